What follows belongs to an exercise in optimizing a design on an open flow for small area, a short achievable clock period and few clock cycles; a production flow would make more cautious choices. At most, simulation tests tie the RTL to the original design; equivalence was not proved. The runs stand in the order in which they began. Some may have run side by side, so a run need not build on the results above it, and the first need not be the original design. The series may have gaps, and a smaller design here may also do less where the tests do not look. Function not checked in runs 1 to 3, 5 to 10, 21, 22, 38, 46, 47 and 53: the RTL went through the layout flow alone. No activity file was given, so power comes from the tool's default toggle rates.

## flow/run.sh

```bash
#!/bin/bash
# synth_recipe.tcl (not shown) runs the flow's synth.tcl, then flattens the netlist and writes it again
# the make line also repeats each setting of config.mk as NAME=value (left out here)
make -C /OpenROAD-flow-scripts/flow DESIGN_CONFIG=/design/flow/config.mk WORK_HOME=/design/flow/orfs CLKGATE_MAP_FILE= SYNTH_SCRIPT=/design/flow/synth_recipe.tcl finish
```

## flow/config.mk

```make
export PLATFORM = sky130hd
export DESIGN_NAME = cordic
export DESIGN_NICKNAME = cordic
export VERILOG_FILES = /design/flow/design.v
export SDC_FILE = /design/flow/constraint.sdc
export NUM_CORES = 4
export LEC_CHECK = 0
export CAP_MARGIN = 20
export CORE_MARGIN = 2
export CORE_UTILIZATION = 40
export SLEW_MARGIN = 20
```

## flow/constraint.sdc

```tcl
create_clock -name core_clock -period 10.0 [get_ports {clk}]
set_input_delay 2.0000 -clock core_clock [delete_from_list [all_inputs] [get_ports {clk}]]
set_output_delay 2.0000 -clock core_clock [all_outputs]
set_load 0.01 [all_outputs]
```

## flow/design.v

```verilog
/*verilator lint_off EOFNEWLINE*/
/*verilator lint_off WIDTHEXPAND*/
module cordic #(
    parameter WIDTH = 16,                
    parameter ITERATIONS = 12,           
    parameter MODE = 0                   
)(
    input wire clk,
    input wire rst_n,
    input wire start,                    
    input wire [WIDTH-1:0] x_in,         
    input wire [WIDTH-1:0] y_in,         
    input wire [WIDTH-1:0] z_in,         
    output reg done,                     
    output reg [WIDTH-1:0] x_out,        
    output reg [WIDTH-1:0] y_out,        
    output reg [WIDTH-1:0] z_out         
);
    localparam IDLE = 2'd0;
    localparam SETUP = 2'd1;
    localparam ITERATE = 2'd2;
    localparam DONE = 2'd3;
    reg [1:0] state, next_state;
    reg signed [WIDTH-1:0] x, y;
    reg [WIDTH-1:0] z;
    reg signed [WIDTH-1:0] x_next, y_next;
    reg [WIDTH-1:0] z_next;
    reg [$clog2(ITERATIONS)-1:0] iteration;
    function [WIDTH-1:0] atan_table;
        input [3:0] idx;
        begin
            case (idx)
                4'd0:  atan_table = 16'd8192;    
                4'd1:  atan_table = 16'd4836;    
                4'd2:  atan_table = 16'd2555;    
                4'd3:  atan_table = 16'd1297;    
                4'd4:  atan_table = 16'd651;     
                4'd5:  atan_table = 16'd326;     
                4'd6:  atan_table = 16'd163;     
                4'd7:  atan_table = 16'd81;      
                4'd8:  atan_table = 16'd41;      
                4'd9:  atan_table = 16'd20;      
                4'd10: atan_table = 16'd10;      
                4'd11: atan_table = 16'd5;       
                default: atan_table = 16'd0;
            endcase
        end
    endfunction
    always @(posedge clk or negedge rst_n) begin
        if (!rst_n) begin
            state <= IDLE;
            x <= 0;
            y <= 0;
            z <= 0;
            iteration <= 0;
            done <= 1'b0;
            x_out <= 0;
            y_out <= 0;
            z_out <= 0;
        end else begin
            state <= next_state;
            case (state)
                IDLE: begin
                    done <= 1'b0;
                end
                SETUP: begin
                    x <= x_in;
                    y <= y_in;
                    z <= z_in;
                    iteration <= 0;
                end
                ITERATE: begin
                    x <= x_next;
                    y <= y_next;
                    z <= z_next;
                    iteration <= iteration + 1;
                end
                DONE: begin
                    done <= 1'b1;
                    x_out <= x;
                    y_out <= y;
                    z_out <= z;
                end
            endcase
        end
    end
    always @(*) begin
        next_state = state;
        case (state)
            IDLE: begin
                if (start) begin
                    next_state = SETUP;
                end
            end
            SETUP: begin
                next_state = ITERATE;
            end
            ITERATE: begin
                if (iteration == ITERATIONS - 1) begin
                    next_state = DONE;
                end
            end
            DONE: begin
                next_state = IDLE;
            end
        endcase
    end
    wire [WIDTH-1:0] shift_x = x >>> iteration;
    wire [WIDTH-1:0] shift_y = y >>> iteration;
    always @(*) begin
        x_next = x;
        y_next = y;
        z_next = z;
        if (state == ITERATE) begin
            if (MODE == 0) begin
                if (z[WIDTH-1] == 1'b0) begin   
                    x_next = x - shift_y;
                    y_next = y + shift_x;
                    z_next = z - atan_table(iteration);
                end else begin   
                    x_next = x + shift_y;
                    y_next = y - shift_x;
                    z_next = z + atan_table(iteration);
                end
            end else begin
                if (y[WIDTH-1] == 1'b0) begin   
                    x_next = x + shift_y;
                    y_next = y - shift_x;
                    z_next = z + atan_table(iteration);
                end else begin   
                    x_next = x - shift_y;
                    y_next = y + shift_x;
                    z_next = z - atan_table(iteration);
                end
            end
        end
    end
endmodule
/*verilator lint_on EOFNEWLINE*/
/*verilator lint_on WIDTHEXPAND*/ 
```

==> run notes, run 1 <==
GRT:
- For this run, the total global-route usage over all layers was measured as 20.6%.
- The maximum number of pins on one net before global-route repair is 85.
- The number of global-route vias before repair is 7674.
- The first global-routing pass estimated roughly 40000 um of wire.
- The initial antenna violation count is 0.
- Global routing finished with a remaining overflow of 0.

Floorplan:
- The chip width is around 160 um.
- The area of the die is 24200 um^2.
- The initialized floorplan defines 55 standard-cell rows.
- The placeable core region is 22600 um^2.
- The vertical extent of the die is 155 um.
- The initial utilization of the core area, before any placement, comes to about two fifths.
- The number of top-level pins is 100.

Synth:
- The total standard cell area after synthesis is 9180 um^2.
- The share of the Yosys chip area taken by registers is 28.1%.
- The number of unique standard cell types used by synthesis is 70.
- In the synthesized netlist the async set-or-reset flop fraction comes to 100%.
- The mean instance size in the synthesized netlist is between 9 and 10 um^2.
- The count of flip-flops with a built-in enable after synthesis is 0.
- For this run, the leading register cell type out of synthesis is sky130_fd_sc_hd__dfrtp_1.
- Synthesis handed over a netlist of 993 instances.
- The number of warnings printed during yosys synthesis is 1.
- The post-synth net total is 1113.
- In this run, synthesis produced a sequential element count of about 100.

Timing:
- Setup repair after global routing left no endpoint under its margin.
- The highest attainable clock frequency is 193 MHz.
- The final critical-path share of the clock period is 51.9%.
- In the post-route analysis, the smallest setup slack over all paths is 4810 ps.
- For the finished layout, the period the worst path requires is 5190 ps.
- For the final database, setup skew stands at between 7 and 8 ps.
- At the pin with the least slew margin, the transition time is between 800 and 900 ps.
- The hold violation count in the final report came to 0.
- The number of failing setup endpoints in the final timing report is 0.
- The worst-case headroom to the max-slew limit is a little over two fifths.
- The number of max-slew violations in the final report is 0.
- The setup TNS after final layout is 0 ps.

CTS:
- In this run the post-CTS setup repair buffer count came out at 0.
- The clock insertion delay at the later pin of the skew report is between 300 and 400 ps.
- In this run, post-CTS repair resized a total of 0 instances.
- Clock tree synthesis selected as its root buffer the cell sky130_fd_sc_hd__clkbuf_16.
- The CTS tree is built.
- The CTS buffer count is 9.
- Clock-pin slew was measured on the worst setup and hold paths at 70 ps.
- Clock tree synthesis found a total of 103 sinks.
- The depth of the CTS H-tree is 3.
- For this design, the CTS-stage hold fixing added 0 buffers.
- The longest clock path from root to sink contains 2 buffers.

Detailed routing:
- The pre-antenna-repair detailed-routing pass consisted of 5 iterations.
- The remaining design rule violation count is 0.
- In this run the remaining antenna-violating nets after routing total 0.
- The DRC violation total after the first TritonRoute iteration is around 530.
- The routed design has 24300 um of wire.
- In the final routed layout, each cell accounts on average for 18.1 um.
- The via count is 7737.
- Using the TritonRoute via totals, the vias-per-cell ratio works out to 5.76.

Run:
- Across the run, the number of max-cap violations was 0.

Layout:
- Leaving out fill and tap cells, the most frequent cell in the layout is sky130_fd_sc_hd__a21oi_1.
- The fraction of final layout cells with drive strength greater than 1 is approximately an eighth.
- The area growth from synthesis to layout is 16.4%.
- The number of antenna diodes in the final layout is 0.
- The finished cells cover roughly 11000 um^2.
- Leaving out fill and tap cells, the most frequent cells in the layout are 104 x sky130_fd_sc_hd__a21oi_1, 101 x sky130_fd_sc_hd__dfrtp_1, 98 x sky130_fd_sc_hd__clkdlybuf4s50_1.
- The net count of the finished layout is approximately 1.2k.
- Cells fill 47.3% of the core in the end.

Worst setup path:
- The class of the most critical setup path is reg2reg.
- The arrival time reported for the critical path endpoint is between 5000 and 6000 ps.
- Data on the critical path is required at its endpoint by roughly 10000 ps.
- The startpoint type of the worst setup path is a register.
- The type of destination of the critical path is a register.
- The peak fanout along the critical path is 31.

Placed design:
- The worst setup slack after placement is slightly below 5000 ps.
- After detailed placement, the total cell area comes to 10400 um^2.
- The detailed placer's ending HPWL is roughly 18000 um.
- The weighted congestion at the end of routability-driven global placement is between 0.9 and 1.
- The number of port buffers is 99.

Status:
- The run finished with no timing, DRC or antenna violations.

Worst hold path:
- The min-delay analysis places its worst path in the category reg2reg.
-- per-layer routing --
metal	track usage, %	routed length [um]	up-vias
met5	0	0	-
met2	35.5	11800	240
met3	3.01	1350	28
met4	5.11	322	0
li1	-	-	3771
met1	27.1	10900	3698
-- final cells by class --
cell class / instances / area (um^2)
Tap cell: 285 / 357
Timing Repair Buffer: 111 / 1080
Clock buffer: 10 / 229
Inverter: 29 / 109
Multi-Input combinational cell: 801 / 6260
Clock inverter: 4 / 72.6
Fill cell: 2157 / 11900
Sequential cell: 103 / 2580
-- registers in the layout, indices dropped and copies added, names as in the netlist --
| register | flops |
|---|---|
| y | 16 |
| z | 16 |
| done | 1 |
| iteration | 4 |
| x | 16 |
| y_out | 16 |
| x_out | 16 |
| z_out | 16 |
| state | 2 |
-- worst paths after layout --
path                         startpoint      endpoint  slack, ps  depth (start not counted)
max                        iteration[0]         y[14]       4810                         15
min                            z_out[2]      z_out[2]        500                          1
max reg2reg                iteration[0]         y[14]       4810                         15
min reg2reg                    z_out[2]      z_out[2]        500                          1
max in group asynchronous         rst_n  iteration[1]       7110                          2
min in group asynchronous         rst_n     z_out[12]       1690                          1
-- synthesized netlist by cell type, types with 28 or more instances --
cell type / n / area (um^2)
sky130_fd_sc_hd__nand2_1: 50 / 188
sky130_fd_sc_hd__mux2i_1: 51 / 510
sky130_fd_sc_hd__xnor2_1: 40 / 350
sky130_fd_sc_hd__mux4_2: 28 / 631
sky130_fd_sc_hd__a21oi_1: 104 / 521
sky130_fd_sc_hd__nor2_1: 92 / 345
sky130_fd_sc_hd__ha_1: 66 / 826
sky130_fd_sc_hd__o21ai_0: 32 / 160
sky130_fd_sc_hd__xor2_1: 28 / 245
sky130_fd_sc_hd__clkbuf_1: 36 / 135
sky130_fd_sc_hd__dfrtp_1: 103 / 2580
sky130_fd_sc_hd__mux2_2: 57 / 642
-- critical path, stage by stage, from the launching register on --
cell                        delay (ps)
sky130_fd_sc_hd__dfrtp_2           530
sky130_fd_sc_hd__buf_4             500
sky130_fd_sc_hd__mux4_2            620
sky130_fd_sc_hd__mux4_2            520
sky130_fd_sc_hd__a311o_1           340
sky130_fd_sc_hd__nor2_2            140
sky130_fd_sc_hd__and2_1            220
sky130_fd_sc_hd__nor2_1             70
sky130_fd_sc_hd__xnor2_1           170
sky130_fd_sc_hd__ha_1              250
sky130_fd_sc_hd__a2111oi_0         580
sky130_fd_sc_hd__o31ai_1           220
sky130_fd_sc_hd__o41ai_1           460
sky130_fd_sc_hd__o21ai_0           200
sky130_fd_sc_hd__xnor2_1           160
sky130_fd_sc_hd__o21ai_0            80
-- metrics by stage --
step,instances,hold WS [ps]
after floorplan,993,473
after global placement,1329,489
after detailed placement,1329,494
after CTS,1343,511
after global routing,1343,519
final,1343,504
-- kinds of logic after synthesis --
group	count (synthesis)	synth area share (%)
simple gates	262	13.8
xor+xnor	68	6.49
fa+ha+maj	69	9.65
mux	139	19.8
flops	103	28.1
compound gates	263	18.3
buf+inv	89	3.94
Power of run 1 is not shown: default switching activity piles up to over one toggle a cycle in this logic, so the estimate is an artifact.
==> run 2, diff against run 1 <==
==> flow/design.v (replaced) <==
module cordic (
    input  wire        clk,
    input  wire        rst_n,
    input  wire        start,
    input  wire [15:0] x_in,
    input  wire [15:0] y_in,
    input  wire [15:0] z_in,
    output reg         done,
    output wire [15:0] x_out,
    output wire [15:0] y_out,
    output wire [15:0] z_out
);
    reg signed [15:0] x, y;
    reg        [15:0] z;
    reg        [3:0]  iter;
    reg               busy;
    function [15:0] z_step;
        input [3:0] idx;
        input       neg;
        reg   [15:0] a;
        begin
            case (idx)
                4'd0:  a = 16'd8192;
                4'd1:  a = 16'd4836;
                4'd2:  a = 16'd2555;
                4'd3:  a = 16'd1297;
                4'd4:  a = 16'd651;
                4'd5:  a = 16'd326;
                4'd6:  a = 16'd163;
                4'd7:  a = 16'd81;
                4'd8:  a = 16'd41;
                4'd9:  a = 16'd20;
                4'd10: a = 16'd10;
                4'd11: a = 16'd5;
                default: a = 16'd0;
            endcase
            z_step = neg ? a : (~a + 16'd1);
        end
    endfunction
    wire        neg = z[15];
    wire [15:0] xs  = x >>> iter;
    wire [15:0] ys  = y >>> iter;
    wire [16:0] xa  = {x, 1'b1} + {(neg ? ys : ~ys), ~neg};
    wire [16:0] ya  = {y, 1'b1} + {(neg ? ~xs : xs), neg};
    wire [15:0] zn  = z + z_step(iter, neg);
    always @(posedge clk) begin
        if (start) begin
            x <= x_in;
            y <= y_in;
            z <= z_in;
        end else begin
            x <= xa[16:1];
            y <= ya[16:1];
            z <= zn;
        end
    end
    always @(posedge clk or negedge rst_n) begin
        if (!rst_n) begin
            iter <= 4'd0;
            busy <= 1'b0;
            done <= 1'b0;
        end else begin
            done <= busy && iter == 4'd11;
            if (start) begin
                iter <= 4'd0;
                busy <= 1'b1;
            end else begin
                iter <= iter + 4'd1;
                if (iter == 4'd11) busy <= 1'b0;
            end
        end
    end
    assign x_out = x;
    assign y_out = y;
    assign z_out = z;
endmodule
==> run 2 against run 1 <==
  * Via count shrank 24%
  * Hold slack lost 22 ps
  * Final area shrank 31%
  * Clock-buffer cell count shrank 4
  * Register-to-register slack gained 97 ps
  * Critical path depth grew 4
  * Clock skew grew 0.55 ps
==> run notes, run 2 <==
Synth:
- The number of unique standard cell types used by synthesis is 68 (-2.9%).
- The number of warnings printed during yosys synthesis is 1 (unchanged).
- In the post-synthesis netlist, the cell with the most instances is sky130_fd_sc_hd__nand2_1.
- The biggest area contributor in the post-synthesis netlist is sky130_fd_sc_hd__dfxtp_1.
- The total standard cell area after synthesis was 6240 um^2 (-32%).
- The count of flip-flops with a built-in enable after synthesis is 0 (unchanged).
- The post-synthesis share of cell area spent on xor and xnor gates is 10.4% (+3.9 points).
- The mean instance size in the synthesized netlist is 7.96 um^2 (-14%).
- The post-synth net total came to 891 (-20%).
- The number of instances in the synthesized netlist came to 784 (-21%).
- The most used flip-flop cell after synthesis is sky130_fd_sc_hd__dfxtp_1.
- The compound-gate portion of the synthesized area is 23.3% (+5.0 points).
- The simple-gate share of the synthesized area is 17.6% (+3.8 points).
- By area the synthesized netlist is led by sky130_fd_sc_hd__dfxtp_1 15%, sky130_fd_sc_hd__ha_1 11%, sky130_fd_sc_hd__xnor2_1 7.4%.

Detailed routing:
- The DRC violation total after the first TritonRoute iteration came to 319 (-40%).
- The mean number of vias per cell is 5.68 (-1.4%).
- The remaining design rule violation count is 0 (unchanged).
- The via count is 5902 (-24%).
- The final wirelength is 17900 um (-26%).
- The detailed-routing wirelength on met1 is 8760 um (-19%).
- The routed wire length on met3 was 887 um (-34%).
- The routed length on met2 is 8010 um (-32%).
- The detailed-route wire length per cell is 17.2 um (-4.9%).
- The length of the first detailed-routing pass in iterations was 5 (unchanged).

CTS:
- The clock sink total is 54 (-48%).
- The clock insertion delay at the later pin of the skew report is 310 ps (-50 ps).
- The buffers inserted during post-CTS setup optimization is 0 (unchanged).
- The number of buffers added to fix hold violations after cts is 0 (unchanged).
- The CTS buffer count came to 5 (-4).
- The CTS tree is built.
- The register clock-pin slew on the reported worst setup and hold paths is 80 ps (about the same).
- The root buffer cell chosen for the clock tree is sky130_fd_sc_hd__clkbuf_16.
- The maximum clock path buffer count was 2 (unchanged).

Status:
- The flow ran to the end and the layout has no timing, DRC or antenna violations.

Floorplan:
- The standard-cell row count is 45 (-18%).
- The chip width was 129 um (-17%).
- The placeable core region is 15200 um^2 (-33%).
- The number of top-level pins is 100 (unchanged).
- The area of the die is 16600 um^2 (-31%).
- The initial core utilization is 41.0% (+0.39 points).

Timing:
- The final critical-path share of the clock period is 50.9% (-0.97 points).
- The worst-case headroom to the max-slew limit was 34.0% (-9.2 points).
- The setup TNS after final layout is 0 ps (unchanged).
- The final worst clock skew is 7.77 ps (+0.555 ps).
- The number of failing setup endpoints in the final timing report was 0 (unchanged).
- The transition time of the tightest slew-check pin was 989 ps (+138 ps).
- The worst hold margin is 482 ps (-21.8 ps).
- The number of max-slew violations in the final report is 0 (unchanged).
- Setup repair after global routing left no endpoint under its margin.

GRT:
- The overflow left after global routing came to 0 (unchanged).
- The first-pass GRT wire length is 28700 um (-28%).
- The maximum number of pins on one net before global-route repair is 57 (-33%).
- The initial antenna violation count came to 0 (unchanged).
- The combined global-route utilization of all metal layers is 21.6% (+1.1 points).

Worst setup path:
- The critical path buffer and inverter count came to 2 (+1).
- The depth of the worst register-to-register path is 19 (+4).
- The most frequent cell on the critical path is sky130_fd_sc_hd__nor2b_1.
- The slowest stage of the critical path is the sky130_fd_sc_hd__a211oi_1 cell.
- The arrival time reported for the critical path endpoint is 5280 ps (-130 ps).
- The total number of cells along the worst setup path was 19 (+4).
- Grouping stages by cell kind, the critical path spends the most delay in simple AND/OR/NAND/NOR gates.
- The register-to-register path setup slack is 4910 ps (+100 ps).

Layout:
- The fraction of final layout cells with drive strength greater than 1 is 6.93% (-5.3 points).
- The final-stage net count came to 957 (-19%).
- The largest registers in the layout are x x16, y x16, z x16.
- The area growth from synthesis to layout is 18.3%.

Placed design:
- The weighted congestion at the end of routability-driven global placement is 0.878 (-3.1%).
- The number of port buffers is 99 (unchanged).

Worst hold path:
- The min-delay analysis places its worst path in the category reg2reg.
- The number of instances on the worst hold path is 2 (+1).

Run:
- The number of maximum-capacitance constraint violations is 0 (unchanged).
==> run 2: kinds of logic (layout without fill, tap and decap cells) <==
family | Yosys count | in the layout
compound gates | 233 | 233
fa+ha+maj | 56 | 56
xor+xnor | 74 | 74
mux | 59 | 59
flops | 54 | 54
simple gates | 238 | 238
buf+inv | 70 | 137
==> run 2: per-stage QoR <==
stage	util (%)	setup WS, ps	instances
after global routing	48.6	4520	1039
after floorplan	-	5320	784
after CTS	48.6	4990	1039
after global placement	47.5	5160	1031
after detailed placement	47.5	5000	1031
final	48.6	4910	1039
==> run 2: cell type report <==
cell class | count | area [um^2] | area share, %
Multi-Input combinational cell | 660 | 4750 | 64.4
Sequential cell | 54 | 1110 | 15.1
Timing Repair Buffer | 105 | 1030 | 14.0
Tap cell | 188 | 235 | 3.19
Clock buffer | 6 | 139 | 1.88
Inverter | 24 | 90.1 | 1.22
Clock inverter | 2 | 17.5 | 0.237
==> run 2: metal layers <==
layer | vias to the layer above | global-route usage (%)
met5 | - | 0
met4 | 0 | 4.99
met3 | 20 | 3.45
met2 | 168 | 34.6
met1 | 2769 | 30.7
li1 | 2945 | -
==> run 2: path summary, 6_finish.rpt <==
check,start,endpoint
max,iter[1],z[15]
min,busy,busy
max reg2reg,iter[1],z[15]
min reg2reg,busy,busy
max in group asynchronous,rst_n,iter[2]
min in group asynchronous,rst_n,done
==> run 2: worst reg2reg max path, cell delays in order, from the launching register on <==
cell                       delay (ps)
sky130_fd_sc_hd__dfrtp_1          370
sky130_fd_sc_hd__buf_4            260
sky130_fd_sc_hd__inv_2            370
sky130_fd_sc_hd__ha_1             390
sky130_fd_sc_hd__nor2b_1           80
sky130_fd_sc_hd__o31a_1           310
sky130_fd_sc_hd__nor4bb_1         360
sky130_fd_sc_hd__nor2b_1          200
sky130_fd_sc_hd__nor2b_1          190
sky130_fd_sc_hd__nand2b_1         130
sky130_fd_sc_hd__and2_1           270
sky130_fd_sc_hd__mux2_2           310
sky130_fd_sc_hd__ha_1             350
sky130_fd_sc_hd__and3_1           200
sky130_fd_sc_hd__a31o_2           250
sky130_fd_sc_hd__a211oi_1         400
sky130_fd_sc_hd__o31ai_1          130
sky130_fd_sc_hd__a21oi_1          190
sky130_fd_sc_hd__xnor2_1          120
sky130_fd_sc_hd__o21ai_0           80
Power of run 2 is not shown: the default activity estimate is doubtful for this run.
==> run 3, diff against run 2 <==
--- a/flow/config.mk
+++ b/flow/config.mk
@@ -8,4 +8,5 @@
 export CAP_MARGIN = 20
 export CORE_MARGIN = 2
 export CORE_UTILIZATION = 40
+export SETUP_SLACK_MARGIN = 5
 export SLEW_MARGIN = 20
==> run 3 against run 2 <==
  * Maximum frequency is 9.4% higher
  * Utilization is 0.31 points higher
  * Hold slack worse by 2.1 ps
  * Via count is 0.24% higher
  * Die area stayed put
  * Critical path depth stayed put
  * Area after synthesis stayed put
  * Critical endpoint unchanged
  * Largest cell class unchanged
  * Highest routed layer unchanged
==> run notes, run 3 <==
Status:
- The flow ran to the end and the layout has no timing, DRC or antenna violations.

Layout:
- Compared with the post-synthesis result, the final layout area differs by 19.0%.
- The number of fill cells in the layout is 1518.
- The diode insertion count for antenna repair is 0.
- In the final layout, the registers with the most flip-flops are x x16, y x16, z x16.
- The fraction of final layout cells with drive strength greater than 1 was 7.51% (+0.58 points).
- With fillers left out, the area of the finished cells amounts to 7430 um^2.
- The final-stage net count is 958 (+0.10%).

Worst hold path:
- The type of the most critical hold path is reg2reg.

Floorplan:
- The area of the die came to 16600 um^2 (unchanged).
- The standard-cell row count is 45 (unchanged).
- The chip width is 129 um (unchanged).
- The initial core utilization is 41.0% (unchanged).
- The placeable core region came to 15200 um^2 (unchanged).
- The number of top-level pins is 100 (unchanged).

Placed design:
- The number of port buffers is 99 (unchanged).
- The worst setup slack after placement was 5000 ps (unchanged).
- The weighted congestion at the end of routability-driven global placement is 0.878 (unchanged).

Synth:
- The number of warnings printed during yosys synthesis came to 1 (unchanged).
- The most used standard cell by instance count after synthesis is sky130_fd_sc_hd__nand2_1.
- For this run, the leading register cell type out of synthesis is sky130_fd_sc_hd__dfxtp_1.
- The total standard cell area after synthesis is 6240 um^2 (unchanged).
- Yosys attributes the largest share of cell area to sky130_fd_sc_hd__dfxtp_1 15%, sky130_fd_sc_hd__ha_1 11%, sky130_fd_sc_hd__xnor2_1 7.4%.
- The number of unique standard cell types used by synthesis is 68 (unchanged).
- The post-synth net total is 891 (unchanged).
- Of all cell types, the one taking the most synthesized area is sky130_fd_sc_hd__dfxtp_1.
- The count of flip-flops with a built-in enable after synthesis is 0 (unchanged).
- The mean instance size in the synthesized netlist came to 7.96 um^2 (unchanged).
- The number of instances in the synthesized netlist is 784 (unchanged).

Detailed routing:
- The final wirelength came to 18000 um (+0.58%).
- The routed length on met2 is 8160 um (+1.9%).
- The length of the first detailed-routing pass in iterations is 5 (unchanged).
- The routed wire length on met3 is 912 um (+2.8%).
- The remaining design rule violation count is 0 (unchanged).
- The detailed-routing wirelength on met1 is 8690 um (-0.72%).
- The detailed-route wire length per cell was 17.3 um (+0.48%).
- The via count is 5916 (+0.24%).
- The mean number of vias per cell is 5.69 (+0.14%).
- The DRC violation total after the first TritonRoute iteration is 288 (-9.7%).

Timing:
- The final worst-path setup slack was 5350 ps (+436 ps).
- Setup repair after global routing left no endpoint under its margin.
- The number of max-slew violations in the final report came to 0 (unchanged).
- The worst-case headroom to the max-slew limit is 46.9% (+13 points).
- The final critical-path share of the clock period came to 46.5% (-4.4 points).
- The number of failing setup endpoints in the final timing report is 0 (unchanged).
- The final worst clock skew is 7.90 ps (+0.125 ps).
- The setup TNS after final layout is 0 ps (unchanged).
- Timing would allow up to 215 MHz.
- The transition time of the tightest slew-check pin is 796 ps (-193 ps).

GRT:
- The maximum number of pins on one net before global-route repair is 57 (unchanged).
- The overflow left after global routing came to 0 (unchanged).
- The initial antenna violation count is 0 (unchanged).
- The first-pass GRT wire length was 28700 um (unchanged).
- The combined global-route utilization of all metal layers is 21.6% (unchanged).

CTS:
- The register clock-pin slew on the reported worst setup and hold paths is 80 ps (about the same).
- The maximum clock path buffer count is 2 (unchanged).
- The clock sink total is 54 (unchanged).
- The root buffer cell is sky130_fd_sc_hd__clkbuf_16.
- TritonCTS built the clock tree.
- The CTS buffer count is 5 (unchanged).
- The clock insertion delay at the later pin of the skew report came to 310 ps (about the same).
- The buffers inserted during post-CTS setup optimization is 0 (unchanged).

Worst setup path:
- The arrival time reported for the critical path endpoint was 4840 ps (-440 ps).
- STA classifies the critical path startpoint as a register.
- The most numerous cell type found on the critical path is sky130_fd_sc_hd__nor2b_1.
- Among all stages on the critical path, the largest delay is contributed by sky130_fd_sc_hd__dfrtp_1.
- The critical path buffer and inverter count is 2 (unchanged).
- The kind of cell with the highest combined delay on the critical path is simple AND/OR/NAND/NOR gates.
- The signal on the critical path passes through clkbuf_8 -> inv_6 -> ha_2 -> nor2b_1 -> o31a_1 -> nor4bb_1 -> nor2b_1 -> nor2b_1 -> nand2b_1 -> and2_1 -> mux2_2 -> ha_1 -> and3_1 -> a31o_2 -> a211oi_2 -> o31ai_1 -> a21oi_1 -> xnor2_1 -> o21ai_0.
- The type of destination of the critical path is a register.

Run:
- The number of maximum-capacitance constraint violations is 0 (unchanged).
-- run 3: cell counts after synthesis --
No cell type changed its count.
-- run 3: per-stage QoR --
step,utilization (%),cells,hold slack (ps)
floorplan,-,784,438
detailed placement,47.5,1031,456
finish,48.9,1040,480
global route,48.9,1040,513
CTS,48.6,1039,479
global placement,47.5,1031,451
-- run 3: tightest hold or removal path, stage by stage (launching register included) --
cell	delay [ps]
sky130_fd_sc_hd__dfrtp_1	350
sky130_fd_sc_hd__nand2_1	50
sky130_fd_sc_hd__nand2_1	50
-- run 3: final timing paths --
path                       slack (ps)  cells after the start      end    start
min                               480                      2     busy     busy
min reg2reg                       480                      2     busy     busy
max reg2reg                      5350                     19    z[15]  iter[1]
min in group asynchronous        1930                      1     done    rst_n
max                              5350                     19    z[15]  iter[1]
max in group asynchronous        7820                      1  iter[2]    rst_n
-- run 3: metal layers --
layer  up-vias  track usage, %
met5         -               0
met4         0            4.99
met3        20            3.45
met2       174            34.6
met1      2765            30.7
li1       2957               -
-- run 3: kinds of logic (layout without fill, tap and decap cells) --
logic type	after synthesis	after routing	synth area share, %
AND/OR/NAND/NOR	238	238	17.6
flip-flops	54	54	17.8
AO/OA/AOI/OAI	233	233	23.3
adder cells (fa/ha/maj)	56	56	11.3
XOR/XNOR	74	74	10.4
multiplexers	59	59	13.6
buffers and inverters	70	138	6.02
-- run 3: final cells by class --
cell class	count	area (um^2)	share of cell area (%)
inverters	24	98.8	1.33
multi-input cells	660	4770	64.2
clock inverters	2	17.5	0.236
clock buffers	6	139	1.87
repair inverters	1	5.00	0.0674
well taps	188	235	3.17
flip-flops and latches	54	1120	15.0
repair buffers	105	1050	14.1
-- run 3: what timing repair did --
action	in CTS	in global routing
gates cloned	0	1
setup endpoints to repair	1	10
endpoints found under the hold margin	0	0
gates resized for setup	1	12
hold buffers	0	0
Power of run 3 is not shown: the default activity estimate is doubtful for this run.
==> run 4, diff against run 3 <==
--- a/flow/design.v
+++ b/flow/design.v
@@ -17,24 +17,34 @@
     function [15:0] z_step;
         input [3:0] idx;
         input       neg;
-        reg   [15:0] a;
         begin
-            case (idx)
-                4'd0:  a = 16'd8192;
-                4'd1:  a = 16'd4836;
-                4'd2:  a = 16'd2555;
-                4'd3:  a = 16'd1297;
-                4'd4:  a = 16'd651;
-                4'd5:  a = 16'd326;
-                4'd6:  a = 16'd163;
-                4'd7:  a = 16'd81;
-                4'd8:  a = 16'd41;
-                4'd9:  a = 16'd20;
-                4'd10: a = 16'd10;
-                4'd11: a = 16'd5;
-                default: a = 16'd0;
+            case ({neg, idx})
+                5'b0_0000: z_step = 16'he000;   
+                5'b0_0001: z_step = 16'hed1c;   
+                5'b0_0010: z_step = 16'hf605;   
+                5'b0_0011: z_step = 16'hfaef;   
+                5'b0_0100: z_step = 16'hfd75;   
+                5'b0_0101: z_step = 16'hfeba;   
+                5'b0_0110: z_step = 16'hff5d;   
+                5'b0_0111: z_step = 16'hffaf;   
+                5'b0_1000: z_step = 16'hffd7;   
+                5'b0_1001: z_step = 16'hffec;   
+                5'b0_1010: z_step = 16'hfff6;   
+                5'b0_1011: z_step = 16'hfffb;   
+                5'b1_0000: z_step = 16'h2000;   
+                5'b1_0001: z_step = 16'h12e4;   
+                5'b1_0010: z_step = 16'h09fb;   
+                5'b1_0011: z_step = 16'h0511;   
+                5'b1_0100: z_step = 16'h028b;   
+                5'b1_0101: z_step = 16'h0146;   
+                5'b1_0110: z_step = 16'h00a3;   
+                5'b1_0111: z_step = 16'h0051;   
+                5'b1_1000: z_step = 16'h0029;   
+                5'b1_1001: z_step = 16'h0014;   
+                5'b1_1010: z_step = 16'h000a;   
+                5'b1_1011: z_step = 16'h0005;   
+                default: z_step = 16'h0000;
             endcase
-            z_step = neg ? a : (~a + 16'd1);
         end
     endfunction
     wire        neg = z[15];
==> run 4 against run 3 <==
  * Clock-buffer cell count did not move
  * Maximum frequency increased by 0.77%
  * Register-to-register slack gained 40 ps
  * Still clean
  * Area after synthesis fell by 2.6%
  * Sequential cell count unchanged
  * Synthesized cell count grew 1.5%
  * Critical path type unchanged
  * Hold slack better by 4.7 ps
  * Worst setup slack better by 36 ps
  * Critical path depth down 4
  * Die area is 2.5% lower
==> run notes, run 4 <==
Status:
- The run finished with no timing, DRC or antenna violations.

Detailed routing:
- The mean number of vias per cell came to 5.67 (-0.24%).
- The DRC violation total after the first TritonRoute iteration was 418 (+45%).
- The final wirelength is 18600 um (+3.5%).
- The detailed-route wire length per cell was 17.8 um (+2.6%).
- The length of the first detailed-routing pass in iterations is 5 (unchanged).
- The remaining design rule violation count is 0 (unchanged).
- The via count was 5953 (+0.63%).

CTS:
- The maximum clock path buffer count is 2 (unchanged).
- The register clock-pin slew on the reported worst setup and hold paths came to 70 ps (about the same).
- The clock sink total is 54 (unchanged).
- The clock insertion delay at the later pin of the skew report was 310 ps (about the same).
- The buffers inserted during post-CTS setup optimization is 0 (unchanged).
- The root buffer cell is sky130_fd_sc_hd__clkbuf_16.
- The CTS buffer count was 5 (unchanged).
- TritonCTS built the clock tree.

Timing:
- The number of failing setup endpoints in the final timing report is 0 (unchanged).
- The transition time of the tightest slew-check pin is 914 ps (+118 ps).
- The final critical-path share of the clock period was 46.2% (-0.36 points).
- The highest attainable clock frequency is 217 MHz (+0.77%).
- The final worst clock skew was 7.29 ps (-0.612 ps).
- The setup TNS after final layout came to 0 ps (unchanged).
- The number of max-slew violations in the final report is 0 (unchanged).
- The worst-case headroom to the max-slew limit came to 39.0% (-7.9 points).
- The time the final worst path needs with I/O delays and setup is 4620 ps.
- Setup repair after global routing could not meet its margin everywhere.

Worst hold path:
- The type of the most critical hold path is reg2reg.
- In this run the most critical hold path is launched from busy.
- The hold-critical path endpoint is busy.
- The number of instances on the worst hold path was 2 (unchanged).

Worst setup path:
- The most numerous cell type found on the critical path is sky130_fd_sc_hd__a21oi_1.
- Among all stages on the critical path, the largest delay is contributed by sky130_fd_sc_hd__a2111oi_0.
- Traced cell by cell, the critical path runs through buf_6 -> mux2i_1 -> a21oi_1 -> a211oi_1 -> a21oi_1 -> xnor2_1 -> ha_1 -> a21o_1 -> a21o_1 -> a2111oi_0 -> o31ai_1 -> a221oi_1 -> a21oi_1 -> a31oi_1 -> o211ai_1.
- The launching point of the worst reg2reg path is iter[1].
- Among cell families on the critical path, the largest total delay comes from compound AO/OA/AOI/OAI gates.
- The type of destination of the critical path is a register.
- The critical path buffer and inverter count is 1 (-1).
- The critical path launch point is iter[1].
- The arrival time reported for the critical path endpoint came to 4800 ps (-40 ps).
- In this run the critical register-to-register path is captured at y[15].
- The depth of the worst register-to-register path is 15 (-4).
- The register-to-register path setup slack is 5380 ps (+40 ps).

Layout:
- The fraction of final layout cells with drive strength greater than 1 is 6.16% (-1.4 points).
- The final-stage net count was 970 (+1.3%).
- The final cell count without fillers was 1049 (+0.87%).
- In the final layout, the registers with the most flip-flops are x x16, y x16, z x16.
- The area growth from synthesis to layout is 20.3%.

GRT:
- The maximum number of pins on one net before global-route repair is 63 (+11%).
- The first-pass GRT wire length came to 30000 um (+4.4%).
- The initial antenna violation count is 0 (unchanged).
- The overflow left after global routing is 0 (unchanged).
- The combined global-route utilization of all metal layers is 23.0% (+1.4 points).

Placed design:
- The weighted congestion at the end of routability-driven global placement came to 0.932 (+6.1%).
- The post-placement cell count was 1041 (+0.97%).
- The number of port buffers was 99 (unchanged).

Floorplan:
- The placeable core region is 15000 um^2 (-1.1%).
- The area of the die is 16200 um^2 (-2.5%).
- The chip width is 127 um (-1.3%).
- The number of top-level pins is 100 (unchanged).
- The standard-cell row count came to 45 (unchanged).

Synth:
- The total standard cell area after synthesis came to 6080 um^2 (-2.6%).
- The number of warnings printed during yosys synthesis came to 1 (unchanged).
- Sorting the synthesized cells by area gives the leading types as sky130_fd_sc_hd__dfxtp_1 16%, sky130_fd_sc_hd__ha_1 12%, sky130_fd_sc_hd__mux2i_1 6.9%.
- Yosys instantiated no cell more often than sky130_fd_sc_hd__nand2_1.
- Among all flip-flop cells after synthesis, the most frequent one is sky130_fd_sc_hd__dfxtp_1.
- The number of unique standard cell types used by synthesis is 62 (-8.8%).
- The number of instances in the synthesized netlist is 796 (+1.5%).
- The mean instance size in the synthesized netlist is 7.63 um^2 (-4.1%).
- The post-synth net total is 906 (+1.7%).
- The count of flip-flops with a built-in enable after synthesis is 0 (unchanged).

Run:
- The number of maximum-capacitance constraint violations is 0 (unchanged).
==> run 4: cell types whose count changed in the layout (fill, tap and decap cells not counted), moves of 7 or more <==
cell	change
sky130_fd_sc_hd__mux2i_1	+13
sky130_fd_sc_hd__mux4_2	-10
sky130_fd_sc_hd__nor2_1	-8
sky130_fd_sc_hd__nor2b_1	-7
sky130_fd_sc_hd__o21ai_0	+12
sky130_fd_sc_hd__o22ai_1	+7
==> run 4: worst max-delay path by stage <==
stage / slack (ps) / cells past startpoint / to
5_1_grt: 4980 / 15 / z[11]
6_report: 5380 / 15 / y[15]
3_5_place_dp: 5400 / 15 / y[15]
2_1_floorplan: 5910 / 16 / y[15]
3_3_place_gp: 5500 / 15 / y[15]
4_1_cts: 5380 / 15 / y[15]
==> run 4: layout make-up <==
type / instances / area [um^2]
Fill cell: 1528 / 7720
Multi-Input combinational cell: 670 / 4660
Sequential cell: 54 / 1110
Timing Repair Buffer: 106 / 1040
Tap cell: 188 / 235
Clock buffer: 6 / 129
Inverter: 23 / 90.1
Clock inverter: 2 / 37.5
==> run 4: metal layers <==
layer	track usage (%)	up-vias	share of wire [%]
met3	3.02	25	4.1
met5	0	-	0
met4	7.05	0	2.3
li1	-	3008	-
met1	32.6	2757	49
met2	36.6	163	45
==> run 4: cells by family (layout without fill, tap and decap cells) <==
group | after synthesis | after routing | synth area share, %
AO/OA/AOI/OAI | 253 | 253 | 25.2
buffers and inverters | 72 | 137 | 4.98
multiplexers | 68 | 68 | 13.3
AND/OR/NAND/NOR | 223 | 223 | 16.3
flip-flops | 54 | 54 | 18.3
adder cells (fa/ha/maj) | 59 | 59 | 12.3
XOR/XNOR | 67 | 67 | 9.66
==> run 4: timing repair <==
item                       in CTS  in global routing
gates resized for setup         0                  2
hold buffers                    0                  0
setup endpoints to repair       0                  1
==> run 4: stage by stage <==
step                      setup WS, ps  cell area [um^2]
after CTS                         5380              7300
after global placement            5500              7140
final                             5380              7310
after global routing              4980              7310
after floorplan                   5910              6080
after detailed placement          5400              7140
Testbench counts for the RTL of run 4, summed over its fixed seeds: cycles 12,488.
Power of run 4 is not shown: the default activity estimate is doubtful for this run.
==> run 5, diff against run 4 <==
==> flow/design.v (replaced) <==
module cordic (
    input  wire        clk,
    input  wire        rst_n,
    input  wire        start,
    input  wire [15:0] x_in,
    input  wire [15:0] y_in,
    input  wire [15:0] z_in,
    output reg         done,
    output wire [15:0] x_out,
    output wire [15:0] y_out,
    output wire [15:0] z_out
);
    reg [15:0] x, y, z;
    reg [3:0] step;      
    reg        busy;
    function [15:0] add16;
        input [15:0] a, b;
        input ci;
        reg [15:0] p, g, pp, gg;
        begin
            p = a ^ b;
            g = a & b;
            gg = g; pp = p;
            gg[0] = g[0] | (p[0] & ci);
            gg[15] = gg[15] | (pp[15] & gg[14]); pp[15] = pp[15] & pp[14];
            gg[13] = gg[13] | (pp[13] & gg[12]); pp[13] = pp[13] & pp[12];
            gg[11] = gg[11] | (pp[11] & gg[10]); pp[11] = pp[11] & pp[10];
            gg[9] = gg[9] | (pp[9] & gg[8]); pp[9] = pp[9] & pp[8];
            gg[7] = gg[7] | (pp[7] & gg[6]); pp[7] = pp[7] & pp[6];
            gg[5] = gg[5] | (pp[5] & gg[4]); pp[5] = pp[5] & pp[4];
            gg[3] = gg[3] | (pp[3] & gg[2]); pp[3] = pp[3] & pp[2];
            gg[1] = gg[1] | (pp[1] & gg[0]); pp[1] = pp[1] & pp[0];
            gg[15] = gg[15] | (pp[15] & gg[13]); pp[15] = pp[15] & pp[13];
            gg[11] = gg[11] | (pp[11] & gg[9]); pp[11] = pp[11] & pp[9];
            gg[7] = gg[7] | (pp[7] & gg[5]); pp[7] = pp[7] & pp[5];
            gg[3] = gg[3] | (pp[3] & gg[1]); pp[3] = pp[3] & pp[1];
            gg[15] = gg[15] | (pp[15] & gg[11]); pp[15] = pp[15] & pp[11];
            gg[7] = gg[7] | (pp[7] & gg[3]); pp[7] = pp[7] & pp[3];
            gg[15] = gg[15] | (pp[15] & gg[7]); pp[15] = pp[15] & pp[7];
            gg[11] = gg[11] | (pp[11] & gg[7]); pp[11] = pp[11] & pp[7];
            gg[13] = gg[13] | (pp[13] & gg[11]); pp[13] = pp[13] & pp[11];
            gg[9] = gg[9] | (pp[9] & gg[7]); pp[9] = pp[9] & pp[7];
            gg[5] = gg[5] | (pp[5] & gg[3]); pp[5] = pp[5] & pp[3];
            gg[14] = gg[14] | (pp[14] & gg[13]); pp[14] = pp[14] & pp[13];
            gg[12] = gg[12] | (pp[12] & gg[11]); pp[12] = pp[12] & pp[11];
            gg[10] = gg[10] | (pp[10] & gg[9]); pp[10] = pp[10] & pp[9];
            gg[8] = gg[8] | (pp[8] & gg[7]); pp[8] = pp[8] & pp[7];
            gg[6] = gg[6] | (pp[6] & gg[5]); pp[6] = pp[6] & pp[5];
            gg[4] = gg[4] | (pp[4] & gg[3]); pp[4] = pp[4] & pp[3];
            gg[2] = gg[2] | (pp[2] & gg[1]); pp[2] = pp[2] & pp[1];
            add16 = p ^ {gg[14:0], ci};
        end
    endfunction
    function [15:0] zadd0;
        input [3:0] s;
        input neg;
        begin
            case ({neg, s})
                {1'b0, 4'd0}: zadd0 = 16'he000;   
                {1'b1, 4'd0}: zadd0 = 16'h2000;   
                {1'b0, 4'd1}: zadd0 = 16'hed1c;   
                {1'b1, 4'd1}: zadd0 = 16'h12e4;   
                {1'b0, 4'd2}: zadd0 = 16'hf605;   
                {1'b1, 4'd2}: zadd0 = 16'h09fb;   
                {1'b0, 4'd3}: zadd0 = 16'hfaef;   
                {1'b1, 4'd3}: zadd0 = 16'h0511;   
                {1'b0, 4'd4}: zadd0 = 16'hfd75;   
                {1'b1, 4'd4}: zadd0 = 16'h028b;   
                {1'b0, 4'd5}: zadd0 = 16'hfeba;   
                {1'b1, 4'd5}: zadd0 = 16'h0146;   
                {1'b0, 4'd6}: zadd0 = 16'hff5d;   
                {1'b1, 4'd6}: zadd0 = 16'h00a3;   
                {1'b0, 4'd7}: zadd0 = 16'hffaf;   
                {1'b1, 4'd7}: zadd0 = 16'h0051;   
                {1'b0, 4'd8}: zadd0 = 16'hffd7;   
                {1'b1, 4'd8}: zadd0 = 16'h0029;   
                {1'b0, 4'd9}: zadd0 = 16'hffec;   
                {1'b1, 4'd9}: zadd0 = 16'h0014;   
                {1'b0, 4'd10}: zadd0 = 16'hfff6;   
                {1'b1, 4'd10}: zadd0 = 16'h000a;   
                {1'b0, 4'd11}: zadd0 = 16'hfffb;   
                {1'b1, 4'd11}: zadd0 = 16'h0005;   
                default: zadd0 = 16'h0000;
            endcase
        end
    endfunction
    function [15:0] sh0;
        input [15:0] v;
        input [3:0] s;
        begin
            case (s)
                4'd0: sh0 = $signed(v) >>> 0;
                4'd1: sh0 = $signed(v) >>> 1;
                4'd2: sh0 = $signed(v) >>> 2;
                4'd3: sh0 = $signed(v) >>> 3;
                4'd4: sh0 = $signed(v) >>> 4;
                4'd5: sh0 = $signed(v) >>> 5;
                4'd6: sh0 = $signed(v) >>> 6;
                4'd7: sh0 = $signed(v) >>> 7;
                4'd8: sh0 = $signed(v) >>> 8;
                4'd9: sh0 = $signed(v) >>> 9;
                4'd10: sh0 = $signed(v) >>> 10;
                default: sh0 = $signed(v) >>> 11;
            endcase
        end
    endfunction
    wire [15:0] x0 = x, y0 = y, z0 = z;
    wire        n0 = z0[15];
    wire [15:0] xs0 = sh0(x0, step);
    wire [15:0] ys0 = sh0(y0, step);
    wire [15:0] x1 = add16(x0, n0 ? ys0 : ~ys0, ~n0);
    wire [15:0] y1 = add16(y0, n0 ? ~xs0 : xs0, n0);
    wire [15:0] z1 = add16(z0, zadd0(step, n0), 1'b0);
    always @(posedge clk) begin
        if (start) begin
            x <= x_in;
            y <= y_in;
            z <= z_in;
        end else begin
            x <= x1;
            y <= y1;
            z <= z1;
        end
    end
    always @(posedge clk or negedge rst_n) begin
        if (!rst_n) begin
            step <= 4'd0;
            busy <= 1'b0;
            done <= 1'b0;
        end else begin
            done <= busy && step == 4'd11;
            if (start) begin
                step <= 4'd0;
                busy <= 1'b1;
            end else begin
                step <= (step == 4'd11) ? 4'd0 : step + 4'd1;
                if (step == 4'd11) busy <= 1'b0;
            end
        end
    end
    assign x_out = x;
    assign y_out = y;
    assign z_out = z;
endmodule
==> run 5 against run 4 <==
  * Sequential cell count stayed put
  * Still clean on timing, DRC and antenna
  * Largest cell class unchanged
  * Maximum frequency is 1.9% lower
  * Die area is 2.4% lower
  * Clock skew hardly changed
  * Utilization is 0.76 points higher
  * Non-clock buffer count is 3 higher
  * Via count is 0.24% higher
  * Worst setup slack worse by 87 ps
  * Final area is 2.2% lower
  * Highest routed layer unchanged
  * Wire length is 6.2% higher
==> run notes, run 5 <==
Status:
- The run finished with no timing, DRC or antenna violations.

Placed design:
- The post-placement cell count is 977 (-6.1%).
- The area of placed instances is 6920 um^2 (-3.0%).
- The weighted congestion at the end of routability-driven global placement was 0.935 (+0.32%).
- The number of port buffers is 99 (unchanged).

Timing:
- The worst-case headroom to the max-slew limit is 42.9% (+3.9 points).
- The highest attainable clock frequency is 213 MHz (-1.9%).
- The number of failing setup endpoints in the final timing report is 0 (unchanged).
- The number of max-slew violations in the final report is 0 (unchanged).
- Setup repair after global routing could not meet its margin everywhere.
- The final worst-path setup slack was 5300 ps (-87.2 ps).
- The setup TNS after final layout was 0 ps (unchanged).
- The final critical-path share of the clock period is 47.0% (+0.87 points).
- The time the final worst path needs with I/O delays and setup is 4700 ps (+87.2 ps).
- The transition time of the tightest slew-check pin is 856 ps (-57.4 ps).

Floorplan:
- The standard-cell row count is 44 (-2.2%).
- The chip width was 126 um (-1.2%).
- The placeable core region is 14500 um^2 (-3.7%).
- The area of the die came to 15800 um^2 (-2.4%).
- The number of top-level pins is 100 (unchanged).

Detailed routing:
- The final wirelength is 19800 um (+6.2%).
- The length of the first detailed-routing pass in iterations came to 5 (unchanged).
- The remaining design rule violation count came to 0 (unchanged).
- The via count came to 5967 (+0.24%).
- The DRC violation total after the first TritonRoute iteration is 547 (+31%).
- The mean number of vias per cell is 6.05 (+6.5%).
- The detailed-route wire length per cell came to 20.1 um (+13%).

Synth:
- The total standard cell area after synthesis was 5930 um^2 (-2.5%).
- By area the synthesized netlist is led by sky130_fd_sc_hd__dfxtp_1 16%, sky130_fd_sc_hd__ha_1 9.5%, sky130_fd_sc_hd__fa_1 8.1%.
- The number of unique standard cell types used by synthesis is 62 (unchanged).
- The number of instances in the synthesized netlist is 748 (-6.0%).
- The number of warnings printed during yosys synthesis is 1 (unchanged).
- The count of flip-flops with a built-in enable after synthesis is 0 (unchanged).
- The post-synth net total is 868 (-4.2%).
- The most used standard cell by instance count after synthesis is sky130_fd_sc_hd__nand2_1.
- The most used flip-flop cell after synthesis is sky130_fd_sc_hd__dfxtp_1.

GRT:
- The met2 global-route usage was 41.0% (+4.4 points).
- The first-pass GRT wire length is 31700 um (+5.8%).
- The busiest layer in global routing is met2.
- The overflow left after global routing is 0 (unchanged).
- The maximum number of pins on one net before global-route repair is 78 (+24%).
- The met3 capacity usage during global routing was 5.18% (+2.2 points).
- The met1 track demand over resource in global routing was 31.7% (-0.90 points).
- The combined global-route utilization of all metal layers came to 24.9% (+1.8 points).

CTS:
- The register clock-pin slew on the reported worst setup and hold paths came to 80 ps (about the same).
- TritonCTS built the clock tree.
- The clock sink total is 54 (unchanged).
- Clock tree synthesis selected as its root buffer the cell sky130_fd_sc_hd__clkbuf_16.
- The number of buffers added to fix hold violations after cts came to 0 (unchanged).
- The CTS buffer count came to 5 (unchanged).

Worst setup path:
- The type of destination of the critical path is a register.
- The arrival time reported for the critical path endpoint is 4910 ps (+110 ps).
- The most frequent cell on the critical path is sky130_fd_sc_hd__ha_1.
- The kind of cell with the highest combined delay along the critical path is compound AO/OA/AOI/OAI gates.
- The register-to-register path setup slack is 5300 ps (-90 ps).
- On the critical path, the stage with the largest delay is an instance of sky130_fd_sc_hd__dfrtp_2.
- The critical path buffer and inverter count is 2 (+1).

Run:
- The number of maximum-capacitance constraint violations is 0 (unchanged).

Layout:
- In the final layout, the registers with the most flip-flops are x x16, y x16, z x16.
- The number of antenna diodes in the final layout is 0.
- The number of fill cells in the layout came to 1421 (-7.0%).
- Cells fill 49.4% of the core in the end.
- The final instance area is 7150 um^2 (-2.2%).
- Relative to the synthesized area, the layout overhead comes to 20.6%.
- The final-stage net count is 922 (-4.9%).
- The final cell count without fillers came to 987 (-5.9%).
- The fraction of final layout cells with drive strength greater than 1 is 6.85% (+0.69 points).
- The area of the multi-input gates is 4440 um^2 (-4.9%).
- The storage element area is 1110 um^2 (+0.11%).

Worst hold path:
- The type of the most critical hold path is reg2reg.

Power and ir drop:
- The proportion of power drawn by the clock network is 7.0%.
-- run 5: changes by cell type after synthesis, moves of 13 or more --
cell | previous run | this run
sky130_fd_sc_hd__a21oi_1 | 72 | 50
sky130_fd_sc_hd__a22oi_1 | 3 | 28
sky130_fd_sc_hd__buf_2 | 1 | 28
sky130_fd_sc_hd__fa_1 | 1 | 24
sky130_fd_sc_hd__ha_1 | 58 | 45
sky130_fd_sc_hd__inv_1 | 20 | 36
sky130_fd_sc_hd__mux2i_1 | 42 | 15
sky130_fd_sc_hd__nor2_1 | 53 | 34
sky130_fd_sc_hd__o21ai_0 | 83 | 60
sky130_fd_sc_hd__o22ai_1 | 8 | 21
-- run 5: path summary, 6_finish.rpt --
path | start | end | cells past startpoint
max | step[0] | y[10] | 16
min | busy | busy | 2
max reg2reg | step[0] | y[10] | 16
min reg2reg | busy | busy | 2
max in group asynchronous | rst_n | step[3] | 1
min in group asynchronous | rst_n | done | 1
-- run 5: worst min-delay path, stage by stage, from the launching register on --
cell,delay (ps)
sky130_fd_sc_hd__dfrtp_1,350
sky130_fd_sc_hd__nand2_1,50
sky130_fd_sc_hd__nand2_1,50
-- run 5: repair_timing --
action,CTS,global route
pin swaps,0,2
resized for setup,6,10
setup buffers,0,1
setup endpoints to repair,11,12
gates cloned,0,1
-- run 5: final cells by class --
type | instances | share of cell area, %
clock inverter | 3 | 0.298
clock buffer | 5 | 1.75
tap | 184 | 3.22
multi-input combinational | 593 | 62.0
timing repair inverter | 1 | 0.0700
inverter | 38 | 2.05
sequential | 54 | 15.6
timing repair buffer | 109 | 15.0
-- run 5: kinds of logic (layout without fill, tap and decap cells) --
group,Yosys count,in the layout,share of synthesized area (%)
muxes,32,32,5.76
adders and majority gates,69,69,17.6
AOI/OAI and AO/OA,257,257,28.7
and+or+nand+nor,180,180,13.7
DFF,54,54,18.7
xor gates and xnor gates,55,55,8.13
buffers and inverters,101,156,7.37
-- run 5: per-layer routing --
layer / part of all wire, % / vias to the layer above
met5: 0 / -
met4: 4.1 / 0
met3: 7.0 / 43
met2: 46 / 251
met1: 43 / 2870
li1: - / 2803
-- run 5: power by group through the flow --
| stage | sequential [uW] | clock [uW] | combinational, uW |
|---|---|---|---|
| 6_report | 558 | 183 | 1890 |
| 5_1_grt | 579 | 199 | 2120 |
| 4_1_cts | 554 | 192 | 1900 |
| 3_5_place_dp | 556 | 0 | 1880 |
| 3_3_place_gp | 559 | 0 | 1820 |
| 2_1_floorplan | 490 | 0 | 1320 |
==> run 6, diff against run 5 <==
==> flow/flow/run.sh (new file) <==
#!/bin/bash
# Standard layout, with the port buffers made from the smallest buffer cell.
set -euo pipefail
export BUFFER_PORTS_ARGS="-buffer_cell sky130_fd_sc_hd__buf_1"
bash standard.sh finish > standard.log 2>&1
==> flow/standard.sh (new file) <==
#!/bin/bash
# synth_recipe.tcl (not shown) runs the flow's synth.tcl, then flattens the netlist and writes it again
# the make line also repeats each setting of config.mk as NAME=value (left out here)
make -C /OpenROAD-flow-scripts/flow DESIGN_CONFIG=/design/flow/config.mk WORK_HOME=/design/flow/orfs CLKGATE_MAP_FILE= SYNTH_SCRIPT=/design/flow/synth_recipe.tcl "${@:-finish}"
removed: flow/run.sh
==> run 6 against run 5 <==
  * Critical endpoint is now y[15]
  * Critical path depth is 2 lower
  * Clock power grew 13%
  * Final area fell by 8.3%
  * Sequential share of layout area up 1.4 points
  * Largest cell class unchanged
  * Final cell count grew 0.20%
  * Sequential power barely moved
==> run notes, run 6 <==
Layout:
- The largest registers in the layout are x x16, y x16, z x16.
- The fraction of final layout cells with drive strength greater than 1 was 6.46% (-0.39 points).
- The commonest non-fill, non-tap cell in the layout is sky130_fd_sc_hd__buf_1.
- Relative to the synthesized area, the layout overhead comes to 10.6%.
- The utilization after layout is 45.3% (-4.1 points).
- The diode insertion count for antenna repair was 0 (unchanged).
- The final cell count without fillers is 989 (+0.20%).
- The final-stage net count is 924 (+0.22%).

Synth:
- The count of flip-flops with a built-in enable after synthesis is 0 (unchanged).
- Sorting the synthesized cells by area gives the leading types as sky130_fd_sc_hd__dfxtp_1 16%, sky130_fd_sc_hd__ha_1 9.5%, sky130_fd_sc_hd__fa_1 8.1%.
- The total standard cell area after synthesis is 5930 um^2 (unchanged).
- The most used flip-flop cell after synthesis is sky130_fd_sc_hd__dfxtp_1.
- The number of warnings printed during yosys synthesis is 1 (unchanged).
- The number of instances in the synthesized netlist is 748 (unchanged).
- sky130_fd_sc_hd__nand2_1 is the most common cell in the netlist.
- The post-synth net total is 868 (unchanged).

GRT:
- The overflow left after global routing is 0 (unchanged).
- The met3 capacity usage during global routing is 3.65% (-1.5 points).
- The first-pass GRT wire length is 29500 um (-7.0%).
- The maximum number of pins on one net before global-route repair is 78 (unchanged).
- The layer flagged by global routing as most heavily used is met2.
- The met1 track demand over resource in global routing is 31.5% (-0.18 points).
- The met2 global-route usage is 36.1% (-4.9 points).
- The combined global-route utilization of all metal layers is 23.0% (-1.9 points).

Worst setup path:
- The arrival time reported for the critical path endpoint was 4890 ps (-20 ps).
- The worst setup path is captured at a register.
- The critical path launch point is step[3].
- The startpoint identified for the worst register-to-register timing path is step[3].
- Following the worst setup path forward leads to its endpoint at y[15].
- The register-to-register path setup slack came to 5290 ps (about the same).
- The worst setup path is launched from a register.
- The depth of the worst register-to-register path is 14 (-2).
- The cell with the largest stage delay on the worst path is sky130_fd_sc_hd__dfrtp_2.
- In this design, the critical path's most frequently occurring cell is sky130_fd_sc_hd__fa_1.
- The endpoint of the worst register-to-register path is y[15].

Timing:
- Setup repair after global routing left no endpoint under its margin.
- The final critical-path share of the clock period was 47.1% (+0.11 points).
- The final worst-path setup slack is 5290 ps (-11.0 ps).
- The setup TNS after final layout is 0 ps (unchanged).
- The worst-case headroom to the max-slew limit came to 45.8% (+2.9 points).
- The highest attainable clock frequency is 212 MHz (-0.23%).
- The transition time of the tightest slew-check pin came to 812 ps (-43.7 ps).
- The number of max-slew violations in the final report is 0 (unchanged).
- The time the final worst path needs with I/O delays and setup is 4710 ps (+11.0 ps).
- The number of failing setup endpoints in the final timing report is 0 (unchanged).

Worst hold path:
- The number of instances on the worst hold path is 2 (unchanged).
- The type of the most critical hold path is reg2reg.

Detailed routing:
- The remaining design rule violation count came to 0 (unchanged).
- The length of the first detailed-routing pass in iterations is 6 (+1).
- The DRC violation total after the first TritonRoute iteration is 584 (+6.8%).
- The via count is 5840 (-2.1%).
- The detailed-route wire length per cell is 18.5 um (-8.0%).
- The final wirelength is 18300 um (-7.8%).
- Once detail routing completed, the nets flagged for antenna violations numbered 0.
- The mean number of vias per cell is 5.90 (-2.3%).

CTS:
- The clock sink total came to 54 (unchanged).
- The CTS buffer count came to 5 (unchanged).
- TritonCTS built the clock tree.
- The root buffer cell is sky130_fd_sc_hd__clkbuf_16.
- The clock insertion delay at the later pin of the skew report is 310 ps.

Floorplan:
- The standard-cell row count was 44 (unchanged).
- The number of top-level pins is 100 (unchanged).
- Once the floorplan was initialized, standard cells occupied 40.9% of the core.
- The placeable core region is 14500 um^2 (unchanged).
- The area of the die was 15800 um^2 (unchanged).

Placed design:
- The weighted congestion at the end of routability-driven global placement is 0.894 (-4.3%).
- The number of port buffers was 99 (unchanged).
- The post-placement cell count is 977 (unchanged).

Status:
- The flow ran to the end and the layout has no timing, DRC or antenna violations.

Power and ir drop:
- The worst supply voltage drop on vdd is 0.128 mV.

Run:
- The number of maximum-capacitance constraint violations was 0 (unchanged).
[run 6: where the power goes]
group	leakage [uW]	internal, uW	switching [uW]
clock	0.0000760	118	88.9
sequential	0.000476	329	232
combinational	0.00202	791	922
total	0.00257	1240	1240
[run 6: layout make-up]
cell class	instances	area [um^2]
clock buffer	5	125
timing repair buffer	112	487
fill	1513	7920
multi-input combinational	593	4410
inverter	38	143
sequential	54	1110
tap	184	230
clock inverter	3	45.0
[run 6: worst min-delay path by stage]
stage / start / end / slack [ps]
2_1_floorplan: busy / busy / 440
3_3_place_gp: busy / busy / 460
3_5_place_dp: busy / busy / 470
4_1_cts: busy / busy / 490
5_1_grt: busy / busy / 530
6_report: busy / busy / 490
[run 6: logic make-up (layout without fill, tap and decap cells)]
family                     count (synthesis)  count (layout)  share of synthesized area [%]
DFF                                       54              54                           18.7
adders and majority gates                 69              69                           17.6
muxes                                     32              32                           5.76
and+or+nand+nor                          180             180                           13.7
buffers and inverters                    101             158                           7.37
AOI/OAI and AO/OA                        257             257                           28.7
xor gates and xnor gates                  55              55                           8.13
[run 6: repair_timing]
action                     CTS  global route
hold buffers                 0             0
pin swaps                    0             2
resized for setup            3             5
buffers inserted             0             4
setup endpoints to repair    3            13
[run 6: worst max-delay path: cells and delay by family, from the launching register on]
| family | cells | cell delay, ps |
|---|---|---|
| adders and majority gates | 2 | 840 |
| muxes | 1 | 180 |
| AOI/OAI and AO/OA | 6 | 1370 |
| xor gates and xnor gates | 1 | 150 |
| buffers and inverters | 1 | 500 |
| and+or+nand+nor | 3 | 760 |
| DFF | 1 | 740 |
[run 6: per-layer routing]
layer | wire [um] | up-vias
li1 | - | 2820
met1 | 7940 | 2689
met2 | 8250 | 285
met3 | 1500 | 46
met4 | 575 | 0
met5 | 0 | -
[run 6: stage by stage]
step | total power, uW | hold WS, ps | area (um^2)
after detailed placement | 2260 | 471 | 6310
after CTS | 2490 | 489 | 6490
final | 2480 | 492 | 6560
after global placement | 2260 | 458 | 6310
after global routing | 2780 | 525 | 6560
after floorplan | 1810 | 439 | 5930
==> run 7, diff against run 6 <==
==> flow/flow/run.sh (replaced) <==
#!/bin/bash
# Standard layout, with the port buffers made from the smallest buffer cell
# and timing repair aimed at a setup slack of 7 ns.
set -euo pipefail
export BUFFER_PORTS_ARGS="-buffer_cell sky130_fd_sc_hd__buf_1"
bash standard.sh SETUP_SLACK_MARGIN=7 finish > standard.log 2>&1
--- a/flow/config.mk
+++ b/flow/config.mk
@@ -8,5 +8,4 @@
 export CAP_MARGIN = 20
 export CORE_MARGIN = 2
 export CORE_UTILIZATION = 40
-export SETUP_SLACK_MARGIN = 5
 export SLEW_MARGIN = 20
==> run 7 against run 6 <==
  * Die area did not move
  * Critical path depth increased by 4
  * Final cell count increased by 9.3%
  * Largest cell class unchanged
  * Still clean on timing, DRC and antenna
  * Sequential share of layout area fell by 2.8 points
  * Synthesized cell count did not move
  * Sequential cell count stayed put
  * Utilization increased by 12 points
  * Maximum frequency up 13%
  * Register-to-register slack gained 530 ps
  * Highest routed layer unchanged
  * Area after synthesis unchanged
  * Non-clock buffer count up 91
  * Global-route usage up 5.8 points
==> run notes, run 7 <==
Worst hold path:
- The worst hold path begins at busy.
- The number of instances on the worst hold path is 2 (unchanged).
- The path with the worst hold slack has its endpoint at busy.
- The min-delay analysis places its worst path in the category reg2reg.

Synth:
- sky130_fd_sc_hd__nand2_1 is the most common cell in the netlist.
- In this run the mean area of a mapped cell was 7.92 um^2.
- The total standard cell area after synthesis is 5930 um^2 (unchanged).
- The number of instances in the synthesized netlist is 748 (unchanged).
- The count of flip-flops with a built-in enable after synthesis came to 0 (unchanged).
- Ranked by total cell area, the synthesized netlist is headed by sky130_fd_sc_hd__dfxtp_1 16%, sky130_fd_sc_hd__ha_1 9.5%, sky130_fd_sc_hd__fa_1 8.1%.
- The post-synth net total is 868 (unchanged).
- The number of warnings printed during yosys synthesis is 1 (unchanged).
- The most used flip-flop cell after synthesis is sky130_fd_sc_hd__dfxtp_1.

Timing:
- The highest attainable clock frequency is 239 MHz (+13%).
- The hold violation count in the final report is 0.
- The number of max-slew violations in the final report is 0 (unchanged).
- The setup TNS after final layout came to 0 ps (unchanged).
- Setup repair after global routing could not meet its margin everywhere.
- The final critical-path share of the clock period is 41.9% (-5.3 points).
- The number of failing setup endpoints in the final timing report was 0 (unchanged).
- The worst-case headroom to the max-slew limit is 49.8% (+4.0 points).
- The time the final worst path needs with I/O delays and setup came to 4190 ps (-528 ps).
- The transition time of the tightest slew-check pin is 748 ps (-64.1 ps).

Detailed routing:
- The DRC violation total after the first TritonRoute iteration is 853 (+46%).
- The post-detailed-route count of antenna-violating nets was 0 (unchanged).
- The via count is 6617 (+13%).
- The detailed-route wire length per cell is 22.1 um (+19%).
- The final wirelength is 23800 um (+31%).
- The length of the first detailed-routing pass in iterations is 9 (+3).
- The mean number of vias per cell is 6.12 (+3.7%).
- The remaining design rule violation count is 0 (unchanged).

Layout:
- The area of the multi-input gates came to 4970 um^2 (+13%).
- The storage element area is 1160 um^2 (+4.5%).
- The number of fill cells in the layout is 1317 (-13%).
- The area growth from synthesis to layout is 38.7%.
- The final-stage net count is 1016 (+10%).
- The diode insertion count for antenna repair came to 0 (unchanged).
- The commonest non-fill, non-tap cell in the layout is sky130_fd_sc_hd__buf_1.
- The largest registers in the layout are x x16, y x16, z x16.
- The fraction of final layout cells with drive strength greater than 1 was 29.9% (+23 points).

Floorplan:
- The area of the die is 15800 um^2 (unchanged).
- The initial core utilization is 40.9% (unchanged).
- The number of top-level pins is 100 (unchanged).
- The standard-cell row count is 44 (unchanged).
- The placeable core region is 14500 um^2 (unchanged).

Worst setup path:
- The slowest stage of the critical path is the sky130_fd_sc_hd__dfrtp_2 cell.
- The register-to-register path setup slack is 5810 ps (+530 ps).
- Among the stages of the critical path, the cell type that occurs most often is sky130_fd_sc_hd__buf_4.
- The worst setup path is captured at a register.
- The depth of the worst register-to-register path was 18 (+4).
- In this run the critical register-to-register path is captured at y[15].
- STA classifies the critical path startpoint as a register.
- The arrival time reported for the critical path endpoint is 4410 ps (-480 ps).
- The startpoint identified for the worst register-to-register timing path is step[0].

CTS:
- Clock-pin slew was measured on the worst setup and hold paths at 80 ps.
- The number of buffers added to fix hold violations after cts is 0 (unchanged).
- The CTS buffer count is 5 (unchanged).
- The clock sink total is 54 (unchanged).
- The root buffer cell is sky130_fd_sc_hd__clkbuf_16.
- The CTS tree is built.
- The depth of the CTS H-tree is 2.
- The clock insertion delay at the later pin of the skew report came to 310 ps (about the same).

GRT:
- The combined global-route utilization of all metal layers is 28.8% (+5.8 points).
- The overflow left after global routing was 0 (unchanged).
- The maximum number of pins on one net before global-route repair came to 84 (+7.7%).
- The first-pass GRT wire length is 36300 um (+23%).

Placed design:
- The detailed placer's ending HPWL is roughly 14000 um.
- The number of port buffers came to 99 (unchanged).
- The weighted congestion at the end of routability-driven global placement is 0.924 (+3.4%).

Run:
- The number of maximum-capacitance constraint violations was 0 (unchanged).

Status:
- The run finished with no timing, DRC or antenna violations.
-- run 7: metal layers --
layer  routed length [um]  track usage (%)
met3                 2630             7.18
met4                  955             9.87
met1                 9770             40.2
met5                    0                0
met2                10500             43.5
-- run 7: critical path, delay by kind of cell, from the launching register on --
| kind | cells | cell delay, ps |
|---|---|---|
| adder cells (fa/ha/maj) | 3 | 1050 |
| flip-flops | 1 | 450 |
| AND/OR/NAND/NOR | 2 | 380 |
| XOR/XNOR | 2 | 290 |
| buffers and inverters | 5 | 820 |
| AO/OA/AOI/OAI | 6 | 1120 |
-- run 7: timing repair --
action / 4_1_cts / 5_1_grt
gates cloned: 8 / 2
resized for setup: 99 / 43
pin swaps: 34 / 17
setup endpoints to repair: 73 / 54
buffers inserted: 61 / 28
-- run 7: layout make-up --
cell class,instances,share of cell area (%)
well taps,184,2.80
repair buffers,203,18.5
repair inverters,1,0.0913
flip-flops and latches,54,14.2
inverters,38,1.89
clock buffers,5,1.52
multi-input cells,593,60.5
clock inverters,3,0.487
-- run 7: logic make-up after synthesis --
logic type | Yosys count | share of synthesized area [%]
mux | 32 | 5.76
fa+ha+maj | 69 | 17.6
compound gates | 257 | 28.7
flops | 54 | 18.7
xor+xnor | 55 | 8.13
simple gates | 180 | 13.7
buf+inv | 101 | 7.37
-- run 7: stage by stage --
stage                     utilization [%]  std cells  hold slack [ps]  cell area (um^2)  worst slack [ps]
final                                56.8       1081              485              8220              5810
after floorplan                         -        748              439              6270              6090
after global placement               45.2        974              455              6540              5470
after global routing                 56.8       1081              515              8220              5680
after detailed placement             45.2        974              460              6540              5380
after CTS                            53.7       1051              481              7780              6000
-- run 7: worst max path at each step --
| stage | start | to | slack [ps] | depth (start not counted) |
|---|---|---|---|---|
| after global routing | step[0] | y[15] | 5680 | 19 |
| after global placement | step[3] | x[10] | 5470 | 14 |
| final | step[0] | y[15] | 5810 | 18 |
| after detailed placement | step[3] | x[10] | 5380 | 14 |
| after floorplan | step[0] | y[10] | 6090 | 17 |
| after CTS | step[0] | x[15] | 6000 | 17 |
Power of run 7 is not shown: the default activity estimate is doubtful for this run.
==> run 8, diff against run 7 <==
==> flow/flow/run.sh (replaced) <==
#!/bin/bash
# Standard layout, with the port buffers made from the smallest buffer cell
# and timing repair aimed at a setup slack of 6 ns.
set -euo pipefail
export BUFFER_PORTS_ARGS="-buffer_cell sky130_fd_sc_hd__buf_1"
bash standard.sh SETUP_SLACK_MARGIN=6 finish > standard.log 2>&1
==> run 8 against run 7 <==
  * Die area stayed put
  * Wire length is 14% lower
  * Final cell count is 3.3% lower
  * Worst setup slack better by 21 ps
  * First-iteration DRC count is 21% lower
  * Register-to-register slack better by 20 ps
  * Hold slack worse by 9.8 ps
  * Via count is 4.9% lower
  * Still clean
  * Sequential share of layout area is 0.75 points higher
  * Non-clock buffer count is 36 lower
  * Clock skew is 0.68 ps higher
==> run notes, run 8 <==
Timing:
- The highest attainable clock frequency is 240 MHz (+0.51%).
- The number of max-slew violations in the final report came to 0 (unchanged).
- The hold violation count in the final report was 0 (unchanged).
- The number of failing setup endpoints in the final timing report is 0 (unchanged).
- Setup repair after global routing could not meet its margin everywhere.
- The final critical-path share of the clock period is 41.6% (-0.21 points).
- The setup TNS after final layout is 0 ps (unchanged).
- The time the final worst path needs with I/O delays and setup is 4160 ps (-21.4 ps).
- The final worst-path setup slack is 5840 ps (+21.4 ps).
- The transition time of the tightest slew-check pin is 751 ps (+3.01 ps).
- The worst-case headroom to the max-slew limit was 49.9% (+0.11 points).

Layout:
- The commonest non-fill, non-tap cell in the layout is sky130_fd_sc_hd__buf_1.
- The fraction of final layout cells with drive strength greater than 1 came to 18.4% (-12 points).
- The largest registers in the layout are x x16, y x16, z x16.
- Relative to the synthesized area, the layout overhead comes to 26.2%.
- The diode insertion count for antenna repair is 0 (unchanged).
- The final-stage net count is 980 (-3.5%).

GRT:
- The met2 global-route usage is 37.1% (-6.3 points).
- The met1 track demand over resource in global routing is 34.9% (-5.3 points).
- The combined global-route utilization of all metal layers is 25.0% (-3.8 points).
- met2 is the most crowded layer.
- The maximum number of pins on one net before global-route repair is 84 (unchanged).
- The first-pass GRT wire length is 31700 um (-13%).
- The met3 capacity usage during global routing came to 5.18% (-2.0 points).
- The overflow left after global routing is 0 (unchanged).

Floorplan:
- The initial core utilization was 40.9% (unchanged).
- The area of the die is 15800 um^2 (unchanged).
- The standard-cell row count is 44 (unchanged).
- The chip width is 126 um.
- The placeable core region is 14500 um^2 (unchanged).

Synth:
- By area the synthesized netlist is led by sky130_fd_sc_hd__dfxtp_1 16%, sky130_fd_sc_hd__ha_1 9.5%, sky130_fd_sc_hd__fa_1 8.1%.
- The number of warnings printed during yosys synthesis is 1 (unchanged).
- The number of instances in the synthesized netlist is 748 (unchanged).
- The post-synth net total is 868 (unchanged).
- sky130_fd_sc_hd__nand2_1 is the most common cell in the netlist.
- The most used flip-flop cell after synthesis is sky130_fd_sc_hd__dfxtp_1.
- The mean instance size in the synthesized netlist is 7.92 um^2 (unchanged).
- The count of flip-flops with a built-in enable after synthesis is 0 (unchanged).
- The total standard cell area after synthesis was 5930 um^2 (unchanged).

CTS:
- The number of buffers added to fix hold violations after cts is 0 (unchanged).
- The depth of the CTS H-tree is 2 (unchanged).
- Clock tree synthesis selected as its root buffer the cell sky130_fd_sc_hd__clkbuf_16.
- The CTS tree is built.
- The register clock-pin slew on the reported worst setup and hold paths was 80 ps (about the same).
- The buffers inserted during post-CTS setup optimization is 39 (-36%).
- The clock insertion delay at the later pin of the skew report is 310 ps (about the same).
- The clock sink total is 54 (unchanged).

Detailed routing:
- The length of the first detailed-routing pass in iterations is 7 (-2).
- The detailed-route wire length per cell came to 19.5 um (-11%).
- The final wirelength was 20400 um (-14%).
- Signal routing reaches up to met4.
- The detailed-routing wirelength on met1 came to 8950 um (-8.4%).
- The remaining design rule violation count is 0 (unchanged).
- The DRC violation total after the first TritonRoute iteration is 677 (-21%).
- The routed wire length on met3 came to 1990 um (-24%).
- The routed length on met2 is 8590 um (-18%).
- The post-detailed-route count of antenna-violating nets is 0 (unchanged).
- The via count is 6293 (-4.9%).

Worst setup path:
- The startpoint type of the worst setup path is a register.
- STA classifies the critical path endpoint as a register.
- The critical path launch point is step[0].
- The launching point of the worst reg2reg path is step[0].
- The arrival time reported for the critical path endpoint is 4330 ps (-80 ps).

Placed design:
- The worst setup slack after placement came to 4790 ps (-591 ps).
- The weighted congestion at the end of routability-driven global placement came to 0.924 (about the same).
- The detailed placer's ending HPWL was 12600 um (-8.0%).
- The number of port buffers is 99 (unchanged).

Worst hold path:
- The type of the most critical hold path is reg2reg.
- The startpoint identified for the worst hold timing path is busy.

Status:
- The flow ran to the end and the layout has no timing, DRC or antenna violations.

Run:
- The number of maximum-capacitance constraint violations is 0 (unchanged).
-- run 8: cell types whose count changed in the layout (fill, tap and decap cells not counted), sizes merged --
cell | before | now
clkbuf | 9 | 7
bufbuf | 5 | 3
clkinv | 5 | 2
inv | 33 | 35
buf | 194 | 162
clkinvlp | 3 | 4
-- run 8: through the flow --
step	area [um^2]	hold slack (ps)	utilization, %	std cells
after floorplan	5970	439	-	748
after global placement	6310	456	43.6	974
after detailed placement	6310	456	43.6	974
after CTS	7150	476	49.4	1025
after global routing	7480	495	51.7	1045
final	7480	475	51.7	1045
-- run 8: cell families (layout without fill, tap and decap cells) --
| family | Yosys count | count (layout) | synth area share (%) |
|---|---|---|---|
| compound gates | 257 | 257 | 28.7 |
| simple gates | 180 | 180 | 13.7 |
| buf+inv | 101 | 214 | 7.37 |
| fa+ha+maj | 69 | 69 | 17.6 |
| xor+xnor | 55 | 55 | 8.13 |
| flops | 54 | 54 | 18.7 |
| mux | 32 | 32 | 5.76 |
-- run 8: worst paths after layout --
kind                       endpoint  slack, ps  cells after the start
max in group asynchronous   step[3]       8120                      1
max                           y[15]       5840                     18
min in group asynchronous      done       1580                      1
min reg2reg                    busy        480                      2
min                            busy        480                      2
max reg2reg                   y[15]       5840                     18
-- run 8: final cells by class --
type | instances | area, um^2
sequential | 54 | 1120
clock buffer | 5 | 125
timing repair inverter | 1 | 5.00
tap | 184 | 230
inverter | 38 | 154
clock inverter | 3 | 43.8
fill | 1388 | 7000
multi-input combinational | 593 | 4710
timing repair buffer | 167 | 1090
-- run 8: critical path, stage by stage (launching register included) --
cell and delay [ps]:
sky130_fd_sc_hd__dfrtp_2 440, sky130_fd_sc_hd__buf_6 140, sky130_fd_sc_hd__ha_4 160, sky130_fd_sc_hd__buf_12 140
sky130_fd_sc_hd__a222oi_1 350, sky130_fd_sc_hd__buf_4 190, sky130_fd_sc_hd__o21ai_1 70, sky130_fd_sc_hd__a221o_1 370
sky130_fd_sc_hd__mux2i_4 190, sky130_fd_sc_hd__xnor2_2 100, sky130_fd_sc_hd__ha_1 300, sky130_fd_sc_hd__nor2b_4 170
sky130_fd_sc_hd__o2111ai_4 150, sky130_fd_sc_hd__a211oi_2 330, sky130_fd_sc_hd__nor3_4 100, sky130_fd_sc_hd__o21a_1 220
sky130_fd_sc_hd__fa_2 350, sky130_fd_sc_hd__xnor2_1 140, sky130_fd_sc_hd__o21ai_0 80
Power of run 8 is not shown: the default activity estimate is doubtful for this run.
==> run 9, diff against run 8 <==
==> flow/design.v (replaced) <==
module cordic (
    input  wire        clk,
    input  wire        rst_n,
    input  wire        start,
    input  wire [15:0] x_in,
    input  wire [15:0] y_in,
    input  wire [15:0] z_in,
    output reg         done,
    output wire [15:0] x_out,
    output wire [15:0] y_out,
    output wire [15:0] z_out
);
    reg [15:0] x, y, z;
    reg        busy;
    reg [3:0]  it;            
    wire [3:0] i_x = it, i_y = it, i_z = it;
    function [15:0] add16;
        input [15:0] a, b;
        input ci;
        reg [15:0] p, g, pp, gg;
        begin
            p = a ^ b;
            g = a & b;
            gg = g; pp = p;
            gg[0] = g[0] | (p[0] & ci);
            gg[15] = gg[15] | (pp[15] & gg[14]); pp[15] = pp[15] & pp[14];
            gg[13] = gg[13] | (pp[13] & gg[12]); pp[13] = pp[13] & pp[12];
            gg[11] = gg[11] | (pp[11] & gg[10]); pp[11] = pp[11] & pp[10];
            gg[9] = gg[9] | (pp[9] & gg[8]); pp[9] = pp[9] & pp[8];
            gg[7] = gg[7] | (pp[7] & gg[6]); pp[7] = pp[7] & pp[6];
            gg[5] = gg[5] | (pp[5] & gg[4]); pp[5] = pp[5] & pp[4];
            gg[3] = gg[3] | (pp[3] & gg[2]); pp[3] = pp[3] & pp[2];
            gg[1] = gg[1] | (pp[1] & gg[0]); pp[1] = pp[1] & pp[0];
            gg[15] = gg[15] | (pp[15] & gg[13]); pp[15] = pp[15] & pp[13];
            gg[11] = gg[11] | (pp[11] & gg[9]); pp[11] = pp[11] & pp[9];
            gg[7] = gg[7] | (pp[7] & gg[5]); pp[7] = pp[7] & pp[5];
            gg[3] = gg[3] | (pp[3] & gg[1]); pp[3] = pp[3] & pp[1];
            gg[15] = gg[15] | (pp[15] & gg[11]); pp[15] = pp[15] & pp[11];
            gg[7] = gg[7] | (pp[7] & gg[3]); pp[7] = pp[7] & pp[3];
            gg[15] = gg[15] | (pp[15] & gg[7]); pp[15] = pp[15] & pp[7];
            gg[11] = gg[11] | (pp[11] & gg[7]); pp[11] = pp[11] & pp[7];
            gg[13] = gg[13] | (pp[13] & gg[11]); pp[13] = pp[13] & pp[11];
            gg[9] = gg[9] | (pp[9] & gg[7]); pp[9] = pp[9] & pp[7];
            gg[5] = gg[5] | (pp[5] & gg[3]); pp[5] = pp[5] & pp[3];
            gg[14] = gg[14] | (pp[14] & gg[13]); pp[14] = pp[14] & pp[13];
            gg[12] = gg[12] | (pp[12] & gg[11]); pp[12] = pp[12] & pp[11];
            gg[10] = gg[10] | (pp[10] & gg[9]); pp[10] = pp[10] & pp[9];
            gg[8] = gg[8] | (pp[8] & gg[7]); pp[8] = pp[8] & pp[7];
            gg[6] = gg[6] | (pp[6] & gg[5]); pp[6] = pp[6] & pp[5];
            gg[4] = gg[4] | (pp[4] & gg[3]); pp[4] = pp[4] & pp[3];
            gg[2] = gg[2] | (pp[2] & gg[1]); pp[2] = pp[2] & pp[1];
            add16 = p ^ {gg[14:0], ci};
        end
    endfunction
    function [15:0] zadd;
        input [3:0] i;
        input neg;
        begin
            case ({neg, i})
                {1'b0, 4'd0}: zadd = 16'he000;   
                {1'b1, 4'd0}: zadd = 16'h2000;   
                {1'b0, 4'd1}: zadd = 16'hed1c;   
                {1'b1, 4'd1}: zadd = 16'h12e4;   
                {1'b0, 4'd2}: zadd = 16'hf605;   
                {1'b1, 4'd2}: zadd = 16'h09fb;   
                {1'b0, 4'd3}: zadd = 16'hfaef;   
                {1'b1, 4'd3}: zadd = 16'h0511;   
                {1'b0, 4'd4}: zadd = 16'hfd75;   
                {1'b1, 4'd4}: zadd = 16'h028b;   
                {1'b0, 4'd5}: zadd = 16'hfeba;   
                {1'b1, 4'd5}: zadd = 16'h0146;   
                {1'b0, 4'd6}: zadd = 16'hff5d;   
                {1'b1, 4'd6}: zadd = 16'h00a3;   
                {1'b0, 4'd7}: zadd = 16'hffaf;   
                {1'b1, 4'd7}: zadd = 16'h0051;   
                {1'b0, 4'd8}: zadd = 16'hffd7;   
                {1'b1, 4'd8}: zadd = 16'h0029;   
                {1'b0, 4'd9}: zadd = 16'hffec;   
                {1'b1, 4'd9}: zadd = 16'h0014;   
                {1'b0, 4'd10}: zadd = 16'hfff6;   
                {1'b1, 4'd10}: zadd = 16'h000a;   
                {1'b0, 4'd11}: zadd = 16'hfffb;   
                {1'b1, 4'd11}: zadd = 16'h0005;   
                default: zadd = 16'h0000;
            endcase
        end
    endfunction
    function [15:0] shr;
        input [15:0] v;
        input [3:0] s;
        begin
            shr = $signed(v) >>> s;
        end
    endfunction
    wire        neg = z[15];
    wire [15:0] xs  = shr(x, i_x);
    wire [15:0] ys  = shr(y, i_y);
    wire [15:0] xn  = add16(x, neg ? ys : ~ys, ~neg);
    wire [15:0] yn  = add16(y, neg ? ~xs : xs, neg);
    wire [15:0] zn  = add16(z, zadd(i_z, neg), 1'b0);
    always @(posedge clk) begin
        if (start) begin
            x <= x_in;
            y <= y_in;
            z <= z_in;
        end else begin
            x <= xn;
            y <= yn;
            z <= zn;
        end
    end
    always @(posedge clk) begin
        if (start) it <= 4'd0;
        else       it <= it + 4'd1;
    end
    wire last = it == 4'd11;
    always @(posedge clk or negedge rst_n) begin
        if (!rst_n) begin
            busy <= 1'b0;
            done <= 1'b0;
        end else begin
            done <= busy && last;
            if (start)     busy <= 1'b1;
            else if (last) busy <= 1'b0;
        end
    end
    assign x_out = x;
    assign y_out = y;
    assign z_out = z;
endmodule
==> flow/flow/run.sh (replaced) <==
#!/bin/bash
# Standard layout, with the port buffers made from the smallest buffer cell
# and timing repair aimed at a setup slack of 5 ns.
set -euo pipefail
export BUFFER_PORTS_ARGS="-buffer_cell sky130_fd_sc_hd__buf_1"
bash standard.sh SETUP_SLACK_MARGIN=5 finish > standard.log 2>&1
==> run 9 against run 8 <==
  * Clock-buffer cell count is 2 higher
  * Register-to-register slack worse by 480 ps
  * Area after synthesis is 5.9% lower
  * Clock skew hardly changed
  * Worst setup slack worse by 480 ps
  * Via count is 20% lower
  * Highest routed layer unchanged
  * Non-clock buffer count is 62 lower
==> run notes, run 9 <==
Synth:
- Among all cell types in the netlist, the one instantiated most often is sky130_fd_sc_hd__nand2_1.
- The number of warnings printed during yosys synthesis is 1 (unchanged).
- By area the synthesized netlist is led by sky130_fd_sc_hd__dfxtp_1 19%, sky130_fd_sc_hd__ha_1 10%, sky130_fd_sc_hd__fa_1 8.6%.
- The most used flip-flop cell after synthesis is sky130_fd_sc_hd__dfxtp_1.
- The number of instances in the synthesized netlist is 639 (-15%).
- The total standard cell area after synthesis is 5580 um^2 (-5.9%).
- The post-synth net total came to 759 (-13%).
- The count of flip-flops with a built-in enable after synthesis is 0 (unchanged).
- The mean instance size in the synthesized netlist was 8.73 um^2 (+10%).
- The async set-or-reset flop fraction in the synthesized netlist is between 3 and 4%.

Floorplan:
- The placeable core region was 13800 um^2 (-4.9%).
- The initial core utilization is 40.5% (-0.44 points).
- The standard-cell row count came to 43 (-2.3%).
- The chip width is 122 um (-2.9%).

GRT:
- The maximum number of pins on one net before global-route repair came to 84 (unchanged).
- The overflow left after global routing is 0 (unchanged).
- The combined global-route utilization of all metal layers came to 20.9% (-4.1 points).
- The first-pass GRT wire length is 24600 um (-22%).

CTS:
- CTS placed an instance of sky130_fd_sc_hd__clkbuf_16 at the clock tree root.
- The depth of the CTS H-tree was 2 (unchanged).
- The register clock-pin slew on the reported worst setup and hold paths is 70 ps (about the same).
- The clock insertion delay at the later pin of the skew report was 310 ps (about the same).
- The clock sink total is 54 (unchanged).
- TritonCTS built the clock tree.
- Buffers inserted during clock tree synthesis total 5.
- The buffers inserted during post-CTS setup optimization came to 0 (-100%).

Layout:
- The area growth from synthesis to layout is 10.6%.
- The diode insertion count for antenna repair came to 0 (unchanged).
- The number of fill cells in the layout is 1407 (+1.4%).
- The final-stage net count is 828 (-16%).
- The commonest non-fill, non-tap cell in the layout is sky130_fd_sc_hd__buf_1.
- The storage element area is 1100 um^2 (-1.8%).
- In the layout the commonest cells are 98 x sky130_fd_sc_hd__buf_1, 83 x sky130_fd_sc_hd__nand2_1, 78 x sky130_fd_sc_hd__o21ai_0.
- The area of the multi-input gates came to 4180 um^2 (-11%).
- The final instance area is 6170 um^2 (-18%).
- The largest registers in the layout are x x16, y x16, z x16.

Timing:
- The number of max-slew violations in the final report is 0 (unchanged).
- The worst-case headroom to the max-slew limit is 32.1% (-18 points).
- The time the final worst path needs with I/O delays and setup is 4650 ps (+481 ps).
- The highest attainable clock frequency came to 215 MHz (-10%).
- The setup TNS after final layout was 0 ps (unchanged).
- Setup repair after global routing left no endpoint under its margin.
- The hold violation count in the final report is 0 (unchanged).
- The number of failing setup endpoints in the final timing report came to 0 (unchanged).
- The final critical-path share of the clock period came to 46.5% (+4.8 points).
- The transition time of the tightest slew-check pin is 1020 ps (+266 ps).

Worst setup path:
- The critical path launch point is it[2].
- The signal on the critical path passes through buf_4 -> clkinvlp_2 -> mux2_2 -> mux2_2 -> xnor2_1 -> ha_1 -> a21o_1 -> a21oi_1 -> nand2_1 -> a31oi_1 -> o21ai_0 -> fa_1 -> mux2_2.
- The slowest stage of the critical path belongs to the cell sky130_fd_sc_hd__clkinvlp_2.
- The critical path buffer and inverter count is 2 (-1).
- The type of destination of the critical path is a register.
- Grouping stages by cell kind, the critical path spends the most delay in buffers and inverters.
- The arrival time reported for the critical path endpoint is 4850 ps (+520 ps).
- The launching point of the worst reg2reg path is it[2].
- The delay of the slowest cell on the worst path is 840 ps (+400 ps).
- The most frequent cell on the critical path is sky130_fd_sc_hd__mux2_2.

Detailed routing:
- The length of the first detailed-routing pass in iterations came to 4 (-3).
- The detailed-route wire length per cell was 17.2 um (-12%).
- The via count is 5004 (-20%).
- The final wirelength is 15300 um (-25%).
- The DRC violation total after the first TritonRoute iteration is 333 (-51%).
- The remaining design rule violation count is 0 (unchanged).
- The post-detailed-route count of antenna-violating nets is 0 (unchanged).

Placed design:
- The weighted congestion at the end of routability-driven global placement is 0.906 (-2.0%).
- The detailed placer's ending HPWL is 11300 um (-11%).
- The number of port buffers is 99 (unchanged).
- The area of placed instances is 6010 um^2 (-4.8%).

Run:
- The number of maximum-capacitance constraint violations is 0 (unchanged).

Worst hold path:
- The worst hold path belongs to the class reg2reg.
- The worst min-delay path startpoint is busy.

Status:
- The run finished with no timing, DRC or antenna violations.
run 9: changes by cell type after synthesis, moves of 10 or more:
| cell | change |
|---|---|
| sky130_fd_sc_hd__o21ai_0 | +18 |
| sky130_fd_sc_hd__o22ai_1 | -14 |
| sky130_fd_sc_hd__inv_1 | -13 |
| sky130_fd_sc_hd__a21oi_1 | -10 |
| sky130_fd_sc_hd__buf_2 | -18 |
| sky130_fd_sc_hd__a22oi_1 | -27 |
| sky130_fd_sc_hd__mux2_2 | +14 |
run 9: worst reg2reg max path, delay by kind of cell, from the launching register on:
family / cells / cell delay, ps
xor+xnor: 1 / 130
mux: 3 / 1070
buf+inv: 2 / 1350
fa+ha+maj: 2 / 680
compound gates: 4 / 860
simple gates: 1 / 130
flops: 1 / 320
run 9: metrics by stage:
| step | worst slack (ps) | cells | utilization [%] | hold WS (ps) |
|---|---|---|---|---|
| floorplan | 6180 | 639 | - | 438 |
| global placement | 5420 | 880 | 43.6 | 459 |
| detailed placement | 5290 | 880 | 43.6 | 467 |
| CTS | 5290 | 888 | 44.7 | 485 |
| global route | 5070 | 889 | 44.8 | 532 |
| finish | 5350 | 889 | 44.8 | 482 |
run 9: cell families after synthesis:
logic type	share of synthesized area, %
simple gates	11.8
buf+inv	5.54
flops	19.6
mux	17.5
fa+ha+maj	18.7
xor+xnor	8.48
compound gates	18.4
run 9: final cells by class:
cell class / instances / area share [%]
inverters: 25 / 1.64
well taps: 180 / 3.65
repair inverters: 1 / 0.0811
multi-input cells: 516 / 67.7
repair buffers: 105 / 6.77
clock buffers: 7 / 2.31
flip-flops and latches: 54 / 17.8
clock inverters: 1 / 0.0811
run 9: repair_timing:
item | CTS | global route
hold buffers | 0 | 0
endpoints found under the setup margin | 0 | 1
hold endpoints to repair | 0 | 0
gates resized for setup | 0 | 3
run 9: worst paths after layout:
kind                         end  slack [ps]  cells past startpoint
max                        x[10]        5350                     13
min                         busy         480                      2
max reg2reg                x[10]        5350                     13
min reg2reg                 busy         480                      2
max in group asynchronous   busy        8410                      1
min in group asynchronous   done        1460                      1
run 9: routing by layer:
layer	vias up	GRT usage, %	wire [um]
met2	140	36.0	7500
met5	-	0	0
met3	20	2.90	616
met1	2432	27.2	6970
li1	2412	-	-
met4	0	5.82	228
Power of run 9 is not shown: the default activity estimate is doubtful for this run.
==> run 10, diff against run 9 <==
==> flow/flow/run.sh (replaced) <==
#!/bin/bash
# Standard layout, with the port buffers made from the smallest buffer cell
# and timing repair aimed at a setup slack of 0 ns.
set -euo pipefail
export BUFFER_PORTS_ARGS="-buffer_cell sky130_fd_sc_hd__buf_1"
bash standard.sh SETUP_SLACK_MARGIN=0 finish > standard.log 2>&1
==> run 10 against run 9 <==
  * Sequential cell count did not move
  * Final cell count fell by 0.11%
  * Non-clock buffer count did not move
  * Via count fell by 0.88%
  * Utilization fell by 0.11 points
  * Still clean
  * Critical path type unchanged
  * Hold slack barely moved
==> run notes, run 10 <==
Layout:
- The area of the multi-input gates is 4180 um^2 (unchanged).
- The storage element area came to 1090 um^2 (-0.23%).
- Cells with a size suffix above 1 make up 8.76% of the layout.
- The largest registers in the layout are x x16, y x16, z x16.
- The area growth from synthesis to layout is 10.4%.
- In the layout the commonest cells are 98 x sky130_fd_sc_hd__buf_1, 83 x sky130_fd_sc_hd__nand2_1, 78 x sky130_fd_sc_hd__o21ai_0.
- The final-stage net count was 827 (-0.12%).
- The diode insertion count for antenna repair is 0 (unchanged).
- Leaving out fill and tap cells, the most frequent cell in the layout is sky130_fd_sc_hd__buf_1.
- The number of fill cells in the layout was 1408 (+0.071%).

CTS:
- The CTS buffer count is 5 (unchanged).
- The clock passes through at most 2 buffers.
- TritonCTS built the clock tree.
- The number of buffers added to fix hold violations after cts is 0 (unchanged).
- The clock insertion delay at the later pin of the skew report is 310 ps (about the same).
- The buffers inserted during post-CTS setup optimization is 0 (unchanged).
- The depth of the CTS H-tree is 2 (unchanged).
- The root buffer cell is sky130_fd_sc_hd__clkbuf_16.
- The clock sink total is 54 (unchanged).
- The number of cells upsized or downsized after cts was 0 (unchanged).
- The register clock-pin slew on the reported worst setup and hold paths is 70 ps (about the same).

Status:
- The flow ran to the end and the layout has no timing, DRC or antenna violations.

GRT:
- The overflow left after global routing came to 0 (unchanged).
- The number of global-route vias before repair was 4917.
- The initial antenna violation count came to 0.
- The first-pass GRT wire length is 24600 um (unchanged).
- The maximum number of pins on one net before global-route repair was 84 (unchanged).
- The combined global-route utilization of all metal layers was 20.9% (unchanged).

Worst setup path:
- The delay of the slowest cell on the worst path is 750 ps (-90 ps).
- The kind of cell with the highest combined delay on the critical path is multiplexers.
- The most frequent cell on the critical path is sky130_fd_sc_hd__mux2_2.
- The register-to-register path setup slack was 5330 ps (-30 ps).
- The worst setup path is captured at a register.
- The critical path buffer and inverter count came to 1 (-1).
- The signal on the critical path passes through buf_4 -> mux4_1 -> mux2_2 -> mux2_4 -> xnor2_1 -> ha_1 -> nor2b_1 -> o2111ai_1 -> nand2_1 -> a31oi_1 -> o21ai_0 -> fa_1 -> mux2_2.
- The peak fanout along the critical path is 29.
- At the worst endpoint, the required time is 10210 ps.
- The arrival time reported for the critical path endpoint is 4880 ps (+30 ps).
- By startpoint and endpoint, the worst setup path is classified as reg2reg.
- STA classifies the critical path startpoint as a register.
- On the critical path, the stage with the largest delay is an instance of sky130_fd_sc_hd__dfxtp_2.

Detailed routing:
- The post-detailed-route count of antenna-violating nets is 0 (unchanged).
- Using the TritonRoute via totals, the vias-per-cell ratio works out to 5.59.
- The detailed-route wire length per cell is 17.1 um (-0.73%).
- The final wirelength is 15200 um (-0.84%).
- The DRC violation total after the first TritonRoute iteration is 298 (-11%).
- The remaining design rule violation count is 0 (unchanged).
- The via count came to 4960 (-0.88%).
- The length of the first detailed-routing pass in iterations came to 5 (+1).

Floorplan:
- The vertical extent of the die is 122 um.
- The placeable core region is 13800 um^2 (unchanged).
- The chip width was 122 um (unchanged).
- The initial core utilization came to 40.5% (unchanged).
- The number of top-level pins is 100.
- The standard-cell row count was 43 (unchanged).
- The area of the die is 14900 um^2.

Synth:
- The synthesized design spends more area on one cell type than any other, namely sky130_fd_sc_hd__dfxtp_1.
- After synthesis, the largest family of logic cells by area is adder cells.
- The mean instance size in the synthesized netlist is 8.73 um^2 (unchanged).
- The compound-gate portion of the synthesized area is 18.4% (unchanged).
- The count of flip-flops with a built-in enable after synthesis was 0 (unchanged).
- The commonest cells after synthesis are 83 x sky130_fd_sc_hd__nand2_1, 78 x sky130_fd_sc_hd__o21ai_0, 52 x sky130_fd_sc_hd__dfxtp_1.
- Among all cell types in the netlist, the one instantiated most often is sky130_fd_sc_hd__nand2_1.
- Synthesis inferred 54 register bits.
- The async set-or-reset flop fraction in the synthesized netlist is 3.70% (unchanged).
- The post-synth net total is 759 (unchanged).
- The simple-gate share of the synthesized area is 11.8% (unchanged).
- The netlist uses between 50 and 60 different library cells.
- The portion of netlist area occupied by mux cells was 17.5% (unchanged).
- The post-synthesis share of cell area spent on xor and xnor gates is 8.48% (unchanged).
- By area the synthesized netlist is led by sky130_fd_sc_hd__dfxtp_1 19%, sky130_fd_sc_hd__ha_1 10%, sky130_fd_sc_hd__fa_1 8.6%.
- The synthesized design devotes to its leading area cell type a little under a fifth of total area.
- The most used flip-flop cell after synthesis is sky130_fd_sc_hd__dfxtp_1.
- The arithmetic-cell share of the synthesized area counting full adders, half adders and majority gates is 18.7% (unchanged).
- The total standard cell area after synthesis is 5580 um^2 (unchanged).
- Of the synthesized area, sequential elements account for 19.6%.
- The number of instances in the synthesized netlist is 639 (unchanged).
- The number of warnings printed during yosys synthesis is 1 (unchanged).

Timing:
- The number of failing setup endpoints in the final timing report is 0 (unchanged).
- The setup TNS after final layout is 0 ps (unchanged).
- The transition time of the tightest slew-check pin is 1020 ps (+3.21 ps).
- The number of max-slew violations in the final report is 0 (unchanged).
- The highest attainable clock frequency is 214 MHz (-0.61%).
- The worst-case headroom to the max-slew limit was 31.9% (-0.21 points).
- Across the routed clock network, the largest skew measured is ~7.5 ps.
- The time the final worst path needs with I/O delays and setup came to 4670 ps (+28.3 ps).
- The final critical-path share of the clock period came to 46.7% (+0.28 points).
- The hold violation count in the final report is 0 (unchanged).
- Setup repair after global routing left no endpoint under its margin.

Run:
- The number of maximum-capacitance constraint violations was 0 (unchanged).

Placed design:
- The detailed placer's ending HPWL came to 11300 um (unchanged).
- The weighted congestion at the end of routability-driven global placement is 0.906 (unchanged).
- The number of port buffers is 99 (unchanged).

Worst hold path:
- The tightest min-delay check is of the reg2reg type.
==> run 10: worst paths after layout <==
check,startpoint,endpoint,cells after the start
max,it[0],x[10],13
min,busy,busy,2
max reg2reg,it[0],x[10],13
min reg2reg,busy,busy,2
max in group asynchronous,rst_n,busy,1
min in group asynchronous,rst_n,done,1
==> run 10: area by class of cell <==
class,count,area share (%)
timing repair buffer,105,6.79
sequential,54,17.8
inverter,25,1.52
clock inverter,1,0.0813
tap,180,3.66
multi-input combinational,516,67.9
clock buffer,7,2.32
==> run 10: logic make-up after synthesis <==
group	after synthesis
AOI/OAI and AO/OA	175
xor gates and xnor gates	54
adders and majority gates	69
buffers and inverters	69
DFF	54
muxes	68
and+or+nand+nor	150
==> run 10: per-stage QoR <==
stage / hold slack, ps / util [%] / worst slack (ps) / cells / instance area [um^2]
finish: 482 / 44.7 / 5330 / 888 / 6160
global placement: 459 / 43.6 / 5420 / 880 / 6010
CTS: 485 / 44.7 / 5290 / 888 / 6160
floorplan: 438 / - / 6180 / 639 / 5580
detailed placement: 467 / 43.6 / 5290 / 880 / 6010
global route: 532 / 44.7 / 4910 / 888 / 6160
==> run 10: tightest hold or removal path: cells and delay by family, from the launching register on <==
| family | cells | cell delay, ps |
|---|---|---|
| flops | 1 | 340 |
| simple gates | 2 | 110 |
==> run 10: routing by layer <==
layer	GRT usage, %	share of wire, %	vias to the layer above
li1	-	-	2410
met1	27.2	45	2380
met2	36.0	50	154
met3	2.90	4.3	16
met4	5.82	1.5	0
met5	0	0	-
Power of run 10 is not shown: the default activity estimate is doubtful for this run.
==> run 11, diff against run 10 <==
--- a/flow/design.v
+++ b/flow/design.v
@@ -85,11 +85,11 @@
             endcase
         end
     endfunction
-    function [15:0] shr;
-        input [15:0] v;
+    function signed [15:0] shr;
+        input signed [15:0] v;
         input [3:0] s;
         begin
-            shr = $signed(v) >>> s;
+            shr = v >>> s;
         end
     endfunction
     wire        neg = z[15];
==> flow/flow/run.sh (replaced) <==
#!/bin/bash
# Standard layout, with the port buffers made from the smallest buffer cell
# and timing repair aimed at a setup slack of 5 ns.
set -euo pipefail
export BUFFER_PORTS_ARGS="-buffer_cell sky130_fd_sc_hd__buf_1"
bash standard.sh SETUP_SLACK_MARGIN=5 finish > standard.log 2>&1
==> run 11 against run 10 <==
  * First-iteration DRC count increased by 12%
  * Worst setup slack improved by 28 ps
  * Area after synthesis did not move
  * Synthesized cell count stayed put
  * Final cell count increased by 0.11%
  * Maximum frequency increased by 0.61%
  * Critical path depth unchanged
  * Utilization increased by 0.11 points
  * Global-route usage is the same
  * Die area is the same
==> run notes, run 11 <==
Status:
- The run finished with no timing, DRC or antenna violations.

CTS:
- The register clock-pin slew on the reported worst setup and hold paths is 70 ps (about the same).
- TritonCTS built the clock tree.
- The depth of the CTS H-tree is 2 (unchanged).
- The clock insertion delay at the later pin of the skew report is 310 ps (about the same).
- The maximum clock path buffer count was 2 (unchanged).
- The number of buffers added to fix hold violations after cts was 0 (unchanged).
- The CTS buffer count is 5 (unchanged).
- The clock sink total is 54 (unchanged).

Floorplan:
- The area of the die is 14900 um^2 (unchanged).
- The standard-cell row count is 43 (unchanged).
- The placeable core region is 13800 um^2 (unchanged).
- The chip width is 122 um (unchanged).
- The number of top-level pins is 100 (unchanged).

Synth:
- The portion of netlist area occupied by mux cells was 17.5% (unchanged).
- The mean instance size in the synthesized netlist came to 8.73 um^2 (unchanged).
- For this run, the leading register cell type out of synthesis is sky130_fd_sc_hd__dfxtp_1.
- By count the netlist is led by 83 x sky130_fd_sc_hd__nand2_1, 78 x sky130_fd_sc_hd__o21ai_0, 52 x sky130_fd_sc_hd__dfxtp_1.
- The total of flip-flops plus latches after synthesis is 54 (unchanged).
- The arithmetic-cell share of the synthesized area counting full adders, half adders and majority gates came to 18.7% (unchanged).
- The number of instances in the synthesized netlist is 639 (unchanged).
- The fraction of synthesized cell area taken by the top area cell type is 18.7% (unchanged).
- The post-synthesis share of cell area spent on xor and xnor gates is 8.48% (unchanged).
- Yosys attributes the largest share of cell area to sky130_fd_sc_hd__dfxtp_1 19%, sky130_fd_sc_hd__ha_1 10%, sky130_fd_sc_hd__fa_1 8.6%.
- The count of flip-flops with a built-in enable after synthesis came to 0 (unchanged).
- The number of unique standard cell types used by synthesis is 55 (unchanged).
- The number of warnings printed during yosys synthesis came to 1 (unchanged).
- sky130_fd_sc_hd__nand2_1 is the most common cell in the netlist.
- The synthesized design spends more area on one cell type than any other, namely sky130_fd_sc_hd__dfxtp_1.
- The portion of the post-synthesis area used by sequential elements is 19.6% (unchanged).
- By area, the combinational part of the netlist is dominated by adder cells.
- The post-synth net total was 759 (unchanged).

Detailed routing:
- The via count is 5004 (+0.89%).
- The remaining design rule violation count is 0 (unchanged).
- The length of the first detailed-routing pass in iterations is 4 (-1).
- The post-detailed-route count of antenna-violating nets is 0 (unchanged).
- The detailed-route wire length per cell is 17.2 um (+0.74%).
- The final wirelength is 15300 um (+0.85%).
- The mean number of vias per cell is 5.63 (+0.77%).

Timing:
- The time the final worst path needs with I/O delays and setup is 4650 ps (-28.3 ps).
- The hold violation count in the final report is 0 (unchanged).
- The transition time of the tightest slew-check pin came to 1020 ps (-3.21 ps).
- The setup TNS after final layout is 0 ps (unchanged).
- The highest attainable clock frequency is 215 MHz (+0.61%).
- Setup repair after global routing left no endpoint under its margin.
- The number of max-slew violations in the final report is 0 (unchanged).
- The number of failing setup endpoints in the final timing report is 0 (unchanged).

Layout:
- The area of the multi-input gates came to 4180 um^2 (unchanged).
- The top cell types in the final layout, fill and taps aside, are 98 x sky130_fd_sc_hd__buf_1, 83 x sky130_fd_sc_hd__nand2_1, 78 x sky130_fd_sc_hd__o21ai_0.
- The largest registers in the layout are x x16, y x16, z x16.
- The area growth from synthesis to layout is 10.6%.
- The fraction of final layout cells with drive strength greater than 1 is 9.17% (+0.41 points).
- The final-stage net count was 828 (+0.12%).
- The final cell count without fillers is 889 (+0.11%).
- The diode insertion count for antenna repair was 0 (unchanged).

Placed design:
- The weighted congestion at the end of routability-driven global placement is 0.906 (unchanged).
- The detailed placer's ending HPWL was 11300 um (unchanged).
- The area of placed instances is 6010 um^2 (unchanged).

Worst setup path:
- The cell with the largest stage delay on the worst path is sky130_fd_sc_hd__clkinvlp_2.
- The peak fanout along the critical path is 55 (+90%).
- The type of destination of the critical path is a register.
- The critical path goes through buf_4 -> clkinvlp_2 -> mux2_2 -> mux2_2 -> xnor2_1 -> ha_1 -> a21o_1 -> a21oi_1 -> nand2_1 -> a31oi_1 -> o21ai_0 -> fa_1 -> mux2_2.
- The class of the most critical setup path is reg2reg.
- The most frequent cell on the critical path is sky130_fd_sc_hd__mux2_2.
- The worst setup path is launched from a register.
- The delay of the slowest cell on the worst path was 840 ps (+90 ps).

GRT:
- The overflow left after global routing was 0 (unchanged).
- The number of global-route vias before repair is 4917 (unchanged).
- The initial antenna violation count is 0 (unchanged).
- The first-pass GRT wire length is 24600 um (unchanged).

Worst hold path:
- The min-delay analysis places its worst path in the category reg2reg.
-- run 11: cell counts after synthesis --
No cell type changed its count.
-- run 11: cells by family (layout without fill, tap and decap cells) --
kind of cell	count (synthesis)	in the layout
fa+ha+maj	69	69
xor+xnor	54	54
mux	68	68
buf+inv	69	139
simple gates	150	150
flops	54	54
compound gates	175	175
-- run 11: through the flow --
step | util, % | hold WS [ps] | setup WS [ps]
after global routing | 44.8 | 532 | 5070
after detailed placement | 43.6 | 467 | 5290
final | 44.8 | 482 | 5350
after CTS | 44.7 | 485 | 5290
after global placement | 43.6 | 459 | 5420
after floorplan | - | 438 | 6180
-- run 11: path summary, 6_finish.rpt --
| path | from | to | slack, ps | cells past startpoint |
|---|---|---|---|---|
| max | it[2] | x[10] | 5350 | 13 |
| min reg2reg | busy | busy | 480 | 2 |
| min | busy | busy | 480 | 2 |
| min in group asynchronous | rst_n | done | 1460 | 1 |
| max reg2reg | it[2] | x[10] | 5350 | 13 |
| max in group asynchronous | rst_n | busy | 8410 | 1 |
-- run 11: per-layer routing --
metal / track usage [%] / share of wire, % / vias to the layer above
met5: 0 / 0 / -
met4: 5.82 / 1.5 / 0
met3: 2.90 / 4.0 / 20
met2: 36.0 / 49 / 140
met1: 27.2 / 46 / 2432
li1: - / - / 2412
-- run 11: final cells by class --
cell class,count,share of cell area [%]
clock buffers,7,2.31
well taps,180,3.65
multi-input cells,516,67.7
repair inverters,1,0.0811
repair buffers,105,6.77
clock inverters,1,0.0811
inverters,25,1.64
flip-flops and latches,54,17.8
-- run 11: worst max-delay path, delay by kind of cell, from the launching register on --
family                     cells  cell delay [ps]
and+or+nand+nor                1              130
adders and majority gates      2              680
AOI/OAI and AO/OA              4              860
muxes                          3             1070
DFF                            1              320
buffers and inverters          2             1320
xor gates and xnor gates       1              130
-- run 11: what timing repair did --
| action | in CTS | in global routing |
|---|---|---|
| endpoints found under the hold margin | 0 | 0 |
| resized for setup | 0 | 3 |
| setup buffers | 0 | 0 |
| setup endpoints to repair | 0 | 1 |
Testbench counts for the RTL of run 11, summed over its fixed seeds: cycles 12,488.
Power of run 11 is not shown: the default activity estimate is doubtful for this run.
==> run 12, diff against run 11 <==
--- a/flow/design.v
+++ b/flow/design.v
@@ -12,8 +12,10 @@
 );
     reg [15:0] x, y, z;
     reg        busy;
-    reg [3:0]  it;            
-    wire [3:0] i_x = it, i_y = it, i_z = it;
+    reg [3:0]  ia, ib;
+    wire [3:0] i_x = ia;
+    wire [3:0] i_y = ~ib;
+    wire [3:0] i_z = ia;
     function [15:0] add16;
         input [15:0] a, b;
         input ci;
@@ -110,10 +112,15 @@
         end
     end
     always @(posedge clk) begin
-        if (start) it <= 4'd0;
-        else       it <= it + 4'd1;
+        if (start) begin
+            ia <= 4'd0;
+            ib <= 4'd15;
+        end else begin
+            ia <= ia + 4'd1;
+            ib <= ib - 4'd1;
+        end
     end
-    wire last = it == 4'd11;
+    wire last = ia == 4'd11;
     always @(posedge clk or negedge rst_n) begin
         if (!rst_n) begin
             busy <= 1'b0;
==> run 12 against run 11 <==
  * Final cell count fell by 0.45%
  * Still clean
  * Critical path depth did not move
  * Via count fell by 3.1%
  * Synthesized cell count fell by 1.6%
==> run notes, run 12 <==
Synth:
- The portion of the post-synthesis area used by sequential elements is 20.7% (+1.1 points).
- The total of flip-flops plus latches after synthesis is 58 (+7.4%).
- The count of flip-flops with a built-in enable after synthesis was 0 (unchanged).
- The post-synth net total was 750 (-1.2%).
- The number of unique standard cell types used by synthesis is 52 (-5.5%).
- The number of instances in the synthesized netlist is 629 (-1.6%).
- Ranked by instance count, the synthesized netlist is headed by 70 x sky130_fd_sc_hd__nand2_1, 68 x sky130_fd_sc_hd__o21ai_0, 56 x sky130_fd_sc_hd__dfxtp_1.
- The top cell type by total area after synthesis is sky130_fd_sc_hd__dfxtp_1.
- Yosys attributes the largest share of cell area to sky130_fd_sc_hd__dfxtp_1 20%, sky130_fd_sc_hd__ha_1 10%, sky130_fd_sc_hd__fa_1 8.5%.
- The most common cell in the synthesized netlist is sky130_fd_sc_hd__nand2_1.
- The mean instance size in the synthesized netlist is 9.00 um^2 (+3.1%).
- In the synthesized netlist the dominant register cell turns out to be sky130_fd_sc_hd__dfxtp_1.
- The fraction of synthesized cell area taken by the top area cell type is 19.8% (+1.1 points).
- The number of warnings printed during yosys synthesis was 1 (unchanged).

Detailed routing:
- The mean number of vias per cell is 5.48 (-2.7%).
- The length of the first detailed-routing pass in iterations is 6 (+2).
- The via count is 4847 (-3.1%).
- The post-detailed-route count of antenna-violating nets came to 0 (unchanged).
- After the first detailed-routing iteration, the DRC count stood at 280.
- The remaining design rule violation count is 0 (unchanged).
- The detailed-route wire length per cell is 16.3 um (-5.2%).
- The final wirelength was 14500 um (-5.6%).

GRT:
- The number of global-route vias before repair is 4777 (-2.8%).
- The first-pass GRT wire length came to 23600 um (-4.2%).
- The initial antenna violation count is 0 (unchanged).
- The overflow left after global routing is 0 (unchanged).

Worst setup path:
- Walking the worst path, the cells encountered are mux2_2 -> mux4_2 -> o221ai_2 -> o21ai_0 -> fa_1 -> nor2b_1 -> o2111ai_1 -> a211oi_1 -> nor3_1 -> o21a_1 -> fa_1 -> xor2_1 -> o21ai_0.
- STA puts the critical path data required time at 10260 ps.
- The critical path buffer and inverter count is 0 (-2).
- The type of destination of the critical path is a register.
- The delay of the slowest cell on the worst path is 960 ps (+120 ps).
- The total number of cells along the worst setup path is 13 (unchanged).
- The depth of the worst register-to-register path was 13 (unchanged).
- The startpoint type of the worst setup path is a register.
- The class of the most critical setup path is reg2reg.
- Among all stages on the critical path, the largest delay is contributed by sky130_fd_sc_hd__dfxtp_1.
- The kind of cell with the highest combined delay on the critical path is compound AO/OA/AOI/OAI gates.
- The peak fanout along the critical path came to 21 (-62%).

CTS:
- The clock sink total is 58 (+7.4%).
- The CTS tree is built.
- The depth of the CTS H-tree is 3 (+1).
- The CTS buffer count is 9 (+4).
- The maximum clock path buffer count is 2 (unchanged).
- The clock insertion delay at the later pin of the skew report is 340 ps (+30 ps).
- The buffers inserted during post-CTS setup optimization is 0 (unchanged).
- The register clock-pin slew on the reported worst setup and hold paths is 50 ps (-20 ps).

Floorplan:
- The area of the die is 15100 um^2 (+1.5%).
- The placeable core region was 13800 um^2 (+0.39%).
- The standard-cell row count was 43 (unchanged).
- The chip width is 123 um (+0.72%).
- The initial core utilization is 40.9%.

Timing:
- The highest attainable clock frequency is 217 MHz (+1.0%).
- The number of max-slew violations in the final report is 0 (unchanged).
- The setup TNS after final layout is 0 ps (unchanged).
- The time the final worst path needs with I/O delays and setup is 4600 ps (-46.3 ps).
- The transition time of the tightest slew-check pin came to 982 ps (-35.4 ps).
- The final worst-path setup slack is 5400 ps (+46.3 ps).
- The hold violation count in the final report is 0 (unchanged).
- The number of failing setup endpoints in the final timing report is 0 (unchanged).

Layout:
- The final-stage net count is 821 (-0.85%).
- The diode insertion count for antenna repair was 0 (unchanged).
- The fraction of final layout cells with drive strength greater than 1 is 8.51% (-0.66 points).
- The area growth from synthesis to layout is 12.8%.
- The library cells used most frequently in the layout, excluding fill and tap cells, are 98 x sky130_fd_sc_hd__buf_1, 70 x sky130_fd_sc_hd__nand2_1, 68 x sky130_fd_sc_hd__o21ai_0.
- In the final layout, the registers with the most flip-flops are x x16, y x16, z x16.

Worst hold path:
- The type of the most critical hold path is reg2reg.
- The number of instances on the worst hold path is 1 (-1).

Status:
- The flow ran to the end and the layout has no timing, DRC or antenna violations.

Placed design:
- The worst setup slack after placement was 4950 ps (-342 ps).
- The detailed placer's ending HPWL is 11000 um (-2.4%).
- The weighted congestion at the end of routability-driven global placement is 0.908 (+0.24%).
-- run 12: changes by cell type after synthesis, moves of 4 or more --
cell                       before  now
sky130_fd_sc_hd__buf_2         10    6
sky130_fd_sc_hd__o21ai_0       78   68
sky130_fd_sc_hd__a21oi_1       40   35
sky130_fd_sc_hd__nor2_1        28   23
sky130_fd_sc_hd__xnor2_1       46   50
sky130_fd_sc_hd__mux2_2        31   23
sky130_fd_sc_hd__mux2i_1       17   39
sky130_fd_sc_hd__nor3_1         8    4
sky130_fd_sc_hd__inv_1         23   28
sky130_fd_sc_hd__nand2_1       83   70
sky130_fd_sc_hd__dfxtp_1       52   56
sky130_fd_sc_hd__clkbuf_1      20   26
-- run 12: metal layers --
layer | vias to the layer above | global-route usage, % | routed length, um
li1 | 2383 | - | -
met5 | - | 0 | 0
met4 | 0 | 7.46 | 311
met2 | 124 | 35.2 | 7230
met3 | 20 | 3.46 | 646
met1 | 2320 | 24.9 | 6270
-- run 12: kinds of logic after synthesis --
logic type	count (synthesis)	synth area share (%)
xor+xnor	59	9.13
simple gates	125	9.66
buf+inv	73	5.44
flops	58	20.7
mux	81	19.2
fa+ha+maj	70	18.7
compound gates	163	17.2
-- run 12: worst paths after layout --
check,slack (ps),end,startpoint
setup / recovery,5400,x[15],ib[0]
hold / removal,470,busy,busy
setup reg to reg,5400,x[15],ib[0]
hold reg to reg,470,busy,busy
max in group asynchronous,8450,busy,rst_n
min in group asynchronous,1430,done,rst_n
-- run 12: through the flow --
step / hold WS [ps] / instance area [um^2] / std cells / util [%]
final: 471 / 6380 / 885 / 46.2
after detailed placement: 461 / 6100 / 869 / 44.1
after floorplan: 442 / 5660 / 629 / -
after global placement: 456 / 6100 / 869 / 44.1
after CTS: 473 / 6380 / 885 / 46.2
after global routing: 505 / 6380 / 885 / 46.2
-- run 12: area by class of cell --
| class | instances | area, um^2 |
|---|---|---|
| well taps | 180 | 225 |
| multi-input cells | 498 | 4180 |
| clock buffers | 14 | 274 |
| clock inverters | 2 | 10.0 |
| flip-flops and latches | 58 | 1170 |
| fillers | 1396 | 7440 |
| inverters | 29 | 109 |
| repair buffers | 104 | 410 |
-- run 12: what timing repair did --
action | in CTS | in global routing
gates resized for setup | 1 | 0
hold buffers | 0 | 0
setup endpoints to repair | 1 | 0
Testbench counts for the RTL of run 12, summed over its fixed seeds: cycles 12,488.
Power of run 12 is not shown: the default activity estimate is doubtful for this run.
==> run 13, diff against run 12 <==
==> flow/flow/run.sh (replaced) <==
#!/bin/bash
# Standard layout, with the port buffers made from the smallest buffer cell
# and timing repair aimed at a setup slack of 5.5 ns.
set -euo pipefail
export BUFFER_PORTS_ARGS="-buffer_cell sky130_fd_sc_hd__buf_1"
bash standard.sh SETUP_SLACK_MARGIN=5.5 finish > standard.log 2>&1
==> run 13 against run 12 <==
  * Clock-buffer cell count stayed put
  * Final area is 0.47% higher
  * Non-clock buffer count stayed put
  * Hold slack better by 1.1 ps
  * Clock skew hardly changed
==> run notes, run 13 <==
Synth:
- The number of instances in the synthesized netlist is 629 (unchanged).
- The fraction of synthesized cell area taken by the top area cell type is 19.8% (unchanged).
- The count of flip-flops with a built-in enable after synthesis is 0 (unchanged).
- Among all cell types in the netlist, the one instantiated most often is sky130_fd_sc_hd__nand2_1.
- The number of warnings printed during yosys synthesis is 1 (unchanged).
- The most used flip-flop cell after synthesis is sky130_fd_sc_hd__dfxtp_1.
- The async set-or-reset flop fraction in the synthesized netlist is 3.45%.
- The mean instance size in the synthesized netlist came to 9.00 um^2 (unchanged).
- In this run the cell area of the synthesized design comes to 5660 um^2.
- The portion of the post-synthesis area used by sequential elements is 20.7% (unchanged).
- By area the synthesized netlist is led by sky130_fd_sc_hd__dfxtp_1 20%, sky130_fd_sc_hd__ha_1 10%, sky130_fd_sc_hd__fa_1 8.5%.
- After synthesis, the most frequently instantiated cells are 70 x sky130_fd_sc_hd__nand2_1, 68 x sky130_fd_sc_hd__o21ai_0, 56 x sky130_fd_sc_hd__dfxtp_1.
- The number of unique standard cell types used by synthesis is 52 (unchanged).
- Of all cell types, the one taking the most synthesized area is sky130_fd_sc_hd__dfxtp_1.
- The total of flip-flops plus latches after synthesis is 58 (unchanged).
- The post-synth net total was 750 (unchanged).

GRT:
- The number of global-route vias before repair is 4777 (unchanged).
- Global routing consumed, over all layers together, 20.2% of the routing resources.
- The initial antenna violation count was 0 (unchanged).
- The first-pass GRT wire length is 23600 um (unchanged).
- The maximum number of pins on one net before global-route repair is between 90 and 100.
- The overflow left after global routing is 0 (unchanged).

Worst setup path:
- The peak fanout along the critical path is 44 (+110%).
- The worst setup path is launched from a register.
- The data required time at the worst endpoint is 10230 ps (-30 ps).
- The type of destination of the critical path is a register.
- The class of the most critical setup path is reg2reg.
- For the worst setup path, the data arrival time is approximately 4400 ps.

CTS:
- The depth of the CTS H-tree came to 3 (unchanged).
- The number of buffers added to fix hold violations after cts is 0 (unchanged).
- The maximum clock path buffer count is 2 (unchanged).
- The root buffer cell is sky130_fd_sc_hd__clkbuf_16.
- The register clock-pin slew on the reported worst setup and hold paths was 50 ps (about the same).
- The CTS buffer count is 9 (unchanged).
- The clock insertion delay at the later pin of the skew report is 340 ps (about the same).
- The buffers inserted during post-CTS setup optimization was 0 (unchanged).
- TritonCTS built the clock tree.
- The clock sink total came to 58 (unchanged).

Floorplan:
- The initial core utilization is 40.9% (unchanged).
- The number of top-level pins is 100.
- The vertical extent of the die is 123 um.
- The standard-cell row count was 43 (unchanged).
- The chip width is 123 um (unchanged).
- The placeable core region is 13800 um^2 (unchanged).
- The area of the die is 15100 um^2 (unchanged).

Layout:
- The fraction of final layout cells with drive strength greater than 1 is 9.21% (+0.70 points).
- The diode insertion count for antenna repair came to 0 (unchanged).
- The commonest non-fill, non-tap cell in the layout is sky130_fd_sc_hd__buf_1.
- The final-stage net count is 822 (+0.12%).
- Compared with the post-synthesis result, the final layout area differs by 13.3%.
- In the layout the commonest cells are 98 x sky130_fd_sc_hd__buf_1, 70 x sky130_fd_sc_hd__nand2_1, 67 x sky130_fd_sc_hd__o21ai_0.
- In the final layout, the registers with the most flip-flops are x x16, y x16, z x16.

Timing:
- The setup TNS after final layout is 0 ps (unchanged).
- The worst-case headroom to the max-slew limit is 44.3%.
- The final worst clock skew is around 7 ps.
- The hold violation count in the final report is 0 (unchanged).
- The transition time of the tightest slew-check pin was 835 ps (-147 ps).
- The highest attainable clock frequency is 240 MHz (+11%).
- Setup repair after global routing left no endpoint under its margin.
- The final worst-path setup slack is 5840 ps (+441 ps).
- The time the final worst path needs with I/O delays and setup is 4160 ps (-441 ps).
- After layout, the worst path uses 41.6% of the clock period.
- The number of failing setup endpoints in the final timing report is 0 (unchanged).
- The number of max-slew violations in the final report is 0 (unchanged).

Run:
- The tool flagged a number of max-cap violations equal to 0.

Detailed routing:
- The length of the first detailed-routing pass in iterations is 7 (+1).
- The detailed-route wire length per cell was 16.4 um (+0.68%).
- The final wirelength was 14600 um (+0.80%).
- The DRC violation total after the first TritonRoute iteration was 240 (-14%).
- The post-detailed-route count of antenna-violating nets was 0 (unchanged).
- The via count was 4852 (+0.10%).
- The remaining design rule violation count was 0 (unchanged).
- The mean number of vias per cell is 5.48 (about the same).

Worst hold path:
- The type of the most critical hold path is reg2reg.

Placed design:
- During placement, the flow inserted port buffers numbering 99.
- The weighted congestion at the end of routability-driven global placement is 0.908 (unchanged).
- The worst setup slack after placement is 4950 ps (unchanged).
- The detailed placer's ending HPWL was 11000 um (unchanged).

Status:
- The run finished with no timing, DRC or antenna violations.
==> run 13: final timing paths <==
kind,from,end,slack (ps),cells past startpoint
hold reg to reg,busy,busy,470,1
min in group asynchronous,rst_n,done,1430,1
setup / recovery,ia[2],y[10],5840,14
hold / removal,busy,busy,470,1
max in group asynchronous,rst_n,busy,8450,1
setup reg to reg,ia[2],y[10],5840,14
==> run 13: area by class of cell <==
type | instances | area (um^2)
flip-flops and latches | 58 | 1180
repair buffers | 104 | 418
multi-input cells | 498 | 4190
inverters | 29 | 113
clock buffers | 14 | 274
well taps | 180 | 225
repair inverters | 1 | 5.00
clock inverters | 2 | 10.0
fillers | 1395 | 7410
==> run 13: routing by layer <==
layer | GRT usage, % | vias to the layer above | wire length (um)
met4 | 7.46 | 0 | 308
met1 | 24.9 | 2324 | 6450
met3 | 3.46 | 20 | 578
met2 | 35.2 | 120 | 7230
li1 | - | 2388 | -
met5 | 0 | - | 0
==> run 13: worst max-delay path, cell delays in order, from the launching register on <==
cell and delay (ps):
sky130_fd_sc_hd__dfxtp_1 330, sky130_fd_sc_hd__buf_6 300, sky130_fd_sc_hd__mux4_2 560, sky130_fd_sc_hd__mux2i_1 290, sky130_fd_sc_hd__a221oi_2 160, sky130_fd_sc_hd__nor2_1 120, sky130_fd_sc_hd__a21oi_1 70, sky130_fd_sc_hd__fa_1 440
sky130_fd_sc_hd__nor2b_1 210, sky130_fd_sc_hd__o2111ai_1 180, sky130_fd_sc_hd__nand2_1 150, sky130_fd_sc_hd__a31oi_1 150, sky130_fd_sc_hd__o21ai_0 310, sky130_fd_sc_hd__fa_1 480, sky130_fd_sc_hd__mux2_2 270
==> run 13: through the flow <==
step / cells / cell area [um^2] / hold slack (ps) / util, %
floorplan: 629 / 5660 / 442 / -
detailed placement: 869 / 6100 / 461 / 44.1
global route: 886 / 6410 / 505 / 46.4
CTS: 885 / 6380 / 473 / 46.2
global placement: 869 / 6100 / 456 / 44.1
finish: 886 / 6410 / 472 / 46.4
==> run 13: timing repair <==
item	4_1_cts	5_1_grt
resized for setup	2	8
setup endpoints to repair	16	13
gates cloned	0	1
==> run 13: kinds of logic after synthesis <==
kind of cell	after synthesis	synth area share, %
XOR/XNOR	59	9.13
adder cells (fa/ha/maj)	70	18.7
multiplexers	81	19.2
flip-flops	58	20.7
AO/OA/AOI/OAI	163	17.2
AND/OR/NAND/NOR	125	9.66
buffers and inverters	73	5.44
Power of run 13 is not shown: the default activity estimate is doubtful for this run.
==> run 14, diff against run 13 <==
==> flow/flow/run.sh (replaced) <==
#!/bin/bash
# Standard layout, with the port buffers made from the smallest buffer cell
# and timing repair aimed at a setup slack of 6.5 ns.
set -euo pipefail
export BUFFER_PORTS_ARGS="-buffer_cell sky130_fd_sc_hd__buf_1"
bash standard.sh SETUP_SLACK_MARGIN=6.5 finish > standard.log 2>&1
==> run 14 against run 13 <==
  * Still clean on timing, DRC and antenna
  * Clock skew up 4.7 ps
  * Critical path depth down 1
  * Hold slack better by 2.2 ps
  * Synthesized cell count unchanged
  * Non-clock buffer count up 61
  * Global-route usage up 1.8 points
  * Worst setup slack better by 500 ps
  * Die area unchanged
  * Via count up 6.7%
==> run notes, run 14 <==
Synth:
- In the post-synthesis netlist, the biggest area contributors are sky130_fd_sc_hd__dfxtp_1 20%, sky130_fd_sc_hd__ha_1 10%, sky130_fd_sc_hd__fa_1 8.5%.
- The count of flip-flops with a built-in enable after synthesis is 0 (unchanged).
- The total of flip-flops plus latches after synthesis came to 58 (unchanged).
- The async set-or-reset flop fraction in the synthesized netlist is 3.45% (unchanged).
- The number of warnings printed during yosys synthesis is 1 (unchanged).
- The number of instances in the synthesized netlist was 629 (unchanged).
- The number of unique standard cell types used by synthesis is 52 (unchanged).
- The biggest area contributor in the post-synthesis netlist is sky130_fd_sc_hd__dfxtp_1.
- In the synthesized netlist, the cells that appear most often are 70 x sky130_fd_sc_hd__nand2_1, 68 x sky130_fd_sc_hd__o21ai_0, 56 x sky130_fd_sc_hd__dfxtp_1.
- The portion of the post-synthesis area used by sequential elements is 20.7% (unchanged).
- The post-synth net total is 750 (unchanged).
- The mean instance size in the synthesized netlist is 9.00 um^2 (unchanged).
- The most used flip-flop cell after synthesis is sky130_fd_sc_hd__dfxtp_1.
- In the post-synthesis netlist, the cell with the most instances is sky130_fd_sc_hd__nand2_1.

Worst setup path:
- The most frequent cell on the critical path is sky130_fd_sc_hd__fa_2.
- The peak fanout along the critical path was 7 (-84%).
- The data required time at the worst endpoint is 10200 ps (-30 ps).
- The delay of the slowest cell on the worst path is 540 ps (-20 ps).
- The arrival time reported for the critical path endpoint is 3850 ps (-540 ps).
- The class of the most critical setup path is reg2reg.
- The critical path goes through buf_6 -> mux4_2 -> or3b_4 -> o221ai_4 -> o21ai_2 -> fa_2 -> nor2b_4 -> o2111ai_4 -> a211oi_2 -> nor3_2 -> o21a_1 -> fa_2 -> o21ai_1.

Detailed routing:
- The remaining design rule violation count came to 0 (unchanged).
- The mean number of vias per cell is 5.46 (-0.28%).
- The DRC violation total after the first TritonRoute iteration is 311 (+30%).
- The final wirelength is 16300 um (+12%).
- The via count is 5177 (+6.7%).
- The length of the first detailed-routing pass in iterations is 7 (unchanged).
- The detailed-route wire length per cell is 17.2 um (+4.5%).
- The post-detailed-route count of antenna-violating nets is 0 (unchanged).

GRT:
- The maximum number of pins on one net before global-route repair is 92 (unchanged).
- The initial antenna violation count is 0 (unchanged).
- The overflow left after global routing is 0 (unchanged).
- The first-pass GRT wire length is 25700 um (+8.8%).
- The combined global-route utilization of all metal layers is 21.9% (+1.8 points).

Floorplan:
- The placeable core region was 13800 um^2 (unchanged).
- The chip width is 123 um (unchanged).
- The vertical extent of the die was 123 um (unchanged).
- The standard-cell row count is 43 (unchanged).
- The number of top-level pins is 100 (unchanged).
- The area of the die came to 15100 um^2 (unchanged).
- The initial core utilization is 40.9% (unchanged).

CTS:
- The clock insertion delay at the later pin of the skew report was 350 ps (about the same).
- The CTS buffer count is 9 (unchanged).
- The register clock-pin slew on the reported worst setup and hold paths is 50 ps (about the same).
- The clock sink total is 58 (unchanged).
- The depth of the CTS H-tree came to 3 (unchanged).

Placed design:
- The number of port buffers is 99 (unchanged).
- The detailed placer's ending HPWL is 11200 um (+2.0%).
- The post-placement cell count came to 868 (-0.12%).
- The weighted congestion at the end of routability-driven global placement is 0.936 (+3.1%).

Layout:
- The fraction of final layout cells with drive strength greater than 1 is 26.7% (+17 points).
- The library cells used most frequently in the layout, excluding fill and tap cells, are 98 x sky130_fd_sc_hd__buf_1, 68 x sky130_fd_sc_hd__nand2_1, 54 x sky130_fd_sc_hd__o21ai_0.
- The commonest non-fill, non-tap cell in the layout is sky130_fd_sc_hd__buf_1.
- In the final layout, the registers with the most flip-flops are x x16, y x16, z x16.
- The area growth from synthesis to layout is 31.3%.
- The final-stage net count is 884 (+7.5%).
- The diode insertion count for antenna repair was 0 (unchanged).

Timing:
- Setup repair after global routing could not meet its margin everywhere.
- The highest attainable clock frequency is 274 MHz (+14%).
- The time the final worst path needs with I/O delays and setup came to 3650 ps (-503 ps).
- The hold violation count in the final report is 0 (unchanged).
- The worst-case headroom to the max-slew limit came to 44.0% (-0.31 points).
- The number of failing setup endpoints in the final timing report is 0 (unchanged).
- The setup TNS after final layout came to 0 ps (unchanged).
- The final worst clock skew is 11.9 ps (+4.68 ps).
- The number of max-slew violations in the final report came to 0 (unchanged).
- The transition time of the tightest slew-check pin is 839 ps (+4.58 ps).
- The final critical-path share of the clock period was 36.5% (-5.0 points).

Run:
- The number of maximum-capacitance constraint violations was 0 (unchanged).

Worst hold path:
- The worst hold path belongs to the class reg2reg.

Status:
- The run finished with no timing, DRC or antenna violations.
[run 14: what timing repair did]
item,CTS,global route
buffers inserted,45,16
endpoints found under the hold margin,0,0
gates cloned,2,1
pin swaps,22,37
endpoints found under the setup margin,35,26
hold buffers,0,0
gates resized for setup,72,60
[run 14: cell type report]
| type | instances | area, um^2 |
|---|---|---|
| clock buffers | 13 | 250 |
| clock inverters | 3 | 15.0 |
| fillers | 1260 | 6390 |
| inverters | 29 | 131 |
| multi-input cells | 498 | 4590 |
| flip-flops and latches | 58 | 1190 |
| well taps | 180 | 225 |
| repair buffers | 165 | 1020 |
| repair inverters | 2 | 12.5 |
[run 14: kinds of logic (layout without fill, tap and decap cells)]
logic type	after synthesis	after routing	synth area share, %
mux	81	81	19.2
buf+inv	73	212	5.44
fa+ha+maj	70	70	18.7
xor+xnor	59	59	9.13
flops	58	58	20.7
compound gates	163	163	17.2
simple gates	125	125	9.66
[run 14: final timing paths]
path | start | end | slack (ps) | cells past startpoint
worst max register to register | ib[0] | x[14] | 6350 | 13
worst min-delay path | busy | busy | 470 | 1
worst max-delay path | ib[0] | x[14] | 6350 | 13
max in group asynchronous | rst_n | done | 8450 | 1
worst min register to register | busy | busy | 470 | 1
min in group asynchronous | rst_n | busy | 1430 | 1
[run 14: critical path: cells and delay by family, from the launching register on]
| kind | cells | cell delay, ps |
|---|---|---|
| buffers and inverters | 1 | 150 |
| flip-flops | 1 | 400 |
| multiplexers | 1 | 520 |
| AND/OR/NAND/NOR | 3 | 630 |
| AO/OA/AOI/OAI | 6 | 840 |
| adder cells (fa/ha/maj) | 2 | 960 |
[run 14: routing by layer]
layer,vias to the layer above,global-route usage (%),share of wire (%)
met5,-,0,0
met4,0,10.0,3.7
met3,44,3.74,4.6
met2,171,37.6,48
met1,2456,26.9,43
li1,2506,-,-
[run 14: stage by stage]
| step | utilization [%] | hold slack, ps | instance area (um^2) | setup slack (ps) |
|---|---|---|---|---|
| after floorplan | - | 442 | 5710 | 6480 |
| after global placement | 44.3 | 455 | 6130 | 5850 |
| after detailed placement | 44.3 | 461 | 6130 | 5720 |
| after CTS | 50.7 | 472 | 7010 | 6350 |
| after global routing | 53.8 | 504 | 7430 | 6210 |
| final | 53.8 | 474 | 7430 | 6350 |
Power of run 14 is not shown: the default activity estimate is doubtful for this run.
==> run 15, diff against run 14 <==
==> flow/flow/run.sh (replaced) <==
#!/bin/bash
# Standard layout, with the port buffers made from the smallest buffer cell
# and timing repair aimed at a setup slack of 7 ns.
set -euo pipefail
export BUFFER_PORTS_ARGS="-buffer_cell sky130_fd_sc_hd__buf_1"
bash standard.sh SETUP_SLACK_MARGIN=7 finish > standard.log 2>&1
==> run 15 against run 14 <==
  * Sequential cell count did not move
  * Via count rose by 3.6%
  * Critical path depth rose by 3
  * Critical path type unchanged
  * Largest cell class unchanged
==> run notes, run 15 <==
Synth:
- The number of unique standard cell types used by synthesis came to 52 (unchanged).
- The share of synthesized area in the top cell type comes to 19.8%.
- The most used standard cell by instance count after synthesis is sky130_fd_sc_hd__nand2_1.
- The most used flip-flop cell after synthesis is sky130_fd_sc_hd__dfxtp_1.
- The mean instance size in the synthesized netlist was 9.00 um^2 (unchanged).
- The count of flip-flops with a built-in enable after synthesis is 0 (unchanged).
- The number of warnings printed during yosys synthesis was 1 (unchanged).
- The portion of the post-synthesis area used by sequential elements is 20.7% (unchanged).
- The top cell type by total area after synthesis is sky130_fd_sc_hd__dfxtp_1.
- The total of flip-flops plus latches after synthesis is 58 (unchanged).
- The async set-or-reset flop fraction in the synthesized netlist is 3.45% (unchanged).
- Sorting the synthesized cells by area gives the leading types as sky130_fd_sc_hd__dfxtp_1 20%, sky130_fd_sc_hd__ha_1 10%, sky130_fd_sc_hd__fa_1 8.5%.
- Ranked by instance count, the synthesized netlist is headed by 70 x sky130_fd_sc_hd__nand2_1, 68 x sky130_fd_sc_hd__o21ai_0, 56 x sky130_fd_sc_hd__dfxtp_1.
- The cell area that synthesis handed to floorplanning was 5660 um^2.
- The post-synth net total came to 750 (unchanged).
- The number of instances in the synthesized netlist is 629 (unchanged).

Floorplan:
- The placeable core region is 13800 um^2 (unchanged).
- The chip width is 123 um (unchanged).
- The standard-cell row count is 43 (unchanged).
- The number of top-level pins was 100 (unchanged).
- The area of the die is 15100 um^2 (unchanged).
- The initial core utilization is 40.9% (unchanged).
- The vertical extent of the die was 123 um (unchanged).

Layout:
- The final-stage net count is 904 (+2.3%).
- The commonest non-fill, non-tap cell in the layout is sky130_fd_sc_hd__buf_1.
- The storage element area is 1220 um^2 (+2.9%).
- The final instance area is 7950 um^2 (+7.0%).
- The area growth from synthesis to layout is 40.4%.
- Leaving out fill and tap cells, the most frequent cells in the layout are 97 x sky130_fd_sc_hd__buf_1, 66 x sky130_fd_sc_hd__nand2_1, 59 x sky130_fd_sc_hd__buf_4.
- The area of the multi-input gates is 4820 um^2 (+4.8%).
- The number of fill cells in the layout is 1201 (-4.7%).
- The diode insertion count for antenna repair is 0 (unchanged).
- The largest registers in the layout are x x16, y x16, z x16.
- The fraction of final layout cells with drive strength greater than 1 came to 35.8% (+9.1 points).

CTS:
- The register clock-pin slew on the reported worst setup and hold paths is 50 ps (about the same).
- The maximum clock path buffer count is 2.
- The depth of the CTS H-tree is 3 (unchanged).
- The clock insertion delay at the later pin of the skew report is 340 ps (about the same).
- The root buffer cell is sky130_fd_sc_hd__clkbuf_16.
- The clock sink total was 58 (unchanged).
- The CTS buffer count is 9 (unchanged).
- TritonCTS built the clock tree.

Placed design:
- The number of port buffers is 99 (unchanged).
- The worst setup slack after placement was 5960 ps (+242 ps).
- The weighted congestion at the end of routability-driven global placement came to 0.875 (-6.5%).
- The detailed placer's ending HPWL is 11100 um (-1.3%).
- The area of placed instances came to 6240 um^2 (+1.7%).

GRT:
- The maximum number of pins on one net before global-route repair is 61 (-34%).
- The initial antenna violation count was 0 (unchanged).
- The number of global-route vias before repair came to between 5k and 6k.
- The first-pass GRT wire length is 27500 um (+7.3%).
- The combined global-route utilization of all metal layers is 23.5% (+1.6 points).
- The overflow left after global routing is 0 (unchanged).

Timing:
- The highest attainable clock frequency came to 279 MHz (+2.1%).
- The number of failing setup endpoints in the final timing report is 0 (unchanged).
- The hold violation count in the final report came to 0 (unchanged).
- The final worst-path setup slack was 6420 ps (+75.3 ps).
- The worst-case headroom to the max-slew limit was 44.4% (+0.45 points).
- The transition time of the tightest slew-check pin came to 832 ps (-6.70 ps).
- The worst hold margin is 488 ps (+13.5 ps).
- The setup TNS after final layout is 0 ps (unchanged).
- The final worst clock skew is 5.22 ps (-6.65 ps).
- The final critical-path share of the clock period was 35.8% (-0.75 points).
- Setup repair after global routing could not meet its margin everywhere.
- The time the final worst path needs with I/O delays and setup is 3580 ps (-75.3 ps).
- The number of max-slew violations in the final report is 0 (unchanged).

Run:
- The number of maximum-capacitance constraint violations is 0 (unchanged).

Detailed routing:
- The final wirelength was 17400 um (+7.1%).
- The mean number of vias per cell is 5.54 (+1.5%).
- The remaining design rule violation count is 0 (unchanged).
- The post-detailed-route count of antenna-violating nets came to 0 (unchanged).
- The length of the first detailed-routing pass in iterations came to 5 (-2).
- The via count is 5363 (+3.6%).
- The DRC violation total after the first TritonRoute iteration is 303 (-2.6%).
- The detailed-route wire length per cell is 18.0 um (+4.9%).

Worst setup path:
- The class of the most critical setup path is reg2reg.
- Walking the worst path, the cells encountered are buf_6 -> buf_4 -> mux2i_2 -> mux2i_1 -> mux2i_1 -> mux2i_1 -> xnor2_1 -> fa_2 -> nor2b_2 -> o2111ai_2 -> a211oi_2 -> nor3_2 -> o21a_1 -> fa_2 -> xor2_1 -> o21ai_1.
- The worst setup path is launched from a register.
- The delay of the slowest cell on the worst path is 400 ps (-140 ps).
- The critical path buffer and inverter count is 2 (+1).
- The peak fanout along the critical path was 10 (+3).
- Among cell families on the critical path, the largest total delay comes from compound AO/OA/AOI/OAI gates.
- The arrival time reported for the critical path endpoint was 3850 ps (about the same).
- The data required time at the worst endpoint came to 10270 ps (+70 ps).
- The largest individual stage delay along the critical path comes from the cell sky130_fd_sc_hd__dfxtp_4.
- The type of destination of the critical path is a register.
- The cell that appears most often on the critical path is sky130_fd_sc_hd__mux2i_1.

Worst hold path:
- The type of the most critical hold path is reg2reg.

Status:
- The run finished with no timing, DRC or antenna violations.
[run 15: cell counts after synthesis]
No cell type changed its count.
[run 15: cells by family after synthesis]
kind of cell	share of synthesized area, %
muxes	19.2
AOI/OAI and AO/OA	17.2
xor gates and xnor gates	9.13
buffers and inverters	5.44
adders and majority gates	18.7
DFF	20.7
and+or+nand+nor	9.66
[run 15: layout make-up]
| cell class | instances | share of cell area (%) |
|---|---|---|
| multi-input combinational | 498 | 60.6 |
| timing repair buffer | 186 | 16.1 |
| sequential | 58 | 15.4 |
| clock buffer | 13 | 3.15 |
| tap | 180 | 2.83 |
| inverter | 29 | 1.68 |
| clock inverter | 3 | 0.189 |
| timing repair inverter | 1 | 0.0944 |
[run 15: path summary, 6_finish.rpt]
| check | start | to | slack, ps | cells after the start |
|---|---|---|---|---|
| max in group asynchronous | rst_n | done | 8450 | 1 |
| worst max-delay path | ib[0] | x[15] | 6420 | 16 |
| worst min-delay path | busy | busy | 490 | 1 |
| worst max register to register | ib[0] | x[15] | 6420 | 16 |
| min in group asynchronous | rst_n | busy | 1430 | 1 |
| worst min register to register | busy | busy | 490 | 1 |
[run 15: layer usage]
| layer | track usage (%) | wire length (um) |
|---|---|---|
| met1 | 27.4 | 7080 |
| met5 | 0 | 0 |
| met4 | 8.45 | 450 |
| met2 | 41.8 | 8950 |
| met3 | 5.90 | 959 |
[run 15: repair_timing]
action	CTS	global route
endpoints found under the setup margin	59	51
hold buffers	0	0
gates cloned	6	0
setup buffers	66	13
pin swaps	60	49
resized for setup	131	56
[run 15: per-stage QoR]
step,utilization (%),cells
floorplan,-,629
global placement,45.1,867
detailed placement,45.1,867
CTS,55.3,955
global route,57.5,968
finish,57.5,968
Power of run 15 is not shown: the default activity estimate is doubtful for this run.
==> run 16, diff against run 15 <==
==> flow/flow/run.sh (replaced) <==
#!/bin/bash
# Standard layout, with the port buffers made from the smallest buffer cell
# and timing repair aimed at a setup slack of 6 ns.
set -euo pipefail
export BUFFER_PORTS_ARGS="-buffer_cell sky130_fd_sc_hd__buf_1"
bash standard.sh SETUP_SLACK_MARGIN=6 finish > standard.log 2>&1
==> run 16 against run 15 <==
  * Still clean on timing, DRC and antenna
  * Final cell count decreased by 6.5%
  * Die area is the same
  * Worst setup slack worse by 320 ps
  * Hold slack worse by 16 ps
  * Utilization down 8.8 points
==> run notes, run 16 <==
Layout:
- The top cell types in the final layout, fill and taps aside, are 98 x sky130_fd_sc_hd__buf_1, 69 x sky130_fd_sc_hd__nand2_1, 61 x sky130_fd_sc_hd__o21ai_0.
- The diode insertion count for antenna repair is 0 (unchanged).
- The final cell count without fillers is 905 (-6.5%).
- The final-stage net count is 841 (-7.0%).
- The largest registers in the layout are x x16, y x16, z x16.
- Relative to the synthesized area, the layout overhead comes to 18.9%.
- The commonest non-fill, non-tap cell in the layout is sky130_fd_sc_hd__buf_1.
- The fraction of final layout cells with drive strength greater than 1 is 14.8% (-21 points).

GRT:
- The overflow left after global routing came to 0 (unchanged).
- The first-pass GRT wire length is 24000 um (-13%).
- The maximum number of pins on one net before global-route repair is 92 (+51%).
- The initial antenna violation count is 0 (unchanged).
- The combined global-route utilization of all metal layers came to 20.6% (-3.0 points).
- The number of global-route vias before repair came to 4844 (-13%).

Synth:
- The most common cell in the synthesized netlist is sky130_fd_sc_hd__nand2_1.
- The number of unique standard cell types used by synthesis is 52 (unchanged).
- The fraction of synthesized cell area taken by the top area cell type is 19.8% (unchanged).
- The number of warnings printed during yosys synthesis is 1 (unchanged).
- By area the synthesized netlist is led by sky130_fd_sc_hd__dfxtp_1 20%, sky130_fd_sc_hd__ha_1 10%, sky130_fd_sc_hd__fa_1 8.5%.
- The post-synth net total is 750 (unchanged).
- The number of instances in the synthesized netlist is 629 (unchanged).
- The mean instance size in the synthesized netlist is 9.00 um^2 (unchanged).
- The async set-or-reset flop fraction in the synthesized netlist was 3.45% (unchanged).
- The portion of the post-synthesis area used by sequential elements is 20.7% (unchanged).
- The count of flip-flops with a built-in enable after synthesis is 0 (unchanged).
- The most used flip-flop cell after synthesis is sky130_fd_sc_hd__dfxtp_1.
- The commonest cells after synthesis are 70 x sky130_fd_sc_hd__nand2_1, 68 x sky130_fd_sc_hd__o21ai_0, 56 x sky130_fd_sc_hd__dfxtp_1.
- The total of flip-flops plus latches after synthesis came to 58 (unchanged).
- The total standard cell area after synthesis came to 5660 um^2 (unchanged).
- The top cell type by total area after synthesis is sky130_fd_sc_hd__dfxtp_1.

Placed design:
- The worst setup slack after placement is 4950 ps (-1010 ps).
- The post-placement cell count is 869 (+0.23%).
- The detailed placer's ending HPWL is 11000 um (-0.61%).
- The number of port buffers came to 99 (unchanged).
- The weighted congestion at the end of routability-driven global placement is 0.908 (+3.8%).

Floorplan:
- The standard-cell row count was 43 (unchanged).
- The chip width came to 123 um (unchanged).
- The placeable core region is 13800 um^2 (unchanged).
- The vertical extent of the die is 123 um (unchanged).
- The number of top-level pins is 100 (unchanged).
- The initial core utilization is 40.9% (unchanged).
- The area of the die came to 15100 um^2 (unchanged).

Worst setup path:
- The signal on the critical path passes through mux4_2 -> o21a_1 -> o21ai_0 -> xnor2_1 -> ha_1 -> nor2b_2 -> o2111ai_2 -> nand2_1 -> a31oi_2 -> o21ai_1 -> fa_1 -> mux2_2.
- The data required time at the worst endpoint is 10230 ps (-40 ps).
- The peak fanout along the critical path is 14 (+4).
- The kind of cell with the highest combined delay on the critical path is compound AO/OA/AOI/OAI gates.
- The cell with the largest stage delay on the worst path is sky130_fd_sc_hd__mux4_2.
- The arrival time reported for the critical path endpoint is 4130 ps (+280 ps).
- The critical path buffer and inverter count came to 0 (-2).
- The delay of the slowest cell on the worst path came to 580 ps (+180 ps).
- The startpoint type of the worst setup path is a register.
- The class of the most critical setup path is reg2reg.
- The type of destination of the critical path is a register.

CTS:
- The maximum clock path buffer count is 2 (unchanged).
- The register clock-pin slew on the reported worst setup and hold paths is 50 ps (about the same).
- The CTS buffer count was 9 (unchanged).
- The number of buffers added to fix hold violations after cts was 0 (unchanged).
- Clock tree synthesis selected as its root buffer the cell sky130_fd_sc_hd__clkbuf_16.
- The clock insertion delay at the later pin of the skew report is 340 ps (about the same).
- The CTS tree is built.
- The depth of the CTS H-tree came to 3 (unchanged).
- The clock sink total is 58 (unchanged).

Status:
- The flow ran to the end and the layout has no timing, DRC or antenna violations.

Detailed routing:
- The via count is 4979 (-7.2%).
- The final wirelength is 15100 um (-13%).
- The DRC violation total after the first TritonRoute iteration was 253 (-17%).
- The post-detailed-route count of antenna-violating nets came to 0 (unchanged).
- The detailed-route wire length per cell is 16.7 um (-7.1%).
- The length of the first detailed-routing pass in iterations was 5 (unchanged).
- The remaining design rule violation count came to 0 (unchanged).
- The mean number of vias per cell came to 5.50 (-0.70%).

Timing:
- The setup TNS after final layout is 0 ps (unchanged).
- The highest attainable clock frequency came to 256 MHz (-8.2%).
- The worst-case headroom to the max-slew limit is 44.3% (-0.14 points).
- The final worst-path setup slack was 6100 ps (-322 ps).
- The worst hold margin is 472 ps (-15.6 ps).
- The number of max-slew violations in the final report is 0 (unchanged).
- The transition time of the tightest slew-check pin was 835 ps (+2.15 ps).
- The time the final worst path needs with I/O delays and setup is 3900 ps (+322 ps).
- The number of failing setup endpoints in the final timing report is 0 (unchanged).
- The final worst clock skew is 7.59 ps (+2.37 ps).
- The hold violation count in the final report is 0 (unchanged).
- Setup repair after global routing could not meet its margin everywhere.
- The final critical-path share of the clock period came to 39.0% (+3.2 points).

Worst hold path:
- The type of the most critical hold path is reg2reg.

Run:
- The number of maximum-capacitance constraint violations is 0 (unchanged).
run 16: per-stage QoR:
| step | area, um^2 | utilization (%) |
|---|---|---|
| after floorplan | 5660 | - |
| final | 6730 | 48.7 |
| after global placement | 6100 | 44.1 |
| after detailed placement | 6100 | 44.1 |
| after global routing | 6730 | 48.7 |
| after CTS | 6540 | 47.3 |
run 16: per-layer routing:
layer,GRT usage [%],up-vias,wire length (um),part of all wire [%]
li1,-,2424,-,-
met5,0,-,0,0
met4,7.03,0,290,1.9
met2,36.0,140,7660,51
met3,3.46,21,679,4.5
met1,25.5,2394,6520,43
run 16: cell type report:
class,instances,area (um^2)
inverters,29,120
well taps,180,225
fillers,1381,7090
clock buffers,14,274
repair buffers,123,628
clock inverters,2,10.0
multi-input cells,498,4280
flip-flops and latches,58,1180
repair inverters,1,7.51
run 16: cell families (layout without fill, tap and decap cells):
family / count (synthesis) / after routing / share of synthesized area [%]
simple gates: 125 / 125 / 9.66
flops: 58 / 58 / 20.7
mux: 81 / 81 / 19.2
buf+inv: 73 / 169 / 5.44
fa+ha+maj: 70 / 70 / 18.7
xor+xnor: 59 / 59 / 9.13
compound gates: 163 / 163 / 17.2
run 16: path summary, 6_finish.rpt:
path                       slack (ps)  cells after the start  startpoint    end
setup / recovery                 6100                     12       ia[0]  y[10]
hold / removal                    470                      1        busy   busy
setup reg to reg                 6100                     12       ia[0]  y[10]
hold reg to reg                   470                      1        busy   busy
max in group asynchronous        8450                      1       rst_n   busy
min in group asynchronous        1430                      1       rst_n   done
run 16: timing repair:
item / CTS / global route
endpoints found under the setup margin: 33 / 13
pin swaps: 0 / 1
cloned: 2 / 1
buffers inserted: 9 / 8
resized for setup: 18 / 31
Power of run 16 is not shown: the default activity estimate is doubtful for this run.
==> run 17, diff against run 16 <==
--- a/flow/design.v
+++ b/flow/design.v
@@ -34,23 +34,29 @@
             gg[3] = gg[3] | (pp[3] & gg[2]); pp[3] = pp[3] & pp[2];
             gg[1] = gg[1] | (pp[1] & gg[0]); pp[1] = pp[1] & pp[0];
             gg[15] = gg[15] | (pp[15] & gg[13]); pp[15] = pp[15] & pp[13];
+            gg[14] = gg[14] | (pp[14] & gg[13]); pp[14] = pp[14] & pp[13];
             gg[11] = gg[11] | (pp[11] & gg[9]); pp[11] = pp[11] & pp[9];
+            gg[10] = gg[10] | (pp[10] & gg[9]); pp[10] = pp[10] & pp[9];
             gg[7] = gg[7] | (pp[7] & gg[5]); pp[7] = pp[7] & pp[5];
+            gg[6] = gg[6] | (pp[6] & gg[5]); pp[6] = pp[6] & pp[5];
             gg[3] = gg[3] | (pp[3] & gg[1]); pp[3] = pp[3] & pp[1];
+            gg[2] = gg[2] | (pp[2] & gg[1]); pp[2] = pp[2] & pp[1];
             gg[15] = gg[15] | (pp[15] & gg[11]); pp[15] = pp[15] & pp[11];
+            gg[14] = gg[14] | (pp[14] & gg[11]); pp[14] = pp[14] & pp[11];
+            gg[13] = gg[13] | (pp[13] & gg[11]); pp[13] = pp[13] & pp[11];
+            gg[12] = gg[12] | (pp[12] & gg[11]); pp[12] = pp[12] & pp[11];
             gg[7] = gg[7] | (pp[7] & gg[3]); pp[7] = pp[7] & pp[3];
+            gg[6] = gg[6] | (pp[6] & gg[3]); pp[6] = pp[6] & pp[3];
+            gg[5] = gg[5] | (pp[5] & gg[3]); pp[5] = pp[5] & pp[3];
+            gg[4] = gg[4] | (pp[4] & gg[3]); pp[4] = pp[4] & pp[3];
             gg[15] = gg[15] | (pp[15] & gg[7]); pp[15] = pp[15] & pp[7];
+            gg[14] = gg[14] | (pp[14] & gg[7]); pp[14] = pp[14] & pp[7];
+            gg[13] = gg[13] | (pp[13] & gg[7]); pp[13] = pp[13] & pp[7];
+            gg[12] = gg[12] | (pp[12] & gg[7]); pp[12] = pp[12] & pp[7];
             gg[11] = gg[11] | (pp[11] & gg[7]); pp[11] = pp[11] & pp[7];
-            gg[13] = gg[13] | (pp[13] & gg[11]); pp[13] = pp[13] & pp[11];
+            gg[10] = gg[10] | (pp[10] & gg[7]); pp[10] = pp[10] & pp[7];
             gg[9] = gg[9] | (pp[9] & gg[7]); pp[9] = pp[9] & pp[7];
-            gg[5] = gg[5] | (pp[5] & gg[3]); pp[5] = pp[5] & pp[3];
-            gg[14] = gg[14] | (pp[14] & gg[13]); pp[14] = pp[14] & pp[13];
-            gg[12] = gg[12] | (pp[12] & gg[11]); pp[12] = pp[12] & pp[11];
-            gg[10] = gg[10] | (pp[10] & gg[9]); pp[10] = pp[10] & pp[9];
             gg[8] = gg[8] | (pp[8] & gg[7]); pp[8] = pp[8] & pp[7];
-            gg[6] = gg[6] | (pp[6] & gg[5]); pp[6] = pp[6] & pp[5];
-            gg[4] = gg[4] | (pp[4] & gg[3]); pp[4] = pp[4] & pp[3];
-            gg[2] = gg[2] | (pp[2] & gg[1]); pp[2] = pp[2] & pp[1];
             add16 = p ^ {gg[14:0], ci};
         end
     endfunction
--- a/flow/config.mk
+++ b/flow/config.mk
@@ -7,5 +7,5 @@
 export LEC_CHECK = 0
 export CAP_MARGIN = 20
 export CORE_MARGIN = 2
-export CORE_UTILIZATION = 40
+export CORE_UTILIZATION = 60
 export SLEW_MARGIN = 20
==> run 17 against run 16 <==
  * Wire length grew 0.30%
  * Sequential share of layout area grew 0.80 points
  * Clock-buffer cell count is the same
  * Critical path depth grew 4
  * Non-clock buffer count shrank 19
  * First-iteration DRC count grew 5.1%
  * Hold slack gained 9.7 ps
  * Area after synthesis grew 4.0%
  * Largest cell class unchanged
  * Highest routed layer unchanged
==> run notes, run 17 <==
Timing:
- Setup repair after global routing could not meet its margin everywhere.
- The highest attainable clock frequency is 262 MHz (+2.2%).
- The hold violation count in the final report is 0 (unchanged).
- The worst-case headroom to the max-slew limit is 39.2% (-5.1 points).
- The transition time of the tightest slew-check pin was 912 ps (+77.6 ps).
- The final worst clock skew came to 7.27 ps (-0.323 ps).
- The setup TNS after final layout was 0 ps (unchanged).
- The time the final worst path needs with I/O delays and setup is 3820 ps (-85.4 ps).
- The worst hold margin was 482 ps (+9.74 ps).
- The final worst-path setup slack is 6180 ps (+85.4 ps).
- The final critical-path share of the clock period is 38.2% (-0.85 points).
- The number of failing setup endpoints in the final timing report is 0 (unchanged).
- The number of max-slew violations in the final report was 0 (unchanged).

Detailed routing:
- The routed wire length on met3 came to 730 um (+7.5%).
- The post-detailed-route count of antenna-violating nets is 0 (unchanged).
- The highest layer used for signal routing is met4.
- The length of the first detailed-routing pass in iterations is 5 (unchanged).
- The final wirelength is 15200 um (+0.30%).
- The remaining design rule violation count was 0 (unchanged).
- The routed length on met2 is 7780 um (+1.6%).
- The detailed-routing wirelength on met1 is 6420 um (-1.4%).
- The detailed-route wire length per cell came to 16.6 um (-1.0%).
- The mean number of vias per cell came to 5.91 (+7.4%).

Placed design:
- The detailed placer's ending HPWL is 11000 um (about the same).
- The weighted congestion at the end of routability-driven global placement is 0.871 (-4.1%).

Worst setup path:
- The data required time at the worst endpoint is 10220 ps (about the same).
- STA classifies the critical path endpoint as a register.
- The startpoint type of the worst setup path is a register.
- The peak fanout along the critical path is 39 (+25).
- The class of the most critical setup path is reg2reg.
- The arrival time reported for the critical path endpoint came to 4040 ps (-90 ps).

CTS:
- The maximum clock path buffer count was 2 (unchanged).
- TritonCTS built the clock tree.
- The buffers inserted during post-CTS setup optimization was 0 (-9).
- The CTS buffer count is 9 (unchanged).
- The clock insertion delay at the later pin of the skew report is 380 ps (+40 ps).
- CTS placed an instance of sky130_fd_sc_hd__clkbuf_8 at the clock tree root.
- The number of buffers added to fix hold violations after cts is 0 (unchanged).
- The depth of the CTS H-tree is 3 (unchanged).

Worst hold path:
- In this run the worst hold path is classified as reg2reg.

Layout:
- Compared with the post-synthesis result, the final layout area differs by 9.43%.
- The diode insertion count for antenna repair is 0 (unchanged).
- The commonest non-fill, non-tap cell in the layout is sky130_fd_sc_hd__buf_1.
- The final-stage net count is 893 (+6.2%).
- In the layout the commonest cells are 98 x sky130_fd_sc_hd__buf_1, 72 x sky130_fd_sc_hd__nand2_1, 60 x sky130_fd_sc_hd__o21ai_0.

Synth:
- The mean instance size in the synthesized netlist is 8.27 um^2 (-8.1%).
- Ranked by instance count, the synthesized netlist is headed by 72 x sky130_fd_sc_hd__nand2_1, 60 x sky130_fd_sc_hd__o21ai_0, 56 x sky130_fd_sc_hd__dfxtp_1.
- The post-synth net total was 824 (+9.9%).
- The most used flip-flop cell after synthesis is sky130_fd_sc_hd__dfxtp_1.
- The top cell type by total area after synthesis is sky130_fd_sc_hd__dfxtp_1.
- The number of warnings printed during yosys synthesis was 1 (unchanged).
- The number of unique standard cell types used by synthesis is 63 (+21%).
- The count of flip-flops with a built-in enable after synthesis is 0 (unchanged).
- Sorting the synthesized cells by area gives the leading types as sky130_fd_sc_hd__dfxtp_1 19%, sky130_fd_sc_hd__ha_1 10%, sky130_fd_sc_hd__mux2i_1 7.8%.
- The async set-or-reset flop fraction in the synthesized netlist is 3.45% (unchanged).
- The fraction of synthesized cell area taken by the top area cell type is 19.0% (-0.77 points).
- The number of instances in the synthesized netlist is 712 (+13%).
- The total of flip-flops plus latches after synthesis was 58 (unchanged).
- The portion of the post-synthesis area used by sequential elements is 19.9% (-0.80 points).
- The total standard cell area after synthesis was 5890 um^2 (+4.0%).

GRT:
- The overflow left after global routing is 0 (unchanged).
- The first-pass GRT wire length was 23800 um (-1.0%).

Floorplan:
- The number of top-level pins is 100 (unchanged).
- The initial core utilization was 61.1% (+20 points).
- The standard-cell row count is 36 (-16%).
- The chip width is 103 um (-16%).
- The vertical extent of the die is 103 um (-16%).
- The placeable core region is 9640 um^2 (-30%).
- The area of the die came to 10600 um^2 (-30%).

Run:
- The number of maximum-capacitance constraint violations is 0 (unchanged).

Status:
- The run finished with no timing, DRC or antenna violations.
[run 17: cell type report]
cell class | instances | area, um^2
fillers | 860 | 3190
inverters | 37 | 143
multi-input cells | 570 | 4360
well taps | 133 | 166
clock buffers | 14 | 153
flip-flops and latches | 58 | 1180
repair inverters | 1 | 5.00
repair buffers | 104 | 438
[run 17: cell families after synthesis]
| group | share of synthesized area [%] |
|---|---|
| AO/OA/AOI/OAI | 21.0 |
| XOR/XNOR | 8.77 |
| adder cells (fa/ha/maj) | 14.5 |
| buffers and inverters | 6.16 |
| flip-flops | 19.9 |
| multiplexers | 16.4 |
| AND/OR/NAND/NOR | 13.3 |
[run 17: metrics by stage]
stage / instance area, um^2 / instances / util, %
2_1_floorplan: 5890 / 712 / -
3_3_place_gp: 6250 / 902 / 64.8
3_5_place_dp: 6250 / 902 / 64.8
4_1_cts: 6410 / 916 / 66.5
5_1_grt: 6450 / 917 / 66.9
6_report: 6450 / 917 / 66.9
[run 17: worst paths after layout]
check | start | end | slack, ps | cells past startpoint
max | ia[2] | y[9] | 6180 | 16
min | busy | busy | 480 | 1
min in group asynchronous | rst_n | busy | 1400 | 1
min reg2reg | busy | busy | 480 | 1
max reg2reg | ia[2] | y[9] | 6180 | 16
max in group asynchronous | rst_n | done | 8480 | 1
[run 17: layer usage]
metal	up-vias	GRT usage, %
met2	152	52.0
li1	2674	-
met1	2561	33.5
met5	-	0
met4	0	10.2
met3	29	6.98
[run 17: critical path, cell delays in order (launching register included)]
cell                       delay (ps)
sky130_fd_sc_hd__dfxtp_1          360
sky130_fd_sc_hd__buf_12           220
sky130_fd_sc_hd__mux4_2           540
sky130_fd_sc_hd__mux2_2           310
sky130_fd_sc_hd__nand2_1           80
sky130_fd_sc_hd__o21ai_2           80
sky130_fd_sc_hd__nor2_1           100
sky130_fd_sc_hd__a21oi_1           70
sky130_fd_sc_hd__fa_1             410
sky130_fd_sc_hd__nand2b_1         170
sky130_fd_sc_hd__a21o_1           200
sky130_fd_sc_hd__nor2b_1          170
sky130_fd_sc_hd__o21bai_1         190
sky130_fd_sc_hd__a21oi_1          120
sky130_fd_sc_hd__fa_1             410
sky130_fd_sc_hd__xor2_1           160
sky130_fd_sc_hd__o21ai_0           80
[run 17: timing repair]
item / in CTS / in global routing
gates cloned: 0 / 1
endpoints found under the setup margin: 9 / 6
gates resized for setup: 4 / 12
Testbench counts for the RTL of run 17, summed over its fixed seeds: cycles 12,488.
Power of run 17 is not shown: the default activity estimate is doubtful for this run.
==> run 18, diff against run 17 <==
==> flow/flow/run.sh (replaced) <==
#!/bin/bash
# Standard layout, with the port buffers made from the smallest buffer cell
# and timing repair aimed at a setup slack of 6.5 ns.
set -euo pipefail
export BUFFER_PORTS_ARGS="-buffer_cell sky130_fd_sc_hd__buf_1"
bash standard.sh SETUP_SLACK_MARGIN=6.5 finish > standard.log 2>&1
--- a/flow/config.mk
+++ b/flow/config.mk
@@ -7,5 +7,5 @@
 export LEC_CHECK = 0
 export CAP_MARGIN = 20
 export CORE_MARGIN = 2
-export CORE_UTILIZATION = 60
+export CORE_UTILIZATION = 40
 export SLEW_MARGIN = 20
==> run 18 against run 17 <==
  * Still clean on timing, DRC and antenna
  * Final area up 13%
  * Wire length rose by 8.9%
  * Final cell count up 10%
  * Die area is 48% higher
  * Via count rose by 1.5%
  * Critical path depth grew 3
  * Synthesized cell count stayed put
  * Hold slack worse by 11 ps
  * Critical path type unchanged
==> run notes, run 18 <==
Synth:
- In the post-synthesis netlist, the biggest area contributors are sky130_fd_sc_hd__dfxtp_1 19%, sky130_fd_sc_hd__ha_1 10%, sky130_fd_sc_hd__mux2i_1 7.8%.
- The top cell type by total area after synthesis is sky130_fd_sc_hd__dfxtp_1.
- The number of instances in the synthesized netlist is 712 (unchanged).
- The number of unique standard cell types used by synthesis was 63 (unchanged).
- The portion of netlist area occupied by mux cells was 16.4% (unchanged).
- The total standard cell area after synthesis is 5890 um^2 (unchanged).
- The portion of the post-synthesis area used by sequential elements is 19.9% (unchanged).
- By count the netlist is led by 72 x sky130_fd_sc_hd__nand2_1, 60 x sky130_fd_sc_hd__o21ai_0, 56 x sky130_fd_sc_hd__dfxtp_1.
- The mean instance size in the synthesized netlist is 8.27 um^2 (unchanged).
- The fraction of synthesized cell area taken by the top area cell type is 19.0% (unchanged).
- The async set-or-reset flop fraction in the synthesized netlist was 3.45% (unchanged).
- The number of warnings printed during yosys synthesis is 1 (unchanged).
- The most used flip-flop cell after synthesis is sky130_fd_sc_hd__dfxtp_1.
- The post-synth net total is 824 (unchanged).
- The largest family of logic cells by synthesized area is compound AO/OA/AOI/OAI gates.
- The compound-gate portion of the synthesized area is 21.0% (unchanged).
- The post-synthesis share of cell area spent on xor and xnor gates is 8.77% (unchanged).
- The simple-gate share of the synthesized area is 13.3% (unchanged).
- The count of flip-flops with a built-in enable after synthesis came to 0 (unchanged).
- The arithmetic-cell share of the synthesized area counting full adders, half adders and majority gates is 14.5% (unchanged).

CTS:
- The number of cells upsized or downsized after cts was 38 (+34).
- The buffers inserted during post-CTS setup optimization is 26 (+26).
- The clock insertion delay at the later pin of the skew report is 350 ps (-30 ps).
- The cell sitting at the root of the clock tree is a sky130_fd_sc_hd__clkbuf_16.
- The depth of the CTS H-tree is 3 (unchanged).
- TritonCTS built the clock tree.
- The CTS buffer count is 9 (unchanged).

Floorplan:
- The standard-cell row count came to 44 (+22%).
- The placeable core region is 14500 um^2 (+50%).
- The initial core utilization came to 40.7% (-20 points).
- The number of top-level pins is 100 (unchanged).
- The area of the die is 15700 um^2 (+48%).
- The chip width is 125 um (+22%).
- The vertical extent of the die is 125 um (+22%).

Timing:
- The time the final worst path needs with I/O delays and setup came to 3530 ps (-287 ps).
- The highest attainable clock frequency is 283 MHz (+8.1%).
- The worst-case headroom to the max-slew limit is 36.6% (-2.6 points).
- The worst hold margin is 471 ps (-11.2 ps).
- The hold violation count in the final report is 0 (unchanged).
- The final critical-path share of the clock period is 35.3% (-2.9 points).
- The transition time of the tightest slew-check pin came to 951 ps (+38.5 ps).
- The number of failing setup endpoints in the final timing report is 0 (unchanged).
- The setup TNS after final layout is 0 ps (unchanged).
- The number of max-slew violations in the final report is 0 (unchanged).
- The final worst clock skew came to 4.78 ps (-2.49 ps).
- Setup repair after global routing could not meet its margin everywhere.

Layout:
- The final cell count without fillers is 1010 (+10%).
- The diode insertion count for antenna repair was 0 (unchanged).
- The library cell used most frequently in the layout, excluding fill and tap cells, is sky130_fd_sc_hd__buf_1.
- The area growth from synthesis to layout is 24.1%.
- The final-stage net count was 933 (+4.5%).
- In the layout the commonest cells are 98 x sky130_fd_sc_hd__buf_1, 70 x sky130_fd_sc_hd__nand2_1, 55 x sky130_fd_sc_hd__o21ai_0.

Detailed routing:
- The length of the first detailed-routing pass in iterations is 5 (unchanged).
- The post-detailed-route count of antenna-violating nets is 0 (unchanged).
- The mean number of vias per cell is 5.44 (-7.9%).
- The final wirelength is 16500 um (+8.9%).

GRT:
- The number of global-route vias before repair is 5280.
- The first-pass GRT wire length is 26400 um (+11%).
- The overflow left after global routing is 0 (unchanged).

Status:
- The run finished with no timing, DRC or antenna violations.

Worst setup path:
- The data required time at the worst endpoint is 10190 ps (-30 ps).
- The arrival time reported for the critical path endpoint is 3720 ps (-320 ps).
- The startpoint type of the worst setup path is a register.
- The critical path in this run is classified as reg2reg.
- The type of destination of the critical path is a register.
- The peak fanout along the critical path was 14 (-64%).

Placed design:
- The detailed placer's ending HPWL is 11300 um (+2.4%).
- The weighted congestion at the end of routability-driven global placement came to 0.861 (-1.1%).
- The post-placement cell count is 953 (+5.7%).

Run:
- The number of maximum-capacitance constraint violations is 0 (unchanged).

Worst hold path:
- In this run the worst hold path is classified as reg2reg.
-- run 18: cell counts after synthesis --
Identical to the previous run, type by type.
-- run 18: logic make-up (layout without fill, tap and decap cells) --
logic type               after synthesis  in the layout
flip-flops                            58             58
AO/OA/AOI/OAI                        200            200
AND/OR/NAND/NOR                      172            172
XOR/XNOR                              59             59
multiplexers                          78             78
adder cells (fa/ha/maj)               61             61
buffers and inverters                 84            198
-- run 18: routing by layer --
layer | wire length, um | GRT usage [%] | vias to the layer above
li1 | - | - | 2769
met1 | 7440 | 26.5 | 2552
met2 | 7970 | 34.9 | 150
met3 | 802 | 5.52 | 26
met4 | 330 | 6.21 | 0
met5 | 0 | 0 | -
-- run 18: layout make-up --
type | count | area [um^2]
fillers | 1410 | 7170
multi-input cells | 570 | 4510
flip-flops and latches | 58 | 1200
repair buffers | 144 | 877
well taps | 184 | 230
clock buffers | 10 | 229
inverters | 37 | 154
clock inverters | 6 | 105
repair inverters | 1 | 7.51
-- run 18: worst paths after layout --
check,from,endpoint,slack (ps),cells after the start
worst max-delay path,ia[1],y[7],6470,19
worst min-delay path,busy,busy,470,1
worst max register to register,ia[1],y[7],6470,19
worst min register to register,busy,busy,470,1
max in group asynchronous,rst_n,busy,8440,1
min in group asynchronous,rst_n,done,1430,1
-- run 18: metrics by stage --
stage               worst slack [ps]  util (%)  cell area (um^2)
global route                    6330      50.5              7310
finish                          6470      50.5              7310
detailed placement              5720      43.7              6330
global placement                5820      43.7              6330
floorplan                       6530         -              5920
CTS                             6490      49.0              7090
-- run 18: critical path: stages, from the launching register on --
cell and delay, ps:
sky130_fd_sc_hd__dfxtp_2 330, sky130_fd_sc_hd__buf_4 130, sky130_fd_sc_hd__bufbuf_16 280, sky130_fd_sc_hd__mux2i_2 170, sky130_fd_sc_hd__mux2_2 300, sky130_fd_sc_hd__nor2_1 90
sky130_fd_sc_hd__a21oi_1 60, sky130_fd_sc_hd__a21oi_1 240, sky130_fd_sc_hd__xnor2_1 190, sky130_fd_sc_hd__ha_1 310, sky130_fd_sc_hd__nand2b_4 90, sky130_fd_sc_hd__a21o_1 150
sky130_fd_sc_hd__nor2b_4 200, sky130_fd_sc_hd__o21bai_4 80, sky130_fd_sc_hd__buf_4 130, sky130_fd_sc_hd__buf_4 120, sky130_fd_sc_hd__buf_4 120, sky130_fd_sc_hd__buf_4 120
sky130_fd_sc_hd__xnor2_1 170, sky130_fd_sc_hd__o21ai_0 100
Power of run 18 is not shown: the default activity estimate is doubtful for this run.
==> run 19, diff against run 18 <==
==> flow/flow/run.sh (replaced) <==
#!/bin/bash
# Standard layout, with the port buffers made from the smallest buffer cell
# and timing repair aimed at a setup slack of 6 ns.
set -euo pipefail
export BUFFER_PORTS_ARGS="-buffer_cell sky130_fd_sc_hd__buf_1"
bash standard.sh SETUP_SLACK_MARGIN=6 finish > standard.log 2>&1
==> run 19 against run 18 <==
  * Global-route usage decreased by 1.0 points
  * First-iteration DRC count increased by 65%
  * Wire length decreased by 7.5%
  * Area after synthesis unchanged
  * Die area unchanged
  * Sequential share of layout area increased by 1.3 points
  * Final area decreased by 8.5%
==> run notes, run 19 <==
Status:
- The flow ran to the end and the layout has no timing, DRC or antenna violations.

Layout:
- The diode insertion count for antenna repair is 0 (unchanged).
- In the layout the commonest cells are 98 x sky130_fd_sc_hd__buf_1, 72 x sky130_fd_sc_hd__nand2_1, 60 x sky130_fd_sc_hd__o21ai_0.
- The utilization after layout is 46.2% (-4.3 points).
- The final instance area is 6690 um^2 (-8.5%).
- The number of fill cells in the layout is 1518 (+7.7%).
- The area of the multi-input gates was 4360 um^2 (-3.2%).
- The final-stage net count was 895 (-4.1%).
- Relative to the synthesized area, the layout overhead comes to 13.5%.

Detailed routing:
- The highest metal layer carrying signal wires in the routed design is met4.
- The routed length on met2 is 7410 um (-7.1%).
- The final wirelength was 15300 um (-7.5%).
- The mean number of vias per cell was 5.43 (-0.30%).
- The post-detailed-route count of antenna-violating nets came to 0 (unchanged).
- The length of the first detailed-routing pass in iterations came to 4 (-1).

GRT:
- The number of global-route vias before repair is 5076 (-3.9%).
- Entering global routing, the biggest net connects 63 pins.
- The first-pass GRT wire length is 25000 um (-5.1%).

Placed design:
- The area of placed instances is 6310 um^2 (-0.26%).
- The detailed placer's ending HPWL is 11300 um (+0.31%).
- The worst setup slack after placement was 5760 ps (+33.7 ps).

Worst setup path:
- STA classifies the critical path endpoint as a register.
- The delay of the slowest cell on the worst path is 490 ps (+160 ps).
- The worst register-to-register path begins at ia[1].
- The arrival time reported for the critical path endpoint came to 3990 ps (+270 ps).
- The peak fanout along the critical path came to 14 (unchanged).
- STA classifies the critical path startpoint as a register.
- The register-to-register path setup slack was 6290 ps (-180 ps).
- The class of the most critical setup path is reg2reg.
- The endpoint of the worst register-to-register path is y[9].
- The data required time at the worst endpoint came to 10270 ps (+80 ps).
- The signal on the critical path passes through buf_12 -> mux4_2 -> mux2_2 -> nand2_1 -> o21ai_2 -> nor2_1 -> a21oi_1 -> fa_1 -> nand2b_1 -> a21o_1 -> nor2b_1 -> o21bai_1 -> a21oi_1 -> fa_1 -> xor2_1 -> o21ai_0.

Synth:
- The number of unique standard cell types used by synthesis is 63 (unchanged).
- The top cell type by total area after synthesis is sky130_fd_sc_hd__dfxtp_1.
- The portion of netlist area occupied by mux cells is 16.4% (unchanged).
- The count of flip-flops with a built-in enable after synthesis came to 0 (unchanged).
- The portion of the post-synthesis area used by sequential elements is 19.9% (unchanged).
- The mean instance size in the synthesized netlist is 8.27 um^2 (unchanged).
- The total standard cell area after synthesis is 5890 um^2 (unchanged).
- The arithmetic-cell share of the synthesized area counting full adders, half adders and majority gates is 14.5% (unchanged).
- The post-synthesis share of cell area spent on xor and xnor gates is 8.77% (unchanged).
- The number of warnings printed during yosys synthesis is 1 (unchanged).
- The most used flip-flop cell after synthesis is sky130_fd_sc_hd__dfxtp_1.
- The number of instances in the synthesized netlist is 712 (unchanged).
- The async set-or-reset flop fraction in the synthesized netlist is 3.45% (unchanged).
- The post-synth net total is 824 (unchanged).
- The compound-gate portion of the synthesized area came to 21.0% (unchanged).
- The fraction of synthesized cell area taken by the top area cell type was 19.0% (unchanged).
- The simple-gate share of the synthesized area is 13.3% (unchanged).

Run:
- The number of maximum-capacitance constraint violations is 0 (unchanged).

Floorplan:
- The chip width is 125 um (unchanged).
- The area of the die was 15700 um^2 (unchanged).
- The vertical extent of the die is 125 um (unchanged).
- The standard-cell row count is 44 (unchanged).
- The initial core utilization came to 40.7% (unchanged).

CTS:
- The depth of the CTS H-tree was 3 (unchanged).
- TritonCTS built the clock tree.
- The CTS buffer count is 9 (unchanged).
- The clock insertion delay at the later pin of the skew report was 350 ps (about the same).

Timing:
- The hold violation count in the final report was 0 (unchanged).
- The final worst clock skew came to 4.05 ps (-0.732 ps).
- The final critical-path share of the clock period is 37.1% (+1.8 points).
- The final worst-path setup slack came to 6290 ps (-184 ps).
- The highest attainable clock frequency is 269 MHz (-4.9%).
- The setup TNS after final layout is 0 ps (unchanged).
- The number of failing setup endpoints in the final timing report was 0 (unchanged).
- The time the final worst path needs with I/O delays and setup is 3710 ps (+184 ps).
- Setup repair after global routing left no endpoint under its margin.

Worst hold path:
- The number of instances on the worst hold path is 1 (unchanged).
- For hold timing, the worst endpoint is busy.
- The worst min-delay path startpoint is busy.
run 19: cells by family (layout without fill, tap and decap cells):
logic type      Yosys count  count (layout)
flops                    58              58
compound gates          200             200
simple gates            172             172
buf+inv                  84             159
fa+ha+maj                61              61
xor+xnor                 59              59
mux                      78              78
run 19: worst max path at each step:
stage | cells after the start | startpoint | to
final | 16 | ia[1] | y[9]
after global routing | 16 | ia[2] | y[9]
after CTS | 14 | z[15] | z[9]
after detailed placement | 15 | ib[0] | x[9]
after global placement | 15 | ib[0] | x[9]
after floorplan | 18 | ia[1] | z[9]
run 19: worst max-delay path, delay by kind of cell (launching register included):
kind                       cells  cell delay (ps)
DFF                            1              370
AOI/OAI and AO/OA              6              790
and+or+nand+nor                4              520
adders and majority gates      2              820
muxes                          2              790
xor gates and xnor gates       1              170
buffers and inverters          1              170
run 19: repair_timing:
action | in CTS | in global routing
endpoints found under the hold margin | 0 | 0
setup endpoints to repair | 6 | 14
cloned | 1 | 1
setup buffers | 0 | 1
gates resized for setup | 3 | 14
run 19: area by class of cell:
class | count | area share [%]
Timing Repair Buffer | 106 | 6.96
Timing Repair inverter | 1 | 0.112
Tap cell | 184 | 3.44
Clock inverter | 2 | 0.150
Multi-Input combinational cell | 570 | 65.2
Sequential cell | 58 | 17.7
Clock buffer | 13 | 4.19
Inverter | 37 | 2.19
run 19: routing by layer:
metal / GRT usage, % / up-vias
met5: 0 / -
met4: 5.49 / 0
met2: 33.6 / 120
met1: 25.9 / 2442
met3: 3.89 / 15
li1: - / 2692
run 19: through the flow:
| stage | instances | hold slack (ps) |
|---|---|---|
| after global placement | 953 | 453 |
| after floorplan | 712 | 442 |
| final | 971 | 467 |
| after CTS | 969 | 471 |
| after detailed placement | 953 | 459 |
| after global routing | 971 | 487 |
Power of run 19 is not shown: the default activity estimate is doubtful for this run.
==> run 20, diff against run 19 <==
--- a/flow/config.mk
+++ b/flow/config.mk
@@ -5,6 +5,7 @@
 export SDC_FILE = /design/flow/constraint.sdc
 export NUM_CORES = 4
 export LEC_CHECK = 0
+export ABC_AREA = 1
 export CAP_MARGIN = 20
 export CORE_MARGIN = 2
 export CORE_UTILIZATION = 40
==> run 20 against run 19 <==
  * First-iteration DRC count is 69% higher
  * Register-to-register slack better by 40 ps
  * Synthesized cell count is 42% higher
  * Global-route usage is 1.3 points higher
==> run notes, run 20 <==
Status:
- The flow ran to the end and the layout has no timing, DRC or antenna violations.

CTS:
- The clock insertion delay at the later pin of the skew report is 340 ps (about the same).
- The CTS tree is built.
- The clock net in this run drives a total of 58 sinks.
- After clock tree synthesis, the clock-pin slew on the worst setup and hold paths is 50 ps.
- The depth of the CTS H-tree came to 3 (unchanged).
- The CTS buffer count is 9 (unchanged).

Synth:
- The commonest cells after synthesis are 396 x sky130_fd_sc_hd__nand2_1, 153 x sky130_fd_sc_hd__nand3_1, 97 x sky130_fd_sc_hd__inv_1.
- The mean instance size in the synthesized netlist came to 5.90 um^2 (-29%).
- The simple-gate share of the synthesized area came to 41.7% (+28 points).
- The total of flip-flops plus latches after synthesis is 58.
- The compound-gate portion of the synthesized area was 10.3% (-11 points).
- The fraction of synthesized cell area taken by the top area cell type is 25.0% (+5.9 points).
- The portion of netlist area occupied by mux cells was 0% (-16 points).
- The count of flip-flops with a built-in enable after synthesis is 0 (unchanged).
- By area, the combinational part of the netlist is dominated by simple AND/OR/NAND/NOR gates.
- The post-synth net total is 1122 (+36%).
- The total standard cell area after synthesis is 5960 um^2 (+1.1%).
- The number of unique standard cell types used by synthesis is 34 (-46%).
- The async set-or-reset flop fraction in the synthesized netlist is 3.45% (unchanged).
- The arithmetic-cell share of the synthesized area counting full adders, half adders and majority gates came to 14.3% (-0.16 points).
- The portion of the post-synthesis area used by sequential elements is 19.7% (-0.22 points).
- The number of instances in the synthesized netlist is 1010 (+42%).
- The most used flip-flop cell after synthesis is sky130_fd_sc_hd__dfxtp_1.
- The number of warnings printed during yosys synthesis is 1 (unchanged).
- The top cell type by total area after synthesis is sky130_fd_sc_hd__nand2_1.
- The post-synthesis share of cell area spent on xor and xnor gates is 3.38% (-5.4 points).

Layout:
- The number of fill cells in the layout is 1604 (+5.7%).
- The area of the multi-input gates is 4160 um^2 (-4.7%).
- The area growth from synthesis to layout is 11.3%.
- In the layout the commonest cells are 396 x sky130_fd_sc_hd__nand2_1, 153 x sky130_fd_sc_hd__nand3_1, 98 x sky130_fd_sc_hd__buf_1.
- The diode insertion count for antenna repair is 0 (unchanged).
- The final-stage net count is 1190 (+33%).
- The fraction of final layout cells with drive strength greater than 1 is 2.40%.
- The commonest non-fill, non-tap cell in the layout is sky130_fd_sc_hd__nand2_1.

Detailed routing:
- The mean number of vias per cell is 5.04 (-7.1%).
- The post-detailed-route count of antenna-violating nets is 0 (unchanged).
- The via count is 6384.
- Dividing the detail-routed wire length by the instance count gives between 10 and 15 um.
- The length of the first detailed-routing pass in iterations came to 5 (+1).
- The remaining design rule violation count is 0.
- The final wirelength is 16800 um (+9.9%).
- The DRC violation total after the first TritonRoute iteration is 570.

GRT:
- The number of global-route vias before repair is 5638 (+11%).
- The maximum number of pins on one net before global-route repair is 73 (+16%).
- The first-pass GRT wire length was 27600 um (+10%).
- The overflow left after global routing is 0.

Floorplan:
- The vertical extent of the die is 126 um (+0.54%).
- The total area inside the core boundary comes to roughly 15000 um^2.
- The chip width is 126 um (+0.54%).
- The standard-cell row count is 44 (unchanged).
- The initial core utilization is 41.0% (+0.30 points).
- The area of the die is 15900 um^2 (+1.1%).

Worst setup path:
- The type of destination of the critical path is a register.
- The data required time at the worst endpoint is 10190 ps (-80 ps).
- The arrival time reported for the critical path endpoint is 3860 ps (-130 ps).
- The peak fanout along the critical path is 27 (+13).
- The startpoint type of the worst setup path is a register.
- The class of the most critical setup path is reg2reg.

Placed design:
- The detailed placer's ending HPWL is 12700 um (+12%).

Timing:
- The hold violation count in the final report was 0 (unchanged).
- The time the final worst path needs with I/O delays and setup came to 3670 ps (-43.5 ps).
- The final worst clock skew came to 6.18 ps (+2.14 ps).
- The highest attainable clock frequency came to 273 MHz (+1.2%).
- For the pin with the worst max-slew slack, the measured transition is 726 ps.
- The number of failing setup endpoints in the final timing report is 0 (unchanged).
- The worst-case headroom to the max-slew limit is 51.6%.
- The final critical-path share of the clock period is 36.7% (-0.43 points).
- The setup TNS after final layout is 0 ps (unchanged).
- Setup repair after global routing left no endpoint under its margin.

Run:
- The number of maximum-capacitance constraint violations is 0 (unchanged).
run 20: path summary, 6_finish.rpt:
check	cells past startpoint	slack (ps)	endpoint	from
max in group asynchronous	1	8440	busy	rst_n
min in group asynchronous	1	1440	done	rst_n
setup reg to reg	17	6330	z[9]	ia[0]
hold / removal	2	470	busy	busy
setup / recovery	17	6330	z[9]	ia[0]
hold reg to reg	2	470	busy	busy
run 20: cell families after synthesis:
family	after synthesis
and+or+nand+nor	606
buffers and inverters	150
AOI/OAI and AO/OA	112
adders and majority gates	61
DFF	58
xor gates and xnor gates	23
run 20: routing by layer:
metal | global-route usage (%) | vias to the layer above | wire length (um)
li1 | - | 3381 | -
met1 | 32.1 | 2793 | 8600
met2 | 30.7 | 195 | 7040
met3 | 3.31 | 15 | 916
met4 | 6.27 | 0 | 257
met5 | 0 | - | 0
run 20: repair_timing:
item,4_1_cts,5_1_grt
setup buffers,0,0
endpoints found under the setup margin,1,7
gates cloned,0,0
gates resized for setup,1,1
hold buffers,0,0
run 20: cell type report:
type	instances	area share, %
multi-input combinational	802	62.7
tap	184	3.47
sequential	58	17.7
clock inverter	3	0.226
clock buffer	12	3.87
inverter	102	5.77
timing repair buffer	105	6.30
run 20: per-stage QoR:
stage / instance area (um^2) / utilization, % / hold WS, ps / std cells / worst slack [ps]
2_1_floorplan: 5960 / - / 442 / 1010 / 6900
3_3_place_gp: 6360 / 43.8 / 455 / 1251 / 6110
3_5_place_dp: 6360 / 43.8 / 459 / 1251 / 5970
4_1_cts: 6630 / 45.6 / 472 / 1266 / 6010
5_1_grt: 6630 / 45.6 / 512 / 1266 / 6030
6_report: 6630 / 45.6 / 472 / 1266 / 6330
run 20: critical path: stages, from the launching register on:
cell and delay, ps:
sky130_fd_sc_hd__dfxtp_2 630, sky130_fd_sc_hd__inv_2 270, sky130_fd_sc_hd__ha_1 390, sky130_fd_sc_hd__nor2_1 120, sky130_fd_sc_hd__inv_1 80, sky130_fd_sc_hd__o21ai_0 190
sky130_fd_sc_hd__ha_1 180, sky130_fd_sc_hd__inv_1 50, sky130_fd_sc_hd__fa_1 370, sky130_fd_sc_hd__inv_1 90, sky130_fd_sc_hd__nand3_1 80, sky130_fd_sc_hd__nand2_1 110
sky130_fd_sc_hd__nand2_1 60, sky130_fd_sc_hd__nand2_1 200, sky130_fd_sc_hd__inv_1 90, sky130_fd_sc_hd__fa_1 410, sky130_fd_sc_hd__xor2_1 130, sky130_fd_sc_hd__o21ai_0 80
Power of run 20 is not shown: the default activity estimate is doubtful for this run.
==> run 21, diff against run 20 <==
--- a/flow/design.v
+++ b/flow/design.v
@@ -101,10 +101,10 @@
         end
     endfunction
     wire        neg = z[15];
-    wire [15:0] xs  = shr(x, i_x);
-    wire [15:0] ys  = shr(y, i_y);
-    wire [15:0] xn  = add16(x, neg ? ys : ~ys, ~neg);
-    wire [15:0] yn  = add16(y, neg ? ~xs : xs, neg);
+    wire [15:0] xsi = shr(neg ? ~x : x, i_x);    
+    wire [15:0] ysi = shr(neg ? y : ~y, i_y);    
+    wire [15:0] xn  = add16(x, ysi, ~neg);
+    wire [15:0] yn  = add16(y, xsi, neg);
     wire [15:0] zn  = add16(z, zadd(i_z, neg), 1'b0);
     always @(posedge clk) begin
         if (start) begin
--- a/flow/config.mk
+++ b/flow/config.mk
@@ -5,7 +5,6 @@
 export SDC_FILE = /design/flow/constraint.sdc
 export NUM_CORES = 4
 export LEC_CHECK = 0
-export ABC_AREA = 1
 export CAP_MARGIN = 20
 export CORE_MARGIN = 2
 export CORE_UTILIZATION = 40
==> run 21 against run 20 <==
  * Wire length is 10% lower
  * Die area is 4.3% lower
  * Maximum frequency is 3.4% lower
  * Sequential cell count stayed put
  * Via count is 19% lower
  * Utilization is 1.8 points higher
  * Register-to-register slack worse by 130 ps
  * Worst setup slack worse by 130 ps
  * Hold slack worse by 5.3 ps
  * Critical path depth is 2 lower
  * Highest routed layer unchanged
==> run notes, run 21 <==
Status:
- The flow ran to the end and the layout has no timing, DRC or antenna violations.

Floorplan:
- 100 I/O pins were placed.
- The vertical extent of the die is 123 um (-2.2%).
- The initial core utilization is 41.0% (about the same).
- The placeable core region was 13900 um^2 (-4.5%).
- The standard-cell row count is 43 (-2.3%).
- The area of the die is 15200 um^2 (-4.3%).
- The chip width is 123 um (-2.2%).

Timing:
- The time the final worst path needs with I/O delays and setup is 3800 ps (+129 ps).
- The setup TNS after final layout came to 0 ps (unchanged).
- The final worst-path setup slack is 6200 ps (-129 ps).
- The worst-case headroom to the max-slew limit came to 41.5% (-10 points).
- The transition time of the tightest slew-check pin is 877 ps (+152 ps).
- The final worst clock skew was 8.52 ps (+2.34 ps).
- Setup repair after global routing left no endpoint under its margin.
- The hold violation count in the final report is 0 (unchanged).
- The final critical-path share of the clock period is 38.0% (+1.3 points).
- The highest attainable clock frequency is 263 MHz (-3.4%).
- The number of failing setup endpoints in the final timing report was 0 (unchanged).

Layout:
- The library cell used most frequently in the layout, excluding fill and tap cells, is sky130_fd_sc_hd__buf_1.
- The utilization after layout is 47.4% (+1.8 points).
- The area growth from synthesis to layout is 15.6%.
- The fraction of final layout cells with drive strength greater than 1 is 10.8% (+8.4 points).
- The number of fill cells in the layout came to 1399 (-13%).
- The diode insertion count for antenna repair is 0 (unchanged).
- The final-stage net count is 891 (-25%).
- Leaving out fill and tap cells, the most frequent cells in the layout are 98 x sky130_fd_sc_hd__buf_1, 92 x sky130_fd_sc_hd__nand2_1, 71 x sky130_fd_sc_hd__o21ai_0.

Synth:
- Sorting the synthesized cells by how often they occur yields 92 x sky130_fd_sc_hd__nand2_1, 72 x sky130_fd_sc_hd__o21ai_0, 56 x sky130_fd_sc_hd__dfxtp_1.
- The number of instances in the synthesized netlist is 696 (-31%).
- The compound-gate portion of the synthesized area was 20.9% (+11 points).
- For this run, the leading register cell type out of synthesis is sky130_fd_sc_hd__dfxtp_1.
- The async set-or-reset flop fraction in the synthesized netlist was 3.45% (unchanged).
- The number of unique standard cell types used by synthesis was 54 (+59%).
- The total standard cell area after synthesis is 5690 um^2 (-4.4%).
- The fraction of synthesized cell area taken by the top area cell type is 19.7% (-5.3 points).
- The top cell type by total area after synthesis is sky130_fd_sc_hd__dfxtp_1.
- The post-synth net total was 810 (-28%).
- The arithmetic-cell share of the synthesized area counting full adders, half adders and majority gates is 15.7% (+1.4 points).
- The total of flip-flops plus latches after synthesis is 58 (unchanged).
- The number of warnings printed during yosys synthesis is 1 (unchanged).
- The largest family of logic cells by synthesized area is compound AO/OA/AOI/OAI gates.
- The portion of netlist area occupied by mux cells is 13.2% (+13 points).

Detailed routing:
- The mean number of vias per cell came to 5.40 (+7.0%).
- The via count came to 5186 (-19%).
- The length of the first detailed-routing pass in iterations is 5 (unchanged).
- The post-detailed-route count of antenna-violating nets was 0 (unchanged).
- The DRC violation total after the first TritonRoute iteration is 368 (-35%).
- The remaining design rule violation count came to 0 (unchanged).
- The detailed-route wire length per cell is 15.7 um (+18%).
- The final wirelength came to 15100 um (-10%).

Worst setup path:
- The arrival time reported for the critical path endpoint was 4030 ps (+170 ps).
- The delay of the slowest cell on the worst path came to 380 ps (-250 ps).
- The peak fanout along the critical path came to 28 (+3.7%).
- The worst setup path is captured at a register.
- The most frequent cell on the critical path is sky130_fd_sc_hd__nor2_1.
- The worst setup path is launched from a register.
- The worst setup path is of the reg2reg kind.
- The cell with the largest stage delay on the worst path is sky130_fd_sc_hd__mux2_2.
- The data required time at the worst endpoint was 10230 ps (+40 ps).

CTS:
- The register clock-pin slew on the reported worst setup and hold paths is 50 ps (about the same).
- The depth of the CTS H-tree came to 3 (unchanged).
- The clock sink total is 58 (unchanged).
- The CTS tree is built.
- The CTS buffer count is 9 (unchanged).
- The clock insertion delay at the later pin of the skew report is 350 ps (about the same).

GRT:
- The maximum number of pins on one net before global-route repair is 97 (+33%).
- The first-pass GRT wire length came to 24000 um (-13%).
- The number of global-route vias before repair is 4777 (-15%).

Worst hold path:
- The tightest min-delay check is of the reg2reg type.

Placed design:
- The worst setup slack after placement came to 5420 ps (-542 ps).
- The detailed placer's ending HPWL was 11200 um (-12%).
-- run 21: changes by cell type after synthesis, moves of 15 or more --
cell,delta
sky130_fd_sc_hd__nand2_1,-304
sky130_fd_sc_hd__nand3_1,-146
sky130_fd_sc_hd__inv_1,-71
sky130_fd_sc_hd__xnor2_1,+34
sky130_fd_sc_hd__mux2i_1,+29
sky130_fd_sc_hd__o21ai_0,+23
sky130_fd_sc_hd__a21oi_1,+19
sky130_fd_sc_hd__mux2_2,+15
-- run 21: layer usage --
layer / vias to the layer above / track usage [%] / routed length (um)
li1: 2599 / - / -
met1: 2421 / 28.1 / 7240
met2: 145 / 31.4 / 6790
met3: 21 / 3.27 / 673
met4: 0 / 9.30 / 394
met5: - / 0 / 0
-- run 21: critical path, delay by kind of cell (launching register included) --
kind            cells  cell delay [ps]
simple gates        3              320
flops               1              320
compound gates      8             1930
xor+xnor            1              180
mux                 1              380
fa+ha+maj           1              290
buf+inv             1              260
-- run 21: cell type report --
class | instances | area [um^2] | share of cell area, %
Clock buffer | 13 | 260 | 3.95
Clock inverter | 2 | 12.5 | 0.190
Sequential cell | 58 | 1180 | 18.0
Inverter | 30 | 124 | 1.88
Multi-Input combinational cell | 563 | 4260 | 64.7
Timing Repair Buffer | 115 | 517 | 7.85
Tap cell | 180 | 225 | 3.42
-- run 21: final timing paths --
check / startpoint / endpoint / slack [ps] / cells past startpoint
min in group asynchronous: rst_n / done / 1430 / 1
setup / recovery: ia[1] / y[14] / 6200 / 15
setup reg to reg: ia[1] / y[14] / 6200 / 15
hold reg to reg: busy / busy / 470 / 1
hold / removal: busy / busy / 470 / 1
max in group asynchronous: rst_n / busy / 8440 / 1
-- run 21: through the flow --
stage          instance area, um^2  std cells  hold WS (ps)
6_report                      6580        961           467
5_1_grt                       6580        961           482
4_1_cts                       6440        954           470
3_5_place_dp                  6130        936           459
3_3_place_gp                  6130        936           459
2_1_floorplan                 5690        696           442
-- run 21: what timing repair did --
item / CTS / global route
setup buffers: 3 / 7
gates cloned: 0 / 0
pin swaps: 0 / 0
resized for setup: 5 / 23
setup endpoints to repair: 10 / 16
Power of run 21 is not shown: the default activity estimate is doubtful for this run.
==> run 22, diff against run 21 <==
--- a/flow/config.mk
+++ b/flow/config.mk
@@ -5,6 +5,7 @@
 export SDC_FILE = /design/flow/constraint.sdc
 export NUM_CORES = 4
 export LEC_CHECK = 0
+export ABC_AREA = 1
 export CAP_MARGIN = 20
 export CORE_MARGIN = 2
 export CORE_UTILIZATION = 40
==> run 22 against run 21 <==
  * Synthesized cell count grew 50%
  * Worst setup slack gained 160 ps
  * Global-route usage grew 1.6 points
  * Sequential share of layout area shrank 0.80 points
  * Critical endpoint is now x[8]
  * Non-clock buffer count shrank 10
  * Utilization shrank 1.9 points
==> run notes, run 22 <==
Timing:
- The final worst clock skew came to 5.26 ps (-3.26 ps).
- The final critical-path share of the clock period is 36.4% (-1.6 points).
- The number of failing setup endpoints in the final timing report is 0 (unchanged).
- The transition time of the tightest slew-check pin is 735 ps (-142 ps).
- The highest attainable clock frequency is 275 MHz (+4.5%).
- The setup TNS after final layout came to 0 ps (unchanged).
- Setup repair after global routing left no endpoint under its margin.
- The hold violation count in the final report is 0 (unchanged).
- The time the final worst path needs with I/O delays and setup is 3640 ps (-163 ps).

GRT:
- The first-pass GRT wire length came to 28800 um (+20%).
- The number of global-route vias before repair is 5949 (+25%).
- The maximum number of pins on one net before global-route repair was 77 (-21%).

Layout:
- The multi-input logic portion of the cell area is 62.5% (-2.2 points).
- The storage element area came to 1180 um^2 (-0.32%).
- The layout sequential cell count is 58 (unchanged).
- Ranked by total area, the top cell class in this layout is multi-input gates.
- The library cell used most frequently in the layout, excluding fill and tap cells, is sky130_fd_sc_hd__nand2_1.
- The number of multi-input combinational cells is 819 (+45%).
- The proportion of final cell area spent on non-clock buffers is 6.27% (-1.6 points).
- The sequential portion of the cell area came to 17.2% (-0.80 points).
- The number of non-clock buffers came to 105 (-8.7%).
- The diode insertion count for antenna repair is 0 (unchanged).
- The non-clock inverter total of the final layout was 122 (+310%).
- Compared with the post-synthesis result, the final layout area differs by 11.7%.
- The final-stage net count is 1229 (+38%).
- The clock distribution area overhead in the final layout is 3.84% (-0.30 points).
- The number of fill cells in the layout is 1686 (+21%).

Worst setup path:
- The type of destination of the critical path is a register.
- The arrival time reported for the critical path endpoint was 3860 ps (-170 ps).
- STA classifies the critical path startpoint as a register.
- By startpoint and endpoint, the worst setup path is classified as reg2reg.
- The data required time at the worst endpoint was 10230 ps (about the same).
- The peak fanout along the critical path came to 18 (-36%).

Floorplan:
- The chip width is 128 um (+3.8%).
- The vertical extent of the die was 128 um (+3.8%).
- The area of the die was 16400 um^2 (+7.7%).
- The standard-cell row count is 45 (+4.7%).
- The number of top-level pins came to 100 (unchanged).
- The initial core utilization is 40.7% (-0.28 points).
- The placeable core region is 15100 um^2 (+8.7%).
- The number of tap instances is 188 (+4.4%).

Synth:
- The number of unique standard cell types used by synthesis is 36 (-33%).
- The number of instances in the synthesized netlist is 1041 (+50%).
- Summing the areas of all and, or, nand and nor instances in the mapped netlist gives between 40% and 50% of the synthesized area.
- The top cell type by total area after synthesis is sky130_fd_sc_hd__nand2_1.
- The total standard cell area after synthesis came to 6150 um^2 (+8.0%).
- The number of warnings printed during yosys synthesis was 1 (unchanged).
- After synthesis, the largest family of logic cells by area is simple AND/OR/NAND/NOR gates.
- The post-synth net total was 1155 (+43%).
- After synthesis, the most frequently instantiated cells are 396 x sky130_fd_sc_hd__nand2_1, 162 x sky130_fd_sc_hd__nand3_1, 117 x sky130_fd_sc_hd__inv_1.
- The compound-gate portion of the synthesized area was 9.73% (-11 points).
- The total of flip-flops plus latches after synthesis is 58 (unchanged).
- The arithmetic-cell share of the synthesized area counting full adders, half adders and majority gates was 14.5% (-1.2 points).
- The fraction of synthesized cell area taken by the top area cell type is 24.2% (+4.5 points).
- The portion of netlist area occupied by mux cells came to 0% (-13 points).
- The most used flip-flop cell after synthesis is sky130_fd_sc_hd__dfxtp_1.

CTS:
- The CTS buffer count is 9 (unchanged).
- The clock sink total is 58 (unchanged).
- The depth of the CTS H-tree came to 3 (unchanged).
- The clock insertion delay at the later pin of the skew report came to 330 ps (-20 ps).
- The register clock-pin slew on the reported worst setup and hold paths is 50 ps (about the same).
- TritonCTS built the clock tree.

Placed design:
- The detailed placer's ending HPWL was 13300 um (+19%).

Status:
- The flow ran to the end and the layout has no timing, DRC or antenna violations.

Worst hold path:
- In this run the worst hold path is classified as reg2reg.

Detailed routing:
- The detailed-route wire length per cell was 13.3 um (-15%).
- The DRC violation total after the first TritonRoute iteration is 405 (+10%).
- The remaining design rule violation count came to 0 (unchanged).
- The post-detailed-route count of antenna-violating nets is 0 (unchanged).
- The via count is 6564 (+27%).
- The mean number of vias per cell was 5.03 (-6.9%).
[run 22: path summary, 6_finish.rpt]
check / start / end / slack, ps / cells after the start
setup / recovery: ib[2] / x[8] / 6360 / 15
hold / removal: busy / busy / 510 / 2
setup reg to reg: ib[2] / x[8] / 6360 / 15
hold reg to reg: busy / busy / 510 / 2
max in group asynchronous: rst_n / busy / 8430 / 1
min in group asynchronous: rst_n / done / 1440 / 1
[run 22: per-stage QoR]
stage | util [%] | hold slack [ps] | cells | instance area (um^2) | setup slack, ps
global placement | 43.4 | 483 | 1288 | 6550 | 5910
CTS | 45.3 | 506 | 1303 | 6830 | 6100
floorplan | - | 456 | 1041 | 6150 | 6870
finish | 45.5 | 508 | 1306 | 6870 | 6360
global route | 45.5 | 539 | 1306 | 6870 | 6010
detailed placement | 43.4 | 493 | 1288 | 6550 | 5840
[run 22: cells by family (layout without fill, tap and decap cells)]
| logic type | after synthesis | in the layout |
|---|---|---|
| AOI/OAI and AO/OA | 111 | 111 |
| buffers and inverters | 164 | 241 |
| adders and majority gates | 63 | 63 |
| xor gates and xnor gates | 26 | 26 |
| and+or+nand+nor | 619 | 619 |
| DFF | 58 | 58 |
[run 22: worst max-delay path: stages, from the launching register on]
cell and delay (ps):
sky130_fd_sc_hd__dfxtp_1 730, sky130_fd_sc_hd__inv_1 440, sky130_fd_sc_hd__nand3_1 200, sky130_fd_sc_hd__nand2_1 100, sky130_fd_sc_hd__nand2_1 80, sky130_fd_sc_hd__nand2_1 70
sky130_fd_sc_hd__fa_1 390, sky130_fd_sc_hd__fa_1 410, sky130_fd_sc_hd__inv_1 100, sky130_fd_sc_hd__nand3_1 70, sky130_fd_sc_hd__nand2_1 100, sky130_fd_sc_hd__nand2_1 60
sky130_fd_sc_hd__nand2_1 220, sky130_fd_sc_hd__fa_1 450, sky130_fd_sc_hd__nand2_1 70, sky130_fd_sc_hd__nand2_1 40
[run 22: repair_timing]
| item | in CTS | in global routing |
|---|---|---|
| setup buffers | 0 | 2 |
| pin swaps | 0 | 0 |
| resized for setup | 2 | 9 |
| gates cloned | 1 | 1 |
| endpoints found under the setup margin | 5 | 25 |
[run 22: metal layers]
| layer | vias up | wire length, um | global-route usage (%) |
|---|---|---|---|
| met5 | - | 0 | 0 |
| met4 | 0 | 289 | 7.24 |
| met3 | 15 | 761 | 2.80 |
| met2 | 183 | 7390 | 33.1 |
| met1 | 2879 | 8980 | 32.5 |
| li1 | 3487 | - | - |
Power of run 22 is not shown: the default activity estimate is doubtful for this run.
==> run 23, diff against run 22 <==
--- a/flow/design.v
+++ b/flow/design.v
@@ -101,10 +101,10 @@
         end
     endfunction
     wire        neg = z[15];
-    wire [15:0] xsi = shr(neg ? ~x : x, i_x);    
-    wire [15:0] ysi = shr(neg ? y : ~y, i_y);    
-    wire [15:0] xn  = add16(x, ysi, ~neg);
-    wire [15:0] yn  = add16(y, xsi, neg);
+    wire [15:0] xs  = shr(x, i_x);
+    wire [15:0] ys  = shr(y, i_y);
+    wire [15:0] xn  = add16(x, neg ? ys : ~ys, ~neg);
+    wire [15:0] yn  = add16(y, neg ? ~xs : xs, neg);
     wire [15:0] zn  = add16(z, zadd(i_z, neg), 1'b0);
     always @(posedge clk) begin
         if (start) begin
--- a/flow/config.mk
+++ b/flow/config.mk
@@ -5,8 +5,10 @@
 export SDC_FILE = /design/flow/constraint.sdc
 export NUM_CORES = 4
 export LEC_CHECK = 0
-export ABC_AREA = 1
 export CAP_MARGIN = 20
 export CORE_MARGIN = 2
 export CORE_UTILIZATION = 40
+export CTS_BUF_LIST = sky130_fd_sc_hd__clkbuf_4
+export CTS_CLUSTER_DIAMETER = 100
+export CTS_CLUSTER_SIZE = 30
 export SLEW_MARGIN = 20
==> run 23 against run 22 <==
  * Non-clock buffer count up 2
  * Utilization down 0.66 points
  * Clock skew up 7.0 ps
  * Global-route usage down 2.5 points
  * First-iteration DRC count down 20%
  * Largest cell class unchanged
  * Highest routed layer unchanged
==> run notes, run 23 <==
Status:
- The flow ran to the end and the layout has no timing, DRC or antenna violations.

Floorplan:
- The standard-cell row count came to 44 (-2.2%).
- The vertical extent of the die was 125 um (-2.0%).
- The chip width came to 125 um (-2.0%).
- The number of top-level pins is 100 (unchanged).
- The area of the die is 15700 um^2 (-4.0%).
- The initial core utilization is 40.7% (-0.045 points).
- The placeable core region is 14500 um^2 (-4.0%).

CTS:
- The clock sink total is 58 (unchanged).
- The clock insertion delay at the later pin of the skew report is 450 ps (+120 ps).
- The CTS tree is built.
- The CTS buffer count is 9 (unchanged).
- The register clock-pin slew on the reported worst setup and hold paths was 110 ps (+60 ps).
- The depth of the CTS H-tree was 3 (unchanged).

Detailed routing:
- The DRC violation total after the first TritonRoute iteration is 325 (-20%).
- The remaining design rule violation count is 0 (unchanged).
- The detailed-route wire length per cell is 15.7 um (+18%).
- The via count is 5289 (-19%).
- The post-detailed-route count of antenna-violating nets is 0 (unchanged).
- The mean number of vias per cell is 5.44 (+8.3%).

Synth:
- The number of warnings printed during yosys synthesis came to 1 (unchanged).
- The post-synth net total was 824 (-29%).
- By count the netlist is led by 72 x sky130_fd_sc_hd__nand2_1, 60 x sky130_fd_sc_hd__o21ai_0, 56 x sky130_fd_sc_hd__dfxtp_1.
- The number of unique standard cell types used by synthesis is 63 (+75%).
- The most used flip-flop cell after synthesis is sky130_fd_sc_hd__dfxtp_1.
- The fraction of synthesized cell area taken by the top area cell type is 19.0% (-5.2 points).
- The largest total area in the synthesized netlist belongs to sky130_fd_sc_hd__dfxtp_1.
- The number of instances in the synthesized netlist is 712 (-32%).
- The total of flip-flops plus latches after synthesis is 58 (unchanged).
- The total standard cell area after synthesis is 5890 um^2 (-4.2%).

GRT:
- The first-pass GRT wire length is 24700 um (-14%).
- The initial antenna violation count came to 0.
- The maximum number of pins on one net before global-route repair was 63 (-18%).
- After global routing the overflow that remains totals 0.
- The number of global-route vias before repair is 5065 (-15%).

Layout:
- The utilization after layout is 44.8% (-0.66 points).
- The storage element area was 1190 um^2 (+0.64%).
- The number of fill cells in the layout is 1545 (-8.4%).
- Relative to the synthesized area, the layout overhead comes to 10.2%.
- Leaving out fill and tap cells, the most frequent cells in the layout are 98 x sky130_fd_sc_hd__buf_1, 72 x sky130_fd_sc_hd__nand2_1, 60 x sky130_fd_sc_hd__o21ai_0.
- The commonest non-fill, non-tap cell in the layout is sky130_fd_sc_hd__buf_1.
- The final-stage net count was 896 (-27%).
- The diode insertion count for antenna repair is 0 (unchanged).

Worst setup path:
- The depth of the worst register-to-register path was 16 (+1).
- The peak fanout along the critical path was 14 (-4).
- The type of destination of the critical path is a register.
- Walking the worst path, the cells encountered are buf_12 -> mux4_2 -> mux2_2 -> nand2_1 -> o21ai_2 -> nor2_1 -> a21oi_1 -> fa_1 -> nand2b_1 -> a21o_1 -> nor2b_1 -> o21bai_1 -> a21oi_1 -> fa_1 -> xor2_1 -> o21ai_0.
- The arrival time reported for the critical path endpoint was 4110 ps (+250 ps).
- The most critical setup path has its endpoint at y[9].
- The worst register-to-register path ends at y[9].
- The class of the most critical setup path is reg2reg.
- The delay of the slowest cell on the worst path is 490 ps (-240 ps).
- The worst register-to-register path begins at ia[1].
- The critical path launch point is ia[1].
- The cell with the largest stage delay on the worst path is sky130_fd_sc_hd__mux4_2.
- The startpoint type of the worst setup path is a register.
- The register-to-register path setup slack came to 6270 ps (-100 ps).
- The data required time at the worst endpoint is 10370 ps (+140 ps).

Timing:
- The final worst clock skew was 12.3 ps (+7.03 ps).
- The transition time of the tightest slew-check pin was 757 ps (+21.8 ps).
- The setup TNS after final layout is 0 ps (unchanged).
- The highest attainable clock frequency is 268 MHz (-2.6%).
- The number of failing setup endpoints in the final timing report is 0 (unchanged).
- The time the final worst path needs with I/O delays and setup came to 3730 ps (+95.3 ps).
- The hold violation count in the final report came to 0 (unchanged).
- The worst hold margin is 481 ps (-26.9 ps).
- Setup repair after global routing left no endpoint under its margin.
- The final critical-path share of the clock period is 37.3% (+0.95 points).

Placed design:
- The detailed placer's ending HPWL is 11300 um (-15%).
- The number of port buffers is 99.

Worst hold path:
- In this run the worst hold path is classified as reg2reg.
## run 23: cell types whose count changed in the layout (fill, tap and decap cells not counted), sizes merged, moves of 7 or more
cell,before,now
nand3,163,8
a21o,0,15
or2,8,1
o21a,0,10
inv,118,35
xnor2,12,48
o21ai,44,65
nand2b,0,14
nand2,396,73
mux2,0,19
mux2i,0,46
mux4,0,13
a31oi,1,8
a211oi,1,8
## run 23: critical path, delay by kind of cell (launching register included)
family	cells	cell delay, ps
XOR/XNOR	1	170
buffers and inverters	1	170
AO/OA/AOI/OAI	6	790
flip-flops	1	390
AND/OR/NAND/NOR	4	530
multiplexers	2	790
adder cells (fa/ha/maj)	2	820
## run 23: metrics by stage
stage	cell area (um^2)	setup slack (ps)	instances
floorplan	5890	6430	712
global placement	6310	5840	953
detailed placement	6310	5760	953
CTS	6420	6020	969
global route	6490	6000	972
finish	6490	6270	972
## run 23: area by class of cell
cell class | instances | share of cell area [%]
Clock buffer | 9 | 1.04
Clock inverter | 6 | 0.385
Inverter | 37 | 2.25
Multi-Input combinational cell | 570 | 67.1
Sequential cell | 58 | 18.3
Tap cell | 184 | 3.55
Timing Repair Buffer | 107 | 7.28
Timing Repair inverter | 1 | 0.0771
## run 23: worst min path at each step
stage          start  endpoint  slack, ps  cells after the start
2_1_floorplan   busy      busy        440                      1
3_3_place_gp    busy      busy        450                      1
3_5_place_dp    busy      busy        460                      1
4_1_cts         busy      busy        480                      1
5_1_grt         busy      busy        500                      1
6_report        busy      busy        480                      1
## run 23: layer usage
metal | share of wire, % | track usage [%] | vias up
li1 | - | - | 2691
met5 | 0 | 0 | -
met2 | 49 | 33.1 | 127
met4 | 1.5 | 5.69 | 0
met1 | 45 | 25.4 | 2453
met3 | 4.5 | 3.85 | 18
## run 23: what timing repair did
action                                  in CTS  in global routing
endpoints found under the setup margin       6                  8
hold buffers                                 0                  0
resized for setup                            4                 12
cloned                                       1                  1
setup buffers                                0                  2
## run 23: cells by family (layout without fill, tap and decap cells)
group                    Yosys count  count (layout)  share of synthesized area, %
buffers and inverters             84             160                          6.16
AO/OA/AOI/OAI                    200             200                          21.0
adder cells (fa/ha/maj)           61              61                          14.5
XOR/XNOR                          59              59                          8.77
flip-flops                        58              58                          19.9
AND/OR/NAND/NOR                  172             172                          13.3
multiplexers                      78              78                          16.4
Testbench counts for the RTL of run 23, summed over its fixed seeds: cycles 12,488.
Power of run 23 is not shown: the default activity estimate is doubtful for this run.
==> run 24, diff against run 23 <==
--- a/flow/config.mk
+++ b/flow/config.mk
@@ -5,6 +5,7 @@
 export SDC_FILE = /design/flow/constraint.sdc
 export NUM_CORES = 4
 export LEC_CHECK = 0
+export ABC_AREA = 1
 export CAP_MARGIN = 20
 export CORE_MARGIN = 2
 export CORE_UTILIZATION = 40
==> run 24 against run 23 <==
  * Still clean on timing, DRC and antenna
  * Register-to-register slack better by 50 ps
  * Clock-buffer cell count is 1 higher
  * Critical path depth is 1 higher
  * Final cell count is 30% higher
  * Final area is 0.50% lower
  * Clock skew is 4.7 ps higher
  * Global-route usage is 1.6 points higher
  * Largest cell class unchanged
==> run notes, run 24 <==
Timing:
- The worst hold margin came to 479 ps (-1.72 ps).
- The final worst clock skew is 17.0 ps (+4.70 ps).
- The time the final worst path needs with I/O delays and setup was 3680 ps (-54.9 ps).
- The final critical-path share of the clock period came to 36.8% (-0.55 points).
- The number of failing setup endpoints in the final timing report is 0 (unchanged).
- The setup TNS after final layout is 0 ps (unchanged).
- The transition time of the tightest slew-check pin is 739 ps (-18.3 ps).
- The final worst-path setup slack is 6320 ps (+54.9 ps).
- The hold violation count in the final report is 0 (unchanged).

Layout:
- The final-stage net count was 1190 (+33%).
- In the layout the commonest cells are 396 x sky130_fd_sc_hd__nand2_1, 153 x sky130_fd_sc_hd__nand3_1, 98 x sky130_fd_sc_hd__buf_1.
- The final cell count without fillers was 1267 (+30%).
- The utilization after layout is 44.5% (-0.39 points).
- The final instance area is 6460 um^2 (-0.50%).
- Leaving out fill and tap cells, the most frequent cell in the layout is sky130_fd_sc_hd__nand2_1.
- The area growth from synthesis to layout is 8.46%.

Detailed routing:
- The remaining design rule violation count was 0 (unchanged).
- The DRC violation total after the first TritonRoute iteration is 586 (+80%).
- The via count is 6411 (+21%).
- The detailed-route wire length per cell is 13.3 um (-16%).
- The mean number of vias per cell came to 5.06 (-7.0%).
- The first detailed-routing pass took 5 iterations.
- The post-detailed-route count of antenna-violating nets came to 0 (unchanged).

Floorplan:
- The chip width was 126 um (+0.54%).
- The standard-cell row count is 44 (unchanged).
- The number of top-level pins is 100 (unchanged).
- The initial core utilization came to 41.0% (+0.30 points).
- The area of the die is 15900 um^2 (+1.1%).
- The placeable core region was 14500 um^2 (+0.38%).
- The vertical extent of the die is 126 um (+0.54%).

Synth:
- The most used flip-flop cell after synthesis is sky130_fd_sc_hd__dfxtp_1.
- The mean instance size in the synthesized netlist is 5.90 um^2.
- The number of unique standard cell types used by synthesis is 34 (-46%).
- The biggest area contributor in the post-synthesis netlist is sky130_fd_sc_hd__nand2_1.
- The total of flip-flops plus latches after synthesis was 58 (unchanged).
- The number of instances in the synthesized netlist is 1010 (+42%).
- The fraction of synthesized cell area taken by the top area cell type is 25.0% (+5.9 points).
- The total standard cell area after synthesis is 5960 um^2 (+1.1%).
- The post-synth net total is 1122 (+36%).
- The number of warnings printed during yosys synthesis was 1 (unchanged).
- Sorting the synthesized cells by how often they occur yields 396 x sky130_fd_sc_hd__nand2_1, 153 x sky130_fd_sc_hd__nand3_1, 97 x sky130_fd_sc_hd__inv_1.

CTS:
- The clock sink total is 58 (unchanged).
- The number of buffers added to fix hold violations after cts is 0 (unchanged).
- The clock insertion delay at the later pin of the skew report is 460 ps (about the same).
- The buffers inserted during post-CTS setup optimization is 0 (unchanged).
- The depth of the CTS H-tree is 3 (unchanged).
- The register clock-pin slew on the reported worst setup and hold paths is 100 ps (about the same).
- The CTS buffer count is 9 (unchanged).
- The CTS tree is built.

GRT:
- The number of global-route vias before repair came to 5612 (+11%).
- The combined global-route utilization of all metal layers is 21.1%.
- The maximum number of pins on one net before global-route repair is 73 (+16%).
- The first-pass GRT wire length is 27500 um (+11%).
- The overflow left after global routing was 0 (unchanged).
- The initial antenna violation count is 1 (+1).

Worst setup path:
- The arrival time reported for the critical path endpoint is 4000 ps (-110 ps).
- The startpoint type of the worst setup path is a register.
- STA classifies the critical path endpoint as a register.
- The delay of the slowest cell on the worst path is 650 ps (+160 ps).
- Walking the worst path, the cells encountered are inv_2 -> ha_1 -> nor2_1 -> inv_1 -> o21ai_0 -> ha_1 -> inv_1 -> fa_1 -> inv_1 -> nand3_1 -> nand2_1 -> nand2_1 -> nand2_1 -> inv_1 -> fa_1 -> xor2_1 -> o21ai_0.
- The critical path is of the reg2reg type.
- The data required time at the worst endpoint is 10320 ps (-50 ps).
- The peak fanout along the critical path is 27 (+13).
- The largest individual stage delay along the critical path comes from the cell sky130_fd_sc_hd__dfxtp_2.

Placed design:
- The number of port buffers is 99 (unchanged).
- The area of placed instances is 6360 um^2 (+0.75%).
- The post-placement cell count is 1251 (+31%).
- Routability-driven placement finished with a final weighted congestion of 0.889.
- The detailed placer's ending HPWL was 12700 um (+12%).

Status:
- The flow ran to the end and the layout has no timing, DRC or antenna violations.

Worst hold path:
- The type of the most critical hold path is reg2reg.
-- run 24: changes by cell type after synthesis, moves of 11 or more --
| cell | change |
|---|---|
| sky130_fd_sc_hd__nand3_1 | +145 |
| sky130_fd_sc_hd__nand2_1 | +324 |
| sky130_fd_sc_hd__o21ai_0 | -11 |
| sky130_fd_sc_hd__mux4_2 | -13 |
| sky130_fd_sc_hd__a21oi_1 | -14 |
| sky130_fd_sc_hd__nand2b_1 | -14 |
| sky130_fd_sc_hd__mux2i_1 | -46 |
| sky130_fd_sc_hd__mux2_2 | -19 |
| sky130_fd_sc_hd__a21o_1 | -12 |
| sky130_fd_sc_hd__xnor2_1 | -45 |
| sky130_fd_sc_hd__inv_1 | +64 |
-- run 24: timing repair --
| item | CTS | global route |
|---|---|---|
| pin swaps | 0 | 0 |
| gates cloned | 0 | 0 |
| endpoints found under the setup margin | 1 | 8 |
| gates resized for setup | 1 | 1 |
-- run 24: final timing paths --
check	depth (start not counted)	endpoint	startpoint	slack (ps)
max	17	z[9]	ia[0]	6320
min	2	busy	busy	480
max reg2reg	17	z[9]	ia[0]	6320
min reg2reg	2	busy	busy	480
max in group asynchronous	1	busy	rst_n	8570
min in group asynchronous	1	done	rst_n	1310
-- run 24: final cells by class --
cell class	count	area [um^2]
diodes	1	2.50
clock buffers	10	75.1
clock inverters	5	22.5
fillers	1636	8070
inverters	102	383
multi-input cells	802	4160
flip-flops and latches	58	1170
well taps	184	230
repair buffers	105	418
-- run 24: cells by family (layout without fill, tap and decap cells) --
kind of cell	Yosys count	in the layout	synth area share, %
buffers and inverters	150	222	10.6
DFF	58	58	19.7
adders and majority gates	61	61	14.3
and+or+nand+nor	606	606	41.7
other	0	1	0
AOI/OAI and AO/OA	112	112	10.3
xor gates and xnor gates	23	23	3.38
-- run 24: critical path, delay by kind of cell (launching register included) --
kind | cells | cell delay, ps
DFF | 1 | 650
buffers and inverters | 5 | 590
adders and majority gates | 4 | 1340
xor gates and xnor gates | 1 | 130
AOI/OAI and AO/OA | 2 | 270
and+or+nand+nor | 5 | 570
-- run 24: layer usage --
| layer | global-route usage [%] | part of all wire, % | vias up |
|---|---|---|---|
| li1 | - | - | 3379 |
| met3 | 3.14 | 5.7 | 19 |
| met5 | 0 | 0 | - |
| met4 | 7.30 | 1.8 | 0 |
| met2 | 30.7 | 42 | 194 |
| met1 | 31.7 | 51 | 2819 |
Power of run 24 is not shown: the default activity estimate is doubtful for this run.
==> run 25, diff against run 24 <==
--- a/flow/config.mk
+++ b/flow/config.mk
@@ -12,4 +12,5 @@
 export CTS_BUF_LIST = sky130_fd_sc_hd__clkbuf_4
 export CTS_CLUSTER_DIAMETER = 100
 export CTS_CLUSTER_SIZE = 30
+export PLACE_DENSITY = 0.8
 export SLEW_MARGIN = 20
==> run 25 against run 24 <==
  * Wire length is 5.0% lower
  * Highest routed layer unchanged
  * Utilization is 0.13 points higher
  * Global-route usage is 0.42 points lower
  * Maximum frequency is 1.9% higher
  * Sequential share of layout area hardly changed
  * First-iteration DRC count is 6.0% lower
  * Worst setup slack better by 70 ps
  * Still clean on timing, DRC and antenna
  * Final area is 0.29% higher
  * Largest cell class unchanged
  * Die area stayed put
==> run notes, run 25 <==
Layout:
- The area of the multi-input gates is 4160 um^2 (unchanged).
- The number of fill cells in the layout came to 1602 (-2.1%).
- Leaving out fill and tap cells, the most frequent cells in the layout are 396 x sky130_fd_sc_hd__nand2_1, 153 x sky130_fd_sc_hd__nand3_1, 98 x sky130_fd_sc_hd__buf_1.
- The storage element area is 1180 um^2 (+0.32%).
- The final instance area is 6480 um^2 (+0.29%).
- The final-stage net count is 1190 (unchanged).
- From synthesis to final layout, the design area changed by 8.78%.
- The commonest non-fill, non-tap cell in the layout is sky130_fd_sc_hd__nand2_1.

Timing:
- The time the final worst path needs with I/O delays and setup came to 3610 ps (-69.8 ps).
- The hold violation count in the final report is 0 (unchanged).
- The final critical-path share of the clock period is 36.1% (-0.70 points).
- The number of failing setup endpoints in the final timing report was 0 (unchanged).
- The setup TNS after final layout is 0 ps (unchanged).
- The final worst clock skew is 13.0 ps (-3.98 ps).
- The transition time of the tightest slew-check pin is 1010 ps (+267 ps).

Floorplan:
- The chip width is 126 um (unchanged).
- The area of the die was 15900 um^2 (unchanged).
- The number of top-level pins is 100 (unchanged).
- The standard-cell row count is 44 (unchanged).
- The placeable core region is 14500 um^2 (unchanged).
- The initial core utilization came to 41.0% (unchanged).
- The vertical extent of the die is 126 um (unchanged).

Detailed routing:
- The DRC violation total after the first TritonRoute iteration is 551 (-6.0%).
- The via count is 6477 (+1.0%).
- The length of the first detailed-routing pass in iterations was 8 (+3).
- The remaining design rule violation count is 0 (unchanged).
- The detailed-route wire length per cell came to 12.6 um (-5.1%).
- The post-detailed-route count of antenna-violating nets is 0 (unchanged).

Synth:
- Sorting the synthesized cells by how often they occur yields 396 x sky130_fd_sc_hd__nand2_1, 153 x sky130_fd_sc_hd__nand3_1, 97 x sky130_fd_sc_hd__inv_1.
- In the post-synthesis netlist, the biggest area contributors are sky130_fd_sc_hd__nand2_1 25%, sky130_fd_sc_hd__dfxtp_1 19%, sky130_fd_sc_hd__nand3_1 13%.
- The most used standard cell by instance count after synthesis is sky130_fd_sc_hd__nand2_1.
- The number of unique standard cell types used by synthesis came to 34 (unchanged).
- Counting flops with a built-in enable in the synthesized netlist gives 0.
- The most used flip-flop cell after synthesis is sky130_fd_sc_hd__dfxtp_1.
- The post-synth net total is 1122 (unchanged).
- The top cell type by total area after synthesis is sky130_fd_sc_hd__nand2_1.
- The mean instance size in the synthesized netlist was 5.90 um^2 (unchanged).
- The total standard cell area after synthesis is 5960 um^2 (unchanged).
- The number of warnings printed during yosys synthesis is 1 (unchanged).
- The fraction of synthesized cell area taken by the top area cell type is 25.0% (unchanged).
- The number of instances in the synthesized netlist is 1010 (unchanged).

CTS:
- The depth of the CTS H-tree was 3 (unchanged).
- The CTS tree is built.
- The CTS buffer count is 9 (unchanged).
- The clock insertion delay at the later pin of the skew report came to 460 ps (about the same).
- The register clock-pin slew on the reported worst setup and hold paths is 110 ps (about the same).
- The clock sink total is 58 (unchanged).
- The root buffer cell is sky130_fd_sc_hd__clkbuf_4.

GRT:
- The first-pass GRT wire length was 27200 um (-1.1%).
- The overflow left after global routing came to 0 (unchanged).
- The combined global-route utilization of all metal layers is 20.7% (-0.42 points).
- The initial antenna violation count was 1 (unchanged).
- The maximum number of pins on one net before global-route repair came to 73 (unchanged).
- The number of global-route vias before repair is 5765 (+2.7%).

Placed design:
- The detailed placer's ending HPWL is 12300 um (-3.5%).
- The number of port buffers was 99 (unchanged).
- The area of placed instances is 6340 um^2 (-0.35%).
- The weighted congestion at the end of routability-driven global placement is 0.945 (+6.2%).

Worst setup path:
- The critical path in this run is classified as reg2reg.
- The critical path buffer and inverter count is 5 (unchanged).
- The peak fanout along the critical path was 27 (unchanged).
- The delay of the slowest cell on the worst path came to 660 ps (about the same).
- The critical path goes through inv_2 -> ha_1 -> nor2_1 -> inv_1 -> o21ai_0 -> ha_1 -> inv_1 -> fa_1 -> inv_1 -> nand3_1 -> nand2_1 -> nand2_1 -> nand2_1 -> inv_1 -> fa_1 -> xor2_1 -> o21ai_0.
- The arrival time reported for the critical path endpoint is 4000 ps (about the same).
- The type of destination of the critical path is a register.
- The kind of cell with the highest combined delay along the critical path is adder cells.
- The data required time at the worst endpoint is 10400 ps (+80 ps).
- The cell with the largest stage delay on the worst path is sky130_fd_sc_hd__dfxtp_2.

Worst hold path:
- The type of the most critical hold path is reg2reg.

Run:
- Max-cap violations in this run came to 0.

Status:
- The run finished with no timing, DRC or antenna violations.
-- run 25: cell counts after synthesis --
Identical to the previous run, type by type.
-- run 25: cell type report --
cell class	instances	area share [%]
clock inverter	4	0.290
antenna	1	0.0386
timing repair buffer	105	6.45
tap	184	3.55
sequential	58	18.2
clock buffer	12	1.39
inverter	102	5.97
multi-input combinational	802	64.1
-- run 25: worst paths after layout --
path | startpoint | endpoint | slack, ps | cells past startpoint
setup / recovery | ia[0] | z[9] | 6390 | 17
hold / removal | busy | busy | 480 | 2
setup reg to reg | ia[0] | z[9] | 6390 | 17
hold reg to reg | busy | busy | 480 | 2
max in group asynchronous | rst_n | busy | 8570 | 1
min in group asynchronous | rst_n | done | 1300 | 1
-- run 25: what timing repair did --
item | in CTS | in global routing
hold buffers | 0 | 0
cloned | 0 | 0
resized for setup | 1 | 5
buffers inserted | 0 | 3
setup endpoints to repair | 1 | 14
-- run 25: through the flow --
stage               worst slack, ps  hold WS, ps  instances  utilization [%]
finish                         6390          481       1268             44.6
global route                   6050          545       1268             44.6
CTS                            6080          487       1264             44.4
detailed placement             5990          462       1248             43.6
global placement               6080          466       1248             43.6
floorplan                      6900          442       1010                -
-- run 25: cells by family (layout without fill, tap and decap cells) --
group           count (synthesis)  count (layout)  synth area share (%)
flops                          58              58                  19.7
simple gates                  606             606                  41.7
xor+xnor                       23              23                  3.38
fa+ha+maj                      61              61                  14.3
compound gates                112             112                  10.3
other cells                     0               1                     0
buf+inv                       150             223                  10.6
-- run 25: layer usage --
| layer | GRT usage (%) | wire length (um) |
|---|---|---|
| met5 | 0 | 0 |
| met4 | 7.82 | 327 |
| met3 | 3.95 | 1050 |
| met2 | 31.0 | 6820 |
| met1 | 29.5 | 7770 |
-- run 25: worst reg2reg max path: cells and delay by family (launching register included) --
family | cells | cell delay [ps]
buf+inv | 5 | 590
simple gates | 5 | 530
fa+ha+maj | 4 | 1340
compound gates | 2 | 280
xor+xnor | 1 | 140
flops | 1 | 660
Power of run 25 is not shown: the default activity estimate is doubtful for this run.
==> run 26, diff against run 25 <==
==> flow/flow/run.sh (replaced) <==
#!/bin/bash
# The standard layout with three changes:
# - synthesis is the standard script, with ABC's mapping script replaced by
#   flow/abc_map.script (the registers are mapped before ABC runs, so they
#   are the standard synthesis's);
# - the port buffers are made from the smallest buffer cell;
# - timing repair aims at a setup slack of 6 ns.
set -euo pipefail
here=$(pwd)
{
  head -n 1 synth_recipe.tcl
  echo "proc abc {args} { set i [lsearch \$args -script]; lset args [expr {\$i + 1}] $here/flow/abc_map.script; yosys abc {*}\$args }"
  tail -n +2 synth_recipe.tcl
} > flow_synth.tcl
export BUFFER_PORTS_ARGS="-buffer_cell sky130_fd_sc_hd__buf_1"
bash standard.sh SYNTH_SCRIPT="$here/flow_synth.tcl" SETUP_SLACK_MARGIN=6 finish > standard.log 2>&1
==> flow/flow/abc_map.script (new file) <==
strash
dch
map -D 2500
topo
buffer -c
upsize -c -D 2500
dnsize -c -D 2500
==> flow/config.mk (replaced) <==
export PLATFORM = sky130hd
export DESIGN_NAME = cordic
export DESIGN_NICKNAME = cordic
export VERILOG_FILES = /design/flow/design.v
export SDC_FILE = /design/flow/constraint.sdc
export NUM_CORES = 4
export LEC_CHECK = 0
export CAP_MARGIN = 20
export CORE_MARGIN = 2
export CORE_UTILIZATION = 40
export CTS_BUF_LIST = sky130_fd_sc_hd__clkbuf_4 sky130_fd_sc_hd__clkbuf_8
export CTS_CLUSTER_DIAMETER = 100
export CTS_CLUSTER_SIZE = 30
export SLEW_MARGIN = 20
==> run 26 against run 25 <==
  * First-iteration DRC count decreased by 38%
  * Worst setup slack got worse by 130 ps
  * Register-to-register slack got worse by 130 ps
  * Critical path depth increased by 2
  * Final area decreased by 5.9%
  * Maximum frequency decreased by 3.4%
==> run notes, run 26 <==
GRT:
- The maximum number of pins on one net before global-route repair is 71 (-2.7%).
- The met3 capacity usage during global routing is 5.80% (+1.8 points).
- The met2 global-route usage is 36.7% (+5.7 points).
- The combined global-route utilization of all metal layers is 21.8% (+1.1 points).
- The number of global-route vias before repair is 5029 (-13%).
- The first-pass GRT wire length came to 24600 um (-9.7%).
- The met1 track demand over resource in global routing came to 27.4% (-2.1 points).

CTS:
- The CTS buffer count came to 9 (unchanged).
- The root buffer cell is sky130_fd_sc_hd__clkbuf_8.
- The number of cells upsized or downsized after cts was 10 (+9).
- The register clock-pin slew on the reported worst setup and hold paths is 70 ps (-40 ps).
- The clock insertion delay at the later pin of the skew report is 380 ps (-80 ps).
- The number of buffers added to fix hold violations after cts is 0 (unchanged).
- TritonCTS built the clock tree.

Worst setup path:
- The data required time at the worst endpoint came to 10290 ps (-110 ps).
- The cell with the largest stage delay on the worst path is sky130_fd_sc_hd__dfxtp_4.
- The arrival time reported for the critical path endpoint came to 4030 ps (+30 ps).
- The worst setup path is captured at a register.
- Broken down by cell family, the worst path's largest delay share belongs to compound AO/OA/AOI/OAI gates.
- The delay of the slowest cell on the worst path is 480 ps (-180 ps).
- By startpoint and endpoint, the worst setup path is classified as reg2reg.
- The peak fanout along the critical path is 19 (-30%).
- The critical path buffer and inverter count is 4 (-1).
- Traced cell by cell, the critical path runs through clkinvlp_4 -> buf_4 -> buf_4 -> nand2_1 -> o21ai_0 -> a221o_1 -> o21ai_0 -> xor2_1 -> fa_1 -> o31ai_2 -> a31oi_1 -> nor2_1 -> a211oi_2 -> o21ai_2 -> inv_1 -> nor2_1 -> nor2_1 -> xor2_1 -> o21ai_0.

Detailed routing:
- The highest metal layer carrying signal wires in the routed design is met4.
- The length of the first detailed-routing pass in iterations is 5 (-3).
- The routed wire length on met3 is 957 um (-8.6%).
- The via count was 5384 (-17%).
- The routed length on met2 is 7360 um (+8.0%).
- The DRC violation total after the first TritonRoute iteration is 342 (-38%).
- The post-detailed-route count of antenna-violating nets is 0 (unchanged).
- The detailed-routing wirelength on met1 is 6580 um (-15%).
- The remaining design rule violation count is 0 (unchanged).
- The detailed-route wire length per cell came to 14.4 um (+15%).

Timing:
- The final worst clock skew is 8.39 ps (-4.62 ps).
- The time the final worst path needs with I/O delays and setup is 3730 ps (+125 ps).
- The hold violation count in the final report is 0 (unchanged).
- The number of failing setup endpoints in the final timing report came to 0 (unchanged).
- The final critical-path share of the clock period is 37.3% (+1.3 points).
- The setup TNS after final layout is 0 ps (unchanged).
- The transition time of the tightest slew-check pin came to 677 ps (-329 ps).

Synth:
- The number of unique standard cell types used by synthesis came to 33 (-2.9%).
- Sorting the synthesized cells by area gives the leading types as sky130_fd_sc_hd__dfxtp_1 21%, sky130_fd_sc_hd__ha_1 12%, sky130_fd_sc_hd__nand2_1 11%.
- The total standard cell area after synthesis is 5280 um^2 (-11%).
- The post-synth net total is 896 (-20%).
- The number of instances in the synthesized netlist came to 784 (-22%).
- The count of flip-flops with a built-in enable after synthesis is 0 (unchanged).
- The number of warnings printed during yosys synthesis is 1 (unchanged).
- The fraction of synthesized cell area taken by the top area cell type is 21.2% (-3.7 points).
- The most used flip-flop cell after synthesis is sky130_fd_sc_hd__dfxtp_1.
- The mean instance size in the synthesized netlist was 6.74 um^2 (+14%).
- The commonest cells after synthesis are 153 x sky130_fd_sc_hd__nand2_1, 114 x sky130_fd_sc_hd__o21ai_0, 91 x sky130_fd_sc_hd__inv_1.

Floorplan:
- The vertical extent of the die is 119 um (-5.7%).
- The placeable core region is 12800 um^2 (-12%).
- The area of the die was 14100 um^2 (-11%).
- The initial core utilization is 41.3% (+0.36 points).
- The chip width came to 119 um (-5.7%).
- The standard-cell row count is 41 (-6.8%).

Layout:
- The diode insertion count for antenna repair was 0 (-1).
- The number of fill cells in the layout is 1374 (-14%).
- The library cells used most frequently in the layout, excluding fill and tap cells, are 153 x sky130_fd_sc_hd__nand2_1, 109 x sky130_fd_sc_hd__o21ai_0, 98 x sky130_fd_sc_hd__buf_1.
- The storage element area came to 1190 um^2 (+0.85%).
- In the final layout, the share of cells above drive strength 1 is 6.17%.
- The final-stage net count is 983 (-17%).
- The area growth from synthesis to layout is 15.4%.

Placed design:
- The number of port buffers is 99 (unchanged).
- The detailed placer's ending HPWL is 11300 um (-7.7%).
- The weighted congestion at the end of routability-driven global placement is 0.925 (-2.1%).

Worst hold path:
- The min-delay analysis places its worst path in the category reg2reg.

Status:
- The run finished with no timing, DRC or antenna violations.

Run:
- The number of maximum-capacitance constraint violations came to 0 (unchanged).
-- run 26: cell count changes in the layout (fill, tap and decap cells not counted), moves of 6 or more --
| cell | change |
|---|---|
| sky130_fd_sc_hd__a31oi_1 | +8 |
| sky130_fd_sc_hd__nand3_1 | -145 |
| sky130_fd_sc_hd__xor2_1 | +25 |
| sky130_fd_sc_hd__o21a_1 | +6 |
| sky130_fd_sc_hd__buf_4 | +7 |
| sky130_fd_sc_hd__o211ai_1 | -6 |
| sky130_fd_sc_hd__clkbuf_8 | +9 |
| sky130_fd_sc_hd__nand2_1 | -243 |
| sky130_fd_sc_hd__clkbuf_4 | -10 |
| sky130_fd_sc_hd__o21ai_0 | +60 |
| sky130_fd_sc_hd__inv_1 | -8 |
| sky130_fd_sc_hd__mux2i_1 | +12 |
| sky130_fd_sc_hd__nor2_1 | +29 |
| sky130_fd_sc_hd__a21oi_1 | +24 |
-- run 26: final cells by class --
class | count | share of cell area [%]
inverter | 95 | 6.16
clock buffer | 11 | 2.28
sequential | 58 | 19.5
timing repair buffer | 113 | 8.05
clock inverter | 4 | 0.328
tap | 172 | 3.53
multi-input combinational | 593 | 60.1
timing repair inverter | 1 | 0.0821
-- run 26: cells by family after synthesis --
group                      after synthesis  synth area share, %
adders and majority gates               61                 16.2
muxes                                   12                 2.27
buffers and inverters                  133                 9.52
xor gates and xnor gates                49                 8.13
AOI/OAI and AO/OA                      223                 23.5
DFF                                     58                 22.2
and+or+nand+nor                        248                 18.2
-- run 26: per-stage QoR --
| stage | area, um^2 | setup WS [ps] | hold WS (ps) | std cells | util, % |
|---|---|---|---|---|---|
| floorplan | 5280 | 6330 | 455 | 784 | - |
| global placement | 5750 | 5190 | 487 | 1021 | 45.0 |
| detailed placement | 5750 | 5160 | 488 | 1021 | 45.0 |
| CTS | 5950 | 6010 | 504 | 1039 | 46.6 |
| global route | 6100 | 5970 | 537 | 1047 | 47.7 |
| finish | 6100 | 6270 | 500 | 1047 | 47.7 |
-- run 26: worst paths after layout --
| kind | start | endpoint | slack, ps | depth (start not counted) |
|---|---|---|---|---|
| hold / removal | busy | busy | 500 | 2 |
| max in group asynchronous | rst_n | busy | 8470 | 1 |
| setup / recovery | ia[1] | y[13] | 6270 | 19 |
| hold reg to reg | busy | busy | 500 | 2 |
| min in group asynchronous | rst_n | done | 1400 | 1 |
| setup reg to reg | ia[1] | y[13] | 6270 | 19 |
Power of run 26 is not shown: the default activity estimate is doubtful for this run.
==> run 27, diff against run 26 <==
--- a/flow/design.v
+++ b/flow/design.v
@@ -12,10 +12,8 @@
 );
     reg [15:0] x, y, z;
     reg        busy;
-    reg [3:0]  ia, ib;
-    wire [3:0] i_x = ia;
-    wire [3:0] i_y = ~ib;
-    wire [3:0] i_z = ia;
+    reg [3:0]  it;            
+    wire [3:0] i_x = it, i_y = it, i_z = it;
     function [15:0] add16;
         input [15:0] a, b;
         input ci;
@@ -118,15 +116,10 @@
         end
     end
     always @(posedge clk) begin
-        if (start) begin
-            ia <= 4'd0;
-            ib <= 4'd15;
-        end else begin
-            ia <= ia + 4'd1;
-            ib <= ib - 4'd1;
-        end
+        if (start) it <= 4'd0;
+        else       it <= it + 4'd1;
     end
-    wire last = ia == 4'd11;
+    wire last = it == 4'd11;
     always @(posedge clk or negedge rst_n) begin
         if (!rst_n) begin
             busy <= 1'b0;
==> run 27 against run 26 <==
  * Clock-buffer cell count shrank 6
  * Synthesized cell count decreased by 2.2%
  * Final cell count is 2.1% lower
  * Clock skew up 11 ps
  * Worst setup slack lost 110 ps
  * Final area decreased by 0.99%
  * Non-clock buffer count up 5
  * Utilization is 0.30 points higher
  * Maximum frequency shrank 2.8%
  * Hold slack improved by 9.4 ps
  * Area after synthesis fell by 2.9%
  * Global-route usage down 0.28 points
  * Highest routed layer unchanged
==> run notes, run 27 <==
Synth:
- By count the netlist is led by 153 x sky130_fd_sc_hd__nand2_1, 111 x sky130_fd_sc_hd__o21ai_0, 85 x sky130_fd_sc_hd__inv_1.
- The number of instances in the synthesized netlist is 767 (-2.2%).
- The fraction of synthesized cell area taken by the top area cell type is 20.3% (-0.93 points).
- In the post-synthesis netlist, the biggest area contributors are sky130_fd_sc_hd__dfxtp_1 20%, sky130_fd_sc_hd__ha_1 12%, sky130_fd_sc_hd__nand2_1 11%.
- The synthesized design contains 54 register bits.
- The total standard cell area after synthesis is 5130 um^2 (-2.9%).
- The number of warnings printed during yosys synthesis is 1 (unchanged).
- The mean instance size in the synthesized netlist was 6.69 um^2 (-0.71%).
- The number of unique standard cell types used by synthesis is 36 (+9.1%).
- In the synthesized netlist the dominant register cell turns out to be sky130_fd_sc_hd__dfxtp_1.
- The post-synth net total is 878 (-2.0%).
- The count of flip-flops with a built-in enable after synthesis is 0 (unchanged).

Detailed routing:
- The remaining design rule violation count came to 0 (unchanged).
- The post-detailed-route count of antenna-violating nets is 0 (unchanged).
- The final wirelength is around 15000 um.
- The via count is 5267 (-2.2%).
- The detailed-route wire length per cell is 14.7 um (+1.7%).
- The length of the first detailed-routing pass in iterations is 5 (unchanged).
- The DRC violation total after the first TritonRoute iteration is 370 (+8.2%).

Placed design:
- The weighted congestion at the end of routability-driven global placement is 0.931 (+0.67%).
- The number of port buffers is 99 (unchanged).
- The detailed placer's ending HPWL is 11000 um (-2.8%).
- The post-placement cell count came to 1006 (-1.5%).

Layout:
- From synthesis to final layout, the design area changed by 17.7%.
- The final cell count without fillers is 1025 (-2.1%).
- The number of fill cells in the layout is 1351 (-1.7%).
- The final-stage net count is 963 (-2.0%).
- The library cells used most frequently in the layout, excluding fill and tap cells, are 153 x sky130_fd_sc_hd__nand2_1, 98 x sky130_fd_sc_hd__o21ai_0, 98 x sky130_fd_sc_hd__buf_1.
- The diode insertion count for antenna repair is 0 (unchanged).
- The fraction of final layout cells with drive strength greater than 1 is 6.80% (+0.63 points).

Worst setup path:
- STA classifies the critical path endpoint as a register.
- The kind of cell with the highest combined delay on the critical path is compound AO/OA/AOI/OAI gates.
- The worst setup path is of the reg2reg kind.
- Walking the worst path, the cells encountered are buf_12 -> clkbuf_16 -> mux2i_1 -> o21ai_0 -> o21ai_0 -> a32oi_1 -> xor2_1 -> fa_2 -> o31ai_4 -> a31oi_2 -> nor2_1 -> a211oi_2 -> buf_4 -> o21ai_4 -> inv_1 -> nor2_2 -> nor2_1 -> xor2_1 -> o21ai_0.
- The arrival time reported for the critical path endpoint is 4100 ps (+70 ps).
- The most numerous cell type found on the critical path is sky130_fd_sc_hd__o21ai_0.
- The delay of the slowest cell on the worst path was 450 ps (-30 ps).
- The data required time at the worst endpoint came to 10260 ps (-30 ps).
- Among all stages on the critical path, the largest delay is contributed by sky130_fd_sc_hd__o21ai_0.
- The critical path buffer and inverter count came to 4 (unchanged).
- The peak fanout along the critical path came to 11 (-8).

Status:
- The run finished with no timing, DRC or antenna violations.

Timing:
- The time the final worst path needs with I/O delays and setup is 3840 ps (+107 ps).
- The hold violation count in the final report is 0 (unchanged).
- The worst pin sits at a relative slew slack of 56.5%.
- The final critical-path share of the clock period came to 38.4% (+1.1 points).
- The number of failing setup endpoints in the final timing report was 0 (unchanged).
- The final worst clock skew is 18.9 ps (+10.5 ps).
- The transition time of the tightest slew-check pin was 651 ps (-25.7 ps).
- The setup TNS after final layout is 0 ps (unchanged).

Worst hold path:
- In this run the worst hold path is classified as reg2reg.

Floorplan:
- The vertical extent of the die is 117 um (-1.4%).
- The standard-cell row count is 41 (unchanged).
- The initial core utilization is 40.8% (-0.53 points).
- The chip width was 117 um (-1.4%).
- The area of the die is 13700 um^2 (-2.8%).
- The placeable core region is 12600 um^2 (-1.6%).

CTS:
- The CTS buffer count is 5 (-4).
- The CTS tree is built.
- The clock insertion delay at the later pin of the skew report came to 340 ps (-40 ps).
- The tree is rooted in a sky130_fd_sc_hd__clkbuf_8.
- The register clock-pin slew on the reported worst setup and hold paths is 120 ps (+50 ps).

Run:
- The number of maximum-capacitance constraint violations is 0 (unchanged).

GRT:
- The first-pass GRT wire length is 23200 um (-5.4%).
- The busiest layer in global routing is met2.
- The maximum number of pins on one net before global-route repair is 47 (-34%).
- The combined global-route utilization of all metal layers is 21.6% (-0.28 points).
- The met3 capacity usage during global routing is 3.60% (-2.2 points).
- The met1 track demand over resource in global routing was 31.4% (+4.0 points).
- The met2 global-route usage was 32.8% (-4.0 points).
- The number of global-route vias before repair is 4649 (-7.6%).
## run 27: what timing repair did
| action | 4_1_cts | 5_1_grt |
|---|---|---|
| gates resized for setup | 20 | 37 |
| hold buffers | 0 | 0 |
| pin swaps | 1 | 10 |
| cloned | 0 | 2 |
| buffers inserted | 1 | 8 |
| setup endpoints to repair | 40 | 23 |
## run 27: cell type report
type / instances / area, um^2 / share of cell area (%)
Inverter: 87 / 332 / 5.49
Multi-Input combinational cell: 586 / 3690 / 61.2
Clock inverter: 3 / 21.3 / 0.352
Clock buffer: 5 / 68.8 / 1.14
Sequential cell: 54 / 1100 / 18.3
Timing Repair Buffer: 118 / 603 / 9.99
Tap cell: 172 / 215 / 3.57
## run 27: routing by layer
metal  part of all wire [%]  vias up
li1                       -     2714
met1                     49     2358
met2                     44      174
met3                    5.5       21
met4                    1.5        0
met5                      0        -
## run 27: path summary, 6_finish.rpt
| kind | start | endpoint | slack (ps) | cells after the start |
|---|---|---|---|---|
| worst max-delay path | it[0] | y[13] | 6160 | 19 |
| worst min-delay path | busy | busy | 510 | 2 |
| worst max register to register | it[0] | y[13] | 6160 | 19 |
| worst min register to register | busy | busy | 510 | 2 |
| max in group asynchronous | rst_n | busy | 8470 | 1 |
| min in group asynchronous | rst_n | busy | 1410 | 1 |
## run 27: cells by family after synthesis
| family | synth area share [%] |
|---|---|
| AO/OA/AOI/OAI | 23.5 |
| XOR/XNOR | 8.20 |
| adder cells (fa/ha/maj) | 16.4 |
| buffers and inverters | 9.37 |
| flip-flops | 21.3 |
| multiplexers | 1.95 |
| AND/OR/NAND/NOR | 19.3 |
## run 27: worst min-delay path, cell delays in order, from the launching register on
cell                      delay [ps]
sky130_fd_sc_hd__dfrtp_1         360
sky130_fd_sc_hd__o21ai_0          80
sky130_fd_sc_hd__nand2_1          50
## run 27: through the flow
stage | setup WS [ps] | hold slack [ps] | cell area [um^2] | utilization, %
after floorplan | 6210 | 455 | 5130 | -
after global placement | 4890 | 486 | 5620 | 44.7
after detailed placement | 4780 | 487 | 5620 | 44.7
after CTS | 5960 | 518 | 5780 | 46.0
after global routing | 5950 | 566 | 6040 | 48.0
final | 6160 | 509 | 6040 | 48.0
Testbench counts for the RTL of run 27, summed over its fixed seeds: cycles 12,488.
Power of run 27 is not shown: the default activity estimate is doubtful for this run.
==> run 28, diff against run 27 <==
--- a/flow/design.v
+++ b/flow/design.v
@@ -12,8 +12,10 @@
 );
     reg [15:0] x, y, z;
     reg        busy;
-    reg [3:0]  it;            
-    wire [3:0] i_x = it, i_y = it, i_z = it;
+    reg [3:0]  ia, ib;
+    wire [3:0] i_x = ia;
+    wire [3:0] i_y = ~ib;
+    wire [3:0] i_z = ia;
     function [15:0] add16;
         input [15:0] a, b;
         input ci;
@@ -116,10 +118,15 @@
         end
     end
     always @(posedge clk) begin
-        if (start) it <= 4'd0;
-        else       it <= it + 4'd1;
+        if (start) begin
+            ia <= 4'd0;
+            ib <= 4'd15;
+        end else begin
+            ia <= ia + 4'd1;
+            ib <= ib - 4'd1;
+        end
     end
-    wire last = it == 4'd11;
+    wire last = ia == 4'd11;
     always @(posedge clk or negedge rst_n) begin
         if (!rst_n) begin
             busy <= 1'b0;
--- a/flow/config.mk
+++ b/flow/config.mk
@@ -11,4 +11,5 @@
 export CTS_BUF_LIST = sky130_fd_sc_hd__clkbuf_4 sky130_fd_sc_hd__clkbuf_8
 export CTS_CLUSTER_DIAMETER = 100
 export CTS_CLUSTER_SIZE = 30
+export PLACE_DENSITY = 0.8
 export SLEW_MARGIN = 20
==> run 28 against run 27 <==
  * Still clean
  * Wire length down 2.5%
  * First-iteration DRC count up 10%
  * Utilization up 0.17 points
  * Via count up 3.6%
  * Worst setup slack better by 100 ps
  * Final cell count up 2.5%
  * Clock-buffer cell count up 5
  * Largest cell class unchanged
==> run notes, run 28 <==
Synth:
- Among all flip-flop cells after synthesis, the most frequent one is sky130_fd_sc_hd__dfxtp_1.
- The number of unique standard cell types used by synthesis is 33 (-8.3%).
- After synthesis, the cell types taking the most area are sky130_fd_sc_hd__dfxtp_1 21%, sky130_fd_sc_hd__ha_1 12%, sky130_fd_sc_hd__nand2_1 11%.
- In the synthesized netlist, the cells that appear most often are 153 x sky130_fd_sc_hd__nand2_1, 114 x sky130_fd_sc_hd__o21ai_0, 91 x sky130_fd_sc_hd__inv_1.
- The total standard cell area after synthesis is 5280 um^2 (+3.0%).
- The mean instance size in the synthesized netlist is 6.74 um^2 (+0.72%).
- The total of flip-flops plus latches after synthesis is 58 (+7.4%).
- The post-synth net total was 896 (+2.1%).
- The count of flip-flops with a built-in enable after synthesis was 0 (unchanged).
- The number of instances in the synthesized netlist came to 784 (+2.2%).
- The fraction of synthesized cell area taken by the top area cell type is 21.2% (+0.93 points).
- The number of warnings printed during yosys synthesis is 1 (unchanged).

Layout:
- The fraction of final layout cells with drive strength greater than 1 came to 6.26% (-0.54 points).
- The library cells used most frequently in the layout, excluding fill and tap cells, are 153 x sky130_fd_sc_hd__nand2_1, 109 x sky130_fd_sc_hd__o21ai_0, 98 x sky130_fd_sc_hd__buf_1.
- The diode insertion count for antenna repair is 0 (unchanged).
- The final instance area came to 6160 um^2 (+2.0%).
- Relative to the synthesized area, the layout overhead comes to 16.6%.
- The largest registers in the layout are x x16, y x16, z x16.
- The utilization after layout was 48.2% (+0.17 points).
- The final-stage net count is 986 (+2.4%).

GRT:
- The first-pass GRT wire length was 23600 um (+1.6%).
- The maximum number of pins on one net before global-route repair is 95 (+100%).
- The combined global-route utilization of all metal layers came to 20.7% (-0.88 points).
- After global routing the overflow that remains totals 0.
- The number of global-route vias before repair is 4976 (+7.0%).

Detailed routing:
- The length of the first detailed-routing pass in iterations is 5 (unchanged).
- The detailed-route wire length per cell is 14.0 um (-5.0%).
- The DRC violation total after the first TritonRoute iteration is 408 (+10%).
- The remaining design rule violation count is 0 (unchanged).
- The post-detailed-route count of antenna-violating nets is 0 (unchanged).
- The final wirelength came to 14700 um (-2.5%).
- The via count is 5454 (+3.6%).

Timing:
- The setup TNS after final layout is 0 ps (unchanged).
- The hold violation count in the final report is 0 (unchanged).
- The time the final worst path needs with I/O delays and setup is 3740 ps (-101 ps).
- The transition time of the tightest slew-check pin was 840 ps (+189 ps).
- Static timing analysis puts the maximum clock frequency at 268 MHz.
- The number of failing setup endpoints in the final timing report is 0 (unchanged).
- The worst-case headroom to the max-slew limit is 44.0% (-13 points).
- The final worst clock skew is 11.3 ps (-7.63 ps).
- The final critical-path share of the clock period was 37.4% (-1.0 points).

Placed design:
- The area of placed instances was 5750 um^2 (+2.2%).
- The detailed placer's ending HPWL was 11000 um (+0.36%).
- The weighted congestion at the end of routability-driven global placement is 0.936 (+0.50%).
- The number of port buffers was 99 (unchanged).

CTS:
- The register clock-pin slew on the reported worst setup and hold paths is 60 ps (-60 ps).
- The CTS buffer count is 9 (+4).
- The number of buffers added to fix hold violations after cts is 0 (unchanged).
- The clock insertion delay at the later pin of the skew report is 370 ps (+30 ps).
- The CTS tree is built.
- The root buffer cell is sky130_fd_sc_hd__clkbuf_8.

Worst setup path:
- The critical path buffer and inverter count is 4 (unchanged).
- The kind of cell with the highest combined delay on the critical path is compound AO/OA/AOI/OAI gates.
- The most frequent cell on the critical path is sky130_fd_sc_hd__nor2_1.
- The largest individual stage delay along the critical path comes from the cell sky130_fd_sc_hd__dfxtp_4.
- The data required time at the worst endpoint came to 10210 ps (-50 ps).
- The peak fanout along the critical path came to 19 (+8).
- The critical path in this run is classified as reg2reg.
- The arrival time reported for the critical path endpoint is 3950 ps (-150 ps).
- The delay of the slowest cell on the worst path is 470 ps (+20 ps).
- The critical path goes through clkinvlp_4 -> ha_1 -> nor2_1 -> inv_1 -> o22ai_1 -> ha_1 -> inv_1 -> fa_1 -> o31ai_1 -> a31oi_1 -> nor2_1 -> a211oi_2 -> o21ai_2 -> inv_1 -> nor2_1 -> nor2_1 -> xor2_1 -> o21ai_0.
- The type of destination of the critical path is a register.

Floorplan:
- The vertical extent of the die is 119 um (+1.4%).
- The chip width is 119 um (+1.4%).
- The placeable core region is 12800 um^2 (+1.6%).
- The initial core utilization came to 41.3% (+0.53 points).
- The standard-cell row count was 41 (unchanged).
- The area of the die is 14100 um^2 (+2.9%).

Worst hold path:
- The path class of the tightest hold or removal check is reg2reg.

Status:
- The flow ran to the end and the layout has no timing, DRC or antenna violations.

Run:
- The number of maximum-capacitance constraint violations is 0 (unchanged).
-- run 28: cell families (layout without fill, tap and decap cells) --
| family | count (synthesis) | after routing | share of synthesized area [%] |
|---|---|---|---|
| AND/OR/NAND/NOR | 248 | 248 | 18.2 |
| adder cells (fa/ha/maj) | 61 | 61 | 16.2 |
| flip-flops | 58 | 58 | 22.2 |
| multiplexers | 12 | 12 | 2.27 |
| XOR/XNOR | 49 | 49 | 8.13 |
| AO/OA/AOI/OAI | 223 | 223 | 23.5 |
| buffers and inverters | 133 | 228 | 9.52 |
-- run 28: layout make-up --
type / instances / area [um^2]
multi-input combinational: 593 / 3630
clock inverter: 6 / 105
inverter: 95 / 373
timing repair buffer: 116 / 500
sequential: 58 / 1190
fill: 1323 / 6620
timing repair inverter: 1 / 5.00
tap: 172 / 215
clock buffer: 10 / 131
-- run 28: worst paths after layout --
path / slack, ps / from / cells after the start / to
setup / recovery: 6260 / ia[1] / 18 / z[13]
hold / removal: 490 / busy / 2 / busy
setup reg to reg: 6260 / ia[1] / 18 / z[13]
hold reg to reg: 490 / busy / 2 / busy
max in group asynchronous: 8450 / rst_n / 1 / busy
min in group asynchronous: 1420 / rst_n / 1 / done
-- run 28: what timing repair did --
item                                    4_1_cts  5_1_grt
endpoints found under the hold margin         0        0
gates resized for setup                      12       17
endpoints found under the setup margin       29       23
pin swaps                                     0        1
buffers inserted                              2       12
cloned                                        0        1
-- run 28: stage by stage --
step	cells	setup WS (ps)	hold slack (ps)
CTS	1038	6060	500
detailed placement	1020	5260	484
global placement	1020	5360	484
floorplan	784	6330	455
finish	1051	6260	494
global route	1051	5980	554
-- run 28: worst min-delay path, delay by kind of cell, from the launching register on --
family | cells | cell delay [ps]
and+or+nand+nor | 1 | 50
AOI/OAI and AO/OA | 1 | 80
DFF | 1 | 340
-- run 28: routing by layer --
metal	vias up	track usage, %	share of wire [%]
met5	-	0	0
met4	0	5.73	1.4
met3	20	5.12	6.3
met2	171	34.6	48
met1	2473	26.5	45
li1	2790	-	-
Testbench counts for the RTL of run 28, summed over its fixed seeds: cycles 12,488.
Power of run 28 is not shown: the default activity estimate is doubtful for this run.
==> run 29, diff against run 28 <==
==> flow/flow/abc_map.script (replaced) <==
strash
dch
map -a
topo
buffer -c
upsize -c
dnsize -c
--- a/flow/config.mk
+++ b/flow/config.mk
@@ -11,5 +11,4 @@
 export CTS_BUF_LIST = sky130_fd_sc_hd__clkbuf_4 sky130_fd_sc_hd__clkbuf_8
 export CTS_CLUSTER_DIAMETER = 100
 export CTS_CLUSTER_SIZE = 30
-export PLACE_DENSITY = 0.8
 export SLEW_MARGIN = 20
==> run 29 against run 28 <==
  * Synthesized cell count unchanged
  * Utilization decreased by 2.4 points
  * Maximum frequency increased by 4.1%
  * Highest routed layer unchanged
  * Critical path depth decreased by 3
  * Global-route usage increased by 0.82 points
  * Clock-buffer cell count increased by 3
==> run notes, run 29 <==
Status:
- The flow ran to the end and the layout has no timing, DRC or antenna violations.

Run:
- The number of maximum-capacitance constraint violations was 0 (unchanged).

Layout:
- The final cell count without fillers is 1039 (-1.1%).
- The final-stage net count came to 970 (-1.6%).
- The final instance area is 6040 um^2 (-1.9%).
- The diode insertion count for antenna repair was 0 (unchanged).
- The area of the multi-input gates is 3710 um^2 (+2.0%).
- The area growth from synthesis to layout is 12.0%.
- The fraction of final layout cells with drive strength greater than 1 is 9.50% (+3.2 points).
- The largest registers in the layout are x x16, y x16, z x16.
- The top cell types in the final layout, fill and taps aside, are 153 x sky130_fd_sc_hd__nand2_1, 98 x sky130_fd_sc_hd__buf_1, 81 x sky130_fd_sc_hd__o21ai_1.

GRT:
- The combined global-route utilization of all metal layers came to 21.5% (+0.82 points).
- The overflow left after global routing is 0 (unchanged).
- The maximum number of pins on one net before global-route repair came to 95 (unchanged).
- The number of global-route vias before repair is 5007 (+0.62%).
- The first-pass GRT wire length is 24600 um (+4.2%).

Detailed routing:
- The post-detailed-route count of antenna-violating nets is 0 (unchanged).
- The length of the first detailed-routing pass in iterations is 5 (unchanged).
- The final wirelength was 14600 um (-0.37%).
- The remaining design rule violation count came to 0 (unchanged).
- The via count is 5216 (-4.4%).

Worst setup path:
- The total number of cells along the worst setup path is 15 (-3).
- The peak fanout along the critical path is 19 (unchanged).
- The most frequent cell on the critical path is sky130_fd_sc_hd__o21ai_1.
- The cell with the largest stage delay on the worst path is sky130_fd_sc_hd__dfxtp_2.
- The type of destination of the critical path is a register.
- Traced cell by cell, the critical path runs through inv_2 -> o21ai_1 -> nand2_1 -> a31oi_1 -> o21ai_1 -> nand2_1 -> o21ai_0 -> fa_1 -> o31ai_2 -> a31oi_2 -> nor2_2 -> a211oi_2 -> fa_1 -> xor2_1 -> o21ai_1.
- The arrival time reported for the critical path endpoint was 3810 ps (-140 ps).
- The delay of the slowest cell on the worst path was 550 ps (+80 ps).
- The cell family contributing the most delay on the critical path is compound AO/OA/AOI/OAI gates.
- The data required time at the worst endpoint came to 10210 ps (about the same).
- The critical path buffer and inverter count is 1 (-3).
- The depth of the worst register-to-register path is 15 (-3).

Synth:
- The simple-gate share of the synthesized area is 18.4% (+0.18 points).
- The count of flip-flops with a built-in enable after synthesis is 0 (unchanged).
- For this run, the leading register cell type out of synthesis is sky130_fd_sc_hd__dfxtp_1.
- The arithmetic-cell share of the synthesized area counting full adders, half adders and majority gates is 15.8% (-0.33 points).
- The compound-gate portion of the synthesized area is 24.4% (+0.84 points).
- The post-synthesis share of cell area spent on xor and xnor gates is 7.96% (-0.17 points).
- The fraction of synthesized cell area taken by the top area cell type is 20.8% (-0.43 points).
- After synthesis, the cell types taking the most area are sky130_fd_sc_hd__dfxtp_1 21%, sky130_fd_sc_hd__ha_1 11%, sky130_fd_sc_hd__nand2_1 11%.
- The mean instance size in the synthesized netlist is 6.88 um^2 (+2.1%).
- The number of instances in the synthesized netlist came to 784 (unchanged).
- The number of unique standard cell types used by synthesis is 43 (+30%).
- The total standard cell area after synthesis was 5390 um^2 (+2.1%).
- After synthesis, the largest family of logic cells by area is compound AO/OA/AOI/OAI gates.
- The total of flip-flops plus latches after synthesis is 58 (unchanged).
- The number of warnings printed during yosys synthesis is 1 (unchanged).

Placed design:
- The area of placed instances is 5850 um^2 (+1.8%).
- The weighted congestion at the end of routability-driven global placement is 0.919 (-1.8%).
- The post-placement cell count was 1023 (+0.29%).
- The detailed placer's ending HPWL is 11300 um (+2.7%).

Floorplan:
- The chip width is 120 um (+1.0%).
- The initial core utilization is 40.9% (-0.47 points).
- The vertical extent of the die was 120 um (+1.0%).
- The standard-cell row count is 42 (+2.4%).

CTS:
- TritonCTS built the clock tree.
- The CTS buffer count is 9 (unchanged).
- The clock drives 58 sinks.
- The clock insertion delay at the later pin of the skew report came to 380 ps (about the same).
- The buffers inserted during post-CTS setup optimization is 0 (-2).
- The root buffer cell is sky130_fd_sc_hd__clkbuf_8.

Timing:
- The worst-case headroom to the max-slew limit came to 41.2% (-2.8 points).
- The worst hold margin is 477 ps (-16.8 ps).
- The number of failing setup endpoints in the final timing report is 0 (unchanged).
- The transition time of the tightest slew-check pin is 882 ps (+41.3 ps).
- The time the final worst path needs with I/O delays and setup was 3590 ps (-146 ps).
- The setup TNS after final layout is 0 ps (unchanged).
- The final worst clock skew is 15.4 ps (+4.11 ps).

Worst hold path:
- The number of instances on the worst hold path is 2 (unchanged).
- The type of the most critical hold path is reg2reg.
-- run 29: what timing repair did --
item,CTS,global route
endpoints found under the setup margin,8,23
endpoints found under the hold margin,0,0
resized for setup,1,6
hold buffers,0,0
-- run 29: cell families (layout without fill, tap and decap cells) --
logic type      after synthesis  after routing
compound gates              223            223
buf+inv                     133            212
xor+xnor                     49             49
mux                          12             12
flops                        58             58
simple gates                248            248
fa+ha+maj                    61             61
-- run 29: layout make-up --
cell class / count / share of cell area [%]
multi-input cells: 593 / 61.4
clock inverters: 3 / 0.249
repair buffers: 101 / 6.46
clock buffers: 13 / 2.76
inverters: 95 / 5.91
flip-flops and latches: 58 / 19.6
well taps: 176 / 3.65
-- run 29: path summary, 6_finish.rpt --
| path | startpoint | endpoint | slack, ps |
|---|---|---|---|
| setup / recovery | ib[0] | x[9] | 6410 |
| hold / removal | busy | busy | 480 |
| setup reg to reg | ib[0] | x[9] | 6410 |
| hold reg to reg | busy | busy | 480 |
| max in group asynchronous | rst_n | busy | 8480 |
| min in group asynchronous | rst_n | done | 1400 |
-- run 29: per-stage QoR --
stage / util (%) / worst slack [ps]
after CTS: 45.7 / 6110
after global placement: 44.3 / 6040
after floorplan: - / 6640
final: 45.8 / 6410
after global routing: 45.8 / 5980
after detailed placement: 44.3 / 5930
-- run 29: layer usage --
metal  GRT usage (%)  part of all wire [%]  wire, um
met1            28.5                    49      7090
met2            35.3                    46      6720
met3            4.90                   4.3       622
met4            5.59                   1.2       177
met5               0                     0         0
-- run 29: worst min-delay path, cell delays in order, from the launching register on --
cell                      delay [ps]
sky130_fd_sc_hd__dfrtp_1         340
sky130_fd_sc_hd__o21ai_1          60
sky130_fd_sc_hd__nand2_1          50
Power of run 29 is not shown: the default activity estimate is doubtful for this run.
==> run 30, diff against run 29 <==
==> flow/flow/run.sh (replaced) <==
#!/bin/bash
# The standard layout with these changes:
# - synthesis is the standard script, with ABC's mapping script replaced by
#   flow/abc_map.script and without the step that maps adders to full- and
#   half-adder cells, so ABC maps the adders' logic itself (the registers are
#   mapped before ABC runs and are the standard synthesis's);
# - the port buffers are made from the smallest buffer cell;
# - timing repair aims at a setup slack of 6 ns.
set -euo pipefail
here=$(pwd)
{
  head -n 1 synth_recipe.tcl
  echo "proc abc {args} { set i [lsearch \$args -script]; lset args [expr {\$i + 1}] $here/flow/abc_map.script; yosys abc {*}\$args }"
  tail -n +2 synth_recipe.tcl
} > flow_synth.tcl
export BUFFER_PORTS_ARGS="-buffer_cell sky130_fd_sc_hd__buf_1"
bash standard.sh SYNTH_SCRIPT="$here/flow_synth.tcl" ADDER_MAP_FILE= SETUP_SLACK_MARGIN=6 finish > standard.log 2>&1
==> run 30 against run 29 <==
  * Clock-buffer cell count decreased by 2
  * First-iteration DRC count is 97% higher
  * Still clean on timing, DRC and antenna
  * Die area rose by 4.8%
  * Critical endpoint is now z[13]
==> run notes, run 30 <==
Status:
- The run finished with no timing, DRC or antenna violations.

Floorplan:
- The vertical extent of the die is 123 um (+2.4%).
- The chip width came to 123 um (+2.4%).
- The initial core utilization is 40.9% (+0.054 points).
- The standard-cell row count was 43 (+2.4%).
- For this design the top-level I/O count stands at 100.

Synth:
- The count of flip-flops with a built-in enable after synthesis is 0 (unchanged).
- The number of unique standard cell types used by synthesis is 52 (+21%).
- The arithmetic-cell share of the synthesized area counting full adders, half adders and majority gates came to 0% (-16 points).
- The fraction of synthesized cell area taken by the top area cell type is 19.8% (-0.98 points).
- By area the synthesized netlist is led by sky130_fd_sc_hd__dfxtp_1 20%, sky130_fd_sc_hd__nand2_1 15%, sky130_fd_sc_hd__nor2_1 9.6%.
- In the synthesized netlist the dominant register cell turns out to be sky130_fd_sc_hd__dfxtp_1.
- After synthesis, the most frequently instantiated cells are 227 x sky130_fd_sc_hd__nand2_1, 145 x sky130_fd_sc_hd__nor2_1, 106 x sky130_fd_sc_hd__inv_1.
- The total of flip-flops plus latches after synthesis is 58 (unchanged).
- The simple-gate share of the synthesized area is 31.5% (+13 points).
- The post-synthesis share of cell area spent on xor and xnor gates is 9.75% (+1.8 points).
- The mean instance size in the synthesized netlist is 5.91 um^2 (-14%).
- The total standard cell area after synthesis came to 5660 um^2 (+5.0%).
- By area, the combinational part of the netlist is dominated by simple AND/OR/NAND/NOR gates.
- The number of instances in the synthesized netlist is 958 (+22%).
- The number of warnings printed during yosys synthesis is 1 (unchanged).
- The compound-gate portion of the synthesized area is 24.9% (+0.57 points).

Timing:
- The worst-case headroom to the max-slew limit is 38.9% (-2.3 points).
- The transition time of the tightest slew-check pin is 915 ps (+33.4 ps).
- The final worst clock skew was 17.6 ps (+2.16 ps).
- The number of failing setup endpoints in the final timing report is 0 (unchanged).
- Static timing analysis puts the maximum clock frequency at 277 MHz.
- The setup TNS after final layout is 0 ps (unchanged).
- The time the final worst path needs with I/O delays and setup is 3620 ps (+23.2 ps).

Layout:
- The area growth from synthesis to layout is 10.8%.
- The final-stage net count came to 1083 (+12%).
- The top cell types in the final layout, fill and taps aside, are 227 x sky130_fd_sc_hd__nand2_1, 145 x sky130_fd_sc_hd__nor2_1, 106 x sky130_fd_sc_hd__inv_1.
- The fraction of final layout cells with drive strength greater than 1 came to 10.0% (+0.53 points).
- The final cell count without fillers was 1217 (+17%).
- In the final layout, the registers with the most flip-flops are x x16, y x16, z x16.
- The diode insertion count for antenna repair is 0 (unchanged).

Worst setup path:
- The critical path buffer and inverter count was 5 (+4).
- The total number of cells along the worst setup path was 21 (+6).
- Traced cell by cell, the critical path runs through inv_2 -> nor2_2 -> nor2_4 -> inv_2 -> o31ai_4 -> xor2_1 -> inv_1 -> nor2_1 -> a21oi_1 -> nor2_1 -> nor2_2 -> nand2_1 -> nand2_1 -> inv_2 -> a211oi_2 -> nor2_2 -> a21oi_2 -> inv_2 -> a31oi_1 -> xor2_1 -> o21ai_1.
- The type of destination of the critical path is a register.
- The delay of the slowest cell on the worst path is 820 ps (+270 ps).
- The arrival time reported for the critical path endpoint is 3860 ps (+50 ps).
- The cell with the largest stage delay on the worst path is sky130_fd_sc_hd__dfxtp_1.
- The data required time at the worst endpoint came to 10240 ps (+30 ps).
- In this design, the critical path's most frequently occurring cell is sky130_fd_sc_hd__inv_2.
- The critical path is of the reg2reg type.
- The peak fanout along the critical path is 21 (+2).
- In this design, the largest share of critical-path delay is due to compound AO/OA/AOI/OAI gates.
- The depth of the worst register-to-register path was 21 (+6).

Worst hold path:
- The number of instances on the worst hold path is 2 (unchanged).
- The type of the most critical hold path is reg2reg.

GRT:
- The first-pass GRT wire length is 24700 um (+0.53%).
- The number of global-route vias before repair is 5205 (+4.0%).
- The maximum number of pins on one net before global-route repair came to 71 (-25%).
- The overflow left after global routing is 0 (unchanged).
- The combined global-route utilization of all metal layers is 20.7% (-0.83 points).

Detailed routing:
- The final wirelength came to 15000 um (+2.5%).
- The post-detailed-route count of antenna-violating nets is 0 (unchanged).
- The remaining design rule violation count is 0 (unchanged).
- The via count is 5893 (+13%).
- The length of the first detailed-routing pass in iterations is 5 (unchanged).

CTS:
- The CTS tree is built.
- The clock insertion delay at the later pin of the skew report is 380 ps (about the same).
- The root buffer cell chosen for the clock tree is sky130_fd_sc_hd__clkbuf_8.
- The clock sink total is 58 (unchanged).
- The CTS buffer count is 9 (unchanged).

Placed design:
- The detailed placer's ending HPWL is 11600 um (+2.4%).
- The worst setup slack after placement is 6390 ps (+464 ps).
- The post-placement cell count came to 1201 (+17%).
- The weighted congestion at the end of routability-driven global placement is 0.897 (-2.3%).

Run:
- The number of maximum-capacitance constraint violations is 0 (unchanged).
[run 30: changes by cell type in the layout (fill, tap and decap cells not counted), moves of 8 or more]
cell	change
sky130_fd_sc_hd__nand2_1	+74
sky130_fd_sc_hd__o21ai_1	-8
sky130_fd_sc_hd__fa_1	-12
sky130_fd_sc_hd__o21ai_0	+12
sky130_fd_sc_hd__nor2_1	+81
sky130_fd_sc_hd__xor2_1	+11
sky130_fd_sc_hd__ha_1	-49
sky130_fd_sc_hd__mux2i_1	-12
sky130_fd_sc_hd__inv_1	+42
[run 30: final timing paths]
path	startpoint	endpoint	slack, ps
max	ia[2]	z[13]	6380
min	busy	busy	510
max reg2reg	ia[2]	z[13]	6380
min reg2reg	busy	busy	510
max in group asynchronous	rst_n	busy	8460
min in group asynchronous	rst_n	done	1400
[run 30: what timing repair did]
action / in CTS / in global routing
endpoints found under the setup margin: 0 / 6
hold buffers: 0 / 0
resized for setup: 0 / 1
setup buffers: 0 / 0
hold endpoints to repair: 0 / 0
[run 30: cell type report]
| cell class | instances | area, um^2 |
|---|---|---|
| fill | 1567 | 7560 |
| multi-input combinational | 722 | 3740 |
| clock buffer | 11 | 151 |
| tap | 180 | 225 |
| inverter | 139 | 524 |
| sequential | 58 | 1170 |
| clock inverter | 5 | 52.6 |
| timing repair buffer | 102 | 398 |
[run 30: cell families after synthesis]
logic type / count (synthesis)
XOR/XNOR: 63
AO/OA/AOI/OAI: 232
AND/OR/NAND/NOR: 427
flip-flops: 58
buffers and inverters: 178
[run 30: layer usage]
metal,share of wire (%),track usage (%),up-vias
li1,-,-,3209
met1,52,30.1,2524
met2,42,30.7,148
met3,4.8,4.06,12
met4,1.2,6.18,0
met5,0,0,-
[run 30: tightest hold or removal path, cell delays in order, from the launching register on]
cell and delay, ps:
sky130_fd_sc_hd__dfrtp_1 350, sky130_fd_sc_hd__o21ai_0 80, sky130_fd_sc_hd__nand2_1 60
[run 30: per-stage QoR]
| stage | area [um^2] | hold WS [ps] | utilization, % |
|---|---|---|---|
| detailed placement | 6060 | 487 | 43.9 |
| floorplan | 5660 | 455 | - |
| CTS | 6270 | 512 | 45.3 |
| global route | 6270 | 538 | 45.3 |
| global placement | 6060 | 482 | 43.9 |
| finish | 6270 | 511 | 45.3 |
Power of run 30 is not shown: the default activity estimate is doubtful for this run.
==> run 31, diff against run 30 <==
==> flow/flow/run.sh (replaced) <==
#!/bin/bash
# The standard layout with three changes:
# - synthesis is the standard script, with ABC's mapping script replaced by
#   flow/abc_map.script (the registers are mapped before ABC runs, so they
#   are the standard synthesis's);
# - the port buffers are made from the smallest buffer cell;
# - timing repair aims at a setup slack of 6.5 ns.
set -euo pipefail
here=$(pwd)
{
  head -n 1 synth_recipe.tcl
  echo "proc abc {args} { set i [lsearch \$args -script]; lset args [expr {\$i + 1}] $here/flow/abc_map.script; yosys abc {*}\$args }"
  tail -n +2 synth_recipe.tcl
} > flow_synth.tcl
export BUFFER_PORTS_ARGS="-buffer_cell sky130_fd_sc_hd__buf_1"
bash standard.sh SYNTH_SCRIPT="$here/flow_synth.tcl" SETUP_SLACK_MARGIN=6.5 finish > standard.log 2>&1
==> run 31 against run 30 <==
  * Synthesized cell count decreased by 18%
  * Sequential share of layout area decreased by 0.29 points
  * Clock-buffer cell count increased by 2
  * Critical endpoint is now x[9]
  * Global-route usage increased by 0.86 points
  * Worst setup slack improved by 200 ps
  * Critical path depth decreased by 5
  * Maximum frequency increased by 5.7%
  * Sequential cell count unchanged
  * Via count decreased by 8.0%
==> run notes, run 31 <==
Floorplan:
- The chip width is 120 um (-2.3%).
- The vertical extent of the die came to 120 um (-2.3%).
- The standard-cell row count is 42 (-2.3%).
- The number of top-level pins was 100 (unchanged).
- The initial core utilization is 40.9% (-0.054 points).

Timing:
- The final critical-path share of the clock period is 34.2%.
- The transition time of the tightest slew-check pin came to 869 ps (-45.5 ps).
- The highest attainable clock frequency is 292 MHz (+5.7%).
- The time the final worst path needs with I/O delays and setup is 3420 ps (-196 ps).
- The number of failing setup endpoints in the final timing report is 0 (unchanged).
- The setup TNS after final layout is 0 ps (unchanged).
- The worst-case headroom to the max-slew limit came to 42.0% (+3.1 points).
- The final worst clock skew is 16.4 ps (-1.13 ps).

Layout:
- Leaving out fill and tap cells, the most frequent cells in the layout are 151 x sky130_fd_sc_hd__nand2_1, 98 x sky130_fd_sc_hd__buf_1, 74 x sky130_fd_sc_hd__o21ai_1.
- The storage element area is 1190 um^2 (+1.9%).
- The area of the multi-input gates is 3900 um^2 (+4.1%).
- The commonest non-fill, non-tap cell in the layout is sky130_fd_sc_hd__nand2_1.
- The area growth from synthesis to layout is 20.4%.
- The fraction of final layout cells with drive strength greater than 1 is 15.6% (+5.6 points).
- The diode insertion count for antenna repair is 0 (unchanged).
- The final-stage net count is 997 (-7.9%).
- The number of fill cells in the layout is 1408 (-10%).

Placed design:
- The weighted congestion at the end of routability-driven global placement came to 0.919 (+2.4%).
- The detailed placer's ending HPWL is 11300 um (-2.3%).

GRT:
- The number of global-route vias before repair was 5018 (-3.6%).
- The overflow left after global routing is 0 (unchanged).
- The first-pass GRT wire length came to 24600 um (-0.39%).
- The combined global-route utilization of all metal layers is 21.5% (+0.86 points).
- The maximum number of pins on one net before global-route repair is 95 (+34%).

Synth:
- After synthesis, the largest family of logic cells by area is compound AO/OA/AOI/OAI gates.
- The count of flip-flops with a built-in enable after synthesis is 0 (unchanged).
- Yosys attributes the largest share of cell area to sky130_fd_sc_hd__dfxtp_1 21%, sky130_fd_sc_hd__ha_1 11%, sky130_fd_sc_hd__nand2_1 11%.
- The compound-gate portion of the synthesized area was 24.4% (-0.57 points).
- By count the netlist is led by 153 x sky130_fd_sc_hd__nand2_1, 81 x sky130_fd_sc_hd__o21ai_1, 64 x sky130_fd_sc_hd__inv_1, 64 x sky130_fd_sc_hd__nor2_1.
- The total standard cell area after synthesis is 5390 um^2 (-4.7%).
- The fraction of synthesized cell area taken by the top area cell type is 20.8% (+0.98 points).
- The arithmetic-cell share of the synthesized area counting full adders, half adders and majority gates is 15.8% (+16 points).
- In the synthesized netlist the dominant register cell turns out to be sky130_fd_sc_hd__dfxtp_1.
- The post-synthesis share of cell area spent on xor and xnor gates is 7.96% (-1.8 points).
- The mean instance size in the synthesized netlist was 6.88 um^2 (+16%).
- The number of instances in the synthesized netlist is 784 (-18%).
- The total of flip-flops plus latches after synthesis came to 58 (unchanged).
- The number of warnings printed during yosys synthesis is 1 (unchanged).
- The number of unique standard cell types used by synthesis is 43 (-17%).
- The simple-gate share of the synthesized area came to 18.4% (-13 points).

Detailed routing:
- The via count was 5419 (-8.0%).
- The final wirelength is 15300 um (+2.5%).
- The length of the first detailed-routing pass in iterations came to 4 (-1).
- The remaining design rule violation count is 0 (unchanged).
- The post-detailed-route count of antenna-violating nets is 0 (unchanged).

CTS:
- The CTS buffer count is 9 (unchanged).
- The CTS tree is built.
- In this run the clock root is driven by a sky130_fd_sc_hd__clkbuf_8.
- The clock insertion delay at the later pin of the skew report is 380 ps (about the same).
- The clock sink total is 58 (unchanged).
- The depth of the CTS H-tree is 3.
- The maximum clock path buffer count is 2.
- The number of buffers added to fix hold violations after cts came to 0 (unchanged).

Worst setup path:
- The worst setup path is of the reg2reg kind.
- The type of destination of the critical path is a register.
- The data required time at the worst endpoint was 10220 ps (-20 ps).
- On the critical path the largest part of the delay comes from compound AO/OA/AOI/OAI gates.
- The largest individual stage delay along the critical path comes from the cell sky130_fd_sc_hd__fa_1.
- The arrival time reported for the critical path endpoint is 3630 ps (-230 ps).
- The peak fanout along the critical path was 8 (-62%).
- The critical path buffer and inverter count was 3 (-2).
- Traced cell by cell, the critical path runs through buf_8 -> o21ai_1 -> mux2i_1 -> a221oi_1 -> a21oi_1 -> xor2_1 -> ha_1 -> inv_1 -> o31ai_4 -> a31oi_4 -> nor2_4 -> a211oi_4 -> buf_4 -> fa_1 -> xor2_1 -> o21ai_1.
- The delay of the slowest cell on the worst path is 400 ps (-420 ps).

Run:
- The number of maximum-capacitance constraint violations is 0 (unchanged).

Status:
- The flow ran to the end and the layout has no timing, DRC or antenna violations.

Worst hold path:
- The worst hold path belongs to the class reg2reg.
run 31: cell count changes after synthesis, sizes merged, moves of 4 or more:
| cell | previous run | this run |
|---|---|---|
| nand2 | 231 | 153 |
| fa | 0 | 12 |
| a21oi | 55 | 59 |
| xor2 | 56 | 45 |
| clkbuf | 15 | 28 |
| o21a | 0 | 6 |
| buf | 24 | 10 |
| nor2 | 166 | 76 |
| o21ai | 124 | 114 |
| inv | 135 | 94 |
| mux2i | 0 | 12 |
| ha | 0 | 49 |
run 31: layout make-up:
type	instances	area share, %
repair buffers	128	9.66
multi-input cells	593	60.1
clock inverters	3	0.231
flip-flops and latches	58	18.4
inverters	95	5.69
well taps	176	3.39
clock buffers	13	2.56
run 31: stage by stage:
stage	utilization, %	area, um^2	hold slack [ps]	instances	setup WS, ps
after floorplan	-	5390	440	784	6640
after global placement	44.3	5850	465	1023	6040
after detailed placement	44.3	5850	468	1023	5930
after CTS	45.9	6050	485	1040	6490
after global routing	49.2	6490	511	1066	6370
final	49.2	6490	478	1066	6580
run 31: worst min-delay path, delay by kind of cell, from the launching register on:
kind	cells	cell delay, ps
AOI/OAI and AO/OA	1	60
DFF	1	340
and+or+nand+nor	1	50
run 31: metal layers:
metal,wire length [um],share of wire (%),track usage [%]
met5,0,0,0
met4,280,1.8,5.59
met3,710,4.6,4.90
met2,7170,47,35.5
met1,7190,47,28.4
run 31: worst paths after layout:
check | start | end | slack, ps | cells past startpoint
worst max register to register | ib[0] | x[9] | 6580 | 16
worst max-delay path | ib[0] | x[9] | 6580 | 16
max in group asynchronous | rst_n | busy | 8480 | 1
min in group asynchronous | rst_n | done | 1390 | 1
worst min register to register | busy | busy | 480 | 2
worst min-delay path | busy | busy | 480 | 2
run 31: kinds of logic after synthesis:
logic type	Yosys count
compound gates	223
flops	58
xor+xnor	49
buf+inv	133
simple gates	248
fa+ha+maj	61
mux	12
run 31: timing repair:
| item | in CTS | in global routing |
|---|---|---|
| setup buffers | 1 | 26 |
| pin swaps | 0 | 28 |
| endpoints found under the setup margin | 33 | 27 |
| gates resized for setup | 9 | 63 |
Power of run 31 is not shown: the default activity estimate is doubtful for this run.
==> run 32, diff against run 31 <==
==> flow/flow/run.sh (replaced) <==
#!/bin/bash
# The standard layout with these changes:
# - synthesis is the standard script, with ABC's mapping script replaced by
#   flow/abc_map.script and without the step that maps adders to full- and
#   half-adder cells, so ABC maps the adders' logic itself (the registers are
#   mapped before ABC runs and are the standard synthesis's);
# - the port buffers are made from the smallest buffer cell;
# - timing repair aims at a setup slack of 6.5 ns.
set -euo pipefail
here=$(pwd)
{
  head -n 1 synth_recipe.tcl
  echo "proc abc {args} { set i [lsearch \$args -script]; lset args [expr {\$i + 1}] $here/flow/abc_map.script; yosys abc {*}\$args }"
  tail -n +2 synth_recipe.tcl
} > flow_synth.tcl
export BUFFER_PORTS_ARGS="-buffer_cell sky130_fd_sc_hd__buf_1"
bash standard.sh SYNTH_SCRIPT="$here/flow_synth.tcl" ADDER_MAP_FILE= SETUP_SLACK_MARGIN=6.5 finish > standard.log 2>&1
==> run 32 against run 31 <==
  * Register-to-register slack gained 270 ps
  * Sequential share of layout area grew 0.47 points
  * Non-clock buffer count shrank 26
==> run notes, run 32 <==
Detailed routing:
- The routed length on met2 is 6250 um (-13%).
- The routed wire length on met3 is 799 um (+13%).
- The remaining design rule violation count is 0 (unchanged).
- The length of the first detailed-routing pass in iterations is 5 (+1).
- The via count is 5888 (+8.7%).
- In this run the top signal layer used is met4.
- The final wirelength is 15000 um (-2.3%).
- For this block, the initial DRC count from the detailed router was 476.
- The detailed-routing wirelength on met1 is 7750 um (+7.8%).
- The post-detailed-route count of antenna-violating nets is 0 (unchanged).

Worst setup path:
- The arrival time reported for the critical path endpoint is 1290 ps (-2340 ps).
- The class of the most critical setup path is reg2out.
- The peak fanout along the critical path is 28 (+20).
- The data required time at the worst endpoint is 8000 ps (-2220 ps).
- The worst setup path is captured at an output pin.

Synth:
- The count of flip-flops with a built-in enable after synthesis was 0 (unchanged).
- The total standard cell area after synthesis is 5660 um^2 (+5.0%).
- The number of instances in the synthesized netlist is 958 (+22%).
- The number of warnings printed during yosys synthesis is 1 (unchanged).
- The fraction of synthesized cell area taken by the top area cell type is 19.8% (-0.98 points).
- The total of flip-flops plus latches after synthesis is 58 (unchanged).
- Ranked by instance count, the synthesized netlist is headed by 227 x sky130_fd_sc_hd__nand2_1, 145 x sky130_fd_sc_hd__nor2_1, 106 x sky130_fd_sc_hd__inv_1.
- The number of unique standard cell types used by synthesis was 52 (+21%).
- After synthesis, the cell types taking the most area are sky130_fd_sc_hd__dfxtp_1 20%, sky130_fd_sc_hd__nand2_1 15%, sky130_fd_sc_hd__nor2_1 9.6%.
- The most used flip-flop cell after synthesis is sky130_fd_sc_hd__dfxtp_1.

CTS:
- The cell sitting at the root of the clock tree is a sky130_fd_sc_hd__clkbuf_8.
- The CTS tree is built.
- The depth of the CTS H-tree is 3 (unchanged).
- The clock insertion delay at the later pin of the skew report is 390 ps (about the same).
- The maximum clock path buffer count is 2 (unchanged).
- The clock sink total is 58 (unchanged).
- The buffers inserted during post-CTS setup optimization is 0 (-1).

Timing:
- The setup TNS after final layout is 0 ps (unchanged).
- The time the final worst path needs with I/O delays and setup is 3290 ps (-127 ps).
- The number of failing setup endpoints in the final timing report is 0 (unchanged).
- The final worst-path setup slack is 6710 ps (+127 ps).
- The final worst clock skew was 18.4 ps (+1.95 ps).
- The transition time of the tightest slew-check pin is 680 ps (-190 ps).
- The worst-case headroom to the max-slew limit is 54.7% (+13 points).
- Setup repair after global routing could not meet its margin everywhere.
- The worst hold margin was 511 ps (+33.6 ps).
- The final critical-path share of the clock period is 32.9% (-1.3 points).
- The highest attainable clock frequency is 304 MHz (+3.9%).

Layout:
- The final-stage net count was 1083 (+8.6%).
- The storage element area came to 1190 um^2 (-0.42%).
- The commonest non-fill, non-tap cell in the layout is sky130_fd_sc_hd__nand2_1.
- The number of fill cells in the layout was 1560 (+11%).
- The diode insertion count for antenna repair is 0 (unchanged).
- The library cells used most frequently in the layout, excluding fill and tap cells, are 227 x sky130_fd_sc_hd__nand2_1, 145 x sky130_fd_sc_hd__nor2_1, 106 x sky130_fd_sc_hd__inv_1.
- The largest registers in the layout are x x16, y x16, z x16.
- Compared with the post-synthesis result, the final layout area differs by 11.4%.
- The area of the multi-input gates is 3740 um^2 (-3.9%).
- The final cell count without fillers is 1217 (+14%).
- The fraction of final layout cells with drive strength greater than 1 is 10.7% (-4.9 points).

GRT:
- The overflow left after global routing is 0 (unchanged).
- The initial antenna violation count is 0.
- The number of global-route vias before repair was 5211 (+3.8%).
- The maximum number of pins on one net before global-route repair is 71 (-25%).
- The combined global-route utilization of all metal layers is 20.7% (-0.85 points).

Run:
- The number of maximum-capacitance constraint violations is 0 (unchanged).

Floorplan:
- The number of top-level pins is 100 (unchanged).
- The chip width is 123 um (+2.4%).
- The standard-cell row count was 43 (+2.4%).
- The initial core utilization is 40.9% (+0.054 points).
- The vertical extent of the die was 123 um (+2.4%).

Placed design:
- The worst setup slack after placement is 6390 ps (+464 ps).
- The weighted congestion at the end of routability-driven global placement is 0.897 (-2.3%).
- The post-placement cell count is 1201 (+17%).
- The detailed placer's ending HPWL was 11600 um (+2.4%).

Worst hold path:
- The type of the most critical hold path is reg2reg.

Status:
- The run finished with no timing, DRC or antenna violations.
run 32: cell types whose count changed in the layout (fill, tap and decap cells not counted), moves of 7 or more:
cell / change
sky130_fd_sc_hd__a31oi_1: +7
sky130_fd_sc_hd__buf_4: -22
sky130_fd_sc_hd__fa_1: -10
sky130_fd_sc_hd__ha_1: -49
sky130_fd_sc_hd__inv_1: +42
sky130_fd_sc_hd__nand2_1: +76
sky130_fd_sc_hd__nor2_1: +84
sky130_fd_sc_hd__o21ai_0: +15
sky130_fd_sc_hd__xor2_1: +11
run 32: area by class of cell:
class | instances | area share (%)
multi-input combinational | 722 | 59.4
clock buffer | 11 | 2.40
inverter | 139 | 8.46
clock inverter | 5 | 0.834
timing repair buffer | 102 | 6.43
sequential | 58 | 18.9
tap | 180 | 3.57
run 32: per-layer routing:
| layer | vias up | track usage [%] |
|---|---|---|
| li1 | 3215 | - |
| met1 | 2505 | 30.1 |
| met2 | 153 | 30.7 |
| met3 | 15 | 4.06 |
| met4 | 0 | 6.18 |
| met5 | - | 0 |
run 32: worst max-delay path: stages (launching register included):
cell                      delay [ps]
sky130_fd_sc_hd__dfxtp_1         310
sky130_fd_sc_hd__buf_4           370
sky130_fd_sc_hd__buf_1           230
run 32: final timing paths:
kind                        from         to  slack [ps]  cells after the start
hold / removal              busy       busy         510                      2
setup / recovery           z[15]  z_out[15]        6710                      2
hold reg to reg             busy       busy         510                      2
min in group asynchronous  rst_n       done        1400                      1
max in group asynchronous  rst_n       busy        8470                      1
setup reg to reg           ib[3]      x[13]        6850                     18
run 32: what timing repair did:
action                                  CTS  global route
gates resized for setup                   4            14
hold buffers                              0             0
endpoints found under the hold margin     0             0
endpoints found under the setup margin   11            24
run 32: cells by family after synthesis:
| kind of cell | after synthesis | share of synthesized area (%) |
|---|---|---|
| AO/OA/AOI/OAI | 232 | 24.9 |
| buffers and inverters | 178 | 13.1 |
| XOR/XNOR | 63 | 9.75 |
| flip-flops | 58 | 20.7 |
| AND/OR/NAND/NOR | 427 | 31.5 |
run 32: per-stage QoR:
step / util (%) / area (um^2)
6_report: 45.6 / 6300
5_1_grt: 45.6 / 6300
4_1_cts: 45.4 / 6270
3_5_place_dp: 43.9 / 6060
3_3_place_gp: 43.9 / 6060
2_1_floorplan: - / 5660
Power of run 32 is not shown: the default activity estimate is doubtful for this run.
==> run 33, diff against run 32 <==
--- a/flow/design.v
+++ b/flow/design.v
@@ -12,10 +12,8 @@
 );
     reg [15:0] x, y, z;
     reg        busy;
-    reg [3:0]  ia, ib;
-    wire [3:0] i_x = ia;
-    wire [3:0] i_y = ~ib;
-    wire [3:0] i_z = ia;
+    reg [3:0]  it;            
+    wire [3:0] i_x = it, i_y = it, i_z = it;
     function [15:0] add16;
         input [15:0] a, b;
         input ci;
@@ -118,15 +116,10 @@
         end
     end
     always @(posedge clk) begin
-        if (start) begin
-            ia <= 4'd0;
-            ib <= 4'd15;
-        end else begin
-            ia <= ia + 4'd1;
-            ib <= ib - 4'd1;
-        end
+        if (start) it <= 4'd0;
+        else       it <= it + 4'd1;
     end
-    wire last = ia == 4'd11;
+    wire last = it == 4'd11;
     always @(posedge clk or negedge rst_n) begin
         if (!rst_n) begin
             busy <= 1'b0;
==> run 33 against run 32 <==
  * Still clean
  * Wire length grew 0.10%
  * Critical path depth up 20
  * Non-clock buffer count is 3 higher
  * Critical endpoint is now z[11]
  * Largest cell class unchanged
==> run notes, run 33 <==
Layout:
- Leaving out fill and tap cells, the most frequent cell in the layout is sky130_fd_sc_hd__nand2_1.
- The utilization after layout came to 44.7% (-0.86 points).
- The area of the multi-input gates is 3790 um^2 (+1.2%).
- The final-stage net count came to 1056 (-2.5%).
- The fraction of final layout cells with drive strength greater than 1 is 11.1% (+0.43 points).
- The storage element area came to 1090 um^2 (-8.2%).
- The number of fill cells in the layout is 1540 (-1.3%).
- The area growth from synthesis to layout is 9.75%.
- The diode insertion count for antenna repair was 0 (unchanged).
- In the layout the commonest cells are 220 x sky130_fd_sc_hd__nand2_1, 130 x sky130_fd_sc_hd__nor2_1, 105 x sky130_fd_sc_hd__inv_1.
- The largest registers in the layout are x x16, y x16, z x16.

Detailed routing:
- The highest layer used for signal routing is met4.
- The detailed-routing wirelength on met1 is 7230 um (-6.6%).
- The final wirelength is 15000 um (+0.10%).
- The length of the first detailed-routing pass in iterations was 5 (unchanged).
- The remaining design rule violation count is 0 (unchanged).
- The DRC violation total after the first TritonRoute iteration is 328 (-31%).
- The routed wire length on met3 is 748 um (-6.4%).
- The post-detailed-route count of antenna-violating nets is 0 (unchanged).
- The via count is 5828 (-1.0%).
- The routed length on met2 is 6790 um (+8.5%).

Floorplan:
- The number of top-level pins is 100 (unchanged).
- The initial core utilization is 40.7% (-0.18 points).
- The standard-cell row count is 43 (unchanged).
- The chip width was 123 um (-0.22%).
- The vertical extent of the die is 123 um (-0.22%).

Timing:
- The setup TNS after final layout was 0 ps (unchanged).
- Setup repair after global routing could not meet its margin everywhere.
- The transition time of the tightest slew-check pin is 692 ps (+12.1 ps).
- The final worst clock skew came to 14.4 ps (-3.98 ps).
- The worst-case headroom to the max-slew limit is 53.8% (-0.85 points).
- The final worst-path setup slack is 6750 ps (+41.2 ps).
- The time the final worst path needs with I/O delays and setup was 3250 ps (-41.2 ps).
- The number of failing setup endpoints in the final timing report was 0 (unchanged).
- The final critical-path share of the clock period is 32.5% (-0.41 points).
- The highest attainable clock frequency is 308 MHz (+1.3%).

CTS:
- The clock insertion delay at the later pin of the skew report came to 340 ps (-50 ps).
- The root buffer cell is sky130_fd_sc_hd__clkbuf_8.
- The number of buffers added to fix hold violations after cts is 0 (unchanged).
- The clock sink total is 54 (-6.9%).
- The maximum clock path buffer count is 2 (unchanged).
- TritonCTS built the clock tree.
- The depth of the CTS H-tree is 2 (-1).

Worst setup path:
- The arrival time reported for the critical path endpoint is 3480 ps (+2190 ps).
- The peak fanout along the critical path was 36 (+29%).
- The worst setup path is captured at a register.
- The data required time at the worst endpoint was 10230 ps (+2230 ps).
- The critical path goes through buf_6 -> clkinv_8 -> nor2_4 -> nor2_4 -> o21ai_1 -> o21ai_2 -> xor2_1 -> inv_1 -> nor2_1 -> a21oi_2 -> nor2_1 -> nor2_2 -> nand2_1 -> nand2_1 -> inv_2 -> a211oi_2 -> nor2_2 -> a21oi_4 -> inv_2 -> a21oi_1 -> xor2_1 -> o21ai_1.
- The delay of the slowest cell on the worst path came to 340 ps (-30 ps).
- The cell with the largest stage delay on the worst path is sky130_fd_sc_hd__dfxtp_1.
- The worst setup path is of the reg2reg kind.

Run:
- The number of maximum-capacitance constraint violations is 0 (unchanged).

Synth:
- The portion of the post-synthesis area used by sequential elements is 19.4%.
- The number of unique standard cell types used by synthesis came to 58 (+12%).
- The fraction of synthesized cell area taken by the top area cell type is 18.5% (-1.3 points).
- The most used flip-flop cell after synthesis is sky130_fd_sc_hd__dfxtp_1.
- The total of flip-flops plus latches after synthesis is 54 (-6.9%).
- The number of warnings printed during yosys synthesis is 1 (unchanged).
- The number of instances in the synthesized netlist is 933 (-2.6%).
- By area the synthesized netlist is led by sky130_fd_sc_hd__dfxtp_1 18%, sky130_fd_sc_hd__nand2_1 15%, sky130_fd_sc_hd__nor2_1 8.7%.
- The total standard cell area after synthesis is 5630 um^2 (-0.44%).

GRT:
- The combined global-route utilization of all metal layers is 20.4% (-0.30 points).
- The initial antenna violation count came to 0 (unchanged).
- The maximum number of pins on one net before global-route repair is 87 (+23%).
- The overflow left after global routing is 0 (unchanged).
- The number of global-route vias before repair is 5124 (-1.7%).

Worst hold path:
- The min-delay analysis places its worst path in the category reg2reg.

Placed design:
- The worst setup slack after placement is 6200 ps (-188 ps).
- The weighted congestion at the end of routability-driven global placement was 0.861 (-4.0%).
- The detailed placer's ending HPWL is 11500 um (-0.84%).

Status:
- The flow ran to the end and the layout has no timing, DRC or antenna violations.
==> run 33: changes by cell type after synthesis, moves of 4 or more <==
cell                      previous run  this run
sky130_fd_sc_hd__nand3_1             9        15
sky130_fd_sc_hd__a21oi_1            50        40
sky130_fd_sc_hd__inv_2              28        23
sky130_fd_sc_hd__o22ai_1             6        11
sky130_fd_sc_hd__o21ai_1            73        77
sky130_fd_sc_hd__nand2_1           227       220
sky130_fd_sc_hd__o21ai_2             9        14
sky130_fd_sc_hd__dfxtp_1            56        52
sky130_fd_sc_hd__o21ai_0            42        35
sky130_fd_sc_hd__nor2_1            145       130
sky130_fd_sc_hd__nor2_2             15        10
==> run 33: cells by family after synthesis <==
group / synth area share [%]
AO/OA/AOI/OAI: 25.3
flip-flops: 19.4
multiplexers: 0.244
XOR/XNOR: 10.3
buffers and inverters: 13.4
AND/OR/NAND/NOR: 31.3
==> run 33: cell type report <==
type | count | share of cell area, %
Clock inverter | 3 | 0.648
Tap cell | 180 | 3.64
Timing Repair Buffer | 105 | 7.14
Inverter | 135 | 8.52
Sequential cell | 54 | 17.7
Multi-Input combinational cell | 704 | 61.3
Clock buffer | 5 | 1.11
==> run 33: worst max-delay path: cells and delay by family (launching register included) <==
kind / cells / cell delay, ps
flip-flops: 1 / 340
buffers and inverters: 5 / 700
XOR/XNOR: 2 / 350
AND/OR/NAND/NOR: 8 / 700
AO/OA/AOI/OAI: 7 / 1050
==> run 33: path summary, 6_finish.rpt <==
path	cells past startpoint	slack, ps	to	startpoint
max in group asynchronous	1	8440	busy	rst_n
hold / removal	2	500	busy	busy
setup reg to reg	22	6750	z[11]	it[2]
min in group asynchronous	1	1430	done	rst_n
hold reg to reg	2	500	busy	busy
setup / recovery	22	6750	z[11]	it[2]
==> run 33: routing by layer <==
layer	vias to the layer above	track usage (%)
met5	-	0
met4	0	6.61
met3	20	2.74
met2	150	32.9
met1	2532	28.0
li1	3126	-
==> run 33: repair_timing <==
action	4_1_cts	5_1_grt
endpoints found under the hold margin	0	0
gates resized for setup	0	14
setup endpoints to repair	0	28
buffers inserted	0	0
==> run 33: stage by stage <==
stage | hold WS (ps) | instance area (um^2) | std cells
floorplan | 456 | 5630 | 933
global placement | 481 | 6040 | 1178
detailed placement | 479 | 6040 | 1178
CTS | 504 | 6140 | 1186
global route | 574 | 6180 | 1186
finish | 498 | 6180 | 1186
Testbench counts for the RTL of run 33, summed over its fixed seeds: cycles 12,488.
Power of run 33 is not shown: the default activity estimate is doubtful for this run.
==> run 34, diff against run 33 <==
==> flow/design.v: back to that of run 12 <==
==> run 34 against run 33 <==
  * Sequential cell count grew 4
  * Via count grew 6.2%
  * Register-to-register slack lost 190 ps
  * Maximum frequency shrank 5.5%
  * Clock skew shrank 2.2 ps
==> run notes, run 34 <==
CTS:
- The maximum clock path buffer count was 2 (unchanged).
- The CTS tree is built.
- The number of buffers added to fix hold violations after cts is 0 (unchanged).
- The clock sink total was 58 (+7.4%).
- The clock insertion delay at the later pin of the skew report is 370 ps (+30 ps).
- The depth of the CTS H-tree was 3 (+1).
- The root buffer cell is sky130_fd_sc_hd__clkbuf_8.

Worst setup path:
- In this run the worst setup path begins at ia[0].
- The startpoint identified for the worst register-to-register timing path is ia[0].
- The register-to-register path setup slack came to 6560 ps (-190 ps).
- The data required time at the worst endpoint was 10240 ps (about the same).
- Among cell families on the critical path, the largest total delay comes from simple AND/OR/NAND/NOR gates.
- The endpoint identified for the worst register-to-register timing path is z[14].
- The critical path buffer and inverter count came to 6 (+1).
- The depth of the worst register-to-register path is 25 (+14%).
- The type of destination of the critical path is a register.
- The end point of the critical path is z[14].
- The class of the most critical setup path is reg2reg.
- The delay of the slowest cell on the worst path is 450 ps (+110 ps).
- The arrival time reported for the critical path endpoint came to 3680 ps (+200 ps).
- The peak fanout along the critical path came to 8 (-78%).
- Among all stages on the critical path, the largest delay is contributed by sky130_fd_sc_hd__dfxtp_4.

Synth:
- The number of warnings printed during yosys synthesis is 1 (unchanged).
- The portion of the post-synthesis area used by sequential elements is 22.1% (+2.7 points).
- The portion of netlist area occupied by mux cells is 0.189% (-0.055 points).
- The compound-gate portion of the synthesized area is 25.0% (-0.30 points).
- The arithmetic-cell share of the synthesized area counting full adders, half adders and majority gates is 0% (unchanged).
- The total standard cell area after synthesis is 5300 um^2 (-5.9%).
- The number of unique standard cell types used by synthesis is 49 (-16%).
- The fraction of synthesized cell area taken by the top area cell type was 21.1% (+2.7 points).
- The simple-gate share of the synthesized area is 30.9% (-0.39 points).
- By area, the combinational part of the netlist is dominated by simple AND/OR/NAND/NOR gates.
- By area the synthesized netlist is led by sky130_fd_sc_hd__dfxtp_1 21%, sky130_fd_sc_hd__nand2_1 16%, sky130_fd_sc_hd__nor2_1 10%.
- The most used flip-flop cell after synthesis is sky130_fd_sc_hd__dfxtp_1.

Floorplan:
- The vertical extent of the die is 119 um (-2.9%).
- The standard-cell row count is 42 (-2.3%).
- The initial core utilization came to 40.5% (-0.23 points).
- The number of top-level pins is 100 (unchanged).

Timing:
- The worst-case headroom to the max-slew limit is 57.9% (+4.1 points).
- The time the final worst path needs with I/O delays and setup is 3440 ps (+188 ps).
- The final worst clock skew was 12.2 ps (-2.20 ps).
- The highest attainable clock frequency is 291 MHz (-5.5%).
- The worst hold margin is 511 ps (+12.7 ps).
- The setup TNS after final layout is 0 ps (unchanged).
- The transition time of the tightest slew-check pin was 631 ps (-60.6 ps).
- The final critical-path share of the clock period is 34.4% (+1.9 points).
- Setup repair after global routing could not meet its margin everywhere.

Run:
- The number of maximum-capacitance constraint violations is 0 (unchanged).

Layout:
- The final cell count without fillers was 1223 (+3.1%).
- The number of fill cells in the layout is 1379 (-10%).
- The final-stage net count is 1094 (+3.6%).
- The utilization after layout is 52.1% (+7.4 points).
- The fraction of final layout cells with drive strength greater than 1 is 17.7% (+6.5 points).
- In the layout the commonest cells are 217 x sky130_fd_sc_hd__nand2_1, 123 x sky130_fd_sc_hd__nor2_1, 98 x sky130_fd_sc_hd__buf_1.
- The area growth from synthesis to layout is 28.7%.
- The library cell used most frequently in the layout, excluding fill and tap cells, is sky130_fd_sc_hd__nand2_1.
- The largest registers in the layout are x x16, y x16, z x16.

Placed design:
- The weighted congestion at the end of routability-driven global placement came to 0.890 (+3.3%).
- The detailed placer's ending HPWL was 11600 um (+0.47%).
- The post-placement cell count is 1142 (-3.1%).

GRT:
- The overflow left after global routing is 0 (unchanged).
- The combined global-route utilization of all metal layers is 22.5% (+2.2 points).
- The initial antenna violation count was 0 (unchanged).

Status:
- The run finished with no timing, DRC or antenna violations.

Detailed routing:
- The length of the first detailed-routing pass in iterations is 5 (unchanged).
- The via count is 6192 (+6.2%).
- The remaining design rule violation count is 0 (unchanged).
- The DRC violation total after the first TritonRoute iteration was 371 (+13%).
- The post-detailed-route count of antenna-violating nets is 0 (unchanged).
- The final wirelength came to 17300 um (+15%).
- The routed wire length on met3 is 981 um (+31%).
run 34: what timing repair did:
action,CTS,global route
pin swaps,7,37
setup buffers,22,40
cloned,2,2
resized for setup,44,107
setup endpoints to repair,38,17
run 34: how the worst min path moves through the flow:
| stage | from | endpoint | cells past startpoint |
|---|---|---|---|
| final | busy | busy | 2 |
| after global routing | busy | done | 1 |
| after CTS | busy | busy | 2 |
| after detailed placement | busy | busy | 2 |
| after global placement | busy | busy | 2 |
| after floorplan | busy | busy | 2 |
run 34: final cells by class:
class                   instances  area (um^2)  share of cell area [%]
repair inverters                2         12.5                   0.183
inverters                     111          453                    6.64
clock inverters                 2         35.0                   0.513
clock buffers                  13          173                    2.53
flip-flops and latches         58         1200                    17.6
well taps                     176          220                    3.23
multi-input cells             696         3780                    55.4
repair buffers                165          951                    13.9
run 34: where the power goes:
part	switching, uW	leakage (uW)	internal, uW	total [uW]
sequential	99.6	0.000497	333	433
clock	104	0.000109	137	241
combinational	1080	0.00255	720	1800
run 34: per-stage QoR:
step | setup WS [ps] | cell area [um^2]
6_report | 6560 | 6820
2_1_floorplan | 6940 | 5300
3_5_place_dp | 5630 | 5710
5_1_grt | 6320 | 6820
3_3_place_gp | 5600 | 5710
4_1_cts | 6480 | 6240
run 34: logic make-up after synthesis:
family,after synthesis
compound gates,226
flops,58
buf+inv,151
simple gates,408
mux,1
xor+xnor,61
run 34: worst min-delay path, stage by stage (launching register included):
cell,delay (ps)
sky130_fd_sc_hd__dfrtp_1,340
sky130_fd_sc_hd__o21ai_0,80
sky130_fd_sc_hd__nand2_1,60
run 34: layer usage:
layer | vias up | GRT usage [%]
li1 | 3192 | -
met1 | 2798 | 29.2
met2 | 180 | 37.4
met3 | 22 | 4.89
met4 | 0 | 6.85
met5 | - | 0
Testbench counts for the RTL of run 34, summed over its fixed seeds: cycles 12,488.
==> run 35, diff against run 34 <==
==> flow/design.v: back to that of run 27 <==
--- a/flow/flow/run.sh
+++ b/flow/flow/run.sh
@@ -5,7 +5,7 @@
 #   half-adder cells, so ABC maps the adders' logic itself (the registers are
 #   mapped before ABC runs and are the standard synthesis's);
 # - the port buffers are made from the smallest buffer cell;
-# - timing repair aims at a setup slack of 6.5 ns.
+# - timing repair aims at a setup slack of 7 ns.
 set -euo pipefail
 here=$(pwd)
 {
@@ -14,4 +14,4 @@
   tail -n +2 synth_recipe.tcl
 } > flow_synth.tcl
 export BUFFER_PORTS_ARGS="-buffer_cell sky130_fd_sc_hd__buf_1"
-bash standard.sh SYNTH_SCRIPT="$here/flow_synth.tcl" ADDER_MAP_FILE= SETUP_SLACK_MARGIN=6.5 finish > standard.log 2>&1
+bash standard.sh SYNTH_SCRIPT="$here/flow_synth.tcl" ADDER_MAP_FILE= SETUP_SLACK_MARGIN=7 finish > standard.log 2>&1
==> flow/flow/abc_map.script (replaced) <==
strash
balance
rewrite
refactor
balance
rewrite
rewrite -z
balance
refactor -z
rewrite -z
balance
dch
map -a
topo
buffer -c
upsize -c
dnsize -c
==> run 35 against run 34 <==
  * Maximum frequency up 4.2%
  * Hold slack better by 7.4 ps
  * First-iteration DRC count up 10%
  * Clock-buffer cell count down 8
  * Worst setup slack better by 140 ps
  * Clock skew about the same
  * Sequential share of layout area down 3.1 points
  * Via count up 6.5%
  * Critical endpoint is now x[1]
==> run notes, run 35 <==
Timing:
- The highest attainable clock frequency came to 303 MHz (+4.2%).
- The setup TNS after final layout was 0 ps (unchanged).
- The time the final worst path needs with I/O delays and setup came to 3300 ps (-139 ps).
- The worst-case headroom to the max-slew limit is 67.3% (+9.4 points).
- The transition time of the tightest slew-check pin is 490 ps (-142 ps).
- The final worst clock skew was 12.4 ps (+0.199 ps).
- Setup repair after global routing could not meet its margin everywhere.
- The final critical-path share of the clock period is 33.0% (-1.4 points).

Worst setup path:
- The data required time at the worst endpoint was 10270 ps (+30 ps).
- The peak fanout along the critical path is 7 (-1).
- The delay of the slowest cell on the worst path is 410 ps (-40 ps).
- In this run the critical register-to-register path is launched from it[0].
- The register-to-register path setup slack is 6700 ps (+140 ps).
- The arrival time reported for the critical path endpoint was 3570 ps (-110 ps).
- The depth of the worst register-to-register path is 24 (-4.0%).
- On the critical path, the stage with the largest delay is an instance of sky130_fd_sc_hd__dfxtp_4.
- The worst setup path is of the reg2reg kind.
- The endpoint of the worst register-to-register path is x[1].
- STA classifies the critical path endpoint as a register.

Synth:
- The number of unique standard cell types used by synthesis was 51 (+4.1%).
- The fraction of synthesized cell area taken by the top area cell type was 19.5% (-1.7 points).
- The simple-gate share of the synthesized area is 32.0% (+1.1 points).
- The synthesized design contains 54 register bits.
- The portion of the post-synthesis area used by sequential elements came to 20.4% (-1.7 points).
- The compound-gate portion of the synthesized area is 24.6% (-0.49 points).
- After synthesis, the largest family of logic cells by area is simple AND/OR/NAND/NOR gates.
- The arithmetic-cell share of the synthesized area counting full adders, half adders and majority gates is 0.187% (+0.19 points).
- The portion of netlist area occupied by mux cells is 0% (-0.19 points).
- The number of warnings printed during yosys synthesis came to 1 (unchanged).
- By area the synthesized netlist is led by sky130_fd_sc_hd__dfxtp_1 19%, sky130_fd_sc_hd__nand2_1 15%, sky130_fd_sc_hd__nor2_1 12%.
- The most used flip-flop cell after synthesis is sky130_fd_sc_hd__dfxtp_1.

Floorplan:
- The vertical extent of the die was 120 um (+0.35%).
- The initial core utilization is 40.6% (+0.13 points).
- The standard-cell row count came to 42 (unchanged).
- The number of top-level pins is 100 (unchanged).

CTS:
- The number of buffers added to fix hold violations after cts is 0 (unchanged).
- The depth of the CTS H-tree came to 2 (-1).
- The clock insertion delay at the later pin of the skew report was 360 ps (about the same).
- The maximum clock path buffer count is 2 (unchanged).
- The clock sink total is 54 (-6.9%).
- The root buffer cell is sky130_fd_sc_hd__clkbuf_8.
- TritonCTS built the clock tree.

Placed design:
- The weighted congestion at the end of routability-driven global placement is 0.897 (+0.81%).
- The area of placed instances was 5750 um^2 (+0.72%).
- The detailed placer's ending HPWL is 11100 um (-4.0%).

Layout:
- The library cell used most frequently in the layout, excluding fill and tap cells, is sky130_fd_sc_hd__nand2_1.
- The area growth from synthesis to layout is 43.5%.
- The largest registers in the layout are x x16, y x16, z x16.
- The top cell types in the final layout, fill and taps aside, are 183 x sky130_fd_sc_hd__nand2_1, 150 x sky130_fd_sc_hd__nor2_1, 97 x sky130_fd_sc_hd__buf_1.
- The fraction of final layout cells with drive strength greater than 1 is 27.9% (+10 points).
- The utilization after layout is 58.3% (+6.2 points).
- The final instance area was 7660 um^2 (+12%).
- The final-stage net count is 1151 (+5.2%).
- The number of fill cells in the layout is 1286 (-6.7%).

Detailed routing:
- The post-detailed-route count of antenna-violating nets came to 0 (unchanged).
- The final wirelength is 18500 um (+7.3%).
- The routed wire length on met3 came to 1140 um (+16%).
- The highest layer used for signal routing is met5.
- The DRC violation total after the first TritonRoute iteration is 408 (+10%).
- The remaining design rule violation count came to 0 (unchanged).
- The via count is 6592 (+6.5%).
- The length of the first detailed-routing pass in iterations was 7 (+2).

Worst hold path:
- For hold timing, the worst endpoint is busy.
- The startpoint identified for the worst hold timing path is busy.
- The type of the most critical hold path is reg2reg.
- The number of instances on the worst hold path is 2 (unchanged).

GRT:
- The overflow left after global routing is 0 (unchanged).
- The combined global-route utilization of all metal layers came to 24.3% (+1.8 points).
- The initial antenna violation count came to 1 (+1).

Status:
- The flow ran to the end and the layout has no timing, DRC or antenna violations.

Run:
- The number of maximum-capacitance constraint violations is 0 (unchanged).
## run 35: routing by layer
metal | vias up | track usage (%)
met5 | - | 0
li1 | 3318 | -
met2 | 250 | 42.5
met4 | 2 | 9.85
met3 | 56 | 3.66
met1 | 2966 | 29.8
## run 35: logic make-up after synthesis
logic type,Yosys count
and+or+nand+nor,427
AOI/OAI and AO/OA,218
buffers and inverters,156
xor gates and xnor gates,65
DFF,54
adders and majority gates,1
## run 35: repair_timing
action / CTS / global route
setup endpoints to repair: 50 / 44
gates resized for setup: 109 / 119
pin swaps: 44 / 81
setup buffers: 60 / 43
endpoints found under the hold margin: 0 / 0
cloned: 7 / 1
## run 35: critical path: cells and delay by family, from the launching register on
kind | cells | cell delay [ps]
buffers and inverters | 12 | 1450
and+or+nand+nor | 6 | 550
DFF | 1 | 410
xor gates and xnor gates | 2 | 430
AOI/OAI and AO/OA | 4 | 350
## run 35: how the worst max path moves through the flow
stage | from | end | depth (start not counted)
floorplan | start | x[2] | 5
global placement | it[2] | z[13] | 22
detailed placement | it[2] | z[13] | 22
CTS | it[2] | z[12] | 22
global route | it[0] | y[13] | 21
finish | it[0] | x[1] | 24
## run 35: final cells by class
type | count | area (um^2) | area share [%]
multi-input combinational | 711 | 4240 | 55.4
timing repair buffer | 212 | 1480 | 19.4
sequential | 54 | 1110 | 14.5
inverter | 115 | 480 | 6.27
tap | 176 | 220 | 2.87
clock buffer | 5 | 68.8 | 0.898
clock inverter | 3 | 47.5 | 0.621
timing repair inverter | 1 | 7.51 | 0.0980
## run 35: per-stage QoR
step                      setup WS (ps)  hold slack (ps)  std cells
after floorplan                    7020              455        921
after global placement             6000              485       1158
after detailed placement           5850              492       1158
after CTS                          6890              521       1233
after global routing               6550              583       1277
final                              6700              518       1277
Testbench counts for the RTL of run 35, summed over its fixed seeds: cycles 12,488.
Power of run 35 is not shown: the default activity estimate is doubtful for this run.
==> run 36, diff against run 35 <==
--- a/flow/flow/run.sh
+++ b/flow/flow/run.sh
@@ -5,7 +5,7 @@
 #   half-adder cells, so ABC maps the adders' logic itself (the registers are
 #   mapped before ABC runs and are the standard synthesis's);
 # - the port buffers are made from the smallest buffer cell;
-# - timing repair aims at a setup slack of 7 ns.
+# - timing repair aims at a setup slack of 6.5 ns.
 set -euo pipefail
 here=$(pwd)
 {
@@ -14,4 +14,4 @@
   tail -n +2 synth_recipe.tcl
 } > flow_synth.tcl
 export BUFFER_PORTS_ARGS="-buffer_cell sky130_fd_sc_hd__buf_1"
-bash standard.sh SYNTH_SCRIPT="$here/flow_synth.tcl" ADDER_MAP_FILE= SETUP_SLACK_MARGIN=7 finish > standard.log 2>&1
+bash standard.sh SYNTH_SCRIPT="$here/flow_synth.tcl" ADDER_MAP_FILE= SETUP_SLACK_MARGIN=6.5 finish > standard.log 2>&1
==> run 36 against run 35 <==
  * Highest routed layer is now met4
  * Non-clock buffer count is 103 lower
  * Area after synthesis stayed put
  * Wire length is 18% lower
==> run notes, run 36 <==
Floorplan:
- The placeable core region is about 13000 um^2.
- The standard-cell row count is 42 (unchanged).
- The initial core utilization is 40.6% (unchanged).
- The die covers 14300 um^2.
- The number of top-level pins is 100 (unchanged).
- The chip width is roughly 120 um.
- The vertical extent of the die is 120 um (unchanged).

CTS:
- The clock insertion delay at the later pin of the skew report is 350 ps (about the same).
- The depth of the CTS H-tree is 2 (unchanged).
- TritonCTS created 5 clock buffers.
- TritonCTS built the clock tree.
- The maximum clock path buffer count is 2 (unchanged).
- The clock sink total came to 54 (unchanged).
- The register clock-pin slew on the reported worst setup and hold paths is 120 ps.
- In this run the clock root is driven by a sky130_fd_sc_hd__clkbuf_8.

GRT:
- The met2 global-route usage came to 36.7% (-5.8 points).
- The first-pass GRT wire length is 24500 um.
- The combined global-route utilization of all metal layers is 20.8% (-3.5 points).
- The number of global-route vias before repair is about 5.3k.
- The met1 track demand over resource in global routing was 26.2% (-3.6 points).
- Entering global routing, the biggest net connects 81 pins.
- The busiest layer in global routing is met2.
- The met3 capacity usage during global routing is 2.85% (-0.81 points).
- The overflow left after global routing is 0 (unchanged).
- The initial antenna violation count came to 0 (-1).

Synth:
- The most used standard cell by instance count after synthesis is sky130_fd_sc_hd__nand2_1.
- The mean instance size in the synthesized netlist is 5.80 um^2.
- In the synthesized netlist the dominant register cell turns out to be sky130_fd_sc_hd__dfxtp_1.
- The number of instances in the synthesized netlist is 921.
- The number of warnings printed during yosys synthesis was 1 (unchanged).
- The post-synth net total is 972.
- In the synthesized netlist, the cells that appear most often are 210 x sky130_fd_sc_hd__nand2_1, 170 x sky130_fd_sc_hd__nor2_1, 92 x sky130_fd_sc_hd__inv_1.
- The synthesized design contains 0 enable-type register cells.
- The top cell type by total area after synthesis is sky130_fd_sc_hd__dfxtp_1.
- Yosys attributes the largest share of cell area to sky130_fd_sc_hd__dfxtp_1 19%, sky130_fd_sc_hd__nand2_1 15%, sky130_fd_sc_hd__nor2_1 12%.
- The portion of the post-synthesis area used by sequential elements came to 20.4% (unchanged).
- The synthesized netlist occupies a cell area of around 5300 um^2.
- After synthesis, the share of flip-flops with an asynchronous set or reset is between 3 and 4%.
- The total of flip-flops plus latches after synthesis was 54 (unchanged).
- The number of unique standard cell types used by synthesis is 51 (unchanged).
- The fraction of synthesized cell area taken by the top area cell type is 19.5% (unchanged).

Timing:
- The final worst-path setup slack was 6740 ps (+44.1 ps).
- The hold violation count in the final report was 0.
- The highest attainable clock frequency is 307 MHz (+1.4%).
- Setup repair after global routing left no endpoint under its margin.
- The transition time of the tightest slew-check pin is 618 ps (+128 ps).
- The final worst clock skew is 15.1 ps (+2.74 ps).
- The number of max-slew violations in the final report is 0.
- The worst-case headroom to the max-slew limit is 58.8% (-8.5 points).
- The setup TNS after final layout is 0 ps (unchanged).
- The time the final worst path needs with I/O delays and setup is 3260 ps (-44.1 ps).
- Setup violations remaining at the end of the flow were counted as 0.
- The final critical-path share of the clock period is 32.6% (-0.44 points).

Layout:
- The final-stage net count is 1048 (-8.9%).
- The number of antenna diodes in the final layout is 0.
- The number of fill cells in the layout was 1497 (+16%).
- The library cell used most frequently in the layout, excluding fill and tap cells, is sky130_fd_sc_hd__nand2_1.
- The final instance area is 6060 um^2 (-21%).
- The area growth from synthesis to layout is 13.5%.
- The area of the multi-input gates came to 3650 um^2 (-14%).
- The storage element area came to 1110 um^2 (-0.67%).
- The largest registers in the layout are x x16, y x16, z x16.
- The fraction of final layout cells with drive strength greater than 1 came to 8.62% (-19 points).
- In the layout the commonest cells are 210 x sky130_fd_sc_hd__nand2_1, 167 x sky130_fd_sc_hd__nor2_1, 98 x sky130_fd_sc_hd__buf_1.

Worst setup path:
- Walking the worst path, the cells encountered are buf_4 -> buf_1.
- The critical path buffer and inverter count was 2 (-10).
- The startpoint type of the worst setup path is a register.
- The arrival time reported for the critical path endpoint is 1260 ps (-2310 ps).
- The kind of cell with the highest combined delay on the critical path is buffers and inverters.
- The peak fanout along the critical path is 26 (+19).
- The slowest stage of the critical path is the sky130_fd_sc_hd__dfxtp_1 cell.
- The type of destination of the critical path is an output pin.
- The delay of the slowest cell on the worst path is 360 ps (-50 ps).
- The data required time at the worst endpoint is 8000 ps (-2270 ps).
- The class of the most critical setup path is reg2out.

Placed design:
- The count of buffers added on input and output ports is 99.
- The area of placed instances was 5750 um^2 (unchanged).
- The worst setup slack after placement is 5850 ps (unchanged).
- The detailed placer's ending HPWL is 11100 um (unchanged).
- The weighted congestion at the end of routability-driven global placement is 0.897 (unchanged).

Status:
- The run finished with no timing, DRC or antenna violations.

Detailed routing:
- In the routed layout, each cell is associated on average with a via count of between 5 and 6.
- The final wirelength is 15300 um (-18%).
- The remaining design rule violation count is 0 (unchanged).
- The length of the first detailed-routing pass in iterations is 5 (-2).
- The via count is 5884 (-11%).
- The detailed-route wire length per cell is about 13 um.
- The post-detailed-route count of antenna-violating nets is 0 (unchanged).
- The DRC violation total after the first TritonRoute iteration is 323 (-21%).

Worst hold path:
- In this run the worst hold path is classified as reg2reg.

Run:
- The number of maximum-capacitance constraint violations is 0 (unchanged).
-- run 36: stage by stage --
stage | instances | hold slack (ps) | util (%)
3_3_place_gp | 1158 | 485 | 43.8
3_5_place_dp | 1158 | 492 | 43.8
5_1_grt | 1174 | 583 | 46.1
4_1_cts | 1166 | 521 | 44.8
6_report | 1174 | 515 | 46.1
2_1_floorplan | 921 | 455 | -
-- run 36: what timing repair did --
item | 4_1_cts | 5_1_grt
resized for setup | 9 | 28
cloned | 0 | 3
buffers inserted | 0 | 5
hold endpoints to repair | 0 | 0
hold buffers | 0 | 0
endpoints found under the setup margin | 33 | 35
pin swaps | 0 | 3
-- run 36: worst min-delay path, delay by kind of cell, from the launching register on --
| kind | cells | cell delay, ps |
|---|---|---|
| simple gates | 1 | 60 |
| compound gates | 1 | 80 |
| flops | 1 | 350 |
-- run 36: logic make-up (layout without fill, tap and decap cells) --
group | Yosys count | in the layout | synth area share [%]
buffers and inverters | 156 | 233 | 12.0
AND/OR/NAND/NOR | 427 | 427 | 32.0
adder cells (fa/ha/maj) | 1 | 1 | 0.187
XOR/XNOR | 65 | 65 | 10.8
flip-flops | 54 | 54 | 20.4
AO/OA/AOI/OAI | 218 | 218 | 24.6
-- run 36: final cells by class --
cell class / count / area share, %
Multi-Input combinational cell: 711 / 60.3
Sequential cell: 54 / 18.2
Timing Repair Buffer: 109 / 8.30
Inverter: 115 / 7.51
Tap cell: 176 / 3.63
Clock buffer: 5 / 1.14
Clock inverter: 3 / 0.784
Timing Repair inverter: 1 / 0.124
-- run 36: final timing paths --
| path | to | from | slack, ps | cells past startpoint |
|---|---|---|---|---|
| worst min-delay path | busy | busy | 510 | 2 |
| min in group asynchronous | done | rst_n | 1420 | 1 |
| worst max-delay path | z_out[15] | z[15] | 6740 | 2 |
| worst min register to register | busy | busy | 510 | 2 |
| worst max register to register | z[13] | it[0] | 6770 | 20 |
| max in group asynchronous | busy | rst_n | 8440 | 1 |
-- run 36: per-layer routing --
metal / up-vias / part of all wire [%]
met4: 0 / 2.1
met5: - / 0
met3: 28 / 5.4
met2: 175 / 48
met1: 2573 / 44
li1: 3108 / -
Power of run 36 is not shown: the default activity estimate is doubtful for this run.
==> run 37, diff against run 36 <==
--- a/flow/flow/run.sh
+++ b/flow/flow/run.sh
@@ -5,7 +5,8 @@
 #   half-adder cells, so ABC maps the adders' logic itself (the registers are
 #   mapped before ABC runs and are the standard synthesis's);
 # - the port buffers are made from the smallest buffer cell;
-# - timing repair aims at a setup slack of 6.5 ns.
+# - timing repair aims at a setup slack of 6.5 ns;
+# - clock tree synthesis adds no dummy loads.
 set -euo pipefail
 here=$(pwd)
 {
@@ -14,4 +15,5 @@
   tail -n +2 synth_recipe.tcl
 } > flow_synth.tcl
 export BUFFER_PORTS_ARGS="-buffer_cell sky130_fd_sc_hd__buf_1"
-bash standard.sh SYNTH_SCRIPT="$here/flow_synth.tcl" ADDER_MAP_FILE= SETUP_SLACK_MARGIN=6.5 finish > standard.log 2>&1
+cts_args="-sink_clustering_enable -repair_clock_nets -sink_clustering_size 30 -sink_clustering_max_diameter 100 -buf_list {sky130_fd_sc_hd__clkbuf_4 sky130_fd_sc_hd__clkbuf_8} -dont_use_dummy_load"
+bash standard.sh CTS_ARGS="$cts_args" SYNTH_SCRIPT="$here/flow_synth.tcl" ADDER_MAP_FILE= SETUP_SLACK_MARGIN=6.5 finish > standard.log 2>&1
==> flow/flow/abc_map.script (replaced) <==
strash
balance
rewrite
refactor
balance
rewrite
rewrite -z
balance
refactor -z
rewrite -z
balance
&get -n
&st
&dch
&nf -R 100 -p
&put
buffer -c
topo
upsize -c
dnsize -c
==> run 37 against run 36 <==
  * Critical path type is now reg2reg
  * Largest cell class unchanged
  * Synthesized cell count fell by 20%
  * Register-to-register slack worse by 50 ps
  * Final cell count fell by 15%
  * Via count is 7.6% lower
  * Still clean on timing, DRC and antenna
==> run notes, run 37 <==
Status:
- The flow ran to the end and the layout has no timing, DRC or antenna violations.

Synth:
- The post-synth net total was 788 (-19%).
- The number of warnings printed during yosys synthesis was 1 (unchanged).
- The total of flip-flops plus latches after synthesis came to 54 (unchanged).
- The total standard cell area after synthesis is 5220 um^2 (-2.2%).
- The async set-or-reset flop fraction in the synthesized netlist is 3.70% (unchanged).
- The number of instances in the synthesized netlist was 737 (-20%).
- The fraction of synthesized cell area taken by the top area cell type came to 19.9% (+0.44 points).
- In the post-synthesis netlist, the biggest area contributors are sky130_fd_sc_hd__dfxtp_1 20%, sky130_fd_sc_hd__xnor2_1 10%, sky130_fd_sc_hd__nand2_1 10%.
- The portion of the post-synthesis area used by sequential elements is 20.9% (+0.47 points).
- Counting instances in the post-synthesis netlist gives the leading cell types as 142 x sky130_fd_sc_hd__nand2_1, 86 x sky130_fd_sc_hd__o21ai_0, 61 x sky130_fd_sc_hd__xnor2_1.
- The number of unique standard cell types used by synthesis came to 63 (+24%).
- The mean instance size in the synthesized netlist is 7.08 um^2 (+22%).

Detailed routing:
- The detailed-route wire length per cell came to 15.1 um (+16%).
- The via count is 5434 (-7.6%).
- Signal routing reaches up to met4.
- The detailed-routing wirelength on met1 was 6480 um (-4.4%).
- The mean number of vias per cell is 5.44 (+8.5%).
- The DRC violation total after the first TritonRoute iteration came to 384 (+19%).
- The remaining design rule violation count is 0 (unchanged).
- The routed length on met2 is 7560 um (+2.8%).
- The length of the first detailed-routing pass in iterations came to 5 (unchanged).
- The post-detailed-route count of antenna-violating nets is 0 (unchanged).

Floorplan:
- The area of the die came to 14000 um^2 (-2.2%).
- The placeable core region is 12700 um^2 (-3.6%).
- The vertical extent of the die is 118 um (-1.1%).
- The initial core utilization came to 41.2% (+0.56 points).
- The standard-cell row count was 41 (-2.4%).
- The number of top-level pins is 100 (unchanged).

Layout:
- The fraction of final layout cells with drive strength greater than 1 came to 11.4% (+2.7 points).
- The largest registers in the layout are x x16, y x16, z x16.
- The area growth from synthesis to layout is 17.1%.
- The final cell count without fillers is 999 (-15%).
- The final instance area is 6110 um^2 (+0.83%).
- In the layout the commonest cells are 139 x sky130_fd_sc_hd__nand2_1, 98 x sky130_fd_sc_hd__buf_1, 73 x sky130_fd_sc_hd__o21ai_0.
- The number of fill cells in the layout is 1373 (-8.3%).
- The final-stage net count is 880 (-16%).

Worst setup path:
- The depth of the worst register-to-register path is 14 (-30%).
- For this design, the slowest cell found on the critical path is sky130_fd_sc_hd__a2111o_1.
- Traced cell by cell, the critical path runs through buf_12 -> nor2_2 -> nor2_1 -> a2111o_1 -> and3_1 -> nor2_1 -> a21o_1 -> and2_1 -> a21o_1 -> a31oi_4 -> o221ai_4 -> a21oi_1 -> xnor2_1 -> mux2_2.
- The peak fanout along the critical path is 24 (-7.7%).
- The class of the most critical setup path is reg2reg.
- The data required time at the worst endpoint is 10240 ps (+2240 ps).
- The worst setup path is captured at a register.
- The arrival time reported for the critical path endpoint is 3520 ps (+2260 ps).

GRT:
- The met1 track demand over resource in global routing was 25.9% (-0.25 points).
- The initial antenna violation count is 0 (unchanged).
- The met2 global-route usage is 37.4% (+0.71 points).
- The combined global-route utilization of all metal layers is 20.9% (+0.073 points).
- The met3 capacity usage during global routing is 3.28% (+0.43 points).
- The first-pass GRT wire length was 24300 um (-0.84%).

Placed design:
- The detailed placer's ending HPWL is 11000 um (-1.1%).
- The post-placement cell count is 972 (-16%).
- The weighted congestion at the end of routability-driven global placement is 0.920 (+2.6%).
- The number of port buffers is 99 (unchanged).
- The area of placed instances is 5630 um^2 (-2.0%).

CTS:
- The clock insertion delay at the later pin of the skew report came to 340 ps (about the same).
- The register clock-pin slew on the reported worst setup and hold paths came to 100 ps (-20 ps).
- The CTS buffer count is 5 (unchanged).
- The CTS tree is built.

Run:
- The number of maximum-capacitance constraint violations was 0 (unchanged).

Worst hold path:
- The number of instances on the worst hold path is 1 (-1).
- The tightest min-delay check is of the reg2reg type.

Timing:
- The number of failing setup endpoints in the final timing report is 0 (unchanged).
- The highest attainable clock frequency is 305 MHz (-0.73%).
- The time the final worst path needs with I/O delays and setup is 3280 ps (+24.1 ps).
- Setup repair after global routing left no endpoint under its margin.
- The number of max-slew violations in the final report is 0 (unchanged).
- The setup TNS after final layout is 0 ps (unchanged).
- The final worst clock skew is 15.5 ps (+0.321 ps).
- The transition time of the tightest slew-check pin came to 849 ps (+231 ps).
## run 37: cell types whose count changed after synthesis, moves of 10 or more
cell,previous run,this run
sky130_fd_sc_hd__a21boi_0,0,10
sky130_fd_sc_hd__nor2b_1,0,19
sky130_fd_sc_hd__inv_1,92,24
sky130_fd_sc_hd__xor2_1,51,33
sky130_fd_sc_hd__mux2_2,0,15
sky130_fd_sc_hd__nor2_1,170,58
sky130_fd_sc_hd__o21ai_1,56,17
sky130_fd_sc_hd__nand2_1,210,142
sky130_fd_sc_hd__mux2i_1,0,20
sky130_fd_sc_hd__xnor2_1,13,61
sky130_fd_sc_hd__nand2b_1,0,16
sky130_fd_sc_hd__o21ai_0,47,86
sky130_fd_sc_hd__inv_2,21,1
## run 37: cell type report
type | instances | area, um^2 | area share [%]
Clock buffer | 5 | 68.8 | 1.13
Inverter | 25 | 110 | 1.80
Multi-Input combinational cell | 617 | 3920 | 64.1
Sequential cell | 54 | 1110 | 18.1
Tap cell | 172 | 215 | 3.52
Timing Repair Buffer | 126 | 691 | 11.3
## run 37: final timing paths
| path | from | end |
|---|---|---|
| setup / recovery | it[0] | z[14] |
| hold / removal | busy | busy |
| setup reg to reg | it[0] | z[14] |
| hold reg to reg | busy | busy |
| max in group asynchronous | rst_n | busy |
| min in group asynchronous | rst_n | done |
## run 37: per-stage QoR
| step | hold slack [ps] | setup WS, ps |
|---|---|---|
| global placement | 452 | 5710 |
| CTS | 481 | 6500 |
| finish | 474 | 6720 |
| detailed placement | 459 | 5540 |
| global route | 498 | 6500 |
| floorplan | 442 | 6950 |
## run 37: cells by family (layout without fill, tap and decap cells)
family / after synthesis / after routing / share of synthesized area (%)
simple gates: 260 / 260 / 21.5
compound gates: 217 / 217 / 26.5
xor+xnor: 94 / 94 / 15.8
buf+inv: 66 / 156 / 5.89
flops: 54 / 54 / 20.9
mux: 37 / 37 / 7.64
fa+ha+maj: 9 / 9 / 1.80
## run 37: repair_timing
item / CTS / global route
setup buffers: 6 / 13
hold buffers: 0 / 0
endpoints found under the setup margin: 42 / 27
gates cloned: 0 / 3
hold endpoints to repair: 0 / 0
resized for setup: 20 / 46
pin swaps: 0 / 6
## run 37: worst max-delay path: cells and delay by family (launching register included)
kind                   cells  cell delay, ps
AO/OA/AOI/OAI              6            1330
AND/OR/NAND/NOR            5             870
flip-flops                 1             380
multiplexers               1             260
buffers and inverters      1             170
XOR/XNOR                   1             150
Power of run 37 is not shown: the default activity estimate is doubtful for this run.
==> run 38, diff against run 37 <==
--- a/flow/design.v
+++ b/flow/design.v
@@ -99,10 +99,10 @@
         end
     endfunction
     wire        neg = z[15];
-    wire [15:0] xs  = shr(x, i_x);
-    wire [15:0] ys  = shr(y, i_y);
-    wire [15:0] xn  = add16(x, neg ? ys : ~ys, ~neg);
-    wire [15:0] yn  = add16(y, neg ? ~xs : xs, neg);
+    wire [15:0] xsi = shr(neg ? ~x : x, i_x);    
+    wire [15:0] ysi = shr(neg ? y : ~y, i_y);    
+    wire [15:0] xn  = add16(x, ysi, ~neg);
+    wire [15:0] yn  = add16(y, xsi, neg);
     wire [15:0] zn  = add16(z, zadd(i_z, neg), 1'b0);
     always @(posedge clk) begin
         if (start) begin
==> flow/flow/abc_map.script (replaced) <==
strash
balance
rewrite
refactor
balance
rewrite
rewrite -z
balance
refactor -z
rewrite -z
balance
dch
map -a
topo
buffer -c
upsize -c
dnsize -c
==> run 38 against run 37 <==
  * Still clean
  * Clock-buffer cell count unchanged
  * Die area up 0.69%
  * Global-route usage grew 0.39 points
  * Non-clock buffer count is 4 lower
  * Critical path type unchanged
==> run notes, run 38 <==
Layout:
- Leaving out fill and tap cells, the most frequent cells in the layout are 235 x sky130_fd_sc_hd__nand2_1, 145 x sky130_fd_sc_hd__nor2_1, 98 x sky130_fd_sc_hd__buf_1.
- The fraction of final layout cells with drive strength greater than 1 is 7.76% (-3.6 points).
- The number of fill cells in the layout came to 1409 (+2.6%).
- Relative to the synthesized area, the layout overhead comes to 16.6%.
- The final instance area is 6130 um^2 (+0.35%).
- The largest registers in the layout are x x16, y x16, z x16.
- The final-stage net count is 1045 (+19%).

CTS:
- The register clock-pin slew on the reported worst setup and hold paths is 100 ps (about the same).
- The clock insertion delay at the later pin of the skew report is 330 ps (about the same).
- The number of buffers added to fix hold violations after cts came to 0 (unchanged).
- TritonCTS built the clock tree.
- The CTS buffer count is 5 (unchanged).

Detailed routing:
- The detailed-route wire length per cell is 13.5 um (-11%).
- The post-detailed-route count of antenna-violating nets was 0 (unchanged).
- The length of the first detailed-routing pass in iterations is 5 (unchanged).
- The via count is 5855 (+7.7%).
- The DRC violation total after the first TritonRoute iteration is 515 (+34%).
- The remaining design rule violation count is 0 (unchanged).

GRT:
- Entering global routing, the biggest net connects 75 pins.
- The first-pass GRT wire length is 24800 um (+2.2%).
- The met2 global-route usage is 30.8% (-6.6 points).
- The initial antenna violation count is 0 (unchanged).
- The met3 capacity usage during global routing is 4.05% (+0.77 points).
- The combined global-route utilization of all metal layers is 21.3% (+0.39 points).

Timing:
- Setup repair after global routing could not meet its margin everywhere.
- The setup TNS after final layout is 0 ps (unchanged).
- The highest attainable clock frequency is 301 MHz (-1.4%).
- The transition time of the tightest slew-check pin is 724 ps (-125 ps).
- The final worst clock skew was 18.7 ps (+3.26 ps).
- The number of failing setup endpoints in the final timing report is 0 (unchanged).
- The time the final worst path needs with I/O delays and setup is 3330 ps (+45.2 ps).
- The number of max-slew violations in the final report is 0 (unchanged).

Synth:
- The total standard cell area after synthesis is 5260 um^2 (+0.72%).
- The most used flip-flop cell after synthesis is sky130_fd_sc_hd__dfxtp_1.
- Yosys attributes the largest share of cell area to sky130_fd_sc_hd__dfxtp_1 20%, sky130_fd_sc_hd__nand2_1 17%, sky130_fd_sc_hd__nor2_1 11%.
- The async set-or-reset flop fraction in the synthesized netlist is 3.70% (unchanged).
- The number of unique standard cell types used by synthesis is 53 (-16%).
- The total of flip-flops plus latches after synthesis is 54 (unchanged).
- The number of warnings printed during yosys synthesis came to 1 (unchanged).
- The number of instances in the synthesized netlist is 904 (+23%).
- The portion of the post-synthesis area used by sequential elements is 20.7% (-0.15 points).
- The post-synth net total is 955 (+21%).
- Sorting the synthesized cells by how often they occur yields 237 x sky130_fd_sc_hd__nand2_1, 149 x sky130_fd_sc_hd__nor2_1, 85 x sky130_fd_sc_hd__inv_1, 85 x sky130_fd_sc_hd__o21ai_0, 52 x sky130_fd_sc_hd__dfxtp_1.
- The fraction of synthesized cell area taken by the top area cell type came to 19.8% (-0.14 points).

Worst hold path:
- The worst hold path terminates at busy.
- The path class of the tightest hold or removal check is reg2reg.
- The worst min-delay path startpoint is busy.
- The number of instances on the worst hold path is 2 (+1).

Worst setup path:
- The arrival time reported for the critical path endpoint is 3510 ps (about the same).
- By startpoint and endpoint, the worst setup path is classified as reg2reg.
- Traced cell by cell, the critical path runs through buf_12 -> xor2_1 -> inv_1 -> o21ai_1 -> nand2_1 -> a31oi_2 -> o21ai_2 -> xor2_2 -> nand2_1 -> o21a_1 -> or2_4 -> nand2_4 -> a21oi_4 -> or3_4 -> nand2_8 -> inv_4 -> nor3_4 -> nor3_2 -> xor2_1 -> o21ai_1.
- The data required time at the worst endpoint is 10190 ps (-50 ps).
- The critical path buffer and inverter count is 3 (+2).
- The depth of the worst register-to-register path is 20 (+6).
- The peak fanout along the critical path was 7 (-71%).
- The type of destination of the critical path is a register.
- The endpoint of the worst register-to-register path is y[13].
- In this run the critical register-to-register path is launched from z[15].
- The kind of cell with the highest combined delay on the critical path is simple AND/OR/NAND/NOR gates.

Placed design:
- The weighted congestion at the end of routability-driven global placement came to 0.929 (+0.97%).
- The area of placed instances was 5660 um^2 (+0.56%).
- The detailed placer's ending HPWL was 11200 um (+2.1%).
- The number of port buffers is 99 (unchanged).

Floorplan:
- The vertical extent of the die is 119 um (+0.35%).
- The area of the die is 14100 um^2 (+0.69%).
- The standard-cell row count was 41 (unchanged).
- The initial core utilization was 41.3% (+0.13 points).
- The number of top-level pins is 100 (unchanged).
- The placeable core region came to 12700 um^2 (+0.40%).

Status:
- The run finished with no timing, DRC or antenna violations.

Run:
- The number of maximum-capacitance constraint violations is 0 (unchanged).
-- run 38: cell types whose count changed in the layout (fill, tap and decap cells not counted), moves of 17 or more --
cell,delta
sky130_fd_sc_hd__inv_1,+61
sky130_fd_sc_hd__mux2i_1,-17
sky130_fd_sc_hd__nand2_1,+96
sky130_fd_sc_hd__nand3_1,+20
sky130_fd_sc_hd__nor2b_1,-18
sky130_fd_sc_hd__xnor2_1,-37
sky130_fd_sc_hd__nor2_1,+91
-- run 38: final cells by class --
type	instances	area (um^2)	share of cell area (%)
timing repair buffer	122	626	10.2
clock buffer	5	68.8	1.12
multi-input combinational	720	3750	61.2
sequential	54	1100	18.0
timing repair inverter	2	12.5	0.204
inverter	89	355	5.79
tap	172	215	3.51
-- run 38: worst max-delay path by stage --
stage,from,endpoint,slack (ps),cells past startpoint
global placement,it[1],z[13],5760,24
global route,it[2],z[13],6430,21
finish,z[15],y[13],6670,20
floorplan,start,x[11],7030,5
CTS,it[2],z[13],6430,20
detailed placement,it[1],z[13],5620,24
-- run 38: cell families (layout without fill, tap and decap cells) --
logic type | after synthesis | after routing | synth area share (%)
xor+xnor | 68 | 68 | 11.5
buf+inv | 130 | 218 | 10.6
flops | 54 | 54 | 20.7
compound gates | 202 | 202 | 22.2
mux | 4 | 4 | 0.785
simple gates | 446 | 446 | 34.2
-- run 38: routing by layer --
| layer | up-vias | wire length [um] |
|---|---|---|
| li1 | 3087 | - |
| met1 | 2526 | 7920 |
| met2 | 217 | 6460 |
| met3 | 25 | 1120 |
| met4 | 0 | 226 |
| met5 | - | 0 |
-- run 38: timing repair --
action                                  CTS  global route
setup buffers                             2            13
endpoints found under the setup margin   44            31
endpoints found under the hold margin     0             0
pin swaps                                 0             2
gates cloned                              2             3
gates resized for setup                  12            37
-- run 38: per-stage QoR --
step	std cells	setup slack (ps)	hold WS, ps	util [%]
after floorplan	904	7030	457	-
after global placement	1139	5760	495	44.5
after detailed placement	1139	5620	489	44.5
after CTS	1148	6430	513	45.8
after global routing	1164	6430	546	48.2
final	1164	6670	524	48.2
Power of run 38 is not shown: the default activity estimate is doubtful for this run.
==> run 39, diff against run 38 <==
--- a/flow/design.v
+++ b/flow/design.v
@@ -99,10 +99,10 @@
         end
     endfunction
     wire        neg = z[15];
-    wire [15:0] xsi = shr(neg ? ~x : x, i_x);    
-    wire [15:0] ysi = shr(neg ? y : ~y, i_y);    
-    wire [15:0] xn  = add16(x, ysi, ~neg);
-    wire [15:0] yn  = add16(y, xsi, neg);
+    wire [15:0] xs  = shr(x, i_x);
+    wire [15:0] ys  = shr(y, i_y);
+    wire [15:0] xn  = add16(x, neg ? ys : ~ys, ~neg);
+    wire [15:0] yn  = add16(y, neg ? ~xs : xs, neg);
     wire [15:0] zn  = add16(z, zadd(i_z, neg), 1'b0);
     always @(posedge clk) begin
         if (start) begin
==> run 39 against run 38 <==
  * Still clean
  * Critical path depth decreased by 18
  * Sequential share of layout area grew 0.49 points
  * Die area is 1.5% higher
  * Highest routed layer unchanged
  * Hold slack got worse by 9.8 ps
  * Global-route usage shrank 0.50 points
  * Clock skew up 13 ps
  * First-iteration DRC count decreased by 37%
  * Critical endpoint is now z_out[15]
  * Wire length is 2.9% lower
  * Sequential cell count unchanged
  * Non-clock buffer count fell by 15
  * Final cell count up 0.43%
==> run notes, run 39 <==
Floorplan:
- The area of the die is 14300 um^2 (+1.5%).
- The initial core utilization is 40.6% (-0.69 points).
- The standard-cell row count is 42 (+2.4%).
- The placeable core region is 13100 um^2 (+3.3%).
- The number of top-level pins is 100 (unchanged).
- The vertical extent of the die is 120 um (+0.75%).

Timing:
- The highest attainable clock frequency is 307 MHz (+2.1%).
- The final worst clock skew is 31.3 ps (+12.6 ps).
- The worst hold margin was 514 ps (-9.75 ps).
- Setup repair after global routing could not meet its margin everywhere.
- The number of max-slew violations in the final report was 0 (unchanged).
- The number of failing setup endpoints in the final timing report is 0 (unchanged).
- The setup TNS after final layout is 0 ps (unchanged).
- The transition time of the tightest slew-check pin is 605 ps (-120 ps).
- The time the final worst path needs with I/O delays and setup is 3260 ps (-68.0 ps).

Layout:
- The final cell count without fillers was 1169 (+0.43%).
- From synthesis to final layout, the design area changed by 12.1%.
- The number of fill cells in the layout is 1511 (+7.2%).
- The final-stage net count is 1046 (+0.096%).
- The fraction of final layout cells with drive strength greater than 1 is 7.75% (-0.0078 points).
- The largest registers in the layout are x x16, y x16, z x16.
- Leaving out fill and tap cells, the most frequent cells in the layout are 210 x sky130_fd_sc_hd__nand2_1, 168 x sky130_fd_sc_hd__nor2_1, 98 x sky130_fd_sc_hd__buf_1.
- The diode insertion count for antenna repair is 0.

Worst setup path:
- The peak fanout along the critical path is 26 (+19).
- The signal on the critical path passes through buf_4 -> buf_1.
- The worst setup path is captured at an output pin.
- The setup path with the least slack is of type reg2out.
- The data required time at the worst endpoint is 8000 ps (-2190 ps).
- The arrival time reported for the critical path endpoint is 1260 ps (-2250 ps).

Run:
- The number of maximum-capacitance constraint violations is 0 (unchanged).

Synth:
- The simple-gate share of the synthesized area came to 32.0% (-2.1 points).
- The fraction of synthesized cell area taken by the top area cell type is 19.5% (-0.30 points).
- The async set-or-reset flop fraction in the synthesized netlist is 3.70% (unchanged).
- By area, the combinational part of the netlist is dominated by simple AND/OR/NAND/NOR gates.
- The portion of the post-synthesis area used by sequential elements is 20.4% (-0.32 points).
- The post-synth net total was 972 (+1.8%).
- The total standard cell area after synthesis is 5340 um^2 (+1.5%).
- After synthesis, the cell types taking the most area are sky130_fd_sc_hd__dfxtp_1 19%, sky130_fd_sc_hd__nand2_1 15%, sky130_fd_sc_hd__nor2_1 12%.
- The number of unique standard cell types used by synthesis was 51 (-3.8%).
- The number of warnings printed during yosys synthesis is 1 (unchanged).
- The portion of netlist area occupied by mux cells came to 0% (-0.79 points).
- The compound-gate portion of the synthesized area is 24.6% (+2.3 points).
- Averaged over all synthesized cells, the footprint is 5.80 um^2.
- The number of instances in the synthesized netlist is 921 (+1.9%).
- The post-synthesis share of cell area spent on xor and xnor gates is 10.8% (-0.67 points).
- The most used flip-flop cell after synthesis is sky130_fd_sc_hd__dfxtp_1.
- The arithmetic-cell share of the synthesized area counting full adders, half adders and majority gates is 0.187% (+0.19 points).
- By count the netlist is led by 210 x sky130_fd_sc_hd__nand2_1, 170 x sky130_fd_sc_hd__nor2_1, 92 x sky130_fd_sc_hd__inv_1.
- The total of flip-flops plus latches after synthesis was 54 (unchanged).

GRT:
- The first-pass GRT wire length is 24500 um (-1.5%).
- The initial antenna violation count is 0 (unchanged).
- The combined global-route utilization of all metal layers was 20.8% (-0.50 points).
- The maximum number of pins on one net before global-route repair is 81 (+8.0%).

Detailed routing:
- The length of the first detailed-routing pass in iterations came to 5 (unchanged).
- The DRC violation total after the first TritonRoute iteration is 322 (-37%).
- The post-detailed-route count of antenna-violating nets is 0 (unchanged).
- The remaining design rule violation count is 0 (unchanged).
- The detailed-route wire length per cell came to 13.1 um (-3.3%).
- The via count is 5873 (+0.31%).

CTS:
- TritonCTS built the clock tree.
- The register clock-pin slew on the reported worst setup and hold paths is 120 ps (+20 ps).
- The clock insertion delay at the later pin of the skew report came to 350 ps (+20 ps).
- The maximum clock path buffer count is 2.
- The CTS buffer count is 5 (unchanged).
- The clock sink total is 54.

Status:
- The run finished with no timing, DRC or antenna violations.

Placed design:
- The weighted congestion at the end of routability-driven global placement was 0.897 (-3.5%).
- The number of port buffers came to 99 (unchanged).
- The post-placement cell count came to 1158 (+1.7%).
- The detailed placer's ending HPWL is 11100 um (-0.96%).

Worst hold path:
- The type of the most critical hold path is reg2reg.
## run 39: changes by cell type in the layout (fill, tap and decap cells not counted), moves of 14 or more
| cell | change |
|---|---|
| sky130_fd_sc_hd__buf_4 | -14 |
| sky130_fd_sc_hd__o21ai_0 | -36 |
| sky130_fd_sc_hd__nor2_1 | +23 |
| sky130_fd_sc_hd__o21ai_1 | +39 |
| sky130_fd_sc_hd__inv_2 | +17 |
| sky130_fd_sc_hd__nand2_1 | -25 |
## run 39: logic make-up after synthesis
kind of cell,Yosys count
buffers and inverters,156
and+or+nand+nor,427
AOI/OAI and AO/OA,218
adders and majority gates,1
xor gates and xnor gates,65
DFF,54
## run 39: area by class of cell
type	count	area [um^2]	area share, %
inverters	115	455	7.61
well taps	176	220	3.68
flip-flops and latches	54	1110	18.5
multi-input cells	711	3640	60.8
clock buffers	5	68.8	1.15
repair buffers	107	488	8.15
repair inverters	1	7.51	0.125
## run 39: layer usage
metal | GRT usage, % | up-vias | share of wire [%]
li1 | - | 3102 | -
met1 | 26.2 | 2576 | 45
met2 | 36.6 | 171 | 48
met3 | 2.85 | 24 | 5.0
met4 | 6.54 | 0 | 1.9
met5 | 0 | - | 0
## run 39: worst paths after layout
path | start | to | slack, ps | depth (start not counted)
setup / recovery | z[15] | z_out[15] | 6740 | 2
hold / removal | busy | busy | 510 | 2
setup reg to reg | it[3] | z[13] | 6780 | 18
hold reg to reg | busy | busy | 510 | 2
max in group asynchronous | rst_n | busy | 8440 | 1
min in group asynchronous | rst_n | done | 1420 | 1
## run 39: repair_timing
| action | 4_1_cts | 5_1_grt |
|---|---|---|
| gates cloned | 0 | 3 |
| buffers inserted | 0 | 3 |
| endpoints found under the hold margin | 0 | 0 |
| setup endpoints to repair | 33 | 35 |
| hold buffers | 0 | 0 |
| resized for setup | 9 | 24 |
## run 39: worst max-delay path, delay by kind of cell, from the launching register on
| family | cells | cell delay [ps] |
|---|---|---|
| flops | 1 | 360 |
| buf+inv | 2 | 550 |
## run 39: stage by stage
stage                     setup slack, ps  utilization, %  cell area, um^2
after global placement               6000            43.8             5750
after CTS                            6480            44.4             5840
after floorplan                      7020               -             5340
after detailed placement             5850            43.8             5750
after global routing                 6470            45.6             5980
final                                6740            45.6             5980
Testbench counts for the RTL of run 39, summed over its fixed seeds: cycles 12,488.
Power of run 39 is not shown: the default activity estimate is doubtful for this run.
==> run 40, diff against run 39 <==
--- a/flow/flow/run.sh
+++ b/flow/flow/run.sh
@@ -5,7 +5,7 @@
 #   half-adder cells, so ABC maps the adders' logic itself (the registers are
 #   mapped before ABC runs and are the standard synthesis's);
 # - the port buffers are made from the smallest buffer cell;
-# - timing repair aims at a setup slack of 6.5 ns;
+# - timing repair aims at a setup slack of 6.2 ns;
 # - clock tree synthesis adds no dummy loads.
 set -euo pipefail
 here=$(pwd)
@@ -16,4 +16,4 @@
 } > flow_synth.tcl
 export BUFFER_PORTS_ARGS="-buffer_cell sky130_fd_sc_hd__buf_1"
 cts_args="-sink_clustering_enable -repair_clock_nets -sink_clustering_size 30 -sink_clustering_max_diameter 100 -buf_list {sky130_fd_sc_hd__clkbuf_4 sky130_fd_sc_hd__clkbuf_8} -dont_use_dummy_load"
-bash standard.sh CTS_ARGS="$cts_args" SYNTH_SCRIPT="$here/flow_synth.tcl" ADDER_MAP_FILE= SETUP_SLACK_MARGIN=6.5 finish > standard.log 2>&1
+bash standard.sh CTS_ARGS="$cts_args" SYNTH_SCRIPT="$here/flow_synth.tcl" ADDER_MAP_FILE= SETUP_SLACK_MARGIN=6.2 finish > standard.log 2>&1
==> run 40 against run 39 <==
  * Still clean on timing, DRC and antenna
  * Via count is 1.4% lower
  * Global-route usage about the same
  * Clock-buffer cell count stayed put
  * Utilization is 1.1 points lower
  * Maximum frequency shrank 5.6%
  * Final area shrank 2.4%
  * Final cell count fell by 0.51%
  * Highest routed layer unchanged
==> run notes, run 40 <==
Status:
- The flow ran to the end and the layout has no timing, DRC or antenna violations.

Synth:
- After synthesis, the cell types taking the most area are sky130_fd_sc_hd__dfxtp_1 19%, sky130_fd_sc_hd__nand2_1 15%, sky130_fd_sc_hd__nor2_1 12%.
- The async set-or-reset flop fraction in the synthesized netlist is 3.70% (unchanged).
- The number of unique standard cell types used by synthesis is 51 (unchanged).
- The post-synthesis share of cell area spent on xor and xnor gates is 10.8% (unchanged).
- The simple-gate share of the synthesized area is 32.0% (unchanged).
- The compound-gate portion of the synthesized area is 24.6% (unchanged).
- The number of warnings printed during yosys synthesis is 1 (unchanged).
- The mean instance size in the synthesized netlist is 5.80 um^2 (unchanged).
- The most used flip-flop cell after synthesis is sky130_fd_sc_hd__dfxtp_1.
- The total of flip-flops plus latches after synthesis is 54 (unchanged).
- The fraction of synthesized cell area taken by the top area cell type is 19.5% (unchanged).
- The arithmetic-cell share of the synthesized area counting full adders, half adders and majority gates came to 0.187% (unchanged).
- The post-synth net total was 972 (unchanged).
- The largest total area in the synthesized netlist belongs to sky130_fd_sc_hd__dfxtp_1.
- The largest family of logic cells by synthesized area is simple AND/OR/NAND/NOR gates.
- The number of instances in the synthesized netlist is 921 (unchanged).
- The count of flip-flops with a built-in enable after synthesis is 0.
- In the synthesized netlist, the cells that appear most often are 210 x sky130_fd_sc_hd__nand2_1, 170 x sky130_fd_sc_hd__nor2_1, 92 x sky130_fd_sc_hd__inv_1.
- The total standard cell area after synthesis is 5340 um^2 (unchanged).
- The portion of netlist area occupied by mux cells is 0% (unchanged).
- The portion of the post-synthesis area used by sequential elements is 20.4% (unchanged).

GRT:
- The initial antenna violation count is 0 (unchanged).
- The first-pass GRT wire length came to 24400 um (-0.22%).
- The combined global-route utilization of all metal layers is 20.7% (-0.048 points).
- The maximum number of pins on one net before global-route repair is 81 (unchanged).

Run:
- The number of maximum-capacitance constraint violations was 0 (unchanged).

Detailed routing:
- The post-detailed-route count of antenna-violating nets is 0 (unchanged).
- The via count is 5793 (-1.4%).
- The remaining design rule violation count is 0 (unchanged).
- The detailed-route wire length per cell is 12.4 um (-5.3%).
- The DRC violation total after the first TritonRoute iteration is 291 (-9.6%).
- The length of the first detailed-routing pass in iterations is 5 (unchanged).

Floorplan:
- The initial core utilization is 40.6% (unchanged).
- The area of the die came to 14300 um^2 (unchanged).
- The standard-cell row count was 42 (unchanged).
- The number of top-level pins is 100 (unchanged).
- The placeable core region is 13100 um^2 (unchanged).
- The vertical extent of the die is 120 um (unchanged).

Layout:
- The library cells used most frequently in the layout, excluding fill and tap cells, are 210 x sky130_fd_sc_hd__nand2_1, 169 x sky130_fd_sc_hd__nor2_1, 98 x sky130_fd_sc_hd__buf_1.
- The fraction of final layout cells with drive strength greater than 1 is 6.69% (-1.1 points).
- The largest registers in the layout are x x16, y x16, z x16.
- The diode insertion count for antenna repair is 0 (unchanged).
- The utilization after layout is 44.5% (-1.1 points).
- The final-stage net count is 1040 (-0.57%).
- From synthesis to final layout, the design area changed by 9.42%.

Worst setup path:
- Traced cell by cell, the critical path runs through inv_4 -> nand2_2 -> a21oi_2 -> o22ai_1 -> nor2_1 -> inv_1 -> nor3_2 -> nor2_1 -> nor2_1 -> nor2_1 -> inv_2 -> nand2_1 -> nand2_2 -> a311o_1 -> nand4_1 -> nand2_2 -> inv_2 -> o31ai_2 -> xor2_1 -> o21ai_1.
- The data required time at the worst endpoint is 10230 ps (+2230 ps).
- The class of the most critical setup path is reg2reg.
- The peak fanout along the critical path is 33 (+27%).
- The worst setup path is captured at a register.
- The arrival time reported for the critical path endpoint is 3680 ps (+2420 ps).

Timing:
- The number of failing setup endpoints in the final timing report is 0 (unchanged).
- The time the final worst path needs with I/O delays and setup was 3450 ps (+192 ps).
- The transition time of the tightest slew-check pin was 870 ps (+265 ps).
- The worst hold margin is 524 ps (+9.70 ps).
- The setup TNS after final layout is 0 ps (unchanged).
- The final worst clock skew is 33.8 ps (+2.54 ps).
- Setup repair after global routing left no endpoint under its margin.
- The number of max-slew violations in the final report is 0 (unchanged).
- The highest attainable clock frequency is 290 MHz (-5.6%).

Placed design:
- The detailed placer's ending HPWL is 11100 um (unchanged).
- The number of port buffers came to 99 (unchanged).
- The weighted congestion at the end of routability-driven global placement was 0.897 (unchanged).

CTS:
- The CTS tree is built.
- The maximum clock path buffer count was 2 (unchanged).
- The CTS buffer count was 5 (unchanged).
- The clock sink total is 54 (unchanged).
- The buffers inserted during post-CTS setup optimization came to 0 (unchanged).
- The register clock-pin slew on the reported worst setup and hold paths was 120 ps (about the same).
- The clock insertion delay at the later pin of the skew report was 350 ps (about the same).
-- run 40: cell counts after synthesis --
Identical to the previous run, type by type.
-- run 40: per-stage QoR --
stage / setup WS, ps / instances / area (um^2)
floorplan: 7020 / 921 / 5340
global placement: 6000 / 1158 / 5750
detailed placement: 5850 / 1158 / 5750
CTS: 6300 / 1163 / 5820
global route: 6240 / 1163 / 5840
finish: 6550 / 1163 / 5840
-- run 40: path summary, 6_finish.rpt --
path                             from  slack (ps)  endpoint  cells after the start
worst max-delay path            it[2]        6550     z[13]                     20
worst min register to register   busy         520      busy                      2
worst max register to register  it[2]        6550     z[13]                     20
min in group asynchronous       rst_n        1410      done                      1
worst min-delay path             busy         520      busy                      2
max in group asynchronous       rst_n        8450      busy                      1
-- run 40: timing repair --
| action | CTS | global route |
|---|---|---|
| gates cloned | 0 | 0 |
| hold buffers | 0 | 0 |
| setup endpoints to repair | 24 | 25 |
| resized for setup | 3 | 12 |
-- run 40: cell type report --
class / instances / area [um^2]
Clock buffer: 5 / 68.8
Fill cell: 1521 / 7290
Inverter: 115 / 437
Multi-Input combinational cell: 711 / 3610
Sequential cell: 54 / 1100
Tap cell: 176 / 220
Timing Repair Buffer: 102 / 403
-- run 40: critical path: cells and delay by family (launching register included) --
kind / cells / cell delay [ps]
and+or+nand+nor: 10 / 1290
AOI/OAI and AO/OA: 5 / 910
buffers and inverters: 4 / 480
DFF: 1 / 470
xor gates and xnor gates: 1 / 170
-- run 40: cells by family after synthesis --
logic type               Yosys count
XOR/XNOR                          65
adder cells (fa/ha/maj)            1
buffers and inverters            156
AO/OA/AOI/OAI                    218
AND/OR/NAND/NOR                  427
flip-flops                        54
-- run 40: layer usage --
layer,up-vias,routed length [um],track usage [%]
li1,3087,-,-
met1,2539,6600,26.2
met2,142,6940,36.4
met3,25,584,2.85
met4,0,269,6.54
met5,-,0,0
Power of run 40 is not shown: the default activity estimate is doubtful for this run.
==> run 41, diff against run 40 <==
--- a/flow/flow/run.sh
+++ b/flow/flow/run.sh
@@ -5,7 +5,7 @@
 #   half-adder cells, so ABC maps the adders' logic itself (the registers are
 #   mapped before ABC runs and are the standard synthesis's);
 # - the port buffers are made from the smallest buffer cell;
-# - timing repair aims at a setup slack of 6.2 ns;
+# - timing repair aims at a setup slack of 6.8 ns;
 # - clock tree synthesis adds no dummy loads.
 set -euo pipefail
 here=$(pwd)
@@ -16,4 +16,4 @@
 } > flow_synth.tcl
 export BUFFER_PORTS_ARGS="-buffer_cell sky130_fd_sc_hd__buf_1"
 cts_args="-sink_clustering_enable -repair_clock_nets -sink_clustering_size 30 -sink_clustering_max_diameter 100 -buf_list {sky130_fd_sc_hd__clkbuf_4 sky130_fd_sc_hd__clkbuf_8} -dont_use_dummy_load"
-bash standard.sh CTS_ARGS="$cts_args" SYNTH_SCRIPT="$here/flow_synth.tcl" ADDER_MAP_FILE= SETUP_SLACK_MARGIN=6.2 finish > standard.log 2>&1
+bash standard.sh CTS_ARGS="$cts_args" SYNTH_SCRIPT="$here/flow_synth.tcl" ADDER_MAP_FILE= SETUP_SLACK_MARGIN=6.8 finish > standard.log 2>&1
==> run 41 against run 40 <==
  * Final area grew 11%
  * Clock-buffer cell count is the same
  * Critical path depth shrank 7
  * Sequential cell count is the same
  * Non-clock buffer count grew 34
  * Sequential share of layout area shrank 1.9 points
  * Area after synthesis is the same
  * Final cell count grew 3.0%
  * Wire length grew 12%
  * Critical path type unchanged
==> run notes, run 41 <==
Placed design:
- The weighted congestion at the end of routability-driven global placement is 0.897 (unchanged).
- The detailed placer's ending HPWL is 11100 um (unchanged).
- The number of port buffers is 99 (unchanged).

GRT:
- The maximum number of pins on one net before global-route repair came to 82 (+1.2%).
- The initial antenna violation count is 0 (unchanged).
- The first-pass GRT wire length is 25500 um (+4.5%).
- The number of global-route vias before repair came to 5484.
- Summed over all layers, the global routing overflow is 0.
- The combined global-route utilization of all metal layers was 21.8% (+1.1 points).

Detailed routing:
- The via count came to 6127 (+5.8%).
- Summed over all layers, the routed wires come to 16100 um.
- The detailed-route wire length per cell was 13.5 um (+8.9%).
- After detailed routing, the number of vias per cell comes to 5.11.
- The post-detailed-route count of antenna-violating nets is 0 (unchanged).
- The length of the first detailed-routing pass in iterations is 5 (unchanged).
- The DRC violation total after the first TritonRoute iteration came to 368 (+26%).
- The remaining design rule violation count is 0 (unchanged).

Floorplan:
- The initial core utilization came to 40.6% (unchanged).
- The number of top-level pins came to 100 (unchanged).
- The chip width is around 120 um.
- The standard-cell row count is 42 (unchanged).
- The area of the die is 14300 um^2 (unchanged).
- The placeable core region is 13100 um^2 (unchanged).
- The vertical extent of the die is 120 um (unchanged).

Synth:
- The number of unique standard cell types used by synthesis came to 51 (unchanged).
- The post-synth net total came to 972 (unchanged).
- The total of flip-flops plus latches after synthesis came to 54 (unchanged).
- Among all flip-flop cells after synthesis, the most frequent one is sky130_fd_sc_hd__dfxtp_1.
- The portion of the post-synthesis area used by sequential elements was 20.4% (unchanged).
- By count the netlist is led by 210 x sky130_fd_sc_hd__nand2_1, 170 x sky130_fd_sc_hd__nor2_1, 92 x sky130_fd_sc_hd__inv_1.
- sky130_fd_sc_hd__dfxtp_1 takes more of the synthesized area than any other cell.
- The count of flip-flops with a built-in enable after synthesis came to 0 (unchanged).
- By area the synthesized netlist is led by sky130_fd_sc_hd__dfxtp_1 19%, sky130_fd_sc_hd__nand2_1 15%, sky130_fd_sc_hd__nor2_1 12%.
- The number of instances in the synthesized netlist is 921 (unchanged).
- The most used standard cell by instance count after synthesis is sky130_fd_sc_hd__nand2_1.
- The total standard cell area after synthesis came to 5340 um^2 (unchanged).
- The async set-or-reset flop fraction in the synthesized netlist is 3.70% (unchanged).
- The fraction of synthesized cell area taken by the top area cell type is 19.5% (unchanged).
- The number of warnings printed during yosys synthesis was 1 (unchanged).
- The mean instance size in the synthesized netlist is 5.80 um^2 (unchanged).

Worst setup path:
- The most frequent cell on the critical path is sky130_fd_sc_hd__xor2_1.
- The critical path goes through buf_16 -> o21ai_1 -> a21oi_1 -> o21ai_0 -> o21ai_0 -> xor2_1 -> xor2_1 -> a311oi_1 -> nand2_2 -> buf_4 -> a311oi_2 -> xor2_1 -> o21ai_1.
- The cell with the largest stage delay on the worst path is sky130_fd_sc_hd__dfxtp_4.
- STA classifies the critical path endpoint as a register.
- The delay of the slowest cell on the worst path is between 400 and 500 ps.
- The arrival time reported for the critical path endpoint is 3340 ps (-340 ps).
- STA classifies the critical path startpoint as a register.
- The data required time at the worst endpoint is 10200 ps (-30 ps).
- The peak fanout along the critical path is 28 (-15%).
- The class of the most critical setup path is reg2reg.

Timing:
- The number of failing setup endpoints in the final timing report is 0 (unchanged).
- The transition time of the tightest slew-check pin is 660 ps (-210 ps).
- Setup repair after global routing could not meet its margin everywhere.
- The time the final worst path needs with I/O delays and setup is 3140 ps (-307 ps).
- The worst-case headroom to the max-slew limit is 56.0%.
- The setup TNS after final layout came to 0 ps (unchanged).
- The hold violation count in the final report came to 0.
- The final critical-path share of the clock period is 31.4%.
- The final worst clock skew is 31.1 ps (-2.79 ps).
- The highest attainable clock frequency came to 318 MHz (+9.8%).
- The number of max-slew violations in the final report is 0 (unchanged).

Layout:
- Leaving out fill and tap cells, the most frequent cells in the layout are 198 x sky130_fd_sc_hd__nand2_1, 162 x sky130_fd_sc_hd__nor2_1, 98 x sky130_fd_sc_hd__buf_1.
- The diode insertion count for antenna repair is 0 (unchanged).
- The final-stage net count is 1075 (+3.4%).
- The fraction of final layout cells with drive strength greater than 1 is 15.6% (+8.9 points).
- From synthesis to final layout, the design area changed by 22.0%.
- The largest registers in the layout are x x16, y x16, z x16.
- The commonest non-fill, non-tap cell in the layout is sky130_fd_sc_hd__nand2_1.

CTS:
- The clock insertion delay at the later pin of the skew report is 350 ps (about the same).
- TritonCTS built the clock tree.
- The clock sink total was 54 (unchanged).
- In this run the number of H-tree levels came out at 2.
- The maximum clock path buffer count is 2 (unchanged).
- The register clock-pin slew on the reported worst setup and hold paths is 120 ps (about the same).
- The cell sitting at the root of the clock tree is a sky130_fd_sc_hd__clkbuf_8.
- The CTS buffer count was 5 (unchanged).

Worst hold path:
- The tightest min-delay check is of the reg2reg type.

Status:
- The flow ran to the end and the layout has no timing, DRC or antenna violations.

Run:
- The number of maximum-capacitance constraint violations is 0 (unchanged).
run 41: critical path, delay by kind of cell (launching register included):
kind / cells / cell delay [ps]
compound gates: 7 / 1380
xor+xnor: 3 / 640
flops: 1 / 450
buf+inv: 2 / 360
simple gates: 1 / 170
run 41: area by class of cell:
class                   count  area (um^2)
repair buffers            136          742
fillers                  1463         6620
multi-input cells         711         3900
flip-flops and latches     54         1110
inverters                 115          465
repair inverters            1         7.51
well taps                 176          220
clock buffers               5         68.8
run 41: cells by family (layout without fill, tap and decap cells):
logic type               after synthesis  after routing  share of synthesized area (%)
flip-flops                            54             54                           20.4
AND/OR/NAND/NOR                      427            427                           32.0
adder cells (fa/ha/maj)                1              1                          0.187
buffers and inverters                156            257                           12.0
XOR/XNOR                              65             65                           10.8
AO/OA/AOI/OAI                        218            218                           24.6
run 41: stage by stage:
stage | instance area, um^2 | hold slack [ps] | cells | utilization [%] | worst slack, ps
after floorplan | 5340 | 455 | 921 | - | 7020
after global placement | 5750 | 485 | 1158 | 43.8 | 6000
after detailed placement | 5750 | 492 | 1158 | 43.8 | 5850
after CTS | 5940 | 521 | 1168 | 45.2 | 6770
after global routing | 6520 | 583 | 1198 | 49.6 | 6590
final | 6520 | 514 | 1198 | 49.6 | 6860
run 41: routing by layer:
| metal | GRT usage, % | part of all wire (%) | up-vias | wire (um) |
|---|---|---|---|---|
| met4 | 7.79 | 1.8 | 0 | 293 |
| met3 | 3.04 | 5.4 | 25 | 870 |
| met2 | 38.2 | 50 | 180 | 8040 |
| met5 | 0 | 0 | - | 0 |
| li1 | - | - | 3164 | - |
| met1 | 27.3 | 43 | 2758 | 6940 |
run 41: timing repair:
action	in CTS	in global routing
pin swaps	0	39
setup buffers	3	27
gates cloned	2	3
setup endpoints to repair	46	33
hold buffers	0	0
resized for setup	22	84
run 41: final timing paths:
check | cells past startpoint | endpoint | startpoint | slack (ps)
max | 13 | y[13] | it[0] | 6860
min | 2 | busy | busy | 510
max reg2reg | 13 | y[13] | it[0] | 6860
min reg2reg | 2 | busy | busy | 510
max in group asynchronous | 1 | busy | rst_n | 8450
min in group asynchronous | 1 | done | rst_n | 1410
Power of run 41 is not shown: the default activity estimate is doubtful for this run.
==> run 42, diff against run 41 <==
==> flow/flow/run.sh (replaced) <==
#!/bin/bash
# The standard layout with these changes:
# - synthesis is the standard script, with ABC's mapping script replaced by
#   flow/abc_map.script and without the step that maps adders to full- and
#   half-adder cells, so ABC maps the adders' logic itself (the registers are
#   mapped before ABC runs and are the standard synthesis's);
# - the port buffers are made from the smallest buffer cell;
# - timing repair aims at a setup slack of 6.5 ns;
# - clock tree synthesis adds no dummy loads.
set -euo pipefail
here=$(pwd)
{
  head -n 1 synth_recipe.tcl
  echo "proc abc {args} { set i [lsearch \$args -script]; lset args [expr {\$i + 1}] $here/flow/abc_map.script; yosys abc {*}\$args }"
  tail -n +2 synth_recipe.tcl
} > flow_synth.tcl
export BUFFER_PORTS_ARGS="-buffer_cell sky130_fd_sc_hd__buf_1"
cts_args="-sink_clustering_enable -repair_clock_nets -sink_clustering_size 20 -sink_clustering_max_diameter 60 -buf_list {sky130_fd_sc_hd__clkbuf_4 sky130_fd_sc_hd__clkbuf_8} -dont_use_dummy_load"
bash standard.sh CTS_ARGS="$cts_args" SYNTH_SCRIPT="$here/flow_synth.tcl" ADDER_MAP_FILE= SETUP_SLACK_MARGIN=6.5 finish > standard.log 2>&1
--- a/flow/config.mk
+++ b/flow/config.mk
@@ -9,6 +9,6 @@
 export CORE_MARGIN = 2
 export CORE_UTILIZATION = 40
 export CTS_BUF_LIST = sky130_fd_sc_hd__clkbuf_4 sky130_fd_sc_hd__clkbuf_8
-export CTS_CLUSTER_DIAMETER = 100
-export CTS_CLUSTER_SIZE = 30
+export CTS_CLUSTER_DIAMETER = 60
+export CTS_CLUSTER_SIZE = 20
 export SLEW_MARGIN = 20
==> run 42 against run 41 <==
  * Critical path type is now reg2out
  * Clock-buffer cell count is the same
  * Synthesized cell count is the same
  * Still clean on timing, DRC and antenna
  * Area after synthesis is the same
  * Critical path depth shrank 11
  * Maximum frequency shrank 3.5%
  * Non-clock buffer count decreased by 29
  * Register-to-register slack worse by 80 ps
  * Sequential share of layout area up 1.5 points
  * Highest routed layer unchanged
==> run notes, run 42 <==
Timing:
- Setup repair after global routing could not meet its margin everywhere.
- The highest attainable clock frequency is 307 MHz (-3.5%).
- The worst-case headroom to the max-slew limit is 59.6% (+3.7 points).
- The final worst clock skew came to 31.3 ps (+0.253 ps).
- The setup TNS after final layout is 0 ps (unchanged).
- The hold violation count in the final report is 0 (unchanged).
- The final critical-path share of the clock period is 32.6% (+1.2 points).
- The number of failing setup endpoints in the final timing report is 0 (unchanged).
- The final worst-path setup slack is 6740 ps (-115 ps).
- The number of max-slew violations in the final report is 0 (unchanged).
- The time the final worst path needs with I/O delays and setup is 3260 ps (+115 ps).
- The transition time of the tightest slew-check pin is 605 ps (-55.2 ps).

CTS:
- The register clock-pin slew on the reported worst setup and hold paths came to 120 ps (about the same).
- The depth of the CTS H-tree is 2 (unchanged).
- The clock sink total is 54 (unchanged).
- The number of buffers added to fix hold violations after cts was 0 (unchanged).
- The tree is rooted in a sky130_fd_sc_hd__clkbuf_8.
- The maximum clock path buffer count is 2 (unchanged).
- The clock insertion delay at the later pin of the skew report came to 350 ps (about the same).
- The CTS tree is built.
- The CTS buffer count came to 5 (unchanged).

Layout:
- The final cell count without fillers is 1169 (-2.4%).
- The final-stage net count is 1046 (-2.7%).
- In the final layout, the registers with the most flip-flops are x x16, y x16, z x16.
- The fraction of final layout cells with drive strength greater than 1 is 7.75% (-7.8 points).
- The library cell used most frequently in the layout, excluding fill and tap cells, is sky130_fd_sc_hd__nand2_1.
- The diode insertion count for antenna repair is 0 (unchanged).
- The final instance area came to 5980 um^2 (-8.1%).
- The library cells used most frequently in the layout, excluding fill and tap cells, are 210 x sky130_fd_sc_hd__nand2_1, 168 x sky130_fd_sc_hd__nor2_1, 98 x sky130_fd_sc_hd__buf_1.
- Relative to the synthesized area, the layout overhead comes to 12.1%.

Floorplan:
- The standard-cell row count is 42 (unchanged).
- The number of top-level pins came to 100 (unchanged).
- The initial core utilization is 40.6% (unchanged).
- The chip width is 120 um (unchanged).
- The vertical extent of the die is 120 um (unchanged).
- The area of the die was 14300 um^2 (unchanged).
- The placeable core region was 13100 um^2 (unchanged).

Placed design:
- The detailed placer's ending HPWL is 11100 um (unchanged).
- The number of port buffers is 99 (unchanged).
- The post-placement cell count is 1158 (unchanged).
- The weighted congestion at the end of routability-driven global placement is 0.897 (unchanged).
- The worst setup slack after placement is 5850 ps (unchanged).
- The area of placed instances came to 5750 um^2 (unchanged).

GRT:
- The maximum number of pins on one net before global-route repair is 81 (-1.2%).
- The initial antenna violation count is 0 (unchanged).
- The number of global-route vias before repair is 5313 (-3.1%).
- The first-pass GRT wire length is 24500 um (-4.1%).
- The overflow left after global routing is 0 (unchanged).
- The combined global-route utilization of all metal layers is 20.8% (-1.0 points).

Synth:
- The mean instance size in the synthesized netlist is 5.80 um^2 (unchanged).
- The total of flip-flops plus latches after synthesis was 54 (unchanged).
- After synthesis, the cell types taking the most area are sky130_fd_sc_hd__dfxtp_1 19%, sky130_fd_sc_hd__nand2_1 15%, sky130_fd_sc_hd__nor2_1 12%.
- The portion of the post-synthesis area used by sequential elements is 20.4% (unchanged).
- The largest total area in the synthesized netlist belongs to sky130_fd_sc_hd__dfxtp_1.
- In the synthesized netlist, the cells that appear most often are 210 x sky130_fd_sc_hd__nand2_1, 170 x sky130_fd_sc_hd__nor2_1, 92 x sky130_fd_sc_hd__inv_1.
- The count of flip-flops with a built-in enable after synthesis is 0 (unchanged).
- The number of unique standard cell types used by synthesis was 51 (unchanged).
- The async set-or-reset flop fraction in the synthesized netlist is 3.70% (unchanged).
- The number of instances in the synthesized netlist is 921 (unchanged).
- The total standard cell area after synthesis is 5340 um^2 (unchanged).
- The number of warnings printed during yosys synthesis came to 1 (unchanged).
- The fraction of synthesized cell area taken by the top area cell type is 19.5% (unchanged).
- For this run, the leading register cell type out of synthesis is sky130_fd_sc_hd__dfxtp_1.
- The most used standard cell by instance count after synthesis is sky130_fd_sc_hd__nand2_1.
- The post-synth net total came to 972 (unchanged).

Detailed routing:
- The DRC violation total after the first TritonRoute iteration was 322 (-13%).
- The detailed-route wire length per cell came to 13.1 um (-3.1%).
- The length of the first detailed-routing pass in iterations is 5 (unchanged).
- The final wirelength is 15300 um (-5.4%).
- The remaining design rule violation count is 0 (unchanged).
- The mean number of vias per cell is 5.02 (-1.8%).
- The via count is 5873 (-4.1%).
- The post-detailed-route count of antenna-violating nets is 0 (unchanged).

Worst setup path:
- STA classifies the critical path startpoint as a register.
- The type of destination of the critical path is an output pin.
- The register-to-register path setup slack is 6780 ps (-80 ps).
- The data required time at the worst endpoint is 8000 ps (-2200 ps).
- The setup path with the least slack is of type reg2out.
- The arrival time reported for the critical path endpoint is 1260 ps (-2080 ps).
- The peak fanout along the critical path was 26 (-7.1%).

Status:
- The run finished with no timing, DRC or antenna violations.

Run:
- The number of maximum-capacitance constraint violations was 0 (unchanged).

Worst hold path:
- The path class of the tightest hold or removal check is reg2reg.
==> run 42: metal layers <==
metal | wire, um | global-route usage (%)
met1 | 6950 | 26.2
met2 | 7270 | 36.6
met3 | 764 | 2.85
met4 | 289 | 6.54
met5 | 0 | 0
==> run 42: timing repair <==
action,CTS,global route
endpoints found under the setup margin,33,35
cloned,0,3
gates resized for setup,9,24
buffers inserted,0,3
==> run 42: critical path, cell delays in order, from the launching register on <==
cell and delay [ps]:
sky130_fd_sc_hd__dfxtp_1 360, sky130_fd_sc_hd__buf_4 350, sky130_fd_sc_hd__buf_1 200
==> run 42: worst paths after layout <==
path / start / endpoint / cells past startpoint
min in group asynchronous: rst_n / done / 1
max in group asynchronous: rst_n / busy / 1
worst max-delay path: z[15] / z_out[15] / 2
worst max register to register: it[3] / z[13] / 18
worst min register to register: busy / busy / 2
worst min-delay path: busy / busy / 2
==> run 42: through the flow <==
stage               utilization [%]  hold WS, ps
detailed placement             43.8          492
finish                         45.6          514
global route                   45.6          583
CTS                            44.4          521
global placement               43.8          485
floorplan                         -          455
==> run 42: cells by family after synthesis <==
group | count (synthesis) | share of synthesized area (%)
xor gates and xnor gates | 65 | 10.8
AOI/OAI and AO/OA | 218 | 24.6
adders and majority gates | 1 | 0.187
DFF | 54 | 20.4
and+or+nand+nor | 427 | 32.0
buffers and inverters | 156 | 12.0
==> run 42: layout make-up <==
class                      instances  area, um^2
tap                              176         220
timing repair buffer             107         488
inverter                         115         455
fill                            1511        7150
multi-input combinational        711        3640
clock buffer                       5        68.8
timing repair inverter             1        7.51
sequential                        54        1110
Power of run 42 is not shown: the default activity estimate is doubtful for this run.
==> run 43, diff against run 42 <==
--- a/flow/config.mk
+++ b/flow/config.mk
@@ -7,7 +7,7 @@
 export LEC_CHECK = 0
 export CAP_MARGIN = 20
 export CORE_MARGIN = 2
-export CORE_UTILIZATION = 40
+export CORE_UTILIZATION = 55
 export CTS_BUF_LIST = sky130_fd_sc_hd__clkbuf_4 sky130_fd_sc_hd__clkbuf_8
 export CTS_CLUSTER_DIAMETER = 60
 export CTS_CLUSTER_SIZE = 20
==> run 43 against run 42 <==
  * Wire length rose by 3.1%
  * Hold slack improved by 25 ps
  * Sequential cell count did not move
  * Sequential share of layout area fell by 0.46 points
  * Non-clock buffer count rose by 13
  * Global-route usage rose by 7.6 points
  * Area after synthesis did not move
  * Final area rose by 2.5%
  * Final cell count fell by 2.8%
  * Highest routed layer unchanged
==> run notes, run 43 <==
Synth:
- The total standard cell area after synthesis is 5340 um^2 (unchanged).
- Sorting the synthesized cells by how often they occur yields 210 x sky130_fd_sc_hd__nand2_1, 170 x sky130_fd_sc_hd__nor2_1, 92 x sky130_fd_sc_hd__inv_1.
- The largest total area in the synthesized netlist belongs to sky130_fd_sc_hd__dfxtp_1.
- The fraction of synthesized cell area taken by the top area cell type is 19.5% (unchanged).
- By instance count, the leading cell after synthesis is sky130_fd_sc_hd__nand2_1.
- The post-synth net total was 972 (unchanged).
- The total of flip-flops plus latches after synthesis is 54 (unchanged).
- The number of warnings printed during yosys synthesis was 1 (unchanged).
- The portion of the post-synthesis area used by sequential elements came to 20.4% (unchanged).
- The number of unique standard cell types used by synthesis is 51 (unchanged).
- The mean instance size in the synthesized netlist came to 5.80 um^2 (unchanged).
- The number of instances in the synthesized netlist came to 921 (unchanged).
- The count of flip-flops with a built-in enable after synthesis is 0 (unchanged).

Placed design:
- The number of port buffers is 99 (unchanged).
- The post-placement cell count is 1111 (-4.1%).
- The detailed placer's ending HPWL is 11100 um (-0.35%).
- The area of placed instances is 5690 um^2 (-1.0%).

Timing:
- The final critical-path share of the clock period is 32.6% (about the same).
- The final worst clock skew is 30.1 ps (-1.20 ps).
- The number of failing setup endpoints in the final timing report is 0 (unchanged).
- The worst-case headroom to the max-slew limit came to 54.4% (-5.2 points).
- The time the final worst path needs with I/O delays and setup is 3260 ps (-0.920 ps).
- The setup TNS after final layout is 0 ps (unchanged).
- The transition time of the tightest slew-check pin is 682 ps (+77.7 ps).
- Setup repair after global routing could not meet its margin everywhere.
- The number of max-slew violations in the final report was 0 (unchanged).
- The highest attainable clock frequency is 307 MHz (about the same).

Floorplan:
- The standard-cell row count is 35 (-17%).
- The initial core utilization is 57.3% (+17 points).
- The area of the die is 10500 um^2 (-26%).
- The vertical extent of the die is 103 um (-14%).
- The number of top-level pins came to 100 (unchanged).
- The placeable core region is 9330 um^2 (-29%).

GRT:
- The first-pass GRT wire length was 24100 um (-1.4%).
- The maximum number of pins on one net before global-route repair is 82 (+1.2%).
- The number of global-route vias before repair is 5350 (+0.70%).
- The overflow left after global routing is 0 (unchanged).

CTS:
- The number of buffers added to fix hold violations after cts is 0 (unchanged).
- The CTS buffer count is 5 (unchanged).
- The maximum clock path buffer count came to 2 (unchanged).
- The clock insertion delay at the later pin of the skew report came to 330 ps (-20 ps).
- The cell sitting at the root of the clock tree is a sky130_fd_sc_hd__clkbuf_8.
- The clock sink total is 54 (unchanged).
- TritonCTS built the clock tree.
- The depth of the CTS H-tree was 2 (unchanged).

Detailed routing:
- The via count is 6122 (+4.2%).
- The mean number of vias per cell is 5.39 (+7.3%).
- The detailed-route wire length per cell is 13.9 um (+6.1%).
- The length of the first detailed-routing pass in iterations is 5 (unchanged).
- The post-detailed-route count of antenna-violating nets is 0 (unchanged).
- The DRC violation total after the first TritonRoute iteration is 319 (-0.93%).
- The remaining design rule violation count is 0 (unchanged).
- The final wirelength is 15800 um (+3.1%).

Layout:
- The largest registers in the layout are x x16, y x16, z x16.
- The area of the multi-input gates is 3720 um^2 (+2.2%).
- The final-stage net count was 1060 (+1.3%).
- The fraction of final layout cells with drive strength greater than 1 came to 10.3% (+2.6 points).
- The commonest non-fill, non-tap cell in the layout is sky130_fd_sc_hd__nand2_1.
- The utilization after layout is 65.8% (+20 points).
- The storage element area is 1110 um^2 (unchanged).
- The number of fill cells in the layout is 953 (-37%).
- The diode insertion count for antenna repair is 0 (unchanged).
- The final cell count without fillers is 1136 (-2.8%).

Worst setup path:
- The setup path with the least slack is of type reg2reg.
- The worst setup path is captured at a register.
- The arrival time reported for the critical path endpoint is 3450 ps (+2190 ps).
- The peak fanout along the critical path is 7 (-73%).
- The startpoint type of the worst setup path is a register.

Run:
- The number of maximum-capacitance constraint violations is 0 (unchanged).

Worst hold path:
- In this run the worst hold path is classified as reg2reg.

Status:
- The run finished with no timing, DRC or antenna violations.
## run 43: per-layer routing
layer  track usage [%]  share of wire (%)  vias to the layer above
li1                  -                  -                     3125
met1              35.3                 43                     2792
met2              52.5                 50                      186
met3              3.12                5.6                       19
met4              6.56                1.4                        0
met5                 0                  0                        -
## run 43: cells by family after synthesis
logic type | share of synthesized area, %
AO/OA/AOI/OAI | 24.6
buffers and inverters | 12.0
XOR/XNOR | 10.8
adder cells (fa/ha/maj) | 0.187
AND/OR/NAND/NOR | 32.0
flip-flops | 20.4
## run 43: timing repair
action / CTS / global route
pin swaps: 0 / 9
setup endpoints to repair: 30 / 32
resized for setup: 8 / 42
cloned: 1 / 1
buffers inserted: 4 / 14
## run 43: worst paths after layout
kind / cells past startpoint / startpoint / endpoint
max in group asynchronous: 1 / rst_n / done
min in group asynchronous: 1 / rst_n / busy
min reg2reg: 2 / busy / busy
max reg2reg: 22 / it[0] / x[13]
min: 2 / busy / busy
max: 22 / it[0] / x[13]
## run 43: area by class of cell
class                   count  area share (%)
clock buffers               5            1.12
flip-flops and latches     54            18.0
multi-input cells         711            60.6
inverters                 115            7.73
repair buffers            120            9.62
well taps                 129            2.63
repair inverters            2           0.265
## run 43: critical path, stage by stage, from the launching register on
cell                      delay [ps]
sky130_fd_sc_hd__dfxtp_4         410
sky130_fd_sc_hd__buf_4           190
sky130_fd_sc_hd__nand2_1          60
sky130_fd_sc_hd__o21ai_1         100
sky130_fd_sc_hd__inv_2            80
sky130_fd_sc_hd__o21ai_2         170
sky130_fd_sc_hd__nor2_1           80
sky130_fd_sc_hd__a31oi_2         210
sky130_fd_sc_hd__or2_1           140
sky130_fd_sc_hd__nand2_1          90
sky130_fd_sc_hd__inv_2            70
sky130_fd_sc_hd__nand2_1          50
sky130_fd_sc_hd__o21ai_0         100
sky130_fd_sc_hd__nand2_1         100
sky130_fd_sc_hd__nand2_1         100
sky130_fd_sc_hd__inv_2            60
sky130_fd_sc_hd__o32ai_4         330
sky130_fd_sc_hd__nand4_1         140
sky130_fd_sc_hd__nand2_2         160
sky130_fd_sc_hd__inv_2            70
sky130_fd_sc_hd__o21ai_1         150
sky130_fd_sc_hd__xor2_1          190
sky130_fd_sc_hd__o21ai_1          70
Power of run 43 is not shown: the default activity estimate is doubtful for this run.
==> run 44, diff against run 43 <==
--- a/flow/flow/run.sh
+++ b/flow/flow/run.sh
@@ -15,5 +15,5 @@
   tail -n +2 synth_recipe.tcl
 } > flow_synth.tcl
 export BUFFER_PORTS_ARGS="-buffer_cell sky130_fd_sc_hd__buf_1"
-cts_args="-sink_clustering_enable -repair_clock_nets -sink_clustering_size 20 -sink_clustering_max_diameter 60 -buf_list {sky130_fd_sc_hd__clkbuf_4 sky130_fd_sc_hd__clkbuf_8} -dont_use_dummy_load"
+cts_args="-sink_clustering_enable -repair_clock_nets -sink_clustering_size 30 -sink_clustering_max_diameter 100 -buf_list {sky130_fd_sc_hd__clkbuf_4 sky130_fd_sc_hd__clkbuf_8} -dont_use_dummy_load"
 bash standard.sh CTS_ARGS="$cts_args" SYNTH_SCRIPT="$here/flow_synth.tcl" ADDER_MAP_FILE= SETUP_SLACK_MARGIN=6.5 finish > standard.log 2>&1
==> flow/flow/abc_map.script (replaced) <==
strash
balance
rewrite
refactor
balance
rewrite
rewrite -z
balance
refactor -z
rewrite -z
balance
dch
amap
topo
buffer -c
upsize -c
dnsize -c
--- a/flow/config.mk
+++ b/flow/config.mk
@@ -7,8 +7,8 @@
 export LEC_CHECK = 0
 export CAP_MARGIN = 20
 export CORE_MARGIN = 2
-export CORE_UTILIZATION = 55
+export CORE_UTILIZATION = 40
 export CTS_BUF_LIST = sky130_fd_sc_hd__clkbuf_4 sky130_fd_sc_hd__clkbuf_8
-export CTS_CLUSTER_DIAMETER = 60
-export CTS_CLUSTER_SIZE = 20
+export CTS_CLUSTER_DIAMETER = 100
+export CTS_CLUSTER_SIZE = 30
 export SLEW_MARGIN = 20
==> run 44 against run 43 <==
  * Non-clock buffer count up 12
  * Global-route usage shrank 6.7 points
  * Hold slack worse by 13 ps
  * Worst setup slack got worse by 150 ps
  * Synthesized cell count is 13% lower
  * Sequential cell count unchanged
  * Final cell count down 8.5%
  * Clock skew decreased by 4.2 ps
  * Maximum frequency fell by 4.4%
  * Critical path depth decreased by 3
  * Via count decreased by 3.8%
  * Register-to-register slack lost 150 ps
==> run notes, run 44 <==
Timing:
- Setup repair after global routing could not meet its margin everywhere.
- The number of failing setup endpoints in the final timing report is 0 (unchanged).
- The highest attainable clock frequency is 293 MHz (-4.4%).
- The final worst clock skew came to 25.9 ps (-4.20 ps).
- The time the final worst path needs with I/O delays and setup is 3410 ps (+151 ps).
- The final critical-path share of the clock period came to 34.1% (+1.5 points).
- The number of max-slew violations in the final report is 0 (unchanged).
- The setup TNS after final layout came to 0 ps (unchanged).

CTS:
- The tree is rooted in a sky130_fd_sc_hd__clkbuf_8.
- The clock sink total is 54 (unchanged).
- The clock insertion delay at the later pin of the skew report is 350 ps (+20 ps).
- The CTS tree is built.
- The maximum clock path buffer count came to 2 (unchanged).
- The depth of the CTS H-tree is 2 (unchanged).
- The CTS buffer count came to 5 (unchanged).
- The number of buffers added to fix hold violations after cts came to 0 (unchanged).

Worst setup path:
- Tracing the worst setup path back leads to its startpoint at it[0].
- The delay of the slowest cell on the worst path is 460 ps (+50 ps).
- The cell with the largest stage delay on the worst path is sky130_fd_sc_hd__dfxtp_4.
- The arrival time reported for the critical path endpoint is 3600 ps (+150 ps).
- The endpoint identified for the worst register-to-register timing path is x[14].
- Counting stages on the worst path, the most repeated cell is sky130_fd_sc_hd__nor2_1.
- The startpoint type of the worst setup path is a register.
- In this run the worst setup path terminates at x[14].
- STA classifies the critical path endpoint as a register.
- The peak fanout along the critical path is 8 (+1).
- The worst register-to-register path begins at it[0].
- The signal on the critical path passes through clkinv_8 -> o22ai_4 -> nor2_1 -> a221oi_2 -> o221ai_2 -> o21a_1 -> nand2_1 -> o21ai_2 -> nor2_2 -> a21o_1 -> nor2_1 -> nor2_2 -> o32ai_4 -> a311oi_4 -> inv_2 -> a21oi_2 -> nor2_1 -> a21oi_1 -> o21ai_1.
- The depth of the worst register-to-register path was 19 (-14%).
- The class of the most critical setup path is reg2reg.

Worst hold path:
- The number of instances on the worst hold path is 2 (unchanged).
- The worst min-delay path startpoint is busy.
- The tightest min-delay check is of the reg2reg type.

Synth:
- The count of flip-flops with a built-in enable after synthesis came to 0 (unchanged).
- The fraction of synthesized cell area taken by the top area cell type was 21.1% (+1.6 points).
- The post-synth net total came to 849 (-13%).
- By count the netlist is led by 168 x sky130_fd_sc_hd__nor2_1, 97 x sky130_fd_sc_hd__a21oi_1, 90 x sky130_fd_sc_hd__nand2_1.
- The portion of the post-synthesis area used by sequential elements is 22.1% (+1.7 points).
- The total standard cell area after synthesis is 4930 um^2 (-7.7%).
- The mean instance size in the synthesized netlist was 6.17 um^2 (+6.5%).
- The number of warnings printed during yosys synthesis came to 1 (unchanged).
- The number of instances in the synthesized netlist is 798 (-13%).
- The most used standard cell by instance count after synthesis is sky130_fd_sc_hd__nor2_1.
- The number of unique standard cell types used by synthesis is 49 (-3.9%).

Status:
- The run finished with no timing, DRC or antenna violations.

Layout:
- The diode insertion count for antenna repair is 0 (unchanged).
- The number of fill cells in the layout is 1289 (+35%).
- The final-stage net count came to 945 (-11%).
- The fraction of final layout cells with drive strength greater than 1 came to 13.0% (+2.7 points).
- In the final layout, the registers with the most flip-flops are x x16, y x16, z x16.
- The commonest non-fill, non-tap cell in the layout is sky130_fd_sc_hd__nor2_1.

Detailed routing:
- The remaining design rule violation count came to 0 (unchanged).
- The length of the first detailed-routing pass in iterations came to 6 (+1).
- The post-detailed-route count of antenna-violating nets was 0 (unchanged).
- The mean number of vias per cell was 5.67 (+5.2%).
- The detailed-route wire length per cell is 15.0 um (+8.1%).
- The via count is 5889 (-3.8%).
- The DRC violation total after the first TritonRoute iteration came to 541 (+70%).

Placed design:
- The detailed placer's ending HPWL is 10500 um (-5.1%).
- The area of placed instances is 5310 um^2 (-6.6%).

Floorplan:
- The placeable core region is 12000 um^2 (+29%).
- The standard-cell row count is 40 (+14%).
- The number of top-level pins is 100 (unchanged).
- The vertical extent of the die came to 115 um (+12%).
- The area of the die came to 13200 um^2 (+26%).

GRT:
- The number of global-route vias before repair came to 4854 (-9.3%).
- The overflow left after global routing is 0 (unchanged).
- The maximum number of pins on one net before global-route repair is 77 (-6.1%).

Run:
- The number of maximum-capacitance constraint violations is 0 (unchanged).

Power and ir drop:
- In this run switching power makes up 55.2% of total power.
- The combinational group share of total power is between 70% and 80%.
==> run 44: changes by cell type in the layout (fill, tap and decap cells not counted), sizes merged, moves of 8 or more <==
| cell | delta |
|---|---|
| a21oi | +40 |
| a31oi | +8 |
| buf | +11 |
| inv | -59 |
| nand2 | -125 |
| nand3 | -8 |
| nor2b | +17 |
| o22a | +40 |
| o22ai | +34 |
| o32ai | +8 |
| xnor2 | -11 |
| xor2 | -52 |
==> run 44: power by group through the flow <==
stage               logic [uW]  clock network [uW]  registers [uW]
floorplan                 1140                   0             432
global placement          1450                   0             426
detailed placement        1450                   0             427
CTS                       1480                 126             420
global route              1850                 133             442
finish                    1650                 123             429
==> run 44: per-layer routing <==
metal | share of wire (%) | global-route usage, % | vias up
li1 | - | - | 3048
met1 | 48 | 32.3 | 2557
met2 | 42 | 32.0 | 253
met3 | 8.3 | 4.32 | 31
met4 | 1.5 | 5.14 | 0
met5 | 0 | 0 | -
==> run 44: cell type report <==
class	count	area, um^2	share of cell area, %
well taps	147	184	3.05
clock buffers	5	68.8	1.14
repair inverters	3	25.0	0.415
flip-flops and latches	54	1110	18.3
multi-input cells	644	3710	61.6
repair buffers	132	699	11.6
inverters	54	233	3.86
==> run 44: logic make-up after synthesis <==
group	synth area share (%)
AO/OA/AOI/OAI	44.8
flip-flops	22.1
AND/OR/NAND/NOR	24.2
buffers and inverters	8.48
XOR/XNOR	0.356
==> run 44: repair_timing <==
| action | in CTS | in global routing |
|---|---|---|
| gates cloned | 3 | 3 |
| resized for setup | 18 | 80 |
| endpoints found under the setup margin | 48 | 44 |
| pin swaps | 4 | 27 |
| setup buffers | 8 | 17 |
==> run 44: critical path: cells and delay by family (launching register included) <==
family                 cells  cell delay, ps
AND/OR/NAND/NOR            6             630
flip-flops                 1             460
buffers and inverters      2             260
AO/OA/AOI/OAI             11            1900
==> run 44: stage by stage <==
step | cells | util [%] | worst slack (ps) | hold slack [ps]
floorplan | 798 | - | 6930 | 469
global placement | 1003 | 44.2 | 5590 | 511
detailed placement | 1003 | 44.2 | 5560 | 518
CTS | 1019 | 46.1 | 6510 | 533
global route | 1039 | 50.2 | 6380 | 556
finish | 1039 | 50.2 | 6590 | 526
==> run 45, diff against run 44 <==
--- a/flow/flow/run.sh
+++ b/flow/flow/run.sh
@@ -5,7 +5,7 @@
 #   half-adder cells, so ABC maps the adders' logic itself (the registers are
 #   mapped before ABC runs and are the standard synthesis's);
 # - the port buffers are made from the smallest buffer cell;
-# - timing repair aims at a setup slack of 6.5 ns;
+# - timing repair aims at a setup slack of 6.2 ns;
 # - clock tree synthesis adds no dummy loads.
 set -euo pipefail
 here=$(pwd)
@@ -16,4 +16,4 @@
 } > flow_synth.tcl
 export BUFFER_PORTS_ARGS="-buffer_cell sky130_fd_sc_hd__buf_1"
 cts_args="-sink_clustering_enable -repair_clock_nets -sink_clustering_size 30 -sink_clustering_max_diameter 100 -buf_list {sky130_fd_sc_hd__clkbuf_4 sky130_fd_sc_hd__clkbuf_8} -dont_use_dummy_load"
-bash standard.sh CTS_ARGS="$cts_args" SYNTH_SCRIPT="$here/flow_synth.tcl" ADDER_MAP_FILE= SETUP_SLACK_MARGIN=6.5 finish > standard.log 2>&1
+bash standard.sh CTS_ARGS="$cts_args" SYNTH_SCRIPT="$here/flow_synth.tcl" ADDER_MAP_FILE= SETUP_SLACK_MARGIN=6.2 finish > standard.log 2>&1
==> run 45 against run 44 <==
  * Non-clock buffer count is 11 lower
  * Total power shrank 7.0%
  * Still clean
  * Final area shrank 6.7%
  * First-iteration DRC count is 21% lower
  * Clock power is essentially flat
  * Global-route usage decreased by 0.79 points
  * Maximum frequency decreased by 2.8%
  * Area after synthesis did not move
  * Register-to-register slack lost 98 ps
  * Final cell count is 1.3% lower
==> run notes, run 45 <==
Worst setup path:
- The critical path launch point is it[1].
- The endpoint of the worst register-to-register path is x[15].
- The cell that appears most often on the critical path is sky130_fd_sc_hd__nor2_1.
- The critical path in this run is classified as reg2reg.
- Traced cell by cell, the critical path runs through buf_12 -> nor2_1 -> a222oi_1 -> nor2_1 -> a21oi_1 -> o22ai_1 -> nor2_1 -> a21oi_1 -> nor2_1 -> nor2_1 -> o32ai_2 -> a311oi_4 -> inv_2 -> a31oi_1 -> nand2_1 -> o21ai_0 -> o21ai_1.
- The kind of cell with the highest combined delay on the critical path is compound AO/OA/AOI/OAI gates.
- The critical path buffer and inverter count is 2 (unchanged).
- The arrival time reported for the critical path endpoint is 3720 ps (+120 ps).
- The launching point of the worst reg2reg path is it[1].
- The depth of the worst register-to-register path is 17 (-2).
- The cell with the largest stage delay on the worst path is sky130_fd_sc_hd__a311oi_4.
- The delay of the slowest cell on the worst path is 450 ps (about the same).
- The end point of the critical path is x[15].
- The startpoint type of the worst setup path is a register.
- The total number of cells along the worst setup path is 17 (-2).
- The peak fanout along the critical path is 19 (+11).
- The type of destination of the critical path is a register.

Detailed routing:
- The DRC violation total after the first TritonRoute iteration was 428 (-21%).
- The via count came to 5639 (-4.2%).
- The remaining design rule violation count is 0 (unchanged).
- The mean number of vias per cell is 5.50 (-2.9%).
- The detailed-route wire length per cell is 14.0 um (-6.3%).
- The length of the first detailed-routing pass in iterations is 5 (-1).
- The post-detailed-route count of antenna-violating nets is 0 (unchanged).

CTS:
- The clock insertion delay at the later pin of the skew report is 340 ps (about the same).
- The number of buffers added to fix hold violations after cts is 0 (unchanged).
- The CTS buffer count is 5 (unchanged).
- The maximum clock path buffer count was 2 (unchanged).
- The number of cells upsized or downsized after cts is 6 (-12).
- The depth of the CTS H-tree is 2 (unchanged).
- The clock sink total is 54 (unchanged).
- TritonCTS built the clock tree.

Synth:
- The portion of the post-synthesis area used by sequential elements is 22.1% (unchanged).
- The commonest cells after synthesis are 168 x sky130_fd_sc_hd__nor2_1, 97 x sky130_fd_sc_hd__a21oi_1, 90 x sky130_fd_sc_hd__nand2_1.
- The number of warnings printed during yosys synthesis is 1 (unchanged).
- By instance count, the leading cell after synthesis is sky130_fd_sc_hd__nor2_1.
- The number of instances in the synthesized netlist is 798 (unchanged).
- The number of unique standard cell types used by synthesis is 49 (unchanged).
- The post-synth net total is 849 (unchanged).
- The count of flip-flops with a built-in enable after synthesis is 0 (unchanged).
- The fraction of synthesized cell area taken by the top area cell type is 21.1% (unchanged).
- The mean instance size in the synthesized netlist is 6.17 um^2 (unchanged).
- The total standard cell area after synthesis came to 4930 um^2 (unchanged).

Placed design:
- The detailed placer's ending HPWL came to 10500 um (unchanged).
- The worst setup slack after placement is 5560 ps (unchanged).
- The post-placement cell count is 1003 (unchanged).
- The count of buffers added on input and output ports is 99.

Layout:
- The utilization after layout is 46.8% (-3.4 points).
- The fraction of final layout cells with drive strength greater than 1 was 6.95% (-6.1 points).
- In the final layout, the registers with the most flip-flops are x x16, y x16, z x16.
- The final-stage net count came to 931 (-1.5%).
- The commonest non-fill, non-tap cell in the layout is sky130_fd_sc_hd__nor2_1.
- The diode insertion count for antenna repair is 0 (unchanged).

GRT:
- The overflow left after global routing came to 0 (unchanged).
- The maximum number of pins on one net before global-route repair came to 77 (unchanged).
- The global routing stage identified its most utilized layer as met1.
- The met1 track demand over resource in global routing is 31.6% (-0.68 points).

Timing:
- Setup repair after global routing left no endpoint under its margin.
- The final worst clock skew was 26.9 ps (+0.962 ps).
- The number of failing setup endpoints in the final timing report was 0 (unchanged).
- The final worst-path setup slack is 6490 ps (-98.3 ps).
- The number of max-slew violations in the final report was 0 (unchanged).
- The time the final worst path needs with I/O delays and setup is 3510 ps (+98.3 ps).
- The setup TNS after final layout is 0 ps (unchanged).

Floorplan:
- The vertical extent of the die is 115 um (unchanged).
- The area of the die is 13200 um^2 (unchanged).
- The placeable core region is 12000 um^2 (unchanged).
- The number of top-level pins is 100 (unchanged).
- The standard-cell row count is 40 (unchanged).

Worst hold path:
- The type of the most critical hold path is reg2reg.

Status:
- The flow ran to the end and the layout has no timing, DRC or antenna violations.
-- run 45: area by class of cell --
type | count | area [um^2] | share of cell area (%)
Sequential cell | 54 | 1100 | 19.6
Tap cell | 147 | 184 | 3.27
Timing Repair inverter | 1 | 7.51 | 0.134
Clock buffer | 5 | 68.8 | 1.22
Inverter | 54 | 216 | 3.85
Timing Repair Buffer | 121 | 594 | 10.6
Multi-Input combinational cell | 643 | 3450 | 61.4
-- run 45: where the power goes --
group / internal [uW] / switching (uW) / total, uW / leakage, uW
combinational: 577 / 927 / 1500 / 0.00170
sequential: 311 / 112 / 423 / 0.000462
clock: 45.5 / 76.4 / 122 / 0.0000359
-- run 45: worst register-to-register path: stages, from the launching register on --
cell and delay (ps):
sky130_fd_sc_hd__dfxtp_2 370, sky130_fd_sc_hd__buf_12 160, sky130_fd_sc_hd__nor2_1 450, sky130_fd_sc_hd__a222oi_1 240, sky130_fd_sc_hd__nor2_1 130, sky130_fd_sc_hd__a21oi_1 50, sky130_fd_sc_hd__o22ai_1 270, sky130_fd_sc_hd__nor2_1 100
sky130_fd_sc_hd__a21oi_1 170, sky130_fd_sc_hd__nor2_1 80, sky130_fd_sc_hd__nor2_1 190, sky130_fd_sc_hd__o32ai_2 150, sky130_fd_sc_hd__a311oi_4 450, sky130_fd_sc_hd__inv_2 110, sky130_fd_sc_hd__a31oi_1 240, sky130_fd_sc_hd__nand2_1 70
sky130_fd_sc_hd__o21ai_0 80, sky130_fd_sc_hd__o21ai_1 70
-- run 45: stage by stage --
| step | instance area (um^2) | hold WS [ps] | total power (uW) |
|---|---|---|---|
| 3_3_place_gp | 5310 | 511 | 1870 |
| 2_1_floorplan | 4930 | 469 | 1570 |
| 4_1_cts | 5420 | 533 | 2010 |
| 6_report | 5620 | 534 | 2050 |
| 3_5_place_dp | 5310 | 518 | 1880 |
| 5_1_grt | 5620 | 556 | 2290 |
-- run 45: routing by layer --
layer | wire length, um | vias up | part of all wire (%)
met5 | 0 | - | 0
met3 | 1120 | 16 | 7.8
met4 | 167 | 0 | 1.2
met1 | 7250 | 2403 | 50
met2 | 5850 | 206 | 41
li1 | - | 3014 | -
-- run 45: cells by family (layout without fill, tap and decap cells) --
| kind of cell | Yosys count | count (layout) | synth area share (%) |
|---|---|---|---|
| compound gates | 345 | 345 | 44.8 |
| flops | 54 | 54 | 22.1 |
| xor+xnor | 2 | 2 | 0.356 |
| simple gates | 296 | 296 | 24.2 |
| buf+inv | 101 | 181 | 8.48 |
==> run 46, diff against run 45 <==
--- a/flow/design.v
+++ b/flow/design.v
@@ -94,8 +94,19 @@
     function signed [15:0] shr;
         input signed [15:0] v;
         input [3:0] s;
+        reg signed [15:0] t;
         begin
-            shr = v >>> s;
+            case (s[3:2])
+                2'd0: t = v;
+                2'd1: t = v >>> 4;
+                default: t = v >>> 8;
+            endcase
+            case (s[1:0])
+                2'd0: shr = t >>> 0;
+                2'd1: shr = t >>> 1;
+                2'd2: shr = t >>> 2;
+                2'd3: shr = t >>> 3;
+            endcase
         end
     endfunction
     wire        neg = z[15];
--- a/flow/flow/run.sh
+++ b/flow/flow/run.sh
@@ -5,7 +5,7 @@
 #   half-adder cells, so ABC maps the adders' logic itself (the registers are
 #   mapped before ABC runs and are the standard synthesis's);
 # - the port buffers are made from the smallest buffer cell;
-# - timing repair aims at a setup slack of 6.2 ns;
+# - timing repair aims at a setup slack of 6.5 ns;
 # - clock tree synthesis adds no dummy loads.
 set -euo pipefail
 here=$(pwd)
@@ -16,4 +16,4 @@
 } > flow_synth.tcl
 export BUFFER_PORTS_ARGS="-buffer_cell sky130_fd_sc_hd__buf_1"
 cts_args="-sink_clustering_enable -repair_clock_nets -sink_clustering_size 30 -sink_clustering_max_diameter 100 -buf_list {sky130_fd_sc_hd__clkbuf_4 sky130_fd_sc_hd__clkbuf_8} -dont_use_dummy_load"
-bash standard.sh CTS_ARGS="$cts_args" SYNTH_SCRIPT="$here/flow_synth.tcl" ADDER_MAP_FILE= SETUP_SLACK_MARGIN=6.2 finish > standard.log 2>&1
+bash standard.sh CTS_ARGS="$cts_args" SYNTH_SCRIPT="$here/flow_synth.tcl" ADDER_MAP_FILE= SETUP_SLACK_MARGIN=6.5 finish > standard.log 2>&1
==> flow/flow/abc_map.script (replaced) <==
strash
balance
rewrite
refactor
balance
rewrite
rewrite -z
balance
refactor -z
rewrite -z
balance
dch
map -a
topo
buffer -c
upsize -c
dnsize -c
==> run 46 against run 45 <==
  * Area after synthesis increased by 7.1%
  * Final cell count increased by 11%
  * Sequential share of layout area decreased by 2.0 points
  * Utilization increased by 2.6 points
  * Clock-buffer cell count unchanged
  * Maximum frequency increased by 6.5%
  * Via count increased by 4.5%
  * Critical endpoint is now z[10]
  * Largest cell class unchanged
==> run notes, run 46 <==
Status:
- The flow ran to the end and the layout has no timing, DRC or antenna violations.

CTS:
- TritonCTS built the clock tree.
- The number of buffers added to fix hold violations after cts is 0 (unchanged).
- The CTS buffer count came to 5 (unchanged).
- The maximum clock path buffer count is 2 (unchanged).
- The clock insertion delay at the later pin of the skew report came to 350 ps (about the same).
- The depth of the CTS H-tree was 2 (unchanged).
- The clock sink total came to 54 (unchanged).

Floorplan:
- The placeable core region came to 12800 um^2 (+6.3%).
- The vertical extent of the die came to 119 um (+3.4%).
- The number of top-level pins was 100 (unchanged).
- The standard-cell row count was 41 (+2.5%).
- The area of the die is 14100 um^2 (+6.8%).

Detailed routing:
- The DRC violation total after the first TritonRoute iteration was 454 (+6.1%).
- The routed wire length on met3 is 1230 um (+9.5%).
- The mean number of vias per cell came to 5.17 (-6.0%).
- The length of the first detailed-routing pass in iterations is 5 (unchanged).
- The highest layer used for signal routing is met4.
- The remaining design rule violation count is 0 (unchanged).
- The post-detailed-route count of antenna-violating nets is 0 (unchanged).
- The detailed-routing wirelength on met1 is 8150 um (+13%).
- The via count was 5893 (+4.5%).
- The detailed-route wire length per cell came to 14.4 um (+2.5%).
- The routed length on met2 is 6800 um (+16%).

Placed design:
- At the end of routability-driven placement, the weighted congestion stood at 0.918.
- The detailed placer's ending HPWL is 11600 um (+11%).
- The number of port buffers is 99 (unchanged).

Layout:
- Leaving out fill and tap cells, the most frequent cell in the layout is sky130_fd_sc_hd__nand2_1.
- The largest registers in the layout are x x16, y x16, z x16.
- The diode insertion count for antenna repair is 0 (unchanged).
- The final-stage net count is 1021 (+9.7%).
- The fraction of final layout cells with drive strength greater than 1 is 13.1% (+6.2 points).

GRT:
- The number of global-route vias before repair is approximately 5.3k.
- met1 is the most crowded layer.
- The met1 track demand over resource in global routing is 34.7% (+3.1 points).
- The maximum number of pins on one net before global-route repair is 83 (+7.8%).
- The met2 global-route usage is 34.1%.
- The overflow left after global routing is 0 (unchanged).

Synth:
- The portion of netlist area occupied by mux cells is 0% (unchanged).
- The total standard cell area after synthesis was 5280 um^2 (+7.1%).
- The post-synth net total is 913 (+7.5%).
- The fraction of synthesized cell area taken by the top area cell type is 19.7% (-1.4 points).
- By instance count, the leading cell after synthesis is sky130_fd_sc_hd__nand2_1.
- The count of flip-flops with a built-in enable after synthesis is 0 (unchanged).
- The number of instances in the synthesized netlist came to 862 (+8.0%).
- The portion of the post-synthesis area used by sequential elements came to 20.7% (-1.5 points).
- The arithmetic-cell share of the synthesized area counting full adders, half adders and majority gates came to 0.190% (+0.19 points).
- The mean instance size in the synthesized netlist is 6.12 um^2 (-0.87%).
- The number of warnings printed during yosys synthesis is 1 (unchanged).
- The compound-gate portion of the synthesized area is 26.5% (-18 points).
- The number of unique standard cell types used by synthesis is 61 (+24%).
- The post-synthesis share of cell area spent on xor and xnor gates came to 10.8% (+10 points).
- The simple-gate share of the synthesized area was 29.0% (+4.9 points).
- The commonest cells after synthesis are 164 x sky130_fd_sc_hd__nand2_1, 155 x sky130_fd_sc_hd__nor2_1, 119 x sky130_fd_sc_hd__inv_1.
- By area, the combinational part of the netlist is dominated by simple AND/OR/NAND/NOR gates.

Worst setup path:
- In this run the register-to-register setup slack is 6710 ps.
- The startpoint type of the worst setup path is a register.
- The arrival time reported for the critical path endpoint was 3510 ps (-210 ps).
- The launching point of the worst reg2reg path is it[0].
- STA classifies the critical path endpoint as a register.
- The peak fanout along the critical path came to 12 (-7).
- The critical path launch point is it[0].

Timing:
- The number of failing setup endpoints in the final timing report is 0 (unchanged).
- For the pin with the worst max-slew slack, the measured transition is approximately 700 ps.
- Setup repair after global routing could not meet its margin everywhere.
- The final worst clock skew is 26.8 ps (-0.0389 ps).
- The setup TNS after final layout is 0 ps (unchanged).
- The hold violation count in the final report is 0.
- The number of max-slew violations in the final report is 0 (unchanged).
- The time the final worst path needs with I/O delays and setup is 3290 ps (-215 ps).

Worst hold path:
- The worst hold path belongs to the class reg2reg.
[run 46: cell count changes after synthesis, sizes merged, moves of 8 or more]
cell / delta
o32ai: -8
nand2: +76
a22oi: +13
o21ai: -36
xor2: +58
o22ai: -23
nor2b: -17
a21oi: -66
inv: +74
o22a: -40
nand3: +11
buf: -9
[run 46: area by class of cell]
type                    count  area (um^2)
inverters                 127          498
clock buffers               5         68.8
well taps                 172          215
repair inverters            1         7.51
fillers                  1356         6460
repair buffers            136          703
flip-flops and latches     54         1110
multi-input cells         645         3710
[run 46: path summary, 6_finish.rpt]
path	to	cells past startpoint
max in group asynchronous	busy	1
worst min register to register	it[3]	1
worst max-delay path	z[10]	19
worst max register to register	z[10]	19
min in group asynchronous	done	1
worst min-delay path	it[3]	1
[run 46: stage by stage]
step / instances / setup slack, ps / hold slack, ps / cell area [um^2] / utilization [%]
6_report: 1140 / 6710 / 517 / 6310 / 49.4
3_5_place_dp: 1100 / 5810 / 506 / 5700 / 44.6
4_1_cts: 1116 / 6500 / 532 / 5890 / 46.1
3_3_place_gp: 1100 / 5830 / 483 / 5700 / 44.6
2_1_floorplan: 862 / 7110 / 455 / 5280 / -
5_1_grt: 1140 / 6430 / 541 / 6310 / 49.4
[run 46: critical path: stages (launching register included)]
cell and delay, ps:
sky130_fd_sc_hd__dfxtp_4 420, sky130_fd_sc_hd__clkinvlp_4 160, sky130_fd_sc_hd__nor2_2 200, sky130_fd_sc_hd__buf_6 190, sky130_fd_sc_hd__nor4_4 60, sky130_fd_sc_hd__a21oi_2 150
sky130_fd_sc_hd__xor2_1 200, sky130_fd_sc_hd__inv_1 70, sky130_fd_sc_hd__nor2_2 100, sky130_fd_sc_hd__nor2_1 60, sky130_fd_sc_hd__nor2_1 120, sky130_fd_sc_hd__nor2_1 80
sky130_fd_sc_hd__nor2_2 160, sky130_fd_sc_hd__nor2_2 80, sky130_fd_sc_hd__o31ai_4 300, sky130_fd_sc_hd__a41oi_4 200, sky130_fd_sc_hd__buf_4 180, sky130_fd_sc_hd__o21ai_0 190
sky130_fd_sc_hd__xor2_1 160, sky130_fd_sc_hd__a21oi_1 70
[run 46: repair_timing]
| action | CTS | global route |
|---|---|---|
| setup endpoints to repair | 35 | 37 |
| buffers inserted | 9 | 23 |
| pin swaps | 3 | 14 |
| gates resized for setup | 14 | 60 |
| cloned | 2 | 1 |
Power of run 46 is not shown: the default activity estimate is doubtful for this run.
==> run 47, diff against run 46 <==
--- a/flow/design.v
+++ b/flow/design.v
@@ -96,16 +96,16 @@
         input [3:0] s;
         reg signed [15:0] t;
         begin
+            case (s[1:0])
+                2'd0: t = v >>> 0;
+                2'd1: t = v >>> 1;
+                2'd2: t = v >>> 2;
+                2'd3: t = v >>> 3;
+            endcase
             case (s[3:2])
-                2'd0: t = v;
-                2'd1: t = v >>> 4;
-                default: t = v >>> 8;
-            endcase
-            case (s[1:0])
-                2'd0: shr = t >>> 0;
-                2'd1: shr = t >>> 1;
-                2'd2: shr = t >>> 2;
-                2'd3: shr = t >>> 3;
+                2'd0: shr = t;
+                2'd1: shr = t >>> 4;
+                default: shr = t >>> 8;
             endcase
         end
     endfunction
==> run 47 against run 46 <==
  * Critical path type is now in2reg
  * Synthesized cell count is 1.9% lower
  * Die area up 1.4%
  * Still clean on timing, DRC and antenna
  * Non-clock buffer count fell by 3
==> run notes, run 47 <==
Layout:
- The diode insertion count for antenna repair is 0 (unchanged).
- The area growth from synthesis to layout is 15.2%.
- The largest registers in the layout are x x16, y x16, z x16.
- The final-stage net count is 999 (-2.2%).
- The fraction of final layout cells with drive strength greater than 1 is 12.7% (-0.43 points).
- The number of fill cells in the layout is 1447 (+6.7%).
- The top cell types in the final layout, fill and taps aside, are 146 x sky130_fd_sc_hd__nand2_1, 133 x sky130_fd_sc_hd__nor2_1, 98 x sky130_fd_sc_hd__buf_1.
- The commonest non-fill, non-tap cell in the layout is sky130_fd_sc_hd__nand2_1.

Detailed routing:
- The mean number of vias per cell is 5.23 (+1.2%).
- The via count is 5868 (-0.42%).
- The length of the first detailed-routing pass in iterations is 5 (unchanged).
- The post-detailed-route count of antenna-violating nets came to 0 (unchanged).
- The remaining design rule violation count is 0 (unchanged).
- The final wirelength is 16500 um.
- The DRC violation total after the first TritonRoute iteration came to 617 (+36%).
- The detailed-route wire length per cell is 14.7 um (+2.2%).

Worst setup path:
- The signal on the critical path passes through clkbuf_2 -> buf_4 -> clkinv_1 -> nand3_1 -> nand2_1.
- The kind of cell with the highest combined delay on the critical path is buffers and inverters.
- The arrival time reported for the critical path endpoint is 3510 ps (about the same).
- The startpoint type of the worst setup path is an input port.
- The critical path buffer and inverter count is 3 (-1).
- The critical path in this run is classified as in2reg.
- STA classifies the critical path endpoint as a register.
- The peak fanout along the critical path came to 36 (+24).
- For the worst setup path, the data required time is approximately 10000 ps.
- The delay of the slowest cell on the worst path is 700 ps (+280 ps).
- The cell with the largest stage delay on the worst path is sky130_fd_sc_hd__clkinv_1.

Placed design:
- The weighted congestion at the end of routability-driven global placement is 0.946 (+3.0%).
- The detailed placer's ending HPWL is 12100 um (+4.2%).
- The number of port buffers is 99 (unchanged).

Timing:
- The time the final worst path needs with I/O delays and setup is 3290 ps (-6.49 ps).
- The final critical-path share of the clock period is 32.9%.
- The final worst clock skew is 25.8 ps (-1.01 ps).
- The number of max-slew violations in the final report is 0 (unchanged).
- The setup TNS after final layout is 0 ps (unchanged).
- Headroom to the max-slew limit came out at between 40% and 50%.
- The transition time of the tightest slew-check pin is 760 ps (+57.1 ps).
- The hold violation count in the final report was 0 (unchanged).
- For this run, the top clock speed supported by timing is 304 MHz.
- Setup repair after global routing left no endpoint under its margin.
- The number of failing setup endpoints in the final timing report is 0 (unchanged).

Synth:
- The most used flip-flop cell after synthesis is sky130_fd_sc_hd__dfxtp_1.
- The number of warnings printed during yosys synthesis is 1 (unchanged).
- The commonest cells after synthesis are 146 x sky130_fd_sc_hd__nand2_1, 138 x sky130_fd_sc_hd__nor2_1, 97 x sky130_fd_sc_hd__inv_1.
- The number of unique standard cell types used by synthesis was 63 (+3.3%).
- The post-synthesis share of cell area spent on xor and xnor gates is 11.1% (+0.34 points).
- Counting flops and latches in the post-synthesis netlist gives 54.
- After synthesis, the largest family of logic cells by area is compound AO/OA/AOI/OAI gates.
- The portion of netlist area occupied by mux cells is 0% (unchanged).
- The compound-gate portion of the synthesized area is 29.3% (+2.7 points).
- The total standard cell area after synthesis is 5350 um^2 (+1.4%).
- Yosys attributes the largest share of cell area to sky130_fd_sc_hd__dfxtp_1 19%, sky130_fd_sc_hd__nand2_1 10%, sky130_fd_sc_hd__nor2_1 9.7%.
- The top cell type by total area after synthesis is sky130_fd_sc_hd__dfxtp_1.
- The count of flip-flops with a built-in enable after synthesis came to 0 (unchanged).
- The fraction of synthesized cell area taken by the top area cell type is 19.4% (-0.28 points).
- The simple-gate share of the synthesized area is 26.7% (-2.3 points).
- The post-synth net total was 897 (-1.8%).
- The number of instances in the synthesized netlist is 846 (-1.9%).
- The mean instance size in the synthesized netlist was 6.33 um^2 (+3.4%).
- sky130_fd_sc_hd__nand2_1 is the most common cell in the netlist.
- The portion of the post-synthesis area used by sequential elements is 20.4% (-0.29 points).
- The arithmetic-cell share of the synthesized area counting full adders, half adders and majority gates is 0.421% (+0.23 points).
- The async set-or-reset flop fraction in the synthesized netlist is 3.70%.

Floorplan:
- The vertical extent of the die is 120 um (+0.70%).
- The number of top-level pins was 100 (unchanged).
- The chip width is 120 um.
- The area of the die came to 14300 um^2 (+1.4%).
- The placeable core region came to 13100 um^2 (+2.9%).
- The standard-cell row count is 42 (+2.4%).
- The initial utilization of the core area, before any placement, comes to 40.7%.

CTS:
- TritonCTS built the clock tree.
- The clock insertion delay at the later pin of the skew report is 340 ps (about the same).
- The root buffer cell is sky130_fd_sc_hd__clkbuf_8.
- The clock sink total is 54 (unchanged).
- The maximum clock path buffer count is 2 (unchanged).
- The register clock-pin slew on the reported worst setup and hold paths is 110 ps.
- The CTS buffer count is 5 (unchanged).
- The depth of the CTS H-tree is 2 (unchanged).

Worst hold path:
- The type of the most critical hold path is reg2reg.

GRT:
- The initial antenna violation count is 0.
- The combined global-route utilization of all metal layers is 22.9%.
- The number of global-route vias before repair is 5312 (+0.63%).
- The overflow left after global routing came to 0 (unchanged).
- The maximum number of pins on one net before global-route repair is 49 (-41%).
- The first-pass GRT wire length is approximately 27000 um.

Status:
- The flow ran to the end and the layout has no timing, DRC or antenna violations.

Run:
- Max-cap violations in this run came to 0.
-- run 47: cell types whose count changed after synthesis, sizes merged, moves of 10 or more --
cell   previous run  this run
nor2            168       149
nand2           166       149
o22ai            12        29
a21oi            33        57
inv             127       113
o21ai            74        84
-- run 47: path summary, 6_finish.rpt --
path	from	end	slack (ps)	cells past startpoint
max	start	x[8]	6710	5
min	busy	busy	550	2
max reg2reg	it[0]	y[11]	6730	18
min reg2reg	busy	busy	550	2
max in group asynchronous	rst_n	busy	8470	1
min in group asynchronous	rst_n	done	1410	1
-- run 47: layout make-up --
cell class	count	area [um^2]	share of cell area, %
clock buffer	5	68.8	1.12
inverter	115	460	7.47
multi-input combinational	639	3680	59.7
sequential	54	1110	17.9
tap	176	220	3.57
timing repair buffer	133	629	10.2
-- run 47: stage by stage --
step / setup slack, ps / instances / hold slack [ps] / util [%] / area (um^2)
2_1_floorplan: 7020 / 846 / 456 / - / 5350
3_3_place_gp: 5840 / 1088 / 489 / 44.0 / 5780
3_5_place_dp: 5670 / 1088 / 502 / 44.0 / 5780
4_1_cts: 6500 / 1098 / 530 / 45.1 / 5920
5_1_grt: 6510 / 1122 / 576 / 46.9 / 6160
6_report: 6710 / 1122 / 546 / 46.9 / 6160
-- run 47: timing repair --
action                     CTS  global route
gates resized for setup     12            18
setup endpoints to repair   38            32
hold buffers                 0             0
pin swaps                    1             6
setup buffers                5            23
cloned                       0             1
-- run 47: worst reg2reg max path, delay by kind of cell (launching register included) --
kind	cells	cell delay, ps
flip-flops	1	420
AND/OR/NAND/NOR	4	410
buffers and inverters	3	420
XOR/XNOR	3	540
AO/OA/AOI/OAI	8	1340
-- run 47: kinds of logic after synthesis --
family / count (synthesis)
fa+ha+maj: 2
flops: 54
xor+xnor: 68
compound gates: 232
buf+inv: 153
simple gates: 337
-- run 47: layer usage --
metal | track usage, % | routed length [um]
met1 | 32.4 | 7590
met2 | 36.4 | 7060
met3 | 3.85 | 1530
met4 | 5.51 | 314
met5 | 0 | 0
Power of run 47 is not shown: the default activity estimate is doubtful for this run.
==> run 48, diff against run 47 <==
==> flow/design.v: back to that of run 11 <==
==> run 48 against run 47 <==
  * Still clean on timing, DRC and antenna
  * Die area shrank 3.4%
  * Worst setup slack worse by 100 ps
  * Clock-buffer cell count did not move
  * First-iteration DRC count fell by 56%
  * Clock skew is 5.1 ps lower
  * Highest routed layer unchanged
==> run notes, run 48 <==
Placed design:
- The area of placed instances was 5580 um^2 (-3.5%).
- The worst setup slack after placement is 5200 ps (-471 ps).
- The weighted congestion at the end of routability-driven global placement is 0.921 (-2.6%).
- The post-placement cell count is 1106 (+1.7%).
- The detailed placer's ending HPWL came to 10900 um (-10%).

CTS:
- The CTS buffer count was 5 (unchanged).
- The number of buffers added to fix hold violations after cts is 0 (unchanged).
- The clock sink total is 54 (unchanged).
- The maximum clock path buffer count came to 2 (unchanged).
- The CTS tree is built.
- The register clock-pin slew on the reported worst setup and hold paths is 100 ps (about the same).
- The depth of the CTS H-tree is 2 (unchanged).

Timing:
- Setup repair after global routing could not meet its margin everywhere.
- The highest attainable clock frequency is 295 MHz (-3.0%).
- The final worst-path setup slack was 6610 ps (-101 ps).
- The hold violation count in the final report is 0 (unchanged).
- The number of failing setup endpoints in the final timing report was 0 (unchanged).
- The worst hold margin is 510 ps (-37.0 ps).
- The transition time of the tightest slew-check pin is 899 ps (+139 ps).
- The time the final worst path needs with I/O delays and setup is 3390 ps (+101 ps).
- The number of max-slew violations in the final report came to 0 (unchanged).
- The final worst clock skew is 20.7 ps (-5.10 ps).
- The setup TNS after final layout is 0 ps (unchanged).

Detailed routing:
- The final wirelength is 15700 um (-4.8%).
- The length of the first detailed-routing pass in iterations is 7 (+2).
- The detailed-route wire length per cell came to 13.7 um (-7.0%).
- The DRC violation total after the first TritonRoute iteration is 271 (-56%).
- The remaining design rule violation count is 0 (unchanged).
- The via count came to 5807 (-1.0%).
- The post-detailed-route count of antenna-violating nets is 0 (unchanged).
- The mean number of vias per cell is 5.06 (-3.3%).

Floorplan:
- The initial core utilization is 40.9% (+0.19 points).
- The chip width is 118 um (-1.7%).
- The number of top-level pins came to 100 (unchanged).
- The area of the die came to 13800 um^2 (-3.4%).
- The placeable core region is 12600 um^2 (-3.9%).
- The vertical extent of the die is 118 um (-1.7%).

GRT:
- The busiest layer in global routing is met2.
- The met2 global-route usage is 37.6% (+1.2 points).
- The overflow left after global routing is 0 (unchanged).
- The met3 capacity usage during global routing came to 3.44% (-0.41 points).
- The maximum number of pins on one net before global-route repair is 41 (-16%).
- The met1 track demand over resource in global routing is 26.1% (-6.3 points).
- The combined global-route utilization of all metal layers is 21.2% (-1.8 points).

Synth:
- The number of instances in the synthesized netlist came to 870 (+2.8%).
- The post-synth net total is 921 (+2.7%).
- The total of flip-flops plus latches after synthesis came to 54 (unchanged).
- The fraction of synthesized cell area taken by the top area cell type is 20.2% (+0.71 points).
- The total standard cell area after synthesis is 5160 um^2 (-3.5%).
- Sorting the synthesized cells by how often they occur yields 218 x sky130_fd_sc_hd__nand2_1, 133 x sky130_fd_sc_hd__nor2_1, 90 x sky130_fd_sc_hd__inv_1, 90 x sky130_fd_sc_hd__o21ai_0.
- The async set-or-reset flop fraction in the synthesized netlist is 3.70% (unchanged).
- The most common cell in the synthesized netlist is sky130_fd_sc_hd__nand2_1.
- The number of warnings printed during yosys synthesis is 1 (unchanged).
- The top cell type by total area after synthesis is sky130_fd_sc_hd__dfxtp_1.
- By area the synthesized netlist is led by sky130_fd_sc_hd__dfxtp_1 20%, sky130_fd_sc_hd__nand2_1 16%, sky130_fd_sc_hd__nor2_1 9.7%.
- The portion of the post-synthesis area used by sequential elements was 21.1% (+0.74 points).
- The number of unique standard cell types used by synthesis is 54 (-14%).
- The mean instance size in the synthesized netlist is 5.94 um^2 (-6.2%).

Layout:
- The largest registers in the layout are x x16, y x16, z x16.
- The final-stage net count is 1029 (+3.0%).
- The diode insertion count for antenna repair is 0 (unchanged).
- The final instance area is 6320 um^2 (+2.5%).
- The area growth from synthesis to layout is 22.4%.
- The fraction of final layout cells with drive strength greater than 1 is 13.1% (+0.43 points).

Worst setup path:
- The startpoint type of the worst setup path is a register.
- The class of the most critical setup path is reg2reg.
- The data required time at the worst endpoint was 10200 ps (-20 ps).
- The arrival time reported for the critical path endpoint is 3590 ps (+80 ps).
- The peak fanout along the critical path was 17 (-53%).

Status:
- The flow ran to the end and the layout has no timing, DRC or antenna violations.

Run:
- The number of maximum-capacitance constraint violations is 0 (unchanged).
run 48: changes by cell type after synthesis, sizes merged, moves of 6 or more:
cell,delta
nand2,+69
o21ai,+30
o22ai,-26
inv,-18
nor2,-11
o221ai,-9
a22oi,-8
or2,+6
run 48: layer usage:
| metal | routed length [um] | share of wire, % | vias up |
|---|---|---|---|
| met3 | 743 | 4.7 | 22 |
| li1 | - | - | 3023 |
| met5 | 0 | 0 | - |
| met4 | 241 | 1.5 | 0 |
| met2 | 7590 | 48 | 176 |
| met1 | 7120 | 45 | 2586 |
run 48: layout make-up:
type / instances / area [um^2]
clock buffers: 5 / 68.8
fillers: 1390 / 6300
inverters: 96 / 427
multi-input cells: 680 / 3700
flip-flops and latches: 54 / 1110
well taps: 172 / 215
repair buffers: 139 / 783
repair inverters: 2 / 20.0
run 48: cell families after synthesis:
logic type	after synthesis	synth area share [%]
flip-flops	54	21.1
adder cells (fa/ha/maj)	3	0.581
XOR/XNOR	65	11.0
AND/OR/NAND/NOR	398	30.9
buffers and inverters	136	11.1
AO/OA/AOI/OAI	214	25.2
run 48: final timing paths:
check / start / endpoint / slack, ps / depth (start not counted)
setup / recovery: it[1] / y[15] / 6610 / 18
hold / removal: busy / busy / 510 / 2
setup reg to reg: it[1] / y[15] / 6610 / 18
hold reg to reg: busy / busy / 510 / 2
max in group asynchronous: rst_n / busy / 8430 / 1
min in group asynchronous: rst_n / done / 1430 / 1
run 48: critical path, cell delays in order, from the launching register on:
cell                       delay (ps)
sky130_fd_sc_hd__dfxtp_4          470
sky130_fd_sc_hd__clkinv_8         140
sky130_fd_sc_hd__nor2_1           220
sky130_fd_sc_hd__a21oi_1          120
sky130_fd_sc_hd__o21ai_2          190
sky130_fd_sc_hd__nand2_1          110
sky130_fd_sc_hd__o21ai_2          110
sky130_fd_sc_hd__xor2_2           210
sky130_fd_sc_hd__xor2_1           130
sky130_fd_sc_hd__nand2_1           90
sky130_fd_sc_hd__o21a_1           190
sky130_fd_sc_hd__o32ai_4          110
sky130_fd_sc_hd__a311oi_4         300
sky130_fd_sc_hd__o221ai_2         170
sky130_fd_sc_hd__a211oi_2         300
sky130_fd_sc_hd__nor2_2            60
sky130_fd_sc_hd__nor2_1           110
sky130_fd_sc_hd__xor2_1           150
sky130_fd_sc_hd__o21ai_1           60
run 48: repair_timing:
action,4_1_cts,5_1_grt
pin swaps,6,19
cloned,1,5
gates resized for setup,38,72
endpoints found under the setup margin,42,25
setup buffers,10,21
Testbench counts for the RTL of run 48, summed over its fixed seeds: cycles 12,488.
Power of run 48 is not shown: the default activity estimate is doubtful for this run.
==> run 49, diff against run 48 <==
==> flow/design.v: back to that of run 27 <==
--- a/flow/config.mk
+++ b/flow/config.mk
@@ -7,7 +7,7 @@
 export LEC_CHECK = 0
 export CAP_MARGIN = 20
 export CORE_MARGIN = 2
-export CORE_UTILIZATION = 40
+export CORE_UTILIZATION = 30
 export CTS_BUF_LIST = sky130_fd_sc_hd__clkbuf_4 sky130_fd_sc_hd__clkbuf_8
 export CTS_CLUSTER_DIAMETER = 100
 export CTS_CLUSTER_SIZE = 30
==> run 49 against run 48 <==
  * Hold slack better by 6.2 ps
  * Synthesized cell count rose by 5.9%
  * Highest routed layer unchanged
  * Area after synthesis up 3.4%
  * Critical path type is now reg2out
  * Register-to-register slack improved by 150 ps
  * Sequential share of layout area up 0.77 points
==> run notes, run 49 <==
Status:
- The run finished with no timing, DRC or antenna violations.

Placed design:
- The detailed placer's ending HPWL was 11900 um (+9.2%).
- The post-placement cell count is 1207 (+9.1%).
- Buffers placed on the I/O ports in this run total 99.
- The area of placed instances is 5810 um^2 (+4.2%).
- The weighted congestion at the end of routability-driven global placement is 0.903 (-2.0%).

Layout:
- The largest registers in the layout are x x16, y x16, z x16.
- The final-stage net count came to 1048 (+1.8%).
- The fraction of final layout cells with drive strength greater than 1 came to 8.14% (-5.0 points).
- The final instance area is 6040 um^2 (-4.5%).
- In the layout the commonest cells are 210 x sky130_fd_sc_hd__nand2_1, 166 x sky130_fd_sc_hd__nor2_1, 98 x sky130_fd_sc_hd__buf_1.
- The number of fill cells in the layout is 2003 (+44%).
- The area growth from synthesis to layout is 13.1%.
- The final cell count without fillers is 1220.
- The diode insertion count for antenna repair was 0 (unchanged).
- The library cell used most frequently in the layout, excluding fill and tap cells, is sky130_fd_sc_hd__nand2_1.

GRT:
- The met1 track demand over resource in global routing is 21.2% (-4.9 points).
- The maximum number of pins on one net before global-route repair is 82 (+100%).
- The overflow left after global routing is 0 (unchanged).
- The met2 global-route usage is 30.5% (-7.2 points).
- In this run the most used layer during global routing was met2.
- The met3 capacity usage during global routing is 2.39% (-1.0 points).
- The combined global-route utilization of all metal layers is 17.0% (-4.2 points).
- The number of global-route vias before repair was 5452.
- The initial antenna violation count is 0.
- The first global-routing pass estimated 25600 um of wire.

Run:
- The number of maximum-capacitance constraint violations is 0 (unchanged).

Worst setup path:
- The register-to-register path setup slack is 6760 ps (+150 ps).
- The critical path is of the reg2out type.
- The critical path launch point is z[15].
- The peak fanout along the critical path was 26 (+9).
- The worst setup path is captured at an output pin.
- The arrival time reported for the critical path endpoint came to 1280 ps (-2310 ps).
- The startpoint type of the worst setup path is a register.
- The depth of the worst register-to-register path is 20 (+2).
- The data required time at the worst endpoint is 8000 ps (-2200 ps).
- The critical path ends at z_out[15].
- The endpoint of the worst register-to-register path is y[13].
- The startpoint identified for the worst register-to-register timing path is it[0].

CTS:
- Clock latency on the worst-skew pair, taken at its later pin, is between 300 and 400 ps.
- The root buffer cell is sky130_fd_sc_hd__clkbuf_8.
- The number of buffers added to fix hold violations after cts is 0 (unchanged).
- The maximum clock path buffer count is 2 (unchanged).
- The register clock-pin slew on the reported worst setup and hold paths is 110 ps (about the same).
- The depth of the CTS H-tree is 2 (unchanged).
- The CTS buffer count is 5 (unchanged).
- The clock sink total is 54 (unchanged).
- TritonCTS built the clock tree.

Synth:
- Yosys instantiated no cell more often than sky130_fd_sc_hd__nand2_1.
- The async set-or-reset flop fraction in the synthesized netlist is 3.70% (unchanged).
- The top cell type by total area after synthesis is sky130_fd_sc_hd__dfxtp_1.
- The number of warnings printed during yosys synthesis was 1 (unchanged).
- Sorting the synthesized cells by how often they occur yields 210 x sky130_fd_sc_hd__nand2_1, 170 x sky130_fd_sc_hd__nor2_1, 92 x sky130_fd_sc_hd__inv_1.
- The most used flip-flop cell after synthesis is sky130_fd_sc_hd__dfxtp_1.
- The post-synth net total is 972 (+5.5%).
- The portion of the post-synthesis area used by sequential elements was 20.4% (-0.69 points).
- The count of flip-flops with a built-in enable after synthesis is 0.
- The number of instances in the synthesized netlist came to 921 (+5.9%).
- Yosys attributes the largest share of cell area to sky130_fd_sc_hd__dfxtp_1 19%, sky130_fd_sc_hd__nand2_1 15%, sky130_fd_sc_hd__nor2_1 12%.
- The mean instance size in the synthesized netlist was 5.80 um^2 (-2.3%).
- The number of unique standard cell types used by synthesis was 51 (-5.6%).
- The total standard cell area after synthesis is 5340 um^2 (+3.4%).
- The total of flip-flops plus latches after synthesis is 54 (unchanged).
- The fraction of synthesized cell area taken by the top area cell type is 19.5% (-0.66 points).

Floorplan:
- The initial core utilization was 30.8% (-10 points).
- The area of the die was 18900 um^2 (+36%).
- The vertical extent of the die is 137 um (+17%).
- The chip width is 137 um (+17%).
- The placeable core region is 17400 um^2 (+38%).
- The number of top-level pins came to 100 (unchanged).
- The initialized floorplan defines 48 standard-cell rows.

Timing:
- The setup TNS after final layout is 0 ps (unchanged).
- The number of failing setup endpoints in the final timing report is 0 (unchanged).
- The time the final worst path needs with I/O delays and setup is 3280 ps (-109 ps).
- The final critical-path share of the clock period is 32.8%.
- The number of max-slew violations in the final report is 0 (unchanged).
- The hold violation count in the final report is 0 (unchanged).
- Setup repair after global routing could not meet its margin everywhere.
- The highest attainable clock frequency came to 305 MHz (+3.3%).
- The transition time of the tightest slew-check pin was 631 ps (-268 ps).
- The worst hold margin is 516 ps (+6.16 ps).
- The worst-case headroom to the max-slew limit is 57.9%.
- The final worst clock skew is 19.2 ps (-1.51 ps).

Detailed routing:
- The via count came to 5909 (+1.8%).
- The length of the first detailed-routing pass in iterations is 5 (-2).
- The final wirelength is 16000 um (+1.7%).
- The DRC violation total after the first TritonRoute iteration is 448 (+65%).
- The detailed-route wire length per cell is 13.1 um (-4.3%).
- The post-detailed-route count of antenna-violating nets is 0 (unchanged).
- The remaining design rule violation count is 0 (unchanged).
- The mean number of vias per cell is 4.84 (-4.2%).

Worst hold path:
- The type of the most critical hold path is reg2reg.
-- run 49: cell families after synthesis --
group,count (synthesis),synth area share (%)
AOI/OAI and AO/OA,218,24.6
buffers and inverters,156,12.0
adders and majority gates,1,0.187
DFF,54,20.4
xor gates and xnor gates,65,10.8
and+or+nand+nor,427,32.0
-- run 49: worst max-delay path, cell delays in order (launching register included) --
cell	delay (ps)
sky130_fd_sc_hd__dfxtp_1	360
sky130_fd_sc_hd__buf_4	350
sky130_fd_sc_hd__buf_1	230
-- run 49: metal layers --
| metal | share of wire, % | vias to the layer above |
|---|---|---|
| met2 | 49 | 164 |
| met5 | 0 | - |
| li1 | - | 3102 |
| met1 | 45 | 2623 |
| met3 | 4.8 | 20 |
| met4 | 1.7 | 0 |
-- run 49: repair_timing --
item | in CTS | in global routing
pin swaps | 0 | 0
gates cloned | 1 | 1
gates resized for setup | 9 | 22
setup endpoints to repair | 38 | 33
buffers inserted | 2 | 4
-- run 49: layout make-up --
cell class	instances	area (um^2)	share of cell area (%)
Multi-Input combinational cell	711	3640	60.3
Sequential cell	54	1100	18.3
Timing Repair Buffer	109	485	8.04
Inverter	115	453	7.50
Tap cell	225	282	4.66
Clock buffer	5	68.8	1.14
Timing Repair inverter	1	7.51	0.124
-- run 49: worst min-delay path by stage --
stage / slack (ps) / cells past startpoint / from / end
after floorplan: 450 / 2 / busy / busy
after CTS: 530 / 2 / busy / busy
after global placement: 500 / 2 / busy / busy
after detailed placement: 500 / 2 / busy / busy
after global routing: 560 / 2 / busy / busy
final: 520 / 2 / busy / busy
-- run 49: stage by stage --
| step | setup WS, ps | utilization, % |
|---|---|---|
| after detailed placement | 5910 | 33.5 |
| final | 6720 | 34.8 |
| after CTS | 6480 | 34.1 |
| after floorplan | 7020 | - |
| after global placement | 5990 | 33.5 |
| after global routing | 6440 | 34.8 |
Testbench counts for the RTL of run 49, summed over its fixed seeds: cycles 12,488.
Power of run 49 is not shown: the default activity estimate is doubtful for this run.
==> run 50, diff against run 49 <==
--- a/flow/design.v
+++ b/flow/design.v
@@ -12,8 +12,10 @@
 );
     reg [15:0] x, y, z;
     reg        busy;
-    reg [3:0]  it;            
-    wire [3:0] i_x = it, i_y = it, i_z = it;
+    reg [3:0]  ia, ib;
+    wire [3:0] i_x = ia;
+    wire [3:0] i_y = ~ib;
+    wire [3:0] i_z = ia;
     function [15:0] add16;
         input [15:0] a, b;
         input ci;
@@ -116,10 +118,15 @@
         end
     end
     always @(posedge clk) begin
-        if (start) it <= 4'd0;
-        else       it <= it + 4'd1;
+        if (start) begin
+            ia <= 4'd0;
+            ib <= 4'd15;
+        end else begin
+            ia <= ia + 4'd1;
+            ib <= ib - 4'd1;
+        end
     end
-    wire last = it == 4'd11;
+    wire last = ia == 4'd11;
     always @(posedge clk or negedge rst_n) begin
         if (!rst_n) begin
             busy <= 1'b0;
--- a/flow/config.mk
+++ b/flow/config.mk
@@ -7,7 +7,7 @@
 export LEC_CHECK = 0
 export CAP_MARGIN = 20
 export CORE_MARGIN = 2
-export CORE_UTILIZATION = 30
+export CORE_UTILIZATION = 40
 export CTS_BUF_LIST = sky130_fd_sc_hd__clkbuf_4 sky130_fd_sc_hd__clkbuf_8
 export CTS_CLUSTER_DIAMETER = 100
 export CTS_CLUSTER_SIZE = 30
==> run 50 against run 49 <==
  * Highest routed layer unchanged
  * Critical path depth is the same
  * Register-to-register slack gained 80 ps
  * Die area shrank 24%
  * Sequential share of layout area grew 1.5 points
  * Worst setup slack gained 57 ps
  * Area after synthesis grew 0.23%
==> run notes, run 50 <==
Timing:
- Setup repair after global routing left no endpoint under its margin.
- The transition time of the tightest slew-check pin is 932 ps (+301 ps).
- The number of max-slew violations in the final report is 0 (unchanged).
- The highest attainable clock frequency is 310 MHz (+1.8%).
- The final worst-path setup slack is 6780 ps (+57.4 ps).
- The final critical-path share of the clock period was 32.2% (-0.57 points).
- The worst-case headroom to the max-slew limit is 37.5% (-20 points).
- The hold violation count in the final report came to 0 (unchanged).
- The final worst clock skew is 15.9 ps (-3.34 ps).
- The number of failing setup endpoints in the final timing report is 0 (unchanged).

Detailed routing:
- The final wirelength is 15600 um (-2.2%).
- The detailed-route wire length per cell came to 13.1 um (+0.33%).
- The remaining design rule violation count is 0 (unchanged).
- The post-detailed-route count of antenna-violating nets was 0 (unchanged).
- The via count is 5970 (+1.0%).
- The DRC violation total after the first TritonRoute iteration was 278 (-38%).
- The length of the first detailed-routing pass in iterations is 5 (unchanged).

Synth:
- The commonest cells after synthesis are 225 x sky130_fd_sc_hd__nand2_1, 170 x sky130_fd_sc_hd__nor2_1, 101 x sky130_fd_sc_hd__inv_1.
- The number of instances in the synthesized netlist is 932 (+1.2%).
- The fraction of synthesized cell area taken by the top area cell type is 20.9% (+1.5 points).
- The post-synth net total is 983 (+1.1%).
- By area the synthesized netlist is led by sky130_fd_sc_hd__dfxtp_1 21%, sky130_fd_sc_hd__nand2_1 16%, sky130_fd_sc_hd__nor2_1 12%.
- The portion of the post-synthesis area used by sequential elements is 21.9% (+1.4 points).
- The count of flip-flops with a built-in enable after synthesis is 0 (unchanged).
- The total of flip-flops plus latches after synthesis is 58 (+7.4%).
- By instance count, the leading cell after synthesis is sky130_fd_sc_hd__nand2_1.
- The total standard cell area after synthesis is 5350 um^2 (+0.23%).
- The number of warnings printed during yosys synthesis is 1 (unchanged).
- The number of unique standard cell types used by synthesis is 47 (-7.8%).
- The async set-or-reset flop fraction in the synthesized netlist was 3.45% (-0.26 points).

Worst hold path:
- The hold-critical path endpoint is busy.
- The startpoint identified for the worst hold timing path is busy.
- The min-delay analysis places its worst path in the category reg2reg.
- The number of instances on the worst hold path came to 2 (unchanged).

Worst setup path:
- STA classifies the critical path endpoint as an output pin.
- The data required time at the worst endpoint is 8000 ps (about the same).
- In this run the worst setup path begins at z[15].
- Following the worst setup path forward leads to its endpoint at z_out[15].
- The arrival time reported for the critical path endpoint is 1220 ps (-60 ps).
- The endpoint identified for the worst register-to-register timing path is y[13].
- The depth of the worst register-to-register path is 18 (-10%).
- The launching point of the worst reg2reg path is ia[0].
- The worst setup path is launched from a register.
- The largest individual stage delay along the critical path comes from the cell sky130_fd_sc_hd__buf_4.
- The critical path is of the reg2out type.
- The delay of the slowest cell on the worst path is 340 ps (-20 ps).

Layout:
- In the layout the commonest cells are 225 x sky130_fd_sc_hd__nand2_1, 168 x sky130_fd_sc_hd__nor2_1, 98 x sky130_fd_sc_hd__inv_1, 98 x sky130_fd_sc_hd__buf_1, 88 x sky130_fd_sc_hd__o21ai_0.
- The commonest non-fill, non-tap cell in the layout is sky130_fd_sc_hd__nand2_1.
- The diode insertion count for antenna repair is 0 (unchanged).
- The largest registers in the layout are x x16, y x16, z x16.
- The fraction of final layout cells with drive strength greater than 1 is 6.02% (-2.1 points).

Floorplan:
- The number of top-level pins is 100 (unchanged).
- The placeable core region is 13100 um^2 (-24%).
- The initial core utilization is 40.7% (+10 points).
- The standard-cell row count is 42 (-13%).
- The chip width is 120 um (-13%).
- The area of the die was 14300 um^2 (-24%).

GRT:
- The first-pass GRT wire length is 25600 um (about the same).
- The combined global-route utilization of all metal layers is 22.1% (+5.1 points).
- The maximum number of pins on one net before global-route repair was 78 (-4.9%).

Run:
- The number of maximum-capacitance constraint violations is 0 (unchanged).

CTS:
- The maximum clock path buffer count is 2 (unchanged).
- The clock sink total is 58 (+7.4%).
- The clock insertion delay at the later pin of the skew report is 370 ps (+20 ps).
- The number of buffers added to fix hold violations after cts is 0 (unchanged).
- The root buffer cell is sky130_fd_sc_hd__clkbuf_8.
- The depth of the CTS H-tree came to 3 (+1).

Placed design:
- The weighted congestion at the end of routability-driven global placement is 0.902 (-0.13%).
- The worst setup slack after placement is 6190 ps (+274 ps).
- The detailed placer's ending HPWL is 11700 um (-1.3%).

Status:
- The run finished with no timing, DRC or antenna violations.
==> run 50: changes by cell type in the layout (fill, tap and decap cells not counted), moves of 4 or more <==
cell,previous run,this run
sky130_fd_sc_hd__inv_2,17,3
sky130_fd_sc_hd__o21ai_0,46,88
sky130_fd_sc_hd__o21ai_2,11,5
sky130_fd_sc_hd__o31ai_1,9,5
sky130_fd_sc_hd__o21ai_1,55,21
sky130_fd_sc_hd__inv_1,91,98
sky130_fd_sc_hd__o22ai_1,1,5
sky130_fd_sc_hd__nand3_1,13,19
sky130_fd_sc_hd__clkbuf_8,5,10
sky130_fd_sc_hd__nand2_1,210,225
sky130_fd_sc_hd__a31oi_1,2,9
sky130_fd_sc_hd__nor2_2,10,3
==> run 50: logic make-up (layout without fill, tap and decap cells) <==
| family | count (synthesis) | in the layout | synth area share (%) |
|---|---|---|---|
| xor+xnor | 68 | 68 | 11.3 |
| compound gates | 218 | 218 | 23.2 |
| simple gates | 438 | 438 | 32.3 |
| flops | 58 | 58 | 21.9 |
| fa+ha+maj | 2 | 2 | 0.374 |
| buf+inv | 148 | 229 | 11.0 |
==> run 50: repair_timing <==
item,CTS,global route
pin swaps,0,0
gates cloned,1,2
buffers inserted,0,8
resized for setup,6,23
endpoints found under the setup margin,22,26
endpoints found under the hold margin,0,0
==> run 50: worst max-delay path: cells and delay by family (launching register included) <==
| kind | cells | cell delay (ps) |
|---|---|---|
| buffers and inverters | 2 | 550 |
| flip-flops | 1 | 300 |
==> run 50: area by class of cell <==
class	count	area, um^2
Clock buffer	9	124
Inverter	108	425
Sequential cell	58	1190
Fill cell	1493	7090
Multi-Input combinational cell	726	3610
Tap cell	176	220
Timing Repair inverter	3	17.5
Timing Repair Buffer	109	454
==> run 50: routing by layer <==
layer  routed length (um)  part of all wire, %  up-vias  global-route usage, %
met3                  651                  4.2       25                   4.18
met4                  311                  2.0        0                   7.35
met2                 7490                   48      127                   37.7
met1                 7160                   46     2660                   28.1
met5                    0                    0        -                      0
li1                     -                    -     3158                      -
==> run 50: through the flow <==
stage | hold WS, ps | instance area (um^2)
final | 494 | 6050
after floorplan | 455 | 5350
after detailed placement | 481 | 5780
after CTS | 498 | 5920
after global placement | 484 | 5780
after global routing | 580 | 6050
Testbench counts for the RTL of run 50, summed over its fixed seeds: cycles 12,488.
Power of run 50 is not shown: the default activity estimate is doubtful for this run.
==> run 51, diff against run 50 <==
--- a/flow/config.mk
+++ b/flow/config.mk
@@ -11,4 +11,5 @@
 export CTS_BUF_LIST = sky130_fd_sc_hd__clkbuf_4 sky130_fd_sc_hd__clkbuf_8
 export CTS_CLUSTER_DIAMETER = 100
 export CTS_CLUSTER_SIZE = 30
+export PLACE_DENSITY = 0.7
 export SLEW_MARGIN = 20
==> run 51 against run 50 <==
  * Clock skew barely moved
  * Sequential share of layout area rose by 0.082 points
  * Maximum frequency fell by 1.9%
  * Worst setup slack got worse by 61 ps
  * Hold slack got worse by 7.6 ps
  * Utilization fell by 0.24 points
  * Non-clock buffer count fell by 1
  * First-iteration DRC count rose by 68%
  * Clock-buffer cell count did not move
  * Area after synthesis did not move
  * Register-to-register slack barely moved
  * Critical path type unchanged
  * Critical endpoint unchanged
  * Largest cell class unchanged
  * Highest routed layer unchanged
==> run notes, run 51 <==
Worst setup path:
- Walking the worst path, the cells encountered are buf_4 -> buf_1.
- The depth of the worst register-to-register path came to 18 (unchanged).
- The data required time at the worst endpoint is 8000 ps (about the same).
- The type of destination of the critical path is an output pin.
- On the critical path, the stage with the largest delay is an instance of sky130_fd_sc_hd__dfxtp_1.
- The endpoint of the worst register-to-register path is x[15].
- The critical path buffer and inverter count came to 2 (unchanged).
- In this run the register-to-register setup slack is 6830 ps.
- The cell family contributing the most delay on the critical path is buffers and inverters.
- STA classifies the critical path startpoint as a register.
- The delay of the slowest cell on the worst path is 340 ps (about the same).
- The arrival time reported for the critical path endpoint is 1280 ps (+60 ps).
- The peak fanout along the critical path is 24.
- The worst register-to-register path begins at ib[0].
- The critical path is of the reg2out type.

Synth:
- The most used flip-flop cell after synthesis is sky130_fd_sc_hd__dfxtp_1.
- The fraction of synthesized cell area taken by the top area cell type is 20.9% (unchanged).
- The mean instance size in the synthesized netlist is 5.74 um^2.
- The number of instances in the synthesized netlist is 932 (unchanged).
- The number of unique standard cell types used by synthesis was 47 (unchanged).
- The portion of the post-synthesis area used by sequential elements is 21.9% (unchanged).
- The count of flip-flops with a built-in enable after synthesis is 0 (unchanged).
- In the post-synthesis netlist, the cell with the most instances is sky130_fd_sc_hd__nand2_1.
- The top cell type by total area after synthesis is sky130_fd_sc_hd__dfxtp_1.
- The async set-or-reset flop fraction in the synthesized netlist is 3.45% (unchanged).
- The total standard cell area after synthesis came to 5350 um^2 (unchanged).
- The number of warnings printed during yosys synthesis was 1 (unchanged).
- In the post-synthesis netlist, the biggest area contributors are sky130_fd_sc_hd__dfxtp_1 21%, sky130_fd_sc_hd__nand2_1 16%, sky130_fd_sc_hd__nor2_1 12%.
- The total of flip-flops plus latches after synthesis is 58 (unchanged).
- The commonest cells after synthesis are 225 x sky130_fd_sc_hd__nand2_1, 170 x sky130_fd_sc_hd__nor2_1, 101 x sky130_fd_sc_hd__inv_1.
- The post-synth net total came to 983 (unchanged).

Detailed routing:
- The post-detailed-route count of antenna-violating nets is 0 (unchanged).
- The detailed-route wire length per cell came to 12.8 um (-2.5%).
- The final wirelength is 15200 um (-2.7%).
- The via count is 6012 (+0.70%).
- The remaining design rule violation count is 0 (unchanged).
- The DRC violation total after the first TritonRoute iteration came to 466 (+68%).
- The length of the first detailed-routing pass in iterations is 5 (unchanged).
- The mean number of vias per cell is 5.06.

Timing:
- Setup repair after global routing could not meet its margin everywhere.
- The final critical-path share of the clock period was 32.8% (+0.61 points).
- The number of failing setup endpoints in the final timing report is 0 (unchanged).
- The highest attainable clock frequency is 305 MHz (-1.9%).
- The hold violation count in the final report was 0 (unchanged).
- The number of max-slew violations in the final report was 0 (unchanged).
- The transition time of the tightest slew-check pin was 913 ps (-19.1 ps).
- The time the final worst path needs with I/O delays and setup is 3280 ps.
- Setup total negative slack on the finished layout was measured at 0 ps.
- The worst-case headroom to the max-slew limit is 38.8% (+1.3 points).
- The final worst clock skew is 15.7 ps (-0.161 ps).

Floorplan:
- Measured along the y axis, the die boundary spans between 100 and 150 um.
- The standard-cell row count came to 42 (unchanged).
- The area of the die was 14300 um^2 (unchanged).
- The initial core utilization is 40.7% (unchanged).
- The chip width is 120 um (unchanged).
- The number of top-level pins is 100 (unchanged).
- The placeable core region was 13100 um^2 (unchanged).

Layout:
- The final-stage net count is 1064.
- The diode insertion count for antenna repair is 0 (unchanged).
- The library cell used most frequently in the layout, excluding fill and tap cells, is sky130_fd_sc_hd__nand2_1.
- The fraction of final layout cells with drive strength greater than 1 is 5.64% (-0.38 points).
- The area growth from synthesis to layout is 12.4%.
- The largest registers in the layout are x x16, y x16, z x16.
- The utilization after layout is 45.8%.
- In the layout the commonest cells are 225 x sky130_fd_sc_hd__nand2_1, 168 x sky130_fd_sc_hd__nor2_1, 99 x sky130_fd_sc_hd__inv_1.

GRT:
- The overflow left after global routing is 0.
- The combined global-route utilization of all metal layers came to 21.0% (-1.2 points).
- The first-pass GRT wire length came to 24100 um (-5.6%).
- The number of global-route vias before repair is 5256.
- The initial antenna violation count is 0.
- The maximum number of pins on one net before global-route repair is 78 (unchanged).

Worst hold path:
- The tightest min-delay check is of the reg2reg type.
- The number of instances on the worst hold path is 2 (unchanged).
- The hold-critical path endpoint is busy.
- The startpoint identified for the worst hold timing path is busy.

Placed design:
- The detailed placer's ending HPWL was 11400 um (-2.5%).
- The weighted congestion at the end of routability-driven global placement is 0.944 (+4.6%).
- In this run the tool buffered the top-level ports with 99 buffer cells.

CTS:
- The root buffer cell is sky130_fd_sc_hd__clkbuf_8.
- The depth of the CTS H-tree is 3 (unchanged).
- The clock insertion delay at the later pin of the skew report was 380 ps (about the same).
- The register clock-pin slew on the reported worst setup and hold paths is 70 ps.
- TritonCTS built the clock tree.
- Buffers inserted during clock tree synthesis total 9.
- The maximum clock path buffer count is 2 (unchanged).
- The clock sink total came to 58 (unchanged).

Run:
- The number of maximum-capacitance constraint violations is 0 (unchanged).

Status:
- The flow ran to the end and the layout has no timing, DRC or antenna violations.
[run 51: cell type report]
cell class                 instances  area [um^2]
clock buffer                       9          124
inverter                         108          419
tap                              176          220
timing repair inverter             2         12.5
timing repair buffer             108          447
sequential                        58         1190
multi-input combinational        726         3600
fill                            1440         7120
[run 51: stage by stage]
step | instance area, um^2 | setup slack [ps] | cells | hold slack (ps)
3_3_place_gp | 5780 | 6330 | 1169 | 481
3_5_place_dp | 5780 | 6210 | 1169 | 478
6_report | 6010 | 6720 | 1187 | 487
5_1_grt | 6010 | 6490 | 1187 | 537
4_1_cts | 5920 | 6430 | 1179 | 490
2_1_floorplan | 5350 | 7070 | 932 | 455
[run 51: worst max-delay path by stage]
stage,start,end,depth (start not counted)
floorplan,start,z[11],5
global placement,ia[0],y[13],18
detailed placement,ia[0],z[9],19
CTS,ia[2],z[9],19
global route,ia[0],y[13],22
finish,z[15],z_out[15],2
[run 51: timing repair]
item                       4_1_cts  5_1_grt
setup endpoints to repair       22       27
hold buffers                     0        0
gates resized for setup          4       18
buffers inserted                 0        7
cloned                           1        1
[run 51: per-layer routing]
metal / wire [um] / global-route usage, % / share of wire [%]
met5: 0 / 0 / 0
met4: 250 / 6.47 / 1.6
met3: 834 / 5.13 / 5.5
met2: 7290 / 36.1 / 48
met1: 6830 / 25.7 / 45
[run 51: cell families after synthesis]
family	count (synthesis)	share of synthesized area, %
flops	58	21.9
buf+inv	148	11.0
simple gates	438	32.3
xor+xnor	68	11.3
compound gates	218	23.2
fa+ha+maj	2	0.374
[run 51: tightest hold or removal path: cells and delay by family, from the launching register on]
family,cells,cell delay [ps]
simple gates,1,50
compound gates,1,70
flops,1,330
Power of run 51 is not shown: the default activity estimate is doubtful for this run.
==> run 52, diff against run 51 <==
==> flow/flow/abc_map.script (replaced) <==
strash
balance
rewrite
refactor
balance
rewrite
rewrite -z
balance
refactor -z
rewrite -z
balance
dch
amap
topo
buffer -c
upsize -c
dnsize -c
--- a/flow/config.mk
+++ b/flow/config.mk
@@ -11,5 +11,4 @@
 export CTS_BUF_LIST = sky130_fd_sc_hd__clkbuf_4 sky130_fd_sc_hd__clkbuf_8
 export CTS_CLUSTER_DIAMETER = 100
 export CTS_CLUSTER_SIZE = 30
-export PLACE_DENSITY = 0.7
 export SLEW_MARGIN = 20
==> run 52 against run 51 <==
  * Still clean on timing, DRC and antenna
  * Final cell count shrank 10%
  * Final area is 2.8% lower
  * Sequential cell count unchanged
  * First-iteration DRC count fell by 20%
  * Wire length down 0.40%
  * Clock-buffer cell count unchanged
  * Synthesized cell count decreased by 13%
  * Hold slack got worse by 15 ps
  * Via count shrank 4.0%
  * Clock skew fell by 9.0 ps
  * Non-clock buffer count increased by 10
  * Maximum frequency is 1.7% lower
  * Critical endpoint is now z[13]
  * Highest routed layer unchanged
==> run notes, run 52 <==
Status:
- The flow ran to the end and the layout has no timing, DRC or antenna violations.

Detailed routing:
- The via count is 5773 (-4.0%).
- The mean number of vias per cell is 5.42 (+7.0%).
- The DRC violation total after the first TritonRoute iteration was 372 (-20%).
- The length of the first detailed-routing pass in iterations is 5 (unchanged).
- The final wirelength was 15100 um (-0.40%).

Layout:
- The area growth from synthesis to layout is 16.9%.
- The storage element area is 1200 um^2 (+0.32%).
- The number of fill cells in the layout is 1362 (-5.4%).
- The fraction of final layout cells with drive strength greater than 1 came to 10.3% (+4.6 points).
- The area of the multi-input gates is 3550 um^2 (-1.3%).
- The diode insertion count for antenna repair is 0 (unchanged).
- The final-stage net count is 950 (-11%).
- The commonest non-fill, non-tap cell in the layout is sky130_fd_sc_hd__nor2_1.
- The utilization after layout is 48.3% (+2.5 points).
- In the layout the commonest cells are 157 x sky130_fd_sc_hd__nor2_1, 101 x sky130_fd_sc_hd__nand2_1, 98 x sky130_fd_sc_hd__buf_1.
- The final instance area came to 5850 um^2 (-2.8%).

Worst setup path:
- The critical path buffer and inverter count was 3 (+1).
- In this run the critical register-to-register path is launched from ia[3].
- The delay of the slowest cell on the worst path is 450 ps (+110 ps).
- The signal on the critical path passes through clkinvlp_4 -> nor2_1 -> inv_1 -> a31oi_1 -> a31oi_1 -> nand2_1 -> o21ai_0 -> nor2_1 -> a21oi_2 -> nor2_1 -> a21oi_2 -> nor2_2 -> inv_2 -> o221ai_2 -> a21oi_4 -> o221ai_1 -> nor2_1 -> a21oi_1 -> o21ai_1.
- The register-to-register path setup slack came to 6660 ps (-170 ps).
- The worst setup path is captured at a register.
- The data required time at the worst endpoint is 10230 ps (+2230 ps).
- The critical path is of the reg2reg type.
- The peak fanout along the critical path came to 14 (-42%).
- On the critical path the largest part of the delay comes from compound AO/OA/AOI/OAI gates.
- The arrival time reported for the critical path endpoint is 3570 ps (+2290 ps).

GRT:
- The combined global-route utilization of all metal layers was 22.4% (+1.5 points).
- The maximum number of pins on one net before global-route repair came to 80 (+2.6%).
- The number of global-route vias before repair is 4760 (-9.4%).
- The first-pass GRT wire length was 23800 um (-1.4%).

CTS:
- The CTS buffer count is 9 (unchanged).
- The register clock-pin slew on the reported worst setup and hold paths is 60 ps (about the same).
- The maximum clock path buffer count is 2 (unchanged).
- The root buffer cell chosen for the clock tree is sky130_fd_sc_hd__clkbuf_8.
- TritonCTS built the clock tree.
- The clock insertion delay at the later pin of the skew report came to 370 ps (about the same).
- The clock sink total was 58 (unchanged).

Synth:
- The most used standard cell by instance count after synthesis is sky130_fd_sc_hd__nor2_1.
- The count of flip-flops with a built-in enable after synthesis is 0 (unchanged).
- The total of flip-flops plus latches after synthesis is 58 (unchanged).
- The most used flip-flop cell after synthesis is sky130_fd_sc_hd__dfxtp_1.
- The number of instances in the synthesized netlist is 814 (-13%).
- The total standard cell area after synthesis is 5000 um^2 (-6.6%).
- The top cell type by total area after synthesis is sky130_fd_sc_hd__dfxtp_1.
- The fraction of synthesized cell area taken by the top area cell type is 22.4% (+1.5 points).
- The mean instance size in the synthesized netlist is 6.14 um^2 (+6.9%).
- The post-synth net total is 865 (-12%).
- By count the netlist is led by 161 x sky130_fd_sc_hd__nor2_1, 102 x sky130_fd_sc_hd__a21oi_1, 102 x sky130_fd_sc_hd__o21ai_0.
- The async set-or-reset flop fraction in the synthesized netlist is 3.45% (unchanged).

Timing:
- The hold violation count in the final report was 0 (unchanged).
- The worst-case headroom to the max-slew limit was 48.0% (+9.2 points).
- The highest attainable clock frequency is 300 MHz (-1.7%).
- Setup repair after global routing could not meet its margin everywhere.
- The final critical-path share of the clock period came to 33.4% (+0.56 points).
- The number of max-slew violations in the final report came to 0 (unchanged).

Floorplan:
- The standard-cell row count is 40 (-4.8%).
- The vertical extent of the die is 116 um (-3.3%).
- The chip width was 116 um (-3.3%).
- The area of the die was 13400 um^2 (-6.4%).
- The placeable core region was 12100 um^2 (-7.8%).
- The number of top-level pins is 100 (unchanged).

Worst hold path:
- The type of the most critical hold path is reg2reg.
- The number of instances on the worst hold path is 1 (-1).
- The hold-critical path endpoint is ib[0].
- In this run the most critical hold path is launched from ib[0].

Placed design:
- The area of placed instances is 5400 um^2 (-6.5%).
- The detailed placer's ending HPWL is 11000 um (-3.9%).
- The number of port buffers is 99 (unchanged).

Run:
- The number of maximum-capacitance constraint violations came to 0 (unchanged).
-- run 52: cell count changes in the layout (fill, tap and decap cells not counted), sizes merged, moves of 17 or more --
cell,change
o22ai,+32
o22a,+33
nand3,-17
inv,-48
nand2,-128
a21oi,+45
xor2,-55
-- run 52: kinds of logic (layout without fill, tap and decap cells) --
logic type / count (synthesis) / after routing / share of synthesized area [%]
AO/OA/AOI/OAI: 363 / 363 / 45.0
XOR/XNOR: 2 / 2 / 0.351
buffers and inverters: 102 / 185 / 8.19
flip-flops: 58 / 58 / 23.4
AND/OR/NAND/NOR: 289 / 289 / 23.1
-- run 52: how the worst max path moves through the flow --
stage,cells after the start,to,from
floorplan,20,y[15],ia[0]
global placement,4,x[0],start
detailed placement,4,x[0],start
CTS,18,z[13],z[15]
global route,18,x[15],ib[1]
finish,19,z[13],ia[3]
-- run 52: layout make-up --
type                    instances  area share, %
multi-input cells             654           60.8
flip-flops and latches         58           20.5
repair buffers                118           8.88
inverters                      57           4.07
well taps                     168           3.60
clock buffers                   9           2.12
repair inverters                1         0.0856
-- run 52: per-stage QoR --
stage | worst slack [ps] | instances | power [uW] | hold WS, ps
finish | 6660 | 1065 | 2170 | 471
global route | 6450 | 1065 | 2420 | 499
CTS | 6440 | 1050 | 2080 | 507
detailed placement | 5580 | 1038 | 1870 | 497
global placement | 5620 | 1038 | 1870 | 494
floorplan | 6990 | 814 | 1550 | 469
-- run 52: repair_timing --
| item | 4_1_cts | 5_1_grt |
|---|---|---|
| setup endpoints to repair | 48 | 44 |
| pin swaps | 1 | 7 |
| gates resized for setup | 19 | 43 |
| gates cloned | 1 | 0 |
| buffers inserted | 2 | 15 |
-- run 52: power groups by stage --
stage / clock, uW / combinational [uW] / sequential [uW]
2_1_floorplan: 0 / 1100 / 458
3_3_place_gp: 0 / 1390 / 473
3_5_place_dp: 0 / 1400 / 470
4_1_cts: 176 / 1440 / 466
5_1_grt: 183 / 1750 / 488
6_report: 170 / 1530 / 469
-- run 52: routing by layer --
layer | GRT usage, % | vias up | part of all wire (%)
li1 | - | 3082 | -
met1 | 33.5 | 2491 | 51
met2 | 32.0 | 185 | 41
met3 | 5.60 | 15 | 6.5
met4 | 5.95 | 0 | 1.1
met5 | 0 | - | 0
==> run 53, diff against run 52 <==
--- a/flow/design.v
+++ b/flow/design.v
@@ -101,10 +101,10 @@
         end
     endfunction
     wire        neg = z[15];
-    wire [15:0] xs  = shr(x, i_x);
-    wire [15:0] ys  = shr(y, i_y);
-    wire [15:0] xn  = add16(x, neg ? ys : ~ys, ~neg);
-    wire [15:0] yn  = add16(y, neg ? ~xs : xs, neg);
+    wire [15:0] xsi = shr(neg ? ~x : x, i_x);    
+    wire [15:0] ysi = shr(neg ? y : ~y, i_y);    
+    wire [15:0] xn  = add16(x, ysi, ~neg);
+    wire [15:0] yn  = add16(y, xsi, neg);
     wire [15:0] zn  = add16(z, zadd(i_z, neg), 1'b0);
     always @(posedge clk) begin
         if (start) begin
==> flow/flow/abc_map.script (replaced) <==
strash
balance
rewrite
refactor
balance
rewrite
rewrite -z
balance
refactor -z
rewrite -z
balance
dch
map -a
topo
buffer -c
upsize -c
dnsize -c
==> run 53 against run 52 <==
  * Still clean
  * Die area up 10%
  * Final area up 6.8%
  * Critical path depth unchanged
  * Critical endpoint is now x[15]
==> run notes, run 53 <==
Worst setup path:
- In this run the critical register-to-register path is captured at x[15].
- The launching point of the worst reg2reg path is ib[1].
- The worst setup path is captured at a register.
- The delay of the slowest cell on the worst path is 630 ps (+180 ps).
- The data required time at the worst endpoint came to 10230 ps (about the same).
- The register-to-register path setup slack was 6830 ps (+170 ps).
- Tracing the worst setup path back leads to its startpoint at ib[1].
- The critical path is of the reg2reg type.
- The arrival time reported for the critical path endpoint came to 3400 ps (-170 ps).
- The critical path buffer and inverter count is 2 (-1).
- The kind of cell with the highest combined delay on the critical path is compound AO/OA/AOI/OAI gates.
- Traced cell by cell, the critical path runs through inv_2 -> nor2_1 -> inv_1 -> a21oi_1 -> a21oi_1 -> o21ai_0 -> o21ai_1 -> nand2_2 -> xor2_2 -> nand2_1 -> o21ai_2 -> a21oi_2 -> o22ai_2 -> nand4_1 -> nand2_2 -> nand3_1 -> o21ai_1 -> xor2_1 -> o21ai_1.
- The peak fanout along the critical path is 17 (+3).
- The slowest stage of the critical path is the sky130_fd_sc_hd__dfxtp_1 cell.

GRT:
- The first-pass GRT wire length was 25100 um (+5.2%).
- The number of global-route vias before repair came to 5148 (+8.2%).
- The combined global-route utilization of all metal layers came to 21.5% (-0.93 points).
- The initial antenna violation count is 0.
- The maximum number of pins on one net before global-route repair is 87 (+8.8%).

Timing:
- The worst-case headroom to the max-slew limit is 58.1% (+10 points).
- Setup repair after global routing left no endpoint under its margin.
- The number of max-slew violations in the final report is 0 (unchanged).
- The hold violation count in the final report is 0 (unchanged).
- The final critical-path share of the clock period came to 31.7% (-1.7 points).
- The highest attainable clock frequency is 315 MHz (+5.3%).

Synth:
- The count of flip-flops with a built-in enable after synthesis is 0 (unchanged).
- The number of instances in the synthesized netlist is 930 (+14%).
- The total standard cell area after synthesis was 5530 um^2 (+11%).
- The fraction of synthesized cell area taken by the top area cell type came to 20.3% (-2.1 points).
- The mean instance size in the synthesized netlist was 5.94 um^2 (-3.2%).
- The most common cell in the synthesized netlist is sky130_fd_sc_hd__nand2_1.
- The total of flip-flops plus latches after synthesis is 58 (unchanged).
- The commonest cells after synthesis are 226 x sky130_fd_sc_hd__nand2_1, 153 x sky130_fd_sc_hd__nor2_1, 80 x sky130_fd_sc_hd__inv_1.
- The most used flip-flop cell after synthesis is sky130_fd_sc_hd__dfxtp_1.
- The async set-or-reset flop fraction in the synthesized netlist was 3.45% (unchanged).
- The post-synth net total is 981 (+13%).
- The top cell type by total area after synthesis is sky130_fd_sc_hd__dfxtp_1.

Layout:
- The diode insertion count for antenna repair is 0 (unchanged).
- The area growth from synthesis to layout is 13.0%.
- The final-stage net count is 1069 (+13%).
- The top cell types in the final layout, fill and taps aside, are 226 x sky130_fd_sc_hd__nand2_1, 151 x sky130_fd_sc_hd__nor2_1, 98 x sky130_fd_sc_hd__buf_1.
- The fraction of final layout cells with drive strength greater than 1 was 9.15% (-1.1 points).
- Leaving out fill and tap cells, the most frequent cell in the layout is sky130_fd_sc_hd__nand2_1.
- The number of fill cells in the layout is 1510 (+11%).

Worst hold path:
- The number of instances on the worst hold path came to 1 (unchanged).
- The worst hold path terminates at ia[0].
- The tightest min-delay check is of the reg2reg type.
- The worst min-delay path startpoint is ia[0].

CTS:
- The clock insertion delay at the later pin of the skew report is 360 ps (about the same).
- The CTS buffer count came to 9 (unchanged).
- The maximum clock path buffer count is 2 (unchanged).
- CTS placed an instance of sky130_fd_sc_hd__clkbuf_8 at the clock tree root.
- The clock sink total was 58 (unchanged).
- TritonCTS built the clock tree.
- The register clock-pin slew on the reported worst setup and hold paths is 60 ps (about the same).

Placed design:
- The detailed placer's ending HPWL is 11900 um (+8.2%).
- The number of port buffers is 99 (unchanged).
- The weighted congestion at the end of routability-driven global placement is 0.917.

Detailed routing:
- The length of the first detailed-routing pass in iterations is 5 (unchanged).
- The DRC violation total after the first TritonRoute iteration is 386 (+3.8%).
- The via count is 5972 (+3.4%).
- The mean number of vias per cell is 5.01 (-7.6%).
- The final wirelength is 15900 um (+4.9%).

Status:
- The run finished with no timing, DRC or antenna violations.

Floorplan:
- The area of the die came to 14800 um^2 (+10%).
- The placeable core region is 13300 um^2 (+10%).
- The vertical extent of the die is 122 um (+5.0%).
- The chip width is 122 um (+5.0%).
- The number of top-level pins is 100 (unchanged).
- The standard-cell row count is 42 (+5.0%).

Run:
- The number of maximum-capacitance constraint violations is 0 (unchanged).
-- run 53: area by class of cell --
| cell class | count | area [um^2] | share of cell area [%] |
|---|---|---|---|
| inverters | 98 | 389 | 6.23 |
| repair buffers | 115 | 527 | 8.44 |
| multi-input cells | 734 | 3780 | 60.5 |
| repair inverters | 2 | 12.5 | 0.200 |
| well taps | 176 | 220 | 3.53 |
| flip-flops and latches | 58 | 1190 | 19.1 |
| clock buffers | 9 | 124 | 1.98 |
-- run 53: how the worst max path moves through the flow --
stage | slack [ps] | end | cells after the start
finish | 6830 | x[15] | 19
global route | 6500 | x[15] | 22
CTS | 6510 | y[13] | 18
detailed placement | 6110 | y[15] | 5
global placement | 6180 | y[10] | 5
floorplan | 7250 | z[4] | 3
-- run 53: cell families after synthesis --
group	Yosys count	share of synthesized area, %
AOI/OAI and AO/OA	217	23.5
xor gates and xnor gates	66	11.0
buffers and inverters	138	10.9
DFF	58	21.2
and+or+nand+nor	451	33.4
-- run 53: what timing repair did --
| item | 4_1_cts | 5_1_grt |
|---|---|---|
| buffers inserted | 0 | 13 |
| setup endpoints to repair | 12 | 38 |
| gates cloned | 0 | 3 |
| gates resized for setup | 5 | 28 |
| pin swaps | 0 | 1 |
-- run 53: metrics by stage --
step | utilization, % | area, um^2 | setup WS, ps | hold WS, ps | std cells
floorplan | - | 5530 | 7250 | 456 | 930
global route | 46.8 | 6240 | 6500 | 516 | 1192
CTS | 45.2 | 6040 | 6510 | 525 | 1176
detailed placement | 44.2 | 5900 | 6110 | 507 | 1167
global placement | 44.2 | 5900 | 6180 | 487 | 1167
finish | 46.8 | 6240 | 6830 | 496 | 1192
-- run 53: metal layers --
| metal | vias up | routed length (um) | part of all wire, % | GRT usage (%) |
|---|---|---|---|---|
| met4 | 0 | 283 | 1.8 | 7.18 |
| met2 | 179 | 6700 | 42 | 31.0 |
| met5 | - | 0 | 0 | 0 |
| met1 | 2607 | 7870 | 50 | 31.6 |
| met3 | 21 | 1030 | 6.5 | 4.63 |
| li1 | 3165 | - | - | - |
Power of run 53 is not shown: the default activity estimate is doubtful for this run.

==> port drivers added, routing unchanged <==
How much do the figures lean on ideal ports? The routed layouts below were timed once more, with nothing changed but the port constraints. Step 1 sets driving cells, clkbuf_16 on the clock port and buf_2 on the other inputs (assumed; they add their load-dependent delay and slew). Step 2 adds t to the input delays and takes it off the output delays; t is the mean of the earliest and latest rising clock arrival at the registers after step 1. Input paths then give back, and output paths get back, about the clock's delay inside the block. Slacks: ideal ports / drivers / drivers and shift; pairs: ideal ports / drivers.
run	shift t [ns]	slack for setup (ns)	slew at the worst register clock pin (ns)	worst data-port slew with drivers (ns)
run 1	0.402	4.815 / 4.815 / 4.815	0.07 / 0.07	0.05
run 2	0.350	4.912 / 4.912 / 4.912	0.08 / 0.08	0.04
run 3	0.350	5.349 / 5.349 / 5.349	0.08 / 0.08	0.04
run 4	0.349	5.385 / 5.385 / 5.385	0.08 / 0.08	0.04
run 5	0.347	5.297 / 5.297 / 5.297	0.08 / 0.08	0.04
run 6	0.351	5.286 / 5.286 / 5.286	0.07 / 0.07	0.03
run 7	0.350	5.814 / 5.814 / 5.814	0.08 / 0.08	0.04
run 8	0.356	5.836 / 5.836 / 5.836	0.08 / 0.08	0.04
run 9	0.346	5.355 / 5.355 / 5.355	0.07 / 0.07	0.03
run 10	0.347	5.327 / 5.327 / 5.327	0.07 / 0.07	0.03
run 11	0.346	5.355 / 5.355 / 5.355	0.07 / 0.07	0.03
run 12	0.379	5.401 / 5.401 / 5.401	0.05 / 0.05	0.04
run 13	0.379	5.842 / 5.842 / 5.842	0.05 / 0.05	0.04
run 14	0.385	6.345 / 6.345 / 6.345	0.06 / 0.06	0.04
run 15	0.383	6.420 / 6.420 / 6.420	0.05 / 0.05	0.04
run 16	0.378	6.099 / 6.099 / 6.099	0.05 / 0.05	0.04
run 17	0.409	6.184 / 6.184 / 6.184	0.06 / 0.06	0.04
run 18	0.387	6.471 / 6.471 / 6.387	0.05 / 0.05	0.04
run 19	0.385	6.287 / 6.287 / 6.287	0.05 / 0.05	0.04
run 20	0.375	6.331 / 6.331 / 6.331	0.05 / 0.05	0.03
run 21	0.381	6.201 / 6.201 / 6.201	0.05 / 0.05	0.04
run 22	0.374	6.364 / 6.364 / 6.125	0.05 / 0.05	0.04
run 23	0.478	6.269 / 6.269 / 6.269	0.11 / 0.11	0.04
run 24	0.485	6.324 / 6.324 / 6.324	0.11 / 0.11	0.03
run 25	0.489	6.394 / 6.394 / 5.993	0.11 / 0.11	0.04
run 26	0.408	6.268 / 6.268 / 6.268	0.07 / 0.07	0.05
run 27	0.370	6.162 / 6.162 / 6.162	0.12 / 0.12	0.03
run 28	0.396	6.262 / 6.262 / 6.116	0.07 / 0.07	0.04
run 29	0.407	6.408 / 6.408 / 6.408	0.07 / 0.07	0.04
run 30	0.410	6.385 / 6.385 / 6.385	0.08 / 0.08	0.04
run 31	0.408	6.581 / 6.581 / 6.464	0.07 / 0.07	0.04
run 32	0.411	6.708 / 6.672 / 6.656	0.08 / 0.08	0.04
run 33	0.371	6.749 / 6.749 / 6.518	0.11 / 0.11	0.03
run 34	0.400	6.560 / 6.560 / 6.372	0.08 / 0.08	0.04
run 35	0.392	6.699 / 6.699 / 6.699	0.12 / 0.12	0.03
run 36	0.379	6.743 / 6.708 / 6.528	0.12 / 0.12	0.03
run 37	0.361	6.719 / 6.719 / 6.696	0.10 / 0.10	0.04
run 38	0.359	6.674 / 6.674 / 6.664	0.10 / 0.10	0.03
run 39	0.369	6.742 / 6.707 / 6.482	0.12 / 0.12	0.03
run 40	0.371	6.550 / 6.550 / 6.214	0.12 / 0.12	0.03
run 41	0.370	6.857 / 6.857 / 6.713	0.12 / 0.12	0.03
run 42	0.369	6.742 / 6.707 / 6.482	0.12 / 0.12	0.03
run 43	0.353	6.743 / 6.743 / 6.537	0.12 / 0.12	0.04
run 44	0.369	6.591 / 6.591 / 6.591	0.11 / 0.11	0.03
run 45	0.365	6.493 / 6.493 / 6.271	0.11 / 0.11	0.04
run 46	0.369	6.708 / 6.708 / 6.521	0.11 / 0.11	0.03
run 47	0.368	6.714 / 6.706 / 6.360	0.11 / 0.11	0.03
run 48	0.359	6.613 / 6.613 / 6.495	0.10 / 0.10	0.03
run 49	0.372	6.722 / 6.686 / 6.490	0.11 / 0.11	0.03
run 50	0.395	6.779 / 6.744 / 6.627	0.07 / 0.07	0.03
run 51	0.402	6.718 / 6.683 / 6.637	0.07 / 0.07	0.04
run 52	0.400	6.662 / 6.662 / 6.570	0.06 / 0.06	0.04
run 53	0.395	6.829 / 6.807 / 6.479	0.07 / 0.07	0.04
After both steps setup and hold are still met in every run listed. The setup slack of run 25, which loses most, moves by 0.000 ns with the drivers and by -0.401 ns with both steps.
